From an optimization exercise on the open Yosys and OpenROAD flow, aimed at small area; shortcuts taken in it are not production practice. Function was checked by simulation only, so behaviour that the tests miss may differ from the original. Order is by start time. A run may have started before the one above it ended, and the first run may already hold edits. Not every run is shown, and edits may drop behaviour that the tests do not exercise. Power and IR drop assume default switching activity.

--- flow/config.mk ---
export PLATFORM = sky130hd
export DESIGN_NAME = qar_core
export DESIGN_NICKNAME = qar_core
export VERILOG_FILES = /design/flow/design.v
export SDC_FILE = /design/flow/constraint.sdc
export NUM_CORES = 8
export LEC_CHECK = 0
export CAP_MARGIN = 35
export CORE_MARGIN = 2
export CORE_UTILIZATION = 40
export SLEW_MARGIN = 30
--- flow/run.sh ---
#!/bin/bash
# synth_recipe.tcl (not shown) runs the flow's synth.tcl, then flattens the netlist and writes it again
# the make line also repeats each setting of config.mk as NAME=value (left out here)
make -C /OpenROAD-flow-scripts/flow DESIGN_CONFIG=/design/flow/config.mk WORK_HOME=/design/flow/orfs CLKGATE_MAP_FILE= SYNTH_SCRIPT=/design/flow/synth_recipe.tcl finish
--- flow/constraint.sdc ---
create_clock -name core_clock -period 13.0 [get_ports {clk}]
set_input_delay 2.6000 -clock core_clock [delete_from_list [all_inputs] [get_ports {clk}]]
set_output_delay 2.6000 -clock core_clock [all_outputs]
set_load 0.01 [all_outputs]
--- flow/design.v ---
`default_nettype none
module regfile (
    input  wire        clk,
    input  wire        we,             
    input  wire [4:0]  waddr,          
    input  wire [31:0] wdata,          
    input  wire [4:0]  raddr1,         
    input  wire [4:0]  raddr2,         
    output wire [31:0] rdata1,         
    output wire [31:0] rdata2          
);
    (* keep *) reg [31:0] regs [0:31];
    assign rdata1 = (raddr1 == 0) ? 32'b0 : regs[raddr1];
    assign rdata2 = (raddr2 == 0) ? 32'b0 : regs[raddr2];
    always @(posedge clk) begin
        if (we && waddr != 0)
            regs[waddr] <= wdata;
    end
endmodule
`default_nettype wire
`default_nettype none
module alu (
    input  wire [31:0] op_a,
    input  wire [31:0] op_b,
    input  wire [3:0]  alu_op,
    output reg  [31:0] result
);
    localparam ALU_ADD = 4'b0000;
    localparam ALU_SUB = 4'b0001;
    localparam ALU_AND = 4'b0010;
    localparam ALU_OR  = 4'b0011;
    localparam ALU_XOR = 4'b0100;
    localparam ALU_SLL = 4'b0101;
    localparam ALU_SRL = 4'b0110;
    always @(*) begin
        case (alu_op)
            ALU_ADD: result = op_a + op_b;
            ALU_SUB: result = op_a - op_b;
            ALU_AND: result = op_a & op_b;
            ALU_OR:  result = op_a | op_b;
            ALU_XOR: result = op_a ^ op_b;
            ALU_SLL: result = op_a << op_b[4:0];
            ALU_SRL: result = op_a >> op_b[4:0];
            default: result = 32'b0;
        endcase
    end
endmodule
`default_nettype wire
`default_nettype none
module qar_gpio #(
    parameter WIDTH = 32
) (
    input  wire             clk,
    input  wire             rst_n,
    input  wire             write_en,
    input  wire             read_en,
    input  wire [4:0]       addr_word,  
    input  wire [31:0]      wdata,
    output reg  [31:0]      rdata,
    input  wire [WIDTH-1:0] gpio_in,
    input  wire             alt_pwm0,
    input  wire             alt_pwm1,
    output wire [WIDTH-1:0] gpio_out,
    output reg  [WIDTH-1:0] gpio_dir,
    output wire             irq
);
    localparam ADDR_DIR     = 5'd0;
    localparam ADDR_OUT     = 5'd1;
    localparam ADDR_IN      = 5'd2;
    localparam ADDR_OUT_SET = 5'd3;
    localparam ADDR_OUT_CLR = 5'd4;
    localparam ADDR_IRQ_EN      = 5'd5;
    localparam ADDR_IRQ_STATUS  = 5'd6;
    localparam ADDR_ALT_PWM     = 5'd7;
    localparam ADDR_IRQ_RISE    = 5'd8;
    localparam ADDR_IRQ_FALL    = 5'd9;
    localparam ADDR_DB_EN       = 5'd10;
    localparam ADDR_DB_CYCLES   = 5'd11;
    reg  [WIDTH-1:0] gpio_out_reg;
    reg  [WIDTH-1:0] alt_pwm_sel;
    reg  [WIDTH-1:0] pwm_override_values;
    reg  [WIDTH-1:0] pwm_override_mask;
    always @(*) begin
        pwm_override_values = {WIDTH{1'b0}};
        pwm_override_mask   = {WIDTH{1'b0}};
        if (WIDTH > 0) begin
            pwm_override_values[0] = alt_pwm_sel[0] ? alt_pwm0 : 1'b0;
            pwm_override_mask[0]   = alt_pwm_sel[0];
        end
        if (WIDTH > 1) begin
            pwm_override_values[1] = alt_pwm_sel[1] ? alt_pwm1 : 1'b0;
            pwm_override_mask[1]   = alt_pwm_sel[1];
        end
    end
    wire [WIDTH-1:0] gpio_hw_out = (gpio_out_reg & ~pwm_override_mask) | pwm_override_values;
    reg  [WIDTH-1:0] irq_enable;
    reg  [WIDTH-1:0] irq_status;
    reg  [WIDTH-1:0] irq_rise_mask;
    reg  [WIDTH-1:0] irq_fall_mask;
    reg  [WIDTH-1:0] last_input;
    reg  [WIDTH-1:0] debounce_enable;
    reg  [15:0]      debounce_cycles;
    reg  [WIDTH-1:0] debounced_input;
    reg  [15:0]      debounce_counter [0:WIDTH-1];
    assign irq = |(irq_enable & irq_status);
    integer i;
    wire [WIDTH-1:0] input_only = (~gpio_dir) & gpio_in;
    wire [15:0] debounce_threshold = (debounce_cycles == 16'd0) ? 16'd1 : debounce_cycles;
    wire [WIDTH-1:0] filtered_input_only = (~gpio_dir) & debounced_input;
    wire [WIDTH-1:0] rising_edges = (~last_input) & filtered_input_only;
    wire [WIDTH-1:0] falling_edges = last_input & (~filtered_input_only);
    wire [WIDTH-1:0] irq_events = (rising_edges & irq_rise_mask) | (falling_edges & irq_fall_mask);
    wire [WIDTH-1:0] clear_irq_mask =
        (write_en && addr_word == ADDR_IRQ_STATUS) ? wdata[WIDTH-1:0] : {WIDTH{1'b0}};
    always @(posedge clk or negedge rst_n) begin
        if (!rst_n) begin
            gpio_dir    <= {WIDTH{1'b0}};
            gpio_out_reg<= {WIDTH{1'b0}};
            alt_pwm_sel <= {WIDTH{1'b0}};
            irq_enable  <= {WIDTH{1'b0}};
            irq_status  <= {WIDTH{1'b0}};
            irq_rise_mask <= {WIDTH{1'b1}};
            irq_fall_mask <= {WIDTH{1'b0}};
            last_input  <= {WIDTH{1'b0}};
            debounce_enable <= {WIDTH{1'b0}};
            debounce_cycles <= 16'd32;
            debounced_input <= {WIDTH{1'b0}};
            for (i = 0; i < WIDTH; i = i + 1)
                debounce_counter[i] <= 16'd0;
        end else begin
            if (write_en) begin
                case (addr_word)
                    ADDR_DIR:     gpio_dir <= wdata[WIDTH-1:0];
                    ADDR_OUT:     gpio_out_reg <= wdata[WIDTH-1:0];
                    ADDR_OUT_SET: gpio_out_reg <= gpio_out_reg | wdata[WIDTH-1:0];
                    ADDR_OUT_CLR: gpio_out_reg <= gpio_out_reg & ~wdata[WIDTH-1:0];
                    ADDR_IRQ_EN:  irq_enable <= wdata[WIDTH-1:0];
                    ADDR_IRQ_STATUS: ;  
                    ADDR_ALT_PWM: alt_pwm_sel <= wdata[WIDTH-1:0];
                    ADDR_IRQ_RISE: irq_rise_mask <= wdata[WIDTH-1:0];
                    ADDR_IRQ_FALL: irq_fall_mask <= wdata[WIDTH-1:0];
                    ADDR_DB_EN:    debounce_enable <= wdata[WIDTH-1:0];
                    ADDR_DB_CYCLES: debounce_cycles <= wdata[15:0];
                    default: ;
                endcase
            end
            for (i = 0; i < WIDTH; i = i + 1) begin
                if (gpio_dir[i]) begin
                    debounced_input[i] <= gpio_hw_out[i];
                    debounce_counter[i] <= 16'd0;
                end else if (!debounce_enable[i]) begin
                    debounced_input[i] <= input_only[i];
                    debounce_counter[i] <= 16'd0;
                end else begin
                    if (input_only[i] == debounced_input[i]) begin
                        debounce_counter[i] <= 16'd0;
                    end else if (debounce_counter[i] >= debounce_threshold) begin
                        debounced_input[i] <= input_only[i];
                        debounce_counter[i] <= 16'd0;
                    end else begin
                        debounce_counter[i] <= debounce_counter[i] + 16'd1;
                    end
                end
            end
            irq_status <= (irq_status & ~clear_irq_mask) | irq_events;
            last_input <= filtered_input_only;
        end
    end
    always @(*) begin
        if (!read_en) begin
            rdata = 32'b0;
        end else begin
            case (addr_word)
                ADDR_DIR: rdata = {{(32-WIDTH){1'b0}}, gpio_dir};
                ADDR_OUT: rdata = {{(32-WIDTH){1'b0}}, gpio_out_reg};
                ADDR_IN:  rdata = {{(32-WIDTH){1'b0}}, ((gpio_dir & gpio_hw_out) | filtered_input_only)};
                ADDR_IRQ_EN: rdata = {{(32-WIDTH){1'b0}}, irq_enable};
                ADDR_IRQ_STATUS: rdata = {{(32-WIDTH){1'b0}}, irq_status};
                ADDR_ALT_PWM: rdata = {{(32-WIDTH){1'b0}}, alt_pwm_sel};
                ADDR_IRQ_RISE: rdata = {{(32-WIDTH){1'b0}}, irq_rise_mask};
                ADDR_IRQ_FALL: rdata = {{(32-WIDTH){1'b0}}, irq_fall_mask};
                ADDR_DB_EN:    rdata = {{(32-WIDTH){1'b0}}, debounce_enable};
                ADDR_DB_CYCLES:rdata = {16'b0, debounce_cycles};
                default:  rdata = 32'b0;
            endcase
        end
    end
    assign gpio_out = gpio_hw_out;
endmodule
`default_nettype wire
`default_nettype none
module qar_uart #(
    parameter FIFO_DEPTH = 8,
    parameter CLOCK_HZ   = 50_000_000
) (
    input  wire        clk,
    input  wire        rst_n,
    input  wire        bus_write,
    input  wire        bus_read,
    input  wire [3:0]  addr_word,
    input  wire [31:0] wdata,
    output reg  [31:0] rdata,
    output reg         tx,
    input  wire        rx,
    output reg         rs485_de,
    output reg         rs485_re,
    output wire        irq
);
    function integer clog2;
        input integer value;
        integer i;
        begin
            value = value - 1;
            for (i = 0; value > 0; i = i + 1)
                value = value >> 1;
            clog2 = i;
        end
    endfunction
    localparam FIFO_ADDR_BITS = clog2(FIFO_DEPTH);
    localparam MAX_FRAME_BITS = 12;
    function [MAX_FRAME_BITS-1:0] build_tx_frame;
        input [7:0] data_in;
        input       parity_enable_in;
        input       parity_odd_in;
        input       two_stop_in;
        reg [MAX_FRAME_BITS-1:0] frame_tmp;
        reg parity_bit_val;
        integer idx;
        begin
            frame_tmp = {MAX_FRAME_BITS{1'b1}};
            frame_tmp[0] = 1'b0;
            frame_tmp[8:1] = data_in;
            idx = 9;
            if (parity_enable_in) begin
                parity_bit_val = ^data_in;
                if (parity_odd_in)
                    parity_bit_val = ~parity_bit_val;
                frame_tmp[idx] = parity_bit_val;
                idx = idx + 1;
            end
            frame_tmp[idx] = 1'b1;
            idx = idx + 1;
            if (two_stop_in)
                frame_tmp[idx] = 1'b1;
            build_tx_frame = frame_tmp;
        end
    endfunction
    function [4:0] calc_frame_bits;
        input parity_enable_in;
        input two_stop_in;
        begin
            calc_frame_bits = 5'd9;
            if (parity_enable_in)
                calc_frame_bits = calc_frame_bits + 5'd1;
            if (two_stop_in)
                calc_frame_bits = calc_frame_bits + 5'd2;
            else
                calc_frame_bits = calc_frame_bits + 5'd1;
        end
    endfunction
    function parity_match;
        input [7:0] data_in;
        input       parity_enable_in;
        input       parity_odd_in;
        input       sampled_parity;
        reg expected;
        begin
            if (!parity_enable_in) begin
                parity_match = 1'b1;
            end else begin
                expected = ^data_in;
                if (parity_odd_in)
                    expected = ~expected;
                parity_match = (sampled_parity == expected);
            end
        end
    endfunction
    reg [31:0] ctrl;
    reg [31:0] baud_div;
    reg [31:0] irq_en;
    reg [31:0] irq_status;
    reg [31:0] rs485_ctrl;
    reg [31:0] status;
    reg [31:0] idle_cfg;
    reg [31:0] lin_ctrl;
    reg [31:0] lin_cmd;
    reg [31:0] lin_slave_ctrl;
    reg [7:0]  lin_sync_byte;
    reg [7:0]  lin_id_byte;
    reg        lin_header_valid;
    reg        lin_sync_error;
    reg [1:0]  lin_header_state;
    reg        lin_wait_delimiter;
    reg [7:0]  lin_tx_header_id;
    reg        lin_auto_header_pending;
    reg [1:0]  lin_auto_state;
    reg        lin_slave_armed;
    reg        lin_slave_tx_pending;
    reg [7:0]  lin_slave_bytes_remaining;
    reg        lin_slave_underflow;
    reg [7:0] tx_fifo [0:FIFO_DEPTH-1];
    reg [FIFO_ADDR_BITS:0] tx_head, tx_tail;
    reg [7:0] rx_fifo [0:FIFO_DEPTH-1];
    reg [FIFO_ADDR_BITS:0] rx_head, rx_tail;
    wire tx_fifo_full  = (tx_head - tx_tail) == FIFO_DEPTH;
    wire tx_fifo_empty = (tx_head == tx_tail);
    wire rx_fifo_full  = (rx_head - rx_tail) == FIFO_DEPTH;
    wire rx_fifo_empty = (rx_head == rx_tail);
    assign irq = |(irq_en & irq_status);
    reg [MAX_FRAME_BITS-1:0] tx_shift;
    reg [4:0]  tx_bits_remaining;
    reg [31:0] tx_counter;
    reg [31:0] rx_counter;
    reg [31:0] idle_counter;
    reg        idle_irq_pending;
    reg        rx_busy;
    reg        rx_sync1, rx_sync2;
    reg [4:0]  rx_bit_index;
    reg [4:0]  rx_total_bits;
    reg [7:0]  rx_data_latch;
    reg        rx_parity_latch;
    reg        rx_parity_enable_latch;
    reg        rx_parity_odd_latch;
    reg        rx_two_stop_latch;
    reg        rx_stop_error;
    reg        rx_start_error;
    reg        lin_break_pending;
    reg        lin_break_active;
    reg [31:0] lin_break_counter;
    reg [31:0] lin_break_tick;
    reg [31:0] lin_rx_low_counter;
    reg [31:0] lin_rx_tick;
    wire ctrl_enable     = ctrl[0];
    wire ctrl_parity_en  = ctrl[1];
    wire ctrl_parity_odd = ctrl[2];
    wire ctrl_two_stop   = ctrl[3];
    wire ctrl_lin_mode   = ctrl[5];
    wire [15:0] lin_break_length = (lin_ctrl[15:0] == 16'd0) ? 16'd13 : lin_ctrl[15:0];
    wire        lin_slave_enable   = lin_slave_ctrl[16];
    wire [7:0] lin_slave_match_id  = lin_slave_ctrl[15:8];
    wire [7:0] lin_slave_resp_len  = lin_slave_ctrl[7:0];
    wire        lin_slave_gate_block = lin_slave_enable && lin_slave_armed && !lin_slave_tx_pending;
    always @(posedge clk or negedge rst_n) begin
        if (!rst_n) begin
            ctrl        <= 32'h0000_0001;
            baud_div    <= CLOCK_HZ / 115200;
            irq_en      <= 32'b0;
            irq_status  <= 32'b0;
            rs485_ctrl  <= 32'h0000_0001;
            status      <= 32'b0;
            idle_cfg    <= 32'b0;
            lin_ctrl    <= 32'd13;
            lin_cmd     <= 32'b0;
            lin_sync_byte <= 8'h55;
            lin_id_byte   <= 8'h00;
            lin_header_valid <= 1'b0;
            lin_sync_error   <= 1'b0;
            lin_header_state <= 2'b00;
            lin_wait_delimiter <= 1'b0;
            lin_tx_header_id <= 8'h00;
            lin_auto_header_pending <= 1'b0;
            lin_auto_state <= 2'b00;
            lin_slave_ctrl <= 32'b0;
            lin_slave_armed <= 1'b0;
            lin_slave_tx_pending <= 1'b0;
            lin_slave_bytes_remaining <= 8'd0;
            lin_slave_underflow <= 1'b0;
            tx_head     <= 0;
            tx_tail     <= 0;
            rx_head     <= 0;
            rx_tail     <= 0;
            tx          <= 1'b1;
            tx_shift    <= {MAX_FRAME_BITS{1'b1}};
            tx_bits_remaining <= 0;
            tx_counter  <= 0;
            rx_counter  <= 0;
            idle_counter <= 32'b0;
            idle_irq_pending <= 1'b0;
            rx_busy     <= 1'b0;
            rx_sync1    <= 1'b1;
            rx_sync2    <= 1'b1;
            rx_bit_index<= 0;
            rx_total_bits <= 0;
            rx_data_latch <= 8'b0;
            rx_parity_latch <= 1'b0;
            rx_parity_enable_latch <= 1'b0;
            rx_parity_odd_latch <= 1'b0;
            rx_two_stop_latch <= 1'b0;
            rx_stop_error <= 1'b0;
            rx_start_error <= 1'b0;
            lin_break_pending <= 1'b0;
            lin_break_active  <= 1'b0;
            lin_break_counter <= 32'b0;
            lin_break_tick    <= 32'b0;
            lin_rx_low_counter<= 32'b0;
            lin_rx_tick       <= 32'b0;
        end else begin
            rx_sync1 <= rx;
            rx_sync2 <= rx_sync1;
            if (bus_write) begin
                case (addr_word)
                    4'h0: if (!tx_fifo_full) begin
                        tx_fifo[tx_head[FIFO_ADDR_BITS-1:0]] <= wdata[7:0];
                        tx_head <= tx_head + 1;
                        irq_status[1] <= 1'b0;
                    end
                    4'h2: ctrl <= wdata;
                    4'h3: baud_div <= wdata;
                    4'h4: irq_en <= wdata;
                    4'h5: begin
                        irq_status <= irq_status & ~wdata;
                        if (wdata[2]) begin
                            status[2] <= 1'b0;
                            status[3] <= 1'b0;
                            status[5] <= 1'b0;
                        end
                        if (wdata[3]) begin
                            status[6] <= 1'b0;
                            idle_irq_pending <= 1'b0;
                            idle_counter <= 32'b0;
                        end
                        if (wdata[6]) begin
                            lin_slave_underflow <= 1'b0;
                        end
                    end
                    4'h6: rs485_ctrl <= wdata;
                    4'h7: idle_cfg <= wdata;
                    4'h8: lin_ctrl <= wdata;
                    4'h9: begin
                        lin_cmd <= wdata;
                        if (wdata[0]) begin
                            lin_break_pending <= 1'b1;
                            status[7] <= 1'b1;
                            irq_status[4] <= 1'b1;
                        end
                        if (wdata[1]) begin
                            status[7] <= 1'b0;
                            irq_status[4] <= 1'b0;
                        end
                        if (wdata[2]) begin
                            lin_header_state <= 2'b01;
                            lin_header_valid <= 1'b0;
                            lin_sync_error <= 1'b0;
                            lin_wait_delimiter <= 1'b1;
                            rx_head <= rx_tail;
                            irq_status[0] <= 1'b0;
                        end
                        if (wdata[3]) begin
                            lin_auto_header_pending <= 1'b1;
                            lin_break_pending <= 1'b1;
                        end
                        if (wdata[4]) begin
                            lin_slave_underflow <= 1'b0;
                            if (lin_slave_enable && lin_slave_resp_len != 8'd0) begin
                                lin_slave_armed <= 1'b1;
                                lin_slave_tx_pending <= 1'b0;
                            end else begin
                                lin_slave_armed <= 1'b0;
                                lin_slave_tx_pending <= 1'b0;
                            end
                        end
                        if (wdata[5]) begin
                            lin_slave_armed <= 1'b0;
                            lin_slave_tx_pending <= 1'b0;
                            lin_slave_underflow <= 1'b0;
                        end
                    end
                    4'hA: lin_tx_header_id <= wdata[7:0];
                    4'hC: begin
                        lin_slave_ctrl <= wdata;
                        if (!wdata[16]) begin
                            lin_slave_armed <= 1'b0;
                            lin_slave_tx_pending <= 1'b0;
                            lin_slave_underflow <= 1'b0;
                        end
                    end
                endcase
            end
            if (bus_read) begin
                if (addr_word == 4'h0 && !rx_fifo_empty) begin
                    rx_tail <= rx_tail + 1;
                    if ((rx_head - (rx_tail + 1)) == 0)
                        irq_status[0] <= 1'b0;
                end
            end
            status[0] <= !rx_fifo_empty;
            status[1] <= !tx_fifo_full;
            status[4] <= (tx_bits_remaining != 0) || lin_break_active;
            status[8] <= lin_header_valid;
            status[9] <= lin_sync_error;
            status[10] <= lin_slave_tx_pending;
            status[11] <= lin_slave_underflow;
            if (ctrl_lin_mode && !lin_break_active && lin_break_pending && ctrl_enable &&
                tx_bits_remaining == 0 && (tx_fifo_empty || lin_slave_gate_block)) begin
                lin_break_active <= 1'b1;
                lin_break_pending <= 1'b0;
                lin_break_counter <= 32'b0;
            end
            if (!ctrl_enable) begin
                tx_bits_remaining <= 0;
                tx <= 1'b1;
            end else if (lin_break_active) begin
                tx <= 1'b0;
                tx_bits_remaining <= 0;
                if (lin_break_tick >= baud_div) begin
                    lin_break_tick <= 32'b0;
                    if (lin_break_counter >= lin_break_length) begin
                        lin_break_active <= 1'b0;
                        lin_break_counter <= 32'b0;
                        tx <= 1'b1;
                        status[7] <= 1'b1;
                        irq_status[4] <= 1'b1;
                        if (lin_auto_header_pending) begin
                            lin_auto_state <= 2'b01;
                            lin_auto_header_pending <= 1'b0;
                        end
                        lin_break_pending <= 1'b0;
                    end else begin
                        lin_break_counter <= lin_break_counter + 1;
                    end
                end else begin
                    lin_break_tick <= lin_break_tick + 1;
                end
            end else if (tx_bits_remaining == 0) begin
                if (lin_auto_state != 2'b00) begin
                    tx_shift <= build_tx_frame(
                        (lin_auto_state == 2'b01) ? 8'h55 : lin_tx_header_id,
                        ctrl_parity_en,
                        ctrl_parity_odd,
                        ctrl_two_stop);
                    tx_bits_remaining <= calc_frame_bits(ctrl_parity_en, ctrl_two_stop);
                    tx_counter <= 0;
                    if (lin_auto_state == 2'b01)
                        lin_auto_state <= 2'b10;
                    else
                        lin_auto_state <= 2'b00;
                end else if (lin_slave_tx_pending && tx_fifo_empty) begin
                    lin_slave_tx_pending <= 1'b0;
                    lin_slave_underflow <= 1'b1;
                    irq_status[6] <= 1'b1;
                end else if (!tx_fifo_empty && !lin_slave_gate_block) begin
                    tx_shift <= build_tx_frame(
                        tx_fifo[tx_tail[FIFO_ADDR_BITS-1:0]],
                        ctrl_parity_en,
                        ctrl_parity_odd,
                        ctrl_two_stop);
                    tx_bits_remaining <= calc_frame_bits(ctrl_parity_en, ctrl_two_stop);
                    tx_counter <= 0;
                    tx_tail <= tx_tail + 1;
                    if (lin_slave_tx_pending) begin
                        if (lin_slave_bytes_remaining <= 8'd1) begin
                            lin_slave_tx_pending <= 1'b0;
                        end else begin
                            lin_slave_bytes_remaining <= lin_slave_bytes_remaining - 1;
                        end
                    end
                end
            end else begin
                if (tx_counter >= baud_div) begin
                    tx_counter <= 0;
                    tx <= tx_shift[0];
                    tx_shift <= {1'b1, tx_shift[MAX_FRAME_BITS-1:1]};
                    tx_bits_remaining <= tx_bits_remaining - 1;
                    if (tx_bits_remaining == 1 && tx_fifo_empty)
                        irq_status[1] <= 1'b1;
                end else begin
                    tx_counter <= tx_counter + 1;
                end
            end
            if (!ctrl_enable) begin
                rx_busy <= 1'b0;
                rx_bit_index <= 0;
                idle_counter <= 32'b0;
                idle_irq_pending <= 1'b0;
        end else if (!rx_busy) begin
            if (ctrl_lin_mode && lin_wait_delimiter) begin
                if (rx_sync2 == 1'b1)
                    lin_wait_delimiter <= 1'b0;
                idle_counter <= 32'b0;
                idle_irq_pending <= 1'b0;
            end else if (rx_sync2 == 1'b0) begin
                rx_busy <= 1'b1;
                rx_counter <= baud_div >> 1;
                rx_bit_index <= 0;
                    rx_total_bits <= calc_frame_bits(ctrl_parity_en, ctrl_two_stop);
                    rx_parity_enable_latch <= ctrl_parity_en;
                    rx_parity_odd_latch <= ctrl_parity_odd;
                    rx_two_stop_latch <= ctrl_two_stop;
                    rx_data_latch <= 8'b0;
                    rx_parity_latch <= 1'b0;
                    rx_stop_error <= 1'b0;
                    rx_start_error <= 1'b0;
                    idle_counter <= 32'b0;
                    idle_irq_pending <= 1'b0;
                end else if (idle_cfg != 0) begin
                    if (!idle_irq_pending) begin
                        idle_counter <= idle_counter + 1;
                        if (idle_counter >= idle_cfg) begin
                            idle_irq_pending <= 1'b1;
                            irq_status[3] <= 1'b1;
                            status[6] <= 1'b1;
                        end
                    end
                end else begin
                    idle_counter <= 32'b0;
                end
            end else begin
                if (rx_counter >= baud_div) begin
                    rx_counter <= 0;
                    case (rx_bit_index)
                        0: begin
                            if (rx_sync2 != 1'b0)
                                rx_start_error <= 1'b1;
                        end
                        1: rx_data_latch[0] <= rx_sync2;
                        2: rx_data_latch[1] <= rx_sync2;
                        3: rx_data_latch[2] <= rx_sync2;
                        4: rx_data_latch[3] <= rx_sync2;
                        5: rx_data_latch[4] <= rx_sync2;
                        6: rx_data_latch[5] <= rx_sync2;
                        7: rx_data_latch[6] <= rx_sync2;
                        8: rx_data_latch[7] <= rx_sync2;
                        default: begin
                            if (rx_parity_enable_latch && rx_bit_index == 5'd9) begin
                                rx_parity_latch <= rx_sync2;
                            end else begin
                                if (rx_sync2 != 1'b1)
                                    rx_stop_error <= 1'b1;
                            end
                        end
                    endcase
                    rx_bit_index <= rx_bit_index + 1;
                    if (rx_bit_index == rx_total_bits - 1) begin
                        rx_busy <= 1'b0;
                        if (rx_start_error || rx_stop_error) begin
                            status[2] <= 1'b1;
                            irq_status[2] <= 1'b1;
                        end else if (!parity_match(rx_data_latch, rx_parity_enable_latch, rx_parity_odd_latch, rx_parity_latch)) begin
                            status[5] <= 1'b1;
                            irq_status[2] <= 1'b1;
                        end else if (ctrl_lin_mode && lin_header_state != 2'b00) begin
                            if (lin_header_state == 2'b01) begin
                                lin_sync_byte <= rx_data_latch;
                                lin_sync_error <= (rx_data_latch != 8'h55);
                                lin_header_state <= 2'b10;
                            end else begin
                                lin_id_byte <= rx_data_latch;
                                lin_header_valid <= 1'b1;
                                lin_header_state <= 2'b00;
                                irq_status[5] <= 1'b1;
                                if (lin_slave_enable && lin_slave_armed && lin_slave_resp_len != 8'd0 &&
                                    rx_data_latch == lin_slave_match_id) begin
                                    lin_slave_tx_pending <= 1'b1;
                                    lin_slave_bytes_remaining <= lin_slave_resp_len;
                                    lin_slave_underflow <= 1'b0;
                                    lin_slave_armed <= 1'b0;
                                end
                            end
                        end else if (!rx_fifo_full) begin
                            rx_fifo[rx_head[FIFO_ADDR_BITS-1:0]] <= rx_data_latch;
                            rx_head <= rx_head + 1;
                            irq_status[0] <= 1'b1;
                        end else begin
                            status[3] <= 1'b1;
                            irq_status[2] <= 1'b1;
                        end
                    end
                end else begin
                    rx_counter <= rx_counter + 1;
                end
            end
            if (ctrl_lin_mode && ctrl_enable) begin
                if (rx_sync2 == 1'b0) begin
                    if (lin_rx_tick >= baud_div) begin
                        lin_rx_tick <= 32'b0;
                        if ((lin_rx_low_counter + 1) >= {16'b0, lin_break_length}) begin
                            if (!status[7]) begin
                                status[7] <= 1'b1;
                                irq_status[4] <= 1'b1;
                            end
                            lin_header_state <= 2'b01;
                            lin_header_valid <= 1'b0;
                            lin_sync_error <= 1'b0;
                            lin_wait_delimiter <= 1'b1;
                            rx_busy <= 1'b0;
                            rx_bit_index <= 5'b0;
                            rx_counter <= 32'b0;
                            rx_head <= rx_tail;
                            irq_status[0] <= 1'b0;
                        end
                        if (lin_rx_low_counter < 32'h0000FFFF)
                            lin_rx_low_counter <= lin_rx_low_counter + 1;
                    end else begin
                        lin_rx_tick <= lin_rx_tick + 1;
                    end
                end else begin
                    lin_rx_low_counter <= 32'b0;
                    lin_rx_tick <= 32'b0;
                end
            end else begin
                lin_rx_low_counter <= 32'b0;
                lin_rx_tick <= 32'b0;
            end
        end
    end
    reg drive_de_raw;
    reg drive_re_raw;
    always @(*) begin
        if (rs485_ctrl[0]) begin
            drive_de_raw = (tx_bits_remaining != 0) || !tx_fifo_empty;
            drive_re_raw = ~drive_de_raw;
        end else begin
            drive_de_raw = rs485_ctrl[3];
            drive_re_raw = rs485_ctrl[4];
        end
        rs485_de = rs485_ctrl[1] ? ~drive_de_raw : drive_de_raw;
        rs485_re = rs485_ctrl[2] ? ~drive_re_raw : drive_re_raw;
    end
    always @(*) begin
        rdata = 32'b0;
        if (bus_read) begin
            case (addr_word)
                4'h0: rdata = rx_fifo_empty ? 32'b0 : {24'b0, rx_fifo[rx_tail[FIFO_ADDR_BITS-1:0]]};
                4'h1: rdata = status;
                4'h2: rdata = ctrl;
                4'h3: rdata = baud_div;
                4'h4: rdata = irq_en;
                4'h5: rdata = irq_status;
                4'h6: rdata = rs485_ctrl;
                4'h7: rdata = idle_cfg;
                4'h8: rdata = lin_ctrl;
                4'h9: rdata = lin_cmd;
                4'hA: rdata = {24'b0, lin_tx_header_id};
                4'hB: rdata = {16'b0, lin_id_byte, lin_sync_byte};
                4'hC: rdata = lin_slave_ctrl;
                default: rdata = 32'b0;
            endcase
        end
    end
endmodule
`default_nettype wire
`default_nettype none
module qar_spi #(
    parameter FIFO_DEPTH = 4
) (
    input  wire        clk,
    input  wire        rst_n,
    input  wire        bus_write,
    input  wire        bus_read,
    input  wire [5:0]  addr_word,
    input  wire [31:0] wdata,
    output reg  [31:0] rdata,
    output wire        irq,
    output wire        spi_sck,
    output wire        spi_mosi,
    input  wire        spi_miso,
    output wire [3:0]  spi_cs_n
);
    function integer clog2;
        input integer value;
        integer i;
        begin
            value = value - 1;
            for (i = 0; value > 0; i = i + 1)
                value = value >> 1;
            clog2 = i;
        end
    endfunction
    localparam FIFO_ADDR_BITS = clog2(FIFO_DEPTH);
    reg [31:0] ctrl;
    reg [31:0] clkdiv;
    reg [31:0] cs_select;
    reg [31:0] irq_en;
    reg [31:0] irq_status;
    reg [3:0]  cs_active;
    reg [3:0]  cs_auto_count;
    reg        tx_overflow_flag;
    reg        rx_overflow_flag;
    reg        cs_error_flag;
    reg [2:0]  last_fault_code;
    reg [7:0]  last_fault_byte;
    reg [3:0]  last_fault_cs;
    reg [FIFO_ADDR_BITS:0] tx_head, tx_tail;
    reg [7:0]  tx_fifo [0:FIFO_DEPTH-1];
    reg [FIFO_ADDR_BITS:0] rx_head, rx_tail;
    reg [7:0]  rx_fifo [0:FIFO_DEPTH-1];
    wire tx_fifo_full  = (tx_head - tx_tail) == FIFO_DEPTH;
    wire tx_fifo_empty = (tx_head == tx_tail);
    wire rx_fifo_empty = (rx_head == rx_tail);
    wire rx_fifo_full  = (rx_head - rx_tail) == FIFO_DEPTH;
    reg        busy;
    reg [7:0]  tx_shift;
    reg [7:0]  active_tx_byte;
    reg [7:0]  rx_shift;
    reg [2:0]  bit_index;
    reg [15:0] div_counter;
    reg        sck_phase;
    wire       ctrl_enable   = ctrl[0];
    wire       ctrl_cpol     = ctrl[1];
    wire       ctrl_cpha     = ctrl[2];
    wire       ctrl_lsb      = ctrl[3];
    wire       ctrl_loopback = ctrl[4];
    wire [15:0] effective_div = (clkdiv[15:0] == 16'd0) ? 16'd1 : clkdiv[15:0];
    assign spi_sck  = ctrl_cpol ^ (busy ? sck_phase : 1'b0);
    assign spi_mosi = busy ? (ctrl_lsb ? tx_shift[0] : tx_shift[7]) : 1'b0;
    assign spi_cs_n = ~(busy ? cs_active : 4'b0000) | 4'b1111;
    wire tx_ready = !tx_fifo_full;
    wire rx_ready = !rx_fifo_empty;
    wire fault_flag = tx_overflow_flag | rx_overflow_flag | cs_error_flag;
    wire [31:0] status_value = {25'b0, cs_error_flag, rx_overflow_flag, tx_overflow_flag, fault_flag, busy, rx_ready, tx_ready};
    wire [31:0] fault_status_value = {8'b0, last_fault_byte, 4'b0, last_fault_cs, last_fault_code, cs_error_flag, rx_overflow_flag, tx_overflow_flag, 2'b0};
    assign irq = |(irq_en[5:0] & irq_status[5:0]);
    wire sample_bit_comb = ctrl_loopback ? (ctrl_lsb ? tx_shift[0] : tx_shift[7]) : spi_miso;
    wire [7:0] rx_shift_combined = ctrl_lsb ?
        {sample_bit_comb, rx_shift[7:1]} :
        {rx_shift[6:0], sample_bit_comb};
    always @(posedge clk or negedge rst_n) begin
        if (!rst_n) begin
            ctrl       <= 32'h1;
            clkdiv     <= 32'd1;
            cs_select  <= 32'h1;
            cs_auto_count <= 4'd1;
            irq_en     <= 32'h0;
            irq_status <= 32'h0;
            cs_active  <= 4'b0000;
            tx_overflow_flag <= 1'b0;
            rx_overflow_flag <= 1'b0;
            cs_error_flag <= 1'b0;
            last_fault_code <= 3'd0;
            last_fault_byte <= 8'd0;
            last_fault_cs <= 4'd0;
            tx_head    <= 0;
            tx_tail    <= 0;
            rx_head    <= 0;
            rx_tail    <= 0;
            busy       <= 1'b0;
            tx_shift   <= 8'h0;
            rx_shift   <= 8'h0;
            bit_index  <= 3'd0;
            div_counter<= 16'd0;
            sck_phase  <= 1'b0;
        end else begin
            if (bus_write) begin
                case (addr_word)
                    6'h0: ctrl <= wdata;
                    6'h2: clkdiv <= wdata;
                    6'h5: begin
                        cs_select <= wdata;
                        cs_auto_count <= 4'd1;
                    end
                    6'h6: irq_en <= wdata;
                    6'h7: begin
                        irq_status <= irq_status & ~wdata;
                        if (wdata[2]) begin
                            tx_overflow_flag <= 1'b0;
                            rx_overflow_flag <= 1'b0;
                            cs_error_flag <= 1'b0;
                        end
                        if (wdata[3])
                            tx_overflow_flag <= 1'b0;
                        if (wdata[4])
                            rx_overflow_flag <= 1'b0;
                        if (wdata[5])
                            cs_error_flag <= 1'b0;
                    end
                    6'h3: begin
                        if (!tx_fifo_full) begin
                            tx_fifo[tx_head[FIFO_ADDR_BITS-1:0]] <= wdata[7:0];
                            tx_head <= tx_head + 1;
                            irq_status[1] <= 1'b0;
                        end else begin
                            tx_overflow_flag <= 1'b1;
                            irq_status[2] <= 1'b1;
                            irq_status[3] <= 1'b1;
                            last_fault_code <= 3'd1;
                            last_fault_byte <= wdata[7:0];
                            last_fault_cs <= cs_select[3:0];
                        end
                    end
                    default: ;
                endcase
            end
            if (bus_read && addr_word == 6'h4 && !rx_fifo_empty) begin
                rx_tail <= rx_tail + 1;
                if ((rx_head - (rx_tail + 1)) == 0)
                    irq_status[0] <= 1'b0;
            end
            if (!busy && ctrl_enable && !tx_fifo_empty) begin
                if (cs_select[3:0] == 4'b0000) begin
                    cs_error_flag <= 1'b1;
                    irq_status[2] <= 1'b1;
                    irq_status[5] <= 1'b1;
                    last_fault_code <= 3'd3;
                    last_fault_byte <= tx_fifo[tx_tail[FIFO_ADDR_BITS-1:0]];
                    last_fault_cs <= 4'b0000;
                end else begin
                    busy      <= 1'b1;
                    cs_active <= cs_select[3:0];
                    cs_auto_count <= ctrl[8+:4];
                    tx_shift  <= tx_fifo[tx_tail[FIFO_ADDR_BITS-1:0]];
                    active_tx_byte <= tx_fifo[tx_tail[FIFO_ADDR_BITS-1:0]];
                    rx_shift  <= 8'h0;
                    tx_tail   <= tx_tail + 1;
                    bit_index <= 3'd7;
                    div_counter <= 16'd0;
                    sck_phase <= 1'b0;
                    if ((tx_head - (tx_tail + 1)) == 0)
                        irq_status[1] <= 1'b1;
                end
            end
            if (busy) begin
                if (div_counter >= effective_div) begin
                    div_counter <= 16'd0;
                    sck_phase   <= ~sck_phase;
                    if ((sck_phase ^ ctrl_cpha) == 1'b1) begin
                        rx_shift <= rx_shift_combined;
                        if (bit_index == 3'd0) begin
                            busy <= 1'b0;
                            if (cs_auto_count <= 1)
                                cs_active <= 4'b0000;
                            else
                                cs_auto_count <= cs_auto_count - 1;
                            if (!rx_fifo_full) begin
                                rx_fifo[rx_head[FIFO_ADDR_BITS-1:0]] <= ctrl_loopback ? active_tx_byte : rx_shift_combined;
                                rx_head <= rx_head + 1;
                                irq_status[0] <= 1'b1;
                            end else begin
                                rx_overflow_flag <= 1'b1;
                                irq_status[2] <= 1'b1;
                                irq_status[4] <= 1'b1;
                                last_fault_code <= 3'd2;
                                last_fault_byte <= ctrl_loopback ? active_tx_byte : rx_shift_combined;
                                last_fault_cs <= cs_active;
                            end
                        end else begin
                            bit_index <= bit_index - 1;
                        end
                    end else begin
                        if (ctrl_lsb)
                            tx_shift <= {1'b0, tx_shift[7:1]};
                        else
                            tx_shift <= {tx_shift[6:0], 1'b0};
                    end
                end else begin
                    div_counter <= div_counter + 1;
                end
            end else begin
                div_counter <= 16'd0;
                sck_phase   <= 1'b0;
            end
        end
    end
    always @(*) begin
        rdata = 32'h0;
        if (bus_read) begin
            case (addr_word)
                6'h0: rdata = ctrl;
                6'h1: rdata = status_value;
                6'h2: rdata = clkdiv;
                6'h3: rdata = {24'b0, tx_head - tx_tail};
                6'h4: rdata = rx_fifo_empty ? 32'b0 : {24'b0, rx_fifo[rx_tail[FIFO_ADDR_BITS-1:0]]};
                6'h5: rdata = cs_select;
                6'h6: rdata = irq_en;
                6'h7: rdata = irq_status;
                6'h8: rdata = fault_status_value;
                default: rdata = 32'b0;
            endcase
        end
    end
endmodule
`default_nettype wire
`default_nettype none
module qar_can #(
    parameter CLK_HZ = 50_000_000
) (
    input  wire        clk,
    input  wire        rst_n,
    input  wire        bus_write,
    input  wire        bus_read,
    input  wire [5:0]  addr_word,
    input  wire [31:0] wdata,
    output reg  [31:0] rdata,
    output wire        irq
);
    reg [31:0] ctrl;
    reg [31:0] status;
    reg [31:0] bittime;
    reg [31:0] err_counter;
    reg [31:0] irq_en;
    reg [31:0] irq_status;
    reg [31:0] filter_id;
    reg [31:0] filter_mask;
    reg [31:0] tx_id;
    reg [31:0] tx_dlc;
    reg [31:0] tx_data0;
    reg [31:0] tx_data1;
    reg [31:0] rx_fifo_id [0:3];
    reg [31:0] rx_fifo_dlc[0:3];
    reg [31:0] rx_fifo_data0[0:3];
    reg [31:0] rx_fifo_data1[0:3];
    reg [2:0]  rx_head;
    reg [2:0]  rx_tail;
    wire [2:0] rx_entries = rx_head - rx_tail;
    wire ctrl_enable      = ctrl[0];
    wire ctrl_loopback    = ctrl[1];
    wire ctrl_quiet       = ctrl[2];
    wire ctrl_filter_byp  = ctrl[3];
    assign irq = |(irq_en & irq_status);
    always @(posedge clk or negedge rst_n) begin
        if (!rst_n) begin
            ctrl        <= 32'h1;
            status      <= 32'h2;
            bittime     <= 32'h0000_0013;
            err_counter <= 32'h0;
            irq_en      <= 32'h0;
            irq_status  <= 32'h0;
            filter_id   <= 32'h0;
            filter_mask <= 32'h0;
            tx_id       <= 32'h0;
            tx_dlc      <= 32'h0;
            tx_data0    <= 32'h0;
            tx_data1    <= 32'h0;
            rx_head     <= 0;
            rx_tail     <= 0;
        end else begin
            if (bus_write) begin
                case (addr_word)
                    6'h0: ctrl <= wdata;
                    6'h2: bittime <= wdata;
                    6'h3: err_counter <= wdata;
                    6'h4: irq_en <= wdata;
                    6'h5: begin
                        irq_status <= irq_status & ~wdata;
                        if (wdata[0])
                            status[0] <= 1'b0;
                        if (wdata[1])
                            status[1] <= 1'b1;
                    end
                    6'h6: filter_id <= wdata;
                    6'h7: filter_mask <= wdata;
                    6'h8: tx_id <= wdata;
                    6'h9: tx_dlc <= wdata;
                    6'hA: tx_data0 <= wdata;
                    6'hB: tx_data1 <= wdata;
                    6'hC: begin
                        if (ctrl_enable) begin
                            status[1] <= 1'b0;
                            if (ctrl_loopback && !ctrl_quiet &&
                                (ctrl_filter_byp || ((tx_id & filter_mask) == (filter_id & filter_mask)))) begin
                                if (rx_entries < 4) begin
                                    rx_fifo_id[rx_head[1:0]]    <= tx_id;
                                    rx_fifo_dlc[rx_head[1:0]]   <= tx_dlc;
                                    rx_fifo_data0[rx_head[1:0]] <= tx_data0;
                                    rx_fifo_data1[rx_head[1:0]] <= tx_data1;
                                    rx_head <= rx_head + 1;
                                    status[0] <= 1'b1;
                                    irq_status[0] <= 1'b1;
                                end else begin
                                    err_counter <= err_counter + 1;
                                    status[2] <= 1'b1;
                                    irq_status[2] <= 1'b1;
                                end
                            end
                            status[1] <= 1'b1;
                            irq_status[1] <= 1'b1;
                        end
                    end
                    6'h11: begin
                        if (wdata[1]) begin
                            rx_tail <= rx_head;
                            status[0] <= 1'b0;
                        end else if (wdata[0] && rx_entries != 0) begin
                            rx_tail <= rx_tail + 1;
                            if (rx_entries == 1)
                                status[0] <= 1'b0;
                        end
                        if (wdata[2]) begin
                            status[2] <= 1'b0;
                            irq_status[2] <= 1'b0;
                        end
                    end
                    default: ;
                endcase
            end
        end
    end
    always @(*) begin
        if (!bus_read) begin
            rdata = 32'b0;
        end else begin
            case (addr_word)
                6'h0: rdata = ctrl;
                6'h1: rdata = status;
                6'h2: rdata = bittime;
                6'h3: rdata = err_counter;
                6'h4: rdata = irq_en;
                6'h5: rdata = irq_status;
                6'h6: rdata = filter_id;
                6'h7: rdata = filter_mask;
                6'h8: rdata = tx_id;
                6'h9: rdata = tx_dlc;
                6'hA: rdata = tx_data0;
                6'hB: rdata = tx_data1;
                6'hD: rdata = (rx_entries == 3'd0) ? 32'b0 : rx_fifo_id[rx_tail[1:0]];
                6'hE: rdata = (rx_entries == 3'd0) ? 32'b0 : rx_fifo_dlc[rx_tail[1:0]];
                6'hF: rdata = (rx_entries == 3'd0) ? 32'b0 : rx_fifo_data0[rx_tail[1:0]];
                6'h10:rdata = (rx_entries == 3'd0) ? 32'b0 : rx_fifo_data1[rx_tail[1:0]];
                6'h11:rdata = {28'b0, status[2], 1'b0, rx_entries};
                default: rdata = 32'b0;
            endcase
        end
    end
endmodule
`default_nettype wire
`default_nettype none
module qar_timer #(
    parameter CLK_HZ = 50_000_000
) (
    input  wire        clk,
    input  wire        rst_n,
    input  wire        bus_write,
    input  wire        bus_read,
    input  wire [5:0]  addr_word,
    input  wire [31:0] wdata,
    output reg  [31:0] rdata,
    output wire        irq,
    output wire        pwm0,
    output wire        pwm1
);
    reg [31:0] ctrl;
    reg [31:0] prescale;
    reg [31:0] counter;
    reg [31:0] status;
    reg [31:0] irq_en;
    reg [31:0] cmp0;
    reg [31:0] cmp0_period;
    reg [31:0] cmp1;
    reg [31:0] cmp1_period;
    reg [31:0] wdt_load;
    reg [31:0] wdt_counter;
    reg        wdt_enable;
    reg [31:0] pwm0_period;
    reg [31:0] pwm0_duty;
    reg [31:0] pwm1_period;
    reg [31:0] pwm1_duty;
    reg [31:0] capture_ctrl;
    reg [31:0] capture0_value;
    reg [31:0] capture1_value;
    reg [31:0] pwm0_counter;
    reg [31:0] pwm1_counter;
    reg        pwm0_out;
    reg        pwm1_out;
    reg [31:0] prescale_cnt;
    wire counter_enable     = ctrl[0];
    wire cmp0_auto_reload   = ctrl[1];
    wire cmp1_auto_reload   = ctrl[2];
    assign irq = |(status & irq_en);
    always @(posedge clk or negedge rst_n) begin
        if (!rst_n) begin
            ctrl         <= 32'h0;
            prescale     <= 32'h0;
            counter      <= 32'h0;
            status       <= 32'h0;
            irq_en       <= 32'h0;
            cmp0         <= 32'h0;
            cmp0_period  <= 32'h0;
            cmp1         <= 32'h0;
            cmp1_period  <= 32'h0;
            wdt_load     <= 32'h0;
            wdt_counter  <= 32'h0;
            wdt_enable   <= 1'b0;
            pwm0_period  <= 32'h0;
            pwm0_duty    <= 32'h0;
            pwm1_period  <= 32'h0;
            pwm1_duty    <= 32'h0;
            capture_ctrl <= 32'h0;
            capture0_value <= 32'h0;
            capture1_value <= 32'h0;
            pwm0_counter <= 32'h0;
            pwm1_counter <= 32'h0;
            pwm0_out     <= 1'b0;
            pwm1_out     <= 1'b0;
            prescale_cnt <= 32'h0;
        end else begin
            if (bus_write) begin
                case (addr_word)
                    6'h0: ctrl <= wdata;
                    6'h1: prescale <= wdata;
                    6'h2: counter <= wdata;
                    6'h3: status <= status & ~wdata;
                    6'h4: irq_en <= wdata;
                    6'h5: cmp0 <= wdata;
                    6'h6: cmp0_period <= wdata;
                    6'h7: cmp1 <= wdata;
                    6'h8: cmp1_period <= wdata;
                    6'h9: begin
                        wdt_load <= wdata;
                        if (wdt_enable) begin
                            wdt_counter <= wdata;
                            status[2] <= 1'b0;
                        end
                    end
                    6'hA: begin
                        if (!wdt_enable && wdata[0]) begin
                            wdt_counter <= wdt_load;
                            status[2] <= 1'b0;
                        end
                        wdt_enable <= wdata[0];
                        if (wdata[1]) begin
                            wdt_counter <= wdt_load;
                            status[2] <= 1'b0;
                        end
                    end
                    6'hC: begin
                        pwm0_period  <= wdata;
                        pwm0_counter <= 32'h0;
                    end
                    6'hD: pwm0_duty <= wdata;
                    6'hE: begin
                        pwm1_period  <= wdata;
                        pwm1_counter <= 32'h0;
                    end
                    6'hF: pwm1_duty <= wdata;
                    6'h11: begin
                        capture_ctrl <= wdata;
                        if (wdata[0]) begin
                            capture0_value <= counter;
                            status[3] <= 1'b1;
                        end
                        if (wdata[1]) begin
                            capture1_value <= counter;
                            status[4] <= 1'b1;
                        end
                    end
                    default: ;
                endcase
            end
            if (counter_enable) begin
                if (prescale_cnt >= prescale) begin
                    prescale_cnt <= 32'h0;
                    counter <= counter + 1;
                    if (wdt_enable && wdt_counter != 32'h0) begin
                        wdt_counter <= wdt_counter - 1;
                        if (wdt_counter == 32'h1) begin
                            status[2] <= 1'b1;
                        end
                    end
                    if (cmp0 != 32'h0 && counter == cmp0) begin
                        status[0] <= 1'b1;
                        if (cmp0_auto_reload && cmp0_period != 32'h0)
                            cmp0 <= cmp0 + cmp0_period;
                    end
                    if (cmp1 != 32'h0 && counter == cmp1) begin
                        status[1] <= 1'b1;
                        if (cmp1_auto_reload && cmp1_period != 32'h0)
                            cmp1 <= cmp1 + cmp1_period;
                    end
                    if (pwm0_period != 32'h0) begin
                        if (pwm0_counter + 1 >= pwm0_period)
                            pwm0_counter <= 32'h0;
                        else
                            pwm0_counter <= pwm0_counter + 1;
                    end else begin
                        pwm0_counter <= 32'h0;
                    end
                    if (pwm1_period != 32'h0) begin
                        if (pwm1_counter + 1 >= pwm1_period)
                            pwm1_counter <= 32'h0;
                        else
                            pwm1_counter <= pwm1_counter + 1;
                    end else begin
                        pwm1_counter <= 32'h0;
                    end
                    pwm0_out <= (pwm0_period != 32'h0) && (pwm0_counter < pwm0_duty);
                    pwm1_out <= (pwm1_period != 32'h0) && (pwm1_counter < pwm1_duty);
                end else begin
                    prescale_cnt <= prescale_cnt + 1;
                end
            end else begin
                prescale_cnt <= 32'h0;
                pwm0_counter <= 32'h0;
                pwm1_counter <= 32'h0;
                pwm0_out <= (pwm0_period != 32'h0) && (pwm0_duty != 32'h0);
                pwm1_out <= (pwm1_period != 32'h0) && (pwm1_duty != 32'h0);
            end
        end
    end
    always @(*) begin
        if (!bus_read) begin
            rdata = 32'h0;
        end else begin
            case (addr_word)
                6'h0: rdata = ctrl;
                6'h1: rdata = prescale;
                6'h2: rdata = counter;
                6'h3: rdata = status;
                6'h4: rdata = irq_en;
                6'h5: rdata = cmp0;
                6'h6: rdata = cmp0_period;
                6'h7: rdata = cmp1;
                6'h8: rdata = cmp1_period;
                6'h9: rdata = wdt_load;
                6'hA: rdata = {31'b0, wdt_enable};
                6'hB: rdata = wdt_counter;
                6'hC: rdata = pwm0_period;
                6'hD: rdata = pwm0_duty;
                6'hE: rdata = pwm1_period;
                6'hF: rdata = pwm1_duty;
                6'h10: rdata = {30'b0, pwm1_out, pwm0_out};
                6'h11: rdata = capture_ctrl;
                6'h12: rdata = capture0_value;
                6'h13: rdata = capture1_value;
                default: rdata = 32'h0;
            endcase
        end
    end
    assign pwm0 = pwm0_out;
    assign pwm1 = pwm1_out;
endmodule
`default_nettype wire
`default_nettype none
module qar_i2c #(
    parameter FIFO_DEPTH = 4
) (
    input  wire        clk,
    input  wire        rst_n,
    input  wire        bus_write,
    input  wire        bus_read,
    input  wire [5:0]  addr_word,
    input  wire [31:0] wdata,
    output reg  [31:0] rdata,
    output wire        irq,
    output wire        scl,
    output wire        sda_out,
    input  wire        sda_in,
    output wire        sda_oe
);
    function integer clog2;
        input integer value;
        integer i;
        begin
            value = value - 1;
            for (i = 0; value > 0; i = i + 1)
                value = value >> 1;
            clog2 = i;
        end
    endfunction
    localparam FIFO_ADDR_BITS = clog2(FIFO_DEPTH);
    reg [31:0] ctrl;
    reg [31:0] clkdiv;
    reg [31:0] irq_en;
    reg [31:0] irq_status;
    reg [31:0] cmd_reg;
    reg        ack_error_flag;
    reg        rx_overflow_flag;
    reg        tx_overflow_flag;
    reg [2:0]  last_fault_code;
    reg [2:0]  last_fault_cmd;
    reg [7:0]  last_fault_byte;
    reg [FIFO_ADDR_BITS:0] tx_head, tx_tail;
    reg [7:0] tx_fifo [0:FIFO_DEPTH-1];
    reg [FIFO_ADDR_BITS:0] rx_head, rx_tail;
    reg [7:0] rx_fifo [0:FIFO_DEPTH-1];
    wire tx_fifo_full  = (tx_head - tx_tail) == FIFO_DEPTH;
    wire tx_fifo_empty = (tx_head == tx_tail);
    wire rx_fifo_full  = (rx_head - rx_tail) == FIFO_DEPTH;
    wire rx_fifo_empty = (rx_head == rx_tail);
    reg [2:0]  state;
    reg        scl_state;
    reg        sda_state;
    reg        sda_drive;
    reg [3:0]  bit_index;
    reg [7:0]  shift_reg;
    reg [15:0] div_counter;
    localparam STATE_IDLE  = 3'd0;
    localparam STATE_START = 3'd1;
    localparam STATE_WRITE = 3'd2;
    localparam STATE_ACK   = 3'd3;
    localparam STATE_READ  = 3'd4;
    localparam STATE_STOP  = 3'd5;
    assign scl    = scl_state;
    assign sda_out = sda_state;
    assign sda_oe = sda_drive;
    wire ctrl_enable   = ctrl[0];
    wire ctrl_loopback = ctrl[4];
    assign irq = |(irq_en[5:0] & irq_status[5:0]);
    wire busy_flag    = (state != STATE_IDLE);
    wire rx_ready_flag = (rx_head != rx_tail);
    wire tx_empty_flag = (tx_head == tx_tail);
    wire [31:0] status_value = {26'b0, tx_overflow_flag, rx_overflow_flag, ack_error_flag, tx_empty_flag, rx_ready_flag, busy_flag};
    wire [31:0] fault_status_value = {8'b0, last_fault_byte, 4'b0, last_fault_cmd, last_fault_code, ack_error_flag, rx_overflow_flag, tx_overflow_flag, 3'b0};
    always @(posedge clk or negedge rst_n) begin
        if (!rst_n) begin
            ctrl        <= 32'h1;
            clkdiv      <= 32'd100;
            irq_en      <= 32'h0;
            irq_status  <= 32'h0;
            cmd_reg     <= 32'h0;
            ack_error_flag <= 1'b0;
            rx_overflow_flag <= 1'b0;
            tx_overflow_flag <= 1'b0;
            last_fault_code <= 3'd0;
            last_fault_cmd  <= 3'd0;
            last_fault_byte <= 8'd0;
            tx_head     <= 0;
            tx_tail     <= 0;
            rx_head     <= 0;
            rx_tail     <= 0;
            state       <= STATE_IDLE;
            scl_state   <= 1'b1;
            sda_state   <= 1'b1;
            sda_drive   <= 1'b0;
            bit_index   <= 4'd0;
            shift_reg   <= 8'h0;
            div_counter <= 16'd0;
        end else begin
            if (bus_write) begin
                case (addr_word)
                    6'h0: ctrl <= wdata;
                    6'h1: clkdiv <= wdata;
                    6'h2: begin
                        if (wdata[3])
                            ack_error_flag <= 1'b0;
                        if (wdata[4])
                            rx_overflow_flag <= 1'b0;
                        if (wdata[5])
                            tx_overflow_flag <= 1'b0;
                    end
                    6'h3: irq_en <= wdata;
                    6'h4: begin
                        irq_status <= irq_status & ~wdata;
                        if (wdata[2]) begin
                            ack_error_flag <= 1'b0;
                            rx_overflow_flag <= 1'b0;
                            tx_overflow_flag <= 1'b0;
                        end
                        if (wdata[3])
                            tx_overflow_flag <= 1'b0;
                        if (wdata[4])
                            rx_overflow_flag <= 1'b0;
                        if (wdata[5])
                            ack_error_flag <= 1'b0;
                    end
                    6'h5: begin
                        if (!tx_fifo_full) begin
                            tx_fifo[tx_head[FIFO_ADDR_BITS-1:0]] <= wdata[7:0];
                            tx_head <= tx_head + 1;
                            irq_status[1] <= 1'b0;
                        end else begin
                            tx_overflow_flag <= 1'b1;
                            irq_status[2] <= 1'b1;
                            irq_status[3] <= 1'b1;
                            last_fault_code <= 3'd1;
                            last_fault_cmd <= 3'd2;
                            last_fault_byte <= wdata[7:0];
                        end
                    end
                    6'h7: cmd_reg <= wdata;
                    default: ;
                endcase
            end
            if (bus_read && addr_word == 6'h6 && !rx_fifo_empty) begin
                rx_tail <= rx_tail + 1;
                if ((rx_head - (rx_tail + 1)) == 0)
                    irq_status[0] <= 1'b0;
            end
            case (state)
                STATE_IDLE: begin
                    sda_drive <= 1'b0;
                    sda_state <= 1'b1;
                    scl_state <= 1'b1;
                    div_counter <= 16'd0;
                    if (ctrl_enable) begin
                        if (cmd_reg[0]) begin
                            cmd_reg[0] <= 1'b0;
                            sda_drive <= 1'b1;
                            sda_state <= 1'b0;
                            last_fault_cmd <= 3'd1;
                            state <= STATE_START;
                        end else if (cmd_reg[2] && !tx_fifo_empty) begin
                            cmd_reg[2] <= 1'b0;
                            shift_reg <= tx_fifo[tx_tail[FIFO_ADDR_BITS-1:0]];
                            tx_tail <= tx_tail + 1;
                            bit_index <= 4'd7;
                            sda_drive <= 1'b1;
                            sda_state <= tx_fifo[tx_tail[FIFO_ADDR_BITS-1:0]][7];
                            scl_state <= 1'b0;
                            last_fault_cmd <= 3'd2;
                            state <= STATE_WRITE;
                        end else if (cmd_reg[3]) begin
                            cmd_reg[3] <= 1'b0;
                            bit_index <= 4'd7;
                            sda_drive <= 1'b0;
                            scl_state <= 1'b0;
                            last_fault_cmd <= 3'd3;
                            state <= STATE_READ;
                        end else if (cmd_reg[1]) begin
                            cmd_reg[1] <= 1'b0;
                            sda_drive <= 1'b1;
                            sda_state <= 1'b0;
                            last_fault_cmd <= 3'd4;
                            state <= STATE_STOP;
                        end
                    end
                end
                STATE_START: begin
                    if (div_counter >= clkdiv[15:0]) begin
                        div_counter <= 16'd0;
                        sda_state <= 1'b0;
                        scl_state <= 1'b0;
                        state <= STATE_IDLE;
                    end else begin
                        div_counter <= div_counter + 1;
                    end
                end
                STATE_WRITE: begin
                    if (div_counter >= clkdiv[15:0]) begin
                        div_counter <= 16'd0;
                        scl_state <= ~scl_state;
                        if (scl_state) begin
                            if (bit_index == 4'd0) begin
                                sda_drive <= 1'b0;
                                state <= STATE_ACK;
                            end else begin
                                bit_index <= bit_index - 1;
                                sda_state <= shift_reg[bit_index-1];
                            end
                        end
                    end else begin
                        div_counter <= div_counter + 1;
                    end
                end
                STATE_ACK: begin
                    if (div_counter >= clkdiv[15:0]) begin
                        div_counter <= 16'd0;
                        scl_state <= ~scl_state;
                        if (scl_state) begin
                            if (!(ctrl_loopback ? 1'b0 : sda_in)) begin
                                ack_error_flag <= 1'b0;
                            end else begin
                                ack_error_flag <= 1'b1;
                                irq_status[2] <= 1'b1;
                                irq_status[5] <= 1'b1;
                                last_fault_code <= 3'd3;
                                last_fault_byte <= shift_reg;
                            end
                        end else begin
                            state <= STATE_IDLE;
                            if ((tx_head - tx_tail) == 0)
                                irq_status[1] <= 1'b1;
                        end
                    end else begin
                        div_counter <= div_counter + 1;
                    end
                end
                STATE_READ: begin
                    if (div_counter >= clkdiv[15:0]) begin
                        div_counter <= 16'd0;
                        scl_state <= ~scl_state;
                        if (scl_state) begin
                            shift_reg[bit_index] <= ctrl_loopback ? sda_state : sda_in;
                            if (bit_index == 4'd0) begin
                                if (!rx_fifo_full) begin
                                    rx_fifo[rx_head[FIFO_ADDR_BITS-1:0]] <= shift_reg;
                                    rx_head <= rx_head + 1;
                                    irq_status[0] <= 1'b1;
                                end else begin
                                    rx_overflow_flag <= 1'b1;
                                    irq_status[2] <= 1'b1;
                                    irq_status[4] <= 1'b1;
                                    last_fault_code <= 3'd2;
                                    last_fault_byte <= shift_reg;
                                end
                                state <= STATE_IDLE;
                            end else begin
                                bit_index <= bit_index - 1;
                            end
                        end
                    end else begin
                        div_counter <= div_counter + 1;
                    end
                end
                STATE_STOP: begin
                    if (div_counter >= clkdiv[15:0]) begin
                        div_counter <= 16'd0;
                        scl_state <= 1'b1;
                        sda_state <= 1'b1;
                        state <= STATE_IDLE;
                    end else begin
                        div_counter <= div_counter + 1;
                    end
                end
                default: state <= STATE_IDLE;
            endcase
        end
    end
    always @(*) begin
        rdata = 32'h0;
        if (bus_read) begin
            case (addr_word)
                6'h0: rdata = ctrl;
                6'h1: rdata = clkdiv;
                6'h2: rdata = status_value;
                6'h3: rdata = irq_en;
                6'h4: rdata = irq_status;
                6'h5: rdata = 32'b0;
                6'h6: rdata = rx_fifo_empty ? 32'b0 : {24'b0, rx_fifo[rx_tail[FIFO_ADDR_BITS-1:0]]};
                6'h7: rdata = cmd_reg;
                6'h8: rdata = fault_status_value;
                default: rdata = 32'b0;
            endcase
        end
    end
endmodule
`default_nettype wire
`default_nettype none
module qar_adc #(
    parameter integer CHANNELS = 4,
    parameter integer WIDTH    = 12,
    parameter integer CONV_LATENCY = 8
) (
    input  wire                     clk,
    input  wire                     rst_n,
    input  wire                     bus_write,
    input  wire                     bus_read,
    input  wire [4:0]               addr_word,
    input  wire [31:0]              wdata,
    output reg  [31:0]              rdata,
    input  wire [WIDTH-1:0]         ch0,
    input  wire [WIDTH-1:0]         ch1,
    input  wire [WIDTH-1:0]         ch2,
    input  wire [WIDTH-1:0]         ch3,
    output wire                     irq
);
    localparam integer CH_BITS = 2;
    reg        ctrl_enable;
    reg        ctrl_continuous;
    reg [CH_BITS-1:0] ctrl_channel;
    reg        manual_start_pending;
    reg [CHANNELS-1:0] seq_mask;
    reg [15:0]         sample_div;
    reg [15:0]         sample_counter;
    reg [CH_BITS-1:0]  seq_channel;
    reg        busy;
    reg [CH_BITS-1:0] active_channel;
    reg [WIDTH-1:0]   sample_hold;
    reg [7:0]         conv_counter;
    reg        data_valid;
    reg [WIDTH-1:0] result_value;
    reg [CH_BITS-1:0] result_channel;
    reg        data_overrun;
    reg [31:0] irq_en;
    reg [31:0] irq_status;
    wire [15:0] effective_sample_div = (sample_div == 16'd0) ? 16'd1 : sample_div;
    wire continuous_ready = ctrl_enable && ctrl_continuous && (seq_mask != 0);
    assign irq = |(irq_en & irq_status);
    function [WIDTH-1:0] channel_value;
        input [CH_BITS-1:0] idx;
        begin
            case (idx)
                2'd0: channel_value = ch0;
                2'd1: channel_value = ch1;
                2'd2: channel_value = ch2;
                default: channel_value = ch3;
            endcase
        end
    endfunction
    function [CH_BITS-1:0] first_channel;
        input [CHANNELS-1:0] mask;
        begin
            if (mask[0]) first_channel = 2'd0;
            else if (mask[1]) first_channel = 2'd1;
            else if (mask[2]) first_channel = 2'd2;
            else first_channel = 2'd3;
        end
    endfunction
    function [CH_BITS-1:0] next_channel;
        input [CHANNELS-1:0] mask;
        input [CH_BITS-1:0]  curr;
        begin
            case (curr)
                2'd0: begin
                    if (mask[1]) next_channel = 2'd1;
                    else if (mask[2]) next_channel = 2'd2;
                    else if (mask[3]) next_channel = 2'd3;
                    else next_channel = 2'd0;
                end
                2'd1: begin
                    if (mask[2]) next_channel = 2'd2;
                    else if (mask[3]) next_channel = 2'd3;
                    else if (mask[0]) next_channel = 2'd0;
                    else next_channel = 2'd1;
                end
                2'd2: begin
                    if (mask[3]) next_channel = 2'd3;
                    else if (mask[0]) next_channel = 2'd0;
                    else if (mask[1]) next_channel = 2'd1;
                    else next_channel = 2'd2;
                end
                default: begin
                    if (mask[0]) next_channel = 2'd0;
                    else if (mask[1]) next_channel = 2'd1;
                    else if (mask[2]) next_channel = 2'd2;
                    else next_channel = 2'd3;
                end
            endcase
        end
    endfunction
    always @(posedge clk or negedge rst_n) begin
        if (!rst_n) begin
            ctrl_enable          <= 1'b0;
            ctrl_continuous      <= 1'b0;
            ctrl_channel         <= {CH_BITS{1'b0}};
            manual_start_pending <= 1'b0;
            seq_mask             <= 4'b0001;
            sample_div           <= 16'd16;
            sample_counter       <= 16'd0;
            seq_channel          <= 2'd0;
            busy                 <= 1'b0;
            active_channel       <= 2'd0;
            sample_hold          <= {WIDTH{1'b0}};
            conv_counter         <= 8'd0;
            data_valid           <= 1'b0;
            result_value         <= {WIDTH{1'b0}};
            result_channel       <= {CH_BITS{1'b0}};
            data_overrun         <= 1'b0;
            irq_en               <= 32'b0;
            irq_status           <= 32'b0;
        end else begin
            if (bus_write) begin
                case (addr_word)
                    5'h0: begin
                        ctrl_enable     <= wdata[0];
                        ctrl_continuous <= wdata[1];
                        ctrl_channel    <= wdata[5:4];
                        if (wdata[2])
                            manual_start_pending <= 1'b1;
                    end
                    5'h3: irq_en <= wdata;
                    5'h4: begin
                        irq_status <= irq_status & ~wdata;
                        if (wdata[1])
                            data_overrun <= 1'b0;
                        if (wdata[0])
                            data_valid <= 1'b0;
                    end
                    5'h5: begin
                        seq_mask <= wdata[CHANNELS-1:0];
                        seq_channel <= first_channel(wdata[CHANNELS-1:0]);
                    end
                    5'h6: sample_div <= wdata[15:0];
                    default: ;
                endcase
            end
            if (bus_read && addr_word == 5'h2) begin
                data_valid <= 1'b0;
                irq_status[0] <= 1'b0;
            end
            if (!ctrl_continuous)
                sample_counter <= 16'd0;
            if (!busy) begin
                if (manual_start_pending && ctrl_enable) begin
                    manual_start_pending <= 1'b0;
                    busy           <= 1'b1;
                    active_channel <= ctrl_channel;
                    sample_hold    <= channel_value(ctrl_channel);
                    conv_counter   <= 8'd0;
                    data_valid     <= 1'b0;
                end else if (continuous_ready) begin
                    if (seq_mask == 0) begin
                        sample_counter <= 16'd0;
                    end else if (sample_counter >= effective_sample_div) begin
                        sample_counter <= 16'd0;
                        busy           <= 1'b1;
                        active_channel <= seq_channel;
                        sample_hold    <= channel_value(seq_channel);
                        conv_counter   <= 8'd0;
                        data_valid     <= 1'b0;
                        seq_channel    <= next_channel(seq_mask, seq_channel);
                    end else begin
                        sample_counter <= sample_counter + 1;
                    end
                end else begin
                    sample_counter <= 16'd0;
                end
            end else begin
                if (conv_counter >= (CONV_LATENCY - 1)) begin
                    busy         <= 1'b0;
                    result_value <= sample_hold;
                    result_channel <= active_channel;
                    if (data_valid) begin
                        data_overrun <= 1'b1;
                        irq_status[1] <= 1'b1;
                    end
                    data_valid   <= 1'b1;
                    irq_status[0] <= 1'b1;
                    conv_counter <= 8'd0;
                end else begin
                    conv_counter <= conv_counter + 1;
                end
            end
        end
    end
    always @(*) begin
        rdata = 32'b0;
        if (bus_read) begin
            case (addr_word)
                5'h0: rdata = {26'b0, ctrl_channel, ctrl_continuous, ctrl_enable};
                5'h1: rdata = {28'b0, data_overrun, continuous_ready, data_valid, busy};
                5'h2: rdata = {12'b0, result_channel, 4'b0, result_value};
                5'h3: rdata = irq_en;
                5'h4: rdata = irq_status;
                5'h5: rdata = {28'b0, seq_mask};
                5'h6: rdata = {16'b0, sample_div};
                default: rdata = 32'b0;
            endcase
        end
    end
endmodule
`default_nettype wire
`default_nettype none
module qar_core #(
    parameter IMEM_DEPTH        = 64,
    parameter DMEM_DEPTH        = 256,
    parameter USE_INTERNAL_IMEM = 0,
    parameter USE_INTERNAL_DMEM = 0,
    parameter IMEM_DATA_WIDTH   = 32,
    parameter DMEM_DATA_WIDTH   = 32,
    parameter ICACHE_ENTRIES    = 0
) (
    input  wire        clk,
    input  wire        rst_n,
    output wire        imem_valid,
    output wire [31:0] imem_addr,
    input  wire        imem_ready,
    input  wire [IMEM_DATA_WIDTH-1:0] imem_rdata,
    output wire        mem_valid,
    output wire        mem_we,
    output wire [31:0] mem_addr,
    output wire [DMEM_DATA_WIDTH-1:0] mem_wdata,
    input  wire        mem_ready,
    input  wire [DMEM_DATA_WIDTH-1:0] mem_rdata,
    input  wire        irq_timer,
    input  wire        irq_external,
    output reg         irq_timer_ack,
    output reg         irq_external_ack,
    input  wire [31:0] gpio_in,
    output wire [31:0] gpio_out,
    output wire [31:0] gpio_dir,
    output wire        gpio_irq,
    output wire        uart_tx,
    input  wire        uart_rx,
    output wire        uart_de,
    output wire        uart_re,
    output wire        spi_sck,
    output wire        spi_mosi,
    input  wire        spi_miso,
    output wire [3:0]  spi_cs_n,
    output wire        i2c_scl,
    output wire        i2c_sda_out,
    input  wire        i2c_sda_in,
    output wire        i2c_sda_oe,
    input  wire [11:0] adc_ch0,
    input  wire [11:0] adc_ch1,
    input  wire [11:0] adc_ch2,
    input  wire [11:0] adc_ch3
);
    function integer clog2;
        input integer value;
        integer i;
        begin
            value = value - 1;
            for (i = 0; value > 0; i = i + 1)
                value = value >> 1;
            clog2 = i;
        end
    endfunction
    localparam IMEM_ADDR_WIDTH = clog2(IMEM_DEPTH);
    localparam IMEM_ADDR_MSB   = IMEM_ADDR_WIDTH + 1;
    localparam DMEM_ADDR_WIDTH = clog2(DMEM_DEPTH);
    localparam DMEM_ADDR_MSB   = DMEM_ADDR_WIDTH + 1;
    localparam PREFETCH_DEPTH = 2;
    localparam ICACHE_ENABLED      = (ICACHE_ENTRIES > 0) ? 1 : 0;
    localparam ICACHE_INDEX_BITS   = (ICACHE_ENTRIES > 0) ? clog2(ICACHE_ENTRIES) : 1;
    localparam ICACHE_TAG_BITS     = 32 - 2 - ICACHE_INDEX_BITS;
    localparam REAL_ICACHE_ENTRIES = (ICACHE_ENTRIES > 0) ? ICACHE_ENTRIES : 1;
    localparam GPIO_BASE_ADDR      = 32'h4000_0000;
    localparam GPIO_ADDR_MASK      = 32'hFFFF_FF00;
    localparam UART0_BASE_ADDR     = 32'h4000_1000;
    localparam UART_ADDR_MASK      = 32'hFFFF_FF00;
    localparam SPI0_BASE_ADDR      = 32'h4000_4000;
    localparam SPI_ADDR_MASK       = 32'hFFFF_FF00;
    localparam CAN0_BASE_ADDR      = 32'h4000_3000;
    localparam CAN_ADDR_MASK       = 32'hFFFF_FF00;
    localparam TIMER0_BASE_ADDR    = 32'h4000_5000;
    localparam TIMER_ADDR_MASK     = 32'hFFFF_FF00;
    localparam I2C0_BASE_ADDR      = 32'h4000_4400;
    localparam I2C_ADDR_MASK       = 32'hFFFF_FF00;
    localparam ADC0_BASE_ADDR      = 32'h4000_6000;
    localparam ADC_ADDR_MASK       = 32'hFFFF_FF00;
    reg [31:0] pc_fetch;
    reg        fetch_req_pending;
    reg [31:0] fetch_req_addr;
    reg        if_valid;
    reg [31:0] if_instr;
    reg [31:0] if_pc;
    reg        prefetch_slot_valid;
    reg [31:0] prefetch_slot_instr;
    reg [31:0] prefetch_slot_pc;
    integer icache_init_idx;
    reg        start_gpio;
    reg        start_gpio_is_load;
    reg [31:0] start_gpio_addr;
    reg [31:0] start_gpio_wdata;
    reg        start_uart0;
    reg        start_uart0_is_load;
    reg [31:0] start_uart0_addr;
    reg [31:0] start_uart0_wdata;
    reg        start_spi0;
    reg        start_spi0_is_load;
    reg [31:0] start_spi0_addr;
    reg [31:0] start_spi0_wdata;
    reg        start_i2c0;
    reg        start_i2c0_is_load;
    reg [31:0] start_i2c0_addr;
    reg [31:0] start_i2c0_wdata;
    reg        start_adc0;
    reg        start_adc0_is_load;
    reg [31:0] start_adc0_addr;
    reg [31:0] start_adc0_wdata;
    reg        start_can0;
    reg        start_can0_is_load;
    reg [31:0] start_can0_addr;
    reg [31:0] start_can0_wdata;
    reg        start_timer0;
    reg        start_timer0_is_load;
    reg [31:0] start_timer0_addr;
    reg [31:0] start_timer0_wdata;
    reg [31:0] icache_data [0:REAL_ICACHE_ENTRIES-1];
    reg [ICACHE_TAG_BITS-1:0] icache_tag [0:REAL_ICACHE_ENTRIES-1];
    reg                       icache_valid [0:REAL_ICACHE_ENTRIES-1];
    wire        gpio_write_en    = start_gpio && !start_gpio_is_load;
    wire        gpio_read_en     = start_gpio && start_gpio_is_load;
    wire [4:0]  gpio_addr_word   = start_gpio_addr[6:2];
    wire [31:0] gpio_read_data;
    wire        uart0_write_en = start_uart0 && !start_uart0_is_load;
    wire        uart0_read_en  = start_uart0 && start_uart0_is_load;
    wire [3:0]  uart0_addr_word = start_uart0_addr[5:2];
    wire [31:0] uart0_read_data;
    wire        uart0_irq;
    wire        spi0_write_en = start_spi0 && !start_spi0_is_load;
    wire        spi0_read_en  = start_spi0 && start_spi0_is_load;
    wire [5:0]  spi0_addr_word = start_spi0_addr[7:2];
    wire [31:0] spi0_read_data;
    wire        spi0_irq;
    wire        can0_write_en = start_can0 && !start_can0_is_load;
    wire        can0_read_en  = start_can0 && start_can0_is_load;
    wire [5:0]  can0_addr_word = start_can0_addr[7:2];
    wire [31:0] can0_read_data;
    wire        can0_irq;
    wire        i2c0_write_en = start_i2c0 && !start_i2c0_is_load;
    wire        i2c0_read_en  = start_i2c0 && start_i2c0_is_load;
    wire [5:0]  i2c0_addr_word = start_i2c0_addr[7:2];
    wire [31:0] i2c0_read_data;
    wire        i2c0_irq;
    wire        adc0_write_en = start_adc0 && !start_adc0_is_load;
    wire        adc0_read_en  = start_adc0 && start_adc0_is_load;
    wire [4:0]  adc0_addr_word = start_adc0_addr[6:2];
    wire [31:0] adc0_read_data;
    wire        adc0_irq;
    wire        timer0_write_en = start_timer0 && !start_timer0_is_load;
    wire        timer0_read_en  = start_timer0 && start_timer0_is_load;
    wire [5:0]  timer0_addr_word = start_timer0_addr[7:2];
    wire [31:0] timer0_read_data;
    wire        timer0_irq;
    wire        timer_pwm0;
    wire        timer_pwm1;
    always @(*) begin
        if ((ICACHE_ENABLED != 0) &&
            icache_valid[next_cache_index] &&
            (icache_tag[next_cache_index] == next_cache_tag)) begin
            icache_lookup_hit  = 1'b1;
            icache_lookup_word = icache_data[next_cache_index];
        end else begin
            icache_lookup_hit  = 1'b0;
            icache_lookup_word = 32'b0;
        end
    end
    reg [ICACHE_INDEX_BITS-1:0] icache_fill_index;
    reg [ICACHE_TAG_BITS-1:0]   icache_fill_tag;
    reg                         fetch_req_cacheable;
    reg        id_valid;
    reg [31:0] id_instr;
    reg [31:0] id_pc;
    reg        ex_valid;
    reg [31:0] ex_instr;
    reg [31:0] ex_pc;
    reg [31:0] ex_rs1_val;
    reg [31:0] ex_rs2_val;
    wire       imem_ready_in;
    wire [IMEM_DATA_WIDTH-1:0] imem_rdata_in;
    wire [31:0] imem_instr_word = imem_rdata_in[31:0];
    wire [31:0] next_fetch_addr = pc_fetch;
    wire [ICACHE_INDEX_BITS-1:0] next_cache_index = (ICACHE_ENABLED != 0) ?
        next_fetch_addr[ICACHE_INDEX_BITS+1:2] : {ICACHE_INDEX_BITS{1'b0}};
    wire [ICACHE_TAG_BITS-1:0]   next_cache_tag   = next_fetch_addr[ICACHE_INDEX_BITS+ICACHE_TAG_BITS+1:ICACHE_INDEX_BITS+2];
    reg                          icache_lookup_hit;
    reg  [31:0]                  icache_lookup_word;
    assign imem_ready_in = imem_ready;
    assign imem_rdata_in = imem_rdata;
    assign imem_valid = fetch_req_pending;
    assign imem_addr  = fetch_req_addr;
    reg                  mem_req_valid;
    reg                  mem_req_we;
    reg  [31:0]          mem_req_addr;
    reg  [DMEM_DATA_WIDTH-1:0] mem_req_wdata;
    reg                  dmem_pending;
    reg                  dmem_is_load;
    reg  [4:0]           dmem_rd;
    wire                 mem_ready_in;
    wire [DMEM_DATA_WIDTH-1:0] mem_rdata_in;
    wire [31:0]          mem_rdata_word = mem_rdata_in[31:0];
    assign mem_ready_in = mem_ready;
    assign mem_rdata_in = mem_rdata;
    assign mem_valid  = mem_req_valid;
    assign mem_we     = mem_req_we;
    assign mem_addr   = mem_req_addr;
    assign mem_wdata  = mem_req_wdata;
    reg         rf_we;
    reg  [4:0]  rf_waddr;
    reg  [31:0] rf_wdata;
    reg  [4:0]  rf_raddr1;
    reg  [4:0]  rf_raddr2;
    wire [31:0] rf_rdata1;
    wire [31:0] rf_rdata2;
    regfile rf_inst (
        .clk   (clk),
        .we    (rf_we),
        .waddr (rf_waddr),
        .wdata (rf_wdata),
        .raddr1(rf_raddr1),
        .raddr2(rf_raddr2),
        .rdata1(rf_rdata1),
        .rdata2(rf_rdata2)
    );
    qar_gpio #(
        .WIDTH(32)
    ) gpio_inst (
        .clk      (clk),
        .rst_n    (rst_n),
        .write_en (gpio_write_en),
        .read_en  (gpio_read_en),
        .addr_word(gpio_addr_word),
        .wdata    (start_gpio_wdata),
        .rdata    (gpio_read_data),
        .gpio_in  (gpio_in),
        .alt_pwm0 (timer_pwm0),
        .alt_pwm1 (timer_pwm1),
        .gpio_out (gpio_out),
        .gpio_dir (gpio_dir),
        .irq      (gpio_irq)
    );
    qar_uart uart0 (
        .clk       (clk),
        .rst_n     (rst_n),
        .bus_write (uart0_write_en),
        .bus_read  (uart0_read_en),
        .addr_word (uart0_addr_word),
        .wdata     (start_uart0_wdata),
        .rdata     (uart0_read_data),
        .tx        (uart_tx),
        .rx        (uart_rx),
        .rs485_de  (uart_de),
        .rs485_re  (uart_re),
        .irq       (uart0_irq)
    );
    qar_spi spi0 (
        .clk       (clk),
        .rst_n     (rst_n),
        .bus_write (spi0_write_en),
        .bus_read  (spi0_read_en),
        .addr_word (spi0_addr_word),
        .wdata     (start_spi0_wdata),
        .rdata     (spi0_read_data),
        .irq       (spi0_irq),
        .spi_sck   (spi_sck),
        .spi_mosi  (spi_mosi),
        .spi_miso  (spi_miso),
        .spi_cs_n  (spi_cs_n)
    );
    qar_can can0 (
        .clk       (clk),
        .rst_n     (rst_n),
        .bus_write (can0_write_en),
        .bus_read  (can0_read_en),
        .addr_word (can0_addr_word),
        .wdata     (start_can0_wdata),
        .rdata     (can0_read_data),
        .irq       (can0_irq)
    );
    qar_timer timer0 (
        .clk       (clk),
        .rst_n     (rst_n),
        .bus_write (timer0_write_en),
        .bus_read  (timer0_read_en),
        .addr_word (timer0_addr_word),
        .wdata     (start_timer0_wdata),
        .rdata     (timer0_read_data),
        .irq       (timer0_irq),
        .pwm0      (timer_pwm0),
        .pwm1      (timer_pwm1)
    );
    qar_i2c i2c0 (
        .clk       (clk),
        .rst_n     (rst_n),
        .bus_write (i2c0_write_en),
        .bus_read  (i2c0_read_en),
        .addr_word (i2c0_addr_word),
        .wdata     (start_i2c0_wdata),
        .rdata     (i2c0_read_data),
        .irq       (i2c0_irq),
        .scl       (i2c_scl),
        .sda_out   (i2c_sda_out),
        .sda_in    (i2c_sda_in),
        .sda_oe    (i2c_sda_oe)
    );
    qar_adc adc0 (
        .clk       (clk),
        .rst_n     (rst_n),
        .bus_write (adc0_write_en),
        .bus_read  (adc0_read_en),
        .addr_word (adc0_addr_word),
        .wdata     (start_adc0_wdata),
        .rdata     (adc0_read_data),
        .ch0       (adc_ch0),
        .ch1       (adc_ch1),
        .ch2       (adc_ch2),
        .ch3       (adc_ch3),
        .irq       (adc0_irq)
    );
    reg  [31:0] alu_op_a;
    reg  [31:0] alu_op_b;
    reg  [3:0]  alu_op_sel;
    wire [31:0] alu_result;
    alu alu_inst (
        .op_a  (alu_op_a),
        .op_b  (alu_op_b),
        .alu_op(alu_op_sel),
        .result(alu_result)
    );
    localparam ALU_ADD = 4'b0000;
    localparam ALU_SUB = 4'b0001;
    localparam ALU_AND = 4'b0010;
    localparam ALU_OR  = 4'b0011;
    localparam ALU_XOR = 4'b0100;
    localparam ALU_SLL = 4'b0101;
    localparam ALU_SRL = 4'b0110;
    reg [31:0] csr_mstatus;
    reg [31:0] csr_mtvec;
    reg [31:0] csr_mepc;
    reg [31:0] csr_mcause;
    reg [31:0] csr_mie;
    reg [31:0] csr_mip;
    reg [31:0] csr_mtimecmp;
    reg [31:0] csr_mtime;
    reg        csr_irq_priority;
    localparam CSR_ADDR_MSTATUS  = 12'h300;
    localparam CSR_ADDR_MIE      = 12'h304;
    localparam CSR_ADDR_MTVEC    = 12'h305;
    localparam CSR_ADDR_MEPC     = 12'h341;
    localparam CSR_ADDR_MCAUSE   = 12'h342;
    localparam CSR_ADDR_MIP      = 12'h344;
    localparam CSR_ADDR_MTIME    = 12'h701;
    localparam CSR_ADDR_MTIMECMP = 12'h720;
    localparam CSR_ADDR_IRQ_PRIORITY = 12'hBC0;
    localparam CSR_ADDR_IRQ_ACK      = 12'hBC1;
    localparam MCAUSE_ECALL = 32'd11;
    localparam MCAUSE_ILLEGAL = 32'd2;
    localparam MCAUSE_TIMER_IRQ = 32'h8000_0007;
    localparam MCAUSE_EXT_IRQ   = 32'h8000_000B;
    wire [6:0]  id_opcode  = id_instr[6:0];
    wire [2:0]  id_funct3  = id_instr[14:12];
    wire [6:0]  id_funct7  = id_instr[31:25];
    wire [4:0]  id_rs1     = id_instr[19:15];
    wire [4:0]  id_rs2     = id_instr[24:20];
    wire [4:0]  id_rd      = id_instr[11:7];
    wire id_uses_rs1 = (id_opcode == 7'b0110011) ||  
                       (id_opcode == 7'b0010011) ||  
                       (id_opcode == 7'b0000011) ||  
                       (id_opcode == 7'b0100011) ||  
                       (id_opcode == 7'b1100011) ||  
                       (id_opcode == 7'b1100111) ||  
                       (id_opcode == 7'b1110011 && id_funct3 != 3'b000);  
    wire id_uses_rs2 = (id_opcode == 7'b0110011) ||  
                       (id_opcode == 7'b0100011) ||  
                       (id_opcode == 7'b1100011);    
    wire [31:0] id_rs1_raw = rf_rdata1;
    wire [31:0] id_rs2_raw = rf_rdata2;
    wire [6:0]  opcode  = ex_instr[6:0];
    wire [4:0]  rd      = ex_instr[11:7];
    wire [2:0]  funct3  = ex_instr[14:12];
    wire [4:0]  rs1     = ex_instr[19:15];
    wire [4:0]  rs2     = ex_instr[24:20];
    wire [6:0]  funct7  = ex_instr[31:25];
    wire [31:0] imm_i = {{20{ex_instr[31]}}, ex_instr[31:20]};
    wire [31:0] imm_s = {{20{ex_instr[31]}}, ex_instr[31:25], ex_instr[11:7]};
    wire [31:0] imm_b = {{19{ex_instr[31]}}, ex_instr[31], ex_instr[7], ex_instr[30:25], ex_instr[11:8], 1'b0};
    wire [31:0] imm_j = {{11{ex_instr[31]}}, ex_instr[31], ex_instr[19:12], ex_instr[20], ex_instr[30:21], 1'b0};
    wire [31:0] imm_u = {ex_instr[31:12], 12'b0};
    wire [31:0] jalr_sum = ex_rs1_val + imm_i;
    wire [31:0] addr_load_candidate  = ex_rs1_val + imm_i;
    wire [31:0] addr_store_candidate = ex_rs1_val + imm_s;
    wire        load_hits_gpio  = ((addr_load_candidate & GPIO_ADDR_MASK) == GPIO_BASE_ADDR);
    wire        store_hits_gpio = ((addr_store_candidate & GPIO_ADDR_MASK) == GPIO_BASE_ADDR);
    wire        load_hits_uart0  = ((addr_load_candidate & UART_ADDR_MASK) == UART0_BASE_ADDR);
    wire        store_hits_uart0 = ((addr_store_candidate & UART_ADDR_MASK) == UART0_BASE_ADDR);
    wire        load_hits_can0   = ((addr_load_candidate & CAN_ADDR_MASK) == CAN0_BASE_ADDR);
    wire        store_hits_can0  = ((addr_store_candidate & CAN_ADDR_MASK) == CAN0_BASE_ADDR);
    wire        load_hits_spi0   = ((addr_load_candidate & SPI_ADDR_MASK) == SPI0_BASE_ADDR);
    wire        store_hits_spi0  = ((addr_store_candidate & SPI_ADDR_MASK) == SPI0_BASE_ADDR);
    wire        load_hits_timer0 = ((addr_load_candidate & TIMER_ADDR_MASK) == TIMER0_BASE_ADDR);
    wire        store_hits_timer0= ((addr_store_candidate & TIMER_ADDR_MASK) == TIMER0_BASE_ADDR);
    wire        load_hits_i2c0   = ((addr_load_candidate & I2C_ADDR_MASK) == I2C0_BASE_ADDR);
    wire        store_hits_i2c0  = ((addr_store_candidate & I2C_ADDR_MASK) == I2C0_BASE_ADDR);
    wire        load_hits_adc0   = ((addr_load_candidate & ADC_ADDR_MASK) == ADC0_BASE_ADDR);
    wire        store_hits_adc0  = ((addr_store_candidate & ADC_ADDR_MASK) == ADC0_BASE_ADDR);
    wire [31:0] pc_plus4 = ex_pc + 32'd4;
    reg        stall_ex;
    reg        branch_taken;
    reg [31:0] branch_target;
    reg        flush_pipe;
    reg        csr_write_en;
    reg [11:0] csr_write_addr;
    reg [31:0] csr_write_data;
    reg [31:0] csr_read_data;
    reg        trap_request;
    reg [31:0] trap_target;
    reg [31:0] trap_cause;
    reg [31:0] trap_mepc_value;
    reg        start_mem;
    reg        start_mem_is_load;
    reg [31:0] start_mem_addr;
    reg [31:0] start_mem_wdata;
    reg [4:0]  start_mem_rd;
    reg        load_commit;
    reg [4:0]  load_commit_rd;
    reg        illegal_instr;
    wire       ex_active = ex_valid;
    wire       wb_en_forward = ex_active && !stall_ex && rf_we && (rf_waddr != 0);
    wire [31:0] forward_rs1 = (wb_en_forward && (rf_waddr == id_rs1) && id_uses_rs1) ? rf_wdata : id_rs1_raw;
    wire [31:0] forward_rs2 = (wb_en_forward && (rf_waddr == id_rs2) && id_uses_rs2) ? rf_wdata : id_rs2_raw;
    wire hazard_load_rs1 = dmem_pending && dmem_is_load && id_uses_rs1 && (id_rs1 != 0) && (id_rs1 == dmem_rd);
    wire hazard_load_rs2 = dmem_pending && dmem_is_load && id_uses_rs2 && (id_rs2 != 0) && (id_rs2 == dmem_rd);
    wire load_use_hazard = id_valid && (hazard_load_rs1 || hazard_load_rs2);
    always @(*) begin
        case (ex_instr[31:20])
            CSR_ADDR_MSTATUS:  csr_read_data = csr_mstatus;
            CSR_ADDR_MTVEC:    csr_read_data = csr_mtvec;
            CSR_ADDR_MEPC:     csr_read_data = csr_mepc;
            CSR_ADDR_MCAUSE:   csr_read_data = csr_mcause;
            CSR_ADDR_MIE:      csr_read_data = csr_mie;
            CSR_ADDR_MIP:      csr_read_data = csr_mip;
            CSR_ADDR_MTIME:    csr_read_data = csr_mtime;
            CSR_ADDR_MTIMECMP: csr_read_data = csr_mtimecmp;
            CSR_ADDR_IRQ_PRIORITY: csr_read_data = {31'b0, csr_irq_priority};
            CSR_ADDR_IRQ_ACK:      csr_read_data = 32'b0;
            default:           csr_read_data = 32'b0;
        endcase
    end
    always @(*) begin
        rf_we        = 1'b0;
        rf_waddr     = rd;
        rf_wdata     = alu_result;
        rf_raddr1    = id_valid ? id_rs1 : 5'd0;
        rf_raddr2    = id_valid ? id_rs2 : 5'd0;
        alu_op_a     = ex_rs1_val;
        alu_op_b     = ex_rs2_val;
        alu_op_sel   = ALU_ADD;
        branch_taken = 1'b0;
        branch_target= pc_plus4;
        flush_pipe   = 1'b0;
        stall_ex     = 1'b0;
        start_mem         = 1'b0;
        start_mem_is_load = 1'b0;
        start_mem_addr    = 32'b0;
        start_mem_wdata   = 32'b0;
        start_mem_rd      = rd;
        start_gpio         = 1'b0;
        start_gpio_is_load = 1'b0;
        start_gpio_addr    = 32'b0;
        start_gpio_wdata   = 32'b0;
        start_uart0         = 1'b0;
        start_uart0_is_load = 1'b0;
        start_uart0_addr    = 32'b0;
        start_uart0_wdata   = 32'b0;
        start_spi0          = 1'b0;
        start_spi0_is_load  = 1'b0;
        start_spi0_addr     = 32'b0;
        start_spi0_wdata    = 32'b0;
        start_i2c0          = 1'b0;
        start_i2c0_is_load  = 1'b0;
        start_i2c0_addr     = 32'b0;
        start_i2c0_wdata    = 32'b0;
        start_adc0          = 1'b0;
        start_adc0_is_load  = 1'b0;
        start_adc0_addr     = 32'b0;
        start_adc0_wdata    = 32'b0;
        start_can0          = 1'b0;
        start_can0_is_load  = 1'b0;
        start_can0_addr     = 32'b0;
        start_can0_wdata    = 32'b0;
        start_timer0        = 1'b0;
        start_timer0_is_load= 1'b0;
        start_timer0_addr   = 32'b0;
        start_timer0_wdata  = 32'b0;
        load_commit       = 1'b0;
        load_commit_rd    = dmem_rd;
        csr_write_en      = 1'b0;
        csr_write_addr    = 12'b0;
        csr_write_data    = 32'b0;
        trap_request      = 1'b0;
        trap_target       = csr_mtvec;
        trap_cause        = 32'd0;
        trap_mepc_value   = ex_pc;
        illegal_instr     = 1'b0;
        if (dmem_pending && mem_ready_in && dmem_is_load) begin
            load_commit    = 1'b1;
            load_commit_rd = dmem_rd;
        end
        if (dmem_pending && !mem_ready_in)
            stall_ex = 1'b1;
        if (start_mem)
            stall_ex = 1'b1;
        if (ex_active) begin
            case (opcode)
                7'b0010011: begin  
                    rf_we    = 1'b1;
                    rf_waddr = rd;
                    alu_op_a = ex_rs1_val;
                    alu_op_sel = ALU_ADD;
                    alu_op_b = imm_i;
                end
                7'b0110011: begin  
                    rf_we    = 1'b1;
                    rf_waddr = rd;
                    case (funct3)
                        3'b000: begin
                            if (funct7 == 7'b0000000)
                                alu_op_sel = ALU_ADD;
                            else if (funct7 == 7'b0100000)
                                alu_op_sel = ALU_SUB;
                            else
                                illegal_instr = 1'b1;
                        end
                        3'b111: alu_op_sel = ALU_AND;
                        3'b110: alu_op_sel = ALU_OR;
                        3'b100: alu_op_sel = ALU_XOR;
                        3'b001: alu_op_sel = ALU_SLL;
                        3'b101: begin
                            if (funct7 == 7'b0000000)
                                alu_op_sel = ALU_SRL;
                            else
                                illegal_instr = 1'b1;
                        end
                        default: illegal_instr = 1'b1;
                    endcase
                end
                7'b0000011: begin  
                    if (funct3 == 3'b010) begin
                        if (load_hits_gpio) begin
                            start_gpio         = 1'b1;
                            start_gpio_is_load = 1'b1;
                            start_gpio_addr    = addr_load_candidate;
                            rf_we              = 1'b1;
                            rf_waddr           = rd;
                            rf_wdata           = gpio_read_data;
                        end else if (load_hits_uart0) begin
                            start_uart0         = 1'b1;
                            start_uart0_is_load = 1'b1;
                            start_uart0_addr    = addr_load_candidate;
                            rf_we               = 1'b1;
                            rf_waddr            = rd;
                            rf_wdata            = uart0_read_data;
                        end else if (load_hits_spi0) begin
                            start_spi0         = 1'b1;
                            start_spi0_is_load = 1'b1;
                            start_spi0_addr    = addr_load_candidate;
                            rf_we              = 1'b1;
                            rf_waddr           = rd;
                            rf_wdata           = spi0_read_data;
                        end else if (load_hits_i2c0) begin
                            start_i2c0         = 1'b1;
                            start_i2c0_is_load = 1'b1;
                            start_i2c0_addr    = addr_load_candidate;
                            rf_we              = 1'b1;
                            rf_waddr           = rd;
                            rf_wdata           = i2c0_read_data;
                        end else if (load_hits_can0) begin
                            start_can0         = 1'b1;
                            start_can0_is_load = 1'b1;
                            start_can0_addr    = addr_load_candidate;
                            rf_we              = 1'b1;
                            rf_waddr           = rd;
                            rf_wdata           = can0_read_data;
                        end else if (load_hits_timer0) begin
                            start_timer0         = 1'b1;
                            start_timer0_is_load = 1'b1;
                            start_timer0_addr    = addr_load_candidate;
                            rf_we                = 1'b1;
                            rf_waddr             = rd;
                            rf_wdata             = timer0_read_data;
                        end else if (load_hits_adc0) begin
                            start_adc0         = 1'b1;
                            start_adc0_is_load = 1'b1;
                            start_adc0_addr    = addr_load_candidate;
                            rf_we              = 1'b1;
                            rf_waddr           = rd;
                            rf_wdata           = adc0_read_data;
                        end else if (!dmem_pending) begin
                            start_mem         = 1'b1;
                            start_mem_is_load = 1'b1;
                            start_mem_addr    = addr_load_candidate;
                            start_mem_rd      = rd;
                        end
                        if (!load_hits_gpio && !load_hits_uart0 && !load_hits_spi0 && !load_hits_i2c0 && !load_hits_can0 && !load_hits_timer0 && !load_hits_adc0)
                            stall_ex = (dmem_pending && !mem_ready_in) || start_mem;
                    end else begin
                        illegal_instr = 1'b1;
                    end
                end
                7'b0100011: begin  
                    if (funct3 == 3'b010) begin
                        if (store_hits_gpio) begin
                            start_gpio         = 1'b1;
                            start_gpio_is_load = 1'b0;
                            start_gpio_addr    = addr_store_candidate;
                            start_gpio_wdata   = ex_rs2_val;
                        end else if (store_hits_uart0) begin
                            start_uart0         = 1'b1;
                            start_uart0_is_load = 1'b0;
                            start_uart0_addr    = addr_store_candidate;
                            start_uart0_wdata   = ex_rs2_val;
                        end else if (store_hits_spi0) begin
                            start_spi0         = 1'b1;
                            start_spi0_is_load = 1'b0;
                            start_spi0_addr    = addr_store_candidate;
                            start_spi0_wdata   = ex_rs2_val;
                        end else if (store_hits_i2c0) begin
                            start_i2c0         = 1'b1;
                            start_i2c0_is_load = 1'b0;
                            start_i2c0_addr    = addr_store_candidate;
                            start_i2c0_wdata   = ex_rs2_val;
                        end else if (store_hits_can0) begin
                            start_can0         = 1'b1;
                            start_can0_is_load = 1'b0;
                            start_can0_addr    = addr_store_candidate;
                            start_can0_wdata   = ex_rs2_val;
                        end else if (store_hits_timer0) begin
                            start_timer0         = 1'b1;
                            start_timer0_is_load = 1'b0;
                            start_timer0_addr    = addr_store_candidate;
                            start_timer0_wdata   = ex_rs2_val;
                        end else if (store_hits_adc0) begin
                            start_adc0         = 1'b1;
                            start_adc0_is_load = 1'b0;
                            start_adc0_addr    = addr_store_candidate;
                            start_adc0_wdata   = ex_rs2_val;
                        end else if (!dmem_pending) begin
                            start_mem         = 1'b1;
                            start_mem_is_load = 1'b0;
                            start_mem_addr    = addr_store_candidate;
                            start_mem_wdata   = ex_rs2_val;
                        end
                        if (!store_hits_gpio && !store_hits_uart0 && !store_hits_spi0 && !store_hits_i2c0 && !store_hits_can0 && !store_hits_timer0 && !store_hits_adc0)
                            stall_ex = (dmem_pending && !mem_ready_in) || start_mem;
                    end else begin
                        illegal_instr = 1'b1;
                    end
                end
                7'b1100011: begin  
                    case (funct3)
                        3'b000: branch_taken = (ex_rs1_val == ex_rs2_val);  
                        3'b001: branch_taken = (ex_rs1_val != ex_rs2_val);  
                        3'b100: branch_taken = ($signed(ex_rs1_val) < $signed(ex_rs2_val));  
                        3'b101: branch_taken = ($signed(ex_rs1_val) >= $signed(ex_rs2_val));  
                        3'b110: branch_taken = (ex_rs1_val < ex_rs2_val);    
                        3'b111: branch_taken = (ex_rs1_val >= ex_rs2_val);   
                        default: illegal_instr = 1'b1;
                    endcase
                    if (branch_taken) begin
                        branch_target = ex_pc + imm_b;
                        flush_pipe    = 1'b1;
                    end
                end
                7'b1101111: begin  
                    rf_we        = 1'b1;
                    rf_waddr     = rd;
                    rf_wdata     = pc_plus4;
                    branch_taken = 1'b1;
                    branch_target= ex_pc + imm_j;
                    flush_pipe   = 1'b1;
                end
                7'b1100111: begin  
                    if (funct3 == 3'b000) begin
                        rf_we        = 1'b1;
                        rf_waddr     = rd;
                        rf_wdata     = pc_plus4;
                        branch_taken = 1'b1;
                        branch_target= { jalr_sum[31:1], 1'b0 };
                        flush_pipe   = 1'b1;
                    end else begin
                        illegal_instr = 1'b1;
                    end
                end
                7'b1110011: begin  
                    if (funct3 == 3'b001) begin
                        rf_we        = (rd != 0);
                        rf_waddr     = rd;
                        rf_wdata     = csr_read_data;
                        csr_write_en   = 1'b1;
                        csr_write_addr = ex_instr[31:20];
                        csr_write_data = ex_rs1_val;
                    end else if (funct3 == 3'b010) begin
                        rf_we        = (rd != 0);
                        rf_waddr     = rd;
                        rf_wdata     = csr_read_data;
                        csr_write_en   = (rs1 != 0);
                        csr_write_addr = ex_instr[31:20];
                        csr_write_data = csr_read_data | ex_rs1_val;
                    end else if (funct3 == 3'b011) begin
                        rf_we        = (rd != 0);
                        rf_waddr     = rd;
                        rf_wdata     = csr_read_data;
                        csr_write_en   = (rs1 != 0);
                        csr_write_addr = ex_instr[31:20];
                        csr_write_data = csr_read_data & ~ex_rs1_val;
                    end else if (funct3 == 3'b000 && ex_instr[31:20] == 12'b0) begin
                        trap_request    = 1'b1;
                        trap_target     = csr_mtvec;
                        trap_cause      = MCAUSE_ECALL;
                        trap_mepc_value = ex_pc;
                    end else if (funct3 == 3'b000 && ex_instr[31:20] == 12'h302) begin
                        branch_taken = 1'b1;
                        branch_target= csr_mepc;
                        flush_pipe   = 1'b1;
                    end else begin
                        illegal_instr = 1'b1;
                    end
                end
                7'b0110111: begin  
                    rf_we    = 1'b1;
                    rf_waddr = rd;
                    rf_wdata = imm_u;
                end
                7'b0010111: begin  
                    rf_we    = 1'b1;
                    rf_waddr = rd;
                    rf_wdata = ex_pc + imm_u;
                end
                default: begin
                    if (ex_instr != 32'b0)
                        illegal_instr = 1'b1;
                end
            endcase
        end
        if (load_commit) begin
            rf_we    = 1'b1;
        rf_waddr = load_commit_rd;
        rf_wdata = mem_rdata_word;
        end
        if (illegal_instr && ex_active) begin
            trap_request    = 1'b1;
            trap_target     = csr_mtvec;
            trap_cause      = MCAUSE_ILLEGAL;
            trap_mepc_value = ex_pc;
        end
        if (!trap_request) begin
            if (take_timer_irq) begin
                trap_request    = 1'b1;
                trap_target     = csr_mtvec;
                trap_cause      = MCAUSE_TIMER_IRQ;
                if (ex_valid)
                    trap_mepc_value = ex_pc;
                else if (id_valid)
                    trap_mepc_value = id_pc;
                else if (if_valid)
                    trap_mepc_value = if_pc;
                else
                    trap_mepc_value = pc_fetch;
            end else if (take_ext_irq) begin
                trap_request    = 1'b1;
                trap_target     = csr_mtvec;
                trap_cause      = MCAUSE_EXT_IRQ;
                if (ex_valid)
                    trap_mepc_value = ex_pc;
                else if (id_valid)
                    trap_mepc_value = id_pc;
                else if (if_valid)
                    trap_mepc_value = if_pc;
                else
                    trap_mepc_value = pc_fetch;
            end
        end
    end
    wire timer_trigger_level = ((csr_mtime >= csr_mtimecmp) || irq_timer || timer0_irq);
    wire external_trigger_level = irq_external | uart0_irq | can0_irq | gpio_irq | spi0_irq | i2c0_irq | adc0_irq;
    wire timer_pending   = csr_mip[7];
    wire external_pending= csr_mip[11];
    wire global_mie = csr_mstatus[3];
    wire timer_enabled = csr_mie[7];
    wire ext_enabled   = csr_mie[11];
    wire timer_can_fire = global_mie && timer_enabled && timer_pending;
    wire ext_can_fire   = global_mie && ext_enabled && external_pending;
    wire take_timer_irq = timer_can_fire && (!ext_can_fire || !csr_irq_priority);
    wire take_ext_irq   = ext_can_fire && (!timer_can_fire || csr_irq_priority);
    wire ex_can_accept = !ex_valid || !stall_ex;
    wire id_stall = load_use_hazard || (!ex_can_accept && id_valid);
    wire id_accept = if_valid && !id_valid && !id_stall;
    wire [1:0] if_buf_count = if_valid ? 2'd1 : 2'd0;
    wire [1:0] slot_buf_count = prefetch_slot_valid ? 2'd1 : 2'd0;
    wire [1:0] fetch_buffer_occupancy = if_buf_count + slot_buf_count;
    wire slot_to_if = prefetch_slot_valid && (!if_valid || id_accept);
    wire if_fetch_target = (!if_valid || id_accept) && !slot_to_if;
    always @(posedge clk or negedge rst_n) begin
        if (!rst_n) begin
            pc_fetch          <= 32'b0;
            fetch_req_pending <= 1'b0;
            fetch_req_addr    <= 32'b0;
            if_valid          <= 1'b0;
            if_instr          <= 32'b0;
            if_pc             <= 32'b0;
            prefetch_slot_valid <= 1'b0;
            prefetch_slot_instr <= 32'b0;
            prefetch_slot_pc  <= 32'b0;
            fetch_req_cacheable <= 1'b0;
            icache_fill_index <= {ICACHE_INDEX_BITS{1'b0}};
            icache_fill_tag   <= {ICACHE_TAG_BITS{1'b0}};
            id_valid          <= 1'b0;
            id_instr          <= 32'b0;
            id_pc             <= 32'b0;
            ex_valid          <= 1'b0;
            ex_instr          <= 32'b0;
            ex_pc             <= 32'b0;
            ex_rs1_val        <= 32'b0;
            ex_rs2_val        <= 32'b0;
            dmem_pending      <= 1'b0;
            dmem_is_load      <= 1'b0;
            dmem_rd           <= 5'd0;
            mem_req_valid     <= 1'b0;
            mem_req_we        <= 1'b0;
            mem_req_addr      <= 32'b0;
            mem_req_wdata     <= {DMEM_DATA_WIDTH{1'b0}};
            csr_mstatus       <= 32'b0;
            csr_mtvec         <= 32'h00000100;
            csr_mepc          <= 32'b0;
            csr_mcause        <= 32'b0;
            csr_mie           <= 32'b0;
            csr_mip           <= 32'b0;
            csr_mtime         <= 32'b0;
            csr_mtimecmp      <= 32'd200;
            csr_irq_priority  <= 1'b0;
            irq_timer_ack     <= 1'b0;
            irq_external_ack  <= 1'b0;
            for (icache_init_idx = 0; icache_init_idx < REAL_ICACHE_ENTRIES; icache_init_idx = icache_init_idx + 1) begin
                icache_valid[icache_init_idx] <= 1'b0;
                icache_data[icache_init_idx]  <= 32'b0;
                icache_tag[icache_init_idx]   <= {ICACHE_TAG_BITS{1'b0}};
            end
        end else begin
            irq_timer_ack    <= 1'b0;
            irq_external_ack <= 1'b0;
            csr_mtime <= csr_mtime + 32'd1;
            if (csr_write_en && csr_write_addr == CSR_ADDR_MIP) begin
                csr_mip <= csr_write_data;
            end else begin
                csr_mip[7]  <= timer_trigger_level;
                csr_mip[11] <= external_trigger_level;
            end
            if (trap_request || flush_pipe) begin
                pc_fetch            <= trap_request ? trap_target : branch_target;
                fetch_req_pending   <= 1'b0;
                fetch_req_cacheable <= 1'b0;
                if_valid            <= 1'b0;
                prefetch_slot_valid <= 1'b0;
                id_valid            <= 1'b0;
                ex_valid            <= 1'b0;
            end else begin
                if (!fetch_req_pending && (fetch_buffer_occupancy < PREFETCH_DEPTH)) begin
                    if (icache_lookup_hit) begin
                        if (if_fetch_target) begin
                            if_valid <= 1'b1;
                            if_instr <= icache_lookup_word;
                            if_pc    <= pc_fetch;
                        end else begin
                            prefetch_slot_valid <= 1'b1;
                            prefetch_slot_instr <= icache_lookup_word;
                            prefetch_slot_pc    <= pc_fetch;
                        end
                        pc_fetch <= pc_fetch + 32'd4;
                    end else begin
                        fetch_req_pending   <= 1'b1;
                        fetch_req_addr      <= pc_fetch;
                        fetch_req_cacheable <= (ICACHE_ENABLED != 0);
                        icache_fill_index   <= next_cache_index;
                        icache_fill_tag     <= next_cache_tag;
                        pc_fetch            <= pc_fetch + 32'd4;
                    end
                end
                if (id_accept) begin
                    id_valid <= 1'b1;
                    id_instr <= if_instr;
                    id_pc    <= if_pc;
                    if_valid <= 1'b0;
                end
                if (slot_to_if) begin
                    if_valid            <= 1'b1;
                    if_instr            <= prefetch_slot_instr;
                    if_pc               <= prefetch_slot_pc;
                    prefetch_slot_valid <= 1'b0;
                end
                if (fetch_req_pending && imem_ready_in) begin
                    fetch_req_pending <= 1'b0;
                    if (if_fetch_target) begin
                        if_valid <= 1'b1;
                        if_instr <= imem_instr_word;
                        if_pc    <= fetch_req_addr;
                    end else begin
                        prefetch_slot_valid <= 1'b1;
                        prefetch_slot_instr <= imem_instr_word;
                        prefetch_slot_pc    <= fetch_req_addr;
                    end
                    if (fetch_req_cacheable && (ICACHE_ENABLED != 0)) begin
                        icache_data[icache_fill_index]  <= imem_instr_word;
                        icache_tag[icache_fill_index]   <= icache_fill_tag;
                        icache_valid[icache_fill_index] <= 1'b1;
                    end
                    fetch_req_cacheable <= 1'b0;
                end
                if (id_valid && !id_stall && ex_can_accept) begin
                    ex_valid   <= 1'b1;
                    ex_instr   <= id_instr;
                    ex_pc      <= id_pc;
                    ex_rs1_val <= forward_rs1;
                    ex_rs2_val <= forward_rs2;
                    id_valid   <= 1'b0;
                end else if (ex_valid && !stall_ex) begin
                    ex_valid <= 1'b0;
                end
            end
            if (start_mem && !dmem_pending) begin
                mem_req_valid <= 1'b1;
                mem_req_we    <= !start_mem_is_load;
                mem_req_addr  <= start_mem_addr;
                mem_req_wdata <= start_mem_wdata;
                dmem_pending  <= 1'b1;
                dmem_is_load  <= start_mem_is_load;
                dmem_rd       <= start_mem_rd;
            end else if (dmem_pending && mem_ready_in) begin
                mem_req_valid <= 1'b0;
                dmem_pending  <= 1'b0;
            end
            if (csr_write_en) begin
                case (csr_write_addr)
                    CSR_ADDR_MSTATUS:  csr_mstatus <= csr_write_data;
                    CSR_ADDR_MTVEC:    csr_mtvec   <= csr_write_data;
                    CSR_ADDR_MEPC:     csr_mepc    <= csr_write_data;
                    CSR_ADDR_MCAUSE:   csr_mcause  <= csr_write_data;
                    CSR_ADDR_MIE:      csr_mie     <= csr_write_data;
                    CSR_ADDR_MTIME:    csr_mtime   <= csr_write_data;
                    CSR_ADDR_MTIMECMP: csr_mtimecmp<= csr_write_data;
                    CSR_ADDR_IRQ_PRIORITY: csr_irq_priority <= csr_write_data[0];
                    CSR_ADDR_IRQ_ACK: begin
                        if (csr_write_data[0])
                            irq_timer_ack <= 1'b1;
                        if (csr_write_data[1]) begin
                            irq_external_ack <= 1'b1;
                            csr_mip[11] <= 1'b0;
                        end
                    end
                    default: ;
                endcase
            end
            if (trap_request) begin
                csr_mepc   <= trap_mepc_value;
                csr_mcause <= trap_cause;
                csr_mstatus[7] <= csr_mstatus[3];
                csr_mstatus[3] <= 1'b0;
            end else if (ex_active && opcode == 7'b1110011 && funct3 == 3'b000 && ex_instr[31:20] == 12'h302 && !illegal_instr) begin
                csr_mstatus[3] <= csr_mstatus[7];
                csr_mstatus[7] <= 1'b1;
            end
        end
    end
endmodule
`default_nettype wire
==> summary.md, run 1 <==
| Metric | Value |
|---|---|
| LEAKAGE | `0.142 uW` |
| WL/cell | `around 36 um` |
| Worst-margin pin slew | `1150 ps` |
| Max stage delay on crit path | `830 ps` |
| Row count | `320` |
| Max FO, Critical Path | `26` |
| Worst setup SP type | `flop` |
| Reg2Reg Depth | `26` |
| WP depth | `26` |
| Vias in the first global route | `253k` |
| Most common cell after layout, fill and taps aside | `nand2_1` |
| Max-cap viol count | `0` |
| CP Class | `flop to flop` |
| Total number of yosys warnings | `24` |
| Sw power | `26,900 uW` |
| CTS Hold Bufs | `0` |
| Fin crit share | `0.871` |
| Max FFs per register | `1,024` |
| Worst path bufs/invs | `6` |
| Max VDD drop | `0.000178 V` |
| Num CTS Buffers | `641` |
| Int Pwr | `37,300 uW` |
| Worst skew pair latency | `between 1000 and 1500 ps` |
| Crit path launch | `ex_instr[29]` |
| Dpl cells | `40.8k` |
| RSZ-0062 raised after global routing | `false` |
| Pre-CTS WS | `2100 ps` |
| Post-synth ARST share | `0.681` |
| Status | `finished clean` |
| Critical-path top delay cell | `o21ai_1` |
| # clock sinks | `between 5k and 6k` |
| Post_cts resized | `0` |
| Logic pwr share | `0.371` |
| Count of pins over their slew limit | `0` |
| Final setup margin | `between 1500 and 2000 ps` |
| Post-synth cell types | `129` |
| Syn avg cell area | `9.76 um2` |
| Wirelength, routed | `about 1,500,000 um` |
| Delay-heaviest family, CP | `compound AO/OA/AOI/OAI gates` |
| Min Tclk post-route | `11,330 ps` |
| Critical Path End Type | `flop` |
| Global-route wire length before repair | `between 2,000,000 and 2,500,000 um` |
| Core Region | `0.760 mm2` |
| Commonest non-fill, non-tap cells in the layout | `4,333 x nand2_1, 3,718 x dfrtp_1, 2,787 x o21ai_0` |
| Worst reg2reg setup slack | `~1700 ps` |
| Post-detailed-route via-to-cell ratio | `6.44` |
| DRC violations left | `0` |
| Layout cells sized above 1 | `0.104` |
| Placed wire-length estimate | `1,080,000 um` |
| IO Pins | `between 300 and 400` |
| Die Y | `878 um` |
| Crit path capture | `rf_inst.regs[31][30]` |
| Slew margin rel. | `0.231` |
| Post-synthesis cell count | `31.3k` |
| Die X | `878 um` |
| Fillers | `71.4k` |
| RR Startpoint | `ex_instr[29]` |
| Non-filler instance count after layout | `42.2k` |
| Clock skew | `82.8 ps` |
| Endpoints failing setup | `0` |
| Final nets | `32.9k` |
| Pwr dens | `185 mW/mm2` |
| Setup Fix Bufs, Post-CTS | `0` |
| Sequential Area | `0.150 mm2` |
| Vias | `272k` |
| Top flop regs | `rf_inst.regs x1024, gpio_inst.debounce_counter x512` |
| CP required | `around 14,000 ps` |
| Count of buffers from port buffering | `326` |
| Clock power frac | `0.296` |
| Depth of the CTS H-tree | `6` |
| Gr usage total | `0.377` |
| Switch share | `0.420` |
| Mapped Area | `0.305 mm2` |
| Critical Path Most Common Cell | `buf_4` |
| Achievable Freq | `88.3 MHz` |
| CTS tree | `done` |
| Post-Route Setup TNS | `0 ps` |
| Full die area | `0.770 mm2` |
| Layout area overhead | `13.8%` |
| Post-synth EDFFs | `1,800` |
| Multi-input gate area | `~0.15 mm2` |
| First-pass DRT Iterations | `17` |
| Cell Area, Placed | `0.324 mm2` |
| Largest net degree at the start of global routing | `between 150 and 200` |
| CP Data Arrival Time | `12,280 ps` |
| Final Wtd Congestion | `~1.1` |
| Flop pwr share | `0.333` |
| Initial antenna violation count | `220` |
| Worst-path clk slew | `about 60 ps` |
| Design area | `between 0.3 and 0.4 mm2` |
| Hold Path Class | `flop to flop` |
| Clk root buf | `clkbuf_16` |
| Iter 0 DRT Violations | `40.0k` |
| Hold Vio Cnt, Final | `0` |
| Top reg by flops | `rf_inst.regs` |
| Synth Flop Type | `dfrtp_1` |
| Sequential-to-total area share from yosys stat | `0.492` |
| Post-route antenna net violation count | `0` |
| Starting Density | `0.402` |
| Max Root-Sink Buffers | `4` |
| Post-synthesis register bit count | `5,634` |
| Grt ovf | `0` |
| R2R Path End | `rf_inst.regs[31][30]` |
==> cells in the mapped netlist (507+ instances only) <==
| master | instances | area (um2) |
|---|---|---|
| a211oi_1 | 591 | 4440 |
| a21oi_1 | 1462 | 7320 |
| a22oi_1 | 531 | 3990 |
| and3_1 | 507 | 3170 |
| clkbuf_1 | 1651 | 6200 |
| dfrtp_1 | 3754 | 93900 |
| edfxtp_1 | 1800 | 54100 |
| ha_1 | 1403 | 17600 |
| inv_1 | 736 | 2760 |
| mux2_2 | 523 | 5890 |
| nand2_1 | 4418 | 16600 |
| nand3_1 | 794 | 3970 |
| nor2_1 | 2189 | 8220 |
| nor2b_1 | 720 | 4500 |
| o21ai_0 | 2827 | 14100 |
| xnor2_1 | 618 | 5410 |
| xor2_1 | 594 | 5200 |
==> metal layers <==
layer | GRT usage | up-vias | routed length, um
li1 | - | 115000 | -
met1 | 0.489 | 136000 | 584000
met2 | 0.537 | 17400 | 622000
met3 | 0.117 | 4107 | 176000
met4 | 0.259 | 80 | 125000
met5 | 0.00160 | - | 1040
==> power groups by stage <==
stage | Sequential, uW | Combinational, uW | Clock, uW
floorplan | 21200 | 10700 | 0
global placement | 21700 | 21900 | 0
detailed placement | 21700 | 22200 | 0
CTS | 21300 | 22300 | 19100
global route | 21400 | 24000 | 19800
finish | 21400 | 23800 | 19000
==> worst min-delay path by stage <==
stage                              startpoint                to  slack [ps]  depth (start not counted)
global placement               uart0.rx_sync1    uart0.rx_sync2         360                          0
CTS                            uart0.rx_sync1    uart0.rx_sync2         370                          0
detailed placement  uart0.lin_slave_underflow  uart0.status[11]         360                          0
floorplan                      uart0.rx_sync1    uart0.rx_sync2         350                          0
global route                   uart0.rx_sync1    uart0.rx_sync2         380                          0
finish                         uart0.rx_sync1    uart0.rx_sync2         380                          0
==> area by class of cell <==
cell class              count  area share
inverters                 745     0.00806
multi-input cells       22900       0.422
clock inverters           307      0.0104
flip-flops and latches   5634       0.432
clock buffers             878      0.0521
well taps               10100      0.0365
diodes                    185     0.00133
repair buffers           1420      0.0371
==> through the flow <==
| stage | util | hold slack, ps | power, uW |
|---|---|---|---|
| finish | 0.457 | 381 | 64200 |
| CTS | 0.455 | 374 | 62800 |
| global placement | 0.424 | 356 | 43600 |
| floorplan | - | 345 | 31900 |
| global route | 0.457 | 379 | 65200 |
| detailed placement | 0.427 | 362 | 43900 |
==> logic make-up (layout without fill, tap and decap cells) <==
group	after synthesis	after routing	synth area share
other	2	221	0.0000246
and+or+nand+nor	10400	10400	0.155
xor gates and xnor gates	1212	1212	0.0348
buffers and inverters	2776	3350	0.0353
muxes	992	992	0.0363
DFF	5634	5634	0.492
adders and majority gates	1418	1418	0.0584
AOI/OAI and AO/OA	8852	8852	0.188
==> run 2: changes to the inputs <==
--- a/flow/config.mk
+++ b/flow/config.mk
@@ -8,4 +8,5 @@
 export CAP_MARGIN = 35
 export CORE_MARGIN = 2
-export CORE_UTILIZATION = 40
+export CORE_UTILIZATION = 65
+export CTS_BUF_LIST = sky130_fd_sc_hd__clkbuf_8
 export SLEW_MARGIN = 30
==> run 2 against run 1 <==
The run now fails in global routing (5_1_grt). Synthesized cell count unchanged. Area after synthesis unchanged.
==> summary.md, run 2 <==
| Metric | Value |
|---|---|
| Status | `stopped before the end` |
| Failed at | `global routing (5_1_grt)` |
| Run Error | `[ERROR GRT-0232] Routing congestion too high. Check the congestion heatmap in the GUI.` |
| Synth Area in Simple Gates | `0.155 (unchanged)` |
| Placed wire-length estimate | `1,050,000 um (-2.8%)` |
| Largest family of logic cells by synthesized area | `compound AO/OA/AOI/OAI gates` |
| Mapped Area | `0.305 mm2 (unchanged)` |
| Die Y | `689 um (-21%)` |
| Post-synth cell types | `129 (unchanged)` |
| Top cell type's share of synthesized area | `0.308 (unchanged)` |
| Post-synthesis register bit count | `5,634 (unchanged)` |
| CTS Hold Bufs | `0 (unchanged)` |
| Synth Flop Type | `dfrtp_1` |
| Top cells by count, synth | `4,418 x nand2_1, 3,754 x dfrtp_1, 2,827 x o21ai_0` |
| Post-Synth Adder-Cell Area | `0.0584 (unchanged)` |
| Synth area leader | `dfrtp_1` |
| Cell Area, Placed | `0.318 mm2 (-1.9%)` |
| Initial antenna violation count | `388` |
| Total number of yosys warnings | `24 (unchanged)` |
| Dpl cells | `36.7k (-9.9%)` |
| Synth Area in XOR/XNOR | `0.0348 (unchanged)` |
| Largest net degree at the start of global routing | `between 150 and 200` |
| Top-count cell post-synth | `nand2_1` |
| Final Wtd Congestion | `1.22 (+10%)` |
| Num CTS Buffers | `882 (+38%)` |
| Die X | `689 um (-21%)` |
| # clock sinks | `5,634 (unchanged)` |
| Clk root buf | `clkbuf_8` |
| Grt ovf | `34` |
| Depth of the CTS H-tree | `6 (unchanged)` |
| Post-synth ARST share | `0.681 (unchanged)` |
| Post_cts resized | `0 (unchanged)` |
| Count of buffers from port buffering | `326 (unchanged)` |
| Syn avg cell area | `9.76 um2 (unchanged)` |
| Starting Density | `0.653 (+0.251)` |
| Synth top area cells | `dfrtp_1 31%, edfxtp_1 18%, ha_1 5.7%` |
| Gr usage total | `0.738` |
| Post-synthesis mux area share | `0.0363 (unchanged)` |
| Post-synthesis cell count | `31.3k (unchanged)` |
| Post-synth EDFFs | `1,800 (unchanged)` |
| Row count | `251 (-22%)` |
| Max Root-Sink Buffers | `4 (unchanged)` |
| IO Pins | `331 (unchanged)` |
| Sequential-to-total area share from yosys stat | `0.492 (unchanged)` |
| Post-synthesis compound-gate area fraction | `0.188 (unchanged)` |
| Setup Fix Bufs, Post-CTS | `0 (unchanged)` |
run 2: cell counts after synthesis:
No cell type changed its count.
run 2: per-layer routing:
layer,overflow,GRT usage
met4,19,0.667
met1,2,0.773
met3,6,0.612
met2,7,0.869
met5,0,0.334
run 2: worst min path at each step:
| stage | from | cells past startpoint | endpoint |
|---|---|---|---|
| after CTS | uart0.rx_sync1 | 0 | uart0.rx_sync2 |
| after global placement | uart0.lin_slave_underflow | 0 | uart0.status[11] |
| after detailed placement | uart0.rx_sync1 | 0 | uart0.rx_sync2 |
| after floorplan | uart0.rx_sync1 | 0 | uart0.rx_sync2 |
run 2: power groups by stage:
stage                     Clock (uW)  Sequential, uW  Combinational (uW)
after floorplan                    0           21200               10700
after global placement             0           21700               20100
after detailed placement           0           21800               20600
after CTS                      16200           21400               20900
run 2: kinds of logic after synthesis:
kind of cell    count (synthesis)
simple gates                10400
compound gates               8852
flops                        5634
buf+inv                      2776
fa+ha+maj                    1418
xor+xnor                     1212
mux                           992
other cells                     2
run 2: through the flow:
step | util | worst slack (ps)
after CTS | 0.721 | 2500
after detailed placement | 0.681 | 2560
after global placement | 0.678 | 2220
after floorplan | - | 4070
==> run 3: changes to the inputs <==
==> flow/design.v (replaced) <==
`default_nettype none
module regfile (
    input  wire        clk,
    input  wire        we,
    input  wire [4:0]  waddr,
    input  wire [31:0] wdata,
    input  wire [4:0]  raddr1,
    input  wire [4:0]  raddr2,
    output reg  [31:0] rdata1,
    output reg  [31:0] rdata2
);
    reg [31:0] regs [1:31];
    integer i;
    always @(*) begin
        rdata1 = 32'b0;
        rdata2 = 32'b0;
        for (i = 1; i < 32; i = i + 1) begin
            rdata1 = rdata1 | ({32{raddr1 == i}} & regs[i]);
            rdata2 = rdata2 | ({32{raddr2 == i}} & regs[i]);
        end
    end
    always @(posedge clk) begin
        if (we && waddr != 5'd0)
            regs[waddr] <= wdata;
    end
endmodule
`default_nettype wire
`default_nettype none
module qar_gpio #(
    parameter WIDTH = 32
) (
    input  wire             clk,
    input  wire             rst_n,
    input  wire             write_en,
    input  wire             read_en,
    input  wire [4:0]       addr_word,  
    input  wire [31:0]      wdata,
    output reg  [31:0]      rdata,
    input  wire [WIDTH-1:0] gpio_in,
    input  wire             alt_pwm0,
    input  wire             alt_pwm1,
    output wire [WIDTH-1:0] gpio_out,
    output reg  [WIDTH-1:0] gpio_dir,
    output wire             irq
);
    reg  [31:0] gpio_out_reg;
    reg  [31:0] alt_pwm_sel;
    reg  [31:0] irq_enable;
    reg  [31:0] irq_status;
    reg  [31:0] irq_rise_mask;
    reg  [31:0] irq_fall_mask;
    reg  [31:0] last_input;
    reg  [31:0] debounce_enable;
    reg  [15:0] debounce_cycles;
    reg  [31:0] debounced_input;
    reg  [15:0] debounce_counter [0:31];
    wire [31:0] gpio_hw_out = {gpio_out_reg[31:2],
                               alt_pwm_sel[1] ? alt_pwm1 : gpio_out_reg[1],
                               alt_pwm_sel[0] ? alt_pwm0 : gpio_out_reg[0]};
    assign gpio_out = gpio_hw_out;
    assign irq = |(irq_enable & irq_status);
    wire [31:0] filtered_input_only = (~gpio_dir) & debounced_input;
    wire [31:0] irq_events = ((~last_input) & filtered_input_only & irq_rise_mask) |
                             (last_input & (~filtered_input_only) & irq_fall_mask);
    wire wr_dir  = write_en && addr_word == 5'd0;
    wire wr_out  = write_en && addr_word == 5'd1;
    wire wr_set  = write_en && addr_word == 5'd3;
    wire wr_clr  = write_en && addr_word == 5'd4;
    wire wr_ien  = write_en && addr_word == 5'd5;
    wire wr_ist  = write_en && addr_word == 5'd6;
    wire wr_alt  = write_en && addr_word == 5'd7;
    wire wr_rise = write_en && addr_word == 5'd8;
    wire wr_fall = write_en && addr_word == 5'd9;
    wire wr_dben = write_en && addr_word == 5'd10;
    wire wr_dbc  = write_en && addr_word == 5'd11;
    reg [31:0] db_reached;
    integer i;
    always @(*) begin
        for (i = 0; i < 32; i = i + 1)
            db_reached[i] = (debounce_counter[i] >= debounce_cycles) && (debounce_counter[i] != 16'd0);
    end
    always @(posedge clk) begin
        for (i = 0; i < 32; i = i + 1) begin
            if (gpio_dir[i] || !debounce_enable[i] || (gpio_in[i] == debounced_input[i]) || db_reached[i])
                debounce_counter[i] <= 16'd0;
            else
                debounce_counter[i] <= debounce_counter[i] + 16'd1;
        end
    end
    always @(posedge clk or negedge rst_n) begin
        if (!rst_n) begin
            gpio_dir        <= 32'b0;
            gpio_out_reg    <= 32'b0;
            alt_pwm_sel     <= 32'b0;
            irq_enable      <= 32'b0;
            irq_status      <= 32'b0;
            irq_rise_mask   <= 32'hFFFF_FFFF;
            irq_fall_mask   <= 32'b0;
            last_input      <= 32'b0;
            debounce_enable <= 32'b0;
            debounce_cycles <= 16'd32;
            debounced_input <= 32'b0;
        end else begin
            if (wr_dir)  gpio_dir <= wdata;
            if (wr_out)       gpio_out_reg <= wdata;
            else if (wr_set)  gpio_out_reg <= gpio_out_reg | wdata;
            else if (wr_clr)  gpio_out_reg <= gpio_out_reg & ~wdata;
            if (wr_ien)  irq_enable <= wdata;
            if (wr_alt)  alt_pwm_sel <= wdata;
            if (wr_rise) irq_rise_mask <= wdata;
            if (wr_fall) irq_fall_mask <= wdata;
            if (wr_dben) debounce_enable <= wdata;
            if (wr_dbc)  debounce_cycles <= wdata[15:0];
            for (i = 0; i < 32; i = i + 1) begin
                if (gpio_dir[i])
                    debounced_input[i] <= gpio_hw_out[i];
                else if (!debounce_enable[i] || db_reached[i])
                    debounced_input[i] <= gpio_in[i];
            end
            irq_status <= (irq_status & ~({32{wr_ist}} & wdata)) | irq_events;
            last_input <= filtered_input_only;
        end
    end
    always @(*) begin
        case (addr_word)
            5'd0:  rdata = gpio_dir;
            5'd1:  rdata = gpio_out_reg;
            5'd2:  rdata = (gpio_dir & gpio_hw_out) | filtered_input_only;
            5'd5:  rdata = irq_enable;
            5'd6:  rdata = irq_status;
            5'd7:  rdata = alt_pwm_sel;
            5'd8:  rdata = irq_rise_mask;
            5'd9:  rdata = irq_fall_mask;
            5'd10: rdata = debounce_enable;
            5'd11: rdata = {16'b0, debounce_cycles};
            default: rdata = 32'b0;
        endcase
    end
endmodule
`default_nettype wire
`default_nettype none
module qar_uart #(
    parameter FIFO_DEPTH = 8,
    parameter CLOCK_HZ   = 50_000_000
) (
    input  wire        clk,
    input  wire        rst_n,
    input  wire        bus_write,
    input  wire        bus_read,
    input  wire [3:0]  addr_word,
    input  wire [31:0] wdata,
    output reg  [31:0] rdata,
    output reg         tx,
    input  wire        rx,
    output reg         rs485_de,
    output reg         rs485_re,
    output wire        irq
);
    reg [31:0] ctrl;
    reg [31:0] baud_div;
    reg [31:0] irq_en;
    reg [6:0]  irq_status;       
    reg [31:0] rs485_ctrl;
    reg [11:0] status;           
    reg [31:0] idle_cfg;
    reg [31:0] lin_ctrl;
    reg [31:0] lin_cmd;
    reg [31:0] lin_slave_ctrl;
    reg [7:0]  lin_sync_byte;
    reg [7:0]  lin_id_byte;
    reg        lin_header_valid;
    reg        lin_sync_error;
    reg [1:0]  lin_header_state;
    reg        lin_wait_delimiter;
    reg [7:0]  lin_tx_header_id;
    reg        lin_auto_header_pending;
    reg [1:0]  lin_auto_state;
    reg        lin_slave_armed;
    reg        lin_slave_tx_pending;
    reg        lin_slave_underflow;
    reg        lin_break_pending;
    reg        lin_break_active;
    reg [3:0]  tx_head, tx_tail;
    reg [3:0]  rx_head, rx_tail;
    reg [4:0]  tx_bits_remaining;
    reg        idle_irq_pending;
    reg        rx_busy;
    reg        rx_sync1, rx_sync2;
    reg [31:0] tx_tick;
    reg [7:0]  tx_fifo [0:7];
    reg [7:0]  rx_fifo [0:7];
    reg [11:0] tx_shift;
    reg [31:0] rx_counter;
    reg [31:0] idle_counter;
    reg [4:0]  rx_bit_index;
    reg [7:0]  rx_data_latch;
    reg        rx_parity_latch;
    reg        rx_parity_enable_latch;
    reg        rx_parity_odd_latch;
    reg        rx_two_stop_latch;
    reg        rx_stop_error;
    reg        rx_start_error;
    reg [15:0] lin_break_counter;
    reg [31:0] lin_rx_tick;
    reg [15:0] lin_rx_low_counter;
    reg [7:0]  lin_slave_bytes_remaining;
    wire tx_fifo_full  = {1'b0, tx_head} == {1'b0, tx_tail} + 5'd8;   
    wire tx_fifo_empty = (tx_head == tx_tail);
    wire rx_fifo_full  = {1'b0, rx_head} == {1'b0, rx_tail} + 5'd8;
    wire rx_fifo_empty = (rx_head == rx_tail);
    assign irq = |(irq_en[6:0] & irq_status);
    wire ctrl_enable     = ctrl[0];
    wire ctrl_parity_en  = ctrl[1];
    wire ctrl_parity_odd = ctrl[2];
    wire ctrl_two_stop   = ctrl[3];
    wire ctrl_lin_mode   = ctrl[5];
    wire [15:0] lin_break_length = (lin_ctrl[15:0] == 16'd0) ? 16'd13 : lin_ctrl[15:0];
    wire        lin_slave_enable   = lin_slave_ctrl[16];
    wire [7:0]  lin_slave_match_id = lin_slave_ctrl[15:8];
    wire [7:0]  lin_slave_resp_len = lin_slave_ctrl[7:0];
    wire        lin_slave_gate_block = lin_slave_enable && lin_slave_armed && !lin_slave_tx_pending;
    wire [4:0] frame_bits = {1'b0, 2'b10, ctrl_parity_en & ctrl_two_stop, ctrl_parity_en ^ ctrl_two_stop} + 5'd2;
    wire wr_data   = bus_write && addr_word == 4'h0;
    wire wr_irqst  = bus_write && addr_word == 4'h5;
    wire wr_cmd    = bus_write && addr_word == 4'h9;
    wire wr_slave  = bus_write && addr_word == 4'hC;
    wire tx_push   = wr_data && !tx_fifo_full;
    wire rx_pop    = bus_read && addr_word == 4'h0 && !rx_fifo_empty;
    wire break_start = ctrl_lin_mode && !lin_break_active && lin_break_pending && ctrl_enable &&
                       tx_bits_remaining == 5'd0 && (tx_fifo_empty || lin_slave_gate_block);
    wire tick_due    = tx_tick >= baud_div;
    wire brk_run     = ctrl_enable && lin_break_active;
    wire brk_end     = brk_run && tick_due && ({16'b0, lin_break_counter} >= lin_break_length);
    wire tx_idle     = ctrl_enable && !lin_break_active && tx_bits_remaining == 5'd0;
    wire auto_start  = tx_idle && lin_auto_state != 2'b00;
    wire underflow   = tx_idle && lin_auto_state == 2'b00 && lin_slave_tx_pending && tx_fifo_empty;
    wire fifo_start  = tx_idle && lin_auto_state == 2'b00 && !(lin_slave_tx_pending && tx_fifo_empty) &&
                       !tx_fifo_empty && !lin_slave_gate_block;
    wire frame_start = auto_start || fifo_start;
    wire tx_run      = ctrl_enable && !lin_break_active && tx_bits_remaining != 5'd0;
    wire tx_shift_now = tx_run && tick_due;
    wire [7:0] tx_byte = auto_start ? ((lin_auto_state == 2'b01) ? 8'h55 : lin_tx_header_id)
                                    : tx_fifo[tx_tail[2:0]];
    wire tx_par = ^tx_byte ^ ctrl_parity_odd;
    wire [11:0] tx_frame = ctrl_parity_en ? {2'b11, tx_par, tx_byte, 1'b0} : {3'b111, tx_byte, 1'b0};
    wire rx_idle     = ctrl_enable && !rx_busy;
    wire rx_delim    = rx_idle && ctrl_lin_mode && lin_wait_delimiter;
    wire rx_start    = rx_idle && !(ctrl_lin_mode && lin_wait_delimiter) && !rx_sync2;
    wire idle_run    = rx_idle && !(ctrl_lin_mode && lin_wait_delimiter) && rx_sync2 && idle_cfg != 32'b0;
    wire idle_hit    = idle_run && !idle_irq_pending && (idle_counter >= idle_cfg);
    wire rx_sample   = ctrl_enable && rx_busy && (rx_counter >= baud_div);
    wire [4:0] rx_last_index = 5'd9 + {4'b0, rx_parity_enable_latch} + {4'b0, rx_two_stop_latch};
    wire rx_end      = rx_sample && (rx_bit_index == rx_last_index);
    wire rx_err      = rx_start_error || rx_stop_error;
    wire rx_par_bad  = rx_parity_enable_latch && ((^rx_data_latch ^ rx_parity_odd_latch) != rx_parity_latch);
    wire rx_good     = rx_end && !rx_err && !rx_par_bad;
    wire rx_header   = rx_good && ctrl_lin_mode && lin_header_state != 2'b00;
    wire rx_sync_hdr = rx_header && lin_header_state == 2'b01;
    wire rx_id_hdr   = rx_header && lin_header_state != 2'b01;
    wire slave_match = rx_id_hdr && lin_slave_enable && lin_slave_armed && lin_slave_resp_len != 8'd0 &&
                       rx_data_latch == lin_slave_match_id;
    wire rx_push     = rx_good && !rx_header && !rx_fifo_full;
    wire rx_overflow = rx_good && !rx_header && rx_fifo_full;
    wire lin_low     = ctrl_lin_mode && ctrl_enable && !rx_sync2;
    wire lin_tick    = lin_low && (lin_rx_tick >= baud_div);
    wire lin_brk     = lin_tick && ({1'b0, lin_rx_low_counter} + 17'd1 >= {1'b0, lin_break_length});
    always @(posedge clk) begin
        if (tx_push)
            tx_fifo[tx_head[2:0]] <= wdata[7:0];
        if (rx_push)
            rx_fifo[rx_head[2:0]] <= rx_data_latch;
        if (frame_start)
            tx_shift <= tx_frame;
        else if (tx_shift_now)
            tx_shift <= {1'b1, tx_shift[11:1]};
        if (rx_start)
            rx_counter <= {1'b0, baud_div[31:1]};
        else if (rx_sample)
            rx_counter <= 32'b0;
        else if (ctrl_enable && rx_busy)
            rx_counter <= rx_counter + 32'd1;
        if (lin_brk || !ctrl_enable || rx_start)
            rx_bit_index <= 5'd0;
        else if (rx_sample)
            rx_bit_index <= rx_bit_index + 5'd1;
        if (rx_start) begin
            rx_parity_enable_latch <= ctrl_parity_en;
            rx_parity_odd_latch    <= ctrl_parity_odd;
            rx_two_stop_latch      <= ctrl_two_stop;
        end
        if (rx_start) begin
            rx_data_latch   <= 8'b0;
            rx_parity_latch <= 1'b0;
            rx_stop_error   <= 1'b0;
            rx_start_error  <= 1'b0;
        end else if (rx_sample) begin
            case (rx_bit_index)
                5'd0: if (rx_sync2) rx_start_error <= 1'b1;
                5'd1: rx_data_latch[0] <= rx_sync2;
                5'd2: rx_data_latch[1] <= rx_sync2;
                5'd3: rx_data_latch[2] <= rx_sync2;
                5'd4: rx_data_latch[3] <= rx_sync2;
                5'd5: rx_data_latch[4] <= rx_sync2;
                5'd6: rx_data_latch[5] <= rx_sync2;
                5'd7: rx_data_latch[6] <= rx_sync2;
                5'd8: rx_data_latch[7] <= rx_sync2;
                default: begin
                    if (rx_parity_enable_latch && rx_bit_index == 5'd9)
                        rx_parity_latch <= rx_sync2;
                    else if (!rx_sync2)
                        rx_stop_error <= 1'b1;
                end
            endcase
        end
        if (!ctrl_enable || rx_start || rx_delim)
            idle_counter <= 32'b0;
        else if (rx_idle && rx_sync2 && idle_cfg == 32'b0)
            idle_counter <= 32'b0;
        else if (idle_run && !idle_irq_pending)
            idle_counter <= idle_counter + 32'd1;
        else if (wr_irqst && wdata[3])
            idle_counter <= 32'b0;
        if (break_start)
            lin_break_counter <= 16'd0;
        else if (brk_run && tick_due) begin
            if ({16'b0, lin_break_counter} >= lin_break_length)
                lin_break_counter <= 16'd0;
            else
                lin_break_counter <= lin_break_counter + 16'd1;
        end
        if (!lin_low) begin
            lin_rx_low_counter <= 16'd0;
            lin_rx_tick <= 32'b0;
        end else if (lin_tick) begin
            lin_rx_tick <= 32'b0;
            if (lin_rx_low_counter != 16'hFFFF)
                lin_rx_low_counter <= lin_rx_low_counter + 16'd1;
        end else begin
            lin_rx_tick <= lin_rx_tick + 32'd1;
        end
        if (slave_match)
            lin_slave_bytes_remaining <= lin_slave_resp_len;
        else if (fifo_start && lin_slave_tx_pending && lin_slave_bytes_remaining > 8'd1)
            lin_slave_bytes_remaining <= lin_slave_bytes_remaining - 8'd1;
    end
    always @(posedge clk or negedge rst_n) begin
        if (!rst_n) begin
            ctrl        <= 32'h0000_0001;
            baud_div    <= CLOCK_HZ / 115200;
            irq_en      <= 32'b0;
            irq_status  <= 7'b0;
            rs485_ctrl  <= 32'h0000_0001;
            status      <= 12'b0;
            idle_cfg    <= 32'b0;
            lin_ctrl    <= 32'd13;
            lin_cmd     <= 32'b0;
            lin_sync_byte <= 8'h55;
            lin_id_byte   <= 8'h00;
            lin_header_valid <= 1'b0;
            lin_sync_error   <= 1'b0;
            lin_header_state <= 2'b00;
            lin_wait_delimiter <= 1'b0;
            lin_tx_header_id <= 8'h00;
            lin_auto_header_pending <= 1'b0;
            lin_auto_state <= 2'b00;
            lin_slave_ctrl <= 32'b0;
            lin_slave_armed <= 1'b0;
            lin_slave_tx_pending <= 1'b0;
            lin_slave_underflow <= 1'b0;
            lin_break_pending <= 1'b0;
            lin_break_active  <= 1'b0;
            tx_head     <= 4'd0;
            tx_tail     <= 4'd0;
            rx_head     <= 4'd0;
            rx_tail     <= 4'd0;
            tx          <= 1'b1;
            tx_bits_remaining <= 5'd0;
            tx_tick     <= 32'b0;
            idle_irq_pending <= 1'b0;
            rx_busy     <= 1'b0;
            rx_sync1    <= 1'b1;
            rx_sync2    <= 1'b1;
        end else begin
            rx_sync1 <= rx;
            rx_sync2 <= rx_sync1;
            if (bus_write && addr_word == 4'h2) ctrl <= wdata;
            if (bus_write && addr_word == 4'h3) baud_div <= wdata;
            if (bus_write && addr_word == 4'h4) irq_en <= wdata;
            if (bus_write && addr_word == 4'h6) rs485_ctrl <= wdata;
            if (bus_write && addr_word == 4'h7) idle_cfg <= wdata;
            if (bus_write && addr_word == 4'h8) lin_ctrl <= wdata;
            if (wr_cmd)                         lin_cmd <= wdata;
            if (bus_write && addr_word == 4'hA) lin_tx_header_id <= wdata[7:0];
            if (wr_slave)                       lin_slave_ctrl <= wdata;
            if (tx_push) tx_head <= tx_head + 4'd1;
            if (fifo_start) tx_tail <= tx_tail + 4'd1;
            if (rx_pop) rx_tail <= rx_tail + 4'd1;
            if (lin_brk || (wr_cmd && wdata[2] && !rx_push))
                rx_head <= rx_tail;
            else if (rx_push)
                rx_head <= rx_head + 4'd1;
            irq_status[0] <= lin_brk ? 1'b0 :
                             rx_push ? 1'b1 :
                             (rx_pop && {1'b0, rx_head} == {1'b0, rx_tail} + 5'd1) || (wr_cmd && wdata[2]) ? 1'b0 :
                             irq_status[0] && !(wr_irqst && wdata[0]);
            irq_status[1] <= (tx_shift_now && tx_bits_remaining == 5'd1 && tx_fifo_empty) ? 1'b1 :
                             tx_push ? 1'b0 :
                             irq_status[1] && !(wr_irqst && wdata[1]);
            irq_status[2] <= (rx_end && (rx_err || rx_par_bad)) || rx_overflow ||
                             (irq_status[2] && !(wr_irqst && wdata[2]));
            irq_status[3] <= idle_hit || (irq_status[3] && !(wr_irqst && wdata[3]));
            irq_status[4] <= (lin_brk && !status[7]) || brk_end ? 1'b1 :
                             (wr_cmd && wdata[1]) ? 1'b0 :
                             (wr_cmd && wdata[0]) ? 1'b1 :
                             irq_status[4] && !(wr_irqst && wdata[4]);
            irq_status[5] <= rx_id_hdr || (irq_status[5] && !(wr_irqst && wdata[5]));
            irq_status[6] <= underflow || (irq_status[6] && !(wr_irqst && wdata[6]));
            status[0]  <= !rx_fifo_empty;
            status[1]  <= !tx_fifo_full;
            status[4]  <= (tx_bits_remaining != 5'd0) || lin_break_active;
            status[8]  <= lin_header_valid;
            status[9]  <= lin_sync_error;
            status[10] <= lin_slave_tx_pending;
            status[11] <= lin_slave_underflow;
            status[2]  <= (rx_end && rx_err) || (status[2] && !(wr_irqst && wdata[2]));
            status[3]  <= rx_overflow || (status[3] && !(wr_irqst && wdata[2]));
            status[5]  <= (rx_end && !rx_err && rx_par_bad) || (status[5] && !(wr_irqst && wdata[2]));
            status[6]  <= idle_hit || (status[6] && !(wr_irqst && wdata[3]));
            status[7]  <= (lin_brk && !status[7]) || brk_end ? 1'b1 :
                          (wr_cmd && wdata[1]) ? 1'b0 :
                          (wr_cmd && wdata[0]) ? 1'b1 : status[7];
            if (idle_hit)
                idle_irq_pending <= 1'b1;
            else if (!ctrl_enable || rx_start || rx_delim || (wr_irqst && wdata[3]))
                idle_irq_pending <= 1'b0;
            if (lin_brk || (wr_cmd && wdata[2] && !rx_header))
                lin_header_state <= 2'b01;
            else if (rx_sync_hdr)
                lin_header_state <= 2'b10;
            else if (rx_id_hdr)
                lin_header_state <= 2'b00;
            if (lin_brk)
                lin_header_valid <= 1'b0;
            else if (rx_id_hdr)
                lin_header_valid <= 1'b1;
            else if (wr_cmd && wdata[2])
                lin_header_valid <= 1'b0;
            if (lin_brk)
                lin_sync_error <= 1'b0;
            else if (rx_sync_hdr)
                lin_sync_error <= (rx_data_latch != 8'h55);
            else if (wr_cmd && wdata[2])
                lin_sync_error <= 1'b0;
            if (rx_sync_hdr) lin_sync_byte <= rx_data_latch;
            if (rx_id_hdr)   lin_id_byte   <= rx_data_latch;
            if (lin_brk)
                lin_wait_delimiter <= 1'b1;
            else if (rx_delim && rx_sync2)
                lin_wait_delimiter <= 1'b0;
            else if (wr_cmd && wdata[2])
                lin_wait_delimiter <= 1'b1;
            if (break_start || brk_end)
                lin_break_pending <= 1'b0;
            else if (wr_cmd && (wdata[0] || wdata[3]))
                lin_break_pending <= 1'b1;
            if (brk_end)
                lin_break_active <= 1'b0;
            else if (break_start)
                lin_break_active <= 1'b1;
            if (brk_end && lin_auto_header_pending)
                lin_auto_header_pending <= 1'b0;
            else if (wr_cmd && wdata[3])
                lin_auto_header_pending <= 1'b1;
            if (brk_end && lin_auto_header_pending)
                lin_auto_state <= 2'b01;
            else if (auto_start)
                lin_auto_state <= (lin_auto_state == 2'b01) ? 2'b10 : 2'b00;
            if (slave_match)
                lin_slave_armed <= 1'b0;
            else if (wr_slave && !wdata[16])
                lin_slave_armed <= 1'b0;
            else if (wr_cmd && wdata[5])
                lin_slave_armed <= 1'b0;
            else if (wr_cmd && wdata[4])
                lin_slave_armed <= lin_slave_enable && lin_slave_resp_len != 8'd0;
            if (slave_match)
                lin_slave_tx_pending <= 1'b1;
            else if (underflow || (fifo_start && lin_slave_tx_pending && lin_slave_bytes_remaining <= 8'd1) ||
                     (wr_slave && !wdata[16]) || (wr_cmd && (wdata[4] || wdata[5])))
                lin_slave_tx_pending <= 1'b0;
            if (slave_match)
                lin_slave_underflow <= 1'b0;
            else if (underflow)
                lin_slave_underflow <= 1'b1;
            else if ((wr_slave && !wdata[16]) || (wr_cmd && (wdata[4] || wdata[5])) || (wr_irqst && wdata[6]))
                lin_slave_underflow <= 1'b0;
            if (!ctrl_enable)
                tx <= 1'b1;
            else if (lin_break_active)
                tx <= !brk_end ? 1'b0 : 1'b1;
            else if (tx_shift_now)
                tx <= tx_shift[0];
            if (!ctrl_enable || lin_break_active)
                tx_bits_remaining <= 5'd0;
            else if (frame_start)
                tx_bits_remaining <= frame_bits;
            else if (tx_shift_now)
                tx_bits_remaining <= tx_bits_remaining - 5'd1;
            if (ctrl_enable && (lin_break_active || tx_bits_remaining != 5'd0))
                tx_tick <= tick_due ? 32'b0 : tx_tick + 32'd1;
            else if (frame_start || (!ctrl_enable && !lin_break_active))
                tx_tick <= 32'b0;
            if (lin_brk || !ctrl_enable || rx_end)
                rx_busy <= 1'b0;
            else if (rx_start)
                rx_busy <= 1'b1;
        end
    end
    always @(*) begin
        if (rs485_ctrl[0]) begin
            rs485_de = rs485_ctrl[1] ^ ((tx_bits_remaining != 5'd0) || !tx_fifo_empty);
            rs485_re = rs485_ctrl[2] ^ !((tx_bits_remaining != 5'd0) || !tx_fifo_empty);
        end else begin
            rs485_de = rs485_ctrl[1] ^ rs485_ctrl[3];
            rs485_re = rs485_ctrl[2] ^ rs485_ctrl[4];
        end
    end
    always @(*) begin
        case (addr_word)
            4'h0: rdata = rx_fifo_empty ? 32'b0 : {24'b0, rx_fifo[rx_tail[2:0]]};
            4'h1: rdata = {20'b0, status};
            4'h2: rdata = ctrl;
            4'h3: rdata = baud_div;
            4'h4: rdata = irq_en;
            4'h5: rdata = {25'b0, irq_status};
            4'h6: rdata = rs485_ctrl;
            4'h7: rdata = idle_cfg;
            4'h8: rdata = lin_ctrl;
            4'h9: rdata = lin_cmd;
            4'hA: rdata = {24'b0, lin_tx_header_id};
            4'hB: rdata = {16'b0, lin_id_byte, lin_sync_byte};
            4'hC: rdata = lin_slave_ctrl;
            default: rdata = 32'b0;
        endcase
    end
endmodule
`default_nettype wire
`default_nettype none
module qar_spi #(
    parameter FIFO_DEPTH = 4
) (
    input  wire        clk,
    input  wire        rst_n,
    input  wire        bus_write,
    input  wire        bus_read,
    input  wire [5:0]  addr_word,
    input  wire [31:0] wdata,
    output reg  [31:0] rdata,
    output wire        irq,
    output wire        spi_sck,
    output wire        spi_mosi,
    input  wire        spi_miso,
    output wire [3:0]  spi_cs_n
);
    reg [31:0] ctrl;
    reg [31:0] clkdiv;
    reg [31:0] cs_select;
    reg [31:0] irq_en;
    reg [5:0]  irq_status;       
    reg        tx_overflow_flag;
    reg        rx_overflow_flag;
    reg        cs_error_flag;
    reg [2:0]  last_fault_code;
    reg [7:0]  last_fault_byte;
    reg [3:0]  last_fault_cs;
    reg [2:0]  tx_head, tx_tail;
    reg [2:0]  rx_head, rx_tail;
    reg        busy;
    reg [7:0]  tx_fifo [0:3];
    reg [7:0]  rx_fifo [0:3];
    reg [3:0]  cs_active;
    reg [7:0]  tx_shift;
    reg [7:0]  active_tx_byte;
    reg [7:0]  rx_shift;
    reg [2:0]  bit_index;
    reg [15:0] div_counter;
    reg        sck_phase;
    wire tx_fifo_full  = {1'b0, tx_head} == {1'b0, tx_tail} + 4'd4;   
    wire tx_fifo_empty = (tx_head == tx_tail);
    wire rx_fifo_empty = (rx_head == rx_tail);
    wire rx_fifo_full  = {1'b0, rx_head} == {1'b0, rx_tail} + 4'd4;
    wire ctrl_enable   = ctrl[0];
    wire ctrl_cpol     = ctrl[1];
    wire ctrl_cpha     = ctrl[2];
    wire ctrl_lsb      = ctrl[3];
    wire ctrl_loopback = ctrl[4];
    wire tx_bit = ctrl_lsb ? tx_shift[0] : tx_shift[7];
    assign spi_sck  = ctrl_cpol ^ (busy & sck_phase);
    assign spi_mosi = busy & tx_bit;
    assign spi_cs_n = 4'b1111;
    assign irq = |(irq_en[5:0] & irq_status);
    wire sample_bit = ctrl_loopback ? tx_bit : spi_miso;
    wire [7:0] rx_shift_combined = ctrl_lsb ? {sample_bit, rx_shift[7:1]} : {rx_shift[6:0], sample_bit};
    wire [7:0] rx_byte = ctrl_loopback ? active_tx_byte : rx_shift_combined;
    wire [7:0] tx_head_byte = tx_fifo[tx_tail[1:0]];
    wire wr_fifo  = bus_write && addr_word == 6'h3;
    wire tx_push  = wr_fifo && !tx_fifo_full;
    wire tx_ovf   = wr_fifo && tx_fifo_full;
    wire wr_irqst = bus_write && addr_word == 6'h7;
    wire rx_pop   = bus_read && addr_word == 6'h4 && !rx_fifo_empty;
    wire try_start = !busy && ctrl_enable && !tx_fifo_empty;
    wire cs_err   = try_start && cs_select[3:0] == 4'b0000;
    wire start    = try_start && cs_select[3:0] != 4'b0000;
    wire edge_now = busy && (div_counter >= clkdiv[15:0]) && (div_counter != 16'd0);
    wire sample_now = edge_now && (sck_phase ^ ctrl_cpha);
    wire done     = sample_now && bit_index == 3'd0;
    wire rx_push  = done && !rx_fifo_full;
    wire rx_ovf   = done && rx_fifo_full;
    always @(posedge clk) begin
        if (tx_push)
            tx_fifo[tx_head[1:0]] <= wdata[7:0];
        if (rx_push)
            rx_fifo[rx_head[1:0]] <= rx_byte;
        if (start) begin
            cs_active      <= cs_select[3:0];
            tx_shift       <= tx_head_byte;
            active_tx_byte <= tx_head_byte;
            rx_shift       <= 8'h0;
            bit_index      <= 3'd7;
        end else begin
            if (edge_now && !(sck_phase ^ ctrl_cpha))
                tx_shift <= ctrl_lsb ? {1'b0, tx_shift[7:1]} : {tx_shift[6:0], 1'b0};
            if (sample_now) begin
                rx_shift <= rx_shift_combined;
                bit_index <= bit_index - 3'd1;
            end
        end
        if (!busy || edge_now)
            div_counter <= 16'd0;
        else
            div_counter <= div_counter + 16'd1;
        if (!busy)
            sck_phase <= 1'b0;
        else if (edge_now)
            sck_phase <= ~sck_phase;
    end
    always @(posedge clk or negedge rst_n) begin
        if (!rst_n) begin
            ctrl       <= 32'h1;
            clkdiv     <= 32'd1;
            cs_select  <= 32'h1;
            irq_en     <= 32'h0;
            irq_status <= 6'h0;
            tx_overflow_flag <= 1'b0;
            rx_overflow_flag <= 1'b0;
            cs_error_flag <= 1'b0;
            last_fault_code <= 3'd0;
            last_fault_byte <= 8'd0;
            last_fault_cs <= 4'd0;
            tx_head    <= 3'd0;
            tx_tail    <= 3'd0;
            rx_head    <= 3'd0;
            rx_tail    <= 3'd0;
            busy       <= 1'b0;
        end else begin
            if (bus_write && addr_word == 6'h0) ctrl <= wdata;
            if (bus_write && addr_word == 6'h2) clkdiv <= wdata;
            if (bus_write && addr_word == 6'h5) cs_select <= wdata;
            if (bus_write && addr_word == 6'h6) irq_en <= wdata;
            if (tx_ovf)
                tx_overflow_flag <= 1'b1;
            else if (wr_irqst && (wdata[2] || wdata[3]))
                tx_overflow_flag <= 1'b0;
            if (rx_ovf)
                rx_overflow_flag <= 1'b1;
            else if (wr_irqst && (wdata[2] || wdata[4]))
                rx_overflow_flag <= 1'b0;
            if (cs_err)
                cs_error_flag <= 1'b1;
            else if (wr_irqst && (wdata[2] || wdata[5]))
                cs_error_flag <= 1'b0;
            if (cs_err) begin
                last_fault_code <= 3'd3;
                last_fault_byte <= tx_head_byte;
                last_fault_cs   <= 4'b0000;
            end else if (rx_ovf) begin
                last_fault_code <= 3'd2;
                last_fault_byte <= rx_byte;
                last_fault_cs   <= cs_active;
            end else if (tx_ovf) begin
                last_fault_code <= 3'd1;
                last_fault_byte <= wdata[7:0];
                last_fault_cs   <= cs_select[3:0];
            end
            irq_status[0] <= rx_push ? 1'b1 :
                             (rx_pop && {1'b0, rx_head} == {1'b0, rx_tail} + 4'd1) ? 1'b0 :
                             irq_status[0] && !(wr_irqst && wdata[0]);
            irq_status[1] <= (start && {1'b0, tx_head} == {1'b0, tx_tail} + 4'd1) ? 1'b1 :
                             tx_push ? 1'b0 :
                             irq_status[1] && !(wr_irqst && wdata[1]);
            irq_status[2] <= tx_ovf || cs_err || rx_ovf || (irq_status[2] && !(wr_irqst && wdata[2]));
            irq_status[3] <= tx_ovf || (irq_status[3] && !(wr_irqst && wdata[3]));
            irq_status[4] <= rx_ovf || (irq_status[4] && !(wr_irqst && wdata[4]));
            irq_status[5] <= cs_err || (irq_status[5] && !(wr_irqst && wdata[5]));
            if (tx_push) tx_head <= tx_head + 3'd1;
            if (start)   tx_tail <= tx_tail + 3'd1;
            if (rx_push) rx_head <= rx_head + 3'd1;
            if (rx_pop)  rx_tail <= rx_tail + 3'd1;
            if (start)
                busy <= 1'b1;
            else if (done)
                busy <= 1'b0;
        end
    end
    wire fault_flag = tx_overflow_flag | rx_overflow_flag | cs_error_flag;
    always @(*) begin
        case (addr_word)
            6'h0: rdata = ctrl;
            6'h1: rdata = {25'b0, cs_error_flag, rx_overflow_flag, tx_overflow_flag, fault_flag, busy, !rx_fifo_empty, !tx_fifo_full};
            6'h2: rdata = clkdiv;
            6'h3: rdata = {29'b0, tx_head - tx_tail};
            6'h4: rdata = rx_fifo_empty ? 32'b0 : {24'b0, rx_fifo[rx_tail[1:0]]};
            6'h5: rdata = cs_select;
            6'h6: rdata = irq_en;
            6'h7: rdata = {26'b0, irq_status};
            6'h8: rdata = {8'b0, last_fault_byte, 4'b0, last_fault_cs, last_fault_code, cs_error_flag, rx_overflow_flag, tx_overflow_flag, 2'b0};
            default: rdata = 32'b0;
        endcase
    end
endmodule
`default_nettype wire
`default_nettype none
module qar_can #(
    parameter CLK_HZ = 50_000_000
) (
    input  wire        clk,
    input  wire        rst_n,
    input  wire        bus_write,
    input  wire        bus_read,
    input  wire [5:0]  addr_word,
    input  wire [31:0] wdata,
    output reg  [31:0] rdata,
    output wire        irq
);
    reg [31:0] ctrl;
    reg [2:0]  status;           
    reg [31:0] bittime;
    reg [31:0] err_counter;
    reg [31:0] irq_en;
    reg [2:0]  irq_status;       
    reg [31:0] filter_id;
    reg [31:0] filter_mask;
    reg [31:0] tx_id;
    reg [31:0] tx_dlc;
    reg [31:0] tx_data0;
    reg [31:0] tx_data1;
    reg [31:0] rx_fifo_id [0:3];
    reg [31:0] rx_fifo_dlc[0:3];
    reg [31:0] rx_fifo_data0[0:3];
    reg [31:0] rx_fifo_data1[0:3];
    reg [2:0]  rx_head;
    reg [2:0]  rx_tail;
    wire [2:0] rx_entries = rx_head - rx_tail;
    wire ctrl_enable      = ctrl[0];
    wire ctrl_loopback    = ctrl[1];
    wire ctrl_quiet       = ctrl[2];
    wire ctrl_filter_byp  = ctrl[3];
    assign irq = |(irq_en[2:0] & irq_status);
    always @(posedge clk or negedge rst_n) begin
        if (!rst_n) begin
            ctrl        <= 32'h1;
            status      <= 3'h2;
            bittime     <= 32'h0000_0013;
            err_counter <= 32'h0;
            irq_en      <= 32'h0;
            irq_status  <= 3'h0;
            filter_id   <= 32'h0;
            filter_mask <= 32'h0;
            tx_id       <= 32'h0;
            tx_dlc      <= 32'h0;
            tx_data0    <= 32'h0;
            tx_data1    <= 32'h0;
            rx_head     <= 0;
            rx_tail     <= 0;
        end else begin
            if (bus_write) begin
                case (addr_word)
                    6'h0: ctrl <= wdata;
                    6'h2: bittime <= wdata;
                    6'h3: err_counter <= wdata;
                    6'h4: irq_en <= wdata;
                    6'h5: begin
                        irq_status <= irq_status & ~wdata[2:0];
                        if (wdata[0])
                            status[0] <= 1'b0;
                        if (wdata[1])
                            status[1] <= 1'b1;
                    end
                    6'h6: filter_id <= wdata;
                    6'h7: filter_mask <= wdata;
                    6'h8: tx_id <= wdata;
                    6'h9: tx_dlc <= wdata;
                    6'hA: tx_data0 <= wdata;
                    6'hB: tx_data1 <= wdata;
                    6'hC: begin
                        if (ctrl_enable) begin
                            status[1] <= 1'b0;
                            if (ctrl_loopback && !ctrl_quiet &&
                                (ctrl_filter_byp || ((tx_id & filter_mask) == (filter_id & filter_mask)))) begin
                                if (rx_entries < 4) begin
                                    rx_fifo_id[rx_head[1:0]]    <= tx_id;
                                    rx_fifo_dlc[rx_head[1:0]]   <= tx_dlc;
                                    rx_fifo_data0[rx_head[1:0]] <= tx_data0;
                                    rx_fifo_data1[rx_head[1:0]] <= tx_data1;
                                    rx_head <= rx_head + 1;
                                    status[0] <= 1'b1;
                                    irq_status[0] <= 1'b1;
                                end else begin
                                    err_counter <= err_counter + 1;
                                    status[2] <= 1'b1;
                                    irq_status[2] <= 1'b1;
                                end
                            end
                            status[1] <= 1'b1;
                            irq_status[1] <= 1'b1;
                        end
                    end
                    6'h11: begin
                        if (wdata[1]) begin
                            rx_tail <= rx_head;
                            status[0] <= 1'b0;
                        end else if (wdata[0] && rx_entries != 0) begin
                            rx_tail <= rx_tail + 1;
                            if (rx_entries == 1)
                                status[0] <= 1'b0;
                        end
                        if (wdata[2]) begin
                            status[2] <= 1'b0;
                            irq_status[2] <= 1'b0;
                        end
                    end
                    default: ;
                endcase
            end
        end
    end
    always @(*) begin
        begin
            case (addr_word)
                6'h0: rdata = ctrl;
                6'h1: rdata = {29'b0, status[2], 1'b1, status[0]};
                6'h2: rdata = bittime;
                6'h3: rdata = err_counter;
                6'h4: rdata = irq_en;
                6'h5: rdata = {29'b0, irq_status};
                6'h6: rdata = filter_id;
                6'h7: rdata = filter_mask;
                6'h8: rdata = tx_id;
                6'h9: rdata = tx_dlc;
                6'hA: rdata = tx_data0;
                6'hB: rdata = tx_data1;
                6'hD: rdata = (rx_entries == 3'd0) ? 32'b0 : rx_fifo_id[rx_tail[1:0]];
                6'hE: rdata = (rx_entries == 3'd0) ? 32'b0 : rx_fifo_dlc[rx_tail[1:0]];
                6'hF: rdata = (rx_entries == 3'd0) ? 32'b0 : rx_fifo_data0[rx_tail[1:0]];
                6'h10:rdata = (rx_entries == 3'd0) ? 32'b0 : rx_fifo_data1[rx_tail[1:0]];
                6'h11:rdata = {28'b0, status[2], 1'b0, rx_entries};
                default: rdata = 32'b0;
            endcase
        end
    end
endmodule
`default_nettype wire
`default_nettype none
module qar_timer #(
    parameter CLK_HZ = 50_000_000
) (
    input  wire        clk,
    input  wire        rst_n,
    input  wire        bus_write,
    input  wire        bus_read,
    input  wire [5:0]  addr_word,
    input  wire [31:0] wdata,
    output reg  [31:0] rdata,
    output wire        irq,
    output wire        pwm0,
    output wire        pwm1
);
    reg [31:0] ctrl;
    reg [31:0] prescale;
    reg [31:0] counter;
    reg [4:0]  status;           
    reg [31:0] irq_en;
    reg [31:0] cmp0;
    reg [31:0] cmp0_period;
    reg [31:0] cmp1;
    reg [31:0] cmp1_period;
    reg [31:0] wdt_load;
    reg [31:0] wdt_counter;
    reg        wdt_enable;
    reg [31:0] pwm0_period;
    reg [31:0] pwm0_duty;
    reg [31:0] pwm1_period;
    reg [31:0] pwm1_duty;
    reg [31:0] capture_ctrl;
    reg [31:0] capture0_value;
    reg [31:0] capture1_value;
    reg        pwm0_out;
    reg        pwm1_out;
    reg [31:0] pwm0_counter;
    reg [31:0] pwm1_counter;
    reg [31:0] prescale_cnt;
    wire counter_enable   = ctrl[0];
    wire cmp0_auto_reload = ctrl[1];
    wire cmp1_auto_reload = ctrl[2];
    assign irq = |(status & irq_en[4:0]);
    assign pwm0 = pwm0_out;
    assign pwm1 = pwm1_out;
    wire wr = bus_write;
    wire wr_ctrl  = wr && addr_word == 6'h0;
    wire wr_wload = wr && addr_word == 6'h9;
    wire wr_wctl  = wr && addr_word == 6'hA;
    wire wr_p0    = wr && addr_word == 6'hC;
    wire wr_p1    = wr && addr_word == 6'hE;
    wire wr_cap   = wr && addr_word == 6'h11;
    wire wr_stat  = wr && addr_word == 6'h3;
    wire tick = counter_enable && (prescale_cnt >= prescale);
    wire p0_on = pwm0_period != 32'h0;
    wire p1_on = pwm1_period != 32'h0;
    wire [31:0] pwm0_inc = pwm0_counter + 32'd1;
    wire [31:0] pwm1_inc = pwm1_counter + 32'd1;
    wire wdt_dec  = tick && wdt_enable && (wdt_counter != 32'h0);
    wire wdt_hit  = wdt_dec && (wdt_counter == 32'h1);
    wire wdt_load_now = (wr_wload && wdt_enable) || (wr_wctl && ((!wdt_enable && wdata[0]) || wdata[1]));
    wire cmp0_hit = tick && (cmp0 != 32'h0) && (counter == cmp0);
    wire cmp1_hit = tick && (cmp1 != 32'h0) && (counter == cmp1);
    always @(posedge clk) begin
        if (!counter_enable || tick)
            prescale_cnt <= 32'h0;
        else
            prescale_cnt <= prescale_cnt + 32'd1;
        if (tick) begin
            pwm0_counter <= (!p0_on || pwm0_inc >= pwm0_period) ? 32'h0 : pwm0_inc;
            pwm1_counter <= (!p1_on || pwm1_inc >= pwm1_period) ? 32'h0 : pwm1_inc;
        end else if (!counter_enable) begin
            pwm0_counter <= 32'h0;
            pwm1_counter <= 32'h0;
        end else begin
            if (wr_p0) pwm0_counter <= 32'h0;
            if (wr_p1) pwm1_counter <= 32'h0;
        end
    end
    always @(posedge clk or negedge rst_n) begin
        if (!rst_n) begin
            ctrl         <= 32'h0;
            prescale     <= 32'h0;
            counter      <= 32'h0;
            status       <= 5'h0;
            irq_en       <= 32'h0;
            cmp0         <= 32'h0;
            cmp0_period  <= 32'h0;
            cmp1         <= 32'h0;
            cmp1_period  <= 32'h0;
            wdt_load     <= 32'h0;
            wdt_counter  <= 32'h0;
            wdt_enable   <= 1'b0;
            pwm0_period  <= 32'h0;
            pwm0_duty    <= 32'h0;
            pwm1_period  <= 32'h0;
            pwm1_duty    <= 32'h0;
            capture_ctrl <= 32'h0;
            capture0_value <= 32'h0;
            capture1_value <= 32'h0;
            pwm0_out     <= 1'b0;
            pwm1_out     <= 1'b0;
        end else begin
            if (wr_ctrl)                  ctrl <= wdata;
            if (wr && addr_word == 6'h1)  prescale <= wdata;
            if (wr && addr_word == 6'h4)  irq_en <= wdata;
            if (wr && addr_word == 6'h6)  cmp0_period <= wdata;
            if (wr && addr_word == 6'h8)  cmp1_period <= wdata;
            if (wr_wload)                 wdt_load <= wdata;
            if (wr_wctl)                  wdt_enable <= wdata[0];
            if (wr_p0)                    pwm0_period <= wdata;
            if (wr && addr_word == 6'hD)  pwm0_duty <= wdata;
            if (wr_p1)                    pwm1_period <= wdata;
            if (wr && addr_word == 6'hF)  pwm1_duty <= wdata;
            if (wr_cap)                   capture_ctrl <= wdata;
            if (wr_cap && wdata[0])       capture0_value <= counter;
            if (wr_cap && wdata[1])       capture1_value <= counter;
            if (tick)
                counter <= counter + 32'd1;
            else if (wr && addr_word == 6'h2)
                counter <= wdata;
            if (wdt_dec)
                wdt_counter <= wdt_counter - 32'd1;
            else if (wdt_load_now)
                wdt_counter <= wr_wload ? wdata : wdt_load;
            if (cmp0_hit && cmp0_auto_reload && cmp0_period != 32'h0)
                cmp0 <= cmp0 + cmp0_period;
            else if (wr && addr_word == 6'h5)
                cmp0 <= wdata;
            if (cmp1_hit && cmp1_auto_reload && cmp1_period != 32'h0)
                cmp1 <= cmp1 + cmp1_period;
            else if (wr && addr_word == 6'h7)
                cmp1 <= wdata;
            status[0] <= cmp0_hit || (status[0] && !(wr_stat && wdata[0]));
            status[1] <= cmp1_hit || (status[1] && !(wr_stat && wdata[1]));
            status[2] <= wdt_hit  || (status[2] && !(wr_stat && wdata[2]) && !wdt_load_now);
            status[3] <= (wr_cap && wdata[0]) || (status[3] && !(wr_stat && wdata[3]));
            status[4] <= (wr_cap && wdata[1]) || (status[4] && !(wr_stat && wdata[4]));
            if (tick) begin
                pwm0_out <= p0_on && (pwm0_counter < pwm0_duty);
                pwm1_out <= p1_on && (pwm1_counter < pwm1_duty);
            end else if (!counter_enable) begin
                pwm0_out <= p0_on && (pwm0_duty != 32'h0);
                pwm1_out <= p1_on && (pwm1_duty != 32'h0);
            end
        end
    end
    always @(*) begin
        case (addr_word)
            6'h0: rdata = ctrl;
            6'h1: rdata = prescale;
            6'h2: rdata = counter;
            6'h3: rdata = {27'b0, status};
            6'h4: rdata = irq_en;
            6'h5: rdata = cmp0;
            6'h6: rdata = cmp0_period;
            6'h7: rdata = cmp1;
            6'h8: rdata = cmp1_period;
            6'h9: rdata = wdt_load;
            6'hA: rdata = {31'b0, wdt_enable};
            6'hB: rdata = wdt_counter;
            6'hC: rdata = pwm0_period;
            6'hD: rdata = pwm0_duty;
            6'hE: rdata = pwm1_period;
            6'hF: rdata = pwm1_duty;
            6'h10: rdata = {30'b0, pwm1_out, pwm0_out};
            6'h11: rdata = capture_ctrl;
            6'h12: rdata = capture0_value;
            6'h13: rdata = capture1_value;
            default: rdata = 32'h0;
        endcase
    end
endmodule
`default_nettype wire
`default_nettype none
module qar_i2c #(
    parameter FIFO_DEPTH = 4
) (
    input  wire        clk,
    input  wire        rst_n,
    input  wire        bus_write,
    input  wire        bus_read,
    input  wire [5:0]  addr_word,
    input  wire [31:0] wdata,
    output reg  [31:0] rdata,
    output wire        irq,
    output wire        scl,
    output wire        sda_out,
    input  wire        sda_in,
    output wire        sda_oe
);
    function integer clog2;
        input integer value;
        integer i;
        begin
            value = value - 1;
            for (i = 0; value > 0; i = i + 1)
                value = value >> 1;
            clog2 = i;
        end
    endfunction
    localparam FIFO_ADDR_BITS = clog2(FIFO_DEPTH);
    reg [31:0] ctrl;
    reg [31:0] clkdiv;
    reg [31:0] irq_en;
    reg [5:0]  irq_status;       
    reg [31:0] cmd_reg;
    reg        ack_error_flag;
    reg        rx_overflow_flag;
    reg        tx_overflow_flag;
    reg [2:0]  last_fault_code;
    reg [2:0]  last_fault_cmd;
    reg [7:0]  last_fault_byte;
    reg [FIFO_ADDR_BITS:0] tx_head, tx_tail;
    reg [7:0] tx_fifo [0:FIFO_DEPTH-1];
    reg [FIFO_ADDR_BITS:0] rx_head, rx_tail;
    reg [7:0] rx_fifo [0:FIFO_DEPTH-1];
    wire tx_fifo_full  = (tx_head - tx_tail) == FIFO_DEPTH;
    wire tx_fifo_empty = (tx_head == tx_tail);
    wire rx_fifo_full  = (rx_head - rx_tail) == FIFO_DEPTH;
    wire rx_fifo_empty = (rx_head == rx_tail);
    reg [2:0]  state;
    reg        scl_state;
    reg        sda_state;
    reg        sda_drive;
    reg [3:0]  bit_index;
    reg [7:0]  shift_reg;
    reg [15:0] div_counter;
    localparam STATE_IDLE  = 3'd0;
    localparam STATE_START = 3'd1;
    localparam STATE_WRITE = 3'd2;
    localparam STATE_ACK   = 3'd3;
    localparam STATE_READ  = 3'd4;
    localparam STATE_STOP  = 3'd5;
    assign scl    = scl_state;
    assign sda_out = sda_state;
    assign sda_oe = sda_drive;
    wire ctrl_enable   = ctrl[0];
    wire ctrl_loopback = ctrl[4];
    assign irq = |(irq_en[5:0] & irq_status);
    wire busy_flag    = (state != STATE_IDLE);
    wire rx_ready_flag = (rx_head != rx_tail);
    wire tx_empty_flag = (tx_head == tx_tail);
    wire [31:0] status_value = {26'b0, tx_overflow_flag, rx_overflow_flag, ack_error_flag, tx_empty_flag, rx_ready_flag, busy_flag};
    wire [31:0] fault_status_value = {8'b0, last_fault_byte, 4'b0, last_fault_cmd, last_fault_code, ack_error_flag, rx_overflow_flag, tx_overflow_flag, 3'b0};
    always @(posedge clk or negedge rst_n) begin
        if (!rst_n) begin
            ctrl        <= 32'h1;
            clkdiv      <= 32'd100;
            irq_en      <= 32'h0;
            irq_status  <= 6'h0;
            cmd_reg     <= 32'h0;
            ack_error_flag <= 1'b0;
            rx_overflow_flag <= 1'b0;
            tx_overflow_flag <= 1'b0;
            last_fault_code <= 3'd0;
            last_fault_cmd  <= 3'd0;
            last_fault_byte <= 8'd0;
            tx_head     <= 0;
            tx_tail     <= 0;
            rx_head     <= 0;
            rx_tail     <= 0;
            state       <= STATE_IDLE;
            scl_state   <= 1'b1;
            sda_state   <= 1'b1;
            sda_drive   <= 1'b0;
            bit_index   <= 4'd0;
            shift_reg   <= 8'h0;
            div_counter <= 16'd0;
        end else begin
            if (bus_write) begin
                case (addr_word)
                    6'h0: ctrl <= wdata;
                    6'h1: clkdiv <= wdata;
                    6'h2: begin
                        if (wdata[3])
                            ack_error_flag <= 1'b0;
                        if (wdata[4])
                            rx_overflow_flag <= 1'b0;
                        if (wdata[5])
                            tx_overflow_flag <= 1'b0;
                    end
                    6'h3: irq_en <= wdata;
                    6'h4: begin
                        irq_status <= irq_status & ~wdata[5:0];
                        if (wdata[2]) begin
                            ack_error_flag <= 1'b0;
                            rx_overflow_flag <= 1'b0;
                            tx_overflow_flag <= 1'b0;
                        end
                        if (wdata[3])
                            tx_overflow_flag <= 1'b0;
                        if (wdata[4])
                            rx_overflow_flag <= 1'b0;
                        if (wdata[5])
                            ack_error_flag <= 1'b0;
                    end
                    6'h5: begin
                        if (!tx_fifo_full) begin
                            tx_fifo[tx_head[FIFO_ADDR_BITS-1:0]] <= wdata[7:0];
                            tx_head <= tx_head + 1;
                            irq_status[1] <= 1'b0;
                        end else begin
                            tx_overflow_flag <= 1'b1;
                            irq_status[2] <= 1'b1;
                            irq_status[3] <= 1'b1;
                            last_fault_code <= 3'd1;
                            last_fault_cmd <= 3'd2;
                            last_fault_byte <= wdata[7:0];
                        end
                    end
                    6'h7: cmd_reg <= wdata;
                    default: ;
                endcase
            end
            if (bus_read && addr_word == 6'h6 && !rx_fifo_empty) begin
                rx_tail <= rx_tail + 1;
                if ((rx_head - (rx_tail + 1)) == 0)
                    irq_status[0] <= 1'b0;
            end
            case (state)
                STATE_IDLE: begin
                    sda_drive <= 1'b0;
                    sda_state <= 1'b1;
                    scl_state <= 1'b1;
                    div_counter <= 16'd0;
                    if (ctrl_enable) begin
                        if (cmd_reg[0]) begin
                            cmd_reg[0] <= 1'b0;
                            sda_drive <= 1'b1;
                            sda_state <= 1'b0;
                            last_fault_cmd <= 3'd1;
                            state <= STATE_START;
                        end else if (cmd_reg[2] && !tx_fifo_empty) begin
                            cmd_reg[2] <= 1'b0;
                            shift_reg <= tx_fifo[tx_tail[FIFO_ADDR_BITS-1:0]];
                            tx_tail <= tx_tail + 1;
                            bit_index <= 4'd7;
                            sda_drive <= 1'b1;
                            sda_state <= tx_fifo[tx_tail[FIFO_ADDR_BITS-1:0]][7];
                            scl_state <= 1'b0;
                            last_fault_cmd <= 3'd2;
                            state <= STATE_WRITE;
                        end else if (cmd_reg[3]) begin
                            cmd_reg[3] <= 1'b0;
                            bit_index <= 4'd7;
                            sda_drive <= 1'b0;
                            scl_state <= 1'b0;
                            last_fault_cmd <= 3'd3;
                            state <= STATE_READ;
                        end else if (cmd_reg[1]) begin
                            cmd_reg[1] <= 1'b0;
                            sda_drive <= 1'b1;
                            sda_state <= 1'b0;
                            last_fault_cmd <= 3'd4;
                            state <= STATE_STOP;
                        end
                    end
                end
                STATE_START: begin
                    if (div_counter >= clkdiv[15:0]) begin
                        div_counter <= 16'd0;
                        sda_state <= 1'b0;
                        scl_state <= 1'b0;
                        state <= STATE_IDLE;
                    end else begin
                        div_counter <= div_counter + 1;
                    end
                end
                STATE_WRITE: begin
                    if (div_counter >= clkdiv[15:0]) begin
                        div_counter <= 16'd0;
                        scl_state <= ~scl_state;
                        if (scl_state) begin
                            if (bit_index == 4'd0) begin
                                sda_drive <= 1'b0;
                                state <= STATE_ACK;
                            end else begin
                                bit_index <= bit_index - 1;
                                sda_state <= shift_reg[bit_index-1];
                            end
                        end
                    end else begin
                        div_counter <= div_counter + 1;
                    end
                end
                STATE_ACK: begin
                    if (div_counter >= clkdiv[15:0]) begin
                        div_counter <= 16'd0;
                        scl_state <= ~scl_state;
                        if (scl_state) begin
                            if (!(ctrl_loopback ? 1'b0 : sda_in)) begin
                                ack_error_flag <= 1'b0;
                            end else begin
                                ack_error_flag <= 1'b1;
                                irq_status[2] <= 1'b1;
                                irq_status[5] <= 1'b1;
                                last_fault_code <= 3'd3;
                                last_fault_byte <= shift_reg;
                            end
                        end else begin
                            state <= STATE_IDLE;
                            if ((tx_head - tx_tail) == 0)
                                irq_status[1] <= 1'b1;
                        end
                    end else begin
                        div_counter <= div_counter + 1;
                    end
                end
                STATE_READ: begin
                    if (div_counter >= clkdiv[15:0]) begin
                        div_counter <= 16'd0;
                        scl_state <= ~scl_state;
                        if (scl_state) begin
                            shift_reg[bit_index] <= ctrl_loopback ? sda_state : sda_in;
                            if (bit_index == 4'd0) begin
                                if (!rx_fifo_full) begin
                                    rx_fifo[rx_head[FIFO_ADDR_BITS-1:0]] <= shift_reg;
                                    rx_head <= rx_head + 1;
                                    irq_status[0] <= 1'b1;
                                end else begin
                                    rx_overflow_flag <= 1'b1;
                                    irq_status[2] <= 1'b1;
                                    irq_status[4] <= 1'b1;
                                    last_fault_code <= 3'd2;
                                    last_fault_byte <= shift_reg;
                                end
                                state <= STATE_IDLE;
                            end else begin
                                bit_index <= bit_index - 1;
                            end
                        end
                    end else begin
                        div_counter <= div_counter + 1;
                    end
                end
                STATE_STOP: begin
                    if (div_counter >= clkdiv[15:0]) begin
                        div_counter <= 16'd0;
                        scl_state <= 1'b1;
                        sda_state <= 1'b1;
                        state <= STATE_IDLE;
                    end else begin
                        div_counter <= div_counter + 1;
                    end
                end
                default: state <= STATE_IDLE;
            endcase
        end
    end
    always @(*) begin
        case (addr_word)
            6'h0: rdata = ctrl;
            6'h1: rdata = clkdiv;
            6'h2: rdata = status_value;
            6'h3: rdata = irq_en;
            6'h4: rdata = {26'b0, irq_status};
            6'h6: rdata = rx_fifo_empty ? 32'b0 : {24'b0, rx_fifo[rx_tail[FIFO_ADDR_BITS-1:0]]};
            6'h7: rdata = cmd_reg;
            6'h8: rdata = fault_status_value;
            default: rdata = 32'b0;
        endcase
    end
endmodule
`default_nettype wire
`default_nettype none
module qar_adc #(
    parameter integer CHANNELS = 4,
    parameter integer WIDTH    = 12,
    parameter integer CONV_LATENCY = 8
) (
    input  wire                     clk,
    input  wire                     rst_n,
    input  wire                     bus_write,
    input  wire                     bus_read,
    input  wire [4:0]               addr_word,
    input  wire [31:0]              wdata,
    output reg  [31:0]              rdata,
    input  wire [WIDTH-1:0]         ch0,
    input  wire [WIDTH-1:0]         ch1,
    input  wire [WIDTH-1:0]         ch2,
    input  wire [WIDTH-1:0]         ch3,
    output wire                     irq
);
    reg        ctrl_enable;
    reg        ctrl_continuous;
    reg [1:0]  ctrl_channel;
    reg        manual_start_pending;
    reg [3:0]  seq_mask;
    reg [15:0] sample_div;
    reg [15:0] sample_counter;    
    reg [1:0]  seq_channel;
    reg        busy;
    reg [1:0]  active_channel;    
    reg [WIDTH-1:0] sample_hold;  
    reg [2:0]  conv_counter;      
    reg        data_valid;
    reg [WIDTH-1:0] result_value;
    reg [1:0]  result_channel;
    reg        data_overrun;
    reg [31:0] irq_en;
    reg [1:0]  irq_status;        
    wire continuous_ready = ctrl_enable && ctrl_continuous && (seq_mask != 4'd0);
    wire div_reached = (sample_counter >= sample_div) && (sample_counter != 16'd0);
    assign irq = |(irq_en[1:0] & irq_status);
    wire wr0 = bus_write && addr_word == 5'h0;
    wire wr4 = bus_write && addr_word == 5'h4;
    wire wr5 = bus_write && addr_word == 5'h5;
    wire rd2 = bus_read  && addr_word == 5'h2;
    wire manual_start = !busy && manual_start_pending && ctrl_enable;
    wire seq_start    = !busy && !(manual_start_pending && ctrl_enable) && continuous_ready && div_reached;
    wire start        = manual_start || seq_start;
    wire done         = busy && (conv_counter == 3'd7);
    wire [1:0] start_channel = manual_start_pending ? ctrl_channel : seq_channel;
    reg [WIDTH-1:0] start_value;
    always @(*) begin
        case (start_channel)
            2'd0: start_value = ch0;
            2'd1: start_value = ch1;
            2'd2: start_value = ch2;
            default: start_value = ch3;
        endcase
    end
    reg [1:0] next_seq;
    always @(*) begin
        case (seq_channel)
            2'd0: next_seq = seq_mask[1] ? 2'd1 : seq_mask[2] ? 2'd2 : seq_mask[3] ? 2'd3 : 2'd0;
            2'd1: next_seq = seq_mask[2] ? 2'd2 : seq_mask[3] ? 2'd3 : seq_mask[0] ? 2'd0 : 2'd1;
            2'd2: next_seq = seq_mask[3] ? 2'd3 : seq_mask[0] ? 2'd0 : seq_mask[1] ? 2'd1 : 2'd2;
            default: next_seq = seq_mask[0] ? 2'd0 : seq_mask[1] ? 2'd1 : seq_mask[2] ? 2'd2 : 2'd3;
        endcase
    end
    always @(posedge clk) begin
        if (busy)
            conv_counter <= conv_counter + 3'd1;
        else
            conv_counter <= 3'd0;
        if (start) begin
            active_channel <= start_channel;
            sample_hold    <= start_value;
        end
        if (!ctrl_continuous)
            sample_counter <= 16'd0;
        else if (!busy && !(manual_start_pending && ctrl_enable)) begin
            if (continuous_ready && !div_reached)
                sample_counter <= sample_counter + 16'd1;
            else
                sample_counter <= 16'd0;
        end
    end
    always @(posedge clk or negedge rst_n) begin
        if (!rst_n) begin
            ctrl_enable          <= 1'b0;
            ctrl_continuous      <= 1'b0;
            ctrl_channel         <= 2'd0;
            manual_start_pending <= 1'b0;
            seq_mask             <= 4'b0001;
            sample_div           <= 16'd16;
            seq_channel          <= 2'd0;
            busy                 <= 1'b0;
            data_valid           <= 1'b0;
            result_value         <= {WIDTH{1'b0}};
            result_channel       <= 2'd0;
            data_overrun         <= 1'b0;
            irq_en               <= 32'b0;
            irq_status           <= 2'b0;
        end else begin
            if (wr0) begin
                ctrl_enable     <= wdata[0];
                ctrl_continuous <= wdata[1];
                ctrl_channel    <= wdata[5:4];
            end
            if (bus_write && addr_word == 5'h3)
                irq_en <= wdata;
            if (bus_write && addr_word == 5'h6)
                sample_div <= wdata[15:0];
            if (manual_start)
                manual_start_pending <= 1'b0;
            else if (wr0 && wdata[2])
                manual_start_pending <= 1'b1;
            if (seq_start)
                seq_channel <= next_seq;
            else if (wr5)
                seq_channel <= wdata[0] ? 2'd0 : wdata[1] ? 2'd1 : wdata[2] ? 2'd2 : 2'd3;
            if (wr5)
                seq_mask <= wdata[3:0];
            if (start)
                busy <= 1'b1;
            else if (done)
                busy <= 1'b0;
            if (done) begin
                result_value   <= sample_hold;
                result_channel <= active_channel;
            end
            if (done)
                data_valid <= 1'b1;
            else if (start || rd2 || (wr4 && wdata[0]))
                data_valid <= 1'b0;
            if (done && data_valid)
                data_overrun <= 1'b1;
            else if (wr4 && wdata[1])
                data_overrun <= 1'b0;
            if (done)
                irq_status[0] <= 1'b1;
            else if (rd2 || (wr4 && wdata[0]))
                irq_status[0] <= 1'b0;
            if (done && data_valid)
                irq_status[1] <= 1'b1;
            else if (wr4 && wdata[1])
                irq_status[1] <= 1'b0;
        end
    end
    always @(*) begin
        case (addr_word)
            5'h0: rdata = {26'b0, ctrl_channel, ctrl_continuous, ctrl_enable};
            5'h1: rdata = {28'b0, data_overrun, continuous_ready, data_valid, busy};
            5'h2: rdata = {12'b0, result_channel, 4'b0, result_value};
            5'h3: rdata = irq_en;
            5'h4: rdata = {30'b0, irq_status};
            5'h5: rdata = {28'b0, seq_mask};
            5'h6: rdata = {16'b0, sample_div};
            default: rdata = 32'b0;
        endcase
    end
endmodule
`default_nettype wire
`default_nettype none
module qar_core #(
    parameter IMEM_DEPTH        = 64,
    parameter DMEM_DEPTH        = 256,
    parameter USE_INTERNAL_IMEM = 0,
    parameter USE_INTERNAL_DMEM = 0,
    parameter IMEM_DATA_WIDTH   = 32,
    parameter DMEM_DATA_WIDTH   = 32,
    parameter ICACHE_ENTRIES    = 0
) (
    input  wire        clk,
    input  wire        rst_n,
    output wire        imem_valid,
    output wire [31:0] imem_addr,
    input  wire        imem_ready,
    input  wire [IMEM_DATA_WIDTH-1:0] imem_rdata,
    output wire        mem_valid,
    output wire        mem_we,
    output wire [31:0] mem_addr,
    output wire [DMEM_DATA_WIDTH-1:0] mem_wdata,
    input  wire        mem_ready,
    input  wire [DMEM_DATA_WIDTH-1:0] mem_rdata,
    input  wire        irq_timer,
    input  wire        irq_external,
    output reg         irq_timer_ack,
    output reg         irq_external_ack,
    input  wire [31:0] gpio_in,
    output wire [31:0] gpio_out,
    output wire [31:0] gpio_dir,
    output wire        gpio_irq,
    output wire        uart_tx,
    input  wire        uart_rx,
    output wire        uart_de,
    output wire        uart_re,
    output wire        spi_sck,
    output wire        spi_mosi,
    input  wire        spi_miso,
    output wire [3:0]  spi_cs_n,
    output wire        i2c_scl,
    output wire        i2c_sda_out,
    input  wire        i2c_sda_in,
    output wire        i2c_sda_oe,
    input  wire [11:0] adc_ch0,
    input  wire [11:0] adc_ch1,
    input  wire [11:0] adc_ch2,
    input  wire [11:0] adc_ch3
);
    localparam CSR_ADDR_MSTATUS  = 12'h300;
    localparam CSR_ADDR_MIE      = 12'h304;
    localparam CSR_ADDR_MTVEC    = 12'h305;
    localparam CSR_ADDR_MEPC     = 12'h341;
    localparam CSR_ADDR_MCAUSE   = 12'h342;
    localparam CSR_ADDR_MIP      = 12'h344;
    localparam CSR_ADDR_MTIME    = 12'h701;
    localparam CSR_ADDR_MTIMECMP = 12'h720;
    localparam CSR_ADDR_IRQ_PRIORITY = 12'hBC0;
    localparam CSR_ADDR_IRQ_ACK      = 12'hBC1;
    reg [31:0] pc_fetch;
    reg        fetch_req_pending;
    reg        if_valid;
    reg        prefetch_slot_valid;
    reg        id_valid;
    reg        ex_valid;
    reg        dmem_pending;         
    reg [31:0] fetch_req_addr;
    reg [31:0] if_instr;
    reg [31:0] if_pc;
    reg [31:0] prefetch_slot_instr;
    reg [31:0] prefetch_slot_pc;
    reg [31:0] id_instr;
    reg [31:0] id_pc;
    reg [31:0] ex_instr;
    reg [31:0] ex_pc;
    reg [31:0] ex_rs1_val;
    reg [31:0] ex_rs2_val;
    reg        dmem_is_load;
    reg [4:0]  dmem_rd;
    reg        mem_req_we;
    reg [31:0] mem_req_addr;
    reg [31:0] mem_req_wdata;
    reg [31:0] csr_mstatus;
    reg [31:0] csr_mtvec;
    reg [31:0] csr_mepc;
    reg [31:0] csr_mcause;
    reg [31:0] csr_mie;
    reg [31:0] csr_mip;
    reg [31:0] csr_mtimecmp;
    reg [31:0] csr_mtime;
    reg        csr_irq_priority;
    assign imem_valid = fetch_req_pending;
    assign imem_addr  = fetch_req_addr;
    assign mem_valid  = dmem_pending;
    assign mem_we     = mem_req_we;
    assign mem_addr   = mem_req_addr;
    assign mem_wdata  = mem_req_wdata;
    wire [6:0]  id_opcode = id_instr[6:0];
    wire [2:0]  id_funct3 = id_instr[14:12];
    wire [4:0]  id_rs1    = id_instr[19:15];
    wire [4:0]  id_rs2    = id_instr[24:20];
    wire id_uses_rs1 = (id_opcode == 7'b0110011) || (id_opcode == 7'b0010011) ||
                       (id_opcode == 7'b0000011) || (id_opcode == 7'b0100011) ||
                       (id_opcode == 7'b1100011) || (id_opcode == 7'b1100111) ||
                       (id_opcode == 7'b1110011 && id_funct3 != 3'b000);
    wire id_uses_rs2 = (id_opcode == 7'b0110011) || (id_opcode == 7'b0100011) ||
                       (id_opcode == 7'b1100011);
    wire [6:0]  opcode = ex_instr[6:0];
    wire [4:0]  rd     = ex_instr[11:7];
    wire [2:0]  funct3 = ex_instr[14:12];
    wire [4:0]  rs1    = ex_instr[19:15];
    wire [6:0]  funct7 = ex_instr[31:25];
    wire [11:0] csr_addr = ex_instr[31:20];
    wire op_imm   = opcode == 7'b0010011;
    wire op_reg   = opcode == 7'b0110011;
    wire op_load  = opcode == 7'b0000011;
    wire op_store = opcode == 7'b0100011;
    wire op_br    = opcode == 7'b1100011;
    wire op_jal   = opcode == 7'b1101111;
    wire op_jalr  = opcode == 7'b1100111;
    wire op_sys   = opcode == 7'b1110011;
    wire op_lui   = opcode == 7'b0110111;
    wire op_auipc = opcode == 7'b0010111;
    wire f3_word  = funct3 == 3'b010;
    wire [31:0] imm_i = {{20{ex_instr[31]}}, ex_instr[31:20]};
    wire [31:0] imm_s = {{20{ex_instr[31]}}, ex_instr[31:25], ex_instr[11:7]};
    wire [31:0] imm_b = {{19{ex_instr[31]}}, ex_instr[31], ex_instr[7], ex_instr[30:25], ex_instr[11:8], 1'b0};
    wire [31:0] imm_j = {{11{ex_instr[31]}}, ex_instr[31], ex_instr[19:12], ex_instr[20], ex_instr[30:21], 1'b0};
    wire [31:0] imm_u = {ex_instr[31:12], 12'b0};
    wire add_sub = op_br || (op_reg && funct3 == 3'b000 && funct7 == 7'b0100000);
    wire [31:0] add_b = (op_reg || op_br) ? ex_rs2_val : (op_store ? imm_s : imm_i);
    wire [32:0] add_full = {1'b0, ex_rs1_val} + {1'b0, add_b ^ {32{add_sub}}} + {32'b0, add_sub};
    wire [31:0] sum = add_full[31:0];
    wire br_eq  = (sum == 32'b0);
    wire br_ltu = !add_full[32];
    wire br_lt  = (ex_rs1_val[31] ^ ex_rs2_val[31]) ? ex_rs1_val[31] : sum[31];
    reg  br_cond;
    always @(*) begin
        case (funct3)
            3'b000:  br_cond = br_eq;
            3'b001:  br_cond = !br_eq;
            3'b100:  br_cond = br_lt;
            3'b101:  br_cond = !br_lt;
            3'b110:  br_cond = br_ltu;
            default: br_cond = !br_ltu;
        endcase
    end
    wire br_f3_ok = funct3 != 3'b010 && funct3 != 3'b011;
    wire        shift_left = !funct3[2];
    reg  [31:0] sh_in;
    reg  [31:0] sh_out;
    reg  [31:0] sh_res;
    integer k;
    always @(*) begin
        for (k = 0; k < 32; k = k + 1)
            sh_in[k] = shift_left ? ex_rs1_val[31-k] : ex_rs1_val[k];
        sh_out = sh_in >> ex_rs2_val[4:0];
        for (k = 0; k < 32; k = k + 1)
            sh_res[k] = shift_left ? sh_out[31-k] : sh_out[k];
    end
    reg  [31:0] op_result;
    always @(*) begin
        case (funct3)
            3'b111:  op_result = ex_rs1_val & ex_rs2_val;
            3'b110:  op_result = ex_rs1_val | ex_rs2_val;
            3'b100:  op_result = ex_rs1_val ^ ex_rs2_val;
            3'b001:  op_result = sh_res;
            3'b101:  op_result = (funct7 == 7'b0000000) ? sh_res : sum;
            default: op_result = sum;
        endcase
    end
    wire op_illegal = (funct3 == 3'b000) ? (funct7 != 7'b0000000 && funct7 != 7'b0100000) :
                      (funct3 == 3'b101) ? (funct7 != 7'b0000000) :
                      (funct3 == 3'b010 || funct3 == 3'b011);
    wire [31:0] pc_imm = op_br ? imm_b : (op_jal ? imm_j : imm_u);
    wire [31:0] pc_rel = ex_pc + pc_imm;
    wire [31:0] pc_plus4 = {ex_pc[31:2] + 30'd1, ex_pc[1:0]};
    wire win_4000 = (sum[31:16] == 16'h4000);
    wire hit_gpio  = win_4000 && sum[15:8] == 8'h00;
    wire hit_uart  = win_4000 && sum[15:8] == 8'h10;
    wire hit_can   = win_4000 && sum[15:8] == 8'h30;
    wire hit_spi   = win_4000 && sum[15:8] == 8'h40;
    wire hit_i2c   = win_4000 && sum[15:8] == 8'h44;
    wire hit_timer = win_4000 && sum[15:8] == 8'h50;
    wire hit_adc   = win_4000 && sum[15:8] == 8'h60;
    wire hit_periph = hit_gpio | hit_uart | hit_can | hit_spi | hit_i2c | hit_timer | hit_adc;
    wire ls_word  = ex_valid && (op_load || op_store) && f3_word;
    wire p_read   = ls_word && op_load;
    wire p_write  = ls_word && !op_load;
    wire [31:0] bus_wdata = ex_rs2_val;
    wire [31:0] gpio_read_data, uart0_read_data, spi0_read_data, can0_read_data;
    wire [31:0] i2c0_read_data, adc0_read_data, timer0_read_data;
    wire uart0_irq, spi0_irq, can0_irq, i2c0_irq, adc0_irq, timer0_irq;
    wire timer_pwm0, timer_pwm1;
    qar_gpio #(.WIDTH(32)) gpio_inst (
        .clk(clk), .rst_n(rst_n),
        .write_en(p_write && hit_gpio), .read_en(p_read && hit_gpio),
        .addr_word(sum[6:2]), .wdata(bus_wdata), .rdata(gpio_read_data),
        .gpio_in(gpio_in), .alt_pwm0(timer_pwm0), .alt_pwm1(timer_pwm1),
        .gpio_out(gpio_out), .gpio_dir(gpio_dir), .irq(gpio_irq)
    );
    qar_uart uart0 (
        .clk(clk), .rst_n(rst_n),
        .bus_write(p_write && hit_uart), .bus_read(p_read && hit_uart),
        .addr_word(sum[5:2]), .wdata(bus_wdata), .rdata(uart0_read_data),
        .tx(uart_tx), .rx(uart_rx), .rs485_de(uart_de), .rs485_re(uart_re), .irq(uart0_irq)
    );
    qar_spi spi0 (
        .clk(clk), .rst_n(rst_n),
        .bus_write(p_write && hit_spi), .bus_read(p_read && hit_spi),
        .addr_word(sum[7:2]), .wdata(bus_wdata), .rdata(spi0_read_data), .irq(spi0_irq),
        .spi_sck(spi_sck), .spi_mosi(spi_mosi), .spi_miso(spi_miso), .spi_cs_n(spi_cs_n)
    );
    qar_can can0 (
        .clk(clk), .rst_n(rst_n),
        .bus_write(p_write && hit_can), .bus_read(p_read && hit_can),
        .addr_word(sum[7:2]), .wdata(bus_wdata), .rdata(can0_read_data), .irq(can0_irq)
    );
    qar_timer timer0 (
        .clk(clk), .rst_n(rst_n),
        .bus_write(p_write && hit_timer), .bus_read(p_read && hit_timer),
        .addr_word(sum[7:2]), .wdata(bus_wdata), .rdata(timer0_read_data), .irq(timer0_irq),
        .pwm0(timer_pwm0), .pwm1(timer_pwm1)
    );
    qar_i2c i2c0 (
        .clk(clk), .rst_n(rst_n),
        .bus_write(p_write && hit_i2c), .bus_read(p_read && hit_i2c),
        .addr_word(sum[7:2]), .wdata(bus_wdata), .rdata(i2c0_read_data), .irq(i2c0_irq),
        .scl(i2c_scl), .sda_out(i2c_sda_out), .sda_in(i2c_sda_in), .sda_oe(i2c_sda_oe)
    );
    qar_adc adc0 (
        .clk(clk), .rst_n(rst_n),
        .bus_write(p_write && hit_adc), .bus_read(p_read && hit_adc),
        .addr_word(sum[6:2]), .wdata(bus_wdata), .rdata(adc0_read_data),
        .ch0(adc_ch0), .ch1(adc_ch1), .ch2(adc_ch2), .ch3(adc_ch3), .irq(adc0_irq)
    );
    wire [31:0] periph_rdata = ({32{hit_gpio}}  & gpio_read_data)  |
                               ({32{hit_uart}}  & uart0_read_data) |
                               ({32{hit_spi}}   & spi0_read_data)  |
                               ({32{hit_can}}   & can0_read_data)  |
                               ({32{hit_timer}} & timer0_read_data)|
                               ({32{hit_i2c}}   & i2c0_read_data)  |
                               ({32{hit_adc}}   & adc0_read_data);
    reg [31:0] csr_read_data;
    always @(*) begin
        case (csr_addr)
            CSR_ADDR_MSTATUS:  csr_read_data = csr_mstatus;
            CSR_ADDR_MTVEC:    csr_read_data = csr_mtvec;
            CSR_ADDR_MEPC:     csr_read_data = csr_mepc;
            CSR_ADDR_MCAUSE:   csr_read_data = csr_mcause;
            CSR_ADDR_MIE:      csr_read_data = csr_mie;
            CSR_ADDR_MIP:      csr_read_data = csr_mip;
            CSR_ADDR_MTIME:    csr_read_data = csr_mtime;
            CSR_ADDR_MTIMECMP: csr_read_data = csr_mtimecmp;
            CSR_ADDR_IRQ_PRIORITY: csr_read_data = {31'b0, csr_irq_priority};
            default:           csr_read_data = 32'b0;
        endcase
    end
    wire sys_csr   = op_sys && (funct3 == 3'b001 || funct3 == 3'b010 || funct3 == 3'b011);
    wire sys_ecall = op_sys && funct3 == 3'b000 && csr_addr == 12'h000;
    wire sys_mret  = op_sys && funct3 == 3'b000 && csr_addr == 12'h302;
    wire illegal_instr = ex_valid && (
        (op_reg && op_illegal) ||
        ((op_load || op_store) && !f3_word) ||
        (op_br && !br_f3_ok) ||
        (op_jalr && funct3 != 3'b000) ||
        (op_sys && !sys_csr && !sys_ecall && !sys_mret) ||
        (!op_imm && !op_reg && !op_load && !op_store && !op_br && !op_jal && !op_jalr &&
         !op_sys && !op_lui && !op_auipc && ex_instr != 32'b0));
    wire start_mem = ls_word && !hit_periph && !dmem_pending;
    wire load_commit = dmem_pending && mem_ready && dmem_is_load;
    wire stall_ex = (dmem_pending && !mem_ready) || start_mem;
    wire br_taken  = op_br && br_f3_ok && br_cond;
    wire flush_pipe = ex_valid && (br_taken || op_jal || (op_jalr && funct3 == 3'b000) || sys_mret);
    wire [31:0] branch_target = sys_mret ? csr_mepc :
                                op_jalr  ? {sum[31:1], 1'b0} : pc_rel;
    wire ex_rf_we = ex_valid && (op_imm || op_reg || op_lui || op_auipc || op_jal ||
                                 (op_jalr && funct3 == 3'b000) ||
                                 (p_read && hit_periph) ||
                                 (sys_csr && rd != 5'd0));
    wire rf_we = ex_rf_we || load_commit;
    wire [4:0] rf_waddr = load_commit ? dmem_rd : rd;
    reg  [31:0] rf_wdata;
    always @(*) begin
        if (load_commit)
            rf_wdata = mem_rdata;
        else if (op_reg)
            rf_wdata = op_result;
        else if (op_load)
            rf_wdata = periph_rdata;
        else if (op_jal || op_jalr)
            rf_wdata = pc_plus4;
        else if (op_sys)
            rf_wdata = csr_read_data;
        else if (op_lui)
            rf_wdata = imm_u;
        else if (op_auipc)
            rf_wdata = pc_rel;
        else
            rf_wdata = sum;
    end
    wire csr_write_en = ex_valid && sys_csr && (funct3 == 3'b001 || rs1 != 5'd0);
    wire [31:0] csr_write_data = (funct3 == 3'b001) ? ex_rs1_val :
                                 (funct3 == 3'b010) ? (csr_read_data | ex_rs1_val) :
                                                      (csr_read_data & ~ex_rs1_val);
    wire timer_trigger_level = ((csr_mtime >= csr_mtimecmp) || irq_timer || timer0_irq);
    wire external_trigger_level = irq_external | uart0_irq | can0_irq | gpio_irq | spi0_irq | i2c0_irq | adc0_irq;
    wire global_mie = csr_mstatus[3];
    wire timer_can_fire = global_mie && csr_mie[7] && csr_mip[7];
    wire ext_can_fire   = global_mie && csr_mie[11] && csr_mip[11];
    wire take_timer_irq = timer_can_fire && (!ext_can_fire || !csr_irq_priority);
    wire take_ext_irq   = ext_can_fire && (!timer_can_fire || csr_irq_priority);
    wire exc_request  = illegal_instr || (ex_valid && sys_ecall);
    wire trap_request = exc_request || take_timer_irq || take_ext_irq;
    wire [31:0] trap_cause = illegal_instr ? 32'd2 :
                             (ex_valid && sys_ecall) ? 32'd11 :
                             take_timer_irq ? 32'h8000_0007 : 32'h8000_000B;
    wire [31:0] trap_mepc_value = (exc_request || ex_valid) ? ex_pc :
                                  id_valid ? id_pc :
                                  if_valid ? if_pc : pc_fetch;
    wire [31:0] rf_rdata1, rf_rdata2;
    regfile rf_inst (
        .clk(clk), .we(rf_we), .waddr(rf_waddr), .wdata(rf_wdata),
        .raddr1(id_rs1), .raddr2(id_rs2),
        .rdata1(rf_rdata1), .rdata2(rf_rdata2)
    );
    wire wb_en_forward = ex_valid && !stall_ex && rf_we && (rf_waddr != 5'd0);
    wire [31:0] forward_rs1 = (wb_en_forward && (rf_waddr == id_rs1) && id_uses_rs1) ? rf_wdata : rf_rdata1;
    wire [31:0] forward_rs2 = (wb_en_forward && (rf_waddr == id_rs2) && id_uses_rs2) ? rf_wdata : rf_rdata2;
    wire hazard_load_rs1 = dmem_pending && dmem_is_load && id_uses_rs1 && (id_rs1 != 5'd0) && (id_rs1 == dmem_rd);
    wire hazard_load_rs2 = dmem_pending && dmem_is_load && id_uses_rs2 && (id_rs2 != 5'd0) && (id_rs2 == dmem_rd);
    wire load_use_hazard = id_valid && (hazard_load_rs1 || hazard_load_rs2);
    wire ex_can_accept = !ex_valid || !stall_ex;
    wire id_stall  = load_use_hazard || (!ex_can_accept && id_valid);
    wire id_accept = if_valid && !id_valid && !id_stall;
    wire slot_to_if = prefetch_slot_valid && (!if_valid || id_accept);
    wire if_fetch_target = (!if_valid || id_accept) && !slot_to_if;
    wire redirect  = trap_request || flush_pipe;
    wire fetch_issue = !fetch_req_pending && !(if_valid && prefetch_slot_valid);
    wire fetch_resp  = fetch_req_pending && imem_ready;
    wire id_to_ex  = id_valid && !id_stall && ex_can_accept;
    always @(posedge clk) begin
        if (fetch_issue)
            fetch_req_addr <= pc_fetch;
        begin
            if (fetch_resp && if_fetch_target) begin
                if_instr <= imem_rdata;
                if_pc    <= fetch_req_addr;
            end else if (slot_to_if) begin
                if_instr <= prefetch_slot_instr;
                if_pc    <= prefetch_slot_pc;
            end
            if (fetch_resp && !if_fetch_target) begin
                prefetch_slot_instr <= imem_rdata;
                prefetch_slot_pc    <= fetch_req_addr;
            end
            if (id_accept) begin
                id_instr <= if_instr;
                id_pc    <= if_pc;
            end
            if (id_to_ex) begin
                ex_instr   <= id_instr;
                ex_pc      <= id_pc;
                ex_rs1_val <= forward_rs1;
                ex_rs2_val <= forward_rs2;
            end
        end
        if (start_mem) begin
            mem_req_we    <= !op_load;
            mem_req_addr  <= sum;
            mem_req_wdata <= ex_rs2_val;
            dmem_is_load  <= op_load;
            dmem_rd       <= rd;
        end
    end
    always @(posedge clk or negedge rst_n) begin
        if (!rst_n) begin
            pc_fetch          <= 32'b0;
            fetch_req_pending <= 1'b0;
            if_valid          <= 1'b0;
            prefetch_slot_valid <= 1'b0;
            id_valid          <= 1'b0;
            ex_valid          <= 1'b0;
            dmem_pending      <= 1'b0;
            csr_mstatus       <= 32'b0;
            csr_mtvec         <= 32'h00000100;
            csr_mepc          <= 32'b0;
            csr_mcause        <= 32'b0;
            csr_mie           <= 32'b0;
            csr_mip           <= 32'b0;
            csr_mtime         <= 32'b0;
            csr_mtimecmp      <= 32'd200;
            csr_irq_priority  <= 1'b0;
            irq_timer_ack     <= 1'b0;
            irq_external_ack  <= 1'b0;
        end else begin
            if (redirect) begin
                pc_fetch            <= trap_request ? csr_mtvec : branch_target;
                fetch_req_pending   <= 1'b0;
                if_valid            <= 1'b0;
                prefetch_slot_valid <= 1'b0;
                id_valid            <= 1'b0;
                ex_valid            <= 1'b0;
            end else begin
                if (fetch_issue) begin
                    fetch_req_pending <= 1'b1;
                    pc_fetch          <= pc_fetch + 32'd4;
                end else if (fetch_resp) begin
                    fetch_req_pending <= 1'b0;
                end
                if (slot_to_if || (fetch_resp && if_fetch_target))
                    if_valid <= 1'b1;
                else if (id_accept)
                    if_valid <= 1'b0;
                if (fetch_resp && !if_fetch_target)
                    prefetch_slot_valid <= 1'b1;
                else if (slot_to_if)
                    prefetch_slot_valid <= 1'b0;
                if (id_accept)
                    id_valid <= 1'b1;
                else if (id_to_ex)
                    id_valid <= 1'b0;
                if (id_to_ex)
                    ex_valid <= 1'b1;
                else if (ex_valid && !stall_ex)
                    ex_valid <= 1'b0;
            end
            if (start_mem)
                dmem_pending <= 1'b1;
            else if (dmem_pending && mem_ready)
                dmem_pending <= 1'b0;
            irq_timer_ack    <= csr_write_en && csr_addr == CSR_ADDR_IRQ_ACK && csr_write_data[0];
            irq_external_ack <= csr_write_en && csr_addr == CSR_ADDR_IRQ_ACK && csr_write_data[1];
            csr_mtime <= (csr_write_en && csr_addr == CSR_ADDR_MTIME) ? csr_write_data : csr_mtime + 32'd1;
            if (csr_write_en && csr_addr == CSR_ADDR_MIP) begin
                csr_mip <= csr_write_data;
            end else begin
                csr_mip[7]  <= timer_trigger_level;
                csr_mip[11] <= external_trigger_level &&
                               !(csr_write_en && csr_addr == CSR_ADDR_IRQ_ACK && csr_write_data[1]);
            end
            if (csr_write_en && csr_addr == CSR_ADDR_MTVEC)    csr_mtvec <= csr_write_data;
            if (csr_write_en && csr_addr == CSR_ADDR_MIE)      csr_mie <= csr_write_data;
            if (csr_write_en && csr_addr == CSR_ADDR_MTIMECMP) csr_mtimecmp <= csr_write_data;
            if (csr_write_en && csr_addr == CSR_ADDR_IRQ_PRIORITY) csr_irq_priority <= csr_write_data[0];
            if (trap_request) begin
                csr_mepc   <= trap_mepc_value;
                csr_mcause <= trap_cause;
            end else begin
                if (csr_write_en && csr_addr == CSR_ADDR_MEPC)   csr_mepc <= csr_write_data;
                if (csr_write_en && csr_addr == CSR_ADDR_MCAUSE) csr_mcause <= csr_write_data;
            end
            if (csr_write_en && csr_addr == CSR_ADDR_MSTATUS)
                csr_mstatus <= csr_write_data;
            if (trap_request) begin
                csr_mstatus[7] <= csr_mstatus[3];
                csr_mstatus[3] <= 1'b0;
            end else if (ex_valid && sys_mret) begin
                csr_mstatus[3] <= csr_mstatus[7];
                csr_mstatus[7] <= 1'b1;
            end
        end
    end
endmodule
`default_nettype wire
--- a/flow/config.mk
+++ b/flow/config.mk
@@ -8,5 +8,4 @@
 export CAP_MARGIN = 35
 export CORE_MARGIN = 2
-export CORE_UTILIZATION = 65
-export CTS_BUF_LIST = sky130_fd_sc_hd__clkbuf_8
+export CORE_UTILIZATION = 40
 export SLEW_MARGIN = 30
==> run 3 against run 2 <==
Now clean on timing, DRC and antenna. Area after synthesis is 12% lower. Synthesized cell count fell by 21%.
==> summary.md, run 3 <==
| Metric | Value |
|---|---|
| Status | `finished clean` |
| Count of pins over their slew limit | `0` |
| Total number of yosys warnings | `16 (-33%)` |
| CP Class | `flop to flop` |
| Fin crit share | `0.850` |
| Worst-path clk slew | `60 ps` |
| Post-Route Setup TNS | `0 ps` |
| First-pass DRT Iterations | `14` |
| Gr usage total | `0.351` |
| Post-synthesis register bit count | `5,361 (-4.8%)` |
| Placed wire-length estimate | `849,000 um (-19%)` |
| Critical path, cell by cell | `nor3_1 > nand4_1 > nand2_2 > xnor2_1 > nand2_1 > o21ai_0 > ha_1 > o211ai_1 > o211ai_1 > nand4_1 > a21o_1 > and4_1 > nor4_1 > o22a_1 > mux2i_1 > nor2_1 > inv_1 > nand3_1 > or2_2 > buf_4 > a31oi_2 > or4_1 > o21ai_2 > inv_1` |
| Vias | `227k` |
| Min Tclk post-route | `11,060 ps` |
| Max VDD drop | `0.000386 V` |
| WL met1 | `454,000 um` |
| Post-detailed-route via-to-cell ratio | `6.58` |
| Mapped Area | `0.270 mm2 (-12%)` |
| Endpoints failing setup | `0` |
| Top-count cell post-synth | `edfxtp_1` |
| Top reg by flops | `rf_inst.regs` |
| Depth of the CTS H-tree | `6 (unchanged)` |
| Top cell type's share of synthesized area | `0.260 (-0.0478)` |
| Layout cells sized above 1 | `0.138` |
| Starting Density | `0.401 (-0.252)` |
| Met2 wire len | `505,000 um` |
| Post_cts resized | `0 (unchanged)` |
| Max FFs per register | `992` |
| LEAKAGE | `approximately 0.12 uW` |
| CP required | `13,770 ps` |
| DRC violations left | `0` |
| Max FO, Critical Path | `31` |
| Synth area leader | `edfxtp_1` |
| Iter 0 DRT Violations | `38.5k` |
| Hold Path Class | `flop to flop` |
| Clk root buf | `clkbuf_16` |
| RR Startpoint | `ex_instr[13]` |
| Largest net degree at the start of global routing | `172` |
| IO Pins | `331 (unchanged)` |
| Row count | `301 (+20%)` |
| Final core utilization | `0.459` |
| Pwr dens | `196 mW/mm2` |
| Achievable Freq | `90.4 MHz` |
| Worst hold start | `uart0.lin_sync_error` |
| Hold Vio Cnt, Final | `0` |
| Post-route antenna net violation count | `0` |
| Max stage delay on crit path | `850 ps` |
| Final setup margin | `1940 ps` |
| Worst setup SP type | `flop` |
| Syn avg cell area | `10.9 um2 (+12%)` |
| Top cells by count, synth | `2,333 x edfxtp_1, 2,255 x dfrtp_1, 2,156 x nand2_1` |
| Synth Flop Type | `edfxtp_1` |
| Vias in the first global route | `about 210k` |
| Most common cell after layout, fill and taps aside | `edfxtp_1` |
| Count of buffers from port buffering | `326 (unchanged)` |
| CTS Hold Bufs | `0 (unchanged)` |
| Wirelength, routed | `~1,200,000 um` |
| Clock skew | `111 ps` |
| Crit path launch | `ex_instr[13]` |
| Initial antenna violation count | `148` |
| Synth top area cells | `edfxtp_1 26%, dfrtp_1 21%, ha_1 5.8%` |
| Post-synth EDFFs | `2,333 (+30%)` |
| CTS tree | `done` |
| Commonest non-fill, non-tap cells in the layout | `2,333 x edfxtp_1, 2,251 x dfrtp_1, 2,140 x nand2_1` |
| Critical-path top delay cell | `or2_2` |
| Post-synth ARST share | `0.434 (-0.247)` |
| WL/cell | `35.9 um` |
| Post-synth cell types | `109 (-16%)` |
| Critical Path End Type | `flop` |
| Setup Fix Bufs, Post-CTS | `0 (unchanged)` |
| Grt ovf | `0` |
| CP Data Arrival Time | `11,830 ps` |
| RSZ-0062 raised after global routing | `false` |
| Hold Slack | `approximately 350 ps` |
| Worst skew pair latency | `roughly 1200 ps` |
| Core Region | `~0.67 mm2` |
| Num CTS Buffers | `601 (-32%)` |
| Full die area | `between 0.6 and 0.7 mm2` |
| Max Root-Sink Buffers | `4 (unchanged)` |
| # clock sinks | `5,361 (-4.8%)` |
| Worst-margin pin slew | `1210 ps` |
| Global-route wire length before repair | `1,700,000 um` |
| Post-synthesis cell count | `24.7k (-21%)` |
| Die Y | `825 um (+20%)` |
| Met3 Wirelength | `about 160,000 um` |
| Slew margin rel. | `0.194` |
| Top flop regs | `rf_inst.regs x992, gpio_inst.debounce_counter x512` |
| Sequential-to-total area share from yosys stat | `0.528 (+0.0366)` |
| Pre-CTS WS | `2720 ps (+164 ps)` |
| Highest routed layer | `met5` |
| Layout area overhead | `14.5%` |
| Final Wtd Congestion | `1.10 (-10%)` |
| Die X | `825 um (+20%)` |
| Final nets | `26.4k` |
| Max-cap viol count | `0` |
[run 3: cells by family (layout without fill, tap and decap cells)]
group / Yosys count / after routing / share of synthesized area
AND/OR/NAND/NOR: 6996 / 6996 / 0.122
buffers and inverters: 2191 / 2979 / 0.0321
flip-flops: 5361 / 5361 / 0.528
adder cells (fa/ha/maj): 1267 / 1267 / 0.0590
multiplexers: 1523 / 1523 / 0.0657
AO/OA/AOI/OAI: 6200 / 6200 / 0.157
XOR/XNOR: 1125 / 1125 / 0.0367
other: 1 / 114 / 0.0000139
[run 3: worst max-delay path, delay by kind of cell (launching register included)]
family | cells | cell delay [ps]
adders and majority gates | 1 | 800
xor gates and xnor gates | 1 | 150
DFF | 1 | 580
and+or+nand+nor | 11 | 4940
buffers and inverters | 3 | 1460
muxes | 1 | 250
AOI/OAI and AO/OA | 7 | 2430
[run 3: final timing paths]
check                           slack, ps              endpoint  depth (start not counted)
max in group asynchronous            8700          csr_mtime[9]                          5
worst max register to register       1940  rf_inst.regs[26][18]                         24
worst max-delay path                 1940  rf_inst.regs[26][18]                         24
worst min-delay path                  350       uart0.status[9]                          0
worst min register to register        350       uart0.status[9]                          0
min in group asynchronous            1380     uart0.tx_tick[28]                          1
[run 3: layout make-up]
type                       count  area, um2
clock inverter               284       3600
fill                       61900     363000
antenna                      110        275
sequential                  5361     142000
timing repair buffer        1152      10800
tap                         8938      11200
inverter                     710       2670
clock buffer                 833      16900
multi-input combinational  17100     121000
[run 3: power breakdown]
| part | switching, uW | internal [uW] |
|---|---|---|
| Sequential | 756 | 20200 |
| Combinational | 17300 | 4300 |
| Clock | 7750 | 10100 |
[run 3: per-layer routing]
layer  global-route usage  up-vias
met5              0.00770        -
met4                0.252       66
met3                0.132     4766
met2                0.498    16700
met1                0.436   112000
li1                     -    93000
[run 3: per-stage QoR]
step	total power, uW	cell area [um2]	cells
global route	60700	308000	34400
finish	60500	309000	34500
global placement	40800	286000	33200
detailed placement	41100	287000	33200
CTS	58800	308000	34400
floorplan	29100	270000	24700
==> run 4: changes to the inputs <==
--- a/flow/design.v
+++ b/flow/design.v
@@ -45,5 +45,7 @@
 );
     reg  [31:0] gpio_out_reg;
-    reg  [31:0] alt_pwm_sel;
+    reg [1:0] alt_pwm_sel;
+    reg [31:2] alt_pwm_sel_hi;         
+    reg        alt_pwm_sel_hi_written;
     reg  [31:0] irq_enable;
     reg  [31:0] irq_status;
@@ -74,9 +76,20 @@
     wire wr_dben = write_en && addr_word == 5'd10;
     wire wr_dbc  = write_en && addr_word == 5'd11;
+    function automatic uge16(input [15:0] a, input [15:0] b);
+        integer j;
+        reg g;
+        begin
+            g = 1'b1;
+            for (j = 0; j < 16; j = j + 1)
+                g = (a[j] & ~b[j]) | ((a[j] | ~b[j]) & g);
+            uge16 = g;
+        end
+    endfunction
+    wire [15:0] db_threshold = {debounce_cycles[15:1], debounce_cycles[0] | (debounce_cycles == 16'd0)};
     reg [31:0] db_reached;
     integer i;
     always @(*) begin
         for (i = 0; i < 32; i = i + 1)
-            db_reached[i] = (debounce_counter[i] >= debounce_cycles) && (debounce_counter[i] != 16'd0);
+            db_reached[i] = uge16(debounce_counter[i], db_threshold);
     end
     always @(posedge clk) begin
@@ -88,9 +101,14 @@
         end
     end
+    always @(posedge clk) begin
+        if (wr_alt)
+            alt_pwm_sel_hi <= wdata[31:2];
+    end
     always @(posedge clk or negedge rst_n) begin
         if (!rst_n) begin
             gpio_dir        <= 32'b0;
             gpio_out_reg    <= 32'b0;
-            alt_pwm_sel     <= 32'b0;
+            alt_pwm_sel     <= 2'd0;
+            alt_pwm_sel_hi_written <= 1'b0;
             irq_enable      <= 32'b0;
             irq_status      <= 32'b0;
@@ -103,9 +121,10 @@
         end else begin
             if (wr_dir)  gpio_dir <= wdata;
-            if (wr_out)       gpio_out_reg <= wdata;
-            else if (wr_set)  gpio_out_reg <= gpio_out_reg | wdata;
-            else if (wr_clr)  gpio_out_reg <= gpio_out_reg & ~wdata;
+            for (i = 0; i < 32; i = i + 1)
+                if (wr_out || ((wr_set || wr_clr) && wdata[i]))
+                    gpio_out_reg[i] <= wr_out ? wdata[i] : wr_set;
             if (wr_ien)  irq_enable <= wdata;
-            if (wr_alt)  alt_pwm_sel <= wdata;
+            if (wr_alt)  alt_pwm_sel <= wdata[1:0];
+            if (wr_alt)  alt_pwm_sel_hi_written <= 1'b1;
             if (wr_rise) irq_rise_mask <= wdata;
             if (wr_fall) irq_fall_mask <= wdata;
@@ -129,5 +148,5 @@
             5'd5:  rdata = irq_enable;
             5'd6:  rdata = irq_status;
-            5'd7:  rdata = alt_pwm_sel;
+            5'd7:  rdata = {(alt_pwm_sel_hi_written ? alt_pwm_sel_hi : 30'b0), alt_pwm_sel};
             5'd8:  rdata = irq_rise_mask;
             5'd9:  rdata = irq_fall_mask;
@@ -157,14 +176,25 @@
     output wire        irq
 );
-    reg [31:0] ctrl;
+    reg [5:0] ctrl;
+    reg [31:6] ctrl_hi;         
+    reg        ctrl_hi_written;
     reg [31:0] baud_div;
-    reg [31:0] irq_en;
+    reg [6:0] irq_en;
+    reg [31:7] irq_en_hi;         
+    reg        irq_en_hi_written;
     reg [6:0]  irq_status;       
-    reg [31:0] rs485_ctrl;
+    reg [4:0] rs485_ctrl;
+    reg [31:5] rs485_ctrl_hi;         
+    reg        rs485_ctrl_hi_written;
     reg [11:0] status;           
     reg [31:0] idle_cfg;
-    reg [31:0] lin_ctrl;
-    reg [31:0] lin_cmd;
-    reg [31:0] lin_slave_ctrl;
+    reg [15:0] lin_ctrl;
+    reg [31:16] lin_ctrl_hi;         
+    reg        lin_ctrl_hi_written;
+    reg [31:0] lin_cmd_hi;         
+    reg        lin_cmd_hi_written;
+    reg [16:0] lin_slave_ctrl;
+    reg [31:17] lin_slave_ctrl_hi;         
+    reg        lin_slave_ctrl_hi_written;
     reg [7:0]  lin_sync_byte;
     reg [7:0]  lin_id_byte;
@@ -344,15 +374,43 @@
             lin_slave_bytes_remaining <= lin_slave_bytes_remaining - 8'd1;
     end
+    always @(posedge clk) begin
+        if (bus_write && addr_word == 4'h2)
+            ctrl_hi <= wdata[31:6];
+    end
+    always @(posedge clk) begin
+        if (bus_write && addr_word == 4'h4)
+            irq_en_hi <= wdata[31:7];
+    end
+    always @(posedge clk) begin
+        if (bus_write && addr_word == 4'h6)
+            rs485_ctrl_hi <= wdata[31:5];
+    end
+    always @(posedge clk) begin
+        if (bus_write && addr_word == 4'h8)
+            lin_ctrl_hi <= wdata[31:16];
+    end
+    always @(posedge clk) begin
+        if (wr_cmd)
+            lin_cmd_hi <= wdata[31:0];
+    end
+    always @(posedge clk) begin
+        if (wr_slave)
+            lin_slave_ctrl_hi <= wdata[31:17];
+    end
     always @(posedge clk or negedge rst_n) begin
         if (!rst_n) begin
-            ctrl        <= 32'h0000_0001;
+            ctrl        <= 6'd1;
+            ctrl_hi_written <= 1'b0;
             baud_div    <= CLOCK_HZ / 115200;
-            irq_en      <= 32'b0;
+            irq_en      <= 7'd0;
+            irq_en_hi_written <= 1'b0;
             irq_status  <= 7'b0;
-            rs485_ctrl  <= 32'h0000_0001;
+            rs485_ctrl  <= 5'd1;
+            rs485_ctrl_hi_written <= 1'b0;
             status      <= 12'b0;
             idle_cfg    <= 32'b0;
-            lin_ctrl    <= 32'd13;
-            lin_cmd     <= 32'b0;
+            lin_ctrl    <= 16'd13;
+            lin_ctrl_hi_written <= 1'b0;
+            lin_cmd_hi_written <= 1'b0;
             lin_sync_byte <= 8'h55;
             lin_id_byte   <= 8'h00;
@@ -364,5 +422,6 @@
             lin_auto_header_pending <= 1'b0;
             lin_auto_state <= 2'b00;
-            lin_slave_ctrl <= 32'b0;
+            lin_slave_ctrl <= 17'd0;
+            lin_slave_ctrl_hi_written <= 1'b0;
             lin_slave_armed <= 1'b0;
             lin_slave_tx_pending <= 1'b0;
@@ -384,13 +443,18 @@
             rx_sync1 <= rx;
             rx_sync2 <= rx_sync1;
-            if (bus_write && addr_word == 4'h2) ctrl <= wdata;
+            if (bus_write && addr_word == 4'h2) ctrl <= wdata[5:0];
+            if (bus_write && addr_word == 4'h2) ctrl_hi_written <= 1'b1;
             if (bus_write && addr_word == 4'h3) baud_div <= wdata;
-            if (bus_write && addr_word == 4'h4) irq_en <= wdata;
-            if (bus_write && addr_word == 4'h6) rs485_ctrl <= wdata;
+            if (bus_write && addr_word == 4'h4) irq_en <= wdata[6:0];
+            if (bus_write && addr_word == 4'h4) irq_en_hi_written <= 1'b1;
+            if (bus_write && addr_word == 4'h6) rs485_ctrl <= wdata[4:0];
+            if (bus_write && addr_word == 4'h6) rs485_ctrl_hi_written <= 1'b1;
             if (bus_write && addr_word == 4'h7) idle_cfg <= wdata;
-            if (bus_write && addr_word == 4'h8) lin_ctrl <= wdata;
-            if (wr_cmd)                         lin_cmd <= wdata;
+            if (bus_write && addr_word == 4'h8) lin_ctrl <= wdata[15:0];
+            if (bus_write && addr_word == 4'h8) lin_ctrl_hi_written <= 1'b1;
+            if (wr_cmd)                         lin_cmd_hi_written <= 1'b1;
             if (bus_write && addr_word == 4'hA) lin_tx_header_id <= wdata[7:0];
-            if (wr_slave)                       lin_slave_ctrl <= wdata;
+            if (wr_slave)                       lin_slave_ctrl <= wdata[16:0];
+            if (wr_slave)                       lin_slave_ctrl_hi_written <= 1'b1;
             if (tx_push) tx_head <= tx_head + 4'd1;
             if (fifo_start) tx_tail <= tx_tail + 4'd1;
@@ -530,15 +594,15 @@
             4'h0: rdata = rx_fifo_empty ? 32'b0 : {24'b0, rx_fifo[rx_tail[2:0]]};
             4'h1: rdata = {20'b0, status};
-            4'h2: rdata = ctrl;
+            4'h2: rdata = {(ctrl_hi_written ? ctrl_hi : 26'b0), ctrl};
             4'h3: rdata = baud_div;
-            4'h4: rdata = irq_en;
+            4'h4: rdata = {(irq_en_hi_written ? irq_en_hi : 25'b0), irq_en};
             4'h5: rdata = {25'b0, irq_status};
-            4'h6: rdata = rs485_ctrl;
+            4'h6: rdata = {(rs485_ctrl_hi_written ? rs485_ctrl_hi : 27'b0), rs485_ctrl};
             4'h7: rdata = idle_cfg;
-            4'h8: rdata = lin_ctrl;
-            4'h9: rdata = lin_cmd;
+            4'h8: rdata = {(lin_ctrl_hi_written ? lin_ctrl_hi : 16'b0), lin_ctrl};
+            4'h9: rdata = (lin_cmd_hi_written ? lin_cmd_hi : 32'b0);
             4'hA: rdata = {24'b0, lin_tx_header_id};
             4'hB: rdata = {16'b0, lin_id_byte, lin_sync_byte};
-            4'hC: rdata = lin_slave_ctrl;
+            4'hC: rdata = {(lin_slave_ctrl_hi_written ? lin_slave_ctrl_hi : 15'b0), lin_slave_ctrl};
             default: rdata = 32'b0;
         endcase
@@ -563,8 +627,16 @@
     output wire [3:0]  spi_cs_n
 );
-    reg [31:0] ctrl;
-    reg [31:0] clkdiv;
-    reg [31:0] cs_select;
-    reg [31:0] irq_en;
+    reg [4:0] ctrl;
+    reg [31:5] ctrl_hi;         
+    reg        ctrl_hi_written;
+    reg [15:0] clkdiv;
+    reg [31:16] clkdiv_hi;         
+    reg        clkdiv_hi_written;
+    reg [3:0] cs_select;
+    reg [31:4] cs_select_hi;         
+    reg        cs_select_hi_written;
+    reg [5:0] irq_en;
+    reg [31:6] irq_en_hi;         
+    reg        irq_en_hi_written;
     reg [5:0]  irq_status;       
     reg        tx_overflow_flag;
@@ -645,10 +717,30 @@
             sck_phase <= ~sck_phase;
     end
+    always @(posedge clk) begin
+        if (bus_write && addr_word == 6'h0)
+            ctrl_hi <= wdata[31:5];
+    end
+    always @(posedge clk) begin
+        if (bus_write && addr_word == 6'h2)
+            clkdiv_hi <= wdata[31:16];
+    end
+    always @(posedge clk) begin
+        if (bus_write && addr_word == 6'h5)
+            cs_select_hi <= wdata[31:4];
+    end
+    always @(posedge clk) begin
+        if (bus_write && addr_word == 6'h6)
+            irq_en_hi <= wdata[31:6];
+    end
     always @(posedge clk or negedge rst_n) begin
         if (!rst_n) begin
-            ctrl       <= 32'h1;
-            clkdiv     <= 32'd1;
-            cs_select  <= 32'h1;
-            irq_en     <= 32'h0;
+            ctrl       <= 5'd1;
+            ctrl_hi_written <= 1'b0;
+            clkdiv     <= 16'd1;
+            clkdiv_hi_written <= 1'b0;
+            cs_select  <= 4'd1;
+            cs_select_hi_written <= 1'b0;
+            irq_en     <= 6'd0;
+            irq_en_hi_written <= 1'b0;
             irq_status <= 6'h0;
             tx_overflow_flag <= 1'b0;
@@ -664,8 +756,12 @@
             busy       <= 1'b0;
         end else begin
-            if (bus_write && addr_word == 6'h0) ctrl <= wdata;
-            if (bus_write && addr_word == 6'h2) clkdiv <= wdata;
-            if (bus_write && addr_word == 6'h5) cs_select <= wdata;
-            if (bus_write && addr_word == 6'h6) irq_en <= wdata;
+            if (bus_write && addr_word == 6'h0) ctrl <= wdata[4:0];
+            if (bus_write && addr_word == 6'h0) ctrl_hi_written <= 1'b1;
+            if (bus_write && addr_word == 6'h2) clkdiv <= wdata[15:0];
+            if (bus_write && addr_word == 6'h2) clkdiv_hi_written <= 1'b1;
+            if (bus_write && addr_word == 6'h5) cs_select <= wdata[3:0];
+            if (bus_write && addr_word == 6'h5) cs_select_hi_written <= 1'b1;
+            if (bus_write && addr_word == 6'h6) irq_en <= wdata[5:0];
+            if (bus_write && addr_word == 6'h6) irq_en_hi_written <= 1'b1;
             if (tx_ovf)
                 tx_overflow_flag <= 1'b1;
@@ -716,11 +812,11 @@
     always @(*) begin
         case (addr_word)
-            6'h0: rdata = ctrl;
+            6'h0: rdata = {(ctrl_hi_written ? ctrl_hi : 27'b0), ctrl};
             6'h1: rdata = {25'b0, cs_error_flag, rx_overflow_flag, tx_overflow_flag, fault_flag, busy, !rx_fifo_empty, !tx_fifo_full};
-            6'h2: rdata = clkdiv;
+            6'h2: rdata = {(clkdiv_hi_written ? clkdiv_hi : 16'b0), clkdiv};
             6'h3: rdata = {29'b0, tx_head - tx_tail};
             6'h4: rdata = rx_fifo_empty ? 32'b0 : {24'b0, rx_fifo[rx_tail[1:0]]};
-            6'h5: rdata = cs_select;
-            6'h6: rdata = irq_en;
+            6'h5: rdata = {(cs_select_hi_written ? cs_select_hi : 28'b0), cs_select};
+            6'h6: rdata = {(irq_en_hi_written ? irq_en_hi : 26'b0), irq_en};
             6'h7: rdata = {26'b0, irq_status};
             6'h8: rdata = {8'b0, last_fault_byte, 4'b0, last_fault_cs, last_fault_code, cs_error_flag, rx_overflow_flag, tx_overflow_flag, 2'b0};
@@ -743,9 +839,14 @@
     output wire        irq
 );
-    reg [31:0] ctrl;
+    reg [3:0] ctrl;
+    reg [31:4] ctrl_hi;         
+    reg        ctrl_hi_written;
     reg [2:0]  status;           
-    reg [31:0] bittime;
+    reg [31:0] bittime;          
+    reg        bittime_written;
     reg [31:0] err_counter;
-    reg [31:0] irq_en;
+    reg [2:0] irq_en;
+    reg [31:3] irq_en_hi;         
+    reg        irq_en_hi_written;
     reg [2:0]  irq_status;       
     reg [31:0] filter_id;
@@ -767,11 +868,25 @@
     wire ctrl_filter_byp  = ctrl[3];
     assign irq = |(irq_en[2:0] & irq_status);
+    always @(posedge clk) begin
+        if (bus_write && addr_word == 6'h0)
+            ctrl_hi <= wdata[31:4];
+    end
+    always @(posedge clk) begin
+        if (bus_write && addr_word == 6'h4)
+            irq_en_hi <= wdata[31:3];
+    end
+    always @(posedge clk) begin
+        if (bus_write && addr_word == 6'h2)
+            bittime <= wdata;
+    end
     always @(posedge clk or negedge rst_n) begin
         if (!rst_n) begin
-            ctrl        <= 32'h1;
+            ctrl        <= 4'd1;
+            ctrl_hi_written <= 1'b0;
             status      <= 3'h2;
-            bittime     <= 32'h0000_0013;
+            bittime_written <= 1'b0;
             err_counter <= 32'h0;
-            irq_en      <= 32'h0;
+            irq_en      <= 3'd0;
+            irq_en_hi_written <= 1'b0;
             irq_status  <= 3'h0;
             filter_id   <= 32'h0;
@@ -786,8 +901,8 @@
             if (bus_write) begin
                 case (addr_word)
-                    6'h0: ctrl <= wdata;
-                    6'h2: bittime <= wdata;
+                    6'h0: begin ctrl <= wdata[3:0]; ctrl_hi_written <= 1'b1; end
+                    6'h2: bittime_written <= 1'b1;
                     6'h3: err_counter <= wdata;
-                    6'h4: irq_en <= wdata;
+                    6'h4: begin irq_en <= wdata[2:0]; irq_en_hi_written <= 1'b1; end
                     6'h5: begin
                         irq_status <= irq_status & ~wdata[2:0];
@@ -848,9 +963,9 @@
         begin
             case (addr_word)
-                6'h0: rdata = ctrl;
+                6'h0: rdata = {(ctrl_hi_written ? ctrl_hi : 28'b0), ctrl};
                 6'h1: rdata = {29'b0, status[2], 1'b1, status[0]};
-                6'h2: rdata = bittime;
+                6'h2: rdata = bittime_written ? bittime : 32'h0000_0013;
                 6'h3: rdata = err_counter;
-                6'h4: rdata = irq_en;
+                6'h4: rdata = {(irq_en_hi_written ? irq_en_hi : 29'b0), irq_en};
                 6'h5: rdata = {29'b0, irq_status};
                 6'h6: rdata = filter_id;
@@ -886,9 +1001,13 @@
     output wire        pwm1
 );
-    reg [31:0] ctrl;
+    reg [2:0]  ctrl;
+    reg [31:3] ctrl_hi;
+    reg        ctrl_hi_written;
     reg [31:0] prescale;
     reg [31:0] counter;
     reg [4:0]  status;           
-    reg [31:0] irq_en;
+    reg [4:0]  irq_en;
+    reg [31:5] irq_en_hi;
+    reg        irq_en_hi_written;
     reg [31:0] cmp0;
     reg [31:0] cmp0_period;
@@ -903,6 +1022,9 @@
     reg [31:0] pwm1_duty;
     reg [31:0] capture_ctrl;
+    reg        capture_ctrl_written;
     reg [31:0] capture0_value;
+    reg        capture0_written;
     reg [31:0] capture1_value;
+    reg        capture1_written;
     reg        pwm0_out;
     reg        pwm1_out;
@@ -913,5 +1035,5 @@
     wire cmp0_auto_reload = ctrl[1];
     wire cmp1_auto_reload = ctrl[2];
-    assign irq = |(status & irq_en[4:0]);
+    assign irq = |(status & irq_en);
     assign pwm0 = pwm0_out;
     assign pwm1 = pwm1_out;
@@ -924,4 +1046,31 @@
     wire wr_cap   = wr && addr_word == 6'h11;
     wire wr_stat  = wr && addr_word == 6'h3;
+    function automatic [32:0] add_bk(input [31:0] x, input [31:0] y, input cin);
+        reg [31:0] p, g, pp, gg;
+        integer i, j;
+        begin
+            p = x ^ y;
+            g = x & y;
+            pp = p;
+            gg = g;
+            gg[0] = g[0] | (p[0] & cin);
+            for (i = 1; i <= 5; i = i + 1)
+                for (j = (1 << i) - 1; j < 32; j = j + (1 << i)) begin
+                    gg[j] = gg[j] | (pp[j] & gg[j - (1 << (i - 1))]);
+                    pp[j] = pp[j] & pp[j - (1 << (i - 1))];
+                end
+            for (i = 5; i > 0; i = i - 1)
+                for (j = (1 << i) + (1 << (i - 1)) - 1; j < 32; j = j + (1 << i)) begin
+                    gg[j] = gg[j] | (pp[j] & gg[j - (1 << (i - 1))]);
+                    pp[j] = pp[j] & pp[j - (1 << (i - 1))];
+                end
+            add_bk[0] = p[0] ^ cin;
+            for (i = 1; i < 32; i = i + 1)
+                add_bk[i] = p[i] ^ gg[i - 1];
+            add_bk[32] = gg[31];
+        end
+    endfunction
+    wire [32:0] cmp0_sum = add_bk(cmp0, cmp0_period, 1'b0);
+    wire [32:0] cmp1_sum = add_bk(cmp1, cmp1_period, 1'b0);
     wire tick = counter_enable && (prescale_cnt >= prescale);
     wire p0_on = pwm0_period != 32'h0;
@@ -935,4 +1084,14 @@
     wire cmp1_hit = tick && (cmp1 != 32'h0) && (counter == cmp1);
     always @(posedge clk) begin
+        if (wr_ctrl)
+            ctrl_hi <= wdata[31:3];
+        if (wr && addr_word == 6'h4)
+            irq_en_hi <= wdata[31:5];
+        if (wr_cap)
+            capture_ctrl <= wdata;
+        if (wr_cap && wdata[0])
+            capture0_value <= counter;
+        if (wr_cap && wdata[1])
+            capture1_value <= counter;
         if (!counter_enable || tick)
             prescale_cnt <= 32'h0;
@@ -952,9 +1111,11 @@
     always @(posedge clk or negedge rst_n) begin
         if (!rst_n) begin
-            ctrl         <= 32'h0;
+            ctrl         <= 3'h0;
+            ctrl_hi_written <= 1'b0;
             prescale     <= 32'h0;
             counter      <= 32'h0;
             status       <= 5'h0;
-            irq_en       <= 32'h0;
+            irq_en       <= 5'h0;
+            irq_en_hi_written <= 1'b0;
             cmp0         <= 32'h0;
             cmp0_period  <= 32'h0;
@@ -968,13 +1129,15 @@
             pwm1_period  <= 32'h0;
             pwm1_duty    <= 32'h0;
-            capture_ctrl <= 32'h0;
-            capture0_value <= 32'h0;
-            capture1_value <= 32'h0;
+            capture_ctrl_written <= 1'b0;
+            capture0_written <= 1'b0;
+            capture1_written <= 1'b0;
             pwm0_out     <= 1'b0;
             pwm1_out     <= 1'b0;
         end else begin
-            if (wr_ctrl)                  ctrl <= wdata;
+            if (wr_ctrl)                  ctrl <= wdata[2:0];
+            if (wr_ctrl)                  ctrl_hi_written <= 1'b1;
             if (wr && addr_word == 6'h1)  prescale <= wdata;
-            if (wr && addr_word == 6'h4)  irq_en <= wdata;
+            if (wr && addr_word == 6'h4)  irq_en <= wdata[4:0];
+            if (wr && addr_word == 6'h4)  irq_en_hi_written <= 1'b1;
             if (wr && addr_word == 6'h6)  cmp0_period <= wdata;
             if (wr && addr_word == 6'h8)  cmp1_period <= wdata;
@@ -985,7 +1148,7 @@
             if (wr_p1)                    pwm1_period <= wdata;
             if (wr && addr_word == 6'hF)  pwm1_duty <= wdata;
-            if (wr_cap)                   capture_ctrl <= wdata;
-            if (wr_cap && wdata[0])       capture0_value <= counter;
-            if (wr_cap && wdata[1])       capture1_value <= counter;
+            if (wr_cap)                   capture_ctrl_written <= 1'b1;
+            if (wr_cap && wdata[0])       capture0_written <= 1'b1;
+            if (wr_cap && wdata[1])       capture1_written <= 1'b1;
             if (tick)
                 counter <= counter + 32'd1;
@@ -997,9 +1160,9 @@
                 wdt_counter <= wr_wload ? wdata : wdt_load;
             if (cmp0_hit && cmp0_auto_reload && cmp0_period != 32'h0)
-                cmp0 <= cmp0 + cmp0_period;
+                cmp0 <= cmp0_sum[31:0];
             else if (wr && addr_word == 6'h5)
                 cmp0 <= wdata;
             if (cmp1_hit && cmp1_auto_reload && cmp1_period != 32'h0)
-                cmp1 <= cmp1 + cmp1_period;
+                cmp1 <= cmp1_sum[31:0];
             else if (wr && addr_word == 6'h7)
                 cmp1 <= wdata;
@@ -1020,9 +1183,9 @@
     always @(*) begin
         case (addr_word)
-            6'h0: rdata = ctrl;
+            6'h0: rdata = {ctrl_hi_written ? ctrl_hi : 29'b0, ctrl};
             6'h1: rdata = prescale;
             6'h2: rdata = counter;
             6'h3: rdata = {27'b0, status};
-            6'h4: rdata = irq_en;
+            6'h4: rdata = {irq_en_hi_written ? irq_en_hi : 27'b0, irq_en};
             6'h5: rdata = cmp0;
             6'h6: rdata = cmp0_period;
@@ -1037,7 +1200,7 @@
             6'hF: rdata = pwm1_duty;
             6'h10: rdata = {30'b0, pwm1_out, pwm0_out};
-            6'h11: rdata = capture_ctrl;
-            6'h12: rdata = capture0_value;
-            6'h13: rdata = capture1_value;
+            6'h11: rdata = capture_ctrl_written ? capture_ctrl : 32'h0;
+            6'h12: rdata = capture0_written ? capture0_value : 32'h0;
+            6'h13: rdata = capture1_written ? capture1_value : 32'h0;
             default: rdata = 32'h0;
         endcase
@@ -1073,9 +1236,17 @@
     endfunction
     localparam FIFO_ADDR_BITS = clog2(FIFO_DEPTH);
-    reg [31:0] ctrl;
-    reg [31:0] clkdiv;
-    reg [31:0] irq_en;
+    reg [4:0] ctrl;
+    reg [31:5] ctrl_hi;         
+    reg        ctrl_hi_written;
+    reg [15:0] clkdiv;
+    reg [31:16] clkdiv_hi;         
+    reg        clkdiv_hi_written;
+    reg [5:0] irq_en;
+    reg [31:6] irq_en_hi;         
+    reg        irq_en_hi_written;
     reg [5:0]  irq_status;       
-    reg [31:0] cmd_reg;
+    reg [3:0] cmd_reg;
+    reg [31:4] cmd_reg_hi;         
+    reg        cmd_reg_hi_written;
     reg        ack_error_flag;
     reg        rx_overflow_flag;
@@ -1116,11 +1287,31 @@
     wire [31:0] status_value = {26'b0, tx_overflow_flag, rx_overflow_flag, ack_error_flag, tx_empty_flag, rx_ready_flag, busy_flag};
     wire [31:0] fault_status_value = {8'b0, last_fault_byte, 4'b0, last_fault_cmd, last_fault_code, ack_error_flag, rx_overflow_flag, tx_overflow_flag, 3'b0};
+    always @(posedge clk) begin
+        if (bus_write && addr_word == 6'h0)
+            ctrl_hi <= wdata[31:5];
+    end
+    always @(posedge clk) begin
+        if (bus_write && addr_word == 6'h1)
+            clkdiv_hi <= wdata[31:16];
+    end
+    always @(posedge clk) begin
+        if (bus_write && addr_word == 6'h3)
+            irq_en_hi <= wdata[31:6];
+    end
+    always @(posedge clk) begin
+        if (bus_write && addr_word == 6'h7)
+            cmd_reg_hi <= wdata[31:4];
+    end
     always @(posedge clk or negedge rst_n) begin
         if (!rst_n) begin
-            ctrl        <= 32'h1;
-            clkdiv      <= 32'd100;
-            irq_en      <= 32'h0;
+            ctrl        <= 5'd1;
+            ctrl_hi_written <= 1'b0;
+            clkdiv      <= 16'd100;
+            clkdiv_hi_written <= 1'b0;
+            irq_en      <= 6'd0;
+            irq_en_hi_written <= 1'b0;
             irq_status  <= 6'h0;
-            cmd_reg     <= 32'h0;
+            cmd_reg     <= 4'd0;
+            cmd_reg_hi_written <= 1'b0;
             ack_error_flag <= 1'b0;
             rx_overflow_flag <= 1'b0;
@@ -1143,6 +1334,6 @@
             if (bus_write) begin
                 case (addr_word)
-                    6'h0: ctrl <= wdata;
-                    6'h1: clkdiv <= wdata;
+                    6'h0: begin ctrl <= wdata[4:0]; ctrl_hi_written <= 1'b1; end
+                    6'h1: begin clkdiv <= wdata[15:0]; clkdiv_hi_written <= 1'b1; end
                     6'h2: begin
                         if (wdata[3])
@@ -1153,5 +1344,5 @@
                             tx_overflow_flag <= 1'b0;
                     end
-                    6'h3: irq_en <= wdata;
+                    6'h3: begin irq_en <= wdata[5:0]; irq_en_hi_written <= 1'b1; end
                     6'h4: begin
                         irq_status <= irq_status & ~wdata[5:0];
@@ -1182,5 +1373,5 @@
                         end
                     end
-                    6'h7: cmd_reg <= wdata;
+                    6'h7: begin cmd_reg <= wdata[3:0]; cmd_reg_hi_written <= 1'b1; end
                     default: ;
                 endcase
@@ -1323,11 +1514,11 @@
     always @(*) begin
         case (addr_word)
-            6'h0: rdata = ctrl;
-            6'h1: rdata = clkdiv;
+            6'h0: rdata = {(ctrl_hi_written ? ctrl_hi : 27'b0), ctrl};
+            6'h1: rdata = {(clkdiv_hi_written ? clkdiv_hi : 16'b0), clkdiv};
             6'h2: rdata = status_value;
-            6'h3: rdata = irq_en;
+            6'h3: rdata = {(irq_en_hi_written ? irq_en_hi : 26'b0), irq_en};
             6'h4: rdata = {26'b0, irq_status};
             6'h6: rdata = rx_fifo_empty ? 32'b0 : {24'b0, rx_fifo[rx_tail[FIFO_ADDR_BITS-1:0]]};
-            6'h7: rdata = cmd_reg;
+            6'h7: rdata = {(cmd_reg_hi_written ? cmd_reg_hi : 28'b0), cmd_reg};
             6'h8: rdata = fault_status_value;
             default: rdata = 32'b0;
@@ -1371,5 +1562,7 @@
     reg [1:0]  result_channel;
     reg        data_overrun;
-    reg [31:0] irq_en;
+    reg [1:0] irq_en;
+    reg [31:2] irq_en_hi;         
+    reg        irq_en_hi_written;
     reg [1:0]  irq_status;        
     wire continuous_ready = ctrl_enable && ctrl_continuous && (seq_mask != 4'd0);
@@ -1421,4 +1614,8 @@
         end
     end
+    always @(posedge clk) begin
+        if (bus_write && addr_word == 5'h3)
+            irq_en_hi <= wdata[31:2];
+    end
     always @(posedge clk or negedge rst_n) begin
         if (!rst_n) begin
@@ -1435,5 +1632,6 @@
             result_channel       <= 2'd0;
             data_overrun         <= 1'b0;
-            irq_en               <= 32'b0;
+            irq_en               <= 2'd0;
+            irq_en_hi_written <= 1'b0;
             irq_status           <= 2'b0;
         end else begin
@@ -1444,5 +1642,7 @@
             end
             if (bus_write && addr_word == 5'h3)
-                irq_en <= wdata;
+                irq_en <= wdata[1:0];
+            if (bus_write && addr_word == 5'h3)
+                irq_en_hi_written <= 1'b1;
             if (bus_write && addr_word == 5'h6)
                 sample_div <= wdata[15:0];
@@ -1488,5 +1688,5 @@
             5'h1: rdata = {28'b0, data_overrun, continuous_ready, data_valid, busy};
             5'h2: rdata = {12'b0, result_channel, 4'b0, result_value};
-            5'h3: rdata = irq_en;
+            5'h3: rdata = {(irq_en_hi_written ? irq_en_hi : 30'b0), irq_en};
             5'h4: rdata = {30'b0, irq_status};
             5'h5: rdata = {28'b0, seq_mask};
@@ -1561,13 +1761,8 @@
     reg        ex_valid;
     reg        dmem_pending;         
-    reg [31:0] fetch_req_addr;
     reg [31:0] if_instr;
-    reg [31:0] if_pc;
     reg [31:0] prefetch_slot_instr;
-    reg [31:0] prefetch_slot_pc;
     reg [31:0] id_instr;
-    reg [31:0] id_pc;
     reg [31:0] ex_instr;
-    reg [31:0] ex_pc;
     reg [31:0] ex_rs1_val;
     reg [31:0] ex_rs2_val;
@@ -1577,15 +1772,64 @@
     reg [31:0] mem_req_addr;
     reg [31:0] mem_req_wdata;
-    reg [31:0] csr_mstatus;
+    reg        mstatus_mie, mstatus_mpie;       
+    reg [31:0] mstatus_raw;
+    reg        mstatus_written;
+    reg [31:0] mcause_raw;
+    reg        mcause_written;
+    reg        mie_mtie, mie_meie;              
+    reg [31:0] mie_raw;
+    reg        mie_written;
+    reg        mip_mtip, mip_meip;              
+    reg [31:0] mip_raw;
+    reg        mip_written;
+    wire [31:0] csr_mstatus = {mstatus_written ? mstatus_raw[31:8] : 24'b0, mstatus_mpie,
+                               mstatus_written ? mstatus_raw[6:4] : 3'b0, mstatus_mie,
+                               mstatus_written ? mstatus_raw[2:0] : 3'b0};
+    wire [31:0] csr_mcause  = mcause_written ? mcause_raw : 32'b0;
+    wire [31:0] csr_mie     = {mie_written ? mie_raw[31:12] : 20'b0, mie_meie,
+                               mie_written ? mie_raw[10:8] : 3'b0, mie_mtie,
+                               mie_written ? mie_raw[6:0] : 7'b0};
+    wire [31:0] csr_mip     = {mip_written ? mip_raw[31:12] : 20'b0, mip_meip,
+                               mip_written ? mip_raw[10:8] : 3'b0, mip_mtip,
+                               mip_written ? mip_raw[6:0] : 7'b0};
     reg [31:0] csr_mtvec;
     reg [31:0] csr_mepc;
-    reg [31:0] csr_mcause;
-    reg [31:0] csr_mie;
-    reg [31:0] csr_mip;
     reg [31:0] csr_mtimecmp;
     reg [31:0] csr_mtime;
     reg        csr_irq_priority;
+    wire [2:0] n_if  = {2'b0, prefetch_slot_valid} + {2'b0, fetch_req_pending} + 3'd1;
+    wire [2:0] n_id  = n_if + {2'b0, if_valid};
+    wire [2:0] n_ex  = n_id + {2'b0, id_valid};
+    wire [2:0] n_old = ex_valid ? n_ex : id_valid ? n_id : if_valid ? n_if : 3'd0;
+    function automatic [32:0] add_bk(input [31:0] x, input [31:0] y, input cin);
+        reg [31:0] p, g, pp, gg;
+        integer i, j;
+        begin
+            p = x ^ y;
+            g = x & y;
+            pp = p;
+            gg = g;
+            gg[0] = g[0] | (p[0] & cin);
+            for (i = 1; i <= 5; i = i + 1)
+                for (j = (1 << i) - 1; j < 32; j = j + (1 << i)) begin
+                    gg[j] = gg[j] | (pp[j] & gg[j - (1 << (i - 1))]);
+                    pp[j] = pp[j] & pp[j - (1 << (i - 1))];
+                end
+            for (i = 5; i > 0; i = i - 1)
+                for (j = (1 << i) + (1 << (i - 1)) - 1; j < 32; j = j + (1 << i)) begin
+                    gg[j] = gg[j] | (pp[j] & gg[j - (1 << (i - 1))]);
+                    pp[j] = pp[j] & pp[j - (1 << (i - 1))];
+                end
+            add_bk[0] = p[0] ^ cin;
+            for (i = 1; i < 32; i = i + 1)
+                add_bk[i] = p[i] ^ gg[i - 1];
+            add_bk[32] = gg[31];
+        end
+    endfunction
+    wire [32:0] oldest_sum = add_bk({2'b0, pc_fetch[31:2]}, ~{29'b0, n_old}, 1'b1);
+    wire [31:0] oldest_pc = {oldest_sum[29:0], pc_fetch[1:0]};
+    wire [31:0] ex_pc = oldest_pc;
     assign imem_valid = fetch_req_pending;
-    assign imem_addr  = fetch_req_addr;
+    assign imem_addr  = {pc_fetch[31:2] - 30'd1, pc_fetch[1:0]};
     assign mem_valid  = dmem_pending;
     assign mem_we     = mem_req_we;
@@ -1626,5 +1870,5 @@
     wire add_sub = op_br || (op_reg && funct3 == 3'b000 && funct7 == 7'b0100000);
     wire [31:0] add_b = (op_reg || op_br) ? ex_rs2_val : (op_store ? imm_s : imm_i);
-    wire [32:0] add_full = {1'b0, ex_rs1_val} + {1'b0, add_b ^ {32{add_sub}}} + {32'b0, add_sub};
+    wire [32:0] add_full = add_bk(ex_rs1_val, add_b ^ {32{add_sub}}, add_sub);
     wire [31:0] sum = add_full[31:0];
     wire br_eq  = (sum == 32'b0);
@@ -1670,5 +1914,6 @@
                       (funct3 == 3'b010 || funct3 == 3'b011);
     wire [31:0] pc_imm = op_br ? imm_b : (op_jal ? imm_j : imm_u);
-    wire [31:0] pc_rel = ex_pc + pc_imm;
+    wire [32:0] pc_rel_full = add_bk(ex_pc, pc_imm, 1'b0);
+    wire [31:0] pc_rel = pc_rel_full[31:0];
     wire [31:0] pc_plus4 = {ex_pc[31:2] + 30'd1, ex_pc[1:0]};
     wire win_4000 = (sum[31:16] == 16'h4000);
@@ -1802,7 +2047,7 @@
     wire timer_trigger_level = ((csr_mtime >= csr_mtimecmp) || irq_timer || timer0_irq);
     wire external_trigger_level = irq_external | uart0_irq | can0_irq | gpio_irq | spi0_irq | i2c0_irq | adc0_irq;
-    wire global_mie = csr_mstatus[3];
-    wire timer_can_fire = global_mie && csr_mie[7] && csr_mip[7];
-    wire ext_can_fire   = global_mie && csr_mie[11] && csr_mip[11];
+    wire global_mie = mstatus_mie;
+    wire timer_can_fire = global_mie && mie_mtie && mip_mtip;
+    wire ext_can_fire   = global_mie && mie_meie && mip_meip;
     wire take_timer_irq = timer_can_fire && (!ext_can_fire || !csr_irq_priority);
     wire take_ext_irq   = ext_can_fire && (!timer_can_fire || csr_irq_priority);
@@ -1812,7 +2057,5 @@
                              (ex_valid && sys_ecall) ? 32'd11 :
                              take_timer_irq ? 32'h8000_0007 : 32'h8000_000B;
-    wire [31:0] trap_mepc_value = (exc_request || ex_valid) ? ex_pc :
-                                  id_valid ? id_pc :
-                                  if_valid ? if_pc : pc_fetch;
+    wire [31:0] trap_mepc_value = oldest_pc;
     wire [31:0] rf_rdata1, rf_rdata2;
     regfile rf_inst (
@@ -1837,25 +2080,25 @@
     wire id_to_ex  = id_valid && !id_stall && ex_can_accept;
     always @(posedge clk) begin
-        if (fetch_issue)
-            fetch_req_addr <= pc_fetch;
+        if (csr_write_en && csr_addr == CSR_ADDR_MSTATUS)
+            mstatus_raw <= csr_write_data;
+        if (trap_request)
+            mcause_raw <= trap_cause;
+        else if (csr_write_en && csr_addr == CSR_ADDR_MCAUSE)
+            mcause_raw <= csr_write_data;
+        if (csr_write_en && csr_addr == CSR_ADDR_MIE)
+            mie_raw <= csr_write_data;
+        if (csr_write_en && csr_addr == CSR_ADDR_MIP)
+            mip_raw <= csr_write_data;
         begin
-            if (fetch_resp && if_fetch_target) begin
+            if (fetch_resp && if_fetch_target)
                 if_instr <= imem_rdata;
-                if_pc    <= fetch_req_addr;
-            end else if (slot_to_if) begin
+            else if (slot_to_if)
                 if_instr <= prefetch_slot_instr;
-                if_pc    <= prefetch_slot_pc;
-            end
-            if (fetch_resp && !if_fetch_target) begin
+            if (fetch_resp && !if_fetch_target)
                 prefetch_slot_instr <= imem_rdata;
-                prefetch_slot_pc    <= fetch_req_addr;
-            end
-            if (id_accept) begin
+            if (id_accept)
                 id_instr <= if_instr;
-                id_pc    <= if_pc;
-            end
             if (id_to_ex) begin
                 ex_instr   <= id_instr;
-                ex_pc      <= id_pc;
                 ex_rs1_val <= forward_rs1;
                 ex_rs2_val <= forward_rs2;
@@ -1879,10 +2122,16 @@
             ex_valid          <= 1'b0;
             dmem_pending      <= 1'b0;
-            csr_mstatus       <= 32'b0;
+            mstatus_mie       <= 1'b0;
+            mstatus_mpie      <= 1'b0;
+            mstatus_written   <= 1'b0;
             csr_mtvec         <= 32'h00000100;
             csr_mepc          <= 32'b0;
-            csr_mcause        <= 32'b0;
-            csr_mie           <= 32'b0;
-            csr_mip           <= 32'b0;
+            mcause_written    <= 1'b0;
+            mie_mtie          <= 1'b0;
+            mie_meie          <= 1'b0;
+            mie_written       <= 1'b0;
+            mip_mtip          <= 1'b0;
+            mip_meip          <= 1'b0;
+            mip_written       <= 1'b0;
             csr_mtime         <= 32'b0;
             csr_mtimecmp      <= 32'd200;
@@ -1930,29 +2179,38 @@
             csr_mtime <= (csr_write_en && csr_addr == CSR_ADDR_MTIME) ? csr_write_data : csr_mtime + 32'd1;
             if (csr_write_en && csr_addr == CSR_ADDR_MIP) begin
-                csr_mip <= csr_write_data;
+                mip_mtip    <= csr_write_data[7];
+                mip_meip    <= csr_write_data[11];
+                mip_written <= 1'b1;
             end else begin
-                csr_mip[7]  <= timer_trigger_level;
-                csr_mip[11] <= external_trigger_level &&
-                               !(csr_write_en && csr_addr == CSR_ADDR_IRQ_ACK && csr_write_data[1]);
+                mip_mtip <= timer_trigger_level;
+                mip_meip <= external_trigger_level &&
+                            !(csr_write_en && csr_addr == CSR_ADDR_IRQ_ACK && csr_write_data[1]);
             end
             if (csr_write_en && csr_addr == CSR_ADDR_MTVEC)    csr_mtvec <= csr_write_data;
-            if (csr_write_en && csr_addr == CSR_ADDR_MIE)      csr_mie <= csr_write_data;
+            if (csr_write_en && csr_addr == CSR_ADDR_MIE) begin
+                mie_mtie    <= csr_write_data[7];
+                mie_meie    <= csr_write_data[11];
+                mie_written <= 1'b1;
+            end
             if (csr_write_en && csr_addr == CSR_ADDR_MTIMECMP) csr_mtimecmp <= csr_write_data;
             if (csr_write_en && csr_addr == CSR_ADDR_IRQ_PRIORITY) csr_irq_priority <= csr_write_data[0];
             if (trap_request) begin
                 csr_mepc   <= trap_mepc_value;
-                csr_mcause <= trap_cause;
+                mcause_written <= 1'b1;
             end else begin
                 if (csr_write_en && csr_addr == CSR_ADDR_MEPC)   csr_mepc <= csr_write_data;
-                if (csr_write_en && csr_addr == CSR_ADDR_MCAUSE) csr_mcause <= csr_write_data;
+                if (csr_write_en && csr_addr == CSR_ADDR_MCAUSE) mcause_written <= 1'b1;
+            end
+            if (csr_write_en && csr_addr == CSR_ADDR_MSTATUS) begin
+                mstatus_mie     <= csr_write_data[3];
+                mstatus_mpie    <= csr_write_data[7];
+                mstatus_written <= 1'b1;
             end
-            if (csr_write_en && csr_addr == CSR_ADDR_MSTATUS)
-                csr_mstatus <= csr_write_data;
             if (trap_request) begin
-                csr_mstatus[7] <= csr_mstatus[3];
-                csr_mstatus[3] <= 1'b0;
+                mstatus_mpie <= mstatus_mie;
+                mstatus_mie  <= 1'b0;
             end else if (ex_valid && sys_mret) begin
-                csr_mstatus[3] <= csr_mstatus[7];
-                csr_mstatus[7] <= 1'b1;
+                mstatus_mie  <= mstatus_mpie;
+                mstatus_mpie <= 1'b1;
             end
         end
==> flow/flow/run.sh (new file) <==
#!/bin/bash
# Layout flow: the standard ORFS flow (standard.sh), with these changes:
#  1. synthesis maps the combinational logic with an area-oriented ABC script
#     (flow/area.abc) instead of ORFS's delay-oriented one. Everything else in
#     synthesis is the standard flow's own script, so the registers (names, count, cell
#     types) are exactly those of the standard synthesis: ABC only maps the
#     logic between them.
#  2. clock tree: clkbuf_16 buffers, sink clusters of at most 24 sinks within
#     100 um, no dummy loads (CTS_ARGS below).
#  3. (optional, OWN_PORT_BUFFER) the cell used for the port buffers.
# Every tool's output goes to the ORFS logs under orfs/logs/, and make's
# output to flow_make.log in this folder.
set -euo pipefail
W=$(pwd)

# ORFS synth.tcl, with the ABC call given our script
sed 's|^  log_cmd abc {\*}\$abc_args$|  lset abc_args 1 $::env(OWN_ABC_SCRIPT)\n  log_cmd abc {*}$abc_args|' \
    "$FLOW_HOME/scripts/synth.tcl" > "$W/own_synth_core.tcl"
grep -q 'OWN_ABC_SCRIPT' "$W/own_synth_core.tcl"
# The standard flow's synthesis wrapper, sourcing the synth.tcl above
sed "s|source \$::env(SCRIPTS_DIR)/synth.tcl|source $W/own_synth_core.tcl|" \
    "$W/synth_recipe.tcl" > "$W/own_synth.tcl"
grep -q 'own_synth_core' "$W/own_synth.tcl"

export OWN_ABC_SCRIPT="$W/flow/area.abc"
export CTS_ARGS="-sink_clustering_enable -repair_clock_nets -sink_clustering_size 24 -sink_clustering_max_diameter 100 -buf_list sky130_fd_sc_hd__clkbuf_16 -dont_use_dummy_load"

if [[ -f "$W/flow/port_buffer" ]]; then
    export BUFFER_PORTS_ARGS="-buffer_cell $(cat "$W/flow/port_buffer")"
fi

bash "$W/standard.sh" SYNTH_SCRIPT="$W/own_synth.tcl" finish > "$W/flow_make.log" 2>&1
==> flow/flow/area.abc (new file) <==
&get -n
&st
&dc2
&dch -f
&nf -R 1000 -a
&put
topo
stime -c
dnsize -c
==> flow/flow/port_buffer (new file) <==
sky130_fd_sc_hd__buf_1
==> flow/standard.sh (new file) <==
#!/bin/bash
# synth_recipe.tcl (not shown) runs the flow's synth.tcl, then flattens the netlist and writes it again
# the make line also repeats each setting of config.mk as NAME=value (left out here)
make -C /OpenROAD-flow-scripts/flow DESIGN_CONFIG=/design/flow/config.mk WORK_HOME=/design/flow/orfs CLKGATE_MAP_FILE= SYNTH_SCRIPT=/design/flow/synth_recipe.tcl "${@:-finish}"
--- a/flow/config.mk
+++ b/flow/config.mk
@@ -8,4 +8,5 @@
 export CAP_MARGIN = 35
 export CORE_MARGIN = 2
-export CORE_UTILIZATION = 40
+export CORE_UTILIZATION = 52
+export SETUP_SLACK_MARGIN = 0.1
 export SLEW_MARGIN = 30
removed: flow/run.sh
==> run 4 against run 3 <==
Flip-flop and latch count decreased by 132. Setup slack got worse by 1500 ps. Utilization increased by 11 points.
==> summary.md, run 4 <==
| Metric | Value |
|---|---|
| LEAKAGE | `0.0961 uW (-19%)` |
| CP Class | `flop to flop` |
| # clock sinks | `5,229 (-2.5%)` |
| Layout cells sized above 1 | `0.0665 (-0.0719)` |
| CP Data Arrival Time | `13,330 ps (+1500 ps)` |
| RR Startpoint | `ex_instr[5]` |
| R2R Path End | `ex_rs2_val[27]` |
| Clock power frac | `0.204 (-0.092)` |
| Post-synthesis register bit count | `5,229 (-2.5%)` |
| Count of pins over their slew limit | `0 (unchanged)` |
| Top cells by count, synth | `2,931 x edfxtp_1, 2,653 x nand2_1, 1,800 x o21ai_0` |
| Endpoints failing setup | `0 (unchanged)` |
| Synth area leader | `edfxtp_1` |
| IO Pins | `331 (unchanged)` |
| Layout area overhead | `10.0%` |
| Synth Area in XOR/XNOR | `0.0228 (-0.0138)` |
| Sequential-to-total area share from yosys stat | `0.587 (+0.0588)` |
| Post-Synth Adder-Cell Area | `0.0451 (-0.0139)` |
| Max FFs per register | `992 (unchanged)` |
| Critical-path top delay cell | `nor2_4` |
| RSZ-0062 raised after global routing | `false` |
| Clk root buf | `clkbuf_16` |
| Synth Flop Type | `edfxtp_1` |
| Num CTS Buffers | `262 (-56%)` |
| Post-synth cell types | `79 (-28%)` |
| Row count | `250 (-17%)` |
| Worst setup SP type | `flop` |
| Commonest non-fill, non-tap cells in the layout | `2,931 x edfxtp_1, 2,623 x nand2_1, 1,786 x o21ai_0` |
| Die X | `686 um (-17%)` |
| Hold Slack | `364 ps (+12.7 ps)` |
| Reg2Reg Depth | `42 (+75%)` |
| Post-synthesis mux area share | `0.0157 (-0.0500)` |
| Worst reg2reg setup slack | `440 ps (-1500 ps)` |
| Depth of the CTS H-tree | `5 (-1)` |
| Top cell type's share of synthesized area | `0.364 (+0.104)` |
| Largest family of logic cells by synthesized area | `compound AO/OA/AOI/OAI gates` |
| Full die area | `0.471 mm2 (-31%)` |
| Status | `finished clean` |
| Achievable Freq | `79.6 MHz (-12%)` |
| Switch share | `0.407 (-0.0197)` |
| Final core utilization | `0.574 (+0.115)` |
| Gr usage total | `0.449 (+0.0981)` |
| Max-cap viol count | `0 (unchanged)` |
| Final nets | `23.8k (-9.7%)` |
| DRC violations left | `0 (unchanged)` |
| Fin crit share | `0.966 (+0.116)` |
| Post-synth ARST share | `0.305 (-0.129)` |
| Hold Path Class | `flop to flop` |
| Core Region | `0.464 mm2 (-31%)` |
| Largest net degree at the start of global routing | `157 (-8.7%)` |
| Post-route antenna net violation count | `0 (unchanged)` |
| WL/cell | `37.4 um (+4.1%)` |
| Iter 0 DRT Violations | `40.2k (+4.5%)` |
| Int Pwr | `26,400 uW (-24%)` |
| Flop pwr share | `0.457 (+0.110)` |
| Global-route wire length before repair | `1,490,000 um (-12%)` |
| Max Root-Sink Buffers | `4 (unchanged)` |
| Min Tclk post-route | `12,560 ps (+1500 ps)` |
| Synth Area in Simple Gates | `0.133 (+0.0118)` |
| Logic pwr share | `0.338 (-0.019)` |
| Mapped Area | `0.242 mm2 (-10%)` |
| Final Wtd Congestion | `1.09 (-0.42%)` |
| Worst skew pair latency | `1050 ps (-130 ps)` |
| Initial antenna violation count | `120 (-19%)` |
| Hold Vio Cnt, Final | `0 (unchanged)` |
| Worst-margin pin slew | `1210 ps (-2.57 ps)` |
| Top flop regs | `rf_inst.regs x992, gpio_inst.debounce_counter x512` |
| Grt ovf | `0 (unchanged)` |
| Hold depth | `0 (unchanged)` |
| Sw power | `18,100 uW (-30%)` |
| Syn avg cell area | `11.3 um2 (+3.0%)` |
| Total number of yosys warnings | `16 (unchanged)` |
| Worst Hold Path EP | `uart0.rx_sync2` |
| Post-synthesis cell count | `21.5k (-13%)` |
| Top-count cell post-synth | `edfxtp_1` |
| Max VDD drop | `0.000302 V (-22%)` |
| Post-detailed-route via-to-cell ratio | `7.15 (+8.7%)` |
| Starting Density | `0.522 (+0.121)` |
| Critical Path End Type | `flop` |
| Clock skew | `112 ps (+1.67 ps)` |
| Max stage delay on crit path | `890 ps (+40 ps)` |
| Pwr dens | `167 mW/mm2 (-15%)` |
| First-pass DRT Iterations | `17 (+3)` |
| Worst hold start | `uart0.rx_sync1` |
| Vias in the first global route | `188k (-11%)` |
| CTS tree | `done` |
| Placed wire-length estimate | `739,000 um (-13%)` |
| Top reg by flops | `rf_inst.regs` |
| Post-synth EDFFs | `2,931 (+26%)` |
| Worst-path clk slew | `100 ps (+40 ps)` |
| Count of buffers from port buffering | `326 (unchanged)` |
| Synth top area cells | `edfxtp_1 36%, dfrtp_1 16%, dfxtp_1 5.8%` |
| Post-synthesis compound-gate area fraction | `0.180 (+0.0234)` |
| Die Y | `686 um (-17%)` |
| Slew margin rel. | `0.196 (+0.00171)` |
| CP required | `13,770 ps (about the same)` |
| Most common cell after layout, fill and taps aside | `edfxtp_1` |
| Wirelength, routed | `1,090,000 um (-12%)` |
| Vias | `208k (-8.2%)` |
| Max FO, Critical Path | `25 (-19%)` |
| CTS Hold Bufs | `0 (unchanged)` |
[run 4: changes by cell type after synthesis, sizes merged, moves of 471 or more]
cell and delta:
nor2 -731, edfxtp +598, inv -705, nand2 +495, mux2 -1086, clkbuf -1179
ha -532, clkinv +938, dfrtp -727, nor3 +471
[run 4: repair_timing]
action / CTS / global route
endpoints found under the hold margin: 0 / 0
setup endpoints to repair: 0 / 704
setup buffers: 0 / 5
gates resized for setup: 0 / 3
[run 4: through the flow]
| step | instance area, um2 | worst slack, ps | TNS, ps | std cells | power [uW] |
|---|---|---|---|---|---|
| 2_1_floorplan | 242000 | -33.9 | -33.9 | 21500 | 26100 |
| 3_3_place_gp | 258000 | 667 | 0 | 28700 | 34500 |
| 3_5_place_dp | 259000 | 429 | 0 | 28700 | 34600 |
| 4_1_cts | 265000 | 393 | 0 | 29000 | 43400 |
| 5_1_grt | 266000 | 105 | 0 | 29000 | 44800 |
| 6_report | 266000 | 441 | 0 | 29100 | 44600 |
[run 4: cell families (layout without fill, tap and decap cells)]
group / count (synthesis) / after routing
buffers and inverters: 979 / 2322
other: 1 / 120
multiplexers: 303 / 303
adder cells (fa/ha/maj): 839 / 839
XOR/XNOR: 631 / 631
AND/OR/NAND/NOR: 6916 / 6916
flip-flops: 5229 / 5229
AO/OA/AOI/OAI: 6609 / 6609
[run 4: worst max path at each step]
stage,from,to,slack (ps)
global route,ex_instr[5],ex_rs2_val[27],100
detailed placement,ex_instr[5],rf_inst.regs[11][8],430
finish,ex_instr[5],ex_rs2_val[27],440
floorplan,ex_rs2_val[0],timer0.cmp0[1],-30
global placement,ex_instr[5],rf_inst.regs[11][24],670
CTS,ex_instr[5],rf_inst.regs[11][20],390
[run 4: area by class of cell]
class | instances | area, um2
inverters | 943 | 3540
flip-flops and latches | 5229 | 142000
multi-input cells | 15300 | 97900
clock buffers | 262 | 6560
repair buffers | 1117 | 8130
well taps | 6174 | 7720
fillers | 39600 | 197000
diodes | 116 | 290
[run 4: worst max-delay path, delay by kind of cell (launching register included)]
kind,cells,cell delay (ps)
adder cells (fa/ha/maj),2,700
XOR/XNOR,2,700
AO/OA/AOI/OAI,18,4710
flip-flops,1,690
AND/OR/NAND/NOR,15,4360
buffers and inverters,5,1110
[run 4: routing by layer]
metal,track usage,wire (um)
met1,0.577,394000
met2,0.632,445000
met3,0.165,156000
met4,0.298,92800
met5,0.0187,1640
[run 4: power groups by stage]
stage	sequential (uW)	clock [uW]	combinational (uW)
global route	20400	9590	14900
global placement	20800	0	13700
floorplan	20800	0	5300
CTS	20400	9090	13900
detailed placement	20700	0	13900
finish	20400	9100	15100
==> run 5: changes to the inputs <==
--- a/flow/flow/run.sh
+++ b/flow/flow/run.sh
@@ -6,5 +6,5 @@
 #     types) are exactly those of the standard synthesis: ABC only maps the
 #     logic between them.
-#  2. clock tree: clkbuf_16 buffers, sink clusters of at most 24 sinks within
+#  2. clock tree: clkbuf_16 buffers, sink clusters of at most 20 sinks within
 #     100 um, no dummy loads (CTS_ARGS below).
 #  3. (optional, OWN_PORT_BUFFER) the cell used for the port buffers.
@@ -24,5 +24,5 @@
 
 export OWN_ABC_SCRIPT="$W/flow/area.abc"
-export CTS_ARGS="-sink_clustering_enable -repair_clock_nets -sink_clustering_size 24 -sink_clustering_max_diameter 100 -buf_list sky130_fd_sc_hd__clkbuf_16 -dont_use_dummy_load"
+export CTS_ARGS="-sink_clustering_enable -repair_clock_nets -sink_clustering_size 20 -sink_clustering_max_diameter 100 -buf_list sky130_fd_sc_hd__clkbuf_16 -dont_use_dummy_load"
 
 if [[ -f "$W/flow/port_buffer" ]]; then
--- a/flow/config.mk
+++ b/flow/config.mk
@@ -9,4 +9,4 @@
 export CORE_MARGIN = 2
 export CORE_UTILIZATION = 52
-export SETUP_SLACK_MARGIN = 0.1
+export SETUP_SLACK_MARGIN = 0.3
 export SLEW_MARGIN = 30
==> run 5 against run 4 <==
Worst hold slack lost 2.2 ps. Utilization increased by 0.33 points. Register-to-register slack gained 390 ps. First-iteration DRC count is 0.12% higher. Die area unchanged. Setup slack improved by 390 ps. Clock skew grew 24 ps. Wire length barely moved. Critical path depth unchanged. Clock-buffer cell count rose by 44. Global-route usage grew 0.062 points. Sequential share of layout area down 0.30 points. Largest cell class unchanged. Largest power group unchanged.
==> summary.md, run 5 <==
| Metric | Value |
|---|---|
| Most Crowded Layer GR | `met2` |
| GR Layer Usage met1 | `0.577 (about the same)` |
| Full die area | `0.471 mm2 (unchanged)` |
| Vias in the first global route | `189k (+0.23%)` |
| Num CTS Buffers | `306 (+17%)` |
| Max FFs per register | `992 (unchanged)` |
| Critical-path top delay cell | `nor3_1` |
| Max-cap viol count | `0 (unchanged)` |
| Final setup margin | `827 ps (+386 ps)` |
| CP Data Arrival Time | `12,910 ps (-420 ps)` |
| Top-count cell post-synth | `edfxtp_1` |
| Top flop regs | `rf_inst.regs x992, gpio_inst.debounce_counter x512` |
| Pre-CTS WS | `429 ps (unchanged)` |
| Layout area overhead | `10.6%` |
| Grt ovf | `0 (unchanged)` |
| Max VDD drop | `0.000317 V (+4.8%)` |
| Clock skew | `136 ps (+24.0 ps)` |
| Synth area leader | `edfxtp_1` |
| LEAKAGE | `0.0968 uW (+0.76%)` |
| Worst-path clk slew | `80 ps (-20 ps)` |
| Max stage delay on crit path | `790 ps (-100 ps)` |
| First-pass DRT Iterations | `15 (-2)` |
| CP required | `13,740 ps (-30 ps)` |
| Most common cell after layout, fill and taps aside | `edfxtp_1` |
| Met2 usage | `0.632 (about the same)` |
| Hold Vio Cnt, Final | `0 (unchanged)` |
| Total number of yosys warnings | `16 (unchanged)` |
| Worst-margin pin slew | `1150 ps (-57.2 ps)` |
| Syn avg cell area | `11.3 um2 (unchanged)` |
| Top reg by flops | `rf_inst.regs` |
| Post-route antenna net violation count | `0 (unchanged)` |
| Post-synth EDFFs | `2,931 (unchanged)` |
| Min Tclk post-route | `12,170 ps (-386 ps)` |
| CTS Hold Bufs | `0 (unchanged)` |
| Post-detailed-route via-to-cell ratio | `7.15 (about the same)` |
| Post-synthesis register bit count | `5,229 (unchanged)` |
| CP Class | `flop to flop` |
| WL/cell | `37.3 um (-0.29%)` |
| Post-synth ARST share | `0.305 (unchanged)` |
| Vias | `209k (+0.43%)` |
| Status | `finished clean` |
| Final Power | `45,200 uW (+1.4%)` |
| Final Wtd Congestion | `1.09 (unchanged)` |
| Die X | `686 um (unchanged)` |
| Synth top area cells | `edfxtp_1 36%, dfrtp_1 16%, dfxtp_1 5.8%` |
| Core Region | `0.464 mm2 (unchanged)` |
| Fin crit share | `0.936 (-0.0297)` |
| Layout cells sized above 1 | `0.0697 (+0.00317)` |
| Gr usage total | `0.449 (+0.000624)` |
| Post-Route Setup TNS | `0 ps (unchanged)` |
| IO Pins | `331 (unchanged)` |
| Pwr dens | `169 mW/mm2 (+0.87%)` |
| Critical Path End Type | `flop` |
| Final nets | `23.9k (+0.34%)` |
| Multi-input gate area | `0.0980 mm2 (about the same)` |
| Achievable Freq | `82.1 MHz (+3.2%)` |
| Placed wire-length estimate | `739,000 um (unchanged)` |
| Synth Flop Type | `edfxtp_1` |
| Fillers | `39.5k (-0.40%)` |
| Slew margin rel. | `0.234 (+0.0382)` |
| Initial antenna violation count | `136 (+13%)` |
| Die Y | `686 um (unchanged)` |
| Worst setup SP type | `flop` |
| RSZ-0062 raised after global routing | `true` |
| Post-synth cell types | `79 (unchanged)` |
| Max FO, Critical Path | `33 (+32%)` |
| Count of buffers from port buffering | `326 (unchanged)` |
| Met3 usage | `0.167 (+0.00126)` |
| Post-synthesis cell count | `21.5k (unchanged)` |
| Endpoints failing setup | `0 (unchanged)` |
| Wirelength, routed | `1,090,000 um (about the same)` |
| Commonest non-fill, non-tap cells in the layout | `2,931 x edfxtp_1, 2,623 x nand2_1, 1,786 x o21ai_0` |
| Count of pins over their slew limit | `0 (unchanged)` |
| Iter 0 DRT Violations | `40.3k (+0.12%)` |
| Depth of the CTS H-tree | `5 (unchanged)` |
| Sequential-to-total area share from yosys stat | `0.587 (unchanged)` |
| Top cells by count, synth | `2,931 x edfxtp_1, 2,653 x nand2_1, 1,800 x o21ai_0` |
| # clock sinks | `5,229 (unchanged)` |
| DRC violations left | `0 (unchanged)` |
| Clk root buf | `clkbuf_16` |
| Sequential Area | `0.142 mm2 (unchanged)` |
| Max Root-Sink Buffers | `4 (unchanged)` |
| Row count | `250 (unchanged)` |
| Starting Density | `0.522 (unchanged)` |
| Hold Path Class | `flop to flop` |
| Top cell type's share of synthesized area | `0.364 (unchanged)` |
| Mapped Area | `0.242 mm2 (unchanged)` |
| Global-route wire length before repair | `1,500,000 um (about the same)` |
| Largest net degree at the start of global routing | `157 (unchanged)` |
| Final core utilization | `0.578 (+0.00325)` |
| Worst skew pair latency | `1090 ps (+40 ps)` |
| CTS tree | `done` |
## run 5: changes by cell type in the layout (fill, tap and decap cells not counted), sizes merged
cell / previous run / this run
diode: 116 / 150
clkbuf: 269 / 313
nor2: 1252 / 1254
buf: 1108 / 1142
## run 5: metal layers
layer  up-vias  share of wire
li1      86700              -
met4        94          0.084
met1    102000           0.36
met3      4132           0.15
met5         -         0.0018
met2     16500           0.41
## run 5: final timing paths
path	cells after the start	startpoint	slack, ps	endpoint
worst max-delay path	42	ex_instr[5]	830	ex_rs1_val[26]
worst min-delay path	0	uart0.rx_sync1	360	uart0.rx_sync2
worst max register to register	42	ex_instr[5]	830	ex_rs1_val[26]
worst min register to register	0	uart0.rx_sync1	360	uart0.rx_sync2
max in group asynchronous	6	rst_n	8330	can0.tx_data0[20]
min in group asynchronous	2	rst_n	2080	uart0.tx_tick[0]
## run 5: cells by family after synthesis
| kind of cell | Yosys count | synth area share |
|---|---|---|
| buffers and inverters | 979 | 0.0157 |
| AO/OA/AOI/OAI | 6609 | 0.180 |
| multiplexers | 303 | 0.0157 |
| flip-flops | 5229 | 0.587 |
| adder cells (fa/ha/maj) | 839 | 0.0451 |
| other | 1 | 0.0000155 |
| XOR/XNOR | 631 | 0.0228 |
| AND/OR/NAND/NOR | 6916 | 0.133 |
## run 5: final cells by class
| class | count | share of cell area |
|---|---|---|
| sequential | 5229 | 0.531 |
| multi-input combinational | 15300 | 0.366 |
| timing repair buffer | 1151 | 0.0315 |
| tap | 6174 | 0.0288 |
| clock buffer | 306 | 0.0286 |
| inverter | 943 | 0.0132 |
| antenna | 150 | 0.00140 |
## run 5: stage by stage
stage	area, um2	std cells	hold slack (ps)
final	268000	29300	361
after detailed placement	259000	28700	349
after floorplan	242000	21500	345
after global placement	258000	28700	347
after CTS	267000	29000	361
after global routing	267000	29100	367
## run 5: what timing repair did
item	in CTS	in global routing
setup buffers	0	37
gates resized for setup	0	8
endpoints found under the setup margin	0	518
endpoints found under the hold margin	0	0
## run 5: where the power goes
group / internal [uW] / switching [uW] / leakage [uW] / total, uW
Sequential: 19800 / 622 / 0.0546 / 20400
Combinational: 3020 / 12000 / 0.0384 / 15000
Clock: 4200 / 5590 / 0.00377 / 9790
## run 5: worst max-delay path, delay by kind of cell (launching register included)
| family | cells | cell delay [ps] |
|---|---|---|
| AO/OA/AOI/OAI | 18 | 4670 |
| AND/OR/NAND/NOR | 16 | 4450 |
| buffers and inverters | 4 | 870 |
| adder cells (fa/ha/maj) | 2 | 700 |
| flip-flops | 1 | 670 |
| multiplexers | 1 | 280 |
| XOR/XNOR | 1 | 210 |
==> run 6: changes to the inputs <==
--- a/flow/design.v
+++ b/flow/design.v
@@ -35,5 +35,6 @@
     input  wire             read_en,
     input  wire [4:0]       addr_word,  
-    input  wire [31:0]      wdata,
+    input  wire [31:0]      wdata,      
+    input  wire [31:0]      wdata_s,    
     output reg  [31:0]      rdata,
     input  wire [WIDTH-1:0] gpio_in,
@@ -105,4 +106,24 @@
             alt_pwm_sel_hi <= wdata[31:2];
     end
+    always @(posedge clk) begin
+        if ((wr_ien) || !rst_n)
+            irq_enable <= wdata[31:0];
+    end
+    always @(posedge clk) begin
+        if ((wr_rise) || !rst_n)
+            irq_rise_mask <= (wdata[31:0] & ~32'hFFFFFFFF) | (wdata_s[31:0] & 32'hFFFFFFFF);
+    end
+    always @(posedge clk) begin
+        if ((wr_fall) || !rst_n)
+            irq_fall_mask <= wdata[31:0];
+    end
+    always @(posedge clk) begin
+        if ((wr_dben) || !rst_n)
+            debounce_enable <= wdata[31:0];
+    end
+    always @(posedge clk) begin
+        if ((wr_dbc) || !rst_n)
+            debounce_cycles <= (wdata[15:0] & ~16'h20) | (wdata_s[15:0] & 16'h20);
+    end
     always @(posedge clk or negedge rst_n) begin
         if (!rst_n) begin
@@ -111,11 +132,6 @@
             alt_pwm_sel     <= 2'd0;
             alt_pwm_sel_hi_written <= 1'b0;
-            irq_enable      <= 32'b0;
             irq_status      <= 32'b0;
-            irq_rise_mask   <= 32'hFFFF_FFFF;
-            irq_fall_mask   <= 32'b0;
             last_input      <= 32'b0;
-            debounce_enable <= 32'b0;
-            debounce_cycles <= 16'd32;
             debounced_input <= 32'b0;
         end else begin
@@ -124,11 +140,6 @@
                 if (wr_out || ((wr_set || wr_clr) && wdata[i]))
                     gpio_out_reg[i] <= wr_out ? wdata[i] : wr_set;
-            if (wr_ien)  irq_enable <= wdata;
             if (wr_alt)  alt_pwm_sel <= wdata[1:0];
             if (wr_alt)  alt_pwm_sel_hi_written <= 1'b1;
-            if (wr_rise) irq_rise_mask <= wdata;
-            if (wr_fall) irq_fall_mask <= wdata;
-            if (wr_dben) debounce_enable <= wdata;
-            if (wr_dbc)  debounce_cycles <= wdata[15:0];
             for (i = 0; i < 32; i = i + 1) begin
                 if (gpio_dir[i])
@@ -168,5 +179,6 @@
     input  wire        bus_read,
     input  wire [3:0]  addr_word,
-    input  wire [31:0] wdata,
+    input  wire [31:0] wdata,     
+    input  wire [31:0] wdata_s,   
     output reg  [31:0] rdata,
     output reg         tx,
@@ -398,10 +410,35 @@
             lin_slave_ctrl_hi <= wdata[31:17];
     end
+    always @(posedge clk) begin
+        if ((bus_write && addr_word == 4'h2) || !rst_n)
+            ctrl <= (wdata[5:0] & ~6'h1) | (wdata_s[5:0] & 6'h1);
+    end
+    always @(posedge clk) begin
+        if ((bus_write && addr_word == 4'h3) || !rst_n)
+            baud_div <= (wdata[31:0] & ~32'h1B2) | (wdata_s[31:0] & 32'h1B2);
+    end
+    always @(posedge clk) begin
+        if ((bus_write && addr_word == 4'h4) || !rst_n)
+            irq_en <= wdata[6:0];
+    end
+    always @(posedge clk) begin
+        if ((bus_write && addr_word == 4'h7) || !rst_n)
+            idle_cfg <= wdata[31:0];
+    end
+    always @(posedge clk) begin
+        if ((bus_write && addr_word == 4'h8) || !rst_n)
+            lin_ctrl <= (wdata[15:0] & ~16'hD) | (wdata_s[15:0] & 16'hD);
+    end
+    always @(posedge clk) begin
+        if ((bus_write && addr_word == 4'hA) || !rst_n)
+            lin_tx_header_id <= wdata[7:0];
+    end
+    always @(posedge clk) begin
+        if ((wr_slave) || !rst_n)
+            lin_slave_ctrl <= wdata[16:0];
+    end
     always @(posedge clk or negedge rst_n) begin
         if (!rst_n) begin
-            ctrl        <= 6'd1;
             ctrl_hi_written <= 1'b0;
-            baud_div    <= CLOCK_HZ / 115200;
-            irq_en      <= 7'd0;
             irq_en_hi_written <= 1'b0;
             irq_status  <= 7'b0;
@@ -409,6 +446,4 @@
             rs485_ctrl_hi_written <= 1'b0;
             status      <= 12'b0;
-            idle_cfg    <= 32'b0;
-            lin_ctrl    <= 16'd13;
             lin_ctrl_hi_written <= 1'b0;
             lin_cmd_hi_written <= 1'b0;
@@ -419,8 +454,6 @@
             lin_header_state <= 2'b00;
             lin_wait_delimiter <= 1'b0;
-            lin_tx_header_id <= 8'h00;
             lin_auto_header_pending <= 1'b0;
             lin_auto_state <= 2'b00;
-            lin_slave_ctrl <= 17'd0;
             lin_slave_ctrl_hi_written <= 1'b0;
             lin_slave_armed <= 1'b0;
@@ -443,17 +476,10 @@
             rx_sync1 <= rx;
             rx_sync2 <= rx_sync1;
-            if (bus_write && addr_word == 4'h2) ctrl <= wdata[5:0];
             if (bus_write && addr_word == 4'h2) ctrl_hi_written <= 1'b1;
-            if (bus_write && addr_word == 4'h3) baud_div <= wdata;
-            if (bus_write && addr_word == 4'h4) irq_en <= wdata[6:0];
             if (bus_write && addr_word == 4'h4) irq_en_hi_written <= 1'b1;
             if (bus_write && addr_word == 4'h6) rs485_ctrl <= wdata[4:0];
             if (bus_write && addr_word == 4'h6) rs485_ctrl_hi_written <= 1'b1;
-            if (bus_write && addr_word == 4'h7) idle_cfg <= wdata;
-            if (bus_write && addr_word == 4'h8) lin_ctrl <= wdata[15:0];
             if (bus_write && addr_word == 4'h8) lin_ctrl_hi_written <= 1'b1;
             if (wr_cmd)                         lin_cmd_hi_written <= 1'b1;
-            if (bus_write && addr_word == 4'hA) lin_tx_header_id <= wdata[7:0];
-            if (wr_slave)                       lin_slave_ctrl <= wdata[16:0];
             if (wr_slave)                       lin_slave_ctrl_hi_written <= 1'b1;
             if (tx_push) tx_head <= tx_head + 4'd1;
@@ -619,5 +645,6 @@
     input  wire        bus_read,
     input  wire [5:0]  addr_word,
-    input  wire [31:0] wdata,
+    input  wire [31:0] wdata,     
+    input  wire [31:0] wdata_s,   
     output reg  [31:0] rdata,
     output wire        irq,
@@ -733,13 +760,22 @@
             irq_en_hi <= wdata[31:6];
     end
+    always @(posedge clk) begin
+        if ((bus_write && addr_word == 6'h2) || !rst_n)
+            clkdiv <= (wdata[15:0] & ~16'h1) | (wdata_s[15:0] & 16'h1);
+    end
+    always @(posedge clk) begin
+        if ((bus_write && addr_word == 6'h5) || !rst_n)
+            cs_select <= (wdata[3:0] & ~4'h1) | (wdata_s[3:0] & 4'h1);
+    end
+    always @(posedge clk) begin
+        if ((bus_write && addr_word == 6'h6) || !rst_n)
+            irq_en <= wdata[5:0];
+    end
     always @(posedge clk or negedge rst_n) begin
         if (!rst_n) begin
             ctrl       <= 5'd1;
             ctrl_hi_written <= 1'b0;
-            clkdiv     <= 16'd1;
             clkdiv_hi_written <= 1'b0;
-            cs_select  <= 4'd1;
             cs_select_hi_written <= 1'b0;
-            irq_en     <= 6'd0;
             irq_en_hi_written <= 1'b0;
             irq_status <= 6'h0;
@@ -758,9 +794,6 @@
             if (bus_write && addr_word == 6'h0) ctrl <= wdata[4:0];
             if (bus_write && addr_word == 6'h0) ctrl_hi_written <= 1'b1;
-            if (bus_write && addr_word == 6'h2) clkdiv <= wdata[15:0];
             if (bus_write && addr_word == 6'h2) clkdiv_hi_written <= 1'b1;
-            if (bus_write && addr_word == 6'h5) cs_select <= wdata[3:0];
             if (bus_write && addr_word == 6'h5) cs_select_hi_written <= 1'b1;
-            if (bus_write && addr_word == 6'h6) irq_en <= wdata[5:0];
             if (bus_write && addr_word == 6'h6) irq_en_hi_written <= 1'b1;
             if (tx_ovf)
@@ -835,5 +868,6 @@
     input  wire        bus_read,
     input  wire [5:0]  addr_word,
-    input  wire [31:0] wdata,
+    input  wire [31:0] wdata,     
+    input  wire [31:0] wdata_s,   
     output reg  [31:0] rdata,
     output wire        irq
@@ -880,20 +914,44 @@
             bittime <= wdata;
     end
+    always @(posedge clk) begin
+        if ((bus_write && addr_word == 6'h0) || !rst_n)
+            ctrl <= (wdata[3:0] & ~4'h1) | (wdata_s[3:0] & 4'h1);
+    end
+    always @(posedge clk) begin
+        if ((bus_write && addr_word == 6'h4) || !rst_n)
+            irq_en <= wdata[2:0];
+    end
+    always @(posedge clk) begin
+        if ((bus_write && addr_word == 6'h6) || !rst_n)
+            filter_id <= wdata[31:0];
+    end
+    always @(posedge clk) begin
+        if ((bus_write && addr_word == 6'h7) || !rst_n)
+            filter_mask <= wdata[31:0];
+    end
+    always @(posedge clk) begin
+        if ((bus_write && addr_word == 6'h8) || !rst_n)
+            tx_id <= wdata[31:0];
+    end
+    always @(posedge clk) begin
+        if ((bus_write && addr_word == 6'h9) || !rst_n)
+            tx_dlc <= wdata[31:0];
+    end
+    always @(posedge clk) begin
+        if ((bus_write && addr_word == 6'hA) || !rst_n)
+            tx_data0 <= wdata[31:0];
+    end
+    always @(posedge clk) begin
+        if ((bus_write && addr_word == 6'hB) || !rst_n)
+            tx_data1 <= wdata[31:0];
+    end
     always @(posedge clk or negedge rst_n) begin
         if (!rst_n) begin
-            ctrl        <= 4'd1;
             ctrl_hi_written <= 1'b0;
             status      <= 3'h2;
             bittime_written <= 1'b0;
             err_counter <= 32'h0;
-            irq_en      <= 3'd0;
             irq_en_hi_written <= 1'b0;
             irq_status  <= 3'h0;
-            filter_id   <= 32'h0;
-            filter_mask <= 32'h0;
-            tx_id       <= 32'h0;
-            tx_dlc      <= 32'h0;
-            tx_data0    <= 32'h0;
-            tx_data1    <= 32'h0;
             rx_head     <= 0;
             rx_tail     <= 0;
@@ -901,8 +959,8 @@
             if (bus_write) begin
                 case (addr_word)
-                    6'h0: begin ctrl <= wdata[3:0]; ctrl_hi_written <= 1'b1; end
+                    6'h0: ctrl_hi_written <= 1'b1;
                     6'h2: bittime_written <= 1'b1;
                     6'h3: err_counter <= wdata;
-                    6'h4: begin irq_en <= wdata[2:0]; irq_en_hi_written <= 1'b1; end
+                    6'h4: irq_en_hi_written <= 1'b1;
                     6'h5: begin
                         irq_status <= irq_status & ~wdata[2:0];
@@ -912,10 +970,4 @@
                             status[1] <= 1'b1;
                     end
-                    6'h6: filter_id <= wdata;
-                    6'h7: filter_mask <= wdata;
-                    6'h8: tx_id <= wdata;
-                    6'h9: tx_dlc <= wdata;
-                    6'hA: tx_data0 <= wdata;
-                    6'hB: tx_data1 <= wdata;
                     6'hC: begin
                         if (ctrl_enable) begin
@@ -1109,24 +1161,54 @@
         end
     end
+    always @(posedge clk) begin
+        if ((wr_ctrl) || !rst_n)
+            ctrl <= wdata[2:0];
+    end
+    always @(posedge clk) begin
+        if ((wr && addr_word == 6'h1) || !rst_n)
+            prescale <= wdata[31:0];
+    end
+    always @(posedge clk) begin
+        if ((wr && addr_word == 6'h4) || !rst_n)
+            irq_en <= wdata[4:0];
+    end
+    always @(posedge clk) begin
+        if ((wr && addr_word == 6'h6) || !rst_n)
+            cmp0_period <= wdata[31:0];
+    end
+    always @(posedge clk) begin
+        if ((wr && addr_word == 6'h8) || !rst_n)
+            cmp1_period <= wdata[31:0];
+    end
+    always @(posedge clk) begin
+        if ((wr_wload) || !rst_n)
+            wdt_load <= wdata[31:0];
+    end
+    always @(posedge clk) begin
+        if ((wr_p0) || !rst_n)
+            pwm0_period <= wdata[31:0];
+    end
+    always @(posedge clk) begin
+        if ((wr && addr_word == 6'hD) || !rst_n)
+            pwm0_duty <= wdata[31:0];
+    end
+    always @(posedge clk) begin
+        if ((wr_p1) || !rst_n)
+            pwm1_period <= wdata[31:0];
+    end
+    always @(posedge clk) begin
+        if ((wr && addr_word == 6'hF) || !rst_n)
+            pwm1_duty <= wdata[31:0];
+    end
     always @(posedge clk or negedge rst_n) begin
         if (!rst_n) begin
-            ctrl         <= 3'h0;
             ctrl_hi_written <= 1'b0;
-            prescale     <= 32'h0;
             counter      <= 32'h0;
             status       <= 5'h0;
-            irq_en       <= 5'h0;
             irq_en_hi_written <= 1'b0;
             cmp0         <= 32'h0;
-            cmp0_period  <= 32'h0;
             cmp1         <= 32'h0;
-            cmp1_period  <= 32'h0;
-            wdt_load     <= 32'h0;
             wdt_counter  <= 32'h0;
             wdt_enable   <= 1'b0;
-            pwm0_period  <= 32'h0;
-            pwm0_duty    <= 32'h0;
-            pwm1_period  <= 32'h0;
-            pwm1_duty    <= 32'h0;
             capture_ctrl_written <= 1'b0;
             capture0_written <= 1'b0;
@@ -1135,17 +1217,7 @@
             pwm1_out     <= 1'b0;
         end else begin
-            if (wr_ctrl)                  ctrl <= wdata[2:0];
             if (wr_ctrl)                  ctrl_hi_written <= 1'b1;
-            if (wr && addr_word == 6'h1)  prescale <= wdata;
-            if (wr && addr_word == 6'h4)  irq_en <= wdata[4:0];
             if (wr && addr_word == 6'h4)  irq_en_hi_written <= 1'b1;
-            if (wr && addr_word == 6'h6)  cmp0_period <= wdata;
-            if (wr && addr_word == 6'h8)  cmp1_period <= wdata;
-            if (wr_wload)                 wdt_load <= wdata;
             if (wr_wctl)                  wdt_enable <= wdata[0];
-            if (wr_p0)                    pwm0_period <= wdata;
-            if (wr && addr_word == 6'hD)  pwm0_duty <= wdata;
-            if (wr_p1)                    pwm1_period <= wdata;
-            if (wr && addr_word == 6'hF)  pwm1_duty <= wdata;
             if (wr_cap)                   capture_ctrl_written <= 1'b1;
             if (wr_cap && wdata[0])       capture0_written <= 1'b1;
@@ -1217,5 +1289,6 @@
     input  wire        bus_read,
     input  wire [5:0]  addr_word,
-    input  wire [31:0] wdata,
+    input  wire [31:0] wdata,     
+    input  wire [31:0] wdata_s,   
     output reg  [31:0] rdata,
     output wire        irq,
@@ -1303,11 +1376,20 @@
             cmd_reg_hi <= wdata[31:4];
     end
+    always @(posedge clk) begin
+        if ((bus_write && addr_word == 6'h0) || !rst_n)
+            ctrl <= (wdata[4:0] & ~5'h1) | (wdata_s[4:0] & 5'h1);
+    end
+    always @(posedge clk) begin
+        if ((bus_write && addr_word == 6'h1) || !rst_n)
+            clkdiv <= (wdata[15:0] & ~16'h64) | (wdata_s[15:0] & 16'h64);
+    end
+    always @(posedge clk) begin
+        if ((bus_write && addr_word == 6'h3) || !rst_n)
+            irq_en <= wdata[5:0];
+    end
     always @(posedge clk or negedge rst_n) begin
         if (!rst_n) begin
-            ctrl        <= 5'd1;
             ctrl_hi_written <= 1'b0;
-            clkdiv      <= 16'd100;
             clkdiv_hi_written <= 1'b0;
-            irq_en      <= 6'd0;
             irq_en_hi_written <= 1'b0;
             irq_status  <= 6'h0;
@@ -1334,6 +1416,6 @@
             if (bus_write) begin
                 case (addr_word)
-                    6'h0: begin ctrl <= wdata[4:0]; ctrl_hi_written <= 1'b1; end
-                    6'h1: begin clkdiv <= wdata[15:0]; clkdiv_hi_written <= 1'b1; end
+                    6'h0: ctrl_hi_written <= 1'b1;
+                    6'h1: clkdiv_hi_written <= 1'b1;
                     6'h2: begin
                         if (wdata[3])
@@ -1344,5 +1426,5 @@
                             tx_overflow_flag <= 1'b0;
                     end
-                    6'h3: begin irq_en <= wdata[5:0]; irq_en_hi_written <= 1'b1; end
+                    6'h3: irq_en_hi_written <= 1'b1;
                     6'h4: begin
                         irq_status <= irq_status & ~wdata[5:0];
@@ -1929,5 +2011,6 @@
     wire p_read   = ls_word && op_load;
     wire p_write  = ls_word && !op_load;
-    wire [31:0] bus_wdata = ex_rs2_val;
+    wire [31:0] bus_wdata   = ex_rs2_val & {32{rst_n}};
+    wire [31:0] bus_wdata_s = ex_rs2_val | {32{~rst_n}};
     wire [31:0] gpio_read_data, uart0_read_data, spi0_read_data, can0_read_data;
     wire [31:0] i2c0_read_data, adc0_read_data, timer0_read_data;
@@ -1937,5 +2020,5 @@
         .clk(clk), .rst_n(rst_n),
         .write_en(p_write && hit_gpio), .read_en(p_read && hit_gpio),
-        .addr_word(sum[6:2]), .wdata(bus_wdata), .rdata(gpio_read_data),
+        .addr_word(sum[6:2]), .wdata(bus_wdata), .wdata_s(bus_wdata_s), .rdata(gpio_read_data),
         .gpio_in(gpio_in), .alt_pwm0(timer_pwm0), .alt_pwm1(timer_pwm1),
         .gpio_out(gpio_out), .gpio_dir(gpio_dir), .irq(gpio_irq)
@@ -1944,5 +2027,5 @@
         .clk(clk), .rst_n(rst_n),
         .bus_write(p_write && hit_uart), .bus_read(p_read && hit_uart),
-        .addr_word(sum[5:2]), .wdata(bus_wdata), .rdata(uart0_read_data),
+        .addr_word(sum[5:2]), .wdata(bus_wdata), .wdata_s(bus_wdata_s), .rdata(uart0_read_data),
         .tx(uart_tx), .rx(uart_rx), .rs485_de(uart_de), .rs485_re(uart_re), .irq(uart0_irq)
     );
@@ -1950,5 +2033,5 @@
         .clk(clk), .rst_n(rst_n),
         .bus_write(p_write && hit_spi), .bus_read(p_read && hit_spi),
-        .addr_word(sum[7:2]), .wdata(bus_wdata), .rdata(spi0_read_data), .irq(spi0_irq),
+        .addr_word(sum[7:2]), .wdata(bus_wdata), .wdata_s(bus_wdata_s), .rdata(spi0_read_data), .irq(spi0_irq),
         .spi_sck(spi_sck), .spi_mosi(spi_mosi), .spi_miso(spi_miso), .spi_cs_n(spi_cs_n)
     );
@@ -1956,5 +2039,5 @@
         .clk(clk), .rst_n(rst_n),
         .bus_write(p_write && hit_can), .bus_read(p_read && hit_can),
-        .addr_word(sum[7:2]), .wdata(bus_wdata), .rdata(can0_read_data), .irq(can0_irq)
+        .addr_word(sum[7:2]), .wdata(bus_wdata), .wdata_s(bus_wdata_s), .rdata(can0_read_data), .irq(can0_irq)
     );
     qar_timer timer0 (
@@ -1967,5 +2050,5 @@
         .clk(clk), .rst_n(rst_n),
         .bus_write(p_write && hit_i2c), .bus_read(p_read && hit_i2c),
-        .addr_word(sum[7:2]), .wdata(bus_wdata), .rdata(i2c0_read_data), .irq(i2c0_irq),
+        .addr_word(sum[7:2]), .wdata(bus_wdata), .wdata_s(bus_wdata_s), .rdata(i2c0_read_data), .irq(i2c0_irq),
         .scl(i2c_scl), .sda_out(i2c_sda_out), .sda_in(i2c_sda_in), .sda_oe(i2c_sda_oe)
     );
--- a/flow/flow/run.sh
+++ b/flow/flow/run.sh
@@ -6,5 +6,5 @@
 #     types) are exactly those of the standard synthesis: ABC only maps the
 #     logic between them.
-#  2. clock tree: clkbuf_16 buffers, sink clusters of at most 20 sinks within
+#  2. clock tree: clkbuf_16 buffers, sink clusters of at most 24 sinks within
 #     100 um, no dummy loads (CTS_ARGS below).
 #  3. (optional, OWN_PORT_BUFFER) the cell used for the port buffers.
@@ -24,5 +24,5 @@
 
 export OWN_ABC_SCRIPT="$W/flow/area.abc"
-export CTS_ARGS="-sink_clustering_enable -repair_clock_nets -sink_clustering_size 20 -sink_clustering_max_diameter 100 -buf_list sky130_fd_sc_hd__clkbuf_16 -dont_use_dummy_load"
+export CTS_ARGS="-sink_clustering_enable -repair_clock_nets -sink_clustering_size 24 -sink_clustering_max_diameter 100 -buf_list sky130_fd_sc_hd__clkbuf_16 -dont_use_dummy_load"
 
 if [[ -f "$W/flow/port_buffer" ]]; then
--- a/flow/config.mk
+++ b/flow/config.mk
@@ -9,4 +9,4 @@
 export CORE_MARGIN = 2
 export CORE_UTILIZATION = 52
-export SETUP_SLACK_MARGIN = 0.3
+export SETUP_SLACK_MARGIN = 0.1
 export SLEW_MARGIN = 30
==> run 6 against run 5 <==
Still clean. First-iteration DRC count rose by 4.6%. Non-clock buffer count is 6 higher. Setup slack worse by 360 ps. Via count fell by 2.2%. Die area fell by 0.87%. Worst hold slack better by 2.2 ps. Clock skew up 52 ps. Final area is 1.2% lower. Critical endpoint is now rf_inst.regs[4][6].
==> summary.md, run 6 <==
| Metric | Value |
|---|---|
| Status | `finished clean` |
| LEAKAGE | `0.0901 uW (-7.0%)` |
| Post-synthesis cell count | `20.3k (-5.7%)` |
| # clock sinks | `5,229 (unchanged)` |
| Achievable Freq | `79.8 MHz (-2.9%)` |
| IO Pins | `331 (unchanged)` |
| Critical Path End Type | `flop` |
| Post-route antenna net violation count | `0 (unchanged)` |
| CTS Hold Bufs | `0 (unchanged)` |
| Hold Path Class | `flop to flop` |
| Top reg by flops | `rf_inst.regs` |
| Wirelength, routed | `1,130,000 um (+3.9%)` |
| Final nets | `22.6k (-5.3%)` |
| RSZ-0062 raised after global routing | `false` |
| Final Wtd Congestion | `1.09 (+0.14%)` |
| Placed wire-length estimate | `783,000 um (+6.0%)` |
| Count of buffers from port buffering | `326 (unchanged)` |
| Die X | `683 um (-0.44%)` |
| Post-synth EDFFs | `3,709 (+27%)` |
| Count of pins over their slew limit | `0 (unchanged)` |
| Worst hold start | `uart0.rx_sync1` |
| Layout cells sized above 1 | `0.0707 (+0.00107)` |
| Top flop regs | `rf_inst.regs x992, gpio_inst.debounce_counter x512` |
| Die Y | `683 um (-0.44%)` |
| Max VDD drop | `0.000314 V (-0.96%)` |
| Post_cts resized | `0 (unchanged)` |
| Hold Slack | `364 ps (+2.24 ps)` |
| Clock skew | `188 ps (+52.3 ps)` |
| Endpoints failing setup | `0 (unchanged)` |
| Slew margin rel. | `0.154 (-0.0795)` |
| Vias in the first global route | `184k (-2.6%)` |
| Max Root-Sink Buffers | `4 (unchanged)` |
| Max FFs per register | `992 (unchanged)` |
| Fin crit share | `0.964 (+0.0279)` |
| Most common cell after layout, fill and taps aside | `edfxtp_1` |
| Layout area overhead | `10.3%` |
| Post-synthesis register bit count | `5,229 (unchanged)` |
| CP required | `13,500 ps (-240 ps)` |
| Top cell type's share of synthesized area | `0.464 (+0.101)` |
| Setup Fix Bufs, Post-CTS | `0 (unchanged)` |
| Syn avg cell area | `11.8 um2 (+5.1%)` |
| Design area | `0.265 mm2 (-1.2%)` |
| Worst skew pair latency | `1070 ps (-20 ps)` |
| Sequential-to-total area share from yosys stat | `0.608 (+0.0212)` |
| Synth top area cells | `edfxtp_1 46%, dfrtp_1 8.3%, dfxtp_1 5.9%` |
| Core Region | `0.460 mm2 (-0.87%)` |
| Min Tclk post-route | `12,540 ps (+363 ps)` |
| CP Data Arrival Time | `13,040 ps (+130 ps)` |
| CP Class | `flop to flop` |
| Crit path launch | `ex_instr[4]` |
| Mapped Area | `0.240 mm2 (-0.88%)` |
| Num CTS Buffers | `266 (-13%)` |
| CTS tree | `done` |
| Max FO, Critical Path | `31 (-6.1%)` |
| WL/cell | `40.5 um (+8.8%)` |
| Global-route wire length before repair | `1,530,000 um (+2.2%)` |
| Critical Path Most Common Cell | `nand3_1` |
| Post-synth cell types | `75 (-5.1%)` |
| Starting Density | `0.522 (about the same)` |
| Post-detailed-route via-to-cell ratio | `7.33 (+2.4%)` |
| Iter 0 DRT Violations | `42.1k (+4.6%)` |
| Critical-path top delay cell | `clkinv_1` |
| Post-synth ARST share | `0.156 (-0.149)` |
| Clk root buf | `clkbuf_16` |
| Gr usage total | `0.470 (+0.0209)` |
| First-pass DRT Iterations | `15 (unchanged)` |
| Fillers | `38.2k (-3.3%)` |
| Depth of the CTS H-tree | `5 (unchanged)` |
| Largest net degree at the start of global routing | `102 (-35%)` |
| Top cells by count, synth | `3,709 x edfxtp_1, 1,877 x nand2_1, 1,503 x a21oi_1` |
| Worst-margin pin slew | `1270 ps (+117 ps)` |
| Total number of yosys warnings | `16 (unchanged)` |
| DRC violations left | `0 (unchanged)` |
| Cell Area, Placed | `0.257 mm2 (-0.65%)` |
| Max stage delay on crit path | `1040 ps (+250 ps)` |
| Vias | `205k (-2.2%)` |
| Post-Route Setup TNS | `0 ps (unchanged)` |
| Pwr dens | `194 mW/mm2 (+15%)` |
| Synth area leader | `edfxtp_1` |
| Initial antenna violation count | `153 (+13%)` |
| Worst reg2reg setup slack | `460 ps (-360 ps)` |
| Row count | `249 (-0.40%)` |
| Grt ovf | `0 (unchanged)` |
| Worst setup SP type | `flop` |
| Top-count cell post-synth | `edfxtp_1` |
| Synth Flop Type | `edfxtp_1` |
| Max-cap viol count | `0 (unchanged)` |
| Worst-path clk slew | `100 ps (+20 ps)` |
| Full die area | `0.467 mm2 (-0.87%)` |
| Hold Vio Cnt, Final | `0 (unchanged)` |
| RR Startpoint | `ex_instr[4]` |
| Commonest non-fill, non-tap cells in the layout | `3,709 x edfxtp_1, 1,855 x nand2_1, 1,492 x a21oi_1` |
-- run 6: worst max-delay path, delay by kind of cell, from the launching register on --
family,cells,cell delay [ps]
compound gates,18,4960
xor+xnor,1,260
fa+ha+maj,2,690
buf+inv,6,2160
flops,1,570
mux,1,240
simple gates,14,3130
-- run 6: worst paths after layout --
path	end	depth (start not counted)
max reg2reg	rf_inst.regs[4][6]	42
min in group asynchronous	gpio_inst.debounced_input[23]	1
max in group asynchronous	gpio_inst.debounced_input[6]	6
min reg2reg	uart0.rx_sync2	0
min	uart0.rx_sync2	0
max	rf_inst.regs[4][6]	42
-- run 6: layout make-up --
class | count | area [um2] | share of cell area
Clock buffer | 266 | 6660 | 0.0252
Tap cell | 6149 | 7690 | 0.0291
Sequential cell | 5229 | 146000 | 0.551
Timing Repair Buffer | 1157 | 8320 | 0.0314
Multi-Input combinational cell | 14000 | 91700 | 0.346
Antenna cell | 138 | 345 | 0.00131
Inverter | 1055 | 3980 | 0.0150
-- run 6: per-stage QoR --
stage          cells  total power, uW   util  setup slack, ps
2_1_floorplan  20300            29400      -              275
3_3_place_gp   27400            40700  0.557              678
3_5_place_dp   27500            40800  0.560              796
4_1_cts        27800            49600  0.574              796
5_1_grt        27800            51500  0.575              136
6_report       28000            51200  0.576              464
-- run 6: report_power, final --
group	internal, uW	leakage [uW]	switching (uW)	total [uW]
Combinational	4310	0.0371	15900	20200
Clock	3680	0.00328	5460	9140
Sequential	20800	0.0497	1150	21900
Total	28700	0.0901	22500	51200
-- run 6: cells by family (layout without fill, tap and decap cells) --
group / count (synthesis) / in the layout / synth area share
simple gates: 6158 / 6158 / 0.122
xor+xnor: 666 / 666 / 0.0243
other cells: 1 / 142 / 0.0000156
flops: 5229 / 5229 / 0.608
buf+inv: 1091 / 2478 / 0.0176
fa+ha+maj: 838 / 838 / 0.0454
compound gates: 6070 / 6070 / 0.170
mux: 225 / 225 / 0.0123
-- run 6: metal layers --
metal / vias up / part of all wire / GRT usage
met1: 100000 / 0.35 / 0.588
met2: 17400 / 0.41 / 0.659
met5: - / 0.00048 / 0.00194
met4: 60 / 0.099 / 0.371
met3: 4507 / 0.14 / 0.171
li1: 82800 / - / -
==> run 7: changes to the inputs <==
--- a/flow/flow/run.sh
+++ b/flow/flow/run.sh
@@ -6,5 +6,5 @@
 #     types) are exactly those of the standard synthesis: ABC only maps the
 #     logic between them.
-#  2. clock tree: clkbuf_16 buffers, sink clusters of at most 24 sinks within
+#  2. clock tree: clkbuf_16 buffers, sink clusters of at most 20 sinks within
 #     100 um, no dummy loads (CTS_ARGS below).
 #  3. (optional, OWN_PORT_BUFFER) the cell used for the port buffers.
@@ -24,5 +24,5 @@
 
 export OWN_ABC_SCRIPT="$W/flow/area.abc"
-export CTS_ARGS="-sink_clustering_enable -repair_clock_nets -sink_clustering_size 24 -sink_clustering_max_diameter 100 -buf_list sky130_fd_sc_hd__clkbuf_16 -dont_use_dummy_load"
+export CTS_ARGS="-sink_clustering_enable -repair_clock_nets -sink_clustering_size 20 -sink_clustering_max_diameter 100 -buf_list sky130_fd_sc_hd__clkbuf_16 -dont_use_dummy_load"
 
 if [[ -f "$W/flow/port_buffer" ]]; then
--- a/flow/config.mk
+++ b/flow/config.mk
@@ -9,4 +9,4 @@
 export CORE_MARGIN = 2
 export CORE_UTILIZATION = 52
-export SETUP_SLACK_MARGIN = 0.1
+export SETUP_SLACK_MARGIN = 0.3
 export SLEW_MARGIN = 30
==> run 7 against run 6 <==
Still clean on timing, DRC and antenna. Flip-flop and latch count is the same. Non-clock buffer count grew 23. Critical path depth shrank 1. First-iteration DRC count shrank 4.7%. Area after synthesis is the same. Clock skew grew 8.6 ps. Sequential share of layout area shrank 0.23 points. Synthesized cell count is the same. Wire length shrank 0.58%. Via count shrank 0.49%. Die area is the same. Largest cell class unchanged. Largest power group unchanged. Highest routed layer unchanged.
==> summary.md, run 7 <==
| Metric | Value |
|---|---|
| Most Crowded Layer GR | `met2` |
| Commonest non-fill, non-tap cells in the layout | `3,709 x edfxtp_1, 1,851 x nand2_1, 1,494 x a21oi_1` |
| R2R Path End | `rf_inst.regs[13][0]` |
| Fin crit share | `0.953 (-0.0112)` |
| Post-route antenna net violation count | `0 (unchanged)` |
| Top-count cell post-synth | `edfxtp_1` |
| Synth area leader | `edfxtp_1` |
| Worst reg2reg setup slack | `610 ps (+150 ps)` |
| Count of pins over their slew limit | `0 (unchanged)` |
| Count of buffers from port buffering | `326 (unchanged)` |
| Post-synth EDFFs | `3,709 (unchanged)` |
| Initial antenna violation count | `144 (-5.9%)` |
| Top reg by flops | `rf_inst.regs` |
| Hold Vio Cnt, Final | `0 (unchanged)` |
| Worst skew pair latency | `1120 ps (+50 ps)` |
| Largest net degree at the start of global routing | `164 (+61%)` |
| Dpl cells | `27.5k (+0.011%)` |
| Post-synth ARST share | `0.156 (unchanged)` |
| Max FO, Critical Path | `15 (-52%)` |
| Top flop regs | `rf_inst.regs x992, gpio_inst.debounce_counter x512` |
| CP Class | `flop to flop` |
| Post-detailed-route via-to-cell ratio | `7.28 (-0.62%)` |
| Max-cap viol count | `0 (unchanged)` |
| Synth Flop Type | `edfxtp_1` |
| Mapped Area | `0.240 mm2 (unchanged)` |
| Syn avg cell area | `11.8 um2 (unchanged)` |
| Critical-path top delay cell | `nor4_2` |
| Critical Path End Type | `flop` |
| Vias | `204k (-0.49%)` |
| Max Root-Sink Buffers | `4 (unchanged)` |
| GR Layer Usage met1 | `0.588 (about the same)` |
| Final nets | `22.7k (+0.28%)` |
| Num CTS Buffers | `306 (+15%)` |
| Vias in the first global route | `184k (-0.066%)` |
| Reg2Reg Depth | `41 (-2.4%)` |
| # clock sinks | `5,229 (unchanged)` |
| Crit path capture | `rf_inst.regs[13][0]` |
| Top cell type's share of synthesized area | `0.464 (unchanged)` |
| IO Pins | `331 (unchanged)` |
| Gr usage total | `0.468 (-0.00261)` |
| Final core utilization | `0.578 (+0.00241)` |
| Pwr dens | `195 mW/mm2 (+0.66%)` |
| Endpoints failing setup | `0 (unchanged)` |
| Grt ovf | `0 (unchanged)` |
| Post-synth cell types | `75 (unchanged)` |
| Sequential-to-total area share from yosys stat | `0.608 (unchanged)` |
| Clock skew | `197 ps (+8.57 ps)` |
| Crit path launch | `ex_instr[4]` |
| CP required | `13,660 ps (+160 ps)` |
| Wirelength, routed | `1,130,000 um (-0.58%)` |
| Post-synthesis register bit count | `5,229 (unchanged)` |
| Row count | `249 (unchanged)` |
| Post-synthesis cell count | `20.3k (unchanged)` |
| Clk root buf | `clkbuf_16` |
| Placed wire-length estimate | `785,000 um (+0.27%)` |
| Slew margin rel. | `0.194 (+0.0392)` |
| Depth of the CTS H-tree | `5 (unchanged)` |
| Max VDD drop | `0.000283 V (-9.9%)` |
| Full die area | `0.467 mm2 (unchanged)` |
| Starting Density | `0.522 (unchanged)` |
| Most common cell after layout, fill and taps aside | `edfxtp_1` |
| RR Startpoint | `ex_instr[4]` |
| Iter 0 DRT Violations | `40.1k (-4.7%)` |
| Worst hold start | `if_instr[18]` |
| LEAKAGE | `0.0907 uW (+0.66%)` |
| Global-route wire length before repair | `1,520,000 um (-0.52%)` |
| Die X | `683 um (unchanged)` |
| Post-Route Setup TNS | `0 ps (unchanged)` |
| Met3 usage | `0.165 (-0.00574)` |
| Hold Path Class | `flop to flop` |
| Status | `finished clean` |
| Non-filler instance count after layout | `28.0k (+0.14%)` |
| First-pass DRT Iterations | `17 (+2)` |
| Worst setup SP type | `flop` |
| Core Region | `0.460 mm2 (unchanged)` |
| Top cells by count, synth | `3,709 x edfxtp_1, 1,877 x nand2_1, 1,503 x a21oi_1` |
| Layout cells sized above 1 | `0.0739 (+0.00311)` |
| Achievable Freq | `80.7 MHz (+1.2%)` |
| Max stage delay on crit path | `960 ps (-80 ps)` |
| WL/cell | `40.2 um (-0.72%)` |
| Min Tclk post-route | `12,390 ps (-146 ps)` |
| Layout area overhead | `10.7%` |
| CTS Hold Bufs | `0 (unchanged)` |
| DRC violations left | `0 (unchanged)` |
| CTS tree | `done` |
| Total number of yosys warnings | `16 (unchanged)` |
| Die Y | `683 um (unchanged)` |
| Met2 usage | `0.655 (-0.00484)` |
| Final Wtd Congestion | `1.10 (+0.65%)` |
| CP Data Arrival Time | `13,050 ps (about the same)` |
| Worst-path clk slew | `90 ps (about the same)` |
| RSZ-0062 raised after global routing | `true` |
| Max FFs per register | `992 (unchanged)` |
| Synth top area cells | `edfxtp_1 46%, dfrtp_1 8.3%, dfxtp_1 5.9%` |
| Worst-margin pin slew | `1210 ps (-56.4 ps)` |
## run 7: cell counts after synthesis
Identical to the previous run, type by type.
## run 7: critical path, delay by kind of cell (launching register included)
family                     cells  cell delay, ps
DFF                            1             580
muxes                          1             250
and+or+nand+nor               19            5810
buffers and inverters          5            1100
adders and majority gates      2             520
AOI/OAI and AO/OA             14            3720
## run 7: what timing repair did
| item | CTS | global route |
|---|---|---|
| setup buffers | 0 | 17 |
| setup endpoints to repair | 0 | 108 |
| resized for setup | 0 | 1 |
## run 7: how the worst min path moves through the flow
stage / end / cells past startpoint
after detailed placement: uart0.status[8] / 0
after CTS: id_instr[18] / 0
after floorplan: uart0.rx_sync2 / 0
final: id_instr[18] / 0
after global placement: uart0.status[8] / 0
after global routing: id_instr[18] / 0
## run 7: where the power goes
group / switching, uW / internal, uW / total (uW)
registers: 1130 / 20700 / 21900
clock network: 5580 / 4190 / 9780
logic: 15800 / 4340 / 20200
## run 7: cell type report
cell class                      instances  area, um2
Antenna cell                          113        283
Fill cell                           38300     194000
Multi-Input combinational cell      14000      91700
Timing Repair Buffer                 1180       8450
Sequential cell                      5229     146000
Tap cell                             6149       7690
Inverter                             1055       3980
Clock buffer                          306       7660
## run 7: per-stage QoR
stage / setup WS [ps] / cell area [um2] / hold slack (ps) / total power [uW]
final: 610 / 266000 / 337 / 51800
after global routing: 199 / 265000 / 375 / 52100
after CTS: 569 / 265000 / 373 / 50300
after detailed placement: 638 / 257000 / 361 / 40900
after global placement: 528 / 256000 / 352 / 40700
after floorplan: 340 / 240000 / 345 / 29400
## run 7: kinds of logic (layout without fill, tap and decap cells)
group	after synthesis	in the layout	share of synthesized area
AOI/OAI and AO/OA	6070	6070	0.170
xor gates and xnor gates	666	666	0.0243
adders and majority gates	838	838	0.0454
buffers and inverters	1091	2541	0.0176
DFF	5229	5229	0.608
muxes	225	225	0.0123
other	1	117	0.0000156
and+or+nand+nor	6158	6158	0.122
## run 7: layer usage
| layer | share of wire | vias up |
|---|---|---|
| met3 | 0.14 | 4289 |
| met1 | 0.35 | 99500 |
| met2 | 0.41 | 17100 |
| met4 | 0.10 | 90 |
| li1 | - | 82900 |
| met5 | 0.00077 | - |

## static timing again, ports no longer ideal
In the flow no input, the clock included, has a driving cell. The finished layouts below were timed again as built, in two steps.
Step 1 sets driving cells, clkbuf_16 on the clock port and buf_2 on the other inputs (assumed; they add their load-dependent delay and slew).
Step 2 moves the port delays by t, midway between the first and last clock arrival at a register: inputs arrive t later, outputs are due t later. That takes back most of the time a late clock gives input paths.
a / b / c = ideal / step 1 / step 2; a / b = the first two.
run	t, ns	setup slack, ns	clock arrival spread, ns
run 1	1.312	1.673 / 1.673 / 1.673	0.100 / 0.100
run 3	1.285	1.944 / 1.944 / 1.944	0.111 / 0.111
run 4	1.135	0.441 / 0.441 / 0.441	0.117 / 0.117
run 5	1.147	0.827 / 0.827 / 0.827	0.137 / 0.136
run 6	1.107	0.464 / 0.464 / 0.464	0.188 / 0.189
run 7	1.153	0.610 / 0.610 / 0.610	0.198 / 0.198
After both steps setup and hold are still met in every run listed.
